This design comes from an exercise in tuning for small area on the open sky130 flow, not from production work.
The RTL was checked by simulation tests, not by an equivalence proof against the original design.
The runs stand in the order in which they began. Some may have run side by side, so a run need not build on the results above it, and the first need not be the original design.
Not every run is shown, and edits may drop behaviour that the tests do not exercise.
Power figures rest on the tool's default switching activity, not on a simulated workload.

**flow/config.mk**
```make
export PLATFORM = sky130hd
export DESIGN_NAME = mac_unit_Parallel_128_clk
export DESIGN_NICKNAME = mac_unit_Parallel_128_clk
export VERILOG_FILES = /design/flow/design.v
export SDC_FILE = /design/flow/constraint.sdc
export NUM_CORES = 4
export LEC_CHECK = 0
export CAP_MARGIN = 20
export CORE_MARGIN = 2
export CORE_UTILIZATION = 40
export SLEW_MARGIN = 20
```
**flow/constraint.sdc**
```tcl
create_clock -name core_clock -period 8.0 [get_ports {clk}]
set_input_delay 1.6000 -clock core_clock [delete_from_list [all_inputs] [get_ports {clk}]]
set_output_delay 1.6000 -clock core_clock [all_outputs]
set_load 0.01 [all_outputs]
```
**flow/run.sh**
```bash
#!/bin/bash
# synth_recipe.tcl (not shown) runs the flow's synth.tcl, then flattens the netlist and writes it again
# the make line also repeats each setting of config.mk as NAME=value (left out here)
make -C /OpenROAD-flow-scripts/flow DESIGN_CONFIG=/design/flow/config.mk WORK_HOME=/design/flow/orfs CLKGATE_MAP_FILE= SYNTH_SCRIPT=/design/flow/synth_recipe.tcl finish
```
**flow/design.v**
```verilog
module mac_unit_Parallel_128
#(
    parameter DATA_WIDTH    = 8,
    parameter VEC_LENGTH    = 16,
	parameter ACC_WIDTH     = DATA_WIDTH + 16,
	parameter RESULT_WIDTH  = 2*DATA_WIDTH
) (
	input  logic                             clk,
	input  logic                             reset,
	input  logic                             mul_en,
	input  logic                             acc_en,
	input  logic                             load_accum,
	input  logic [VEC_LENGTH*DATA_WIDTH-1:0] act_in_flat, 
	input  logic [VEC_LENGTH*DATA_WIDTH-1:0] w_in_flat, 
	input  logic signed [ACC_WIDTH-1:0]      accum_prev,
	output logic signed [RESULT_WIDTH-1:0]   result
);
	genvar j;
	logic signed [DATA_WIDTH-1:0]     act_in  [VEC_LENGTH-1:0];
	logic signed [DATA_WIDTH-1:0]     w_in    [VEC_LENGTH-1:0];
	generate
		for (j=0; j<VEC_LENGTH; j=j+1) begin
			assign act_in[j] = act_in_flat[DATA_WIDTH*j +: DATA_WIDTH];
			assign w_in[j]   = w_in_flat[DATA_WIDTH*j +: DATA_WIDTH];
		end
	endgenerate
	logic signed [RESULT_WIDTH-1:0]  mul_out [VEC_LENGTH-1:0];
	logic signed [RESULT_WIDTH+0:0]  psum_1 [VEC_LENGTH/2-1:0];
	logic signed [RESULT_WIDTH+1:0]  psum_2 [VEC_LENGTH/4-1:0];
	logic signed [RESULT_WIDTH+2:0]  psum_3 [VEC_LENGTH/8-1:0];
	logic signed [RESULT_WIDTH+3:0]  psum_total, psum_total_reg;
	generate
		for (j=0; j<VEC_LENGTH; j=j+1) begin
			assign mul_out[j] = act_in[j] * w_in[j];
		end
		for (j=0; j<VEC_LENGTH/2; j=j+1) begin
			always @(posedge clk) begin
				if (reset) begin
					psum_1[j] <= 0;
				end else if	(mul_en) begin
			    	psum_1[j] <= mul_out[2*j] + mul_out[2*j+1];
				end
			end
		end
		for (j=0; j<VEC_LENGTH/4; j=j+1) begin
			assign psum_2[j] = psum_1[2*j] + psum_1[2*j+1];
		end
		for (j=0; j<VEC_LENGTH/8; j=j+1) begin
			assign psum_3[j] = psum_2[2*j] + psum_2[2*j+1];
		end
		for (j=0; j<VEC_LENGTH/16; j=j+1) begin
			assign psum_total = psum_3[2*j] + psum_3[2*j+1];
		end
	endgenerate
	logic signed [ACC_WIDTH-1:0]  accum_in, accum_out;
	always_comb begin
		if (load_accum) begin
			accum_in = accum_prev;
		end else begin
			accum_in = accum_out;
		end
	end
	always @(posedge clk) begin
		if (reset) begin
			accum_out <= 0;
			psum_total_reg <= 0;
		end else if	(acc_en) begin
			psum_total_reg <= psum_total;
			accum_out <= psum_total_reg + accum_in;
		end
	end
	assign result = accum_out[ACC_WIDTH-1:ACC_WIDTH-16];
endmodule
module mac_unit_Parallel_128_clk
#(
    parameter DATA_WIDTH    = 8,
    parameter VEC_LENGTH    = 16,
	parameter ACC_WIDTH     = DATA_WIDTH + 16,
	parameter RESULT_WIDTH  = 2*DATA_WIDTH
) (
	input  logic                             clk,
	input  logic                             reset,
	input  logic                             mul_en,
	input  logic                             acc_en,
	input  logic                             load_accum,
	input  logic [VEC_LENGTH*DATA_WIDTH-1:0] act, 
	input  logic [VEC_LENGTH*DATA_WIDTH-1:0] w_in, 
	input  logic signed [ACC_WIDTH-1:0]      accum_prev,
	output logic signed [RESULT_WIDTH-1:0]   result
);
	genvar j;
	logic [VEC_LENGTH*DATA_WIDTH-1:0]  act_in;
	generate
		for (j=0; j<VEC_LENGTH; j=j+1) begin
			always @(posedge clk) begin
				if (reset) begin
					act_in[DATA_WIDTH*j +: DATA_WIDTH] <= 0;
				end else if (mul_en) begin
					act_in[DATA_WIDTH*j +: DATA_WIDTH] <= act[DATA_WIDTH*j +: DATA_WIDTH];
				end
			end
		end
	endgenerate
	mac_unit_Parallel_128 #(DATA_WIDTH, VEC_LENGTH, ACC_WIDTH, RESULT_WIDTH) mac (
		.clk(clk), .reset(reset), .mul_en(mul_en), .acc_en(acc_en), .load_accum(load_accum),
		.act_in_flat(act_in), .w_in_flat(w_in), .accum_prev(accum_prev), .result(result)
	);
endmodule
```
==> results by group, run 1 <==
Status
  • Status: finished clean

Timing
  • Final period utilization: 0.879
  • Worst-Margin Slew: roughly 0.87 ns
  • Fin crit period: around 7 ns
  • Hold WS: around 0.46 ns
  • Max Slew Vio Count: 0
  • Clk_skew: 0.0358 ns
  • Setup violators final: 0
  • Fmax: between 100 and 150 MHz
  • RSZ-0062 raised after global routing: no
  • Final TNS setup: 0 ns
  • Slew HR: 0.421
  • Final hold violation count: 0

Critical path
  • Crit-path most repeated cell: fa_1
  • Reg-to-Reg End: mac.psum_1[0][16]$_SDFFE_PP0P_
  • CP arrival: about 7.6 ns
  • Slowest library cell on the worst path: clkdlybuf4s50_1
  • Top delay family on crit path: adder cells
  • Setup crit end kind: register
  • Crit path cell chain: clkdlybuf4s50_1 -> and2_1 -> fa_1 -> fa_1 -> fa_1 -> fa_1 -> fa_1 -> inv_1 -> fa_1 -> inv_1 -> ha_1 -> or2_2 -> or3_1 -> o21ai_0 -> a21oi_1 -> a41oi_1 -> a21oi_1 -> a2111oi_0
  • CP Buf/Inv Count: 3
  • Worst Path Required: ~8.5 ns
  • FF-to-FF Start: act_in[15]$_SDFFE_PP0P_
  • Worst Path Max Fanout: 8
  • Worst r2r path cells: 17
  • Slowest Stage Delay on Critical Path: around 0.65 ns
  • CP startpoint kind: input port
  • Crit path kind: input port to register
  • R2R Setup Slk: approximately 2.0 ns

Yosys
  • Mean cell area of the mapped netlist: between 9 and 10 µm²
  • Post-synthesis mux area share: 0.0452
  • Largest family of logic cells by synthesized area: adder cells
  • Ys async rst share: 0
  • EDFF count, synth: 0
  • Synth Area in Adders: 0.535
  • Synthesized flop and latch total: a little over 300
  • Mapped cell area: slightly below 0.06 mm²
  • Warnings, synthesis: 8
  • Cell taking the most area after synthesis: fa_1
  • Post-Synth Simple-Gate Area: 0.129
  • Seq/Total Area, Yosys: 0.107
  • Top_reg_cell synth: dfxtp_1
  • Post-synthesis compound-gate area fraction: 0.0454
  • Synth cell types: 72
  • XOR/XNOR share of the synthesized area: 0.0344
  • Synth top area cells: fa_1 (43%), dfxtp_1 (11%), ha_1 (10%), inv_1 (9.4%), and2_1 (6.5%)
  • Post-synth top area share: 0.433
  • Post-synthesis cell count: around 6,000

Floorplan
  • Number of I/O pins: around 300
  • Initial Util: 0.402
  • Die Span X: between 300 and 400 µm
  • DIE HEIGHT: between 300 and 400 µm
  • Row count: around 140
  • Core area: about 0.14 mm²
  • Die area: about 0.15 mm²

Power and ir drop
  • Pwr dens: about 360 mW/mm²
  • Leakage power: around 32 nW
  • Power after layout: 0.0231 W
  • Max IR drop VDD: approximately 0.00042 V

Clock tree
  • Num Clock Sinks: roughly 300
  • Post-CTS Hold Buffers: 0
  • CTS clock-pin slew for the worst setup and hold paths: ~0.060 ns
  • Worst skew pair latency: ~0.64 ns
  • Root buf cell: clkbuf_16
  • CTS tree: yes
  • Post-cts resize count: 0
  • Cts bufs inserted: 45
  • H-tree levels: 2
  • Clock tree buffer depth: 3
  • Setup bufs post-CTS: 0

Finish
  • Layout area overhead: 11.5%
  • Share of cells above drive strength 1: 0.0242
  • Top reg by flops: mac.psum_1
  • Largest registers: mac.psum_1 x136, act_in x128, mac.accum_out x24
  • Fin area: 0.0644 mm²
  • Final Net Count: 8,241
  • Largest register FFs: between 100 and 150

Global routing
  • Total global-route track usage: 0.205
  • Antenna violations before repair: 3
  • Number of global-route vias before repair: between 40,000 and 50,000
  • First-pass GRT wire length: between 200,000 and 250,000 µm
  • Largest net degree at the start of global routing: 84
  • Global route total overflow: 0

Min path
  • Hold EP: mac.psum_1[1][15]$_SDFFE_PP0P_
  • Min-Delay Path Depth: 2
  • Worst hold path startpoint: mac.psum_1[1][15]$_SDFFE_PP0P_
  • Worst Hold Class: register to register

Detailed routing
  • DR vias/cell: roughly 4.8
  • Routed WL: 145,000 µm
  • WL per Instance: 17.8 µm
  • Vias: around 40,000
  • Drt drc: 0
  • Drt initial violations: between 1,500 and 2,000
  • ANT nets after route: 0
  • First drt pass iteration count: 7

Placement
  • Buffers on Ports: 300
  • Post-DP HPWL: between 100,000 and 150,000 µm
  • Routability-driven placement congestion ratio: roughly 0.91
  • Placed cell areas: ~0.063 mm²

Run
  • Max-cap viol count: 0
final cells by class:
type                    count  area [µm²]
well taps                1903        2380
fillers                 13810       79100
flip-flops and latches    308        6170
clock inverters            30         337
multi-input cells        4097       45500
clock buffers              53        1230
diodes                      2        5.00
inverters                1461        5480
repair buffers            326        3200
cell usage in the layout, fill, tap and decap left out, types with 46 or more instances in the layout:
cell / n
a21o_1: 48
a21oi_1: 95
and2_1: 600
clkbuf_16: 46
clkdlybuf4s50_1: 297
dfxtp_1: 308
fa_1: 1250
ha_1: 467
inv_1: 1452
mux2i_1: 235
nand2_1: 370
nor2_1: 403
o21ai_0: 68
xnor2_1: 165
xor2_1: 62
worst max path at each step:
| stage | cells past startpoint | end | from |
|---|---|---|---|
| after floorplan | 18 | mac.psum_1[1][16]$_SDFFE_PP0P_ | w_in[24] |
| after global placement | 20 | mac.psum_1[6][16]$_SDFFE_PP0P_ | w_in[104] |
| after detailed placement | 18 | mac.psum_1[0][16]$_SDFFE_PP0P_ | w_in[9] |
| after CTS | 19 | mac.psum_1[4][15]$_SDFFE_PP0P_ | w_in[65] |
| after global routing | 18 | mac.psum_1[0][16]$_SDFFE_PP0P_ | w_in[9] |
| final | 18 | mac.psum_1[0][16]$_SDFFE_PP0P_ | w_in[9] |
worst reg2reg max path, stage by stage, from the launching register on:
cell       delay (ns)
dfxtp_1          0.60
and2_1           0.46
fa_1             0.52
fa_1             0.51
fa_1             0.56
fa_1             0.45
fa_1             0.50
inv_1            0.05
fa_1             0.48
inv_1            0.04
ha_1             0.19
or2_2            0.34
or3_1            0.31
o21ai_0          0.08
a21oi_1          0.08
a41oi_1          0.32
a21oi_1          0.13
a2111oi_0        0.34
synthesized netlist by cell type, types with 3 or more instances:
cell,n
inv_1,1452
fa_1,1250
and2_1,600
ha_1,467
nor2_1,403
nand2_1,370
dfxtp_1,308
mux2i_1,235
xnor2_1,165
clkbuf_1,97
a21oi_1,95
o21ai_0,68
xor2_1,62
a21o_1,48
nand2b_1,44
a211oi_1,35
o21a_1,24
mux2_2,23
nand3_1,19
nor2b_1,19
buf_4,16
a31oi_1,15
o21bai_1,13
o31ai_1,12
buf_1,11
nor3_1,10
o21ai_1,10
a311oi_1,9
clkinv_1,9
a211o_1,8
or3_1,8
a22o_1,7
nand4_1,7
nand3b_1,6
o22ai_1,6
o211ai_1,5
or2_2,5
a41oi_1,4
nor3b_1,4
o311ai_0,4
and3_1,3
per-stage QoR:
step	util	cells	setup WS, ns
3_3_place_gp	0.438	8095	0.458
3_5_place_dp	0.438	8095	0.301
4_1_cts	0.448	8178	1.02
6_report	0.449	8180	0.970
2_1_floorplan	-	5991	1.12
5_1_grt	0.449	8180	0.583
layer usage:
layer / global-route usage / vias up / share of wire
li1: - / 18392 / -
met1: 0.276 / 20089 / 0.44
met2: 0.352 / 714 / 0.50
met3: 0.0216 / 187 / 0.039
met4: 0.0522 / 0 / 0.027
met5: 0 / - / 0
kinds of logic after synthesis:
family,after synthesis
and+or+nand+nor,1505
adders and majority gates,1717
DFF,308
buffers and inverters,1586
xor gates and xnor gates,227
AOI/OAI and AO/OA,390
muxes,258
where the power goes:
| part | leakage, nW | internal [W] | switching, W |
|---|---|---|---|
| clock network | 0.762 | 0.00127 | 0.000878 |
| logic | 28.5 | 0.00805 | 0.0106 |
| registers | 2.54 | 0.00188 | 0.000396 |
| total | 31.9 | 0.0112 | 0.0119 |
--- run 2: outline of the changes from run 1 ---
flow/design.v: 108 -> 5182 lines; modules unchanged: 0
  mac_fa: new, 4 lines
  mac_ha: new, 4 lines
  mac_unit_Parallel_128_clk: edited, 35 -> 5174 lines, shown in part
  removed: mac_unit_Parallel_128
==> module mac_fa as of run 2 <==
module mac_fa (input logic a, input logic b, input logic c, output logic s, output logic co);
	assign s  = a ^ b ^ c;
	assign co = (a & b) | (a & c) | (b & c);
endmodule
==> module mac_ha as of run 2 <==
module mac_ha (input logic a, input logic b, output logic s, output logic co);
	assign s  = a ^ b;
	assign co = a & b;
endmodule
==> module mac_unit_Parallel_128_clk, changes in run 2, first 103 of 5183 lines <==
@@ -11,25 +11,5164 @@
 	input  logic                             acc_en,
 	input  logic                             load_accum,
-	input  logic [VEC_LENGTH*DATA_WIDTH-1:0] act, 
-	input  logic [VEC_LENGTH*DATA_WIDTH-1:0] w_in, 
+	input  logic [VEC_LENGTH*DATA_WIDTH-1:0] act,
+	input  logic [VEC_LENGTH*DATA_WIDTH-1:0] w_in,
 	input  logic signed [ACC_WIDTH-1:0]      accum_prev,
 	output logic signed [RESULT_WIDTH-1:0]   result
 );
-	genvar j;
-	logic [VEC_LENGTH*DATA_WIDTH-1:0]  act_in;
-	generate
-		for (j=0; j<VEC_LENGTH; j=j+1) begin
-			always @(posedge clk) begin
-				if (reset) begin
-					act_in[DATA_WIDTH*j +: DATA_WIDTH] <= 0;
-				end else if (mul_en) begin
-					act_in[DATA_WIDTH*j +: DATA_WIDTH] <= act[DATA_WIDTH*j +: DATA_WIDTH];
-				end
-			end
+	logic [127:0] a_r;
+	logic a_zero, q_zero;
+	logic [19:0] q0;
+	logic [19:0] q1;
+	logic [19:0] t_r;
+	logic [23:0] acc_r;
+	wire p1;
+	wire p2;
+	wire p3;
+	wire p4;
+	wire p5;
+	wire p6;
+	wire p7;
+	wire p8;
+	wire p9;
+	wire p10;
+	wire p11;
+	wire p12;
+	wire p13;
+	wire p14;
+	wire p15;
+	wire p16;
+	wire p17;
+	wire p18;
+	wire p19;
+	wire p20;
+	wire p21;
+	wire p22;
+	wire p23;
+	wire p24;
+	wire p25;
+	wire p26;
+	wire p27;
+	wire p28;
+	wire p29;
+	wire p30;
+	wire p31;
+	wire p32;
+	wire p33;
+	wire p34;
+	wire p35;
+	wire p36;
+	wire p37;
+	wire p38;
+	wire p39;
+	wire p40;
+	wire p41;
+	wire p42;
+	wire p43;
+	wire p44;
+	wire p45;
+	wire p46;
+	wire p47;
+	wire p48;
+	wire p49;
+	wire p50;
+	wire p51;
+	wire p52;
+	wire p53;
+	wire p54;
+	wire p55;
+	wire p56;
+	wire p57;
+	wire p58;
+	wire p59;
+	wire p60;
+	wire p61;
+	wire p62;
+	wire p63;
+	wire p64;
+	wire p65;
+	wire p66;
+	wire p67;
+	wire p68;
+	wire p69;
+	wire p70;
+	wire p71;
+	wire p72;
+	wire p73;
+	wire p74;
+	wire p75;
+	wire p76;
--- a/flow/config.mk
+++ b/flow/config.mk
@@ -10,2 +10,4 @@
 export CORE_UTILIZATION = 40
 export SLEW_MARGIN = 20
+export SYNTH_HIERARCHICAL = 1
+export SYNTH_MINIMUM_KEEP_SIZE = 0
==> run 2 against run 1 <==
  * Die area fell by 41%
  * Worst hold slack lost 0.046 ns
  * Sequential share of layout area increased by 4.8 points
  * First-iteration DRC count rose by 5.8%
  * Setup slack worse by 0.78 ns
  * Synthesized cell count shrank 53%
  * Non-clock buffer count increased by 160
  * Sequential cell count shrank 104
  * Clock skew is 0.0035 ns higher
  * Critical endpoint is now q1[12]$_DFFE_PP_
  * Highest routed layer is now met5
==> results by group, run 2 <==
Critical path
  • Crit-path most repeated cell: fa_1
  • CP startpoint kind: input port
  • Crit path cell chain: clkdlybuf4s50_1 -> nand2_1 -> fa_1 -> fa_1 -> fa_1 -> fa_1 -> fa_1 -> fa_1 -> fa_1 -> fa_1 -> fa_1 -> fa_1 -> fa_1 -> fa_1
  • Top delay family on crit path: adder cells
  • Worst Path Max Fanout: 6
  • Slowest library cell on the worst path: clkdlybuf4s50_1
  • CP Buf/Inv Count: 1
  • R2R Setup Slk: ~1.3 ns
  • Setup crit end kind: register
  • Slowest Stage Delay on Critical Path: about 0.67 ns
  • CP arrival: between 8 and 9 ns
  • Crit path kind: input port to register
  • Worst Path Required: ~8.4 ns

Placement
  • Routability-driven placement congestion ratio: around 1.0
  • Dpl cells: 4,148
  • Placed cell areas: a little under 0.04 mm²
  • Buffers on Ports: 300
  • Post-DP HPWL: ~120,000 µm

Timing
  • Worst-Margin Slew: 0.869 ns
  • Fin crit period: 7.81 ns
  • Max Slew Vio Count: 0
  • Final hold violation count: 0
  • Setup violators final: 0
  • Slew HR: 0.421
  • Fmax: 128 MHz
  • Final period utilization: 0.976
  • Clk_skew: roughly 0.039 ns
  • RSZ-0062 raised after global routing: no

Yosys
  • Leading cell types by count after synthesis: fa_1 (1,007), nand2_1 (832), clkbuf_1 (239), and2_1 (226), edfxtp_1 (158)
  • Post-synthesis compound-gate area fraction: 0.0233
  • EDFF count, synth: approximately 160
  • Post-synthesis cell count: 2,829
  • Top_reg_cell synth: edfxtp_1
  • Mapped cell area: 0.0337 mm²
  • Post-synthesis mux area share: 0.0116
  • Warnings, synthesis: 7
  • Post-Synth Simple-Gate Area: 0.145
  • Seq/Total Area, Yosys: 0.168
  • Top-count cell post-synth: fa_1
  • Cell taking the most area after synthesis: fa_1
  • Post-synth top area share: 0.599
  • Synth cell types: 48
  • Mean cell area of the mapped netlist: around 12 µm²
  • Synthesized flop and latch total: 204
  • Largest family of logic cells by synthesized area: adder cells
  • Ys async rst share: 0
  • XOR/XNOR share of the synthesized area: 0.00781
  • Synth Area in Adders: 0.613
  • Synth top area cells: fa_1 (60%), edfxtp_1 (14%), nand2_1 (9.3%), and2_1 (4.2%), dfxtp_1 (2.7%)

Global routing
  • First-pass GRT wire length: just under 200,000 µm
  • Total global-route track usage: 0.321
  • Most Used Layer, Global Route: met2
  • Met3 usage: 0.0505
  • Routing usage on met2: 0.524
  • Number of global-route vias before repair: ~26,000
  • Antenna violations before repair: 3
  • Largest net degree at the start of global routing: 72
  • M1 GR Usage: 0.415
  • Global route total overflow: 0

Floorplan
  • Core area: about 0.083 mm²
  • Row count: between 100 and 150
  • Die area: ~0.086 mm²
  • Number of I/O pins: 301
  • Initial Util: 0.404
  • Die Span X: 294 µm
  • DIE HEIGHT: 294 µm

Clock tree
  • Setup bufs post-CTS: 0
  • H-tree levels: 1
  • CTS tree: yes
  • Post-cts resize count: 0
  • Clock tree buffer depth: 3
  • CTS clock-pin slew for the worst setup and hold paths: 0.06 ns
  • Root buf cell: clkbuf_16
  • Worst skew pair latency: around 0.6 ns
  • Cts bufs inserted: 27
  • Post-CTS Hold Buffers: 0
  • Num Clock Sinks: just over 200

Finish
  • Final Net Count: 4,427
  • Layout area overhead: 16.7%
  • Top reg by flops: a_r
  • Final core occ: 0.471
  • Largest register FFs: between 100 and 150
  • Commonest non-fill, non-tap cell in the layout: fa_1
  • Fin area: a little under 0.04 mm²
  • Antenna cell count: 0
  • Share of cells above drive strength 1: 0.0805
  • Commonest cells after routing, fill and taps aside: fa_1 (1,007), nand2_1 (832), clkdlybuf4s50_1 (298), and2_1 (226), buf_4 (181)
  • Fillers: approximately 7,500
  • Cell Count, Final, Fillers Out: 4,197
  • Largest registers: a_r x128, acc_r x24, t_r x20

Status
  • Status: finished clean

Detailed routing
  • DR vias/cell: 5.51
  • Drt drc: 0
  • Vias: 23,124
  • Drt initial violations: 2,096
  • WL per Instance: roughly 32 µm
  • First drt pass iteration count: 6
  • Routed WL: roughly 130,000 µm
  • ANT nets after route: 0

Min path
  • Worst Hold Class: register to register

Run
  • Max-cap viol count: 0
## run 2: cell count changes after synthesis, sizes merged, moves of 222 or more
| cell | change |
|---|---|
| and2 | -375 |
| dfxtp | -262 |
| fa | -243 |
| ha | -429 |
| inv | -1444 |
| mux2i | -222 |
| nand2 | +462 |
| nor2 | -364 |
## run 2: cell families after synthesis
group / after synthesis
buffers and inverters: 265
multiplexers: 36
AO/OA/AOI/OAI: 120
XOR/XNOR: 30
other: 1
adder cells (fa/ha/maj): 1045
flip-flops: 204
AND/OR/NAND/NOR: 1128
## run 2: through the flow
step	setup slack (ns)	setup TNS (ns)	hold WS, ns
floorplan	0.574	0	0.409
global route	0.114	0	0.432
detailed placement	-0.376	-2.10	0.418
CTS	0.267	0	0.422
finish	0.188	0	0.414
global placement	-0.323	-1.79	0.415
## run 2: layout make-up
cell class	instances	area, µm²	area share
Clock buffer	39	731	0.0186
Timing Repair Buffer	486	4460	0.113
Multi-Input combinational cell	2370	27000	0.687
Inverter	8	30.0	0.000764
Tap cell	1080	1350	0.0344
Sequential cell	204	5670	0.144
Clock inverter	10	75.1	0.00191
## run 2: final timing paths
kind	startpoint	end	cells past startpoint
max	w_in[82]	q1[12]$_DFFE_PP_	14
min reg2reg	q0[4]$_DFFE_PP_	t_r[4]$_SDFFE_PP0P_	1
max reg2reg	a_r[83]$_DFFE_PP_	q1[12]$_DFFE_PP_	13
min	q0[4]$_DFFE_PP_	t_r[4]$_SDFFE_PP0P_	1
## run 2: Yosys stat by module (local to each module, per instance)
module                     copies in the design  flip-flops and latches  cells
mac_unit_Parallel_128_clk                     1                     204   1820
mac_fa                                     1005                       0      1
mac_ha                                        4                       0      1
## run 2: metal layers
layer  part of all wire  vias to the layer above
li1                   -                     9219
met1               0.38                    12480
met2               0.48                     1183
met3              0.077                      240
met4              0.064                        2
met5           0.000097                        -
## run 2: worst register-to-register path: cells and delay by family (launching register included)
kind	cells	cell delay [ns]
and+or+nand+nor	1	0.13
adders and majority gates	12	5.76
DFF	1	0.58
Power of run 2 is left out: the tool's default activity adds up to more than one toggle a clock period on the data nets, which glitch-free logic cannot reach.
==> run 3: changes to the inputs <==
--- a/flow/design.v
+++ b/flow/design.v
@@ -3072,4 +3072,20 @@
 	wire s3041;
 	wire c3042;
+	wire s3043;
+	wire c3044;
+	wire s3045;
+	wire c3046;
+	wire s3047;
+	wire c3048;
+	wire s3049;
+	wire c3050;
+	wire s3051;
+	wire c3052;
+	wire s3053;
+	wire c3054;
+	wire s3055;
+	wire c3056;
+	wire s3057;
+	wire c3058;
 	assign p1 = ~(a_r[0] & w_in[0]);
 	assign p2 = ~(a_r[0] & w_in[1]);
@@ -4670,5 +4686,5 @@
 	mac_fa u_s2169 (.a(s2163), .b(s2165), .c(c1944), .s(s2169), .co(c2170));
 	mac_fa u_s2171 (.a(c1946), .b(s2167), .c(s2169), .s(s2171), .co(c2172));
-	mac_ha u_s2173 (.a(c1948), .b(s2171), .s(s2173), .co(c2174));
+	mac_fa u_s2173 (.a(c1948), .b(s2171), .c(c1950), .s(s2173), .co(c2174));
 	mac_fa u_s2175 (.a(1'b1), .b(p24), .c(p31), .s(s2175), .co(c2176));
 	mac_fa u_s2177 (.a(p38), .b(p45), .c(p52), .s(s2177), .co(c2178));
@@ -4774,5 +4790,5 @@
 	mac_fa u_s2377 (.a(s2371), .b(c2168), .c(s2373), .s(s2377), .co(c2378));
 	mac_fa u_s2379 (.a(s2375), .b(c2170), .c(s2377), .s(s2379), .co(c2380));
-	mac_ha u_s2381 (.a(c2172), .b(s2379), .s(s2381), .co(c2382));
+	mac_fa u_s2381 (.a(c2172), .b(s2379), .c(c2174), .s(s2381), .co(c2382));
 	mac_fa u_s2383 (.a(1'b1), .b(p32), .c(p39), .s(s2383), .co(c2384));
 	mac_fa u_s2385 (.a(p46), .b(p53), .c(p60), .s(s2385), .co(c2386));
@@ -4866,5 +4882,5 @@
 	mac_fa u_s2561 (.a(s2555), .b(c2376), .c(s2557), .s(s2561), .co(c2562));
 	mac_fa u_s2563 (.a(c2378), .b(s2559), .c(s2561), .s(s2563), .co(c2564));
-	mac_ha u_s2565 (.a(c2380), .b(s2563), .s(s2565), .co(c2566));
+	mac_fa u_s2565 (.a(c2380), .b(s2563), .c(c2382), .s(s2565), .co(c2566));
 	mac_fa u_s2567 (.a(1'b1), .b(p40), .c(p47), .s(s2567), .co(c2568));
 	mac_fa u_s2569 (.a(p54), .b(p61), .c(p104), .s(s2569), .co(c2570));
@@ -4944,5 +4960,5 @@
 	mac_fa u_s2717 (.a(s2711), .b(s2713), .c(c2560), .s(s2717), .co(c2718));
 	mac_fa u_s2719 (.a(s2715), .b(c2562), .c(s2717), .s(s2719), .co(c2720));
-	mac_ha u_s2721 (.a(c2564), .b(c2566), .s(s2721), .co(c2722));
+	mac_fa u_s2721 (.a(c2564), .b(s2719), .c(c2566), .s(s2721), .co(c2722));
 	mac_fa u_s2723 (.a(p48), .b(p55), .c(p62), .s(s2723), .co(c2724));
 	mac_fa u_s2725 (.a(p112), .b(p119), .c(p126), .s(s2725), .co(c2726));
@@ -5007,102 +5023,110 @@
 	mac_fa u_s2843 (.a(s2839), .b(c2716), .c(s2841), .s(s2843), .co(c2844));
 	mac_fa u_s2845 (.a(c2718), .b(s2843), .c(c2720), .s(s2845), .co(c2846));
-	mac_fa u_s2847 (.a(p56), .b(p63), .c(p120), .s(s2847), .co(c2848));
-	mac_fa u_s2849 (.a(p127), .b(p184), .c(p191), .s(s2849), .co(c2850));
-	mac_fa u_s2851 (.a(p248), .b(p255), .c(p312), .s(s2851), .co(c2852));
-	mac_fa u_s2853 (.a(p319), .b(p376), .c(p383), .s(s2853), .co(c2854));
-	mac_fa u_s2855 (.a(p440), .b(p447), .c(p504), .s(s2855), .co(c2856));
-	mac_fa u_s2857 (.a(p511), .b(p568), .c(p575), .s(s2857), .co(c2858));
-	mac_fa u_s2859 (.a(p632), .b(p639), .c(p696), .s(s2859), .co(c2860));
-	mac_fa u_s2861 (.a(p703), .b(p760), .c(p767), .s(s2861), .co(c2862));
-	mac_fa u_s2863 (.a(p824), .b(p831), .c(p888), .s(s2863), .co(c2864));
-	mac_fa u_s2865 (.a(p895), .b(p952), .c(p959), .s(s2865), .co(c2866));
-	mac_fa u_s2867 (.a(p1016), .b(p1023), .c(c2724), .s(s2867), .co(c2868));
-	mac_fa u_s2869 (.a(c2726), .b(c2728), .c(c2730), .s(s2869), .co(c2870));
-	mac_fa u_s2871 (.a(c2732), .b(c2734), .c(c2736), .s(s2871), .co(c2872));
-	mac_fa u_s2873 (.a(c2738), .b(c2740), .c(c2742), .s(s2873), .co(c2874));
-	mac_fa u_s2875 (.a(c2744), .b(c2746), .c(c2748), .s(s2875), .co(c2876));
-	mac_fa u_s2877 (.a(c2750), .b(c2752), .c(c2754), .s(s2877), .co(c2878));
-	mac_fa u_s2879 (.a(s2847), .b(s2849), .c(s2851), .s(s2879), .co(c2880));
-	mac_fa u_s2881 (.a(s2853), .b(s2855), .c(s2857), .s(s2881), .co(c2882));
-	mac_fa u_s2883 (.a(s2859), .b(s2861), .c(s2863), .s(s2883), .co(c2884));
-	mac_fa u_s2885 (.a(s2865), .b(c2756), .c(c2758), .s(s2885), .co(c2886));
-	mac_fa u_s2887 (.a(c2760), .b(c2762), .c(c2764), .s(s2887), .co(c2888));
-	mac_fa u_s2889 (.a(c2766), .b(c2768), .c(c2770), .s(s2889), .co(c2890));
-	mac_fa u_s2891 (.a(c2772), .b(c2774), .c(c2776), .s(s2891), .co(c2892));
-	mac_fa u_s2893 (.a(c2778), .b(s2867), .c(s2869), .s(s2893), .co(c2894));
-	mac_fa u_s2895 (.a(s2871), .b(s2873), .c(s2875), .s(s2895), .co(c2896));
-	mac_fa u_s2897 (.a(s2877), .b(s2879), .c(s2881), .s(s2897), .co(c2898));
-	mac_fa u_s2899 (.a(s2883), .b(c2780), .c(c2782), .s(s2899), .co(c2900));
-	mac_fa u_s2901 (.a(c2784), .b(c2786), .c(c2788), .s(s2901), .co(c2902));
-	mac_fa u_s2903 (.a(c2790), .b(c2792), .c(c2794), .s(s2903), .co(c2904));
-	mac_fa u_s2905 (.a(s2885), .b(s2887), .c(s2889), .s(s2905), .co(c2906));
-	mac_fa u_s2907 (.a(s2891), .b(s2893), .c(s2895), .s(s2907), .co(c2908));
-	mac_fa u_s2909 (.a(c2796), .b(s2897), .c(c2798), .s(s2909), .co(c2910));
-	mac_fa u_s2911 (.a(c2800), .b(c2802), .c(c2804), .s(s2911), .co(c2912));
-	mac_fa u_s2913 (.a(s2899), .b(c2806), .c(s2901), .s(s2913), .co(c2914));
-	mac_fa u_s2915 (.a(s2903), .b(c2808), .c(c2810), .s(s2915), .co(c2916));
-	mac_fa u_s2917 (.a(s2905), .b(s2907), .c(c2812), .s(s2917), .co(c2918));
-	mac_fa u_s2919 (.a(c2814), .b(c2816), .c(s2909), .s(s2919), .co(c2920));
-	mac_fa u_s2921 (.a(c2818), .b(c2820), .c(s2911), .s(s2921), .co(c2922));
-	mac_fa u_s2923 (.a(s2913), .b(c2822), .c(s2915), .s(s2923), .co(c2924));
-	mac_fa u_s2925 (.a(c2824), .b(s2917), .c(c2826), .s(s2925), .co(c2926));
-	mac_fa u_s2927 (.a(s2919), .b(c2828), .c(s2921), .s(s2927), .co(c2928));
-	mac_fa u_s2929 (.a(c2830), .b(s2923), .c(c2832), .s(s2929), .co(c2930));
-	mac_fa u_s2931 (.a(c2834), .b(s2925), .c(s2927), .s(s2931), .co(c2932));
-	mac_fa u_s2933 (.a(c2836), .b(c2838), .c(s2929), .s(s2933), .co(c2934));
-	mac_fa u_s2935 (.a(s2931), .b(c2840), .c(c2842), .s(s2935), .co(c2936));
-	mac_fa u_s2937 (.a(s2933), .b(c2844), .c(s2935), .s(s2937), .co(c2938));
-	mac_fa u_s2939 (.a(p64), .b(p128), .c(p192), .s(s2939), .co(c2940));
-	mac_fa u_s2941 (.a(p256), .b(p320), .c(p384), .s(s2941), .co(c2942));
-	mac_fa u_s2943 (.a(p448), .b(p512), .c(p576), .s(s2943), .co(c2944));
-	mac_fa u_s2945 (.a(p640), .b(p704), .c(p768), .s(s2945), .co(c2946));
-	mac_fa u_s2947 (.a(p832), .b(p896), .c(p960), .s(s2947), .co(c2948));
-	mac_fa u_s2949 (.a(p1024), .b(c2848), .c(c2850), .s(s2949), .co(c2950));
-	mac_fa u_s2951 (.a(c2852), .b(c2854), .c(c2856), .s(s2951), .co(c2952));
-	mac_fa u_s2953 (.a(c2858), .b(c2860), .c(c2862), .s(s2953), .co(c2954));
-	mac_fa u_s2955 (.a(c2864), .b(c2866), .c(s2939), .s(s2955), .co(c2956));
-	mac_fa u_s2957 (.a(s2941), .b(s2943), .c(s2945), .s(s2957), .co(c2958));
-	mac_fa u_s2959 (.a(s2947), .b(c2868), .c(c2870), .s(s2959), .co(c2960));
-	mac_fa u_s2961 (.a(c2872), .b(c2874), .c(c2876), .s(s2961), .co(c2962));
-	mac_fa u_s2963 (.a(c2878), .b(c2880), .c(c2882), .s(s2963), .co(c2964));
-	mac_fa u_s2965 (.a(c2884), .b(s2949), .c(s2951), .s(s2965), .co(c2966));
-	mac_fa u_s2967 (.a(s2953), .b(s2955), .c(s2957), .s(s2967), .co(c2968));
-	mac_fa u_s2969 (.a(c2886), .b(c2888), .c(c2890), .s(s2969), .co(c2970));
-	mac_fa u_s2971 (.a(c2892), .b(c2894), .c(c2896), .s(s2971), .co(c2972));
-	mac_fa u_s2973 (.a(s2959), .b(s2961), .c(s2963), .s(s2973), .co(c2974));
-	mac_fa u_s2975 (.a(s2965), .b(c2898), .c(s2967), .s(s2975), .co(c2976));
-	mac_fa u_s2977 (.a(c2900), .b(c2902), .c(c2904), .s(s2977), .co(c2978));
-	mac_fa u_s2979 (.a(s2969), .b(s2971), .c(c2906), .s(s2979), .co(c2980));
-	mac_fa u_s2981 (.a(c2908), .b(s2973), .c(s2975), .s(s2981), .co(c2982));
-	mac_fa u_s2983 (.a(c2910), .b(c2912), .c(c2914), .s(s2983), .co(c2984));
-	mac_fa u_s2985 (.a(c2916), .b(s2977), .c(s2979), .s(s2985), .co(c2986));
-	mac_fa u_s2987 (.a(s2981), .b(c2918), .c(c2920), .s(s2987), .co(c2988));
-	mac_fa u_s2989 (.a(c2922), .b(c2924), .c(s2983), .s(s2989), .co(c2990));
-	mac_fa u_s2991 (.a(s2985), .b(c2926), .c(s2987), .s(s2991), .co(c2992));
-	mac_fa u_s2993 (.a(c2928), .b(s2989), .c(c2930), .s(s2993), .co(c2994));
-	mac_fa u_s2995 (.a(s2991), .b(c2932), .c(c2934), .s(s2995), .co(c2996));
-	mac_fa u_s2997 (.a(s2993), .b(s2995), .c(c2936), .s(s2997), .co(c2998));
-	mac_fa u_s2999 (.a(c2940), .b(c2942), .c(c2944), .s(s2999), .co(c3000));
-	mac_fa u_s3001 (.a(c2946), .b(c2948), .c(c2950), .s(s3001), .co(c3002));
-	mac_fa u_s3003 (.a(c2952), .b(c2954), .c(c2956), .s(s3003), .co(c3004));
-	mac_fa u_s3005 (.a(c2958), .b(s2999), .c(c2960), .s(s3005), .co(c3006));
-	mac_fa u_s3007 (.a(c2962), .b(c2964), .c(c2966), .s(s3007), .co(c3008));
-	mac_fa u_s3009 (.a(s3001), .b(s3003), .c(c2968), .s(s3009), .co(c3010));
-	mac_fa u_s3011 (.a(c2970), .b(c2972), .c(s3005), .s(s3011), .co(c3012));
-	mac_fa u_s3013 (.a(s3007), .b(c2974), .c(c2976), .s(s3013), .co(c3014));
-	mac_fa u_s3015 (.a(s3009), .b(c2978), .c(c2980), .s(s3015), .co(c3016));
-	mac_fa u_s3017 (.a(s3011), .b(c2982), .c(s3013), .s(s3017), .co(c3018));
-	mac_fa u_s3019 (.a(c2984), .b(c2986), .c(s3015), .s(s3019), .co(c3020));
-	mac_fa u_s3021 (.a(s3017), .b(c2988), .c(c2990), .s(s3021), .co(c3022));
-	mac_fa u_s3023 (.a(s3019), .b(c2992), .c(s3021), .s(s3023), .co(c3024));
-	mac_fa u_s3025 (.a(c2994), .b(s3023), .c(c2996), .s(s3025), .co(c3026));
-	mac_fa u_s3027 (.a(c3000), .b(c3002), .c(c3004), .s(s3027), .co(c3028));
-	mac_fa u_s3029 (.a(c3006), .b(c3008), .c(s3027), .s(s3029), .co(c3030));
-	mac_fa u_s3031 (.a(c3010), .b(c3012), .c(c3014), .s(s3031), .co(c3032));
-	mac_fa u_s3033 (.a(s3029), .b(c3016), .c(c3018), .s(s3033), .co(c3034));
-	mac_fa u_s3035 (.a(s3031), .b(c3020), .c(s3033), .s(s3035), .co(c3036));
-	mac_fa u_s3037 (.a(c3022), .b(s3035), .c(c3024), .s(s3037), .co(c3038));
-	mac_fa u_s3039 (.a(c3028), .b(c3030), .c(c3032), .s(s3039), .co(c3040));
-	mac_fa u_s3041 (.a(c3034), .b(s3039), .c(c3036), .s(s3041), .co(c3042));
+	mac_ha u_s2847 (.a(s2845), .b(c2722), .s(s2847), .co(c2848));
+	mac_fa u_s2849 (.a(p56), .b(p63), .c(p120), .s(s2849), .co(c2850));
+	mac_fa u_s2851 (.a(p127), .b(p184), .c(p191), .s(s2851), .co(c2852));
+	mac_fa u_s2853 (.a(p248), .b(p255), .c(p312), .s(s2853), .co(c2854));
+	mac_fa u_s2855 (.a(p319), .b(p376), .c(p383), .s(s2855), .co(c2856));
+	mac_fa u_s2857 (.a(p440), .b(p447), .c(p504), .s(s2857), .co(c2858));
+	mac_fa u_s2859 (.a(p511), .b(p568), .c(p575), .s(s2859), .co(c2860));
+	mac_fa u_s2861 (.a(p632), .b(p639), .c(p696), .s(s2861), .co(c2862));
+	mac_fa u_s2863 (.a(p703), .b(p760), .c(p767), .s(s2863), .co(c2864));
+	mac_fa u_s2865 (.a(p824), .b(p831), .c(p888), .s(s2865), .co(c2866));
+	mac_fa u_s2867 (.a(p895), .b(p952), .c(p959), .s(s2867), .co(c2868));
+	mac_fa u_s2869 (.a(p1016), .b(p1023), .c(c2724), .s(s2869), .co(c2870));
+	mac_fa u_s2871 (.a(c2726), .b(c2728), .c(c2730), .s(s2871), .co(c2872));
+	mac_fa u_s2873 (.a(c2732), .b(c2734), .c(c2736), .s(s2873), .co(c2874));
+	mac_fa u_s2875 (.a(c2738), .b(c2740), .c(c2742), .s(s2875), .co(c2876));
+	mac_fa u_s2877 (.a(c2744), .b(c2746), .c(c2748), .s(s2877), .co(c2878));
+	mac_fa u_s2879 (.a(c2750), .b(c2752), .c(c2754), .s(s2879), .co(c2880));
+	mac_fa u_s2881 (.a(s2849), .b(s2851), .c(s2853), .s(s2881), .co(c2882));
+	mac_fa u_s2883 (.a(s2855), .b(s2857), .c(s2859), .s(s2883), .co(c2884));
+	mac_fa u_s2885 (.a(s2861), .b(s2863), .c(s2865), .s(s2885), .co(c2886));
+	mac_fa u_s2887 (.a(s2867), .b(c2756), .c(c2758), .s(s2887), .co(c2888));
+	mac_fa u_s2889 (.a(c2760), .b(c2762), .c(c2764), .s(s2889), .co(c2890));
+	mac_fa u_s2891 (.a(c2766), .b(c2768), .c(c2770), .s(s2891), .co(c2892));
+	mac_fa u_s2893 (.a(c2772), .b(c2774), .c(c2776), .s(s2893), .co(c2894));
+	mac_fa u_s2895 (.a(c2778), .b(s2869), .c(s2871), .s(s2895), .co(c2896));
+	mac_fa u_s2897 (.a(s2873), .b(s2875), .c(s2877), .s(s2897), .co(c2898));
+	mac_fa u_s2899 (.a(s2879), .b(s2881), .c(s2883), .s(s2899), .co(c2900));
+	mac_fa u_s2901 (.a(s2885), .b(c2780), .c(c2782), .s(s2901), .co(c2902));
+	mac_fa u_s2903 (.a(c2784), .b(c2786), .c(c2788), .s(s2903), .co(c2904));
+	mac_fa u_s2905 (.a(c2790), .b(c2792), .c(c2794), .s(s2905), .co(c2906));
+	mac_fa u_s2907 (.a(s2887), .b(s2889), .c(s2891), .s(s2907), .co(c2908));
+	mac_fa u_s2909 (.a(s2893), .b(s2895), .c(s2897), .s(s2909), .co(c2910));
+	mac_fa u_s2911 (.a(c2796), .b(s2899), .c(c2798), .s(s2911), .co(c2912));
+	mac_fa u_s2913 (.a(c2800), .b(c2802), .c(c2804), .s(s2913), .co(c2914));
+	mac_fa u_s2915 (.a(s2901), .b(c2806), .c(s2903), .s(s2915), .co(c2916));
+	mac_fa u_s2917 (.a(s2905), .b(c2808), .c(c2810), .s(s2917), .co(c2918));
+	mac_fa u_s2919 (.a(s2907), .b(s2909), .c(c2812), .s(s2919), .co(c2920));
+	mac_fa u_s2921 (.a(c2814), .b(c2816), .c(s2911), .s(s2921), .co(c2922));
+	mac_fa u_s2923 (.a(c2818), .b(c2820), .c(s2913), .s(s2923), .co(c2924));
+	mac_fa u_s2925 (.a(s2915), .b(c2822), .c(s2917), .s(s2925), .co(c2926));
+	mac_fa u_s2927 (.a(c2824), .b(s2919), .c(c2826), .s(s2927), .co(c2928));
+	mac_fa u_s2929 (.a(s2921), .b(c2828), .c(s2923), .s(s2929), .co(c2930));
+	mac_fa u_s2931 (.a(c2830), .b(s2925), .c(c2832), .s(s2931), .co(c2932));
+	mac_fa u_s2933 (.a(c2834), .b(s2927), .c(s2929), .s(s2933), .co(c2934));
+	mac_fa u_s2935 (.a(c2836), .b(c2838), .c(s2931), .s(s2935), .co(c2936));
+	mac_fa u_s2937 (.a(s2933), .b(c2840), .c(c2842), .s(s2937), .co(c2938));
+	mac_fa u_s2939 (.a(s2935), .b(c2844), .c(s2937), .s(s2939), .co(c2940));
+	mac_fa u_s2941 (.a(s2939), .b(c2846), .c(c2848), .s(s2941), .co(c2942));
+	mac_fa u_s2943 (.a(p64), .b(p128), .c(p192), .s(s2943), .co(c2944));
+	mac_fa u_s2945 (.a(p256), .b(p320), .c(p384), .s(s2945), .co(c2946));
+	mac_fa u_s2947 (.a(p448), .b(p512), .c(p576), .s(s2947), .co(c2948));
+	mac_fa u_s2949 (.a(p640), .b(p704), .c(p768), .s(s2949), .co(c2950));
+	mac_fa u_s2951 (.a(p832), .b(p896), .c(p960), .s(s2951), .co(c2952));
+	mac_fa u_s2953 (.a(p1024), .b(c2850), .c(c2852), .s(s2953), .co(c2954));
+	mac_fa u_s2955 (.a(c2854), .b(c2856), .c(c2858), .s(s2955), .co(c2956));
+	mac_fa u_s2957 (.a(c2860), .b(c2862), .c(c2864), .s(s2957), .co(c2958));
+	mac_fa u_s2959 (.a(c2866), .b(c2868), .c(s2943), .s(s2959), .co(c2960));
+	mac_fa u_s2961 (.a(s2945), .b(s2947), .c(s2949), .s(s2961), .co(c2962));
+	mac_fa u_s2963 (.a(s2951), .b(c2870), .c(c2872), .s(s2963), .co(c2964));
+	mac_fa u_s2965 (.a(c2874), .b(c2876), .c(c2878), .s(s2965), .co(c2966));
+	mac_fa u_s2967 (.a(c2880), .b(c2882), .c(c2884), .s(s2967), .co(c2968));
+	mac_fa u_s2969 (.a(c2886), .b(s2953), .c(s2955), .s(s2969), .co(c2970));
+	mac_fa u_s2971 (.a(s2957), .b(s2959), .c(s2961), .s(s2971), .co(c2972));
+	mac_fa u_s2973 (.a(c2888), .b(c2890), .c(c2892), .s(s2973), .co(c2974));
+	mac_fa u_s2975 (.a(c2894), .b(c2896), .c(c2898), .s(s2975), .co(c2976));
+	mac_fa u_s2977 (.a(s2963), .b(s2965), .c(s2967), .s(s2977), .co(c2978));
+	mac_fa u_s2979 (.a(s2969), .b(c2900), .c(s2971), .s(s2979), .co(c2980));
+	mac_fa u_s2981 (.a(c2902), .b(c2904), .c(c2906), .s(s2981), .co(c2982));
+	mac_fa u_s2983 (.a(s2973), .b(s2975), .c(c2908), .s(s2983), .co(c2984));
+	mac_fa u_s2985 (.a(c2910), .b(s2977), .c(s2979), .s(s2985), .co(c2986));
+	mac_fa u_s2987 (.a(c2912), .b(c2914), .c(c2916), .s(s2987), .co(c2988));
+	mac_fa u_s2989 (.a(c2918), .b(s2981), .c(s2983), .s(s2989), .co(c2990));
+	mac_fa u_s2991 (.a(s2985), .b(c2920), .c(c2922), .s(s2991), .co(c2992));
+	mac_fa u_s2993 (.a(c2924), .b(c2926), .c(s2987), .s(s2993), .co(c2994));
+	mac_fa u_s2995 (.a(s2989), .b(c2928), .c(s2991), .s(s2995), .co(c2996));
+	mac_fa u_s2997 (.a(c2930), .b(s2993), .c(c2932), .s(s2997), .co(c2998));
+	mac_fa u_s2999 (.a(s2995), .b(c2934), .c(c2936), .s(s2999), .co(c3000));
+	mac_fa u_s3001 (.a(s2997), .b(s2999), .c(c2938), .s(s3001), .co(c3002));
+	mac_fa u_s3003 (.a(c2940), .b(s3001), .c(c2942), .s(s3003), .co(c3004));
+	mac_fa u_s3005 (.a(c2944), .b(c2946), .c(c2948), .s(s3005), .co(c3006));
+	mac_fa u_s3007 (.a(c2950), .b(c2952), .c(c2954), .s(s3007), .co(c3008));
+	mac_fa u_s3009 (.a(c2956), .b(c2958), .c(c2960), .s(s3009), .co(c3010));
+	mac_fa u_s3011 (.a(c2962), .b(s3005), .c(c2964), .s(s3011), .co(c3012));
+	mac_fa u_s3013 (.a(c2966), .b(c2968), .c(c2970), .s(s3013), .co(c3014));
+	mac_fa u_s3015 (.a(s3007), .b(s3009), .c(c2972), .s(s3015), .co(c3016));
+	mac_fa u_s3017 (.a(c2974), .b(c2976), .c(s3011), .s(s3017), .co(c3018));
+	mac_fa u_s3019 (.a(s3013), .b(c2978), .c(c2980), .s(s3019), .co(c3020));
+	mac_fa u_s3021 (.a(s3015), .b(c2982), .c(c2984), .s(s3021), .co(c3022));
+	mac_fa u_s3023 (.a(s3017), .b(c2986), .c(s3019), .s(s3023), .co(c3024));
+	mac_fa u_s3025 (.a(c2988), .b(c2990), .c(s3021), .s(s3025), .co(c3026));
+	mac_fa u_s3027 (.a(s3023), .b(c2992), .c(c2994), .s(s3027), .co(c3028));
+	mac_fa u_s3029 (.a(s3025), .b(c2996), .c(s3027), .s(s3029), .co(c3030));
+	mac_fa u_s3031 (.a(c2998), .b(s3029), .c(c3000), .s(s3031), .co(c3032));
+	mac_fa u_s3033 (.a(s3031), .b(c3002), .c(c3004), .s(s3033), .co(c3034));
+	mac_fa u_s3035 (.a(c3006), .b(c3008), .c(c3010), .s(s3035), .co(c3036));
+	mac_fa u_s3037 (.a(c3012), .b(c3014), .c(s3035), .s(s3037), .co(c3038));
+	mac_fa u_s3039 (.a(c3016), .b(c3018), .c(c3020), .s(s3039), .co(c3040));
+	mac_fa u_s3041 (.a(s3037), .b(c3022), .c(c3024), .s(s3041), .co(c3042));
+	mac_fa u_s3043 (.a(s3039), .b(c3026), .c(s3041), .s(s3043), .co(c3044));
+	mac_fa u_s3045 (.a(c3028), .b(s3043), .c(c3030), .s(s3045), .co(c3046));
+	mac_fa u_s3047 (.a(s3045), .b(c3032), .c(c3034), .s(s3047), .co(c3048));
+	mac_fa u_s3049 (.a(c3036), .b(c3038), .c(c3040), .s(s3049), .co(c3050));
+	mac_fa u_s3051 (.a(c3042), .b(s3049), .c(c3044), .s(s3051), .co(c3052));
+	mac_fa u_s3053 (.a(s3051), .b(c3046), .c(c3048), .s(s3053), .co(c3054));
+	mac_fa u_s3055 (.a(c3050), .b(c3052), .c(c3054), .s(s3055), .co(c3056));
+	mac_ha u_s3057 (.a(1'b1), .b(c3056), .s(s3057), .co(c3058));
 	wire [19:0] q0_d, q1_d;
 	assign q0_d[0] = s1039;
@@ -5122,27 +5146,27 @@
 	assign q0_d[7] = s1949;
 	assign q1_d[7] = 1'b0;
-	assign q0_d[8] = c1950;
-	assign q1_d[8] = s2173;
-	assign q0_d[9] = c2174;
-	assign q1_d[9] = s2381;
-	assign q0_d[10] = c2382;
-	assign q1_d[10] = s2565;
-	assign q0_d[11] = s2719;
-	assign q1_d[11] = s2721;
-	assign q0_d[12] = c2722;
-	assign q1_d[12] = s2845;
-	assign q0_d[13] = c2846;
-	assign q1_d[13] = s2937;
-	assign q0_d[14] = c2938;
-	assign q1_d[14] = s2997;
-	assign q0_d[15] = c2998;
-	assign q1_d[15] = s3025;
-	assign q0_d[16] = c3026;
-	assign q1_d[16] = s3037;
-	assign q0_d[17] = c3038;
-	assign q1_d[17] = s3041;
-	assign q0_d[18] = c3040;
-	assign q1_d[18] = c3042;
-	assign q0_d[19] = 1'b1;
+	assign q0_d[8] = s2173;
+	assign q1_d[8] = 1'b0;
+	assign q0_d[9] = s2381;
+	assign q1_d[9] = 1'b0;
+	assign q0_d[10] = s2565;
+	assign q1_d[10] = 1'b0;
+	assign q0_d[11] = s2721;
+	assign q1_d[11] = 1'b0;
+	assign q0_d[12] = s2847;
+	assign q1_d[12] = 1'b0;
+	assign q0_d[13] = s2941;
+	assign q1_d[13] = 1'b0;
+	assign q0_d[14] = s3003;
+	assign q1_d[14] = 1'b0;
+	assign q0_d[15] = s3033;
+	assign q1_d[15] = 1'b0;
+	assign q0_d[16] = s3047;
+	assign q1_d[16] = 1'b0;
+	assign q0_d[17] = s3053;
+	assign q1_d[17] = 1'b0;
+	assign q0_d[18] = s3055;
+	assign q1_d[18] = 1'b0;
+	assign q0_d[19] = s3057;
 	assign q1_d[19] = 1'b0;
 	always @(posedge clk) begin
==> run 3 against run 2 <==
  * Now fails the layout checks on setup timing
  * Final area increased by 7.6%
  * Non-clock buffer count rose by 260
  * Count of clock-buffer cells in the layout fell by 20
  * Clock skew fell by 0.015 ns
  * Setup slack worse by 2.4 ns
  * Fmax shrank 24%
  * Largest cell class unchanged
==> results by group, run 3 <==
Yosys
  • Mapped cell area: approximately 0.033 mm²
  • Post-synthesis cell count: ~2,800
  • Ys async rst share: 0
  • Leading cell types by count after synthesis: fa_1 (1,016), nand2_1 (820), clkbuf_1 (234), and2_1 (225), edfxtp_1 (148)
  • Synthesized flop and latch total: 194
  • Top_reg_cell synth: edfxtp_1
  • Synth top area cells: fa_1 (61%), edfxtp_1 (13%), nand2_1 (9.2%), and2_1 (4.2%), dfxtp_1 (2.8%)
  • Warnings, synthesis: 7
  • Top-count cell post-synth: fa_1
  • EDFF count, synth: 148
  • Mean cell area of the mapped netlist: roughly 12 µm²
  • Synth cell types: 59
  • Seq/Total Area, Yosys: 0.161
  • Post-synth top area share: 0.611
  • Cell taking the most area after synthesis: fa_1

Placement
  • Post-DP HPWL: between 100,000 and 150,000 µm
  • Buffers on Ports: 300
  • Routability-driven placement congestion ratio: ~1.0
  • Pre-CTS WS: -3.35 ns

Clock tree
  • Root buf cell: clkbuf_16
  • Cts bufs inserted: 17
  • CTS tree: yes
  • CTS clock-pin slew for the worst setup and hold paths: 0.10 ns
  • Post-CTS Hold Buffers: 0
  • Worst skew pair latency: around 0.52 ns
  • Num Clock Sinks: between 150 and 200
  • Clock tree buffer depth: 2
  • H-tree levels: 4

Timing
  • Worst setup margin: -2.21 ns
  • Final TNS setup: -10.27 ns
  • Hold WS: ~0.42 ns
  • Fin crit period: between 10 and 15 ns
  • Setup violators final: 8
  • Clk_skew: 0.0243 ns
  • Final hold violation count: 0
  • Slew HR: 0.303
  • Max Slew Vio Count: 0
  • Fmax: between 90 and 100 MHz
  • Final period utilization: 1.28
  • Worst-Margin Slew: approximately 1.0 ns
  • RSZ-0062 raised after global routing: yes

Global routing
  • Number of global-route vias before repair: between 20,000 and 30,000
  • First-pass GRT wire length: about 190,000 µm
  • Global route total overflow: 0
  • Largest net degree at the start of global routing: between 90 and 100
  • Antenna violations before repair: 6
  • Total global-route track usage: 0.324

Critical path
  • FF-to-FF Start: a_r[68]$_DFFE_PP_
  • Slowest Stage Delay on Critical Path: ~0.63 ns
  • CP startpoint kind: input port
  • R2R Setup Slk: -1.62 ns
  • Setup crit end kind: register
  • CP arrival: roughly 11 ns
  • Worst r2r path cells: 24
  • Crit path kind: input port to register
  • Worst Path Required: between 8 and 9 ns
  • Reg-to-Reg End: q0[19]$_DFFE_PP_
  • Worst Path Max Fanout: 7
  • Crit path cell chain: dlygate4sd2_1 -> buf_6 -> and2_1 -> fa_1 -> fa_1 -> fa_2 -> fa_1 -> fa_1 -> fa_1 -> fa_1 -> fa_1 -> fa_1 -> fa_2 -> fa_2 -> fa_2 -> ha_4 -> fa_2 -> fa_2 -> fa_2 -> fa_2 -> fa_2 -> fa_2 -> ha_4
  • Slowest library cell on the worst path: fa_2
  • Crit-path most repeated cell: fa_2

Finish
  • Final Net Count: 4,626
  • Share of cells above drive strength 1: 0.301
  • Layout area overhead: 26.9%
  • Commonest cells after routing, fill and taps aside: fa_1 (749), nand2_1 (726), buf_4 (326), fa_2 (267), and2_1 (200)
  • Commonest non-fill, non-tap cell in the layout: fa_1
  • Largest registers: a_r x128, acc_r x24
  • Largest register FFs: 128
  • Top reg by flops: a_r

Status
  • Failing Checks: setup timing
  • Status: complete, but fails checks

Detailed routing
  • Vias: ~24,000
  • Drt initial violations: between 2,000 and 2,500
  • WL per Instance: just over 30 µm
  • DR vias/cell: between 5 and 6
  • First drt pass iteration count: 5
  • Routed WL: approximately 140,000 µm
  • ANT nets after route: 0
  • Drt drc: 0

Min path
  • Min-Delay Path Depth: 1
  • Hold EP: t_r[4]$_SDFFE_PP0P_
  • Worst Hold Class: register to register
  • Worst hold path startpoint: q0[4]$_DFFE_PP_

Floorplan
  • Core area: a little over 0.08 mm²
  • Die Span X: 293 µm
  • Row count: roughly 110
  • Number of I/O pins: 301
  • Die area: approximately 0.086 mm²
  • DIE HEIGHT: a little under 300 µm
  • Initial Util: 0.405

Run
  • Max-cap viol count: 0
run 3: stage by stage:
stage,util,cells,cell area (µm²)
5_1_grt,0.514,4386,42300
6_report,0.514,4386,42300
2_1_floorplan,-,2797,33700
3_5_place_dp,0.489,4290,40200
4_1_cts,0.511,4378,42100
3_3_place_gp,0.489,4290,40200
run 3: modules after synthesis (local to each module, per instance):
module                     copies in the design  flip-flops and latches  cells  area (µm²)
mac_fa                                     1015                       0      1        20.0
mac_ha                                        2                       0      1        12.5
mac_unit_Parallel_128_clk                     1                     194   1769       13000
run 3: kinds of logic (layout without fill, tap and decap cells):
family / after synthesis / in the layout / share of synthesized area
AND/OR/NAND/NOR: 1119 / 1119 / 0.146
AO/OA/AOI/OAI: 106 / 106 / 0.0227
multiplexers: 35 / 35 / 0.0113
buffers and inverters: 270 / 786 / 0.0337
other: 1 / 15 / 0.000113
XOR/XNOR: 20 / 20 / 0.00526
adder cells (fa/ha/maj): 1041 / 1041 / 0.620
flip-flops: 194 / 194 / 0.161
run 3: worst max-delay path by stage:
stage | slack [ns] | depth (start not counted) | to | startpoint
floorplan | -2.29 | 25 | q0[19]$_DFFE_PP_ | w_in[113]
global route | -2.32 | 26 | q0[19]$_DFFE_PP_ | w_in[113]
detailed placement | -3.35 | 24 | q0[19]$_DFFE_PP_ | w_in[82]
finish | -2.21 | 23 | q0[19]$_DFFE_PP_ | w_in[47]
CTS | -2.23 | 25 | q0[19]$_DFFE_PP_ | w_in[72]
global placement | -3.33 | 25 | q0[19]$_DFFE_PP_ | w_in[64]
run 3: cell type report:
| cell class | instances | area, µm² |
|---|---|---|
| multi-input cells | 2333 | 28000 |
| well taps | 1070 | 1340 |
| fillers | 7259 | 40000 |
| clock buffers | 19 | 433 |
| repair buffers | 746 | 6970 |
| diodes | 3 | 7.51 |
| inverters | 8 | 30.0 |
| clock inverters | 13 | 125 |
| flip-flops and latches | 194 | 5370 |
run 3: repair_timing:
| action | CTS | global route |
|---|---|---|
| pin swaps | 202 | 126 |
| gates resized for setup | 651 | 244 |
| setup buffers | 59 | 16 |
| endpoints found under the setup margin | 10 | 9 |
run 3: metal layers:
layer  global-route usage  routed length (µm)
met5                    0                   0
met4                0.162                7880
met3               0.0765               12100
met2                0.526               65000
met1                0.408               50000
run 3: worst max-delay path, delay by kind of cell:
kind,cells,cell delay (ns)
AND/OR/NAND/NOR,1,0.14
buffers and inverters,2,0.45
adder cells (fa/ha/maj),20,8.40
Power of run 3 is left out for the same reason.
==> run 4: changes to the inputs <==
==> flow/design.v: back to that of run 2 <==
==> flow/flow/run.sh (new file) <==
#!/bin/bash
# Standard ORFS layout (standard.sh, standard synthesis unchanged), with one
# change: the port buffers that global placement inserts on every input and output
# are the smallest buffer cell instead of the default delay buffer.
set -euo pipefail
export BUFFER_PORTS_ARGS="-buffer_cell sky130_fd_sc_hd__buf_1"
bash standard.sh > standard.log 2>&1
==> flow/standard.sh (new file) <==
#!/bin/bash
# synth_recipe.tcl (not shown) runs the flow's synth.tcl, then flattens the netlist and writes it again
# the make line also repeats each setting of config.mk as NAME=value (left out here)
make -C /OpenROAD-flow-scripts/flow DESIGN_CONFIG=/design/flow/config.mk WORK_HOME=/design/flow/orfs CLKGATE_MAP_FILE= SYNTH_SCRIPT=/design/flow/synth_recipe.tcl "${@:-finish}"
removed: flow/run.sh
==> run 4 against run 3 <==
  * Final area shrank 12%
  * Via count down 5.0%
  * Synthesized cell count grew 1.5%
  * Cell count decreased by 6.0%
  * Die area is 1.1% higher
  * The run now finishes clean
  * Count of clock-buffer cells in the layout rose by 13
  * Critical path depth fell by 9
==> results by group, run 4 <==
Status
  • Status: finished clean

Critical path
  • Crit path cell chain: buf_1 -> nand2_1 -> fa_1 -> fa_1 -> fa_1 -> fa_1 -> fa_1 -> fa_1 -> fa_1 -> fa_1 -> fa_1 -> fa_1 -> fa_1 -> fa_1
  • Worst r2r path cells: 13
  • Slowest Stage Delay on Critical Path: about 0.51 ns
  • Setup crit end kind: register
  • Top delay family on crit path: adder cells
  • Crit path kind: input port to register
  • CP startpoint kind: input port
  • Worst Path Max Fanout: 8
  • CP Buf/Inv Count: 1
  • CP arrival: 7.75 ns
  • Crit-path most repeated cell: fa_1
  • Worst Path Required: between 8 and 9 ns
  • Stages on worst setup path: 14
  • Slowest library cell on the worst path: fa_1

Clock tree
  • Worst skew pair latency: ~0.64 ns
  • Post-CTS Hold Buffers: 0
  • Setup bufs post-CTS: 0
  • Num Clock Sinks: approximately 200
  • CTS tree: yes
  • Cts bufs inserted: 28
  • Root buf cell: clkbuf_16
  • Clock tree buffer depth: 3
  • Post-cts resize count: 0
  • H-tree levels: 1
  • CTS clock-pin slew for the worst setup and hold paths: around 0.070 ns

Timing
  • Worst-Margin Slew: ~0.94 ns
  • Clk_skew: between 0.02 and 0.03 ns
  • Fin crit period: 7.37 ns
  • Final hold violation count: 0
  • Max Slew Vio Count: 0
  • Slew HR: 0.373
  • Setup violators final: 0
  • Fmax: 136 MHz
  • Hold WS: between 0.4 and 0.5 ns
  • RSZ-0062 raised after global routing: no
  • Final TNS setup: 0 ns
  • Final period utilization: 0.921

Yosys
  • Cell taking the most area after synthesis: fa_1
  • Synth cell types: 48
  • EDFF count, synth: approximately 160
  • Top-count cell post-synth: fa_1
  • Synth top area cells: fa_1 (60%), edfxtp_1 (14%), nand2_1 (9.3%), and2_1 (4.2%), dfxtp_1 (2.7%)
  • Post-synthesis cell count: ~2,800
  • Ys async rst share: 0
  • Synthesized flop and latch total: roughly 200
  • Top_reg_cell synth: edfxtp_1
  • Mean cell area of the mapped netlist: roughly 12 µm²
  • Warnings, synthesis: 7
  • Post-synth top area share: 0.599
  • Leading cell types by count after synthesis: fa_1 (1,007), nand2_1 (832), clkbuf_1 (239), and2_1 (226), edfxtp_1 (158)
  • Mapped cell area: 0.0337 mm²
  • Seq/Total Area, Yosys: 0.168

Placement
  • Buffers on Ports: 300
  • Post-DP HPWL: 115,000 µm
  • Routability-driven placement congestion ratio: about 1.1

Floorplan
  • Core area: approximately 0.083 mm²
  • Initial Util: 0.404
  • Die Span X: roughly 290 µm
  • DIE HEIGHT: roughly 300 µm
  • Row count: between 100 and 150
  • Number of I/O pins: roughly 300
  • Die area: 0.0865 mm²

Finish
  • Layout area overhead: 10.0%
  • Fillers: approximately 7,800
  • FF/Latch Area: between 0.005 and 0.006 mm²
  • Multi-input gate area: 0.0270 mm²
  • Commonest non-fill, non-tap cell in the layout: fa_1
  • Largest register FFs: between 100 and 150
  • Top reg by flops: a_r
  • Share of cells above drive strength 1: 0.0602
  • Largest registers: a_r x128, acc_r x24, t_r x20
  • Commonest cells after routing, fill and taps aside: fa_1 (1,007), nand2_1 (832), buf_1 (298), and2_1 (226), edfxtp_1 (158)
  • Final Net Count: roughly 4,300

Detailed routing
  • Routed WL: between 100,000 and 150,000 µm
  • First drt pass iteration count: 5
  • WL per Instance: between 30 and 40 µm
  • ANT nets after route: 0
  • Drt initial violations: ~2,200
  • Vias: between 20,000 and 25,000
  • DR vias/cell: 5.52
  • Drt drc: 0

Run
  • Max-cap viol count: 0

Global routing
  • Largest net degree at the start of global routing: 66
  • First-pass GRT wire length: 183,000 µm
  • Global route total overflow: 0
  • Antenna violations before repair: 2
  • Number of global-route vias before repair: 24,808
  • Total global-route track usage: 0.307

Min path
  • Worst Hold Class: register to register
  • Min-Delay Path Depth: 1
==> run 4: cell types whose count changed after synthesis, moves of 6 or more <==
cell      delta
o21ai_1      -8
edfxtp_1    +10
nand2_1     +12
xnor2_1      +6
o21ai_0     +18
ha_1        +13
fa_1         -9
a211oi_1     -8
a21oi_1     +22
nand2b_1     -6
==> run 4: kinds of logic (layout without fill, tap and decap cells) <==
logic type      Yosys count  after routing  synth area share
compound gates          120            120            0.0233
fa+ha+maj              1045           1045             0.613
buf+inv                 265            467            0.0313
flops                   204            204             0.168
mux                      36             36            0.0116
xor+xnor                 30             30           0.00781
other cells               1             13          0.000111
simple gates           1128           1128             0.145
==> run 4: cell type report <==
| cell class | count | share of cell area |
|---|---|---|
| inverters | 8 | 0.000811 |
| diodes | 2 | 0.000135 |
| clock buffers | 32 | 0.0193 |
| multi-input cells | 2370 | 0.728 |
| flip-flops and latches | 204 | 0.153 |
| clock inverters | 20 | 0.00922 |
| well taps | 1080 | 0.0365 |
| repair buffers | 407 | 0.0526 |
==> run 4: Yosys stat by module, one instance, submodules excluded <==
module,area [µm²],cells inside,times used
mac_ha,12.5,1,4
mac_unit_Parallel_128_clk,13500,1820,1
mac_fa,20.0,1,1005
==> run 4: worst reg2reg max path: cells and delay by family (launching register included) <==
| family | cells | cell delay [ns] |
|---|---|---|
| and+or+nand+nor | 1 | 0.15 |
| DFF | 1 | 0.60 |
| adders and majority gates | 12 | 5.81 |
==> run 4: final timing paths <==
kind	start	endpoint	slack, ns
worst max-delay path	w_in[25]	q1[12]$_DFFE_PP_	0.63
worst min-delay path	q0[2]$_DFFE_PP_	t_r[2]$_SDFFE_PP0P_	0.41
worst max register to register	a_r[75]$_DFFE_PP_	q1[12]$_DFFE_PP_	1.22
worst min register to register	q0[2]$_DFFE_PP_	t_r[2]$_SDFFE_PP0P_	0.41
==> run 4: per-layer routing <==
metal  global-route usage  wire length, µm  vias to the layer above
met5                    0               28                        -
met1                0.397            49100                    12224
met4                0.188            10000                        4
li1                     -                -                     9069
met2                0.487            59700                     1213
met3               0.0520            10500                      268
==> run 4: stage by stage <==
stage,area [µm²],utilization,std cells,setup slack [ns]
2_1_floorplan,33700,-,2839,0.574
3_3_place_gp,36000,0.431,4069,0.0761
3_5_place_dp,36000,0.431,4069,0.0408
4_1_cts,37000,0.444,4121,0.733
5_1_grt,37000,0.444,4121,0.567
6_report,37000,0.444,4123,0.632
Power of run 4 is left out for the same reason.
==> run 5: changes to the inputs <==
--- a/flow/config.mk
+++ b/flow/config.mk
@@ -9,4 +9,6 @@
 export CORE_MARGIN = 2
 export CORE_UTILIZATION = 40
+export CTS_BUF_LIST = sky130_fd_sc_hd__clkbuf_4 sky130_fd_sc_hd__clkbuf_8
+export GPL_TIMING_DRIVEN = 0
 export SLEW_MARGIN = 20
 export SYNTH_HIERARCHICAL = 1
==> run 5 against run 4 <==
  * Worst hold slack is essentially flat
  * Critical path type unchanged
  * Critical path depth is the same
  * Die area is the same
  * Register-to-register slack worse by 0.24 ns
  * First-iteration DRC count up 0.55%
  * Critical endpoint is now q1[11]$_DFFE_PP_
  * Count of clock-buffer cells in the layout increased by 20
  * Setup slack lost 0.17 ns
  * Fmax is 2.2% lower
  * Cell count grew 1.5%
==> results by group, run 5 <==
Status
  • Status: finished clean

Finish
  • Largest register FFs: between 100 and 150
  • Final Net Count: roughly 4,400
  • Share of cells above drive strength 1: 0.0364
  • Cell Count, Final, Fillers Out: 4,184
  • Largest registers: a_r x128, acc_r x24, t_r x20
  • Commonest non-fill, non-tap cell in the layout: fa_1
  • Layout area overhead: 9.00%
  • Top reg by flops: a_r
  • Commonest cells after routing, fill and taps aside: fa_1 (1,007), nand2_1 (832), clkbuf_1 (239), and2_1 (226), buf_1 (187)

Clock tree
  • Post-CTS Hold Buffers: 0
  • Post-cts resize count: 0
  • Worst skew pair latency: 0.67 ns
  • Root buf cell: clkbuf_8
  • H-tree levels: 2
  • Clock tree buffer depth: 3
  • Num Clock Sinks: about 200
  • CTS tree: yes
  • Setup bufs post-CTS: 0
  • Cts bufs inserted: 40
  • CTS clock-pin slew for the worst setup and hold paths: 0.06 ns

Yosys
  • Mapped cell area: between 0.03 and 0.04 mm²
  • Ys async rst share: 0
  • Post-synth top area share: 0.599
  • Synth top area cells: fa_1 (60%), edfxtp_1 (14%), nand2_1 (9.3%), and2_1 (4.2%), dfxtp_1 (2.7%)
  • Leading cell types by count after synthesis: fa_1 (1,007), nand2_1 (832), clkbuf_1 (239), and2_1 (226), edfxtp_1 (158)
  • Top_reg_cell synth: edfxtp_1
  • Top-count cell post-synth: fa_1
  • Warnings, synthesis: 7
  • Post-synthesis cell count: between 2,000 and 3,000
  • Mean cell area of the mapped netlist: 11.9 µm²
  • Synth cell types: 48
  • EDFF count, synth: 158
  • Synthesized flop and latch total: ~200
  • Cell taking the most area after synthesis: fa_1
  • Seq/Total Area, Yosys: 0.168

Global routing
  • First-pass GRT wire length: 184,000 µm
  • Total global-route track usage: 0.309
  • Routing usage on met2: 0.480
  • Antenna violations before repair: 3
  • Global route total overflow: 0
  • Met3 usage: 0.0480
  • Largest net degree at the start of global routing: 36
  • Number of global-route vias before repair: 25,154
  • Most Used Layer, Global Route: met2
  • M1 GR Usage: 0.406

Detailed routing
  • Vias: 23,075
  • DR vias/cell: between 5 and 6
  • First drt pass iteration count: 7
  • Routed WL: 130,000 µm
  • Drt drc: 0
  • ANT nets after route: 0
  • Drt initial violations: ~2,200
  • WL per Instance: roughly 31 µm

Timing
  • Setup violators final: 0
  • Final period utilization: 0.942
  • Final hold violation count: 0
  • Hold WS: approximately 0.41 ns
  • RSZ-0062 raised after global routing: no
  • Max Slew Vio Count: 0
  • Worst setup margin: about 0.47 ns
  • Worst-Margin Slew: 0.809 ns
  • Slew HR: 0.461
  • Final TNS setup: 0 ns
  • Fmax: 133 MHz
  • Fin crit period: 7.53 ns
  • Clk_skew: between 0.04 and 0.05 ns

Floorplan
  • Die area: 0.0865 mm²
  • Number of I/O pins: ~300
  • DIE HEIGHT: just under 300 µm
  • Row count: between 100 and 150
  • Initial Util: 0.404
  • Die Span X: about 290 µm
  • Core area: between 0.08 and 0.09 mm²

Critical path
  • Worst Path Required: between 8 and 9 ns
  • Setup crit end kind: register
  • CP startpoint kind: input port
  • CP arrival: between 7 and 8 ns
  • Crit path kind: input port to register
  • Worst Path Max Fanout: 8

Placement
  • Buffers on Ports: roughly 190
  • Post-DP HPWL: ~110,000 µm
  • Routability-driven placement congestion ratio: approximately 1
  • Pre-CTS WS: -0.148 ns
  • Dpl cells: slightly above 4,000

Min path
  • Worst Hold Class: register to register

Run
  • Max-cap viol count: 0
run 5: cell types whose count changed in the layout (fill, tap and decap cells not counted), moves of 2 or more:
cell and delta:
clkbuf_1 +235, buf_1 -111, buf_4 -90, clkbuf_8 +44, clkbuf_16 -28, clkbuf_4 +7, clkinv_1 +7, bufinv_16 -6
buf_12 +4, inv_6 -2
run 5: cell families after synthesis:
logic type / count (synthesis) / share of synthesized area
compound gates: 120 / 0.0233
other cells: 1 / 0.000111
xor+xnor: 30 / 0.00781
simple gates: 1128 / 0.145
fa+ha+maj: 1045 / 0.613
mux: 36 / 0.0116
flops: 204 / 0.168
buf+inv: 265 / 0.0313
run 5: metrics by stage:
step                      utilization  area, µm²
after CTS                       0.440      36700
after floorplan                     -      33700
after global placement          0.429      35700
after detailed placement        0.430      35900
final                           0.440      36700
after global routing            0.440      36700
run 5: layout make-up:
cell class,instances,area (µm²)
clock buffers,52,666
multi-input cells,2370,27000
flip-flops and latches,204,5670
fillers,7949,46700
inverters,8,30.0
clock inverters,20,170
diodes,2,5.00
plain buffers,257,1020
well taps,1080,1350
repair buffers,191,800
run 5: per-layer routing:
metal / wire length (µm) / share of wire
met5: 24 / 0.00019
met4: 10400 / 0.080
met3: 9400 / 0.072
met2: 59700 / 0.46
met1: 50200 / 0.39
run 5: worst paths after layout:
kind	cells past startpoint	end	slack, ns	start
setup / recovery	14	q1[11]$_DFFE_PP_	0.47	w_in[77]
hold reg to reg	1	t_r[0]$_SDFFE_PP0P_	0.41	q0[0]$_DFFE_PP_
setup reg to reg	14	q1[11]$_DFFE_PP_	0.98	a_r[77]$_DFFE_PP_
hold / removal	1	t_r[0]$_SDFFE_PP0P_	0.41	q0[0]$_DFFE_PP_
run 5: per-module statistics from Yosys (local to each module, per instance):
module / times used / flops+latches / area, µm² / cells
mac_unit_Parallel_128_clk: 1 / 204 / 13500 / 1820
mac_fa: 1005 / 0 / 20.0 / 1
mac_ha: 4 / 0 / 12.5 / 1
run 5: critical path: stages:
cell	delay [ns]
clkbuf_1	0.59
nand2_1	0.20
fa_1	0.50
fa_1	0.55
fa_1	0.59
fa_1	0.61
fa_1	0.44
fa_1	0.42
fa_1	0.48
fa_1	0.52
fa_1	0.45
fa_1	0.51
ha_1	0.21
ha_1	0.27
Power of run 5 is left out for the same reason.
==> run 6: changes to the inputs <==
--- a/flow/design.v
+++ b/flow/design.v
@@ -3,4 +3,10 @@
 	assign co = (a & b) | (a & c) | (b & c);
 endmodule
+module mac_bsel (input logic one, input logic two, input logic neg, input logic a0, input logic a1, output logic p);
+	assign p = ((one & a0) | (two & a1)) ^ neg;
+endmodule
+module mac_bseln (input logic one, input logic two, input logic neg, input logic a0, input logic a1, output logic p);
+	assign p = ~(((one & a0) | (two & a1)) ^ neg);
+endmodule
 module mac_ha (input logic a, input logic b, output logic s, output logic co);
 	assign s  = a ^ b;
==> flow/flow/run.sh (replaced) <==
#!/bin/bash
# Standard ORFS layout (standard.sh, standard synthesis unchanged), with these
# changes to how the layout is made:
#  - the port buffers that global placement puts on every input and output are the
#    smallest buffer cell instead of the default delay buffer;
#  - the buffers ABC put in during synthesis are removed at floorplan (the resizer
#    puts back what timing and slew need);
#  - clock tree synthesis adds no dummy loads.
set -euo pipefail
export BUFFER_PORTS_ARGS="-buffer_cell sky130_fd_sc_hd__buf_1"
export REMOVE_ABC_BUFFERS=1
export CTS_ARGS="-sink_clustering_enable -repair_clock_nets -dont_use_dummy_load -buf_list {sky130_fd_sc_hd__clkbuf_4 sky130_fd_sc_hd__clkbuf_8}"
bash standard.sh > standard.log 2>&1
==> run 6 against run 5 <==
  * Largest cell class unchanged
  * Utilization is 0.99 points lower
  * Still clean
  * Critical endpoint is now q1[12]$_DFFE_PP_
  * Register-to-register slack improved by 0.24 ns
  * Area after synthesis did not move
  * First-iteration DRC count is 6.7% higher
  * Non-clock buffer count shrank 142
==> results by group, run 6 <==
Floorplan
  • Number of I/O pins: 301
  • Die area: between 0.08 and 0.09 mm²
  • Initial Util: 0.404
  • Row count: about 110
  • DIE HEIGHT: 294 µm
  • Die Span X: a little under 300 µm
  • Core area: 0.0834 mm²

Placement
  • Post-DP HPWL: between 100,000 and 150,000 µm
  • Routability-driven placement congestion ratio: between 1 and 1.5
  • Buffers on Ports: 300
  • Dpl cells: 3,968

Yosys
  • Synth cell types: 48
  • Mean cell area of the mapped netlist: around 12 µm²
  • Post-synthesis cell count: approximately 2,800
  • Mapped cell area: ~0.034 mm²
  • Synth top area cells: fa_1 (60%), edfxtp_1 (14%), nand2_1 (9.3%), and2_1 (4.2%), dfxtp_1 (2.7%)
  • Seq/Total Area, Yosys: 0.168
  • Post-synth top area share: 0.599
  • EDFF count, synth: approximately 160
  • Top_reg_cell synth: edfxtp_1
  • Ys async rst share: 0
  • Cell taking the most area after synthesis: fa_1
  • Warnings, synthesis: 7
  • Top-count cell post-synth: fa_1
  • Leading cell types by count after synthesis: fa_1 (1,007), nand2_1 (832), clkbuf_1 (239), and2_1 (226), edfxtp_1 (158)
  • Synthesized flop and latch total: approximately 200

Critical path
  • Worst Path Max Fanout: 8
  • R2R Setup Slk: between 1 and 1.5 ns
  • Worst Path Required: roughly 8.3 ns
  • Crit path kind: input port to register
  • CP startpoint kind: input port
  • FF-to-FF Start: a_r[0]$_DFFE_PP_
  • CP arrival: 7.92 ns
  • Crit path launch: w_in[3]
  • Setup crit end kind: register

Global routing
  • Global route total overflow: 0
  • Largest net degree at the start of global routing: between 40 and 50
  • Most Used Layer, Global Route: met2
  • Number of global-route vias before repair: 24,633
  • M1 GR Usage: 0.397
  • First-pass GRT wire length: ~180,000 µm
  • Routing usage on met2: 0.448
  • Antenna violations before repair: 12
  • Met3 usage: 0.0936
  • Total global-route track usage: 0.297

Detailed routing
  • DR vias/cell: 5.63
  • Vias: 22,610
  • Routed WL: ~120,000 µm
  • First drt pass iteration count: 6
  • Drt drc: 0
  • WL per Instance: between 30 and 40 µm
  • Drt initial violations: between 2,000 and 2,500
  • ANT nets after route: 0

Min path
  • Worst hold path startpoint: q0[4]$_DFFE_PP_
  • Worst Hold Class: register to register

Clock tree
  • CTS clock-pin slew for the worst setup and hold paths: about 0.050 ns
  • H-tree levels: 2
  • CTS tree: yes
  • Setup bufs post-CTS: 0
  • Post-cts resize count: 0
  • Worst skew pair latency: 0.65 ns
  • Post-CTS Hold Buffers: 0
  • Clock tree buffer depth: 3
  • Num Clock Sinks: 204
  • Root buf cell: clkbuf_8
  • Cts bufs inserted: between 40 and 50

Finish
  • FF/Latch Area: between 0.005 and 0.006 mm²
  • Cell Count, Final, Fillers Out: approximately 4,000
  • Share of cells above drive strength 1: 0.0266
  • Top reg by flops: a_r
  • Final Net Count: around 4,300
  • Commonest non-fill, non-tap cell in the layout: fa_1
  • Commonest cells after routing, fill and taps aside: fa_1 (1,007), nand2_1 (832), buf_1 (297), and2_1 (226), edfxtp_1 (158)
  • Layout area overhead: 6.55%
  • Fillers: approximately 7,900
  • Multi-input gate area: around 0.027 mm²
  • Largest registers: a_r x128, acc_r x24, t_r x20
  • Largest register FFs: 128

Timing
  • Fin crit period: around 7.6 ns
  • Fmax: between 100 and 150 MHz
  • Final period utilization: 0.952
  • Final hold violation count: 0
  • Slew HR: 0.318
  • Max Slew Vio Count: 0
  • Worst-Margin Slew: 1.02 ns
  • Clk_skew: 0.0749 ns
  • Setup violators final: 0
  • RSZ-0062 raised after global routing: no

Status
  • Status: finished clean

Run
  • Max-cap viol count: 0
-- run 6: cell counts after synthesis --
No cell type changed its count.
-- run 6: final cells by class --
class,instances,area share
Antenna cell,10,0.000698
Clock buffer,41,0.0157
Inverter,8,0.000837
Multi-Input combinational cell,2370,0.752
Sequential cell,204,0.158
Tap cell,1080,0.0377
Timing Repair Buffer,306,0.0349
-- run 6: layer usage --
layer / share of wire / wire length [µm]
met5: 0.00065 / 81
met4: 0.050 / 6250
met2: 0.45 / 56100
met1: 0.38 / 47800
met3: 0.11 / 14200
-- run 6: path summary, 6_finish.rpt --
| check | end | cells after the start |
|---|---|---|
| hold reg to reg | t_r[4]$_SDFFE_PP0P_ | 1 |
| setup / recovery | q1[12]$_DFFE_PP_ | 14 |
| setup reg to reg | q1[12]$_DFFE_PP_ | 13 |
| hold / removal | t_r[4]$_SDFFE_PP0P_ | 1 |
-- run 6: critical path: stages --
cell and delay (ns):
buf_1 0.46, nand2_1 0.18, fa_1 0.52, fa_1 0.54
fa_1 0.50, fa_1 0.47, fa_1 0.46, fa_1 0.55
fa_1 0.43, fa_1 0.40, fa_1 0.39, fa_1 0.48
fa_1 0.42, fa_1 0.51
-- run 6: modules after synthesis, one instance, submodules excluded --
module	cell area (µm²)	times used
mac_fa	20.0	1005
mac_ha	12.5	4
mac_unit_Parallel_128_clk	13500	1
-- run 6: kinds of logic (layout without fill, tap and decap cells) --
group | after synthesis | count (layout) | synth area share
and+or+nand+nor | 1128 | 1128 | 0.145
adders and majority gates | 1045 | 1045 | 0.613
buffers and inverters | 265 | 355 | 0.0313
DFF | 204 | 204 | 0.168
AOI/OAI and AO/OA | 120 | 120 | 0.0233
muxes | 36 | 36 | 0.0116
xor gates and xnor gates | 30 | 30 | 0.00781
other | 1 | 21 | 0.000111
-- run 6: per-stage QoR --
step                worst slack (ns)  TNS (ns)  utilization  hold slack (ns)  area, µm²
finish                         0.383         0        0.430            0.420      35900
global route                   0.320         0        0.430            0.444      35900
CTS                            0.493         0        0.430            0.425      35800
detailed placement            -0.156    -0.337        0.423            0.418      35300
global placement              -0.780   -116.65        0.421            0.414      35200
floorplan                      0.824         0            -            0.409      32700
Power of run 6 is left out for the same reason.
## Run 7: large edit since run 6, in outline
flow/design.v: 5188 -> 3393 lines; modules unchanged: 2
  mac_unit_Parallel_128_clk: edited, 5174 -> 3385 lines, shown in part
  removed: mac_bsel, mac_bseln
==> module mac_unit_Parallel_128_clk, changes in run 7, first 134 of 5752 lines <==
@@ -22,6 +22,6 @@
 	logic [19:0] t_r;
 	logic [23:0] acc_r;
-	wire p1;
-	wire p2;
+	wire bo1;
+	wire bt2;
 	wire p3;
 	wire p4;
@@ -33,6 +33,6 @@
 	wire p10;
 	wire p11;
-	wire p12;
-	wire p13;
+	wire bo12;
+	wire bt13;
 	wire p14;
 	wire p15;
@@ -44,6 +44,6 @@
 	wire p21;
 	wire p22;
-	wire p23;
-	wire p24;
+	wire bo23;
+	wire bt24;
 	wire p25;
 	wire p26;
@@ -55,6 +55,6 @@
 	wire p32;
 	wire p33;
-	wire p34;
-	wire p35;
+	wire bo34;
+	wire bt35;
 	wire p36;
 	wire p37;
@@ -66,6 +66,6 @@
 	wire p43;
 	wire p44;
-	wire p45;
-	wire p46;
+	wire bo45;
+	wire bt46;
 	wire p47;
 	wire p48;
@@ -77,6 +77,6 @@
 	wire p54;
 	wire p55;
-	wire p56;
-	wire p57;
+	wire bo56;
+	wire bt57;
 	wire p58;
 	wire p59;
@@ -88,6 +88,6 @@
 	wire p65;
 	wire p66;
-	wire p67;
-	wire p68;
+	wire bo67;
+	wire bt68;
 	wire p69;
 	wire p70;
@@ -99,6 +99,6 @@
 	wire p76;
 	wire p77;
-	wire p78;
-	wire p79;
+	wire bo78;
+	wire bt79;
 	wire p80;
 	wire p81;
@@ -110,6 +110,6 @@
 	wire p87;
 	wire p88;
-	wire p89;
-	wire p90;
+	wire bo89;
+	wire bt90;
 	wire p91;
 	wire p92;
@@ -121,6 +121,6 @@
 	wire p98;
 	wire p99;
-	wire p100;
-	wire p101;
+	wire bo100;
+	wire bt101;
 	wire p102;
 	wire p103;
@@ -132,6 +132,6 @@
 	wire p109;
 	wire p110;
-	wire p111;
-	wire p112;
+	wire bo111;
+	wire bt112;
 	wire p113;
 	wire p114;
@@ -143,6 +143,6 @@
 	wire p120;
 	wire p121;
-	wire p122;
-	wire p123;
+	wire bo122;
+	wire bt123;
 	wire p124;
 	wire p125;
@@ -154,6 +154,6 @@
 	wire p131;
 	wire p132;
-	wire p133;
-	wire p134;
+	wire bo133;
+	wire bt134;
 	wire p135;
 	wire p136;
@@ -165,6 +165,6 @@
 	wire p142;
 	wire p143;
-	wire p144;
-	wire p145;
+	wire bo144;
+	wire bt145;
 	wire p146;
 	wire p147;
@@ -176,6 +176,6 @@
 	wire p153;
 	wire p154;
-	wire p155;
-	wire p156;
+	wire bo155;
+	wire bt156;
 	wire p157;
--- a/flow/config.mk
+++ b/flow/config.mk
@@ -6,7 +6,8 @@
 export NUM_CORES = 4
 export LEC_CHECK = 0
+export ABC_AREA = 1
 export CAP_MARGIN = 20
 export CORE_MARGIN = 2
-export CORE_UTILIZATION = 40
+export CORE_UTILIZATION = 60
 export CTS_BUF_LIST = sky130_fd_sc_hd__clkbuf_4 sky130_fd_sc_hd__clkbuf_8
 export GPL_TIMING_DRIVEN = 0
==> run 7 against run 6 <==
  * Still clean on timing, DRC and antenna
  * Worst hold slack gained 0.032 ns
  * Wire length shrank 11%
  * Non-clock buffer count is the same
  * Die area shrank 36%
  * Largest cell class unchanged
==> results by group, run 7 <==
Status
  • Status: finished clean

Yosys
  • Top_reg_cell synth: edfxtp_1
  • Mapped cell area: 0.0322 mm²
  • Warnings, synthesis: 7
  • Leading cell types by count after synthesis: fa_1 (614), nand2_1 (480), xor2_1 (415), o22ai_1 (336), inv_1 (311)
  • Post-synthesis cell count: between 3,000 and 4,000
  • Synth top area cells: fa_1 (38%), edfxtp_1 (15%), xor2_1 (11%), o22ai_1 (6.5%), nand2_1 (5.6%)
  • Mean cell area of the mapped netlist: about 9.4 µm²
  • Synth cell types: 33
  • Ys async rst share: 0
  • Synthesized flop and latch total: 206
  • Seq/Total Area, Yosys: 0.178
  • Top-count cell post-synth: fa_1
  • EDFF count, synth: 160
  • Post-synth top area share: 0.381
  • Cell taking the most area after synthesis: fa_1

Global routing
  • Number of global-route vias before repair: approximately 27,000
  • Total global-route track usage: 0.400
  • Largest net degree at the start of global routing: 51
  • Antenna violations before repair: 0
  • First-pass GRT wire length: approximately 160,000 µm
  • Global route total overflow: 0

Timing
  • Slew HR: 0.388
  • Max Slew Vio Count: 0
  • Hold WS: 0.452 ns
  • Fmax: between 100 and 150 MHz
  • Worst-Margin Slew: 0.918 ns
  • Clk_skew: 0.0662 ns
  • Fin crit period: between 7 and 8 ns
  • Final period utilization: 0.984
  • Final TNS setup: 0 ns
  • Final hold violation count: 0
  • RSZ-0062 raised after global routing: no
  • Setup violators final: 0

Run
  • Max-cap viol count: 0

Finish
  • Layout area overhead: 6.93%
  • Largest registers: a_r x128, acc_r x24, t_r x20
  • Commonest cells after routing, fill and taps aside: fa_1 (614), nand2_1 (480), xor2_1 (415), o22ai_1 (336), inv_1 (310)
  • Cell Count, Final, Fillers Out: between 4,000 and 5,000
  • Share of cells above drive strength 1: 0.0304
  • Top reg by flops: a_r
  • Fillers: roughly 4,400
  • Commonest non-fill, non-tap cell in the layout: fa_1
  • Largest register FFs: around 130
  • Final Net Count: approximately 4,600

Critical path
  • Slowest Stage Delay on Critical Path: just under 0.6 ns
  • Crit-path most repeated cell: fa_1
  • Crit path kind: input port to register
  • Slowest library cell on the worst path: fa_1
  • Worst Path Required: approximately 8.3 ns
  • CP startpoint kind: input port
  • CP arrival: about 8.2 ns
  • Setup crit end kind: register
  • CP Buf/Inv Count: 1
  • Crit path cell chain: clkdlybuf4s15_2 -> nor2_1 -> a21oi_1 -> o22ai_1 -> xor2_1 -> fa_1 -> fa_1 -> fa_1 -> fa_1 -> fa_1 -> fa_1 -> fa_1 -> fa_1 -> fa_1 -> fa_1
  • Worst Path Max Fanout: 15
  • Top delay family on crit path: adder cells

Clock tree
  • Worst skew pair latency: about 0.63 ns
  • Post-CTS Hold Buffers: 0
  • Root buf cell: clkbuf_8
  • H-tree levels: 2
  • CTS clock-pin slew for the worst setup and hold paths: approximately 0.06 ns
  • Clock tree buffer depth: 3
  • Num Clock Sinks: 206
  • Cts bufs inserted: 39
  • CTS tree: yes

Placement
  • Post-DP HPWL: approximately 94,000 µm
  • Dpl cells: 4,301
  • Buffers on Ports: 300
  • Routability-driven placement congestion ratio: about 1.1

Floorplan
  • Row count: 84
  • Core area: about 0.053 mm²
  • Initial Util: 0.610
  • Number of I/O pins: 301
  • Die area: 0.0556 mm²
  • Die Span X: ~240 µm
  • DIE HEIGHT: approximately 240 µm

Detailed routing
  • Vias: approximately 27,000
  • DR vias/cell: 6.21
  • Drt initial violations: a little over 3,000
  • Drt drc: 0
  • First drt pass iteration count: 6
  • Routed WL: approximately 110,000 µm
  • WL per Instance: approximately 25 µm
  • ANT nets after route: 0

Min path
  • Worst Hold Class: register to register
## run 7: cell count changes after synthesis, moves of 190 or more
cell      delta
clkbuf_1   -215
fa_1       -393
a21oi_1    +190
inv_1      +303
nor2_1     +266
and2_1     -226
o22ai_1    +336
xor2_1     +402
nand2_1    -352
## run 7: cell families (layout without fill, tap and decap cells)
kind of cell / Yosys count / in the layout / share of synthesized area
multiplexers: 1 / 1 / 0.000349
XOR/XNOR: 416 / 416 / 0.113
adder cells (fa/ha/maj): 664 / 664 / 0.401
other: 1 / 5 / 0.000116
AO/OA/AOI/OAI: 828 / 828 / 0.149
AND/OR/NAND/NOR: 845 / 845 / 0.101
flip-flops: 206 / 206 / 0.178
buffers and inverters: 457 / 688 / 0.0579
## run 7: layout make-up
class                      instances  area, µm²  share of cell area
antenna                            1       2.50           0.0000726
sequential                       206       5730               0.166
multi-input combinational       2758      24700               0.717
timing repair buffer             306       1350              0.0391
inverter                         343       1290              0.0373
clock buffer                      39        537              0.0156
tap                              688        861              0.0250
## run 7: modules after synthesis (local to each module, per instance)
module                     copies in the design  area, µm²  flip-flops and latches  cells inside
mac_fa                                      612       20.0                       0             1
mac_ha                                       14       12.5                       0             1
mac_unit_Parallel_128_clk                     1      19800                     206          2792
## run 7: layer usage
layer	up-vias	GRT usage	part of all wire
met5	-	0	0
met4	0	0.220	0.068
met3	311	0.0769	0.098
met2	1508	0.636	0.46
met1	13296	0.522	0.37
li1	11837	-	-
## run 7: path summary, 6_finish.rpt
path,to,slack (ns),startpoint,depth (start not counted)
setup / recovery,q1[12]$_DFFE_PP_,0.13,w_in[101],15
hold / removal,acc_r[0]$_SDFFE_PP0P_,0.45,acc_r[0]$_SDFFE_PP0P_,2
setup reg to reg,q1[12]$_DFFE_PP_,1.70,a_r[97]$_DFFE_PP_,13
hold reg to reg,acc_r[0]$_SDFFE_PP0P_,0.45,acc_r[0]$_SDFFE_PP0P_,2
## run 7: repair_timing
item,in CTS,in global routing
setup endpoints to repair,1,11
resized for setup,2,62
buffers inserted,0,0
## run 7: per-stage QoR
step,cell area (µm²),setup WS (ns),utilization
floorplan,31700,0.845,-
global placement,33700,-0.598,0.637
detailed placement,33800,-0.671,0.639
CTS,34300,0.0621,0.650
global route,34500,0.00103,0.652
finish,34500,0.126,0.652
## run 7: tightest hold or removal path, cell delays in order, from the launching register on
cell and delay (ns):
dfxtp_1 0.30, inv_1 0.05, a21oi_1 0.05
Power of run 7 is left out for the same reason.
--- run 8: outline of the changes from run 7 ---
flow/design.v: 3393 -> 3393 lines; modules unchanged: 2
  mac_unit_Parallel_128_clk: edited, 3385 -> 3385 lines, shown in part
==> module mac_unit_Parallel_128_clk as of run 8, first 116 of 3385 lines <==
module mac_unit_Parallel_128_clk
#(
    parameter DATA_WIDTH    = 8,
    parameter VEC_LENGTH    = 16,
	parameter ACC_WIDTH     = DATA_WIDTH + 16,
	parameter RESULT_WIDTH  = 2*DATA_WIDTH
) (
	input  logic                             clk,
	input  logic                             reset,
	input  logic                             mul_en,
	input  logic                             acc_en,
	input  logic                             load_accum,
	input  logic [VEC_LENGTH*DATA_WIDTH-1:0] act,
	input  logic [VEC_LENGTH*DATA_WIDTH-1:0] w_in,
	input  logic signed [ACC_WIDTH-1:0]      accum_prev,
	output logic signed [RESULT_WIDTH-1:0]   result
);
	logic [127:0] a_r;
	logic a_zero, q_zero;
	logic [19:0] q0;
	logic [19:0] q1;
	logic [19:0] t_r;
	logic [23:0] acc_r;
	wire bo1;
	wire bt2;
	wire p3;
	wire p4;
	wire p5;
	wire p6;
	wire p7;
	wire p8;
	wire p9;
	wire p10;
	wire p11;
	wire bo12;
	wire bt13;
	wire p14;
	wire p15;
	wire p16;
	wire p17;
	wire p18;
	wire p19;
	wire p20;
	wire p21;
	wire p22;
	wire bo23;
	wire bt24;
	wire p25;
	wire p26;
	wire p27;
	wire p28;
	wire p29;
	wire p30;
	wire p31;
	wire p32;
	wire p33;
	wire bo34;
	wire bt35;
	wire p36;
	wire p37;
	wire p38;
	wire p39;
	wire p40;
	wire p41;
	wire p42;
	wire p43;
	wire p44;
	wire bo45;
	wire bt46;
	wire p47;
	wire p48;
	wire p49;
	wire p50;
	wire p51;
	wire p52;
	wire p53;
	wire p54;
	wire p55;
	wire bo56;
	wire bt57;
	wire p58;
	wire p59;
	wire p60;
	wire p61;
	wire p62;
	wire p63;
	wire p64;
	wire p65;
	wire p66;
	wire bo67;
	wire bt68;
	wire p69;
	wire p70;
	wire p71;
	wire p72;
	wire p73;
	wire p74;
	wire p75;
	wire p76;
	wire p77;
	wire bo78;
	wire bt79;
	wire p80;
	wire p81;
	wire p82;
	wire p83;
	wire p84;
	wire p85;
	wire p86;
	wire p87;
	wire p88;
	wire bo89;
	wire bt90;
	wire p91;
	wire p92;
	wire p93;
--- a/flow/config.mk
+++ b/flow/config.mk
@@ -9,7 +9,8 @@
 export CAP_MARGIN = 20
 export CORE_MARGIN = 2
-export CORE_UTILIZATION = 60
+export CORE_UTILIZATION = 40
 export CTS_BUF_LIST = sky130_fd_sc_hd__clkbuf_4 sky130_fd_sc_hd__clkbuf_8
 export GPL_TIMING_DRIVEN = 0
+export SETUP_SLACK_MARGIN = 0.15
 export SLEW_MARGIN = 20
 export SYNTH_HIERARCHICAL = 1
==> run 8 against run 7 <==
  * Clock skew shrank 0.023 ns
  * Die area up 49%
  * Final area grew 1.1%
  * Still clean
  * Critical path depth shrank 1
  * Non-clock buffer count rose by 1
  * Sequential share of layout area shrank 0.18 points
  * First-iteration DRC count down 17%
  * Critical endpoint unchanged
  * Worst hold slack got worse by 0.0010 ns
  * Utilization decreased by 22 points
  * Synthesized cell count did not move
  * Setup slack better by 0.57 ns
==> results by group, run 8 <==
Placement
  • Routability-driven placement congestion ratio: approximately 1.0
  • Dpl cells: 4,674
  • Post-DP HPWL: 96,500 µm
  • Placed cell areas: 0.0343 mm²
  • Buffers on Ports: 300

Detailed routing
  • Vias: around 26,000
  • Routed WL: 112,000 µm
  • ANT nets after route: 0
  • WL per Instance: 23.8 µm
  • Drt initial violations: between 2,000 and 3,000
  • Drt drc: 0
  • DR vias/cell: ~5.5
  • First drt pass iteration count: 5

Finish
  • Commonest non-fill, non-tap cell in the layout: fa_1
  • Cell Count, Final, Fillers Out: between 4,000 and 5,000
  • Largest registers: a_r x128, acc_r x24, t_r x20
  • Final core occ: 0.435
  • Fin area: around 0.035 mm²
  • Fillers: roughly 8,000
  • Commonest cells after routing, fill and taps aside: fa_1 (614), nand2_1 (480), xor2_1 (415), o22ai_1 (336), inv_1 (310)
  • Top reg by flops: a_r
  • Share of cells above drive strength 1: 0.0216
  • Final Net Count: about 4,600
  • Layout area overhead: 8.10%
  • Largest register FFs: 128

Clock tree
  • Setup bufs post-CTS: 0
  • Post-CTS Hold Buffers: 0
  • Root buf cell: clkbuf_8
  • Post-cts resize count: 0
  • CTS tree: yes
  • Cts bufs inserted: ~40
  • H-tree levels: 2
  • Worst skew pair latency: roughly 0.63 ns
  • CTS clock-pin slew for the worst setup and hold paths: 0.06 ns
  • Clock tree buffer depth: 3
  • Num Clock Sinks: 206

Yosys
  • Synth cell types: 33
  • Top-count cell post-synth: fa_1
  • Mean cell area of the mapped netlist: ~9.4 µm²
  • EDFF count, synth: 160
  • Synthesized flop and latch total: about 200
  • Cell taking the most area after synthesis: fa_1
  • Synth top area cells: fa_1 (38%), edfxtp_1 (15%), xor2_1 (11%), o22ai_1 (6.5%), nand2_1 (5.6%)
  • Top_reg_cell synth: edfxtp_1
  • Post-synthesis cell count: around 3,400
  • Leading cell types by count after synthesis: fa_1 (614), nand2_1 (480), xor2_1 (415), o22ai_1 (336), inv_1 (311)
  • Seq/Total Area, Yosys: 0.178
  • Ys async rst share: 0
  • Warnings, synthesis: 7
  • Mapped cell area: 0.0322 mm²
  • Post-synth top area share: 0.381

Critical path
  • CP startpoint kind: register
  • Slowest library cell on the worst path: edfxtp_1
  • Top delay family on crit path: adder cells
  • CP Buf/Inv Count: 0
  • Worst Path Required: about 8.3 ns
  • Crit path kind: register to register
  • Worst Path Max Fanout: 15
  • Crit path cell chain: nor2_1 -> a21oi_1 -> o22ai_1 -> xor2_1 -> fa_1 -> fa_1 -> fa_1 -> fa_1 -> fa_1 -> fa_1 -> fa_1 -> fa_1 -> fa_1 -> fa_1
  • Setup crit end kind: register
  • Slowest Stage Delay on Critical Path: 0.86 ns
  • CP arrival: 7.63 ns
  • Crit-path most repeated cell: fa_1

Floorplan
  • Row count: ~100
  • Initial Util: 0.402
  • Core area: around 0.080 mm²
  • Number of I/O pins: about 300
  • Die Span X: around 290 µm
  • Die area: approximately 0.083 mm²
  • DIE HEIGHT: 288 µm

Timing
  • RSZ-0062 raised after global routing: no
  • Final period utilization: 0.913
  • Final hold violation count: 0
  • Clk_skew: about 0.043 ns
  • Max Slew Vio Count: 0
  • Hold WS: between 0.4 and 0.5 ns
  • Worst-Margin Slew: about 0.85 ns
  • Fin crit period: 7.30 ns
  • Setup violators final: 0
  • Fmax: approximately 140 MHz
  • Slew HR: 0.435

Min path
  • Worst Hold Class: register to register

Global routing
  • First-pass GRT wire length: ~160,000 µm
  • Total global-route track usage: 0.273
  • Largest net degree at the start of global routing: 48
  • Number of global-route vias before repair: 25,587
  • Antenna violations before repair: 3
  • Global route total overflow: 0

Run
  • Max-cap viol count: 0

Status
  • Status: finished clean
run 8: cell counts after synthesis:
No cell type changed its count.
run 8: cells by family after synthesis:
logic type      Yosys count  share of synthesized area
compound gates          828                      0.149
fa+ha+maj               664                      0.401
xor+xnor                416                      0.113
flops                   206                      0.178
mux                       1                   0.000349
other cells               1                   0.000116
buf+inv                 457                     0.0579
simple gates            845                      0.101
run 8: area by class of cell:
class / instances / area (µm²) / area share
inverters: 343 / 1290 / 0.0369
multi-input cells: 2758 / 24700 / 0.708
clock buffers: 41 / 564 / 0.0162
well taps: 1060 / 1330 / 0.0381
repair buffers: 307 / 1280 / 0.0367
flip-flops and latches: 206 / 5730 / 0.164
diodes: 2 / 5.00 / 0.000144
run 8: through the flow:
stage	TNS [ns]	setup WS (ns)
3_3_place_gp	-95.79	-1.06
5_1_grt	0	0.492
3_5_place_dp	0	0.439
2_1_floorplan	0	1.15
4_1_cts	0	0.773
6_report	0	0.699
run 8: path summary, 6_finish.rpt:
path                    startpoint               endpoint  slack [ns]  cells after the start
max              a_r[91]$_DFFE_PP_       q1[12]$_DFFE_PP_        0.70                     14
min          acc_r[0]$_SDFFE_PP0P_  acc_r[0]$_SDFFE_PP0P_        0.45                      2
min reg2reg  acc_r[0]$_SDFFE_PP0P_  acc_r[0]$_SDFFE_PP0P_        0.45                      2
max reg2reg      a_r[91]$_DFFE_PP_       q1[12]$_DFFE_PP_        0.70                     14
run 8: per-module statistics from Yosys (local to each module, per instance):
module                     area [µm²]  flops+latches  copies in the design  cells inside
mac_fa                           20.0              0                   612             1
mac_unit_Parallel_128_clk       19800            206                     1          2792
mac_ha                           12.5              0                    14             1
run 8: per-layer routing:
layer	vias up	routed length [µm]	part of all wire	track usage
li1	11834	-	-	-
met1	12721	45000	0.40	0.351
met2	1112	53600	0.48	0.453
met3	237	7150	0.064	0.0362
met4	2	6540	0.058	0.134
met5	-	13	0.00012	0
run 8: tightest hold or removal path, delay by kind of cell (launching register included):
family | cells | cell delay, ns
compound gates | 1 | 0.05
buf+inv | 1 | 0.06
flops | 1 | 0.29
Power of run 8 is left out for the same reason.
==> run 9: changes to the inputs <==
--- a/flow/flow/run.sh
+++ b/flow/flow/run.sh
@@ -6,8 +6,8 @@
 #  - the buffers ABC put in during synthesis are removed at floorplan (the resizer
 #    puts back what timing and slew need);
-#  - clock tree synthesis adds no dummy loads.
+#  - clock tree synthesis adds no dummy loads and clusters up to 16 sinks per buffer.
 set -euo pipefail
 export BUFFER_PORTS_ARGS="-buffer_cell sky130_fd_sc_hd__buf_1"
 export REMOVE_ABC_BUFFERS=1
-export CTS_ARGS="-sink_clustering_enable -repair_clock_nets -dont_use_dummy_load -buf_list {sky130_fd_sc_hd__clkbuf_4 sky130_fd_sc_hd__clkbuf_8}"
+export CTS_ARGS="-sink_clustering_enable -repair_clock_nets -dont_use_dummy_load -sink_clustering_size 16 -sink_clustering_max_diameter 100 -buf_list {sky130_fd_sc_hd__clkbuf_4 sky130_fd_sc_hd__clkbuf_8}"
 bash standard.sh > standard.log 2>&1
--- a/flow/config.mk
+++ b/flow/config.mk
@@ -9,5 +9,5 @@
 export CAP_MARGIN = 20
 export CORE_MARGIN = 2
-export CORE_UTILIZATION = 40
+export CORE_UTILIZATION = 60
 export CTS_BUF_LIST = sky130_fd_sc_hd__clkbuf_4 sky130_fd_sc_hd__clkbuf_8
 export GPL_TIMING_DRIVEN = 0
==> run 9 against run 8 <==
  * Critical endpoint unchanged
  * Count of clock-buffer cells in the layout fell by 23
  * Non-clock buffer count shrank 2
  * Largest cell class unchanged
  * Synthesized cell count stayed put
  * Global-route usage grew 13 points
  * Fmax fell by 1.4%
  * Still clean on timing, DRC and antenna
==> results by group, run 9 <==
Global routing
  • First-pass GRT wire length: approximately 160,000 µm
  • Number of global-route vias before repair: around 26,000
  • Largest net degree at the start of global routing: 51
  • Global route total overflow: 0
  • Antenna violations before repair: 0
  • Total global-route track usage: 0.401

Finish
  • Largest registers: a_r x128, acc_r x24, t_r x20
  • FF/Latch Area: ~0.0057 mm²
  • Final Net Count: around 4,600
  • Commonest non-fill, non-tap cell in the layout: fa_1
  • Top reg by flops: a_r
  • Final core occ: 0.644
  • Layout area overhead: 5.53%
  • Multi-input gate area: around 0.025 mm²
  • Largest register FFs: approximately 130
  • Share of cells above drive strength 1: 0.0149
  • Fillers: about 4,400
  • Commonest cells after routing, fill and taps aside: fa_1 (614), nand2_1 (480), xor2_1 (415), o22ai_1 (336), inv_1 (310)

Clock tree
  • Setup bufs post-CTS: 0
  • Cts bufs inserted: 18
  • CTS clock-pin slew for the worst setup and hold paths: 0.11 ns
  • CTS tree: yes
  • Post-CTS Hold Buffers: 0
  • Post-cts resize count: 0
  • H-tree levels: 1
  • Num Clock Sinks: 206
  • Root buf cell: clkbuf_8
  • Worst skew pair latency: about 0.61 ns
  • Clock tree buffer depth: 3

Timing
  • Worst-Margin Slew: ~0.91 ns
  • Worst setup margin: 0.593 ns
  • Final hold violation count: 0
  • Fmax: around 130 MHz
  • Setup violators final: 0
  • Slew HR: 0.390
  • Final period utilization: 0.926
  • Fin crit period: 7.41 ns
  • RSZ-0062 raised after global routing: no
  • Max Slew Vio Count: 0
  • Clk_skew: about 0.063 ns

Critical path
  • Reg-to-Reg End: q1[12]$_DFFE_PP_
  • Worst Path Required: around 8.4 ns
  • Worst r2r path cells: 14
  • Crit path kind: register to register
  • CP arrival: just under 8 ns
  • FF-to-FF Start: a_r[101]$_DFFE_PP_
  • Worst Path Max Fanout: 15
  • R2R Setup Slk: between 0.5 and 0.6 ns
  • Setup crit end kind: register
  • CP startpoint kind: register

Detailed routing
  • Drt drc: 0
  • Drt initial violations: between 2,000 and 3,000
  • Vias: 26,875
  • First drt pass iteration count: 7
  • Routed WL: between 100,000 and 150,000 µm
  • ANT nets after route: 0
  • DR vias/cell: approximately 6.2
  • WL per Instance: 25.5 µm

Placement
  • Routability-driven placement congestion ratio: approximately 1.1
  • Buffers on Ports: 300
  • Post-DP HPWL: about 95,000 µm
  • Pre-CTS WS: between 0.4 and 0.5 ns

Floorplan
  • Core area: around 0.053 mm²
  • DIE HEIGHT: between 200 and 250 µm
  • Die area: about 0.056 mm²
  • Row count: between 80 and 90
  • Number of I/O pins: 301
  • Die Span X: 236 µm
  • Initial Util: 0.610

Yosys
  • Leading cell types by count after synthesis: fa_1 (614), nand2_1 (480), xor2_1 (415), o22ai_1 (336), inv_1 (311)
  • Synth cell types: 33
  • Ys async rst share: 0
  • Mean cell area of the mapped netlist: ~9.4 µm²
  • Synthesized flop and latch total: between 200 and 250
  • Mapped cell area: around 0.032 mm²
  • Seq/Total Area, Yosys: 0.178
  • EDFF count, synth: 160
  • Top_reg_cell synth: edfxtp_1
  • Top-count cell post-synth: fa_1
  • Post-synthesis cell count: 3,418
  • Cell taking the most area after synthesis: fa_1
  • Post-synth top area share: 0.381
  • Warnings, synthesis: 7
  • Synth top area cells: fa_1 (38%), edfxtp_1 (15%), xor2_1 (11%), o22ai_1 (6.5%), nand2_1 (5.6%)

Status
  • Status: finished clean

Min path
  • Worst hold path startpoint: acc_r[0]$_SDFFE_PP0P_
  • Hold EP: acc_r[0]$_SDFFE_PP0P_
  • Min-Delay Path Depth: 2
  • Worst Hold Class: register to register

Run
  • Max-cap viol count: 0
run 9: changes by cell type in the layout (fill, tap and decap cells not counted):
cell,previous run,this run
buf_16,1,0
clkbuf_8,41,18
buf_12,6,5
run 9: cell type report:
cell class	instances	share of cell area
antenna	2	0.000147
tap	688	0.0253
sequential	206	0.168
inverter	343	0.0378
multi-input combinational	2758	0.725
clock buffer	18	0.00728
timing repair buffer	305	0.0362
run 9: cell families (layout without fill, tap and decap cells):
logic type | count (synthesis) | after routing | share of synthesized area
buffers and inverters | 457 | 666 | 0.0579
adder cells (fa/ha/maj) | 664 | 664 | 0.401
other | 1 | 6 | 0.000116
multiplexers | 1 | 1 | 0.000349
AO/OA/AOI/OAI | 828 | 828 | 0.149
flip-flops | 206 | 206 | 0.178
XOR/XNOR | 416 | 416 | 0.113
AND/OR/NAND/NOR | 845 | 845 | 0.101
run 9: Yosys stat by module (local to each module, per instance):
module / cells inside / area [µm²]
mac_unit_Parallel_128_clk: 2792 / 19800
mac_fa: 1 / 20.0
mac_ha: 1 / 12.5
run 9: worst max-delay path by stage:
| stage | startpoint | to | cells past startpoint |
|---|---|---|---|
| after floorplan | w_in[31] | q1[12]$_DFFE_PP_ | 13 |
| after global placement | mul_en | a_zero$_SDFFE_PP1P_ | 2 |
| after detailed placement | w_in[98] | q1[12]$_DFFE_PP_ | 14 |
| after CTS | a_r[101]$_DFFE_PP_ | q1[12]$_DFFE_PP_ | 14 |
| after global routing | a_r[101]$_DFFE_PP_ | q1[12]$_DFFE_PP_ | 14 |
| final | a_r[101]$_DFFE_PP_ | q1[12]$_DFFE_PP_ | 14 |
run 9: layer usage:
metal  GRT usage  part of all wire  wire (µm)  up-vias
met4       0.186             0.060       6650        0
met5           0                 0          0        -
met3      0.0674             0.097      10700      287
met1       0.541              0.38      42100    13255
li1            -                 -          -    11799
met2       0.641              0.46      50700     1534
run 9: worst max-delay path, cell delays in order, from the launching register on:
cell      delay [ns]
edfxtp_1        0.96
nor2_1          0.19
a21oi_1         0.50
o22ai_1         0.21
xor2_1          0.24
fa_1            0.54
fa_1            0.77
fa_1            0.53
fa_1            0.47
fa_1            0.44
fa_1            0.55
fa_1            0.43
fa_1            0.46
fa_1            0.39
fa_1            0.44
run 9: through the flow:
stage	instance area [µm²]	instances	hold slack [ns]	setup TNS, ns
floorplan	31700	3307	0.424	0
global placement	33700	4295	0.435	-31.56
detailed placement	33800	4300	0.446	0
CTS	34000	4318	0.460	0
global route	34000	4318	0.499	0
finish	34000	4320	0.454	0
Power of run 9 is left out for the same reason.
==> run 10: changes to the inputs <==
--- a/flow/design.v
+++ b/flow/design.v
@@ -3373,6 +3373,216 @@
 		end
 	end
-	wire [19:0] q_sum = q0 + q1;
-	wire [19:0] s_val = q_sum;
+	wire [19:0] q_sum, s_val;
+	wire as1957;
+	wire ac1958;
+	wire as1959;
+	wire ac1960;
+	wire as1961;
+	wire ac1962;
+	wire as1963;
+	wire ac1964;
+	wire as1965;
+	wire ac1966;
+	wire as1967;
+	wire ac1968;
+	wire as1969;
+	wire ac1970;
+	wire as1971;
+	wire ac1972;
+	wire as1973;
+	wire ac1974;
+	wire as1975;
+	wire ac1976;
+	wire as1977;
+	wire ac1978;
+	wire as1979;
+	wire ac1980;
+	wire as1981;
+	wire ac1982;
+	wire as1983;
+	wire ac1984;
+	wire as1985;
+	wire ac1986;
+	wire as1987;
+	wire ac1988;
+	wire as1989;
+	wire ac1990;
+	wire as1991;
+	wire ac1992;
+	wire as1993;
+	wire ac1994;
+	wire as1995;
+	wire ac1996;
+	wire as1997;
+	wire ac1998;
+	wire as1999;
+	wire ac2000;
+	wire as2001;
+	wire ac2002;
+	wire as2003;
+	wire ac2004;
+	wire as2005;
+	wire ac2006;
+	wire as2007;
+	wire ac2008;
+	wire as2009;
+	wire ac2010;
+	wire as2011;
+	wire ac2012;
+	wire as2013;
+	wire ac2014;
+	wire as2015;
+	wire ac2016;
+	wire as2017;
+	wire ac2018;
+	wire as2019;
+	wire ac2020;
+	wire as2021;
+	wire ac2022;
+	wire as2023;
+	wire ac2024;
+	wire as2025;
+	wire ac2026;
+	wire as2027;
+	wire ac2028;
+	wire as2029;
+	wire ac2030;
+	wire as2031;
+	wire ac2032;
+	wire ab2033;
+	wire as2034;
+	wire ac2035;
+	wire as2036;
+	wire ac2037;
+	wire as2038;
+	wire ac2039;
+	wire as2040;
+	wire ac2041;
+	wire as2042;
+	wire ac2043;
+	wire as2044;
+	wire ac2045;
+	wire as2046;
+	wire ac2047;
+	wire as2048;
+	wire ac2049;
+	wire as2050;
+	wire ac2051;
+	wire as2052;
+	wire ac2053;
+	wire as2054;
+	wire ac2055;
+	wire as2056;
+	wire ac2057;
+	wire as2058;
+	wire ac2059;
+	wire as2060;
+	wire ac2061;
+	wire as2062;
+	wire ac2063;
+	wire as2064;
+	wire ac2065;
+	wire [23:0] acc_in, acc_sum;
+	assign acc_in = load_accum ? accum_prev : acc_r;
+	mac_ha u_as1957 (.a(q0[6]), .b(q1[6]), .s(as1957), .co(ac1958));
+	mac_fa u_as1959 (.a(q0[7]), .b(q1[7]), .c(ac1958), .s(as1959), .co(ac1960));
+	mac_fa u_as1961 (.a(q0[8]), .b(q1[8]), .c(ac1960), .s(as1961), .co(ac1962));
+	mac_fa u_as1963 (.a(q0[9]), .b(q1[9]), .c(ac1962), .s(as1963), .co(ac1964));
+	mac_fa u_as1965 (.a(q0[10]), .b(q1[10]), .c(ac1964), .s(as1965), .co(ac1966));
+	mac_fa u_as1967 (.a(q0[11]), .b(q1[11]), .c(ac1966), .s(as1967), .co(ac1968));
+	mac_fa u_as1969 (.a(q0[12]), .b(q1[12]), .c(ac1968), .s(as1969), .co(ac1970));
+	mac_fa u_as1971 (.a(q0[13]), .b(q1[13]), .c(ac1970), .s(as1971), .co(ac1972));
+	mac_fa u_as1973 (.a(q0[14]), .b(q1[14]), .c(ac1972), .s(as1973), .co(ac1974));
+	mac_fa u_as1975 (.a(q0[15]), .b(q1[15]), .c(ac1974), .s(as1975), .co(ac1976));
+	mac_fa u_as1977 (.a(q0[16]), .b(q1[16]), .c(ac1976), .s(as1977), .co(ac1978));
+	mac_fa u_as1979 (.a(q0[17]), .b(q1[17]), .c(ac1978), .s(as1979), .co(ac1980));
+	mac_fa u_as1981 (.a(q0[18]), .b(q1[18]), .c(ac1980), .s(as1981), .co(ac1982));
+	mac_ha u_as1983 (.a(1'b1), .b(ac1982), .s(as1983), .co(ac1984));
+	mac_ha u_as1985 (.a(acc_in[0]), .b(t_r[0]), .s(as1985), .co(ac1986));
+	mac_fa u_as1987 (.a(acc_in[1]), .b(t_r[1]), .c(ac1986), .s(as1987), .co(ac1988));
+	mac_fa u_as1989 (.a(acc_in[2]), .b(t_r[2]), .c(ac1988), .s(as1989), .co(ac1990));
+	mac_fa u_as1991 (.a(acc_in[3]), .b(t_r[3]), .c(ac1990), .s(as1991), .co(ac1992));
+	mac_fa u_as1993 (.a(acc_in[4]), .b(t_r[4]), .c(ac1992), .s(as1993), .co(ac1994));
+	mac_fa u_as1995 (.a(acc_in[5]), .b(t_r[5]), .c(ac1994), .s(as1995), .co(ac1996));
+	mac_fa u_as1997 (.a(acc_in[6]), .b(t_r[6]), .c(ac1996), .s(as1997), .co(ac1998));
+	mac_fa u_as1999 (.a(acc_in[7]), .b(t_r[7]), .c(ac1998), .s(as1999), .co(ac2000));
+	mac_ha u_as2001 (.a(acc_in[8]), .b(t_r[8]), .s(as2001), .co(ac2002));
+	mac_fa u_as2003 (.a(acc_in[9]), .b(t_r[9]), .c(ac2002), .s(as2003), .co(ac2004));
+	mac_fa u_as2005 (.a(acc_in[10]), .b(t_r[10]), .c(ac2004), .s(as2005), .co(ac2006));
+	mac_fa u_as2007 (.a(acc_in[11]), .b(t_r[11]), .c(ac2006), .s(as2007), .co(ac2008));
+	mac_fa u_as2009 (.a(acc_in[12]), .b(t_r[12]), .c(ac2008), .s(as2009), .co(ac2010));
+	mac_fa u_as2011 (.a(acc_in[13]), .b(t_r[13]), .c(ac2010), .s(as2011), .co(ac2012));
+	mac_fa u_as2013 (.a(acc_in[14]), .b(t_r[14]), .c(ac2012), .s(as2013), .co(ac2014));
+	mac_fa u_as2015 (.a(acc_in[15]), .b(t_r[15]), .c(ac2014), .s(as2015), .co(ac2016));
+	mac_ha u_as2017 (.a(as2001), .b(ac2000), .s(as2017), .co(ac2018));
+	mac_ha u_as2019 (.a(as2003), .b(ac2018), .s(as2019), .co(ac2020));
+	mac_ha u_as2021 (.a(as2005), .b(ac2020), .s(as2021), .co(ac2022));
+	mac_ha u_as2023 (.a(as2007), .b(ac2022), .s(as2023), .co(ac2024));
+	mac_ha u_as2025 (.a(as2009), .b(ac2024), .s(as2025), .co(ac2026));
+	mac_ha u_as2027 (.a(as2011), .b(ac2026), .s(as2027), .co(ac2028));
+	mac_ha u_as2029 (.a(as2013), .b(ac2028), .s(as2029), .co(ac2030));
+	mac_ha u_as2031 (.a(as2015), .b(ac2030), .s(as2031), .co(ac2032));
+	assign ab2033 = ac2016 | (ac2000 & as2001 & as2003 & as2005 & as2007 & as2009 & as2011 & as2013 & as2015);
+	mac_ha u_as2034 (.a(acc_in[16]), .b(t_r[16]), .s(as2034), .co(ac2035));
+	mac_fa u_as2036 (.a(acc_in[17]), .b(t_r[17]), .c(ac2035), .s(as2036), .co(ac2037));
+	mac_fa u_as2038 (.a(acc_in[18]), .b(t_r[18]), .c(ac2037), .s(as2038), .co(ac2039));
+	mac_fa u_as2040 (.a(acc_in[19]), .b(t_r[19]), .c(ac2039), .s(as2040), .co(ac2041));
+	mac_fa u_as2042 (.a(acc_in[20]), .b(t_r[19]), .c(ac2041), .s(as2042), .co(ac2043));
+	mac_fa u_as2044 (.a(acc_in[21]), .b(t_r[19]), .c(ac2043), .s(as2044), .co(ac2045));
+	mac_fa u_as2046 (.a(acc_in[22]), .b(t_r[19]), .c(ac2045), .s(as2046), .co(ac2047));
+	mac_fa u_as2048 (.a(acc_in[23]), .b(t_r[19]), .c(ac2047), .s(as2048), .co(ac2049));
+	mac_ha u_as2050 (.a(as2034), .b(ab2033), .s(as2050), .co(ac2051));
+	mac_ha u_as2052 (.a(as2036), .b(ac2051), .s(as2052), .co(ac2053));
+	mac_ha u_as2054 (.a(as2038), .b(ac2053), .s(as2054), .co(ac2055));
+	mac_ha u_as2056 (.a(as2040), .b(ac2055), .s(as2056), .co(ac2057));
+	mac_ha u_as2058 (.a(as2042), .b(ac2057), .s(as2058), .co(ac2059));
+	mac_ha u_as2060 (.a(as2044), .b(ac2059), .s(as2060), .co(ac2061));
+	mac_ha u_as2062 (.a(as2046), .b(ac2061), .s(as2062), .co(ac2063));
+	mac_ha u_as2064 (.a(as2048), .b(ac2063), .s(as2064), .co(ac2065));
+	assign q_sum[0] = q0[0];
+	assign q_sum[1] = q0[1];
+	assign q_sum[2] = q0[2];
+	assign q_sum[3] = q0[3];
+	assign q_sum[4] = q0[4];
+	assign q_sum[5] = q0[5];
+	assign q_sum[6] = as1957;
+	assign q_sum[7] = as1959;
+	assign q_sum[8] = as1961;
+	assign q_sum[9] = as1963;
+	assign q_sum[10] = as1965;
+	assign q_sum[11] = as1967;
+	assign q_sum[12] = as1969;
+	assign q_sum[13] = as1971;
+	assign q_sum[14] = as1973;
+	assign q_sum[15] = as1975;
+	assign q_sum[16] = as1977;
+	assign q_sum[17] = as1979;
+	assign q_sum[18] = as1981;
+	assign q_sum[19] = as1983;
+	assign s_val = q_sum;
+	assign acc_sum[0] = as1985;
+	assign acc_sum[1] = as1987;
+	assign acc_sum[2] = as1989;
+	assign acc_sum[3] = as1991;
+	assign acc_sum[4] = as1993;
+	assign acc_sum[5] = as1995;
+	assign acc_sum[6] = as1997;
+	assign acc_sum[7] = as1999;
+	assign acc_sum[8] = as2017;
+	assign acc_sum[9] = as2019;
+	assign acc_sum[10] = as2021;
+	assign acc_sum[11] = as2023;
+	assign acc_sum[12] = as2025;
+	assign acc_sum[13] = as2027;
+	assign acc_sum[14] = as2029;
+	assign acc_sum[15] = as2031;
+	assign acc_sum[16] = as2050;
+	assign acc_sum[17] = as2052;
+	assign acc_sum[18] = as2054;
+	assign acc_sum[19] = as2056;
+	assign acc_sum[20] = as2058;
+	assign acc_sum[21] = as2060;
+	assign acc_sum[22] = as2062;
+	assign acc_sum[23] = as2064;
 	always @(posedge clk) begin
 		if (reset || (acc_en && q_zero)) begin
@@ -3382,10 +3592,9 @@
 		end
 	end
-	wire [23:0] acc_in = load_accum ? accum_prev : acc_r;
 	always @(posedge clk) begin
 		if (reset) begin
 			acc_r <= 0;
 		end else if (acc_en) begin
-			acc_r <= {{4{t_r[19]}}, t_r} + acc_in;
+			acc_r <= acc_sum;
 		end
 	end
==> flow/flow/run.sh (replaced) <==
#!/bin/bash
set -euo pipefail
export BUFFER_PORTS_ARGS="-buffer_cell sky130_fd_sc_hd__buf_1"
export REMOVE_ABC_BUFFERS=1
export CTS_ARGS="-sink_clustering_enable -repair_clock_nets -dont_use_dummy_load -sink_clustering_size 16 -sink_clustering_max_diameter 100 -buf_list {sky130_fd_sc_hd__clkbuf_4 sky130_fd_sc_hd__clkbuf_8}"

rm -rf myscripts
cp -r "$FLOW_HOME/scripts" myscripts
cp flow/abc_area.script myscripts/abc_area.script
sed "s|^make -C |make SCRIPTS_DIR=$PWD/myscripts -C |" standard.sh > synth_custom.sh
bash synth_custom.sh synth > synth.log 2>&1
bash standard.sh > standard.log 2>&1
==> flow/flow/abc_area.script (new file) <==
strash
dch -f
amap
topo
==> run 10 against run 9 <==
  * Still clean
  * Utilization grew 1.1 points
  * Non-clock buffer count is 2 higher
  * Wire length fell by 3.2%
  * Critical path type is now input port to register
  * Largest cell class unchanged
==> results by group, run 10 <==
Global routing
  • Number of global-route vias before repair: 25,158
  • First-pass GRT wire length: 155,000 µm
  • Total global-route track usage: 0.418
  • Global route total overflow: 0
  • Largest net degree at the start of global routing: 46
  • Antenna violations before repair: 3

Detailed routing
  • First drt pass iteration count: 6
  • ANT nets after route: 0
  • Vias: around 27,000
  • DR vias/cell: around 6.6
  • WL per Instance: 26.4 µm
  • Routed WL: 107,000 µm
  • Drt initial violations: 3,615
  • Drt drc: 0

Floorplan
  • Die area: around 0.052 mm²
  • Number of I/O pins: between 300 and 400
  • Row count: 81
  • DIE HEIGHT: roughly 230 µm
  • Initial Util: 0.609
  • Die Span X: between 200 and 250 µm
  • Core area: slightly below 0.05 mm²

Clock tree
  • Worst skew pair latency: just over 0.6 ns
  • Cts bufs inserted: 17
  • H-tree levels: 1
  • CTS tree: yes
  • Setup bufs post-CTS: 0
  • Clock tree buffer depth: 3
  • Post-CTS Hold Buffers: 0
  • CTS clock-pin slew for the worst setup and hold paths: approximately 0.11 ns
  • Num Clock Sinks: approximately 200
  • Root buf cell: clkbuf_8

Yosys
  • Leading cell types by count after synthesis: fa_1 (645), a21oi_1 (593), nor2_1 (580), o22ai_1 (448), clkinv_1 (165)
  • Post-synthesis cell count: 3,053
  • Seq/Total Area, Yosys: 0.192
  • Post-synth top area share: 0.432
  • Synthesized flop and latch total: 206
  • Synth cell types: 20
  • Top-count cell post-synth: fa_1
  • Synth top area cells: fa_1 (43%), edfxtp_1 (16%), a21oi_1 (9.9%), o22ai_1 (9.4%), nor2_1 (7.3%)
  • Warnings, synthesis: 7
  • Cell taking the most area after synthesis: fa_1
  • Ys async rst share: 0
  • Mapped cell area: 0.0299 mm²
  • Mean cell area of the mapped netlist: roughly 9.8 µm²
  • EDFF count, synth: 160
  • Top_reg_cell synth: edfxtp_1

Critical path
  • CP arrival: between 7 and 8 ns
  • CP startpoint kind: input port
  • R2R Setup Slk: approximately 0.58 ns
  • Reg-to-Reg End: q1[12]$_DFFE_PP_
  • Worst r2r path cells: 14
  • FF-to-FF Start: a_r[43]$_DFFE_PP_
  • Worst Path Required: around 8.5 ns
  • Setup crit end kind: register
  • CP Capture Point: acc_r[23]$_SDFFE_PP0P_
  • Crit path kind: input port to register
  • Worst Path Max Fanout: 25
  • Crit path launch: load_accum

Timing
  • Worst-Margin Slew: around 1.2 ns
  • Fmax: 134 MHz
  • Fin crit period: roughly 7.5 ns
  • Slew HR: 0.177
  • RSZ-0062 raised after global routing: no
  • Clk_skew: 0.0430 ns
  • Max Slew Vio Count: 0
  • Setup violators final: 0
  • Hold WS: a little under 0.5 ns
  • Final hold violation count: 0
  • Final period utilization: 0.932

Finish
  • Largest register FFs: roughly 130
  • Final core occ: 0.654
  • Layout area overhead: 7.47%
  • Cell Count, Final, Fillers Out: approximately 4,000
  • Commonest non-fill, non-tap cell in the layout: fa_1
  • Final Net Count: about 4,300
  • Top reg by flops: a_r
  • Share of cells above drive strength 1: 0.00892
  • FF/Latch Area: between 0.005 and 0.006 mm²
  • Commonest cells after routing, fill and taps aside: fa_1 (645), a21oi_1 (593), nor2_1 (580), o22ai_1 (448), buf_1 (297)
  • Fillers: ~4,100
  • Fin area: between 0.03 and 0.04 mm²
  • Multi-input gate area: between 0.02 and 0.025 mm²
  • Largest registers: a_r x128, acc_r x24, t_r x20

Run
  • Max-cap viol count: 0

Placement
  • Placed cell areas: approximately 0.032 mm²
  • Post-DP HPWL: approximately 91,000 µm
  • Buffers on Ports: 300
  • Routability-driven placement congestion ratio: 1.03
  • Dpl cells: around 4,000

Min path
  • Worst Hold Class: register to register

Status
  • Status: finished clean
==> run 10: changes by cell type in the layout (fill, tap and decap cells not counted), sizes merged, moves of 40 or more <==
cell,delta
o21ai,-110
o22ai,+112
xor2,-415
nor2,+272
a21oi,+349
nand3,-44
nand2,-322
inv,-310
clkinv,+132
o22a,+40
==> run 10: area by class of cell <==
type                            instances  share of cell area
Sequential cell                       206               0.178
Timing Repair Buffer                  307              0.0391
Antenna cell                            4            0.000312
Inverter                              165              0.0194
Clock buffer                           17             0.00729
Tap cell                              664              0.0259
Multi-Input combinational cell       2670               0.730
==> run 10: modules after synthesis, one instance, submodules excluded <==
module | cell area (µm²) | copies in the design | cells inside | flops+latches
mac_unit_Parallel_128_clk | 16500 | 1 | 2373 | 206
mac_ha | 12.5 | 35 | 1 | 0
mac_fa | 20.0 | 645 | 1 | 0
==> run 10: worst min-delay path by stage <==
| stage | startpoint | endpoint | slack, ns | cells past startpoint |
|---|---|---|---|---|
| floorplan | q_zero$_SDFFE_PP1P_ | q_zero$_SDFFE_PP1P_ | 0.42 | 2 |
| global placement | q_zero$_SDFFE_PP1P_ | q_zero$_SDFFE_PP1P_ | 0.43 | 2 |
| detailed placement | a_zero$_SDFFE_PP1P_ | q_zero$_SDFFE_PP1P_ | 0.47 | 2 |
| CTS | q_zero$_SDFFE_PP1P_ | q_zero$_SDFFE_PP1P_ | 0.49 | 2 |
| global route | q_zero$_SDFFE_PP1P_ | q_zero$_SDFFE_PP1P_ | 0.50 | 2 |
| finish | q_zero$_SDFFE_PP1P_ | q_zero$_SDFFE_PP1P_ | 0.49 | 2 |
==> run 10: stage by stage <==
step           worst slack, ns  TNS (ns)
2_1_floorplan            0.694         0
3_3_place_gp            -0.796    -20.58
3_5_place_dp             -1.06     -4.69
4_1_cts                  0.329         0
5_1_grt                  0.342         0
6_report                 0.543         0
==> run 10: what timing repair did <==
action / 4_1_cts / 5_1_grt
resized for setup: 3 / 1
pin swaps: 0 / 0
endpoints found under the setup margin: 5 / 1
==> run 10: worst max-delay path, cell delays in order <==
cell,delay (ns)
clkdlybuf4s15_2,0.54
inv_4,0.22
o22a_1,0.25
ha_1,0.21
fa_1,0.39
fa_1,0.39
fa_1,0.40
fa_1,0.42
fa_1,0.43
fa_1,0.42
fa_1,0.47
nand3_1,0.10
nor3_1,0.05
or2_0,0.21
ha_1,0.20
ha_1,0.18
ha_1,0.18
ha_1,0.19
ha_1,0.20
ha_1,0.20
ha_1,0.18
ha_1,0.27
o221a_1,0.25
==> run 10: cells by family (layout without fill, tap and decap cells) <==
kind of cell | Yosys count | count (layout) | share of synthesized area
adders and majority gates | 680 | 680 | 0.447
and+or+nand+nor | 745 | 745 | 0.0939
DFF | 206 | 206 | 0.192
buffers and inverters | 181 | 489 | 0.0248
AOI/OAI and AO/OA | 1240 | 1240 | 0.242
other | 1 | 9 | 0.000126
==> run 10: per-layer routing <==
metal	GRT usage	wire, µm
met1	0.557	38800
met2	0.658	48900
met3	0.0927	12300
met4	0.196	6610
met5	0	0
Power of run 10 is left out for the same reason.
==> run 11: changes to the inputs <==
--- a/flow/design.v
+++ b/flow/design.v
@@ -1986,4 +1986,12 @@
 	wire s1955;
 	wire c1956;
+	wire s1957;
+	wire c1958;
+	wire s1959;
+	wire c1960;
+	wire s1961;
+	wire c1962;
+	wire s1963;
+	wire c1964;
 	assign bo1 = a_r[0] ^ 1'b0;
 	assign bt2 = (a_r[1] & ~a_r[0] & ~1'b0) | (~a_r[1] & a_r[0] & 1'b0);
@@ -2945,375 +2953,379 @@
 	mac_fa u_s1211 (.a(c1082), .b(s1207), .c(s1209), .s(s1211), .co(c1212));
 	mac_fa u_s1213 (.a(c1084), .b(s1211), .c(c1086), .s(s1213), .co(c1214));
-	mac_fa u_s1215 (.a(p10), .b(p19), .c(p28), .s(s1215), .co(c1216));
-	mac_fa u_s1217 (.a(p37), .b(p54), .c(p63), .s(s1217), .co(c1218));
-	mac_fa u_s1219 (.a(p72), .b(p81), .c(p98), .s(s1219), .co(c1220));
-	mac_fa u_s1221 (.a(p107), .b(p116), .c(p125), .s(s1221), .co(c1222));
-	mac_fa u_s1223 (.a(p142), .b(p151), .c(p160), .s(s1223), .co(c1224));
-	mac_fa u_s1225 (.a(p169), .b(p186), .c(p195), .s(s1225), .co(c1226));
-	mac_fa u_s1227 (.a(p204), .b(p213), .c(p230), .s(s1227), .co(c1228));
-	mac_fa u_s1229 (.a(p239), .b(p248), .c(p257), .s(s1229), .co(c1230));
-	mac_fa u_s1231 (.a(p274), .b(p283), .c(p292), .s(s1231), .co(c1232));
-	mac_fa u_s1233 (.a(p301), .b(p318), .c(p327), .s(s1233), .co(c1234));
-	mac_fa u_s1235 (.a(p336), .b(p345), .c(p362), .s(s1235), .co(c1236));
-	mac_fa u_s1237 (.a(p371), .b(p380), .c(p389), .s(s1237), .co(c1238));
-	mac_fa u_s1239 (.a(p406), .b(p415), .c(p424), .s(s1239), .co(c1240));
-	mac_fa u_s1241 (.a(p433), .b(p450), .c(p459), .s(s1241), .co(c1242));
-	mac_fa u_s1243 (.a(p468), .b(p477), .c(p494), .s(s1243), .co(c1244));
-	mac_fa u_s1245 (.a(p503), .b(p512), .c(p521), .s(s1245), .co(c1246));
-	mac_fa u_s1247 (.a(p538), .b(p547), .c(p556), .s(s1247), .co(c1248));
-	mac_fa u_s1249 (.a(p565), .b(p582), .c(p591), .s(s1249), .co(c1250));
-	mac_fa u_s1251 (.a(p600), .b(p609), .c(p626), .s(s1251), .co(c1252));
-	mac_fa u_s1253 (.a(p635), .b(p644), .c(p653), .s(s1253), .co(c1254));
-	mac_fa u_s1255 (.a(p670), .b(p679), .c(p688), .s(s1255), .co(c1256));
-	mac_fa u_s1257 (.a(p697), .b(c1090), .c(c1092), .s(s1257), .co(c1258));
-	mac_fa u_s1259 (.a(c1094), .b(c1096), .c(c1098), .s(s1259), .co(c1260));
-	mac_fa u_s1261 (.a(c1100), .b(c1102), .c(c1104), .s(s1261), .co(c1262));
-	mac_fa u_s1263 (.a(c1106), .b(c1108), .c(c1110), .s(s1263), .co(c1264));
-	mac_fa u_s1265 (.a(c1112), .b(c1114), .c(c1116), .s(s1265), .co(c1266));
-	mac_fa u_s1267 (.a(c1118), .b(c1120), .c(c1122), .s(s1267), .co(c1268));
-	mac_fa u_s1269 (.a(c1124), .b(c1126), .c(c1128), .s(s1269), .co(c1270));
-	mac_fa u_s1271 (.a(c1130), .b(c1132), .c(c1134), .s(s1271), .co(c1272));
-	mac_fa u_s1273 (.a(c1136), .b(c1138), .c(c1140), .s(s1273), .co(c1274));
-	mac_fa u_s1275 (.a(s1215), .b(s1217), .c(s1219), .s(s1275), .co(c1276));
-	mac_fa u_s1277 (.a(s1221), .b(s1223), .c(s1225), .s(s1277), .co(c1278));
-	mac_fa u_s1279 (.a(s1227), .b(s1229), .c(s1231), .s(s1279), .co(c1280));
-	mac_fa u_s1281 (.a(s1233), .b(s1235), .c(s1237), .s(s1281), .co(c1282));
-	mac_fa u_s1283 (.a(s1239), .b(s1241), .c(s1243), .s(s1283), .co(c1284));
-	mac_fa u_s1285 (.a(s1245), .b(s1247), .c(s1249), .s(s1285), .co(c1286));
-	mac_fa u_s1287 (.a(s1251), .b(s1253), .c(s1255), .s(s1287), .co(c1288));
-	mac_fa u_s1289 (.a(c1142), .b(c1144), .c(s1257), .s(s1289), .co(c1290));
-	mac_fa u_s1291 (.a(s1259), .b(c1146), .c(c1148), .s(s1291), .co(c1292));
-	mac_fa u_s1293 (.a(c1150), .b(c1152), .c(c1154), .s(s1293), .co(c1294));
-	mac_fa u_s1295 (.a(c1156), .b(c1158), .c(c1160), .s(s1295), .co(c1296));
-	mac_fa u_s1297 (.a(c1162), .b(c1164), .c(c1166), .s(s1297), .co(c1298));
-	mac_fa u_s1299 (.a(c1168), .b(s1261), .c(s1263), .s(s1299), .co(c1300));
-	mac_fa u_s1301 (.a(s1265), .b(s1267), .c(s1269), .s(s1301), .co(c1302));
-	mac_fa u_s1303 (.a(s1271), .b(s1273), .c(c1170), .s(s1303), .co(c1304));
-	mac_fa u_s1305 (.a(s1275), .b(s1277), .c(s1279), .s(s1305), .co(c1306));
-	mac_fa u_s1307 (.a(s1281), .b(s1283), .c(s1285), .s(s1307), .co(c1308));
-	mac_fa u_s1309 (.a(s1287), .b(s1289), .c(c1172), .s(s1309), .co(c1310));
-	mac_fa u_s1311 (.a(c1174), .b(c1176), .c(c1178), .s(s1311), .co(c1312));
-	mac_fa u_s1313 (.a(s1291), .b(s1293), .c(c1180), .s(s1313), .co(c1314));
-	mac_fa u_s1315 (.a(c1182), .b(c1184), .c(c1186), .s(s1315), .co(c1316));
-	mac_fa u_s1317 (.a(s1295), .b(s1297), .c(s1299), .s(s1317), .co(c1318));
-	mac_fa u_s1319 (.a(s1301), .b(c1188), .c(s1303), .s(s1319), .co(c1320));
-	mac_fa u_s1321 (.a(s1305), .b(s1307), .c(c1190), .s(s1321), .co(c1322));
-	mac_fa u_s1323 (.a(s1309), .b(c1192), .c(s1311), .s(s1323), .co(c1324));
-	mac_fa u_s1325 (.a(c1194), .b(c1196), .c(s1313), .s(s1325), .co(c1326));
-	mac_fa u_s1327 (.a(c1198), .b(s1315), .c(s1317), .s(s1327), .co(c1328));
-	mac_fa u_s1329 (.a(s1319), .b(c1200), .c(s1321), .s(s1329), .co(c1330));
-	mac_fa u_s1331 (.a(c1202), .b(s1323), .c(c1204), .s(s1331), .co(c1332));
-	mac_fa u_s1333 (.a(s1325), .b(s1327), .c(c1206), .s(s1333), .co(c1334));
-	mac_fa u_s1335 (.a(s1329), .b(c1208), .c(s1331), .s(s1335), .co(c1336));
-	mac_fa u_s1337 (.a(c1210), .b(s1333), .c(s1335), .s(s1337), .co(c1338));
-	mac_ha u_s1339 (.a(c1212), .b(s1337), .s(s1339), .co(c1340));
-	mac_fa u_s1341 (.a(p11), .b(p20), .c(p29), .s(s1341), .co(c1342));
-	mac_fa u_s1343 (.a(p38), .b(p55), .c(p64), .s(s1343), .co(c1344));
-	mac_fa u_s1345 (.a(p73), .b(p82), .c(p99), .s(s1345), .co(c1346));
-	mac_fa u_s1347 (.a(p108), .b(p117), .c(p126), .s(s1347), .co(c1348));
-	mac_fa u_s1349 (.a(p143), .b(p152), .c(p161), .s(s1349), .co(c1350));
-	mac_fa u_s1351 (.a(p170), .b(p187), .c(p196), .s(s1351), .co(c1352));
-	mac_fa u_s1353 (.a(p205), .b(p214), .c(p231), .s(s1353), .co(c1354));
-	mac_fa u_s1355 (.a(p240), .b(p249), .c(p258), .s(s1355), .co(c1356));
-	mac_fa u_s1357 (.a(p275), .b(p284), .c(p293), .s(s1357), .co(c1358));
-	mac_fa u_s1359 (.a(p302), .b(p319), .c(p328), .s(s1359), .co(c1360));
-	mac_fa u_s1361 (.a(p337), .b(p346), .c(p363), .s(s1361), .co(c1362));
-	mac_fa u_s1363 (.a(p372), .b(p381), .c(p390), .s(s1363), .co(c1364));
-	mac_fa u_s1365 (.a(p407), .b(p416), .c(p425), .s(s1365), .co(c1366));
-	mac_fa u_s1367 (.a(p434), .b(p451), .c(p460), .s(s1367), .co(c1368));
-	mac_fa u_s1369 (.a(p469), .b(p478), .c(p495), .s(s1369), .co(c1370));
-	mac_fa u_s1371 (.a(p504), .b(p513), .c(p522), .s(s1371), .co(c1372));
-	mac_fa u_s1373 (.a(p539), .b(p548), .c(p557), .s(s1373), .co(c1374));
-	mac_fa u_s1375 (.a(p566), .b(p583), .c(p592), .s(s1375), .co(c1376));
-	mac_fa u_s1377 (.a(p601), .b(p610), .c(p627), .s(s1377), .co(c1378));
-	mac_fa u_s1379 (.a(p636), .b(p645), .c(p654), .s(s1379), .co(c1380));
-	mac_fa u_s1381 (.a(p671), .b(p680), .c(p689), .s(s1381), .co(c1382));
-	mac_fa u_s1383 (.a(p698), .b(c1216), .c(c1218), .s(s1383), .co(c1384));
-	mac_fa u_s1385 (.a(c1220), .b(c1222), .c(c1224), .s(s1385), .co(c1386));
-	mac_fa u_s1387 (.a(c1226), .b(c1228), .c(c1230), .s(s1387), .co(c1388));
-	mac_fa u_s1389 (.a(c1232), .b(c1234), .c(c1236), .s(s1389), .co(c1390));
-	mac_fa u_s1391 (.a(c1238), .b(c1240), .c(c1242), .s(s1391), .co(c1392));
-	mac_fa u_s1393 (.a(c1244), .b(c1246), .c(c1248), .s(s1393), .co(c1394));
-	mac_fa u_s1395 (.a(c1250), .b(c1252), .c(c1254), .s(s1395), .co(c1396));
-	mac_fa u_s1397 (.a(c1256), .b(s1341), .c(s1343), .s(s1397), .co(c1398));
-	mac_fa u_s1399 (.a(s1345), .b(s1347), .c(s1349), .s(s1399), .co(c1400));
-	mac_fa u_s1401 (.a(s1351), .b(s1353), .c(s1355), .s(s1401), .co(c1402));
-	mac_fa u_s1403 (.a(s1357), .b(s1359), .c(s1361), .s(s1403), .co(c1404));
-	mac_fa u_s1405 (.a(s1363), .b(s1365), .c(s1367), .s(s1405), .co(c1406));
-	mac_fa u_s1407 (.a(s1369), .b(s1371), .c(s1373), .s(s1407), .co(c1408));
-	mac_fa u_s1409 (.a(s1375), .b(s1377), .c(s1379), .s(s1409), .co(c1410));
-	mac_fa u_s1411 (.a(s1381), .b(c1258), .c(c1260), .s(s1411), .co(c1412));
-	mac_fa u_s1413 (.a(c1262), .b(c1264), .c(c1266), .s(s1413), .co(c1414));
-	mac_fa u_s1415 (.a(c1268), .b(c1270), .c(c1272), .s(s1415), .co(c1416));
-	mac_fa u_s1417 (.a(c1274), .b(c1276), .c(c1278), .s(s1417), .co(c1418));
-	mac_fa u_s1419 (.a(c1280), .b(c1282), .c(c1284), .s(s1419), .co(c1420));
-	mac_fa u_s1421 (.a(c1286), .b(c1288), .c(s1383), .s(s1421), .co(c1422));
-	mac_fa u_s1423 (.a(s1385), .b(s1387), .c(s1389), .s(s1423), .co(c1424));
-	mac_fa u_s1425 (.a(s1391), .b(s1393), .c(s1395), .s(s1425), .co(c1426));
-	mac_fa u_s1427 (.a(s1397), .b(s1399), .c(s1401), .s(s1427), .co(c1428));
-	mac_fa u_s1429 (.a(s1403), .b(s1405), .c(s1407), .s(s1429), .co(c1430));
-	mac_fa u_s1431 (.a(s1409), .b(c1290), .c(s1411), .s(s1431), .co(c1432));
-	mac_fa u_s1433 (.a(c1292), .b(c1294), .c(c1296), .s(s1433), .co(c1434));
-	mac_fa u_s1435 (.a(c1298), .b(s1413), .c(s1415), .s(s1435), .co(c1436));
-	mac_fa u_s1437 (.a(c1300), .b(c1302), .c(c1304), .s(s1437), .co(c1438));
-	mac_fa u_s1439 (.a(c1306), .b(c1308), .c(s1417), .s(s1439), .co(c1440));
-	mac_fa u_s1441 (.a(s1419), .b(s1421), .c(s1423), .s(s1441), .co(c1442));
-	mac_fa u_s1443 (.a(s1425), .b(s1427), .c(s1429), .s(s1443), .co(c1444));
-	mac_fa u_s1445 (.a(s1431), .b(c1310), .c(c1312), .s(s1445), .co(c1446));
-	mac_fa u_s1447 (.a(c1314), .b(s1433), .c(s1435), .s(s1447), .co(c1448));
-	mac_fa u_s1449 (.a(c1316), .b(c1318), .c(c1320), .s(s1449), .co(c1450));
-	mac_fa u_s1451 (.a(s1437), .b(s1439), .c(s1441), .s(s1451), .co(c1452));
-	mac_fa u_s1453 (.a(s1443), .b(c1322), .c(c1324), .s(s1453), .co(c1454));
-	mac_fa u_s1455 (.a(s1445), .b(c1326), .c(s1447), .s(s1455), .co(c1456));
-	mac_fa u_s1457 (.a(c1328), .b(s1449), .c(s1451), .s(s1457), .co(c1458));
-	mac_fa u_s1459 (.a(c1330), .b(s1453), .c(c1332), .s(s1459), .co(c1460));
-	mac_fa u_s1461 (.a(s1455), .b(s1457), .c(c1334), .s(s1461), .co(c1462));
-	mac_fa u_s1463 (.a(c1336), .b(s1459), .c(s1461), .s(s1463), .co(c1464));
-	mac_ha u_s1465 (.a(c1338), .b(c1340), .s(s1465), .co(c1466));
-	mac_fa u_s1467 (.a(p21), .b(p30), .c(p39), .s(s1467), .co(c1468));
-	mac_fa u_s1469 (.a(p65), .b(p74), .c(p83), .s(s1469), .co(c1470));
-	mac_fa u_s1471 (.a(p109), .b(p118), .c(p127), .s(s1471), .co(c1472));
-	mac_fa u_s1473 (.a(p153), .b(p162), .c(p171), .s(s1473), .co(c1474));
-	mac_fa u_s1475 (.a(p197), .b(p206), .c(p215), .s(s1475), .co(c1476));
-	mac_fa u_s1477 (.a(p241), .b(p250), .c(p259), .s(s1477), .co(c1478));
-	mac_fa u_s1479 (.a(p285), .b(p294), .c(p303), .s(s1479), .co(c1480));
-	mac_fa u_s1481 (.a(p329), .b(p338), .c(p347), .s(s1481), .co(c1482));
-	mac_fa u_s1483 (.a(p373), .b(p382), .c(p391), .s(s1483), .co(c1484));
-	mac_fa u_s1485 (.a(p417), .b(p426), .c(p435), .s(s1485), .co(c1486));
-	mac_fa u_s1487 (.a(p461), .b(p470), .c(p479), .s(s1487), .co(c1488));
-	mac_fa u_s1489 (.a(p505), .b(p514), .c(p523), .s(s1489), .co(c1490));
-	mac_fa u_s1491 (.a(p549), .b(p558), .c(p567), .s(s1491), .co(c1492));
-	mac_fa u_s1493 (.a(p593), .b(p602), .c(p611), .s(s1493), .co(c1494));
-	mac_fa u_s1495 (.a(p637), .b(p646), .c(p655), .s(s1495), .co(c1496));
-	mac_fa u_s1497 (.a(p681), .b(p690), .c(p699), .s(s1497), .co(c1498));
-	mac_fa u_s1499 (.a(c1342), .b(c1344), .c(c1346), .s(s1499), .co(c1500));
-	mac_fa u_s1501 (.a(c1348), .b(c1350), .c(c1352), .s(s1501), .co(c1502));
-	mac_fa u_s1503 (.a(c1354), .b(c1356), .c(c1358), .s(s1503), .co(c1504));
-	mac_fa u_s1505 (.a(c1360), .b(c1362), .c(c1364), .s(s1505), .co(c1506));
-	mac_fa u_s1507 (.a(c1366), .b(c1368), .c(c1370), .s(s1507), .co(c1508));
-	mac_fa u_s1509 (.a(c1372), .b(c1374), .c(c1376), .s(s1509), .co(c1510));
-	mac_fa u_s1511 (.a(c1378), .b(c1380), .c(c1382), .s(s1511), .co(c1512));
-	mac_fa u_s1513 (.a(s1467), .b(s1469), .c(s1471), .s(s1513), .co(c1514));
-	mac_fa u_s1515 (.a(s1473), .b(s1475), .c(s1477), .s(s1515), .co(c1516));
-	mac_fa u_s1517 (.a(s1479), .b(s1481), .c(s1483), .s(s1517), .co(c1518));
-	mac_fa u_s1519 (.a(s1485), .b(s1487), .c(s1489), .s(s1519), .co(c1520));
-	mac_fa u_s1521 (.a(s1491), .b(s1493), .c(s1495), .s(s1521), .co(c1522));
-	mac_fa u_s1523 (.a(s1497), .b(c1384), .c(c1386), .s(s1523), .co(c1524));
-	mac_fa u_s1525 (.a(c1388), .b(c1390), .c(c1392), .s(s1525), .co(c1526));
-	mac_fa u_s1527 (.a(c1394), .b(c1396), .c(c1398), .s(s1527), .co(c1528));
-	mac_fa u_s1529 (.a(c1400), .b(c1402), .c(c1404), .s(s1529), .co(c1530));
-	mac_fa u_s1531 (.a(c1406), .b(c1408), .c(c1410), .s(s1531), .co(c1532));
-	mac_fa u_s1533 (.a(s1499), .b(s1501), .c(s1503), .s(s1533), .co(c1534));
-	mac_fa u_s1535 (.a(s1505), .b(s1507), .c(s1509), .s(s1535), .co(c1536));
-	mac_fa u_s1537 (.a(s1511), .b(c1412), .c(s1513), .s(s1537), .co(c1538));
-	mac_fa u_s1539 (.a(s1515), .b(s1517), .c(s1519), .s(s1539), .co(c1540));
-	mac_fa u_s1541 (.a(s1521), .b(c1414), .c(c1416), .s(s1541), .co(c1542));
-	mac_fa u_s1543 (.a(c1418), .b(c1420), .c(s1523), .s(s1543), .co(c1544));
-	mac_fa u_s1545 (.a(s1525), .b(c1422), .c(c1424), .s(s1545), .co(c1546));
-	mac_fa u_s1547 (.a(c1426), .b(c1428), .c(c1430), .s(s1547), .co(c1548));
-	mac_fa u_s1549 (.a(s1527), .b(s1529), .c(s1531), .s(s1549), .co(c1550));
-	mac_fa u_s1551 (.a(s1533), .b(s1535), .c(c1432), .s(s1551), .co(c1552));
-	mac_fa u_s1553 (.a(s1537), .b(s1539), .c(c1434), .s(s1553), .co(c1554));
-	mac_fa u_s1555 (.a(c1436), .b(s1541), .c(c1438), .s(s1555), .co(c1556));
-	mac_fa u_s1557 (.a(s1543), .b(c1440), .c(c1442), .s(s1557), .co(c1558));
-	mac_fa u_s1559 (.a(s1545), .b(c1444), .c(s1547), .s(s1559), .co(c1560));
-	mac_fa u_s1561 (.a(s1549), .b(s1551), .c(c1446), .s(s1561), .co(c1562));
-	mac_fa u_s1563 (.a(c1448), .b(s1553), .c(c1450), .s(s1563), .co(c1564));
-	mac_fa u_s1565 (.a(s1555), .b(c1452), .c(s1557), .s(s1565), .co(c1566));
-	mac_fa u_s1567 (.a(s1559), .b(c1454), .c(s1561), .s(s1567), .co(c1568));
-	mac_fa u_s1569 (.a(c1456), .b(s1563), .c(c1458), .s(s1569), .co(c1570));
-	mac_fa u_s1571 (.a(s1565), .b(s1567), .c(c1460), .s(s1571), .co(c1572));
-	mac_fa u_s1573 (.a(s1569), .b(c1462), .c(s1571), .s(s1573), .co(c1574));
-	mac_ha u_s1575 (.a(c1464), .b(s1573), .s(s1575), .co(c1576));
-	mac_fa u_s1577 (.a(p22), .b(p31), .c(p40), .s(s1577), .co(c1578));
-	mac_fa u_s1579 (.a(p66), .b(p75), .c(p84), .s(s1579), .co(c1580));
-	mac_fa u_s1581 (.a(p110), .b(p119), .c(p128), .s(s1581), .co(c1582));
-	mac_fa u_s1583 (.a(p154), .b(p163), .c(p172), .s(s1583), .co(c1584));
-	mac_fa u_s1585 (.a(p198), .b(p207), .c(p216), .s(s1585), .co(c1586));
-	mac_fa u_s1587 (.a(p242), .b(p251), .c(p260), .s(s1587), .co(c1588));
-	mac_fa u_s1589 (.a(p286), .b(p295), .c(p304), .s(s1589), .co(c1590));
-	mac_fa u_s1591 (.a(p330), .b(p339), .c(p348), .s(s1591), .co(c1592));
-	mac_fa u_s1593 (.a(p374), .b(p383), .c(p392), .s(s1593), .co(c1594));
-	mac_fa u_s1595 (.a(p418), .b(p427), .c(p436), .s(s1595), .co(c1596));
-	mac_fa u_s1597 (.a(p462), .b(p471), .c(p480), .s(s1597), .co(c1598));
-	mac_fa u_s1599 (.a(p506), .b(p515), .c(p524), .s(s1599), .co(c1600));
-	mac_fa u_s1601 (.a(p550), .b(p559), .c(p568), .s(s1601), .co(c1602));
-	mac_fa u_s1603 (.a(p594), .b(p603), .c(p612), .s(s1603), .co(c1604));
-	mac_fa u_s1605 (.a(p638), .b(p647), .c(p656), .s(s1605), .co(c1606));
-	mac_fa u_s1607 (.a(p682), .b(p691), .c(p700), .s(s1607), .co(c1608));
-	mac_fa u_s1609 (.a(c1468), .b(c1470), .c(c1472), .s(s1609), .co(c1610));
-	mac_fa u_s1611 (.a(c1474), .b(c1476), .c(c1478), .s(s1611), .co(c1612));
-	mac_fa u_s1613 (.a(c1480), .b(c1482), .c(c1484), .s(s1613), .co(c1614));
-	mac_fa u_s1615 (.a(c1486), .b(c1488), .c(c1490), .s(s1615), .co(c1616));
-	mac_fa u_s1617 (.a(c1492), .b(c1494), .c(c1496), .s(s1617), .co(c1618));
-	mac_fa u_s1619 (.a(c1498), .b(s1577), .c(s1579), .s(s1619), .co(c1620));
-	mac_fa u_s1621 (.a(s1581), .b(s1583), .c(s1585), .s(s1621), .co(c1622));
-	mac_fa u_s1623 (.a(s1587), .b(s1589), .c(s1591), .s(s1623), .co(c1624));
-	mac_fa u_s1625 (.a(s1593), .b(s1595), .c(s1597), .s(s1625), .co(c1626));
-	mac_fa u_s1627 (.a(s1599), .b(s1601), .c(s1603), .s(s1627), .co(c1628));
-	mac_fa u_s1629 (.a(s1605), .b(s1607), .c(c1500), .s(s1629), .co(c1630));
-	mac_fa u_s1631 (.a(c1502), .b(c1504), .c(c1506), .s(s1631), .co(c1632));
-	mac_fa u_s1633 (.a(c1508), .b(c1510), .c(c1512), .s(s1633), .co(c1634));
-	mac_fa u_s1635 (.a(c1514), .b(c1516), .c(c1518), .s(s1635), .co(c1636));
-	mac_fa u_s1637 (.a(c1520), .b(c1522), .c(s1609), .s(s1637), .co(c1638));
-	mac_fa u_s1639 (.a(s1611), .b(s1613), .c(s1615), .s(s1639), .co(c1640));
-	mac_fa u_s1641 (.a(s1617), .b(s1619), .c(s1621), .s(s1641), .co(c1642));
-	mac_fa u_s1643 (.a(s1623), .b(s1625), .c(s1627), .s(s1643), .co(c1644));
-	mac_fa u_s1645 (.a(c1524), .b(c1526), .c(c1528), .s(s1645), .co(c1646));
-	mac_fa u_s1647 (.a(c1530), .b(c1532), .c(s1629), .s(s1647), .co(c1648));
-	mac_fa u_s1649 (.a(s1631), .b(s1633), .c(c1534), .s(s1649), .co(c1650));
-	mac_fa u_s1651 (.a(c1536), .b(c1538), .c(c1540), .s(s1651), .co(c1652));
-	mac_fa u_s1653 (.a(s1635), .b(s1637), .c(s1639), .s(s1653), .co(c1654));
-	mac_fa u_s1655 (.a(s1641), .b(s1643), .c(c1542), .s(s1655), .co(c1656));
-	mac_fa u_s1657 (.a(c1544), .b(c1546), .c(s1645), .s(s1657), .co(c1658));
-	mac_fa u_s1659 (.a(s1647), .b(c1548), .c(c1550), .s(s1659), .co(c1660));
-	mac_fa u_s1661 (.a(s1649), .b(c1552), .c(s1651), .s(s1661), .co(c1662));
-	mac_fa u_s1663 (.a(s1653), .b(c1554), .c(s1655), .s(s1663), .co(c1664));
-	mac_fa u_s1665 (.a(c1556), .b(c1558), .c(s1657), .s(s1665), .co(c1666));
-	mac_fa u_s1667 (.a(c1560), .b(s1659), .c(s1661), .s(s1667), .co(c1668));
-	mac_fa u_s1669 (.a(c1562), .b(s1663), .c(c1564), .s(s1669), .co(c1670));
-	mac_fa u_s1671 (.a(c1566), .b(s1665), .c(s1667), .s(s1671), .co(c1672));
-	mac_fa u_s1673 (.a(c1568), .b(s1669), .c(c1570), .s(s1673), .co(c1674));
-	mac_fa u_s1675 (.a(s1671), .b(c1572), .c(s1673), .s(s1675), .co(c1676));
-	mac_ha u_s1677 (.a(c1574), .b(s1675), .s(s1677), .co(c1678));
-	mac_fa u_s1679 (.a(p32), .b(p41), .c(p76), .s(s1679), .co(c1680));
-	mac_fa u_s1681 (.a(p85), .b(p120), .c(p129), .s(s1681), .co(c1682));
-	mac_fa u_s1683 (.a(p164), .b(p173), .c(p208), .s(s1683), .co(c1684));
-	mac_fa u_s1685 (.a(p217), .b(p252), .c(p261), .s(s1685), .co(c1686));
-	mac_fa u_s1687 (.a(p296), .b(p305), .c(p340), .s(s1687), .co(c1688));
-	mac_fa u_s1689 (.a(p349), .b(p384), .c(p393), .s(s1689), .co(c1690));
-	mac_fa u_s1691 (.a(p428), .b(p437), .c(p472), .s(s1691), .co(c1692));
-	mac_fa u_s1693 (.a(p481), .b(p516), .c(p525), .s(s1693), .co(c1694));
-	mac_fa u_s1695 (.a(p560), .b(p569), .c(p604), .s(s1695), .co(c1696));
-	mac_fa u_s1697 (.a(p613), .b(p648), .c(p657), .s(s1697), .co(c1698));
-	mac_fa u_s1699 (.a(p692), .b(p701), .c(c1578), .s(s1699), .co(c1700));
-	mac_fa u_s1701 (.a(c1580), .b(c1582), .c(c1584), .s(s1701), .co(c1702));
-	mac_fa u_s1703 (.a(c1586), .b(c1588), .c(c1590), .s(s1703), .co(c1704));
-	mac_fa u_s1705 (.a(c1592), .b(c1594), .c(c1596), .s(s1705), .co(c1706));
-	mac_fa u_s1707 (.a(c1598), .b(c1600), .c(c1602), .s(s1707), .co(c1708));
-	mac_fa u_s1709 (.a(c1604), .b(c1606), .c(c1608), .s(s1709), .co(c1710));
-	mac_fa u_s1711 (.a(s1679), .b(s1681), .c(s1683), .s(s1711), .co(c1712));
-	mac_fa u_s1713 (.a(s1685), .b(s1687), .c(s1689), .s(s1713), .co(c1714));
-	mac_fa u_s1715 (.a(s1691), .b(s1693), .c(s1695), .s(s1715), .co(c1716));
-	mac_fa u_s1717 (.a(s1697), .b(c1610), .c(c1612), .s(s1717), .co(c1718));
-	mac_fa u_s1719 (.a(c1614), .b(c1616), .c(c1618), .s(s1719), .co(c1720));
-	mac_fa u_s1721 (.a(c1620), .b(c1622), .c(c1624), .s(s1721), .co(c1722));
-	mac_fa u_s1723 (.a(c1626), .b(c1628), .c(s1699), .s(s1723), .co(c1724));
-	mac_fa u_s1725 (.a(s1701), .b(s1703), .c(s1705), .s(s1725), .co(c1726));
-	mac_fa u_s1727 (.a(s1707), .b(s1709), .c(s1711), .s(s1727), .co(c1728));
-	mac_fa u_s1729 (.a(s1713), .b(s1715), .c(c1630), .s(s1729), .co(c1730));
-	mac_fa u_s1731 (.a(c1632), .b(c1634), .c(c1636), .s(s1731), .co(c1732));
-	mac_fa u_s1733 (.a(s1717), .b(s1719), .c(c1638), .s(s1733), .co(c1734));
-	mac_fa u_s1735 (.a(c1640), .b(c1642), .c(c1644), .s(s1735), .co(c1736));
-	mac_fa u_s1737 (.a(s1721), .b(s1723), .c(s1725), .s(s1737), .co(c1738));
-	mac_fa u_s1739 (.a(s1727), .b(c1646), .c(c1648), .s(s1739), .co(c1740));
-	mac_fa u_s1741 (.a(s1729), .b(c1650), .c(s1731), .s(s1741), .co(c1742));
-	mac_fa u_s1743 (.a(c1652), .b(c1654), .c(s1733), .s(s1743), .co(c1744));
-	mac_fa u_s1745 (.a(s1735), .b(s1737), .c(c1656), .s(s1745), .co(c1746));
-	mac_fa u_s1747 (.a(c1658), .b(s1739), .c(c1660), .s(s1747), .co(c1748));
-	mac_fa u_s1749 (.a(s1741), .b(c1662), .c(s1743), .s(s1749), .co(c1750));
-	mac_fa u_s1751 (.a(c1664), .b(s1745), .c(c1666), .s(s1751), .co(c1752));
-	mac_fa u_s1753 (.a(s1747), .b(c1668), .c(s1749), .s(s1753), .co(c1754));
-	mac_fa u_s1755 (.a(c1670), .b(s1751), .c(c1672), .s(s1755), .co(c1756));
-	mac_fa u_s1757 (.a(s1753), .b(c1674), .c(s1755), .s(s1757), .co(c1758));
-	mac_ha u_s1759 (.a(c1676), .b(s1757), .s(s1759), .co(c1760));
-	mac_fa u_s1761 (.a(1'b1), .b(p33), .c(p42), .s(s1761), .co(c1762));
-	mac_fa u_s1763 (.a(p77), .b(p86), .c(p121), .s(s1763), .co(c1764));
-	mac_fa u_s1765 (.a(p130), .b(p165), .c(p174), .s(s1765), .co(c1766));
-	mac_fa u_s1767 (.a(p209), .b(p218), .c(p253), .s(s1767), .co(c1768));
-	mac_fa u_s1769 (.a(p262), .b(p297), .c(p306), .s(s1769), .co(c1770));
-	mac_fa u_s1771 (.a(p341), .b(p350), .c(p385), .s(s1771), .co(c1772));
-	mac_fa u_s1773 (.a(p394), .b(p429), .c(p438), .s(s1773), .co(c1774));
-	mac_fa u_s1775 (.a(p473), .b(p482), .c(p517), .s(s1775), .co(c1776));
-	mac_fa u_s1777 (.a(p526), .b(p561), .c(p570), .s(s1777), .co(c1778));
-	mac_fa u_s1779 (.a(p605), .b(p614), .c(p649), .s(s1779), .co(c1780));
-	mac_fa u_s1781 (.a(p658), .b(p693), .c(p702), .s(s1781), .co(c1782));
-	mac_fa u_s1783 (.a(c1680), .b(c1682), .c(c1684), .s(s1783), .co(c1784));
-	mac_fa u_s1785 (.a(c1686), .b(c1688), .c(c1690), .s(s1785), .co(c1786));
-	mac_fa u_s1787 (.a(c1692), .b(c1694), .c(c1696), .s(s1787), .co(c1788));
-	mac_fa u_s1789 (.a(c1698), .b(s1761), .c(s1763), .s(s1789), .co(c1790));
-	mac_fa u_s1791 (.a(s1765), .b(s1767), .c(s1769), .s(s1791), .co(c1792));
-	mac_fa u_s1793 (.a(s1771), .b(s1773), .c(s1775), .s(s1793), .co(c1794));
-	mac_fa u_s1795 (.a(s1777), .b(s1779), .c(s1781), .s(s1795), .co(c1796));
-	mac_fa u_s1797 (.a(c1700), .b(c1702), .c(c1704), .s(s1797), .co(c1798));
-	mac_fa u_s1799 (.a(c1706), .b(c1708), .c(c1710), .s(s1799), .co(c1800));
-	mac_fa u_s1801 (.a(c1712), .b(c1714), .c(c1716), .s(s1801), .co(c1802));
-	mac_fa u_s1803 (.a(s1783), .b(s1785), .c(s1787), .s(s1803), .co(c1804));
-	mac_fa u_s1805 (.a(s1789), .b(s1791), .c(s1793), .s(s1805), .co(c1806));
-	mac_fa u_s1807 (.a(s1795), .b(c1718), .c(c1720), .s(s1807), .co(c1808));
-	mac_fa u_s1809 (.a(c1722), .b(s1797), .c(s1799), .s(s1809), .co(c1810));
-	mac_fa u_s1811 (.a(c1724), .b(c1726), .c(c1728), .s(s1811), .co(c1812));
-	mac_fa u_s1813 (.a(s1801), .b(s1803), .c(s1805), .s(s1813), .co(c1814));
-	mac_fa u_s1815 (.a(c1730), .b(c1732), .c(s1807), .s(s1815), .co(c1816));
-	mac_fa u_s1817 (.a(c1734), .b(s1809), .c(c1736), .s(s1817), .co(c1818));
-	mac_fa u_s1819 (.a(c1738), .b(s1811), .c(s1813), .s(s1819), .co(c1820));
-	mac_fa u_s1821 (.a(c1740), .b(c1742), .c(s1815), .s(s1821), .co(c1822));
-	mac_fa u_s1823 (.a(c1744), .b(s1817), .c(c1746), .s(s1823), .co(c1824));
-	mac_fa u_s1825 (.a(s1819), .b(c1748), .c(s1821), .s(s1825), .co(c1826));
-	mac_fa u_s1827 (.a(c1750), .b(s1823), .c(c1752), .s(s1827), .co(c1828));
-	mac_fa u_s1829 (.a(s1825), .b(c1754), .c(s1827), .s(s1829), .co(c1830));
-	mac_fa u_s1831 (.a(c1756), .b(s1829), .c(c1758), .s(s1831), .co(c1832));
-	mac_fa u_s1833 (.a(1'b1), .b(p43), .c(p87), .s(s1833), .co(c1834));
-	mac_fa u_s1835 (.a(p131), .b(p175), .c(p219), .s(s1835), .co(c1836));
-	mac_fa u_s1837 (.a(p263), .b(p307), .c(p351), .s(s1837), .co(c1838));
-	mac_fa u_s1839 (.a(p395), .b(p439), .c(p483), .s(s1839), .co(c1840));
-	mac_fa u_s1841 (.a(p527), .b(p571), .c(p615), .s(s1841), .co(c1842));
-	mac_fa u_s1843 (.a(p659), .b(p703), .c(c1762), .s(s1843), .co(c1844));
-	mac_fa u_s1845 (.a(c1764), .b(c1766), .c(c1768), .s(s1845), .co(c1846));
-	mac_fa u_s1847 (.a(c1770), .b(c1772), .c(c1774), .s(s1847), .co(c1848));
-	mac_fa u_s1849 (.a(c1776), .b(c1778), .c(c1780), .s(s1849), .co(c1850));
-	mac_fa u_s1851 (.a(c1782), .b(s1833), .c(s1835), .s(s1851), .co(c1852));
-	mac_fa u_s1853 (.a(s1837), .b(s1839), .c(s1841), .s(s1853), .co(c1854));
-	mac_fa u_s1855 (.a(c1784), .b(c1786), .c(c1788), .s(s1855), .co(c1856));
-	mac_fa u_s1857 (.a(c1790), .b(c1792), .c(c1794), .s(s1857), .co(c1858));
-	mac_fa u_s1859 (.a(c1796), .b(s1843), .c(s1845), .s(s1859), .co(c1860));
-	mac_fa u_s1861 (.a(s1847), .b(s1849), .c(s1851), .s(s1861), .co(c1862));
-	mac_fa u_s1863 (.a(s1853), .b(c1798), .c(c1800), .s(s1863), .co(c1864));
-	mac_fa u_s1865 (.a(c1802), .b(s1855), .c(c1804), .s(s1865), .co(c1866));
-	mac_fa u_s1867 (.a(c1806), .b(s1857), .c(s1859), .s(s1867), .co(c1868));
-	mac_fa u_s1869 (.a(s1861), .b(c1808), .c(c1810), .s(s1869), .co(c1870));
-	mac_fa u_s1871 (.a(s1863), .b(c1812), .c(s1865), .s(s1871), .co(c1872));
-	mac_fa u_s1873 (.a(c1814), .b(s1867), .c(c1816), .s(s1873), .co(c1874));
-	mac_fa u_s1875 (.a(s1869), .b(c1818), .c(s1871), .s(s1875), .co(c1876));
-	mac_fa u_s1877 (.a(c1820), .b(c1822), .c(s1873), .s(s1877), .co(c1878));
-	mac_fa u_s1879 (.a(s1875), .b(c1824), .c(c1826), .s(s1879), .co(c1880));
-	mac_fa u_s1881 (.a(s1877), .b(c1828), .c(s1879), .s(s1881), .co(c1882));
-	mac_ha u_s1883 (.a(c1830), .b(s1881), .s(s1883), .co(c1884));
-	mac_fa u_s1885 (.a(p44), .b(p88), .c(p132), .s(s1885), .co(c1886));
-	mac_fa u_s1887 (.a(p176), .b(p220), .c(p264), .s(s1887), .co(c1888));
-	mac_fa u_s1889 (.a(p308), .b(p352), .c(p396), .s(s1889), .co(c1890));
-	mac_fa u_s1891 (.a(p440), .b(p484), .c(p528), .s(s1891), .co(c1892));
-	mac_fa u_s1893 (.a(p572), .b(p616), .c(p660), .s(s1893), .co(c1894));
-	mac_fa u_s1895 (.a(p704), .b(c1834), .c(c1836), .s(s1895), .co(c1896));
-	mac_fa u_s1897 (.a(c1838), .b(c1840), .c(c1842), .s(s1897), .co(c1898));
-	mac_fa u_s1899 (.a(s1885), .b(s1887), .c(s1889), .s(s1899), .co(c1900));
-	mac_fa u_s1901 (.a(s1891), .b(s1893), .c(c1844), .s(s1901), .co(c1902));
-	mac_fa u_s1903 (.a(c1846), .b(c1848), .c(c1850), .s(s1903), .co(c1904));
-	mac_fa u_s1905 (.a(c1852), .b(c1854), .c(s1895), .s(s1905), .co(c1906));
-	mac_fa u_s1907 (.a(s1897), .b(s1899), .c(c1856), .s(s1907), .co(c1908));
-	mac_fa u_s1909 (.a(c1858), .b(s1901), .c(s1903), .s(s1909), .co(c1910));
-	mac_fa u_s1911 (.a(c1860), .b(c1862), .c(s1905), .s(s1911), .co(c1912));
-	mac_fa u_s1913 (.a(c1864), .b(s1907), .c(c1866), .s(s1913), .co(c1914));
-	mac_fa u_s1915 (.a(s1909), .b(c1868), .c(s1911), .s(s1915), .co(c1916));
-	mac_fa u_s1917 (.a(c1870), .b(c1872), .c(s1913), .s(s1917), .co(c1918));
-	mac_fa u_s1919 (.a(s1915), .b(c1874), .c(c1876), .s(s1919), .co(c1920));
-	mac_fa u_s1921 (.a(s1917), .b(c1878), .c(s1919), .s(s1921), .co(c1922));
-	mac_fa u_s1923 (.a(c1880), .b(s1921), .c(c1882), .s(s1923), .co(c1924));
-	mac_fa u_s1925 (.a(1'b1), .b(c1886), .c(c1888), .s(s1925), .co(c1926));
-	mac_fa u_s1927 (.a(c1890), .b(c1892), .c(c1894), .s(s1927), .co(c1928));
-	mac_fa u_s1929 (.a(c1896), .b(c1898), .c(c1900), .s(s1929), .co(c1930));
-	mac_fa u_s1931 (.a(s1925), .b(s1927), .c(c1902), .s(s1931), .co(c1932));
-	mac_fa u_s1933 (.a(c1904), .b(c1906), .c(s1929), .s(s1933), .co(c1934));
-	mac_fa u_s1935 (.a(c1908), .b(c1910), .c(s1931), .s(s1935), .co(c1936));
-	mac_fa u_s1937 (.a(c1912), .b(s1933), .c(c1914), .s(s1937), .co(c1938));
-	mac_fa u_s1939 (.a(s1935), .b(c1916), .c(c1918), .s(s1939), .co(c1940));
-	mac_fa u_s1941 (.a(s1937), .b(c1920), .c(s1939), .s(s1941), .co(c1942));
-	mac_ha u_s1943 (.a(c1922), .b(s1941), .s(s1943), .co(c1944));
-	mac_fa u_s1945 (.a(c1926), .b(c1928), .c(c1930), .s(s1945), .co(c1946));
-	mac_fa u_s1947 (.a(c1932), .b(s1945), .c(c1934), .s(s1947), .co(c1948));
-	mac_fa u_s1949 (.a(c1936), .b(s1947), .c(c1938), .s(s1949), .co(c1950));
-	mac_fa u_s1951 (.a(c1940), .b(s1949), .c(c1942), .s(s1951), .co(c1952));
-	mac_fa u_s1953 (.a(1'b1), .b(c1946), .c(c1948), .s(s1953), .co(c1954));
-	mac_ha u_s1955 (.a(s1953), .b(c1950), .s(s1955), .co(c1956));
+	mac_ha u_s1215 (.a(c1088), .b(s1213), .s(s1215), .co(c1216));
+	mac_fa u_s1217 (.a(p10), .b(p19), .c(p28), .s(s1217), .co(c1218));
+	mac_fa u_s1219 (.a(p37), .b(p54), .c(p63), .s(s1219), .co(c1220));
+	mac_fa u_s1221 (.a(p72), .b(p81), .c(p98), .s(s1221), .co(c1222));
+	mac_fa u_s1223 (.a(p107), .b(p116), .c(p125), .s(s1223), .co(c1224));
+	mac_fa u_s1225 (.a(p142), .b(p151), .c(p160), .s(s1225), .co(c1226));
+	mac_fa u_s1227 (.a(p169), .b(p186), .c(p195), .s(s1227), .co(c1228));
+	mac_fa u_s1229 (.a(p204), .b(p213), .c(p230), .s(s1229), .co(c1230));
+	mac_fa u_s1231 (.a(p239), .b(p248), .c(p257), .s(s1231), .co(c1232));
+	mac_fa u_s1233 (.a(p274), .b(p283), .c(p292), .s(s1233), .co(c1234));
+	mac_fa u_s1235 (.a(p301), .b(p318), .c(p327), .s(s1235), .co(c1236));
+	mac_fa u_s1237 (.a(p336), .b(p345), .c(p362), .s(s1237), .co(c1238));
+	mac_fa u_s1239 (.a(p371), .b(p380), .c(p389), .s(s1239), .co(c1240));
+	mac_fa u_s1241 (.a(p406), .b(p415), .c(p424), .s(s1241), .co(c1242));
+	mac_fa u_s1243 (.a(p433), .b(p450), .c(p459), .s(s1243), .co(c1244));
+	mac_fa u_s1245 (.a(p468), .b(p477), .c(p494), .s(s1245), .co(c1246));
+	mac_fa u_s1247 (.a(p503), .b(p512), .c(p521), .s(s1247), .co(c1248));
+	mac_fa u_s1249 (.a(p538), .b(p547), .c(p556), .s(s1249), .co(c1250));
+	mac_fa u_s1251 (.a(p565), .b(p582), .c(p591), .s(s1251), .co(c1252));
+	mac_fa u_s1253 (.a(p600), .b(p609), .c(p626), .s(s1253), .co(c1254));
+	mac_fa u_s1255 (.a(p635), .b(p644), .c(p653), .s(s1255), .co(c1256));
+	mac_fa u_s1257 (.a(p670), .b(p679), .c(p688), .s(s1257), .co(c1258));
+	mac_fa u_s1259 (.a(p697), .b(c1090), .c(c1092), .s(s1259), .co(c1260));
+	mac_fa u_s1261 (.a(c1094), .b(c1096), .c(c1098), .s(s1261), .co(c1262));
+	mac_fa u_s1263 (.a(c1100), .b(c1102), .c(c1104), .s(s1263), .co(c1264));
+	mac_fa u_s1265 (.a(c1106), .b(c1108), .c(c1110), .s(s1265), .co(c1266));
+	mac_fa u_s1267 (.a(c1112), .b(c1114), .c(c1116), .s(s1267), .co(c1268));
+	mac_fa u_s1269 (.a(c1118), .b(c1120), .c(c1122), .s(s1269), .co(c1270));
+	mac_fa u_s1271 (.a(c1124), .b(c1126), .c(c1128), .s(s1271), .co(c1272));
+	mac_fa u_s1273 (.a(c1130), .b(c1132), .c(c1134), .s(s1273), .co(c1274));
+	mac_fa u_s1275 (.a(c1136), .b(c1138), .c(c1140), .s(s1275), .co(c1276));
+	mac_fa u_s1277 (.a(s1217), .b(s1219), .c(s1221), .s(s1277), .co(c1278));
+	mac_fa u_s1279 (.a(s1223), .b(s1225), .c(s1227), .s(s1279), .co(c1280));
+	mac_fa u_s1281 (.a(s1229), .b(s1231), .c(s1233), .s(s1281), .co(c1282));
+	mac_fa u_s1283 (.a(s1235), .b(s1237), .c(s1239), .s(s1283), .co(c1284));
+	mac_fa u_s1285 (.a(s1241), .b(s1243), .c(s1245), .s(s1285), .co(c1286));
+	mac_fa u_s1287 (.a(s1247), .b(s1249), .c(s1251), .s(s1287), .co(c1288));
+	mac_fa u_s1289 (.a(s1253), .b(s1255), .c(s1257), .s(s1289), .co(c1290));
+	mac_fa u_s1291 (.a(c1142), .b(c1144), .c(s1259), .s(s1291), .co(c1292));
+	mac_fa u_s1293 (.a(s1261), .b(c1146), .c(c1148), .s(s1293), .co(c1294));
+	mac_fa u_s1295 (.a(c1150), .b(c1152), .c(c1154), .s(s1295), .co(c1296));
+	mac_fa u_s1297 (.a(c1156), .b(c1158), .c(c1160), .s(s1297), .co(c1298));
+	mac_fa u_s1299 (.a(c1162), .b(c1164), .c(c1166), .s(s1299), .co(c1300));
+	mac_fa u_s1301 (.a(c1168), .b(s1263), .c(s1265), .s(s1301), .co(c1302));
+	mac_fa u_s1303 (.a(s1267), .b(s1269), .c(s1271), .s(s1303), .co(c1304));
+	mac_fa u_s1305 (.a(s1273), .b(s1275), .c(c1170), .s(s1305), .co(c1306));
+	mac_fa u_s1307 (.a(s1277), .b(s1279), .c(s1281), .s(s1307), .co(c1308));
+	mac_fa u_s1309 (.a(s1283), .b(s1285), .c(s1287), .s(s1309), .co(c1310));
+	mac_fa u_s1311 (.a(s1289), .b(s1291), .c(c1172), .s(s1311), .co(c1312));
+	mac_fa u_s1313 (.a(c1174), .b(c1176), .c(c1178), .s(s1313), .co(c1314));
+	mac_fa u_s1315 (.a(s1293), .b(s1295), .c(c1180), .s(s1315), .co(c1316));
+	mac_fa u_s1317 (.a(c1182), .b(c1184), .c(c1186), .s(s1317), .co(c1318));
+	mac_fa u_s1319 (.a(s1297), .b(s1299), .c(s1301), .s(s1319), .co(c1320));
+	mac_fa u_s1321 (.a(s1303), .b(c1188), .c(s1305), .s(s1321), .co(c1322));
+	mac_fa u_s1323 (.a(s1307), .b(s1309), .c(c1190), .s(s1323), .co(c1324));
+	mac_fa u_s1325 (.a(s1311), .b(c1192), .c(s1313), .s(s1325), .co(c1326));
+	mac_fa u_s1327 (.a(c1194), .b(c1196), .c(s1315), .s(s1327), .co(c1328));
+	mac_fa u_s1329 (.a(c1198), .b(s1317), .c(s1319), .s(s1329), .co(c1330));
+	mac_fa u_s1331 (.a(s1321), .b(c1200), .c(s1323), .s(s1331), .co(c1332));
+	mac_fa u_s1333 (.a(c1202), .b(s1325), .c(c1204), .s(s1333), .co(c1334));
+	mac_fa u_s1335 (.a(s1327), .b(s1329), .c(c1206), .s(s1335), .co(c1336));
+	mac_fa u_s1337 (.a(s1331), .b(c1208), .c(s1333), .s(s1337), .co(c1338));
+	mac_fa u_s1339 (.a(c1210), .b(s1335), .c(s1337), .s(s1339), .co(c1340));
+	mac_fa u_s1341 (.a(c1212), .b(s1339), .c(c1214), .s(s1341), .co(c1342));
+	mac_ha u_s1343 (.a(c1216), .b(s1341), .s(s1343), .co(c1344));
+	mac_fa u_s1345 (.a(p11), .b(p20), .c(p29), .s(s1345), .co(c1346));
+	mac_fa u_s1347 (.a(p38), .b(p55), .c(p64), .s(s1347), .co(c1348));
+	mac_fa u_s1349 (.a(p73), .b(p82), .c(p99), .s(s1349), .co(c1350));
+	mac_fa u_s1351 (.a(p108), .b(p117), .c(p126), .s(s1351), .co(c1352));
+	mac_fa u_s1353 (.a(p143), .b(p152), .c(p161), .s(s1353), .co(c1354));
+	mac_fa u_s1355 (.a(p170), .b(p187), .c(p196), .s(s1355), .co(c1356));
+	mac_fa u_s1357 (.a(p205), .b(p214), .c(p231), .s(s1357), .co(c1358));
+	mac_fa u_s1359 (.a(p240), .b(p249), .c(p258), .s(s1359), .co(c1360));
+	mac_fa u_s1361 (.a(p275), .b(p284), .c(p293), .s(s1361), .co(c1362));
+	mac_fa u_s1363 (.a(p302), .b(p319), .c(p328), .s(s1363), .co(c1364));
+	mac_fa u_s1365 (.a(p337), .b(p346), .c(p363), .s(s1365), .co(c1366));
+	mac_fa u_s1367 (.a(p372), .b(p381), .c(p390), .s(s1367), .co(c1368));
+	mac_fa u_s1369 (.a(p407), .b(p416), .c(p425), .s(s1369), .co(c1370));
+	mac_fa u_s1371 (.a(p434), .b(p451), .c(p460), .s(s1371), .co(c1372));
+	mac_fa u_s1373 (.a(p469), .b(p478), .c(p495), .s(s1373), .co(c1374));
+	mac_fa u_s1375 (.a(p504), .b(p513), .c(p522), .s(s1375), .co(c1376));
+	mac_fa u_s1377 (.a(p539), .b(p548), .c(p557), .s(s1377), .co(c1378));
+	mac_fa u_s1379 (.a(p566), .b(p583), .c(p592), .s(s1379), .co(c1380));
+	mac_fa u_s1381 (.a(p601), .b(p610), .c(p627), .s(s1381), .co(c1382));
+	mac_fa u_s1383 (.a(p636), .b(p645), .c(p654), .s(s1383), .co(c1384));
+	mac_fa u_s1385 (.a(p671), .b(p680), .c(p689), .s(s1385), .co(c1386));
+	mac_fa u_s1387 (.a(p698), .b(c1218), .c(c1220), .s(s1387), .co(c1388));
+	mac_fa u_s1389 (.a(c1222), .b(c1224), .c(c1226), .s(s1389), .co(c1390));
+	mac_fa u_s1391 (.a(c1228), .b(c1230), .c(c1232), .s(s1391), .co(c1392));
+	mac_fa u_s1393 (.a(c1234), .b(c1236), .c(c1238), .s(s1393), .co(c1394));
+	mac_fa u_s1395 (.a(c1240), .b(c1242), .c(c1244), .s(s1395), .co(c1396));
+	mac_fa u_s1397 (.a(c1246), .b(c1248), .c(c1250), .s(s1397), .co(c1398));
+	mac_fa u_s1399 (.a(c1252), .b(c1254), .c(c1256), .s(s1399), .co(c1400));
+	mac_fa u_s1401 (.a(c1258), .b(s1345), .c(s1347), .s(s1401), .co(c1402));
+	mac_fa u_s1403 (.a(s1349), .b(s1351), .c(s1353), .s(s1403), .co(c1404));
+	mac_fa u_s1405 (.a(s1355), .b(s1357), .c(s1359), .s(s1405), .co(c1406));
+	mac_fa u_s1407 (.a(s1361), .b(s1363), .c(s1365), .s(s1407), .co(c1408));
+	mac_fa u_s1409 (.a(s1367), .b(s1369), .c(s1371), .s(s1409), .co(c1410));
+	mac_fa u_s1411 (.a(s1373), .b(s1375), .c(s1377), .s(s1411), .co(c1412));
+	mac_fa u_s1413 (.a(s1379), .b(s1381), .c(s1383), .s(s1413), .co(c1414));
+	mac_fa u_s1415 (.a(s1385), .b(c1260), .c(c1262), .s(s1415), .co(c1416));
+	mac_fa u_s1417 (.a(c1264), .b(c1266), .c(c1268), .s(s1417), .co(c1418));
+	mac_fa u_s1419 (.a(c1270), .b(c1272), .c(c1274), .s(s1419), .co(c1420));
+	mac_fa u_s1421 (.a(c1276), .b(c1278), .c(c1280), .s(s1421), .co(c1422));
+	mac_fa u_s1423 (.a(c1282), .b(c1284), .c(c1286), .s(s1423), .co(c1424));
+	mac_fa u_s1425 (.a(c1288), .b(c1290), .c(s1387), .s(s1425), .co(c1426));
+	mac_fa u_s1427 (.a(s1389), .b(s1391), .c(s1393), .s(s1427), .co(c1428));
+	mac_fa u_s1429 (.a(s1395), .b(s1397), .c(s1399), .s(s1429), .co(c1430));
+	mac_fa u_s1431 (.a(s1401), .b(s1403), .c(s1405), .s(s1431), .co(c1432));
+	mac_fa u_s1433 (.a(s1407), .b(s1409), .c(s1411), .s(s1433), .co(c1434));
+	mac_fa u_s1435 (.a(s1413), .b(c1292), .c(s1415), .s(s1435), .co(c1436));
+	mac_fa u_s1437 (.a(c1294), .b(c1296), .c(c1298), .s(s1437), .co(c1438));
+	mac_fa u_s1439 (.a(c1300), .b(s1417), .c(s1419), .s(s1439), .co(c1440));
+	mac_fa u_s1441 (.a(c1302), .b(c1304), .c(c1306), .s(s1441), .co(c1442));
+	mac_fa u_s1443 (.a(c1308), .b(c1310), .c(s1421), .s(s1443), .co(c1444));
+	mac_fa u_s1445 (.a(s1423), .b(s1425), .c(s1427), .s(s1445), .co(c1446));
+	mac_fa u_s1447 (.a(s1429), .b(s1431), .c(s1433), .s(s1447), .co(c1448));
+	mac_fa u_s1449 (.a(s1435), .b(c1312), .c(c1314), .s(s1449), .co(c1450));
+	mac_fa u_s1451 (.a(c1316), .b(s1437), .c(s1439), .s(s1451), .co(c1452));
+	mac_fa u_s1453 (.a(c1318), .b(c1320), .c(c1322), .s(s1453), .co(c1454));
+	mac_fa u_s1455 (.a(s1441), .b(s1443), .c(s1445), .s(s1455), .co(c1456));
+	mac_fa u_s1457 (.a(s1447), .b(c1324), .c(c1326), .s(s1457), .co(c1458));
+	mac_fa u_s1459 (.a(s1449), .b(c1328), .c(s1451), .s(s1459), .co(c1460));
+	mac_fa u_s1461 (.a(c1330), .b(s1453), .c(s1455), .s(s1461), .co(c1462));
+	mac_fa u_s1463 (.a(c1332), .b(s1457), .c(c1334), .s(s1463), .co(c1464));
+	mac_fa u_s1465 (.a(s1459), .b(s1461), .c(c1336), .s(s1465), .co(c1466));
+	mac_fa u_s1467 (.a(c1338), .b(s1463), .c(s1465), .s(s1467), .co(c1468));
+	mac_fa u_s1469 (.a(c1340), .b(s1467), .c(c1342), .s(s1469), .co(c1470));
+	mac_ha u_s1471 (.a(c1344), .b(s1469), .s(s1471), .co(c1472));
+	mac_fa u_s1473 (.a(p21), .b(p30), .c(p39), .s(s1473), .co(c1474));
+	mac_fa u_s1475 (.a(p65), .b(p74), .c(p83), .s(s1475), .co(c1476));
+	mac_fa u_s1477 (.a(p109), .b(p118), .c(p127), .s(s1477), .co(c1478));
+	mac_fa u_s1479 (.a(p153), .b(p162), .c(p171), .s(s1479), .co(c1480));
+	mac_fa u_s1481 (.a(p197), .b(p206), .c(p215), .s(s1481), .co(c1482));
+	mac_fa u_s1483 (.a(p241), .b(p250), .c(p259), .s(s1483), .co(c1484));
+	mac_fa u_s1485 (.a(p285), .b(p294), .c(p303), .s(s1485), .co(c1486));
+	mac_fa u_s1487 (.a(p329), .b(p338), .c(p347), .s(s1487), .co(c1488));
+	mac_fa u_s1489 (.a(p373), .b(p382), .c(p391), .s(s1489), .co(c1490));
+	mac_fa u_s1491 (.a(p417), .b(p426), .c(p435), .s(s1491), .co(c1492));
+	mac_fa u_s1493 (.a(p461), .b(p470), .c(p479), .s(s1493), .co(c1494));
+	mac_fa u_s1495 (.a(p505), .b(p514), .c(p523), .s(s1495), .co(c1496));
+	mac_fa u_s1497 (.a(p549), .b(p558), .c(p567), .s(s1497), .co(c1498));
+	mac_fa u_s1499 (.a(p593), .b(p602), .c(p611), .s(s1499), .co(c1500));
+	mac_fa u_s1501 (.a(p637), .b(p646), .c(p655), .s(s1501), .co(c1502));
+	mac_fa u_s1503 (.a(p681), .b(p690), .c(p699), .s(s1503), .co(c1504));
+	mac_fa u_s1505 (.a(c1346), .b(c1348), .c(c1350), .s(s1505), .co(c1506));
+	mac_fa u_s1507 (.a(c1352), .b(c1354), .c(c1356), .s(s1507), .co(c1508));
+	mac_fa u_s1509 (.a(c1358), .b(c1360), .c(c1362), .s(s1509), .co(c1510));
+	mac_fa u_s1511 (.a(c1364), .b(c1366), .c(c1368), .s(s1511), .co(c1512));
+	mac_fa u_s1513 (.a(c1370), .b(c1372), .c(c1374), .s(s1513), .co(c1514));
+	mac_fa u_s1515 (.a(c1376), .b(c1378), .c(c1380), .s(s1515), .co(c1516));
+	mac_fa u_s1517 (.a(c1382), .b(c1384), .c(c1386), .s(s1517), .co(c1518));
+	mac_fa u_s1519 (.a(s1473), .b(s1475), .c(s1477), .s(s1519), .co(c1520));
+	mac_fa u_s1521 (.a(s1479), .b(s1481), .c(s1483), .s(s1521), .co(c1522));
+	mac_fa u_s1523 (.a(s1485), .b(s1487), .c(s1489), .s(s1523), .co(c1524));
+	mac_fa u_s1525 (.a(s1491), .b(s1493), .c(s1495), .s(s1525), .co(c1526));
+	mac_fa u_s1527 (.a(s1497), .b(s1499), .c(s1501), .s(s1527), .co(c1528));
+	mac_fa u_s1529 (.a(s1503), .b(c1388), .c(c1390), .s(s1529), .co(c1530));
+	mac_fa u_s1531 (.a(c1392), .b(c1394), .c(c1396), .s(s1531), .co(c1532));
+	mac_fa u_s1533 (.a(c1398), .b(c1400), .c(c1402), .s(s1533), .co(c1534));
+	mac_fa u_s1535 (.a(c1404), .b(c1406), .c(c1408), .s(s1535), .co(c1536));
+	mac_fa u_s1537 (.a(c1410), .b(c1412), .c(c1414), .s(s1537), .co(c1538));
+	mac_fa u_s1539 (.a(s1505), .b(s1507), .c(s1509), .s(s1539), .co(c1540));
+	mac_fa u_s1541 (.a(s1511), .b(s1513), .c(s1515), .s(s1541), .co(c1542));
+	mac_fa u_s1543 (.a(s1517), .b(c1416), .c(s1519), .s(s1543), .co(c1544));
+	mac_fa u_s1545 (.a(s1521), .b(s1523), .c(s1525), .s(s1545), .co(c1546));
+	mac_fa u_s1547 (.a(s1527), .b(c1418), .c(c1420), .s(s1547), .co(c1548));
+	mac_fa u_s1549 (.a(c1422), .b(c1424), .c(s1529), .s(s1549), .co(c1550));
+	mac_fa u_s1551 (.a(s1531), .b(c1426), .c(c1428), .s(s1551), .co(c1552));
+	mac_fa u_s1553 (.a(c1430), .b(c1432), .c(c1434), .s(s1553), .co(c1554));
+	mac_fa u_s1555 (.a(s1533), .b(s1535), .c(s1537), .s(s1555), .co(c1556));
+	mac_fa u_s1557 (.a(s1539), .b(s1541), .c(c1436), .s(s1557), .co(c1558));
+	mac_fa u_s1559 (.a(s1543), .b(s1545), .c(c1438), .s(s1559), .co(c1560));
+	mac_fa u_s1561 (.a(c1440), .b(s1547), .c(c1442), .s(s1561), .co(c1562));
+	mac_fa u_s1563 (.a(s1549), .b(c1444), .c(c1446), .s(s1563), .co(c1564));
+	mac_fa u_s1565 (.a(s1551), .b(c1448), .c(s1553), .s(s1565), .co(c1566));
+	mac_fa u_s1567 (.a(s1555), .b(s1557), .c(c1450), .s(s1567), .co(c1568));
+	mac_fa u_s1569 (.a(c1452), .b(s1559), .c(c1454), .s(s1569), .co(c1570));
+	mac_fa u_s1571 (.a(s1561), .b(c1456), .c(s1563), .s(s1571), .co(c1572));
+	mac_fa u_s1573 (.a(s1565), .b(c1458), .c(s1567), .s(s1573), .co(c1574));
+	mac_fa u_s1575 (.a(c1460), .b(s1569), .c(c1462), .s(s1575), .co(c1576));
+	mac_fa u_s1577 (.a(s1571), .b(s1573), .c(c1464), .s(s1577), .co(c1578));
+	mac_fa u_s1579 (.a(s1575), .b(c1466), .c(s1577), .s(s1579), .co(c1580));
+	mac_fa u_s1581 (.a(c1468), .b(s1579), .c(c1470), .s(s1581), .co(c1582));
+	mac_ha u_s1583 (.a(c1472), .b(s1581), .s(s1583), .co(c1584));
+	mac_fa u_s1585 (.a(p22), .b(p31), .c(p40), .s(s1585), .co(c1586));
+	mac_fa u_s1587 (.a(p66), .b(p75), .c(p84), .s(s1587), .co(c1588));
+	mac_fa u_s1589 (.a(p110), .b(p119), .c(p128), .s(s1589), .co(c1590));
+	mac_fa u_s1591 (.a(p154), .b(p163), .c(p172), .s(s1591), .co(c1592));
+	mac_fa u_s1593 (.a(p198), .b(p207), .c(p216), .s(s1593), .co(c1594));
+	mac_fa u_s1595 (.a(p242), .b(p251), .c(p260), .s(s1595), .co(c1596));
+	mac_fa u_s1597 (.a(p286), .b(p295), .c(p304), .s(s1597), .co(c1598));
+	mac_fa u_s1599 (.a(p330), .b(p339), .c(p348), .s(s1599), .co(c1600));
+	mac_fa u_s1601 (.a(p374), .b(p383), .c(p392), .s(s1601), .co(c1602));
+	mac_fa u_s1603 (.a(p418), .b(p427), .c(p436), .s(s1603), .co(c1604));
+	mac_fa u_s1605 (.a(p462), .b(p471), .c(p480), .s(s1605), .co(c1606));
+	mac_fa u_s1607 (.a(p506), .b(p515), .c(p524), .s(s1607), .co(c1608));
+	mac_fa u_s1609 (.a(p550), .b(p559), .c(p568), .s(s1609), .co(c1610));
+	mac_fa u_s1611 (.a(p594), .b(p603), .c(p612), .s(s1611), .co(c1612));
+	mac_fa u_s1613 (.a(p638), .b(p647), .c(p656), .s(s1613), .co(c1614));
+	mac_fa u_s1615 (.a(p682), .b(p691), .c(p700), .s(s1615), .co(c1616));
+	mac_fa u_s1617 (.a(c1474), .b(c1476), .c(c1478), .s(s1617), .co(c1618));
+	mac_fa u_s1619 (.a(c1480), .b(c1482), .c(c1484), .s(s1619), .co(c1620));
+	mac_fa u_s1621 (.a(c1486), .b(c1488), .c(c1490), .s(s1621), .co(c1622));
+	mac_fa u_s1623 (.a(c1492), .b(c1494), .c(c1496), .s(s1623), .co(c1624));
+	mac_fa u_s1625 (.a(c1498), .b(c1500), .c(c1502), .s(s1625), .co(c1626));
+	mac_fa u_s1627 (.a(c1504), .b(s1585), .c(s1587), .s(s1627), .co(c1628));
+	mac_fa u_s1629 (.a(s1589), .b(s1591), .c(s1593), .s(s1629), .co(c1630));
+	mac_fa u_s1631 (.a(s1595), .b(s1597), .c(s1599), .s(s1631), .co(c1632));
+	mac_fa u_s1633 (.a(s1601), .b(s1603), .c(s1605), .s(s1633), .co(c1634));
+	mac_fa u_s1635 (.a(s1607), .b(s1609), .c(s1611), .s(s1635), .co(c1636));
+	mac_fa u_s1637 (.a(s1613), .b(s1615), .c(c1506), .s(s1637), .co(c1638));
+	mac_fa u_s1639 (.a(c1508), .b(c1510), .c(c1512), .s(s1639), .co(c1640));
+	mac_fa u_s1641 (.a(c1514), .b(c1516), .c(c1518), .s(s1641), .co(c1642));
+	mac_fa u_s1643 (.a(c1520), .b(c1522), .c(c1524), .s(s1643), .co(c1644));
+	mac_fa u_s1645 (.a(c1526), .b(c1528), .c(s1617), .s(s1645), .co(c1646));
+	mac_fa u_s1647 (.a(s1619), .b(s1621), .c(s1623), .s(s1647), .co(c1648));
+	mac_fa u_s1649 (.a(s1625), .b(s1627), .c(s1629), .s(s1649), .co(c1650));
+	mac_fa u_s1651 (.a(s1631), .b(s1633), .c(s1635), .s(s1651), .co(c1652));
+	mac_fa u_s1653 (.a(c1530), .b(c1532), .c(c1534), .s(s1653), .co(c1654));
+	mac_fa u_s1655 (.a(c1536), .b(c1538), .c(s1637), .s(s1655), .co(c1656));
+	mac_fa u_s1657 (.a(s1639), .b(s1641), .c(c1540), .s(s1657), .co(c1658));
+	mac_fa u_s1659 (.a(c1542), .b(c1544), .c(c1546), .s(s1659), .co(c1660));
+	mac_fa u_s1661 (.a(s1643), .b(s1645), .c(s1647), .s(s1661), .co(c1662));
+	mac_fa u_s1663 (.a(s1649), .b(s1651), .c(c1548), .s(s1663), .co(c1664));
+	mac_fa u_s1665 (.a(c1550), .b(c1552), .c(s1653), .s(s1665), .co(c1666));
+	mac_fa u_s1667 (.a(s1655), .b(c1554), .c(c1556), .s(s1667), .co(c1668));
+	mac_fa u_s1669 (.a(s1657), .b(c1558), .c(s1659), .s(s1669), .co(c1670));
+	mac_fa u_s1671 (.a(s1661), .b(c1560), .c(s1663), .s(s1671), .co(c1672));
+	mac_fa u_s1673 (.a(c1562), .b(c1564), .c(s1665), .s(s1673), .co(c1674));
+	mac_fa u_s1675 (.a(c1566), .b(s1667), .c(s1669), .s(s1675), .co(c1676));
+	mac_fa u_s1677 (.a(c1568), .b(s1671), .c(c1570), .s(s1677), .co(c1678));
+	mac_fa u_s1679 (.a(c1572), .b(s1673), .c(s1675), .s(s1679), .co(c1680));
+	mac_fa u_s1681 (.a(c1574), .b(s1677), .c(c1576), .s(s1681), .co(c1682));
+	mac_fa u_s1683 (.a(s1679), .b(c1578), .c(s1681), .s(s1683), .co(c1684));
+	mac_fa u_s1685 (.a(c1580), .b(s1683), .c(c1582), .s(s1685), .co(c1686));
+	mac_fa u_s1687 (.a(p32), .b(p41), .c(p76), .s(s1687), .co(c1688));
+	mac_fa u_s1689 (.a(p85), .b(p120), .c(p129), .s(s1689), .co(c1690));
+	mac_fa u_s1691 (.a(p164), .b(p173), .c(p208), .s(s1691), .co(c1692));
+	mac_fa u_s1693 (.a(p217), .b(p252), .c(p261), .s(s1693), .co(c1694));
+	mac_fa u_s1695 (.a(p296), .b(p305), .c(p340), .s(s1695), .co(c1696));
+	mac_fa u_s1697 (.a(p349), .b(p384), .c(p393), .s(s1697), .co(c1698));
+	mac_fa u_s1699 (.a(p428), .b(p437), .c(p472), .s(s1699), .co(c1700));
+	mac_fa u_s1701 (.a(p481), .b(p516), .c(p525), .s(s1701), .co(c1702));
+	mac_fa u_s1703 (.a(p560), .b(p569), .c(p604), .s(s1703), .co(c1704));
+	mac_fa u_s1705 (.a(p613), .b(p648), .c(p657), .s(s1705), .co(c1706));
+	mac_fa u_s1707 (.a(p692), .b(p701), .c(c1586), .s(s1707), .co(c1708));
+	mac_fa u_s1709 (.a(c1588), .b(c1590), .c(c1592), .s(s1709), .co(c1710));
+	mac_fa u_s1711 (.a(c1594), .b(c1596), .c(c1598), .s(s1711), .co(c1712));
+	mac_fa u_s1713 (.a(c1600), .b(c1602), .c(c1604), .s(s1713), .co(c1714));
+	mac_fa u_s1715 (.a(c1606), .b(c1608), .c(c1610), .s(s1715), .co(c1716));
+	mac_fa u_s1717 (.a(c1612), .b(c1614), .c(c1616), .s(s1717), .co(c1718));
+	mac_fa u_s1719 (.a(s1687), .b(s1689), .c(s1691), .s(s1719), .co(c1720));
+	mac_fa u_s1721 (.a(s1693), .b(s1695), .c(s1697), .s(s1721), .co(c1722));
+	mac_fa u_s1723 (.a(s1699), .b(s1701), .c(s1703), .s(s1723), .co(c1724));
+	mac_fa u_s1725 (.a(s1705), .b(c1618), .c(c1620), .s(s1725), .co(c1726));
+	mac_fa u_s1727 (.a(c1622), .b(c1624), .c(c1626), .s(s1727), .co(c1728));
+	mac_fa u_s1729 (.a(c1628), .b(c1630), .c(c1632), .s(s1729), .co(c1730));
+	mac_fa u_s1731 (.a(c1634), .b(c1636), .c(s1707), .s(s1731), .co(c1732));
+	mac_fa u_s1733 (.a(s1709), .b(s1711), .c(s1713), .s(s1733), .co(c1734));
+	mac_fa u_s1735 (.a(s1715), .b(s1717), .c(s1719), .s(s1735), .co(c1736));
+	mac_fa u_s1737 (.a(s1721), .b(s1723), .c(c1638), .s(s1737), .co(c1738));
+	mac_fa u_s1739 (.a(c1640), .b(c1642), .c(c1644), .s(s1739), .co(c1740));
+	mac_fa u_s1741 (.a(s1725), .b(s1727), .c(c1646), .s(s1741), .co(c1742));
+	mac_fa u_s1743 (.a(c1648), .b(c1650), .c(c1652), .s(s1743), .co(c1744));
+	mac_fa u_s1745 (.a(s1729), .b(s1731), .c(s1733), .s(s1745), .co(c1746));
+	mac_fa u_s1747 (.a(s1735), .b(c1654), .c(c1656), .s(s1747), .co(c1748));
+	mac_fa u_s1749 (.a(s1737), .b(c1658), .c(s1739), .s(s1749), .co(c1750));
+	mac_fa u_s1751 (.a(c1660), .b(c1662), .c(s1741), .s(s1751), .co(c1752));
+	mac_fa u_s1753 (.a(s1743), .b(s1745), .c(c1664), .s(s1753), .co(c1754));
+	mac_fa u_s1755 (.a(c1666), .b(s1747), .c(c1668), .s(s1755), .co(c1756));
+	mac_fa u_s1757 (.a(s1749), .b(c1670), .c(s1751), .s(s1757), .co(c1758));
+	mac_fa u_s1759 (.a(c1672), .b(s1753), .c(c1674), .s(s1759), .co(c1760));
+	mac_fa u_s1761 (.a(s1755), .b(c1676), .c(s1757), .s(s1761), .co(c1762));
+	mac_fa u_s1763 (.a(c1678), .b(s1759), .c(c1680), .s(s1763), .co(c1764));
+	mac_fa u_s1765 (.a(s1761), .b(c1682), .c(s1763), .s(s1765), .co(c1766));
+	mac_ha u_s1767 (.a(c1684), .b(s1765), .s(s1767), .co(c1768));
+	mac_fa u_s1769 (.a(1'b1), .b(p33), .c(p42), .s(s1769), .co(c1770));
+	mac_fa u_s1771 (.a(p77), .b(p86), .c(p121), .s(s1771), .co(c1772));
+	mac_fa u_s1773 (.a(p130), .b(p165), .c(p174), .s(s1773), .co(c1774));
+	mac_fa u_s1775 (.a(p209), .b(p218), .c(p253), .s(s1775), .co(c1776));
+	mac_fa u_s1777 (.a(p262), .b(p297), .c(p306), .s(s1777), .co(c1778));
+	mac_fa u_s1779 (.a(p341), .b(p350), .c(p385), .s(s1779), .co(c1780));
+	mac_fa u_s1781 (.a(p394), .b(p429), .c(p438), .s(s1781), .co(c1782));
+	mac_fa u_s1783 (.a(p473), .b(p482), .c(p517), .s(s1783), .co(c1784));
+	mac_fa u_s1785 (.a(p526), .b(p561), .c(p570), .s(s1785), .co(c1786));
+	mac_fa u_s1787 (.a(p605), .b(p614), .c(p649), .s(s1787), .co(c1788));
+	mac_fa u_s1789 (.a(p658), .b(p693), .c(p702), .s(s1789), .co(c1790));
+	mac_fa u_s1791 (.a(c1688), .b(c1690), .c(c1692), .s(s1791), .co(c1792));
+	mac_fa u_s1793 (.a(c1694), .b(c1696), .c(c1698), .s(s1793), .co(c1794));
+	mac_fa u_s1795 (.a(c1700), .b(c1702), .c(c1704), .s(s1795), .co(c1796));
+	mac_fa u_s1797 (.a(c1706), .b(s1769), .c(s1771), .s(s1797), .co(c1798));
+	mac_fa u_s1799 (.a(s1773), .b(s1775), .c(s1777), .s(s1799), .co(c1800));
+	mac_fa u_s1801 (.a(s1779), .b(s1781), .c(s1783), .s(s1801), .co(c1802));
+	mac_fa u_s1803 (.a(s1785), .b(s1787), .c(s1789), .s(s1803), .co(c1804));
+	mac_fa u_s1805 (.a(c1708), .b(c1710), .c(c1712), .s(s1805), .co(c1806));
+	mac_fa u_s1807 (.a(c1714), .b(c1716), .c(c1718), .s(s1807), .co(c1808));
+	mac_fa u_s1809 (.a(c1720), .b(c1722), .c(c1724), .s(s1809), .co(c1810));
+	mac_fa u_s1811 (.a(s1791), .b(s1793), .c(s1795), .s(s1811), .co(c1812));
+	mac_fa u_s1813 (.a(s1797), .b(s1799), .c(s1801), .s(s1813), .co(c1814));
+	mac_fa u_s1815 (.a(s1803), .b(c1726), .c(c1728), .s(s1815), .co(c1816));
+	mac_fa u_s1817 (.a(c1730), .b(s1805), .c(s1807), .s(s1817), .co(c1818));
+	mac_fa u_s1819 (.a(c1732), .b(c1734), .c(c1736), .s(s1819), .co(c1820));
+	mac_fa u_s1821 (.a(s1809), .b(s1811), .c(s1813), .s(s1821), .co(c1822));
+	mac_fa u_s1823 (.a(c1738), .b(c1740), .c(s1815), .s(s1823), .co(c1824));
+	mac_fa u_s1825 (.a(c1742), .b(s1817), .c(c1744), .s(s1825), .co(c1826));
+	mac_fa u_s1827 (.a(c1746), .b(s1819), .c(s1821), .s(s1827), .co(c1828));
+	mac_fa u_s1829 (.a(c1748), .b(c1750), .c(s1823), .s(s1829), .co(c1830));
+	mac_fa u_s1831 (.a(c1752), .b(s1825), .c(c1754), .s(s1831), .co(c1832));
+	mac_fa u_s1833 (.a(s1827), .b(c1756), .c(s1829), .s(s1833), .co(c1834));
+	mac_fa u_s1835 (.a(c1758), .b(s1831), .c(c1760), .s(s1835), .co(c1836));
+	mac_fa u_s1837 (.a(s1833), .b(c1762), .c(s1835), .s(s1837), .co(c1838));
+	mac_fa u_s1839 (.a(c1764), .b(s1837), .c(c1766), .s(s1839), .co(c1840));
+	mac_fa u_s1841 (.a(1'b1), .b(p43), .c(p87), .s(s1841), .co(c1842));
+	mac_fa u_s1843 (.a(p131), .b(p175), .c(p219), .s(s1843), .co(c1844));
+	mac_fa u_s1845 (.a(p263), .b(p307), .c(p351), .s(s1845), .co(c1846));
+	mac_fa u_s1847 (.a(p395), .b(p439), .c(p483), .s(s1847), .co(c1848));
+	mac_fa u_s1849 (.a(p527), .b(p571), .c(p615), .s(s1849), .co(c1850));
+	mac_fa u_s1851 (.a(p659), .b(p703), .c(c1770), .s(s1851), .co(c1852));
+	mac_fa u_s1853 (.a(c1772), .b(c1774), .c(c1776), .s(s1853), .co(c1854));
+	mac_fa u_s1855 (.a(c1778), .b(c1780), .c(c1782), .s(s1855), .co(c1856));
+	mac_fa u_s1857 (.a(c1784), .b(c1786), .c(c1788), .s(s1857), .co(c1858));
+	mac_fa u_s1859 (.a(c1790), .b(s1841), .c(s1843), .s(s1859), .co(c1860));
+	mac_fa u_s1861 (.a(s1845), .b(s1847), .c(s1849), .s(s1861), .co(c1862));
+	mac_fa u_s1863 (.a(c1792), .b(c1794), .c(c1796), .s(s1863), .co(c1864));
+	mac_fa u_s1865 (.a(c1798), .b(c1800), .c(c1802), .s(s1865), .co(c1866));
+	mac_fa u_s1867 (.a(c1804), .b(s1851), .c(s1853), .s(s1867), .co(c1868));
+	mac_fa u_s1869 (.a(s1855), .b(s1857), .c(s1859), .s(s1869), .co(c1870));
+	mac_fa u_s1871 (.a(s1861), .b(c1806), .c(c1808), .s(s1871), .co(c1872));
+	mac_fa u_s1873 (.a(c1810), .b(s1863), .c(c1812), .s(s1873), .co(c1874));
+	mac_fa u_s1875 (.a(c1814), .b(s1865), .c(s1867), .s(s1875), .co(c1876));
+	mac_fa u_s1877 (.a(s1869), .b(c1816), .c(c1818), .s(s1877), .co(c1878));
+	mac_fa u_s1879 (.a(s1871), .b(c1820), .c(s1873), .s(s1879), .co(c1880));
+	mac_fa u_s1881 (.a(c1822), .b(s1875), .c(c1824), .s(s1881), .co(c1882));
+	mac_fa u_s1883 (.a(s1877), .b(c1826), .c(s1879), .s(s1883), .co(c1884));
+	mac_fa u_s1885 (.a(c1828), .b(c1830), .c(s1881), .s(s1885), .co(c1886));
+	mac_fa u_s1887 (.a(s1883), .b(c1832), .c(c1834), .s(s1887), .co(c1888));
+	mac_fa u_s1889 (.a(s1885), .b(c1836), .c(s1887), .s(s1889), .co(c1890));
+	mac_ha u_s1891 (.a(c1838), .b(s1889), .s(s1891), .co(c1892));
+	mac_fa u_s1893 (.a(p44), .b(p88), .c(p132), .s(s1893), .co(c1894));
+	mac_fa u_s1895 (.a(p176), .b(p220), .c(p264), .s(s1895), .co(c1896));
+	mac_fa u_s1897 (.a(p308), .b(p352), .c(p396), .s(s1897), .co(c1898));
+	mac_fa u_s1899 (.a(p440), .b(p484), .c(p528), .s(s1899), .co(c1900));
+	mac_fa u_s1901 (.a(p572), .b(p616), .c(p660), .s(s1901), .co(c1902));
+	mac_fa u_s1903 (.a(p704), .b(c1842), .c(c1844), .s(s1903), .co(c1904));
+	mac_fa u_s1905 (.a(c1846), .b(c1848), .c(c1850), .s(s1905), .co(c1906));
+	mac_fa u_s1907 (.a(s1893), .b(s1895), .c(s1897), .s(s1907), .co(c1908));
+	mac_fa u_s1909 (.a(s1899), .b(s1901), .c(c1852), .s(s1909), .co(c1910));
+	mac_fa u_s1911 (.a(c1854), .b(c1856), .c(c1858), .s(s1911), .co(c1912));
+	mac_fa u_s1913 (.a(c1860), .b(c1862), .c(s1903), .s(s1913), .co(c1914));
+	mac_fa u_s1915 (.a(s1905), .b(s1907), .c(c1864), .s(s1915), .co(c1916));
+	mac_fa u_s1917 (.a(c1866), .b(s1909), .c(s1911), .s(s1917), .co(c1918));
+	mac_fa u_s1919 (.a(c1868), .b(c1870), .c(s1913), .s(s1919), .co(c1920));
+	mac_fa u_s1921 (.a(c1872), .b(s1915), .c(c1874), .s(s1921), .co(c1922));
+	mac_fa u_s1923 (.a(s1917), .b(c1876), .c(s1919), .s(s1923), .co(c1924));
+	mac_fa u_s1925 (.a(c1878), .b(c1880), .c(s1921), .s(s1925), .co(c1926));
+	mac_fa u_s1927 (.a(s1923), .b(c1882), .c(c1884), .s(s1927), .co(c1928));
+	mac_fa u_s1929 (.a(s1925), .b(c1886), .c(s1927), .s(s1929), .co(c1930));
+	mac_fa u_s1931 (.a(c1888), .b(s1929), .c(c1890), .s(s1931), .co(c1932));
+	mac_fa u_s1933 (.a(1'b1), .b(c1894), .c(c1896), .s(s1933), .co(c1934));
+	mac_fa u_s1935 (.a(c1898), .b(c1900), .c(c1902), .s(s1935), .co(c1936));
+	mac_fa u_s1937 (.a(c1904), .b(c1906), .c(c1908), .s(s1937), .co(c1938));
+	mac_fa u_s1939 (.a(s1933), .b(s1935), .c(c1910), .s(s1939), .co(c1940));
+	mac_fa u_s1941 (.a(c1912), .b(c1914), .c(s1937), .s(s1941), .co(c1942));
+	mac_fa u_s1943 (.a(c1916), .b(c1918), .c(s1939), .s(s1943), .co(c1944));
+	mac_fa u_s1945 (.a(c1920), .b(s1941), .c(c1922), .s(s1945), .co(c1946));
+	mac_fa u_s1947 (.a(s1943), .b(c1924), .c(c1926), .s(s1947), .co(c1948));
+	mac_fa u_s1949 (.a(s1945), .b(c1928), .c(s1947), .s(s1949), .co(c1950));
+	mac_ha u_s1951 (.a(c1930), .b(s1949), .s(s1951), .co(c1952));
+	mac_fa u_s1953 (.a(c1934), .b(c1936), .c(c1938), .s(s1953), .co(c1954));
+	mac_fa u_s1955 (.a(c1940), .b(s1953), .c(c1942), .s(s1955), .co(c1956));
+	mac_fa u_s1957 (.a(c1944), .b(s1955), .c(c1946), .s(s1957), .co(c1958));
+	mac_fa u_s1959 (.a(c1948), .b(s1957), .c(c1950), .s(s1959), .co(c1960));
+	mac_fa u_s1961 (.a(1'b1), .b(c1954), .c(c1956), .s(s1961), .co(c1962));
+	mac_ha u_s1963 (.a(s1961), .b(c1958), .s(s1963), .co(c1964));
 	wire [19:0] q0_d, q1_d;
 	assign q0_d[0] = s735;
@@ -3329,30 +3341,30 @@
 	assign q0_d[5] = s1087;
 	assign q1_d[5] = 1'b0;
-	assign q0_d[6] = c1088;
-	assign q1_d[6] = s1213;
-	assign q0_d[7] = c1214;
-	assign q1_d[7] = s1339;
-	assign q0_d[8] = s1463;
-	assign q1_d[8] = s1465;
-	assign q0_d[9] = c1466;
-	assign q1_d[9] = s1575;
-	assign q0_d[10] = c1576;
-	assign q1_d[10] = s1677;
-	assign q0_d[11] = c1678;
-	assign q1_d[11] = s1759;
-	assign q0_d[12] = c1760;
-	assign q1_d[12] = s1831;
-	assign q0_d[13] = c1832;
-	assign q1_d[13] = s1883;
-	assign q0_d[14] = c1884;
-	assign q1_d[14] = s1923;
-	assign q0_d[15] = c1924;
-	assign q1_d[15] = s1943;
-	assign q0_d[16] = c1944;
-	assign q1_d[16] = s1951;
-	assign q0_d[17] = c1952;
-	assign q1_d[17] = s1955;
-	assign q0_d[18] = c1954;
-	assign q1_d[18] = c1956;
+	assign q0_d[6] = s1215;
+	assign q1_d[6] = 1'b0;
+	assign q0_d[7] = s1343;
+	assign q1_d[7] = 1'b0;
+	assign q0_d[8] = s1471;
+	assign q1_d[8] = 1'b0;
+	assign q0_d[9] = s1583;
+	assign q1_d[9] = 1'b0;
+	assign q0_d[10] = c1584;
+	assign q1_d[10] = s1685;
+	assign q0_d[11] = c1686;
+	assign q1_d[11] = s1767;
+	assign q0_d[12] = c1768;
+	assign q1_d[12] = s1839;
+	assign q0_d[13] = c1840;
+	assign q1_d[13] = s1891;
+	assign q0_d[14] = c1892;
+	assign q1_d[14] = s1931;
+	assign q0_d[15] = c1932;
+	assign q1_d[15] = s1951;
+	assign q0_d[16] = c1952;
+	assign q1_d[16] = s1959;
+	assign q0_d[17] = c1960;
+	assign q1_d[17] = s1963;
+	assign q0_d[18] = c1962;
+	assign q1_d[18] = c1964;
 	assign q0_d[19] = 1'b1;
 	assign q1_d[19] = 1'b0;
@@ -3374,12 +3386,4 @@
 	end
 	wire [19:0] q_sum, s_val;
-	wire as1957;
-	wire ac1958;
-	wire as1959;
-	wire ac1960;
-	wire as1961;
-	wire ac1962;
-	wire as1963;
-	wire ac1964;
 	wire as1965;
 	wire ac1966;
@@ -3485,9 +3489,5 @@
 	wire [23:0] acc_in, acc_sum;
 	assign acc_in = load_accum ? accum_prev : acc_r;
-	mac_ha u_as1957 (.a(q0[6]), .b(q1[6]), .s(as1957), .co(ac1958));
-	mac_fa u_as1959 (.a(q0[7]), .b(q1[7]), .c(ac1958), .s(as1959), .co(ac1960));
-	mac_fa u_as1961 (.a(q0[8]), .b(q1[8]), .c(ac1960), .s(as1961), .co(ac1962));
-	mac_fa u_as1963 (.a(q0[9]), .b(q1[9]), .c(ac1962), .s(as1963), .co(ac1964));
-	mac_fa u_as1965 (.a(q0[10]), .b(q1[10]), .c(ac1964), .s(as1965), .co(ac1966));
+	mac_ha u_as1965 (.a(q0[10]), .b(q1[10]), .s(as1965), .co(ac1966));
 	mac_fa u_as1967 (.a(q0[11]), .b(q1[11]), .c(ac1966), .s(as1967), .co(ac1968));
 	mac_fa u_as1969 (.a(q0[12]), .b(q1[12]), .c(ac1968), .s(as1969), .co(ac1970));
@@ -3546,8 +3546,8 @@
 	assign q_sum[4] = q0[4];
 	assign q_sum[5] = q0[5];
-	assign q_sum[6] = as1957;
-	assign q_sum[7] = as1959;
-	assign q_sum[8] = as1961;
-	assign q_sum[9] = as1963;
+	assign q_sum[6] = q0[6];
+	assign q_sum[7] = q0[7];
+	assign q_sum[8] = q0[8];
+	assign q_sum[9] = q0[9];
 	assign q_sum[10] = as1965;
 	assign q_sum[11] = as1967;
==> run 11 against run 10 <==
  * Still clean
  * Register-to-register slack worse by 0.30 ns
  * Final area rose by 3.9%
  * Clock skew about the same
  * Fmax down 4.7%
  * Area after synthesis down 0.40%
  * Critical path depth down 5
  * Cell count is 2.2% higher
  * Worst hold slack got worse by 0.0089 ns
  * Non-clock buffer count is 94 higher
  * Wire length increased by 2.7%
  * Via count rose by 2.1%
  * First-iteration DRC count is 6.1% higher
  * Critical endpoint is now q1[10]$_DFFE_PP_
==> results by group, run 11 <==
Yosys
  • Seq/Total Area, Yosys: 0.188
  • Mapped cell area: 0.0297 mm²
  • Top_reg_cell synth: edfxtp_1
  • Top-count cell post-synth: fa_1
  • Mean cell area of the mapped netlist: slightly below 10 µm²
  • Leading cell types by count after synthesis: fa_1 (645), a21oi_1 (593), nor2_1 (580), o22ai_1 (448), clkinv_1 (165)
  • Cell taking the most area after synthesis: fa_1
  • Post-synth top area share: 0.434
  • EDFF count, synth: around 160
  • Synthesized flop and latch total: a little over 200
  • Ys async rst share: 0
  • Synth top area cells: fa_1 (43%), edfxtp_1 (16%), a21oi_1 (10%), o22ai_1 (9.4%), nor2_1 (7.3%)
  • Warnings, synthesis: 7
  • Post-synthesis cell count: ~3,000
  • Synth cell types: 20

Timing
  • Final period utilization: 0.978
  • Setup violators final: 0
  • Hold WS: around 0.48 ns
  • Fin crit period: roughly 7.8 ns
  • Worst-Margin Slew: roughly 1 ns
  • RSZ-0062 raised after global routing: yes
  • Final hold violation count: 0
  • Max Slew Vio Count: 0
  • Clk_skew: between 0.04 and 0.05 ns
  • Slew HR: 0.326
  • Fmax: 128 MHz

Detailed routing
  • Drt drc: 0
  • Drt initial violations: 3,835
  • ANT nets after route: 0
  • Routed WL: ~110,000 µm
  • Vias: between 20,000 and 30,000
  • DR vias/cell: 6.62
  • First drt pass iteration count: 9
  • WL per Instance: between 20 and 30 µm

Critical path
  • Setup crit end kind: register
  • Worst Path Max Fanout: 8
  • Crit-path most repeated cell: fa_1
  • Worst r2r path cells: 17
  • CP arrival: 8.20 ns
  • Crit path kind: input port to register
  • Slowest Stage Delay on Critical Path: about 0.60 ns
  • Worst Path Required: about 8.4 ns
  • Slowest library cell on the worst path: fa_1
  • Crit path cell chain: buf_1 -> clkinvlp_4 -> nor2_2 -> nor2_1 -> a21oi_2 -> fa_1 -> fa_1 -> fa_1 -> fa_1 -> fa_1 -> fa_1 -> fa_1 -> fa_1 -> fa_1 -> fa_2 -> fa_2 -> fa_2 -> fa_1
  • CP startpoint kind: input port

Floorplan
  • Number of I/O pins: 301
  • Core area: between 0.04 and 0.05 mm²
  • DIE HEIGHT: around 230 µm
  • Die area: 0.0514 mm²
  • Row count: 81
  • Initial Util: 0.608
  • Die Span X: about 230 µm

Finish
  • Top reg by flops: a_r
  • Fin area: between 0.03 and 0.04 mm²
  • Fillers: just under 4,000
  • FF/Latch Area: between 0.005 and 0.006 mm²
  • Multi-input gate area: between 0.02 and 0.025 mm²
  • Final Net Count: 4,421
  • Commonest non-fill, non-tap cell in the layout: fa_1
  • Share of cells above drive strength 1: 0.0938
  • Largest register FFs: between 100 and 150
  • Commonest cells after routing, fill and taps aside: fa_1 (609), nor2_1 (561), a21oi_1 (539), o22ai_1 (423), buf_1 (290)
  • Layout area overhead: 12.1%
  • Largest registers: a_r x128, acc_r x24, t_r x20

Clock tree
  • Worst skew pair latency: about 0.63 ns
  • Post-CTS Hold Buffers: 0
  • Root buf cell: clkbuf_8
  • Cts bufs inserted: 16
  • CTS tree: yes
  • Clock tree buffer depth: 3
  • Num Clock Sinks: between 200 and 250
  • CTS clock-pin slew for the worst setup and hold paths: 0.12 ns
  • H-tree levels: 1

Placement
  • Placed cell areas: approximately 0.032 mm²
  • Routability-driven placement congestion ratio: just over 1
  • Post-DP HPWL: 89,400 µm
  • Buffers on Ports: 300

Global routing
  • Largest net degree at the start of global routing: between 40 and 50
  • First-pass GRT wire length: around 160,000 µm
  • Total global-route track usage: 0.426
  • Antenna violations before repair: 3
  • Global route total overflow: 0
  • Number of global-route vias before repair: around 26,000

Min path
  • Worst Hold Class: register to register
  • Min-Delay Path Depth: 2

Status
  • Status: finished clean

Run
  • Max-cap viol count: 0
run 11: cell families after synthesis:
family | count (synthesis) | synth area share
AND/OR/NAND/NOR | 745 | 0.0943
flip-flops | 202 | 0.188
adder cells (fa/ha/maj) | 680 | 0.449
other | 1 | 0.000126
AO/OA/AOI/OAI | 1240 | 0.243
buffers and inverters | 181 | 0.0249
run 11: final cells by class:
type | count | area share
inverters | 165 | 0.0212
flip-flops and latches | 202 | 0.168
well taps | 664 | 0.0249
repair buffers | 401 | 0.0589
multi-input cells | 2670 | 0.720
clock buffers | 16 | 0.00660
diodes | 3 | 0.000225
run 11: what timing repair did:
action | in CTS | in global routing
endpoints found under the setup margin | 11 | 5
setup buffers | 53 | 43
gates resized for setup | 178 | 93
pin swaps | 22 | 17
run 11: per-layer routing:
metal	GRT usage	part of all wire	vias to the layer above
li1	-	-	11976
met1	0.565	0.36	13143
met2	0.662	0.45	1748
met3	0.0941	0.11	421
met4	0.220	0.071	0
met5	0	0	-
run 11: path summary, 6_finish.rpt:
kind / start / endpoint / slack [ns]
worst max-delay path: w_in[104] / q1[10]$_DFFE_PP_ / 0.18
worst min-delay path: q_zero$_SDFFE_PP1P_ / q_zero$_SDFFE_PP1P_ / 0.48
worst max register to register: a_r[81]$_DFFE_PP_ / q1[10]$_DFFE_PP_ / 0.28
worst min register to register: q_zero$_SDFFE_PP1P_ / q_zero$_SDFFE_PP1P_ / 0.48
run 11: Yosys stat by module, one instance, submodules excluded:
module | area (µm²) | flops+latches | cells
mac_fa | 20.0 | 0 | 1
mac_ha | 12.5 | 0 | 1
mac_unit_Parallel_128_clk | 16400 | 202 | 2369
run 11: worst max-delay path, delay by kind of cell:
kind | cells | cell delay [ns]
buf+inv | 2 | 0.37
compound gates | 1 | 0.17
simple gates | 2 | 0.28
fa+ha+maj | 13 | 5.77
run 11: per-stage QoR:
| step | std cells | setup WS [ns] | utilization | setup TNS (ns) |
|---|---|---|---|---|
| after floorplan | 3037 | -0.0596 | - | -0.0596 |
| after global placement | 4001 | -0.937 | 0.645 | -7.85 |
| after detailed placement | 4006 | -1.15 | 0.648 | -10.06 |
| after CTS | 4075 | 0.171 | 0.669 | 0 |
| after global routing | 4120 | 0.0764 | 0.681 | 0 |
| final | 4121 | 0.175 | 0.681 | 0 |
Power of run 11 is left out for the same reason.
==> run 12: changes to the inputs <==
--- a/flow/design.v
+++ b/flow/design.v
@@ -25,5 +25,5 @@
 );
 	logic [127:0] a_r;
-	logic a_zero, q_zero;
+	logic a_zero, q_zero, t_zero;
 	logic [19:0] q0;
 	logic [19:0] q1;
@@ -1986,12 +1986,4 @@
 	wire s1955;
 	wire c1956;
-	wire s1957;
-	wire c1958;
-	wire s1959;
-	wire c1960;
-	wire s1961;
-	wire c1962;
-	wire s1963;
-	wire c1964;
 	assign bo1 = a_r[0] ^ 1'b0;
 	assign bt2 = (a_r[1] & ~a_r[0] & ~1'b0) | (~a_r[1] & a_r[0] & 1'b0);
@@ -2953,379 +2945,375 @@
 	mac_fa u_s1211 (.a(c1082), .b(s1207), .c(s1209), .s(s1211), .co(c1212));
 	mac_fa u_s1213 (.a(c1084), .b(s1211), .c(c1086), .s(s1213), .co(c1214));
-	mac_ha u_s1215 (.a(c1088), .b(s1213), .s(s1215), .co(c1216));
-	mac_fa u_s1217 (.a(p10), .b(p19), .c(p28), .s(s1217), .co(c1218));
-	mac_fa u_s1219 (.a(p37), .b(p54), .c(p63), .s(s1219), .co(c1220));
-	mac_fa u_s1221 (.a(p72), .b(p81), .c(p98), .s(s1221), .co(c1222));
-	mac_fa u_s1223 (.a(p107), .b(p116), .c(p125), .s(s1223), .co(c1224));
-	mac_fa u_s1225 (.a(p142), .b(p151), .c(p160), .s(s1225), .co(c1226));
-	mac_fa u_s1227 (.a(p169), .b(p186), .c(p195), .s(s1227), .co(c1228));
-	mac_fa u_s1229 (.a(p204), .b(p213), .c(p230), .s(s1229), .co(c1230));
-	mac_fa u_s1231 (.a(p239), .b(p248), .c(p257), .s(s1231), .co(c1232));
-	mac_fa u_s1233 (.a(p274), .b(p283), .c(p292), .s(s1233), .co(c1234));
-	mac_fa u_s1235 (.a(p301), .b(p318), .c(p327), .s(s1235), .co(c1236));
-	mac_fa u_s1237 (.a(p336), .b(p345), .c(p362), .s(s1237), .co(c1238));
-	mac_fa u_s1239 (.a(p371), .b(p380), .c(p389), .s(s1239), .co(c1240));
-	mac_fa u_s1241 (.a(p406), .b(p415), .c(p424), .s(s1241), .co(c1242));
-	mac_fa u_s1243 (.a(p433), .b(p450), .c(p459), .s(s1243), .co(c1244));
-	mac_fa u_s1245 (.a(p468), .b(p477), .c(p494), .s(s1245), .co(c1246));
-	mac_fa u_s1247 (.a(p503), .b(p512), .c(p521), .s(s1247), .co(c1248));
-	mac_fa u_s1249 (.a(p538), .b(p547), .c(p556), .s(s1249), .co(c1250));
-	mac_fa u_s1251 (.a(p565), .b(p582), .c(p591), .s(s1251), .co(c1252));
-	mac_fa u_s1253 (.a(p600), .b(p609), .c(p626), .s(s1253), .co(c1254));
-	mac_fa u_s1255 (.a(p635), .b(p644), .c(p653), .s(s1255), .co(c1256));
-	mac_fa u_s1257 (.a(p670), .b(p679), .c(p688), .s(s1257), .co(c1258));
-	mac_fa u_s1259 (.a(p697), .b(c1090), .c(c1092), .s(s1259), .co(c1260));
-	mac_fa u_s1261 (.a(c1094), .b(c1096), .c(c1098), .s(s1261), .co(c1262));
-	mac_fa u_s1263 (.a(c1100), .b(c1102), .c(c1104), .s(s1263), .co(c1264));
-	mac_fa u_s1265 (.a(c1106), .b(c1108), .c(c1110), .s(s1265), .co(c1266));
-	mac_fa u_s1267 (.a(c1112), .b(c1114), .c(c1116), .s(s1267), .co(c1268));
-	mac_fa u_s1269 (.a(c1118), .b(c1120), .c(c1122), .s(s1269), .co(c1270));
-	mac_fa u_s1271 (.a(c1124), .b(c1126), .c(c1128), .s(s1271), .co(c1272));
-	mac_fa u_s1273 (.a(c1130), .b(c1132), .c(c1134), .s(s1273), .co(c1274));
-	mac_fa u_s1275 (.a(c1136), .b(c1138), .c(c1140), .s(s1275), .co(c1276));
-	mac_fa u_s1277 (.a(s1217), .b(s1219), .c(s1221), .s(s1277), .co(c1278));
-	mac_fa u_s1279 (.a(s1223), .b(s1225), .c(s1227), .s(s1279), .co(c1280));
-	mac_fa u_s1281 (.a(s1229), .b(s1231), .c(s1233), .s(s1281), .co(c1282));
-	mac_fa u_s1283 (.a(s1235), .b(s1237), .c(s1239), .s(s1283), .co(c1284));
-	mac_fa u_s1285 (.a(s1241), .b(s1243), .c(s1245), .s(s1285), .co(c1286));
-	mac_fa u_s1287 (.a(s1247), .b(s1249), .c(s1251), .s(s1287), .co(c1288));
-	mac_fa u_s1289 (.a(s1253), .b(s1255), .c(s1257), .s(s1289), .co(c1290));
-	mac_fa u_s1291 (.a(c1142), .b(c1144), .c(s1259), .s(s1291), .co(c1292));
-	mac_fa u_s1293 (.a(s1261), .b(c1146), .c(c1148), .s(s1293), .co(c1294));
-	mac_fa u_s1295 (.a(c1150), .b(c1152), .c(c1154), .s(s1295), .co(c1296));
-	mac_fa u_s1297 (.a(c1156), .b(c1158), .c(c1160), .s(s1297), .co(c1298));
-	mac_fa u_s1299 (.a(c1162), .b(c1164), .c(c1166), .s(s1299), .co(c1300));
-	mac_fa u_s1301 (.a(c1168), .b(s1263), .c(s1265), .s(s1301), .co(c1302));
-	mac_fa u_s1303 (.a(s1267), .b(s1269), .c(s1271), .s(s1303), .co(c1304));
-	mac_fa u_s1305 (.a(s1273), .b(s1275), .c(c1170), .s(s1305), .co(c1306));
-	mac_fa u_s1307 (.a(s1277), .b(s1279), .c(s1281), .s(s1307), .co(c1308));
-	mac_fa u_s1309 (.a(s1283), .b(s1285), .c(s1287), .s(s1309), .co(c1310));
-	mac_fa u_s1311 (.a(s1289), .b(s1291), .c(c1172), .s(s1311), .co(c1312));
-	mac_fa u_s1313 (.a(c1174), .b(c1176), .c(c1178), .s(s1313), .co(c1314));
-	mac_fa u_s1315 (.a(s1293), .b(s1295), .c(c1180), .s(s1315), .co(c1316));
-	mac_fa u_s1317 (.a(c1182), .b(c1184), .c(c1186), .s(s1317), .co(c1318));
-	mac_fa u_s1319 (.a(s1297), .b(s1299), .c(s1301), .s(s1319), .co(c1320));
-	mac_fa u_s1321 (.a(s1303), .b(c1188), .c(s1305), .s(s1321), .co(c1322));
-	mac_fa u_s1323 (.a(s1307), .b(s1309), .c(c1190), .s(s1323), .co(c1324));
-	mac_fa u_s1325 (.a(s1311), .b(c1192), .c(s1313), .s(s1325), .co(c1326));
-	mac_fa u_s1327 (.a(c1194), .b(c1196), .c(s1315), .s(s1327), .co(c1328));
-	mac_fa u_s1329 (.a(c1198), .b(s1317), .c(s1319), .s(s1329), .co(c1330));
-	mac_fa u_s1331 (.a(s1321), .b(c1200), .c(s1323), .s(s1331), .co(c1332));
-	mac_fa u_s1333 (.a(c1202), .b(s1325), .c(c1204), .s(s1333), .co(c1334));
-	mac_fa u_s1335 (.a(s1327), .b(s1329), .c(c1206), .s(s1335), .co(c1336));
-	mac_fa u_s1337 (.a(s1331), .b(c1208), .c(s1333), .s(s1337), .co(c1338));
-	mac_fa u_s1339 (.a(c1210), .b(s1335), .c(s1337), .s(s1339), .co(c1340));
-	mac_fa u_s1341 (.a(c1212), .b(s1339), .c(c1214), .s(s1341), .co(c1342));
-	mac_ha u_s1343 (.a(c1216), .b(s1341), .s(s1343), .co(c1344));
-	mac_fa u_s1345 (.a(p11), .b(p20), .c(p29), .s(s1345), .co(c1346));
-	mac_fa u_s1347 (.a(p38), .b(p55), .c(p64), .s(s1347), .co(c1348));
-	mac_fa u_s1349 (.a(p73), .b(p82), .c(p99), .s(s1349), .co(c1350));
-	mac_fa u_s1351 (.a(p108), .b(p117), .c(p126), .s(s1351), .co(c1352));
-	mac_fa u_s1353 (.a(p143), .b(p152), .c(p161), .s(s1353), .co(c1354));
-	mac_fa u_s1355 (.a(p170), .b(p187), .c(p196), .s(s1355), .co(c1356));
-	mac_fa u_s1357 (.a(p205), .b(p214), .c(p231), .s(s1357), .co(c1358));
-	mac_fa u_s1359 (.a(p240), .b(p249), .c(p258), .s(s1359), .co(c1360));
-	mac_fa u_s1361 (.a(p275), .b(p284), .c(p293), .s(s1361), .co(c1362));
-	mac_fa u_s1363 (.a(p302), .b(p319), .c(p328), .s(s1363), .co(c1364));
-	mac_fa u_s1365 (.a(p337), .b(p346), .c(p363), .s(s1365), .co(c1366));
-	mac_fa u_s1367 (.a(p372), .b(p381), .c(p390), .s(s1367), .co(c1368));
-	mac_fa u_s1369 (.a(p407), .b(p416), .c(p425), .s(s1369), .co(c1370));
-	mac_fa u_s1371 (.a(p434), .b(p451), .c(p460), .s(s1371), .co(c1372));
-	mac_fa u_s1373 (.a(p469), .b(p478), .c(p495), .s(s1373), .co(c1374));
-	mac_fa u_s1375 (.a(p504), .b(p513), .c(p522), .s(s1375), .co(c1376));
-	mac_fa u_s1377 (.a(p539), .b(p548), .c(p557), .s(s1377), .co(c1378));
-	mac_fa u_s1379 (.a(p566), .b(p583), .c(p592), .s(s1379), .co(c1380));
-	mac_fa u_s1381 (.a(p601), .b(p610), .c(p627), .s(s1381), .co(c1382));
-	mac_fa u_s1383 (.a(p636), .b(p645), .c(p654), .s(s1383), .co(c1384));
-	mac_fa u_s1385 (.a(p671), .b(p680), .c(p689), .s(s1385), .co(c1386));
-	mac_fa u_s1387 (.a(p698), .b(c1218), .c(c1220), .s(s1387), .co(c1388));
-	mac_fa u_s1389 (.a(c1222), .b(c1224), .c(c1226), .s(s1389), .co(c1390));
-	mac_fa u_s1391 (.a(c1228), .b(c1230), .c(c1232), .s(s1391), .co(c1392));
-	mac_fa u_s1393 (.a(c1234), .b(c1236), .c(c1238), .s(s1393), .co(c1394));
-	mac_fa u_s1395 (.a(c1240), .b(c1242), .c(c1244), .s(s1395), .co(c1396));
-	mac_fa u_s1397 (.a(c1246), .b(c1248), .c(c1250), .s(s1397), .co(c1398));
-	mac_fa u_s1399 (.a(c1252), .b(c1254), .c(c1256), .s(s1399), .co(c1400));
-	mac_fa u_s1401 (.a(c1258), .b(s1345), .c(s1347), .s(s1401), .co(c1402));
-	mac_fa u_s1403 (.a(s1349), .b(s1351), .c(s1353), .s(s1403), .co(c1404));
-	mac_fa u_s1405 (.a(s1355), .b(s1357), .c(s1359), .s(s1405), .co(c1406));
-	mac_fa u_s1407 (.a(s1361), .b(s1363), .c(s1365), .s(s1407), .co(c1408));
-	mac_fa u_s1409 (.a(s1367), .b(s1369), .c(s1371), .s(s1409), .co(c1410));
-	mac_fa u_s1411 (.a(s1373), .b(s1375), .c(s1377), .s(s1411), .co(c1412));
-	mac_fa u_s1413 (.a(s1379), .b(s1381), .c(s1383), .s(s1413), .co(c1414));
-	mac_fa u_s1415 (.a(s1385), .b(c1260), .c(c1262), .s(s1415), .co(c1416));
-	mac_fa u_s1417 (.a(c1264), .b(c1266), .c(c1268), .s(s1417), .co(c1418));
-	mac_fa u_s1419 (.a(c1270), .b(c1272), .c(c1274), .s(s1419), .co(c1420));
-	mac_fa u_s1421 (.a(c1276), .b(c1278), .c(c1280), .s(s1421), .co(c1422));
-	mac_fa u_s1423 (.a(c1282), .b(c1284), .c(c1286), .s(s1423), .co(c1424));
-	mac_fa u_s1425 (.a(c1288), .b(c1290), .c(s1387), .s(s1425), .co(c1426));
-	mac_fa u_s1427 (.a(s1389), .b(s1391), .c(s1393), .s(s1427), .co(c1428));
-	mac_fa u_s1429 (.a(s1395), .b(s1397), .c(s1399), .s(s1429), .co(c1430));
-	mac_fa u_s1431 (.a(s1401), .b(s1403), .c(s1405), .s(s1431), .co(c1432));
-	mac_fa u_s1433 (.a(s1407), .b(s1409), .c(s1411), .s(s1433), .co(c1434));
-	mac_fa u_s1435 (.a(s1413), .b(c1292), .c(s1415), .s(s1435), .co(c1436));
-	mac_fa u_s1437 (.a(c1294), .b(c1296), .c(c1298), .s(s1437), .co(c1438));
-	mac_fa u_s1439 (.a(c1300), .b(s1417), .c(s1419), .s(s1439), .co(c1440));
-	mac_fa u_s1441 (.a(c1302), .b(c1304), .c(c1306), .s(s1441), .co(c1442));
-	mac_fa u_s1443 (.a(c1308), .b(c1310), .c(s1421), .s(s1443), .co(c1444));
-	mac_fa u_s1445 (.a(s1423), .b(s1425), .c(s1427), .s(s1445), .co(c1446));
-	mac_fa u_s1447 (.a(s1429), .b(s1431), .c(s1433), .s(s1447), .co(c1448));
-	mac_fa u_s1449 (.a(s1435), .b(c1312), .c(c1314), .s(s1449), .co(c1450));
-	mac_fa u_s1451 (.a(c1316), .b(s1437), .c(s1439), .s(s1451), .co(c1452));
-	mac_fa u_s1453 (.a(c1318), .b(c1320), .c(c1322), .s(s1453), .co(c1454));
-	mac_fa u_s1455 (.a(s1441), .b(s1443), .c(s1445), .s(s1455), .co(c1456));
-	mac_fa u_s1457 (.a(s1447), .b(c1324), .c(c1326), .s(s1457), .co(c1458));
-	mac_fa u_s1459 (.a(s1449), .b(c1328), .c(s1451), .s(s1459), .co(c1460));
-	mac_fa u_s1461 (.a(c1330), .b(s1453), .c(s1455), .s(s1461), .co(c1462));
-	mac_fa u_s1463 (.a(c1332), .b(s1457), .c(c1334), .s(s1463), .co(c1464));
-	mac_fa u_s1465 (.a(s1459), .b(s1461), .c(c1336), .s(s1465), .co(c1466));
-	mac_fa u_s1467 (.a(c1338), .b(s1463), .c(s1465), .s(s1467), .co(c1468));
-	mac_fa u_s1469 (.a(c1340), .b(s1467), .c(c1342), .s(s1469), .co(c1470));
-	mac_ha u_s1471 (.a(c1344), .b(s1469), .s(s1471), .co(c1472));
-	mac_fa u_s1473 (.a(p21), .b(p30), .c(p39), .s(s1473), .co(c1474));
-	mac_fa u_s1475 (.a(p65), .b(p74), .c(p83), .s(s1475), .co(c1476));
-	mac_fa u_s1477 (.a(p109), .b(p118), .c(p127), .s(s1477), .co(c1478));
-	mac_fa u_s1479 (.a(p153), .b(p162), .c(p171), .s(s1479), .co(c1480));
-	mac_fa u_s1481 (.a(p197), .b(p206), .c(p215), .s(s1481), .co(c1482));
-	mac_fa u_s1483 (.a(p241), .b(p250), .c(p259), .s(s1483), .co(c1484));
-	mac_fa u_s1485 (.a(p285), .b(p294), .c(p303), .s(s1485), .co(c1486));
-	mac_fa u_s1487 (.a(p329), .b(p338), .c(p347), .s(s1487), .co(c1488));
-	mac_fa u_s1489 (.a(p373), .b(p382), .c(p391), .s(s1489), .co(c1490));
-	mac_fa u_s1491 (.a(p417), .b(p426), .c(p435), .s(s1491), .co(c1492));
-	mac_fa u_s1493 (.a(p461), .b(p470), .c(p479), .s(s1493), .co(c1494));
-	mac_fa u_s1495 (.a(p505), .b(p514), .c(p523), .s(s1495), .co(c1496));
-	mac_fa u_s1497 (.a(p549), .b(p558), .c(p567), .s(s1497), .co(c1498));
-	mac_fa u_s1499 (.a(p593), .b(p602), .c(p611), .s(s1499), .co(c1500));
-	mac_fa u_s1501 (.a(p637), .b(p646), .c(p655), .s(s1501), .co(c1502));
-	mac_fa u_s1503 (.a(p681), .b(p690), .c(p699), .s(s1503), .co(c1504));
-	mac_fa u_s1505 (.a(c1346), .b(c1348), .c(c1350), .s(s1505), .co(c1506));
-	mac_fa u_s1507 (.a(c1352), .b(c1354), .c(c1356), .s(s1507), .co(c1508));
-	mac_fa u_s1509 (.a(c1358), .b(c1360), .c(c1362), .s(s1509), .co(c1510));
-	mac_fa u_s1511 (.a(c1364), .b(c1366), .c(c1368), .s(s1511), .co(c1512));
-	mac_fa u_s1513 (.a(c1370), .b(c1372), .c(c1374), .s(s1513), .co(c1514));
-	mac_fa u_s1515 (.a(c1376), .b(c1378), .c(c1380), .s(s1515), .co(c1516));
-	mac_fa u_s1517 (.a(c1382), .b(c1384), .c(c1386), .s(s1517), .co(c1518));
-	mac_fa u_s1519 (.a(s1473), .b(s1475), .c(s1477), .s(s1519), .co(c1520));
-	mac_fa u_s1521 (.a(s1479), .b(s1481), .c(s1483), .s(s1521), .co(c1522));
-	mac_fa u_s1523 (.a(s1485), .b(s1487), .c(s1489), .s(s1523), .co(c1524));
-	mac_fa u_s1525 (.a(s1491), .b(s1493), .c(s1495), .s(s1525), .co(c1526));
-	mac_fa u_s1527 (.a(s1497), .b(s1499), .c(s1501), .s(s1527), .co(c1528));
-	mac_fa u_s1529 (.a(s1503), .b(c1388), .c(c1390), .s(s1529), .co(c1530));
-	mac_fa u_s1531 (.a(c1392), .b(c1394), .c(c1396), .s(s1531), .co(c1532));
-	mac_fa u_s1533 (.a(c1398), .b(c1400), .c(c1402), .s(s1533), .co(c1534));
-	mac_fa u_s1535 (.a(c1404), .b(c1406), .c(c1408), .s(s1535), .co(c1536));
-	mac_fa u_s1537 (.a(c1410), .b(c1412), .c(c1414), .s(s1537), .co(c1538));
-	mac_fa u_s1539 (.a(s1505), .b(s1507), .c(s1509), .s(s1539), .co(c1540));
-	mac_fa u_s1541 (.a(s1511), .b(s1513), .c(s1515), .s(s1541), .co(c1542));
-	mac_fa u_s1543 (.a(s1517), .b(c1416), .c(s1519), .s(s1543), .co(c1544));
-	mac_fa u_s1545 (.a(s1521), .b(s1523), .c(s1525), .s(s1545), .co(c1546));
-	mac_fa u_s1547 (.a(s1527), .b(c1418), .c(c1420), .s(s1547), .co(c1548));
-	mac_fa u_s1549 (.a(c1422), .b(c1424), .c(s1529), .s(s1549), .co(c1550));
-	mac_fa u_s1551 (.a(s1531), .b(c1426), .c(c1428), .s(s1551), .co(c1552));
-	mac_fa u_s1553 (.a(c1430), .b(c1432), .c(c1434), .s(s1553), .co(c1554));
-	mac_fa u_s1555 (.a(s1533), .b(s1535), .c(s1537), .s(s1555), .co(c1556));
-	mac_fa u_s1557 (.a(s1539), .b(s1541), .c(c1436), .s(s1557), .co(c1558));
-	mac_fa u_s1559 (.a(s1543), .b(s1545), .c(c1438), .s(s1559), .co(c1560));
-	mac_fa u_s1561 (.a(c1440), .b(s1547), .c(c1442), .s(s1561), .co(c1562));
-	mac_fa u_s1563 (.a(s1549), .b(c1444), .c(c1446), .s(s1563), .co(c1564));
-	mac_fa u_s1565 (.a(s1551), .b(c1448), .c(s1553), .s(s1565), .co(c1566));
-	mac_fa u_s1567 (.a(s1555), .b(s1557), .c(c1450), .s(s1567), .co(c1568));
-	mac_fa u_s1569 (.a(c1452), .b(s1559), .c(c1454), .s(s1569), .co(c1570));
-	mac_fa u_s1571 (.a(s1561), .b(c1456), .c(s1563), .s(s1571), .co(c1572));
-	mac_fa u_s1573 (.a(s1565), .b(c1458), .c(s1567), .s(s1573), .co(c1574));
-	mac_fa u_s1575 (.a(c1460), .b(s1569), .c(c1462), .s(s1575), .co(c1576));
-	mac_fa u_s1577 (.a(s1571), .b(s1573), .c(c1464), .s(s1577), .co(c1578));
-	mac_fa u_s1579 (.a(s1575), .b(c1466), .c(s1577), .s(s1579), .co(c1580));
-	mac_fa u_s1581 (.a(c1468), .b(s1579), .c(c1470), .s(s1581), .co(c1582));
-	mac_ha u_s1583 (.a(c1472), .b(s1581), .s(s1583), .co(c1584));
-	mac_fa u_s1585 (.a(p22), .b(p31), .c(p40), .s(s1585), .co(c1586));
-	mac_fa u_s1587 (.a(p66), .b(p75), .c(p84), .s(s1587), .co(c1588));
-	mac_fa u_s1589 (.a(p110), .b(p119), .c(p128), .s(s1589), .co(c1590));
-	mac_fa u_s1591 (.a(p154), .b(p163), .c(p172), .s(s1591), .co(c1592));
-	mac_fa u_s1593 (.a(p198), .b(p207), .c(p216), .s(s1593), .co(c1594));
-	mac_fa u_s1595 (.a(p242), .b(p251), .c(p260), .s(s1595), .co(c1596));
-	mac_fa u_s1597 (.a(p286), .b(p295), .c(p304), .s(s1597), .co(c1598));
-	mac_fa u_s1599 (.a(p330), .b(p339), .c(p348), .s(s1599), .co(c1600));
-	mac_fa u_s1601 (.a(p374), .b(p383), .c(p392), .s(s1601), .co(c1602));
-	mac_fa u_s1603 (.a(p418), .b(p427), .c(p436), .s(s1603), .co(c1604));
-	mac_fa u_s1605 (.a(p462), .b(p471), .c(p480), .s(s1605), .co(c1606));
-	mac_fa u_s1607 (.a(p506), .b(p515), .c(p524), .s(s1607), .co(c1608));
-	mac_fa u_s1609 (.a(p550), .b(p559), .c(p568), .s(s1609), .co(c1610));
-	mac_fa u_s1611 (.a(p594), .b(p603), .c(p612), .s(s1611), .co(c1612));
-	mac_fa u_s1613 (.a(p638), .b(p647), .c(p656), .s(s1613), .co(c1614));
-	mac_fa u_s1615 (.a(p682), .b(p691), .c(p700), .s(s1615), .co(c1616));
-	mac_fa u_s1617 (.a(c1474), .b(c1476), .c(c1478), .s(s1617), .co(c1618));
-	mac_fa u_s1619 (.a(c1480), .b(c1482), .c(c1484), .s(s1619), .co(c1620));
-	mac_fa u_s1621 (.a(c1486), .b(c1488), .c(c1490), .s(s1621), .co(c1622));
-	mac_fa u_s1623 (.a(c1492), .b(c1494), .c(c1496), .s(s1623), .co(c1624));
-	mac_fa u_s1625 (.a(c1498), .b(c1500), .c(c1502), .s(s1625), .co(c1626));
-	mac_fa u_s1627 (.a(c1504), .b(s1585), .c(s1587), .s(s1627), .co(c1628));
-	mac_fa u_s1629 (.a(s1589), .b(s1591), .c(s1593), .s(s1629), .co(c1630));
-	mac_fa u_s1631 (.a(s1595), .b(s1597), .c(s1599), .s(s1631), .co(c1632));
-	mac_fa u_s1633 (.a(s1601), .b(s1603), .c(s1605), .s(s1633), .co(c1634));
-	mac_fa u_s1635 (.a(s1607), .b(s1609), .c(s1611), .s(s1635), .co(c1636));
-	mac_fa u_s1637 (.a(s1613), .b(s1615), .c(c1506), .s(s1637), .co(c1638));
-	mac_fa u_s1639 (.a(c1508), .b(c1510), .c(c1512), .s(s1639), .co(c1640));
-	mac_fa u_s1641 (.a(c1514), .b(c1516), .c(c1518), .s(s1641), .co(c1642));
-	mac_fa u_s1643 (.a(c1520), .b(c1522), .c(c1524), .s(s1643), .co(c1644));
-	mac_fa u_s1645 (.a(c1526), .b(c1528), .c(s1617), .s(s1645), .co(c1646));
-	mac_fa u_s1647 (.a(s1619), .b(s1621), .c(s1623), .s(s1647), .co(c1648));
-	mac_fa u_s1649 (.a(s1625), .b(s1627), .c(s1629), .s(s1649), .co(c1650));
-	mac_fa u_s1651 (.a(s1631), .b(s1633), .c(s1635), .s(s1651), .co(c1652));
-	mac_fa u_s1653 (.a(c1530), .b(c1532), .c(c1534), .s(s1653), .co(c1654));
-	mac_fa u_s1655 (.a(c1536), .b(c1538), .c(s1637), .s(s1655), .co(c1656));
-	mac_fa u_s1657 (.a(s1639), .b(s1641), .c(c1540), .s(s1657), .co(c1658));
-	mac_fa u_s1659 (.a(c1542), .b(c1544), .c(c1546), .s(s1659), .co(c1660));
-	mac_fa u_s1661 (.a(s1643), .b(s1645), .c(s1647), .s(s1661), .co(c1662));
-	mac_fa u_s1663 (.a(s1649), .b(s1651), .c(c1548), .s(s1663), .co(c1664));
-	mac_fa u_s1665 (.a(c1550), .b(c1552), .c(s1653), .s(s1665), .co(c1666));
-	mac_fa u_s1667 (.a(s1655), .b(c1554), .c(c1556), .s(s1667), .co(c1668));
-	mac_fa u_s1669 (.a(s1657), .b(c1558), .c(s1659), .s(s1669), .co(c1670));
-	mac_fa u_s1671 (.a(s1661), .b(c1560), .c(s1663), .s(s1671), .co(c1672));
-	mac_fa u_s1673 (.a(c1562), .b(c1564), .c(s1665), .s(s1673), .co(c1674));
-	mac_fa u_s1675 (.a(c1566), .b(s1667), .c(s1669), .s(s1675), .co(c1676));
-	mac_fa u_s1677 (.a(c1568), .b(s1671), .c(c1570), .s(s1677), .co(c1678));
-	mac_fa u_s1679 (.a(c1572), .b(s1673), .c(s1675), .s(s1679), .co(c1680));
-	mac_fa u_s1681 (.a(c1574), .b(s1677), .c(c1576), .s(s1681), .co(c1682));
-	mac_fa u_s1683 (.a(s1679), .b(c1578), .c(s1681), .s(s1683), .co(c1684));
-	mac_fa u_s1685 (.a(c1580), .b(s1683), .c(c1582), .s(s1685), .co(c1686));
-	mac_fa u_s1687 (.a(p32), .b(p41), .c(p76), .s(s1687), .co(c1688));
-	mac_fa u_s1689 (.a(p85), .b(p120), .c(p129), .s(s1689), .co(c1690));
-	mac_fa u_s1691 (.a(p164), .b(p173), .c(p208), .s(s1691), .co(c1692));
-	mac_fa u_s1693 (.a(p217), .b(p252), .c(p261), .s(s1693), .co(c1694));
-	mac_fa u_s1695 (.a(p296), .b(p305), .c(p340), .s(s1695), .co(c1696));
-	mac_fa u_s1697 (.a(p349), .b(p384), .c(p393), .s(s1697), .co(c1698));
-	mac_fa u_s1699 (.a(p428), .b(p437), .c(p472), .s(s1699), .co(c1700));
-	mac_fa u_s1701 (.a(p481), .b(p516), .c(p525), .s(s1701), .co(c1702));
-	mac_fa u_s1703 (.a(p560), .b(p569), .c(p604), .s(s1703), .co(c1704));
-	mac_fa u_s1705 (.a(p613), .b(p648), .c(p657), .s(s1705), .co(c1706));
-	mac_fa u_s1707 (.a(p692), .b(p701), .c(c1586), .s(s1707), .co(c1708));
-	mac_fa u_s1709 (.a(c1588), .b(c1590), .c(c1592), .s(s1709), .co(c1710));
-	mac_fa u_s1711 (.a(c1594), .b(c1596), .c(c1598), .s(s1711), .co(c1712));
-	mac_fa u_s1713 (.a(c1600), .b(c1602), .c(c1604), .s(s1713), .co(c1714));
-	mac_fa u_s1715 (.a(c1606), .b(c1608), .c(c1610), .s(s1715), .co(c1716));
-	mac_fa u_s1717 (.a(c1612), .b(c1614), .c(c1616), .s(s1717), .co(c1718));
-	mac_fa u_s1719 (.a(s1687), .b(s1689), .c(s1691), .s(s1719), .co(c1720));
-	mac_fa u_s1721 (.a(s1693), .b(s1695), .c(s1697), .s(s1721), .co(c1722));
-	mac_fa u_s1723 (.a(s1699), .b(s1701), .c(s1703), .s(s1723), .co(c1724));
-	mac_fa u_s1725 (.a(s1705), .b(c1618), .c(c1620), .s(s1725), .co(c1726));
-	mac_fa u_s1727 (.a(c1622), .b(c1624), .c(c1626), .s(s1727), .co(c1728));
-	mac_fa u_s1729 (.a(c1628), .b(c1630), .c(c1632), .s(s1729), .co(c1730));
-	mac_fa u_s1731 (.a(c1634), .b(c1636), .c(s1707), .s(s1731), .co(c1732));
-	mac_fa u_s1733 (.a(s1709), .b(s1711), .c(s1713), .s(s1733), .co(c1734));
-	mac_fa u_s1735 (.a(s1715), .b(s1717), .c(s1719), .s(s1735), .co(c1736));
-	mac_fa u_s1737 (.a(s1721), .b(s1723), .c(c1638), .s(s1737), .co(c1738));
-	mac_fa u_s1739 (.a(c1640), .b(c1642), .c(c1644), .s(s1739), .co(c1740));
-	mac_fa u_s1741 (.a(s1725), .b(s1727), .c(c1646), .s(s1741), .co(c1742));
-	mac_fa u_s1743 (.a(c1648), .b(c1650), .c(c1652), .s(s1743), .co(c1744));
-	mac_fa u_s1745 (.a(s1729), .b(s1731), .c(s1733), .s(s1745), .co(c1746));
-	mac_fa u_s1747 (.a(s1735), .b(c1654), .c(c1656), .s(s1747), .co(c1748));
-	mac_fa u_s1749 (.a(s1737), .b(c1658), .c(s1739), .s(s1749), .co(c1750));
-	mac_fa u_s1751 (.a(c1660), .b(c1662), .c(s1741), .s(s1751), .co(c1752));
-	mac_fa u_s1753 (.a(s1743), .b(s1745), .c(c1664), .s(s1753), .co(c1754));
-	mac_fa u_s1755 (.a(c1666), .b(s1747), .c(c1668), .s(s1755), .co(c1756));
-	mac_fa u_s1757 (.a(s1749), .b(c1670), .c(s1751), .s(s1757), .co(c1758));
-	mac_fa u_s1759 (.a(c1672), .b(s1753), .c(c1674), .s(s1759), .co(c1760));
-	mac_fa u_s1761 (.a(s1755), .b(c1676), .c(s1757), .s(s1761), .co(c1762));
-	mac_fa u_s1763 (.a(c1678), .b(s1759), .c(c1680), .s(s1763), .co(c1764));
-	mac_fa u_s1765 (.a(s1761), .b(c1682), .c(s1763), .s(s1765), .co(c1766));
-	mac_ha u_s1767 (.a(c1684), .b(s1765), .s(s1767), .co(c1768));
-	mac_fa u_s1769 (.a(1'b1), .b(p33), .c(p42), .s(s1769), .co(c1770));
-	mac_fa u_s1771 (.a(p77), .b(p86), .c(p121), .s(s1771), .co(c1772));
-	mac_fa u_s1773 (.a(p130), .b(p165), .c(p174), .s(s1773), .co(c1774));
-	mac_fa u_s1775 (.a(p209), .b(p218), .c(p253), .s(s1775), .co(c1776));
-	mac_fa u_s1777 (.a(p262), .b(p297), .c(p306), .s(s1777), .co(c1778));
-	mac_fa u_s1779 (.a(p341), .b(p350), .c(p385), .s(s1779), .co(c1780));
-	mac_fa u_s1781 (.a(p394), .b(p429), .c(p438), .s(s1781), .co(c1782));
-	mac_fa u_s1783 (.a(p473), .b(p482), .c(p517), .s(s1783), .co(c1784));
-	mac_fa u_s1785 (.a(p526), .b(p561), .c(p570), .s(s1785), .co(c1786));
-	mac_fa u_s1787 (.a(p605), .b(p614), .c(p649), .s(s1787), .co(c1788));
-	mac_fa u_s1789 (.a(p658), .b(p693), .c(p702), .s(s1789), .co(c1790));
-	mac_fa u_s1791 (.a(c1688), .b(c1690), .c(c1692), .s(s1791), .co(c1792));
-	mac_fa u_s1793 (.a(c1694), .b(c1696), .c(c1698), .s(s1793), .co(c1794));
-	mac_fa u_s1795 (.a(c1700), .b(c1702), .c(c1704), .s(s1795), .co(c1796));
-	mac_fa u_s1797 (.a(c1706), .b(s1769), .c(s1771), .s(s1797), .co(c1798));
-	mac_fa u_s1799 (.a(s1773), .b(s1775), .c(s1777), .s(s1799), .co(c1800));
-	mac_fa u_s1801 (.a(s1779), .b(s1781), .c(s1783), .s(s1801), .co(c1802));
-	mac_fa u_s1803 (.a(s1785), .b(s1787), .c(s1789), .s(s1803), .co(c1804));
-	mac_fa u_s1805 (.a(c1708), .b(c1710), .c(c1712), .s(s1805), .co(c1806));
-	mac_fa u_s1807 (.a(c1714), .b(c1716), .c(c1718), .s(s1807), .co(c1808));
-	mac_fa u_s1809 (.a(c1720), .b(c1722), .c(c1724), .s(s1809), .co(c1810));
-	mac_fa u_s1811 (.a(s1791), .b(s1793), .c(s1795), .s(s1811), .co(c1812));
-	mac_fa u_s1813 (.a(s1797), .b(s1799), .c(s1801), .s(s1813), .co(c1814));
-	mac_fa u_s1815 (.a(s1803), .b(c1726), .c(c1728), .s(s1815), .co(c1816));
-	mac_fa u_s1817 (.a(c1730), .b(s1805), .c(s1807), .s(s1817), .co(c1818));
-	mac_fa u_s1819 (.a(c1732), .b(c1734), .c(c1736), .s(s1819), .co(c1820));
-	mac_fa u_s1821 (.a(s1809), .b(s1811), .c(s1813), .s(s1821), .co(c1822));
-	mac_fa u_s1823 (.a(c1738), .b(c1740), .c(s1815), .s(s1823), .co(c1824));
-	mac_fa u_s1825 (.a(c1742), .b(s1817), .c(c1744), .s(s1825), .co(c1826));
-	mac_fa u_s1827 (.a(c1746), .b(s1819), .c(s1821), .s(s1827), .co(c1828));
-	mac_fa u_s1829 (.a(c1748), .b(c1750), .c(s1823), .s(s1829), .co(c1830));
-	mac_fa u_s1831 (.a(c1752), .b(s1825), .c(c1754), .s(s1831), .co(c1832));
-	mac_fa u_s1833 (.a(s1827), .b(c1756), .c(s1829), .s(s1833), .co(c1834));
-	mac_fa u_s1835 (.a(c1758), .b(s1831), .c(c1760), .s(s1835), .co(c1836));
-	mac_fa u_s1837 (.a(s1833), .b(c1762), .c(s1835), .s(s1837), .co(c1838));
-	mac_fa u_s1839 (.a(c1764), .b(s1837), .c(c1766), .s(s1839), .co(c1840));
-	mac_fa u_s1841 (.a(1'b1), .b(p43), .c(p87), .s(s1841), .co(c1842));
-	mac_fa u_s1843 (.a(p131), .b(p175), .c(p219), .s(s1843), .co(c1844));
-	mac_fa u_s1845 (.a(p263), .b(p307), .c(p351), .s(s1845), .co(c1846));
-	mac_fa u_s1847 (.a(p395), .b(p439), .c(p483), .s(s1847), .co(c1848));
-	mac_fa u_s1849 (.a(p527), .b(p571), .c(p615), .s(s1849), .co(c1850));
-	mac_fa u_s1851 (.a(p659), .b(p703), .c(c1770), .s(s1851), .co(c1852));
-	mac_fa u_s1853 (.a(c1772), .b(c1774), .c(c1776), .s(s1853), .co(c1854));
-	mac_fa u_s1855 (.a(c1778), .b(c1780), .c(c1782), .s(s1855), .co(c1856));
-	mac_fa u_s1857 (.a(c1784), .b(c1786), .c(c1788), .s(s1857), .co(c1858));
-	mac_fa u_s1859 (.a(c1790), .b(s1841), .c(s1843), .s(s1859), .co(c1860));
-	mac_fa u_s1861 (.a(s1845), .b(s1847), .c(s1849), .s(s1861), .co(c1862));
-	mac_fa u_s1863 (.a(c1792), .b(c1794), .c(c1796), .s(s1863), .co(c1864));
-	mac_fa u_s1865 (.a(c1798), .b(c1800), .c(c1802), .s(s1865), .co(c1866));
-	mac_fa u_s1867 (.a(c1804), .b(s1851), .c(s1853), .s(s1867), .co(c1868));
-	mac_fa u_s1869 (.a(s1855), .b(s1857), .c(s1859), .s(s1869), .co(c1870));
-	mac_fa u_s1871 (.a(s1861), .b(c1806), .c(c1808), .s(s1871), .co(c1872));
-	mac_fa u_s1873 (.a(c1810), .b(s1863), .c(c1812), .s(s1873), .co(c1874));
-	mac_fa u_s1875 (.a(c1814), .b(s1865), .c(s1867), .s(s1875), .co(c1876));
-	mac_fa u_s1877 (.a(s1869), .b(c1816), .c(c1818), .s(s1877), .co(c1878));
-	mac_fa u_s1879 (.a(s1871), .b(c1820), .c(s1873), .s(s1879), .co(c1880));
-	mac_fa u_s1881 (.a(c1822), .b(s1875), .c(c1824), .s(s1881), .co(c1882));
-	mac_fa u_s1883 (.a(s1877), .b(c1826), .c(s1879), .s(s1883), .co(c1884));
-	mac_fa u_s1885 (.a(c1828), .b(c1830), .c(s1881), .s(s1885), .co(c1886));
-	mac_fa u_s1887 (.a(s1883), .b(c1832), .c(c1834), .s(s1887), .co(c1888));
-	mac_fa u_s1889 (.a(s1885), .b(c1836), .c(s1887), .s(s1889), .co(c1890));
-	mac_ha u_s1891 (.a(c1838), .b(s1889), .s(s1891), .co(c1892));
-	mac_fa u_s1893 (.a(p44), .b(p88), .c(p132), .s(s1893), .co(c1894));
-	mac_fa u_s1895 (.a(p176), .b(p220), .c(p264), .s(s1895), .co(c1896));
-	mac_fa u_s1897 (.a(p308), .b(p352), .c(p396), .s(s1897), .co(c1898));
-	mac_fa u_s1899 (.a(p440), .b(p484), .c(p528), .s(s1899), .co(c1900));
-	mac_fa u_s1901 (.a(p572), .b(p616), .c(p660), .s(s1901), .co(c1902));
-	mac_fa u_s1903 (.a(p704), .b(c1842), .c(c1844), .s(s1903), .co(c1904));
-	mac_fa u_s1905 (.a(c1846), .b(c1848), .c(c1850), .s(s1905), .co(c1906));
-	mac_fa u_s1907 (.a(s1893), .b(s1895), .c(s1897), .s(s1907), .co(c1908));
-	mac_fa u_s1909 (.a(s1899), .b(s1901), .c(c1852), .s(s1909), .co(c1910));
-	mac_fa u_s1911 (.a(c1854), .b(c1856), .c(c1858), .s(s1911), .co(c1912));
-	mac_fa u_s1913 (.a(c1860), .b(c1862), .c(s1903), .s(s1913), .co(c1914));
-	mac_fa u_s1915 (.a(s1905), .b(s1907), .c(c1864), .s(s1915), .co(c1916));
-	mac_fa u_s1917 (.a(c1866), .b(s1909), .c(s1911), .s(s1917), .co(c1918));
-	mac_fa u_s1919 (.a(c1868), .b(c1870), .c(s1913), .s(s1919), .co(c1920));
-	mac_fa u_s1921 (.a(c1872), .b(s1915), .c(c1874), .s(s1921), .co(c1922));
-	mac_fa u_s1923 (.a(s1917), .b(c1876), .c(s1919), .s(s1923), .co(c1924));
-	mac_fa u_s1925 (.a(c1878), .b(c1880), .c(s1921), .s(s1925), .co(c1926));
-	mac_fa u_s1927 (.a(s1923), .b(c1882), .c(c1884), .s(s1927), .co(c1928));
-	mac_fa u_s1929 (.a(s1925), .b(c1886), .c(s1927), .s(s1929), .co(c1930));
-	mac_fa u_s1931 (.a(c1888), .b(s1929), .c(c1890), .s(s1931), .co(c1932));
-	mac_fa u_s1933 (.a(1'b1), .b(c1894), .c(c1896), .s(s1933), .co(c1934));
-	mac_fa u_s1935 (.a(c1898), .b(c1900), .c(c1902), .s(s1935), .co(c1936));
-	mac_fa u_s1937 (.a(c1904), .b(c1906), .c(c1908), .s(s1937), .co(c1938));
-	mac_fa u_s1939 (.a(s1933), .b(s1935), .c(c1910), .s(s1939), .co(c1940));
-	mac_fa u_s1941 (.a(c1912), .b(c1914), .c(s1937), .s(s1941), .co(c1942));
-	mac_fa u_s1943 (.a(c1916), .b(c1918), .c(s1939), .s(s1943), .co(c1944));
-	mac_fa u_s1945 (.a(c1920), .b(s1941), .c(c1922), .s(s1945), .co(c1946));
-	mac_fa u_s1947 (.a(s1943), .b(c1924), .c(c1926), .s(s1947), .co(c1948));
-	mac_fa u_s1949 (.a(s1945), .b(c1928), .c(s1947), .s(s1949), .co(c1950));
-	mac_ha u_s1951 (.a(c1930), .b(s1949), .s(s1951), .co(c1952));
-	mac_fa u_s1953 (.a(c1934), .b(c1936), .c(c1938), .s(s1953), .co(c1954));
-	mac_fa u_s1955 (.a(c1940), .b(s1953), .c(c1942), .s(s1955), .co(c1956));
-	mac_fa u_s1957 (.a(c1944), .b(s1955), .c(c1946), .s(s1957), .co(c1958));
-	mac_fa u_s1959 (.a(c1948), .b(s1957), .c(c1950), .s(s1959), .co(c1960));
-	mac_fa u_s1961 (.a(1'b1), .b(c1954), .c(c1956), .s(s1961), .co(c1962));
-	mac_ha u_s1963 (.a(s1961), .b(c1958), .s(s1963), .co(c1964));
+	mac_fa u_s1215 (.a(p10), .b(p19), .c(p28), .s(s1215), .co(c1216));
+	mac_fa u_s1217 (.a(p37), .b(p54), .c(p63), .s(s1217), .co(c1218));
+	mac_fa u_s1219 (.a(p72), .b(p81), .c(p98), .s(s1219), .co(c1220));
+	mac_fa u_s1221 (.a(p107), .b(p116), .c(p125), .s(s1221), .co(c1222));
+	mac_fa u_s1223 (.a(p142), .b(p151), .c(p160), .s(s1223), .co(c1224));
+	mac_fa u_s1225 (.a(p169), .b(p186), .c(p195), .s(s1225), .co(c1226));
+	mac_fa u_s1227 (.a(p204), .b(p213), .c(p230), .s(s1227), .co(c1228));
+	mac_fa u_s1229 (.a(p239), .b(p248), .c(p257), .s(s1229), .co(c1230));
+	mac_fa u_s1231 (.a(p274), .b(p283), .c(p292), .s(s1231), .co(c1232));
+	mac_fa u_s1233 (.a(p301), .b(p318), .c(p327), .s(s1233), .co(c1234));
+	mac_fa u_s1235 (.a(p336), .b(p345), .c(p362), .s(s1235), .co(c1236));
+	mac_fa u_s1237 (.a(p371), .b(p380), .c(p389), .s(s1237), .co(c1238));
+	mac_fa u_s1239 (.a(p406), .b(p415), .c(p424), .s(s1239), .co(c1240));
+	mac_fa u_s1241 (.a(p433), .b(p450), .c(p459), .s(s1241), .co(c1242));
+	mac_fa u_s1243 (.a(p468), .b(p477), .c(p494), .s(s1243), .co(c1244));
+	mac_fa u_s1245 (.a(p503), .b(p512), .c(p521), .s(s1245), .co(c1246));
+	mac_fa u_s1247 (.a(p538), .b(p547), .c(p556), .s(s1247), .co(c1248));
+	mac_fa u_s1249 (.a(p565), .b(p582), .c(p591), .s(s1249), .co(c1250));
+	mac_fa u_s1251 (.a(p600), .b(p609), .c(p626), .s(s1251), .co(c1252));
+	mac_fa u_s1253 (.a(p635), .b(p644), .c(p653), .s(s1253), .co(c1254));
+	mac_fa u_s1255 (.a(p670), .b(p679), .c(p688), .s(s1255), .co(c1256));
+	mac_fa u_s1257 (.a(p697), .b(c1090), .c(c1092), .s(s1257), .co(c1258));
+	mac_fa u_s1259 (.a(c1094), .b(c1096), .c(c1098), .s(s1259), .co(c1260));
+	mac_fa u_s1261 (.a(c1100), .b(c1102), .c(c1104), .s(s1261), .co(c1262));
+	mac_fa u_s1263 (.a(c1106), .b(c1108), .c(c1110), .s(s1263), .co(c1264));
+	mac_fa u_s1265 (.a(c1112), .b(c1114), .c(c1116), .s(s1265), .co(c1266));
+	mac_fa u_s1267 (.a(c1118), .b(c1120), .c(c1122), .s(s1267), .co(c1268));
+	mac_fa u_s1269 (.a(c1124), .b(c1126), .c(c1128), .s(s1269), .co(c1270));
+	mac_fa u_s1271 (.a(c1130), .b(c1132), .c(c1134), .s(s1271), .co(c1272));
+	mac_fa u_s1273 (.a(c1136), .b(c1138), .c(c1140), .s(s1273), .co(c1274));
+	mac_fa u_s1275 (.a(s1215), .b(s1217), .c(s1219), .s(s1275), .co(c1276));
+	mac_fa u_s1277 (.a(s1221), .b(s1223), .c(s1225), .s(s1277), .co(c1278));
+	mac_fa u_s1279 (.a(s1227), .b(s1229), .c(s1231), .s(s1279), .co(c1280));
+	mac_fa u_s1281 (.a(s1233), .b(s1235), .c(s1237), .s(s1281), .co(c1282));
+	mac_fa u_s1283 (.a(s1239), .b(s1241), .c(s1243), .s(s1283), .co(c1284));
+	mac_fa u_s1285 (.a(s1245), .b(s1247), .c(s1249), .s(s1285), .co(c1286));
+	mac_fa u_s1287 (.a(s1251), .b(s1253), .c(s1255), .s(s1287), .co(c1288));
+	mac_fa u_s1289 (.a(c1142), .b(c1144), .c(s1257), .s(s1289), .co(c1290));
+	mac_fa u_s1291 (.a(s1259), .b(c1146), .c(c1148), .s(s1291), .co(c1292));
+	mac_fa u_s1293 (.a(c1150), .b(c1152), .c(c1154), .s(s1293), .co(c1294));
+	mac_fa u_s1295 (.a(c1156), .b(c1158), .c(c1160), .s(s1295), .co(c1296));
+	mac_fa u_s1297 (.a(c1162), .b(c1164), .c(c1166), .s(s1297), .co(c1298));
+	mac_fa u_s1299 (.a(c1168), .b(s1261), .c(s1263), .s(s1299), .co(c1300));
+	mac_fa u_s1301 (.a(s1265), .b(s1267), .c(s1269), .s(s1301), .co(c1302));
+	mac_fa u_s1303 (.a(s1271), .b(s1273), .c(c1170), .s(s1303), .co(c1304));
+	mac_fa u_s1305 (.a(s1275), .b(s1277), .c(s1279), .s(s1305), .co(c1306));
+	mac_fa u_s1307 (.a(s1281), .b(s1283), .c(s1285), .s(s1307), .co(c1308));
+	mac_fa u_s1309 (.a(s1287), .b(s1289), .c(c1172), .s(s1309), .co(c1310));
+	mac_fa u_s1311 (.a(c1174), .b(c1176), .c(c1178), .s(s1311), .co(c1312));
+	mac_fa u_s1313 (.a(s1291), .b(s1293), .c(c1180), .s(s1313), .co(c1314));
+	mac_fa u_s1315 (.a(c1182), .b(c1184), .c(c1186), .s(s1315), .co(c1316));
+	mac_fa u_s1317 (.a(s1295), .b(s1297), .c(s1299), .s(s1317), .co(c1318));
+	mac_fa u_s1319 (.a(s1301), .b(c1188), .c(s1303), .s(s1319), .co(c1320));
+	mac_fa u_s1321 (.a(s1305), .b(s1307), .c(c1190), .s(s1321), .co(c1322));
+	mac_fa u_s1323 (.a(s1309), .b(c1192), .c(s1311), .s(s1323), .co(c1324));
+	mac_fa u_s1325 (.a(c1194), .b(c1196), .c(s1313), .s(s1325), .co(c1326));
+	mac_fa u_s1327 (.a(c1198), .b(s1315), .c(s1317), .s(s1327), .co(c1328));
+	mac_fa u_s1329 (.a(s1319), .b(c1200), .c(s1321), .s(s1329), .co(c1330));
+	mac_fa u_s1331 (.a(c1202), .b(s1323), .c(c1204), .s(s1331), .co(c1332));
+	mac_fa u_s1333 (.a(s1325), .b(s1327), .c(c1206), .s(s1333), .co(c1334));
+	mac_fa u_s1335 (.a(s1329), .b(c1208), .c(s1331), .s(s1335), .co(c1336));
+	mac_fa u_s1337 (.a(c1210), .b(s1333), .c(s1335), .s(s1337), .co(c1338));
+	mac_ha u_s1339 (.a(c1212), .b(s1337), .s(s1339), .co(c1340));
+	mac_fa u_s1341 (.a(p11), .b(p20), .c(p29), .s(s1341), .co(c1342));
+	mac_fa u_s1343 (.a(p38), .b(p55), .c(p64), .s(s1343), .co(c1344));
+	mac_fa u_s1345 (.a(p73), .b(p82), .c(p99), .s(s1345), .co(c1346));
+	mac_fa u_s1347 (.a(p108), .b(p117), .c(p126), .s(s1347), .co(c1348));
+	mac_fa u_s1349 (.a(p143), .b(p152), .c(p161), .s(s1349), .co(c1350));
+	mac_fa u_s1351 (.a(p170), .b(p187), .c(p196), .s(s1351), .co(c1352));
+	mac_fa u_s1353 (.a(p205), .b(p214), .c(p231), .s(s1353), .co(c1354));
+	mac_fa u_s1355 (.a(p240), .b(p249), .c(p258), .s(s1355), .co(c1356));
+	mac_fa u_s1357 (.a(p275), .b(p284), .c(p293), .s(s1357), .co(c1358));
+	mac_fa u_s1359 (.a(p302), .b(p319), .c(p328), .s(s1359), .co(c1360));
+	mac_fa u_s1361 (.a(p337), .b(p346), .c(p363), .s(s1361), .co(c1362));
+	mac_fa u_s1363 (.a(p372), .b(p381), .c(p390), .s(s1363), .co(c1364));
+	mac_fa u_s1365 (.a(p407), .b(p416), .c(p425), .s(s1365), .co(c1366));
+	mac_fa u_s1367 (.a(p434), .b(p451), .c(p460), .s(s1367), .co(c1368));
+	mac_fa u_s1369 (.a(p469), .b(p478), .c(p495), .s(s1369), .co(c1370));
+	mac_fa u_s1371 (.a(p504), .b(p513), .c(p522), .s(s1371), .co(c1372));
+	mac_fa u_s1373 (.a(p539), .b(p548), .c(p557), .s(s1373), .co(c1374));
+	mac_fa u_s1375 (.a(p566), .b(p583), .c(p592), .s(s1375), .co(c1376));
+	mac_fa u_s1377 (.a(p601), .b(p610), .c(p627), .s(s1377), .co(c1378));
+	mac_fa u_s1379 (.a(p636), .b(p645), .c(p654), .s(s1379), .co(c1380));
+	mac_fa u_s1381 (.a(p671), .b(p680), .c(p689), .s(s1381), .co(c1382));
+	mac_fa u_s1383 (.a(p698), .b(c1216), .c(c1218), .s(s1383), .co(c1384));
+	mac_fa u_s1385 (.a(c1220), .b(c1222), .c(c1224), .s(s1385), .co(c1386));
+	mac_fa u_s1387 (.a(c1226), .b(c1228), .c(c1230), .s(s1387), .co(c1388));
+	mac_fa u_s1389 (.a(c1232), .b(c1234), .c(c1236), .s(s1389), .co(c1390));
+	mac_fa u_s1391 (.a(c1238), .b(c1240), .c(c1242), .s(s1391), .co(c1392));
+	mac_fa u_s1393 (.a(c1244), .b(c1246), .c(c1248), .s(s1393), .co(c1394));
+	mac_fa u_s1395 (.a(c1250), .b(c1252), .c(c1254), .s(s1395), .co(c1396));
+	mac_fa u_s1397 (.a(c1256), .b(s1341), .c(s1343), .s(s1397), .co(c1398));
+	mac_fa u_s1399 (.a(s1345), .b(s1347), .c(s1349), .s(s1399), .co(c1400));
+	mac_fa u_s1401 (.a(s1351), .b(s1353), .c(s1355), .s(s1401), .co(c1402));
+	mac_fa u_s1403 (.a(s1357), .b(s1359), .c(s1361), .s(s1403), .co(c1404));
+	mac_fa u_s1405 (.a(s1363), .b(s1365), .c(s1367), .s(s1405), .co(c1406));
+	mac_fa u_s1407 (.a(s1369), .b(s1371), .c(s1373), .s(s1407), .co(c1408));
+	mac_fa u_s1409 (.a(s1375), .b(s1377), .c(s1379), .s(s1409), .co(c1410));
+	mac_fa u_s1411 (.a(s1381), .b(c1258), .c(c1260), .s(s1411), .co(c1412));
+	mac_fa u_s1413 (.a(c1262), .b(c1264), .c(c1266), .s(s1413), .co(c1414));
+	mac_fa u_s1415 (.a(c1268), .b(c1270), .c(c1272), .s(s1415), .co(c1416));
+	mac_fa u_s1417 (.a(c1274), .b(c1276), .c(c1278), .s(s1417), .co(c1418));
+	mac_fa u_s1419 (.a(c1280), .b(c1282), .c(c1284), .s(s1419), .co(c1420));
+	mac_fa u_s1421 (.a(c1286), .b(c1288), .c(s1383), .s(s1421), .co(c1422));
+	mac_fa u_s1423 (.a(s1385), .b(s1387), .c(s1389), .s(s1423), .co(c1424));
+	mac_fa u_s1425 (.a(s1391), .b(s1393), .c(s1395), .s(s1425), .co(c1426));
+	mac_fa u_s1427 (.a(s1397), .b(s1399), .c(s1401), .s(s1427), .co(c1428));
+	mac_fa u_s1429 (.a(s1403), .b(s1405), .c(s1407), .s(s1429), .co(c1430));
+	mac_fa u_s1431 (.a(s1409), .b(c1290), .c(s1411), .s(s1431), .co(c1432));
+	mac_fa u_s1433 (.a(c1292), .b(c1294), .c(c1296), .s(s1433), .co(c1434));
+	mac_fa u_s1435 (.a(c1298), .b(s1413), .c(s1415), .s(s1435), .co(c1436));
+	mac_fa u_s1437 (.a(c1300), .b(c1302), .c(c1304), .s(s1437), .co(c1438));
+	mac_fa u_s1439 (.a(c1306), .b(c1308), .c(s1417), .s(s1439), .co(c1440));
+	mac_fa u_s1441 (.a(s1419), .b(s1421), .c(s1423), .s(s1441), .co(c1442));
+	mac_fa u_s1443 (.a(s1425), .b(s1427), .c(s1429), .s(s1443), .co(c1444));
+	mac_fa u_s1445 (.a(s1431), .b(c1310), .c(c1312), .s(s1445), .co(c1446));
+	mac_fa u_s1447 (.a(c1314), .b(s1433), .c(s1435), .s(s1447), .co(c1448));
+	mac_fa u_s1449 (.a(c1316), .b(c1318), .c(c1320), .s(s1449), .co(c1450));
+	mac_fa u_s1451 (.a(s1437), .b(s1439), .c(s1441), .s(s1451), .co(c1452));
+	mac_fa u_s1453 (.a(s1443), .b(c1322), .c(c1324), .s(s1453), .co(c1454));
+	mac_fa u_s1455 (.a(s1445), .b(c1326), .c(s1447), .s(s1455), .co(c1456));
+	mac_fa u_s1457 (.a(c1328), .b(s1449), .c(s1451), .s(s1457), .co(c1458));
+	mac_fa u_s1459 (.a(c1330), .b(s1453), .c(c1332), .s(s1459), .co(c1460));
+	mac_fa u_s1461 (.a(s1455), .b(s1457), .c(c1334), .s(s1461), .co(c1462));
+	mac_fa u_s1463 (.a(c1336), .b(s1459), .c(s1461), .s(s1463), .co(c1464));
+	mac_ha u_s1465 (.a(c1338), .b(c1340), .s(s1465), .co(c1466));
+	mac_fa u_s1467 (.a(p21), .b(p30), .c(p39), .s(s1467), .co(c1468));
+	mac_fa u_s1469 (.a(p65), .b(p74), .c(p83), .s(s1469), .co(c1470));
+	mac_fa u_s1471 (.a(p109), .b(p118), .c(p127), .s(s1471), .co(c1472));
+	mac_fa u_s1473 (.a(p153), .b(p162), .c(p171), .s(s1473), .co(c1474));
+	mac_fa u_s1475 (.a(p197), .b(p206), .c(p215), .s(s1475), .co(c1476));
+	mac_fa u_s1477 (.a(p241), .b(p250), .c(p259), .s(s1477), .co(c1478));
+	mac_fa u_s1479 (.a(p285), .b(p294), .c(p303), .s(s1479), .co(c1480));
+	mac_fa u_s1481 (.a(p329), .b(p338), .c(p347), .s(s1481), .co(c1482));
+	mac_fa u_s1483 (.a(p373), .b(p382), .c(p391), .s(s1483), .co(c1484));
+	mac_fa u_s1485 (.a(p417), .b(p426), .c(p435), .s(s1485), .co(c1486));
+	mac_fa u_s1487 (.a(p461), .b(p470), .c(p479), .s(s1487), .co(c1488));
+	mac_fa u_s1489 (.a(p505), .b(p514), .c(p523), .s(s1489), .co(c1490));
+	mac_fa u_s1491 (.a(p549), .b(p558), .c(p567), .s(s1491), .co(c1492));
+	mac_fa u_s1493 (.a(p593), .b(p602), .c(p611), .s(s1493), .co(c1494));
+	mac_fa u_s1495 (.a(p637), .b(p646), .c(p655), .s(s1495), .co(c1496));
+	mac_fa u_s1497 (.a(p681), .b(p690), .c(p699), .s(s1497), .co(c1498));
+	mac_fa u_s1499 (.a(c1342), .b(c1344), .c(c1346), .s(s1499), .co(c1500));
+	mac_fa u_s1501 (.a(c1348), .b(c1350), .c(c1352), .s(s1501), .co(c1502));
+	mac_fa u_s1503 (.a(c1354), .b(c1356), .c(c1358), .s(s1503), .co(c1504));
+	mac_fa u_s1505 (.a(c1360), .b(c1362), .c(c1364), .s(s1505), .co(c1506));
+	mac_fa u_s1507 (.a(c1366), .b(c1368), .c(c1370), .s(s1507), .co(c1508));
+	mac_fa u_s1509 (.a(c1372), .b(c1374), .c(c1376), .s(s1509), .co(c1510));
+	mac_fa u_s1511 (.a(c1378), .b(c1380), .c(c1382), .s(s1511), .co(c1512));
+	mac_fa u_s1513 (.a(s1467), .b(s1469), .c(s1471), .s(s1513), .co(c1514));
+	mac_fa u_s1515 (.a(s1473), .b(s1475), .c(s1477), .s(s1515), .co(c1516));
+	mac_fa u_s1517 (.a(s1479), .b(s1481), .c(s1483), .s(s1517), .co(c1518));
+	mac_fa u_s1519 (.a(s1485), .b(s1487), .c(s1489), .s(s1519), .co(c1520));
+	mac_fa u_s1521 (.a(s1491), .b(s1493), .c(s1495), .s(s1521), .co(c1522));
+	mac_fa u_s1523 (.a(s1497), .b(c1384), .c(c1386), .s(s1523), .co(c1524));
+	mac_fa u_s1525 (.a(c1388), .b(c1390), .c(c1392), .s(s1525), .co(c1526));
+	mac_fa u_s1527 (.a(c1394), .b(c1396), .c(c1398), .s(s1527), .co(c1528));
+	mac_fa u_s1529 (.a(c1400), .b(c1402), .c(c1404), .s(s1529), .co(c1530));
+	mac_fa u_s1531 (.a(c1406), .b(c1408), .c(c1410), .s(s1531), .co(c1532));
+	mac_fa u_s1533 (.a(s1499), .b(s1501), .c(s1503), .s(s1533), .co(c1534));
+	mac_fa u_s1535 (.a(s1505), .b(s1507), .c(s1509), .s(s1535), .co(c1536));
+	mac_fa u_s1537 (.a(s1511), .b(c1412), .c(s1513), .s(s1537), .co(c1538));
+	mac_fa u_s1539 (.a(s1515), .b(s1517), .c(s1519), .s(s1539), .co(c1540));
+	mac_fa u_s1541 (.a(s1521), .b(c1414), .c(c1416), .s(s1541), .co(c1542));
+	mac_fa u_s1543 (.a(c1418), .b(c1420), .c(s1523), .s(s1543), .co(c1544));
+	mac_fa u_s1545 (.a(s1525), .b(c1422), .c(c1424), .s(s1545), .co(c1546));
+	mac_fa u_s1547 (.a(c1426), .b(c1428), .c(c1430), .s(s1547), .co(c1548));
+	mac_fa u_s1549 (.a(s1527), .b(s1529), .c(s1531), .s(s1549), .co(c1550));
+	mac_fa u_s1551 (.a(s1533), .b(s1535), .c(c1432), .s(s1551), .co(c1552));
+	mac_fa u_s1553 (.a(s1537), .b(s1539), .c(c1434), .s(s1553), .co(c1554));
+	mac_fa u_s1555 (.a(c1436), .b(s1541), .c(c1438), .s(s1555), .co(c1556));
+	mac_fa u_s1557 (.a(s1543), .b(c1440), .c(c1442), .s(s1557), .co(c1558));
+	mac_fa u_s1559 (.a(s1545), .b(c1444), .c(s1547), .s(s1559), .co(c1560));
+	mac_fa u_s1561 (.a(s1549), .b(s1551), .c(c1446), .s(s1561), .co(c1562));
+	mac_fa u_s1563 (.a(c1448), .b(s1553), .c(c1450), .s(s1563), .co(c1564));
+	mac_fa u_s1565 (.a(s1555), .b(c1452), .c(s1557), .s(s1565), .co(c1566));
+	mac_fa u_s1567 (.a(s1559), .b(c1454), .c(s1561), .s(s1567), .co(c1568));
+	mac_fa u_s1569 (.a(c1456), .b(s1563), .c(c1458), .s(s1569), .co(c1570));
+	mac_fa u_s1571 (.a(s1565), .b(s1567), .c(c1460), .s(s1571), .co(c1572));
+	mac_fa u_s1573 (.a(s1569), .b(c1462), .c(s1571), .s(s1573), .co(c1574));
+	mac_ha u_s1575 (.a(c1464), .b(s1573), .s(s1575), .co(c1576));
+	mac_fa u_s1577 (.a(p22), .b(p31), .c(p40), .s(s1577), .co(c1578));
+	mac_fa u_s1579 (.a(p66), .b(p75), .c(p84), .s(s1579), .co(c1580));
+	mac_fa u_s1581 (.a(p110), .b(p119), .c(p128), .s(s1581), .co(c1582));
+	mac_fa u_s1583 (.a(p154), .b(p163), .c(p172), .s(s1583), .co(c1584));
+	mac_fa u_s1585 (.a(p198), .b(p207), .c(p216), .s(s1585), .co(c1586));
+	mac_fa u_s1587 (.a(p242), .b(p251), .c(p260), .s(s1587), .co(c1588));
+	mac_fa u_s1589 (.a(p286), .b(p295), .c(p304), .s(s1589), .co(c1590));
+	mac_fa u_s1591 (.a(p330), .b(p339), .c(p348), .s(s1591), .co(c1592));
+	mac_fa u_s1593 (.a(p374), .b(p383), .c(p392), .s(s1593), .co(c1594));
+	mac_fa u_s1595 (.a(p418), .b(p427), .c(p436), .s(s1595), .co(c1596));
+	mac_fa u_s1597 (.a(p462), .b(p471), .c(p480), .s(s1597), .co(c1598));
+	mac_fa u_s1599 (.a(p506), .b(p515), .c(p524), .s(s1599), .co(c1600));
+	mac_fa u_s1601 (.a(p550), .b(p559), .c(p568), .s(s1601), .co(c1602));
+	mac_fa u_s1603 (.a(p594), .b(p603), .c(p612), .s(s1603), .co(c1604));
+	mac_fa u_s1605 (.a(p638), .b(p647), .c(p656), .s(s1605), .co(c1606));
+	mac_fa u_s1607 (.a(p682), .b(p691), .c(p700), .s(s1607), .co(c1608));
+	mac_fa u_s1609 (.a(c1468), .b(c1470), .c(c1472), .s(s1609), .co(c1610));
+	mac_fa u_s1611 (.a(c1474), .b(c1476), .c(c1478), .s(s1611), .co(c1612));
+	mac_fa u_s1613 (.a(c1480), .b(c1482), .c(c1484), .s(s1613), .co(c1614));
+	mac_fa u_s1615 (.a(c1486), .b(c1488), .c(c1490), .s(s1615), .co(c1616));
+	mac_fa u_s1617 (.a(c1492), .b(c1494), .c(c1496), .s(s1617), .co(c1618));
+	mac_fa u_s1619 (.a(c1498), .b(s1577), .c(s1579), .s(s1619), .co(c1620));
+	mac_fa u_s1621 (.a(s1581), .b(s1583), .c(s1585), .s(s1621), .co(c1622));
+	mac_fa u_s1623 (.a(s1587), .b(s1589), .c(s1591), .s(s1623), .co(c1624));
+	mac_fa u_s1625 (.a(s1593), .b(s1595), .c(s1597), .s(s1625), .co(c1626));
+	mac_fa u_s1627 (.a(s1599), .b(s1601), .c(s1603), .s(s1627), .co(c1628));
+	mac_fa u_s1629 (.a(s1605), .b(s1607), .c(c1500), .s(s1629), .co(c1630));
+	mac_fa u_s1631 (.a(c1502), .b(c1504), .c(c1506), .s(s1631), .co(c1632));
+	mac_fa u_s1633 (.a(c1508), .b(c1510), .c(c1512), .s(s1633), .co(c1634));
+	mac_fa u_s1635 (.a(c1514), .b(c1516), .c(c1518), .s(s1635), .co(c1636));
+	mac_fa u_s1637 (.a(c1520), .b(c1522), .c(s1609), .s(s1637), .co(c1638));
+	mac_fa u_s1639 (.a(s1611), .b(s1613), .c(s1615), .s(s1639), .co(c1640));
+	mac_fa u_s1641 (.a(s1617), .b(s1619), .c(s1621), .s(s1641), .co(c1642));
+	mac_fa u_s1643 (.a(s1623), .b(s1625), .c(s1627), .s(s1643), .co(c1644));
+	mac_fa u_s1645 (.a(c1524), .b(c1526), .c(c1528), .s(s1645), .co(c1646));
+	mac_fa u_s1647 (.a(c1530), .b(c1532), .c(s1629), .s(s1647), .co(c1648));
+	mac_fa u_s1649 (.a(s1631), .b(s1633), .c(c1534), .s(s1649), .co(c1650));
+	mac_fa u_s1651 (.a(c1536), .b(c1538), .c(c1540), .s(s1651), .co(c1652));
+	mac_fa u_s1653 (.a(s1635), .b(s1637), .c(s1639), .s(s1653), .co(c1654));
+	mac_fa u_s1655 (.a(s1641), .b(s1643), .c(c1542), .s(s1655), .co(c1656));
+	mac_fa u_s1657 (.a(c1544), .b(c1546), .c(s1645), .s(s1657), .co(c1658));
+	mac_fa u_s1659 (.a(s1647), .b(c1548), .c(c1550), .s(s1659), .co(c1660));
+	mac_fa u_s1661 (.a(s1649), .b(c1552), .c(s1651), .s(s1661), .co(c1662));
+	mac_fa u_s1663 (.a(s1653), .b(c1554), .c(s1655), .s(s1663), .co(c1664));
+	mac_fa u_s1665 (.a(c1556), .b(c1558), .c(s1657), .s(s1665), .co(c1666));
+	mac_fa u_s1667 (.a(c1560), .b(s1659), .c(s1661), .s(s1667), .co(c1668));
+	mac_fa u_s1669 (.a(c1562), .b(s1663), .c(c1564), .s(s1669), .co(c1670));
+	mac_fa u_s1671 (.a(c1566), .b(s1665), .c(s1667), .s(s1671), .co(c1672));
+	mac_fa u_s1673 (.a(c1568), .b(s1669), .c(c1570), .s(s1673), .co(c1674));
+	mac_fa u_s1675 (.a(s1671), .b(c1572), .c(s1673), .s(s1675), .co(c1676));
+	mac_ha u_s1677 (.a(c1574), .b(s1675), .s(s1677), .co(c1678));
+	mac_fa u_s1679 (.a(p32), .b(p41), .c(p76), .s(s1679), .co(c1680));
+	mac_fa u_s1681 (.a(p85), .b(p120), .c(p129), .s(s1681), .co(c1682));
+	mac_fa u_s1683 (.a(p164), .b(p173), .c(p208), .s(s1683), .co(c1684));
+	mac_fa u_s1685 (.a(p217), .b(p252), .c(p261), .s(s1685), .co(c1686));
+	mac_fa u_s1687 (.a(p296), .b(p305), .c(p340), .s(s1687), .co(c1688));
+	mac_fa u_s1689 (.a(p349), .b(p384), .c(p393), .s(s1689), .co(c1690));
+	mac_fa u_s1691 (.a(p428), .b(p437), .c(p472), .s(s1691), .co(c1692));
+	mac_fa u_s1693 (.a(p481), .b(p516), .c(p525), .s(s1693), .co(c1694));
+	mac_fa u_s1695 (.a(p560), .b(p569), .c(p604), .s(s1695), .co(c1696));
+	mac_fa u_s1697 (.a(p613), .b(p648), .c(p657), .s(s1697), .co(c1698));
+	mac_fa u_s1699 (.a(p692), .b(p701), .c(c1578), .s(s1699), .co(c1700));
+	mac_fa u_s1701 (.a(c1580), .b(c1582), .c(c1584), .s(s1701), .co(c1702));
+	mac_fa u_s1703 (.a(c1586), .b(c1588), .c(c1590), .s(s1703), .co(c1704));
+	mac_fa u_s1705 (.a(c1592), .b(c1594), .c(c1596), .s(s1705), .co(c1706));
+	mac_fa u_s1707 (.a(c1598), .b(c1600), .c(c1602), .s(s1707), .co(c1708));
+	mac_fa u_s1709 (.a(c1604), .b(c1606), .c(c1608), .s(s1709), .co(c1710));
+	mac_fa u_s1711 (.a(s1679), .b(s1681), .c(s1683), .s(s1711), .co(c1712));
+	mac_fa u_s1713 (.a(s1685), .b(s1687), .c(s1689), .s(s1713), .co(c1714));
+	mac_fa u_s1715 (.a(s1691), .b(s1693), .c(s1695), .s(s1715), .co(c1716));
+	mac_fa u_s1717 (.a(s1697), .b(c1610), .c(c1612), .s(s1717), .co(c1718));
+	mac_fa u_s1719 (.a(c1614), .b(c1616), .c(c1618), .s(s1719), .co(c1720));
+	mac_fa u_s1721 (.a(c1620), .b(c1622), .c(c1624), .s(s1721), .co(c1722));
+	mac_fa u_s1723 (.a(c1626), .b(c1628), .c(s1699), .s(s1723), .co(c1724));
+	mac_fa u_s1725 (.a(s1701), .b(s1703), .c(s1705), .s(s1725), .co(c1726));
+	mac_fa u_s1727 (.a(s1707), .b(s1709), .c(s1711), .s(s1727), .co(c1728));
+	mac_fa u_s1729 (.a(s1713), .b(s1715), .c(c1630), .s(s1729), .co(c1730));
+	mac_fa u_s1731 (.a(c1632), .b(c1634), .c(c1636), .s(s1731), .co(c1732));
+	mac_fa u_s1733 (.a(s1717), .b(s1719), .c(c1638), .s(s1733), .co(c1734));
+	mac_fa u_s1735 (.a(c1640), .b(c1642), .c(c1644), .s(s1735), .co(c1736));
+	mac_fa u_s1737 (.a(s1721), .b(s1723), .c(s1725), .s(s1737), .co(c1738));
+	mac_fa u_s1739 (.a(s1727), .b(c1646), .c(c1648), .s(s1739), .co(c1740));
+	mac_fa u_s1741 (.a(s1729), .b(c1650), .c(s1731), .s(s1741), .co(c1742));
+	mac_fa u_s1743 (.a(c1652), .b(c1654), .c(s1733), .s(s1743), .co(c1744));
+	mac_fa u_s1745 (.a(s1735), .b(s1737), .c(c1656), .s(s1745), .co(c1746));
+	mac_fa u_s1747 (.a(c1658), .b(s1739), .c(c1660), .s(s1747), .co(c1748));
+	mac_fa u_s1749 (.a(s1741), .b(c1662), .c(s1743), .s(s1749), .co(c1750));
+	mac_fa u_s1751 (.a(c1664), .b(s1745), .c(c1666), .s(s1751), .co(c1752));
+	mac_fa u_s1753 (.a(s1747), .b(c1668), .c(s1749), .s(s1753), .co(c1754));
+	mac_fa u_s1755 (.a(c1670), .b(s1751), .c(c1672), .s(s1755), .co(c1756));
+	mac_fa u_s1757 (.a(s1753), .b(c1674), .c(s1755), .s(s1757), .co(c1758));
+	mac_ha u_s1759 (.a(c1676), .b(s1757), .s(s1759), .co(c1760));
+	mac_fa u_s1761 (.a(1'b1), .b(p33), .c(p42), .s(s1761), .co(c1762));
+	mac_fa u_s1763 (.a(p77), .b(p86), .c(p121), .s(s1763), .co(c1764));
+	mac_fa u_s1765 (.a(p130), .b(p165), .c(p174), .s(s1765), .co(c1766));
+	mac_fa u_s1767 (.a(p209), .b(p218), .c(p253), .s(s1767), .co(c1768));
+	mac_fa u_s1769 (.a(p262), .b(p297), .c(p306), .s(s1769), .co(c1770));
+	mac_fa u_s1771 (.a(p341), .b(p350), .c(p385), .s(s1771), .co(c1772));
+	mac_fa u_s1773 (.a(p394), .b(p429), .c(p438), .s(s1773), .co(c1774));
+	mac_fa u_s1775 (.a(p473), .b(p482), .c(p517), .s(s1775), .co(c1776));
+	mac_fa u_s1777 (.a(p526), .b(p561), .c(p570), .s(s1777), .co(c1778));
+	mac_fa u_s1779 (.a(p605), .b(p614), .c(p649), .s(s1779), .co(c1780));
+	mac_fa u_s1781 (.a(p658), .b(p693), .c(p702), .s(s1781), .co(c1782));
+	mac_fa u_s1783 (.a(c1680), .b(c1682), .c(c1684), .s(s1783), .co(c1784));
+	mac_fa u_s1785 (.a(c1686), .b(c1688), .c(c1690), .s(s1785), .co(c1786));
+	mac_fa u_s1787 (.a(c1692), .b(c1694), .c(c1696), .s(s1787), .co(c1788));
+	mac_fa u_s1789 (.a(c1698), .b(s1761), .c(s1763), .s(s1789), .co(c1790));
+	mac_fa u_s1791 (.a(s1765), .b(s1767), .c(s1769), .s(s1791), .co(c1792));
+	mac_fa u_s1793 (.a(s1771), .b(s1773), .c(s1775), .s(s1793), .co(c1794));
+	mac_fa u_s1795 (.a(s1777), .b(s1779), .c(s1781), .s(s1795), .co(c1796));
+	mac_fa u_s1797 (.a(c1700), .b(c1702), .c(c1704), .s(s1797), .co(c1798));
+	mac_fa u_s1799 (.a(c1706), .b(c1708), .c(c1710), .s(s1799), .co(c1800));
+	mac_fa u_s1801 (.a(c1712), .b(c1714), .c(c1716), .s(s1801), .co(c1802));
+	mac_fa u_s1803 (.a(s1783), .b(s1785), .c(s1787), .s(s1803), .co(c1804));
+	mac_fa u_s1805 (.a(s1789), .b(s1791), .c(s1793), .s(s1805), .co(c1806));
+	mac_fa u_s1807 (.a(s1795), .b(c1718), .c(c1720), .s(s1807), .co(c1808));
+	mac_fa u_s1809 (.a(c1722), .b(s1797), .c(s1799), .s(s1809), .co(c1810));
+	mac_fa u_s1811 (.a(c1724), .b(c1726), .c(c1728), .s(s1811), .co(c1812));
+	mac_fa u_s1813 (.a(s1801), .b(s1803), .c(s1805), .s(s1813), .co(c1814));
+	mac_fa u_s1815 (.a(c1730), .b(c1732), .c(s1807), .s(s1815), .co(c1816));
+	mac_fa u_s1817 (.a(c1734), .b(s1809), .c(c1736), .s(s1817), .co(c1818));
+	mac_fa u_s1819 (.a(c1738), .b(s1811), .c(s1813), .s(s1819), .co(c1820));
+	mac_fa u_s1821 (.a(c1740), .b(c1742), .c(s1815), .s(s1821), .co(c1822));
+	mac_fa u_s1823 (.a(c1744), .b(s1817), .c(c1746), .s(s1823), .co(c1824));
+	mac_fa u_s1825 (.a(s1819), .b(c1748), .c(s1821), .s(s1825), .co(c1826));
+	mac_fa u_s1827 (.a(c1750), .b(s1823), .c(c1752), .s(s1827), .co(c1828));
+	mac_fa u_s1829 (.a(s1825), .b(c1754), .c(s1827), .s(s1829), .co(c1830));
+	mac_fa u_s1831 (.a(c1756), .b(s1829), .c(c1758), .s(s1831), .co(c1832));
+	mac_fa u_s1833 (.a(1'b1), .b(p43), .c(p87), .s(s1833), .co(c1834));
+	mac_fa u_s1835 (.a(p131), .b(p175), .c(p219), .s(s1835), .co(c1836));
+	mac_fa u_s1837 (.a(p263), .b(p307), .c(p351), .s(s1837), .co(c1838));
+	mac_fa u_s1839 (.a(p395), .b(p439), .c(p483), .s(s1839), .co(c1840));
+	mac_fa u_s1841 (.a(p527), .b(p571), .c(p615), .s(s1841), .co(c1842));
+	mac_fa u_s1843 (.a(p659), .b(p703), .c(c1762), .s(s1843), .co(c1844));
+	mac_fa u_s1845 (.a(c1764), .b(c1766), .c(c1768), .s(s1845), .co(c1846));
+	mac_fa u_s1847 (.a(c1770), .b(c1772), .c(c1774), .s(s1847), .co(c1848));
+	mac_fa u_s1849 (.a(c1776), .b(c1778), .c(c1780), .s(s1849), .co(c1850));
+	mac_fa u_s1851 (.a(c1782), .b(s1833), .c(s1835), .s(s1851), .co(c1852));
+	mac_fa u_s1853 (.a(s1837), .b(s1839), .c(s1841), .s(s1853), .co(c1854));
+	mac_fa u_s1855 (.a(c1784), .b(c1786), .c(c1788), .s(s1855), .co(c1856));
+	mac_fa u_s1857 (.a(c1790), .b(c1792), .c(c1794), .s(s1857), .co(c1858));
+	mac_fa u_s1859 (.a(c1796), .b(s1843), .c(s1845), .s(s1859), .co(c1860));
+	mac_fa u_s1861 (.a(s1847), .b(s1849), .c(s1851), .s(s1861), .co(c1862));
+	mac_fa u_s1863 (.a(s1853), .b(c1798), .c(c1800), .s(s1863), .co(c1864));
+	mac_fa u_s1865 (.a(c1802), .b(s1855), .c(c1804), .s(s1865), .co(c1866));
+	mac_fa u_s1867 (.a(c1806), .b(s1857), .c(s1859), .s(s1867), .co(c1868));
+	mac_fa u_s1869 (.a(s1861), .b(c1808), .c(c1810), .s(s1869), .co(c1870));
+	mac_fa u_s1871 (.a(s1863), .b(c1812), .c(s1865), .s(s1871), .co(c1872));
+	mac_fa u_s1873 (.a(c1814), .b(s1867), .c(c1816), .s(s1873), .co(c1874));
+	mac_fa u_s1875 (.a(s1869), .b(c1818), .c(s1871), .s(s1875), .co(c1876));
+	mac_fa u_s1877 (.a(c1820), .b(c1822), .c(s1873), .s(s1877), .co(c1878));
+	mac_fa u_s1879 (.a(s1875), .b(c1824), .c(c1826), .s(s1879), .co(c1880));
+	mac_fa u_s1881 (.a(s1877), .b(c1828), .c(s1879), .s(s1881), .co(c1882));
+	mac_ha u_s1883 (.a(c1830), .b(s1881), .s(s1883), .co(c1884));
+	mac_fa u_s1885 (.a(p44), .b(p88), .c(p132), .s(s1885), .co(c1886));
+	mac_fa u_s1887 (.a(p176), .b(p220), .c(p264), .s(s1887), .co(c1888));
+	mac_fa u_s1889 (.a(p308), .b(p352), .c(p396), .s(s1889), .co(c1890));
+	mac_fa u_s1891 (.a(p440), .b(p484), .c(p528), .s(s1891), .co(c1892));
+	mac_fa u_s1893 (.a(p572), .b(p616), .c(p660), .s(s1893), .co(c1894));
+	mac_fa u_s1895 (.a(p704), .b(c1834), .c(c1836), .s(s1895), .co(c1896));
+	mac_fa u_s1897 (.a(c1838), .b(c1840), .c(c1842), .s(s1897), .co(c1898));
+	mac_fa u_s1899 (.a(s1885), .b(s1887), .c(s1889), .s(s1899), .co(c1900));
+	mac_fa u_s1901 (.a(s1891), .b(s1893), .c(c1844), .s(s1901), .co(c1902));
+	mac_fa u_s1903 (.a(c1846), .b(c1848), .c(c1850), .s(s1903), .co(c1904));
+	mac_fa u_s1905 (.a(c1852), .b(c1854), .c(s1895), .s(s1905), .co(c1906));
+	mac_fa u_s1907 (.a(s1897), .b(s1899), .c(c1856), .s(s1907), .co(c1908));
+	mac_fa u_s1909 (.a(c1858), .b(s1901), .c(s1903), .s(s1909), .co(c1910));
+	mac_fa u_s1911 (.a(c1860), .b(c1862), .c(s1905), .s(s1911), .co(c1912));
+	mac_fa u_s1913 (.a(c1864), .b(s1907), .c(c1866), .s(s1913), .co(c1914));
+	mac_fa u_s1915 (.a(s1909), .b(c1868), .c(s1911), .s(s1915), .co(c1916));
+	mac_fa u_s1917 (.a(c1870), .b(c1872), .c(s1913), .s(s1917), .co(c1918));
+	mac_fa u_s1919 (.a(s1915), .b(c1874), .c(c1876), .s(s1919), .co(c1920));
+	mac_fa u_s1921 (.a(s1917), .b(c1878), .c(s1919), .s(s1921), .co(c1922));
+	mac_fa u_s1923 (.a(c1880), .b(s1921), .c(c1882), .s(s1923), .co(c1924));
+	mac_fa u_s1925 (.a(1'b1), .b(c1886), .c(c1888), .s(s1925), .co(c1926));
+	mac_fa u_s1927 (.a(c1890), .b(c1892), .c(c1894), .s(s1927), .co(c1928));
+	mac_fa u_s1929 (.a(c1896), .b(c1898), .c(c1900), .s(s1929), .co(c1930));
+	mac_fa u_s1931 (.a(s1925), .b(s1927), .c(c1902), .s(s1931), .co(c1932));
+	mac_fa u_s1933 (.a(c1904), .b(c1906), .c(s1929), .s(s1933), .co(c1934));
+	mac_fa u_s1935 (.a(c1908), .b(c1910), .c(s1931), .s(s1935), .co(c1936));
+	mac_fa u_s1937 (.a(c1912), .b(s1933), .c(c1914), .s(s1937), .co(c1938));
+	mac_fa u_s1939 (.a(s1935), .b(c1916), .c(c1918), .s(s1939), .co(c1940));
+	mac_fa u_s1941 (.a(s1937), .b(c1920), .c(s1939), .s(s1941), .co(c1942));
+	mac_ha u_s1943 (.a(c1922), .b(s1941), .s(s1943), .co(c1944));
+	mac_fa u_s1945 (.a(c1926), .b(c1928), .c(c1930), .s(s1945), .co(c1946));
+	mac_fa u_s1947 (.a(c1932), .b(s1945), .c(c1934), .s(s1947), .co(c1948));
+	mac_fa u_s1949 (.a(c1936), .b(s1947), .c(c1938), .s(s1949), .co(c1950));
+	mac_fa u_s1951 (.a(c1940), .b(s1949), .c(c1942), .s(s1951), .co(c1952));
+	mac_fa u_s1953 (.a(1'b1), .b(c1946), .c(c1948), .s(s1953), .co(c1954));
+	mac_ha u_s1955 (.a(s1953), .b(c1950), .s(s1955), .co(c1956));
 	wire [19:0] q0_d, q1_d;
 	assign q0_d[0] = s735;
@@ -3341,30 +3329,30 @@
 	assign q0_d[5] = s1087;
 	assign q1_d[5] = 1'b0;
-	assign q0_d[6] = s1215;
-	assign q1_d[6] = 1'b0;
-	assign q0_d[7] = s1343;
-	assign q1_d[7] = 1'b0;
-	assign q0_d[8] = s1471;
-	assign q1_d[8] = 1'b0;
-	assign q0_d[9] = s1583;
-	assign q1_d[9] = 1'b0;
-	assign q0_d[10] = c1584;
-	assign q1_d[10] = s1685;
-	assign q0_d[11] = c1686;
-	assign q1_d[11] = s1767;
-	assign q0_d[12] = c1768;
-	assign q1_d[12] = s1839;
-	assign q0_d[13] = c1840;
-	assign q1_d[13] = s1891;
-	assign q0_d[14] = c1892;
-	assign q1_d[14] = s1931;
-	assign q0_d[15] = c1932;
-	assign q1_d[15] = s1951;
-	assign q0_d[16] = c1952;
-	assign q1_d[16] = s1959;
-	assign q0_d[17] = c1960;
-	assign q1_d[17] = s1963;
-	assign q0_d[18] = c1962;
-	assign q1_d[18] = c1964;
+	assign q0_d[6] = c1088;
+	assign q1_d[6] = s1213;
+	assign q0_d[7] = c1214;
+	assign q1_d[7] = s1339;
+	assign q0_d[8] = s1463;
+	assign q1_d[8] = s1465;
+	assign q0_d[9] = c1466;
+	assign q1_d[9] = s1575;
+	assign q0_d[10] = c1576;
+	assign q1_d[10] = s1677;
+	assign q0_d[11] = c1678;
+	assign q1_d[11] = s1759;
+	assign q0_d[12] = c1760;
+	assign q1_d[12] = s1831;
+	assign q0_d[13] = c1832;
+	assign q1_d[13] = s1883;
+	assign q0_d[14] = c1884;
+	assign q1_d[14] = s1923;
+	assign q0_d[15] = c1924;
+	assign q1_d[15] = s1943;
+	assign q0_d[16] = c1944;
+	assign q1_d[16] = s1951;
+	assign q0_d[17] = c1952;
+	assign q1_d[17] = s1955;
+	assign q0_d[18] = c1954;
+	assign q1_d[18] = c1956;
 	assign q0_d[19] = 1'b1;
 	assign q1_d[19] = 1'b0;
@@ -3386,4 +3374,12 @@
 	end
 	wire [19:0] q_sum, s_val;
+	wire as1957;
+	wire ac1958;
+	wire as1959;
+	wire ac1960;
+	wire as1961;
+	wire ac1962;
+	wire as1963;
+	wire ac1964;
 	wire as1965;
 	wire ac1966;
@@ -3488,6 +3484,15 @@
 	wire ac2065;
 	wire [23:0] acc_in, acc_sum;
-	assign acc_in = load_accum ? accum_prev : acc_r;
-	mac_ha u_as1965 (.a(q0[10]), .b(q1[10]), .s(as1965), .co(ac1966));
+	wire [19:0] t_in;
+	wire take_t = acc_en & ~reset & ~t_zero;
+	wire take_prev = acc_en & load_accum & ~reset;
+	wire keep_acc = ~(acc_en & load_accum) & ~reset;
+	assign t_in = take_t ? t_r : 20'd0;
+	assign acc_in = ({24{take_prev}} & accum_prev) | ({24{keep_acc}} & acc_r);
+	mac_ha u_as1957 (.a(q0[6]), .b(q1[6]), .s(as1957), .co(ac1958));
+	mac_fa u_as1959 (.a(q0[7]), .b(q1[7]), .c(ac1958), .s(as1959), .co(ac1960));
+	mac_fa u_as1961 (.a(q0[8]), .b(q1[8]), .c(ac1960), .s(as1961), .co(ac1962));
+	mac_fa u_as1963 (.a(q0[9]), .b(q1[9]), .c(ac1962), .s(as1963), .co(ac1964));
+	mac_fa u_as1965 (.a(q0[10]), .b(q1[10]), .c(ac1964), .s(as1965), .co(ac1966));
 	mac_fa u_as1967 (.a(q0[11]), .b(q1[11]), .c(ac1966), .s(as1967), .co(ac1968));
 	mac_fa u_as1969 (.a(q0[12]), .b(q1[12]), .c(ac1968), .s(as1969), .co(ac1970));
@@ -3499,20 +3504,20 @@
 	mac_fa u_as1981 (.a(q0[18]), .b(q1[18]), .c(ac1980), .s(as1981), .co(ac1982));
 	mac_ha u_as1983 (.a(1'b1), .b(ac1982), .s(as1983), .co(ac1984));
-	mac_ha u_as1985 (.a(acc_in[0]), .b(t_r[0]), .s(as1985), .co(ac1986));
-	mac_fa u_as1987 (.a(acc_in[1]), .b(t_r[1]), .c(ac1986), .s(as1987), .co(ac1988));
-	mac_fa u_as1989 (.a(acc_in[2]), .b(t_r[2]), .c(ac1988), .s(as1989), .co(ac1990));
-	mac_fa u_as1991 (.a(acc_in[3]), .b(t_r[3]), .c(ac1990), .s(as1991), .co(ac1992));
-	mac_fa u_as1993 (.a(acc_in[4]), .b(t_r[4]), .c(ac1992), .s(as1993), .co(ac1994));
-	mac_fa u_as1995 (.a(acc_in[5]), .b(t_r[5]), .c(ac1994), .s(as1995), .co(ac1996));
-	mac_fa u_as1997 (.a(acc_in[6]), .b(t_r[6]), .c(ac1996), .s(as1997), .co(ac1998));
-	mac_fa u_as1999 (.a(acc_in[7]), .b(t_r[7]), .c(ac1998), .s(as1999), .co(ac2000));
-	mac_ha u_as2001 (.a(acc_in[8]), .b(t_r[8]), .s(as2001), .co(ac2002));
-	mac_fa u_as2003 (.a(acc_in[9]), .b(t_r[9]), .c(ac2002), .s(as2003), .co(ac2004));
-	mac_fa u_as2005 (.a(acc_in[10]), .b(t_r[10]), .c(ac2004), .s(as2005), .co(ac2006));
-	mac_fa u_as2007 (.a(acc_in[11]), .b(t_r[11]), .c(ac2006), .s(as2007), .co(ac2008));
-	mac_fa u_as2009 (.a(acc_in[12]), .b(t_r[12]), .c(ac2008), .s(as2009), .co(ac2010));
-	mac_fa u_as2011 (.a(acc_in[13]), .b(t_r[13]), .c(ac2010), .s(as2011), .co(ac2012));
-	mac_fa u_as2013 (.a(acc_in[14]), .b(t_r[14]), .c(ac2012), .s(as2013), .co(ac2014));
-	mac_fa u_as2015 (.a(acc_in[15]), .b(t_r[15]), .c(ac2014), .s(as2015), .co(ac2016));
+	mac_ha u_as1985 (.a(acc_in[0]), .b(t_in[0]), .s(as1985), .co(ac1986));
+	mac_fa u_as1987 (.a(acc_in[1]), .b(t_in[1]), .c(ac1986), .s(as1987), .co(ac1988));
+	mac_fa u_as1989 (.a(acc_in[2]), .b(t_in[2]), .c(ac1988), .s(as1989), .co(ac1990));
+	mac_fa u_as1991 (.a(acc_in[3]), .b(t_in[3]), .c(ac1990), .s(as1991), .co(ac1992));
+	mac_fa u_as1993 (.a(acc_in[4]), .b(t_in[4]), .c(ac1992), .s(as1993), .co(ac1994));
+	mac_fa u_as1995 (.a(acc_in[5]), .b(t_in[5]), .c(ac1994), .s(as1995), .co(ac1996));
+	mac_fa u_as1997 (.a(acc_in[6]), .b(t_in[6]), .c(ac1996), .s(as1997), .co(ac1998));
+	mac_fa u_as1999 (.a(acc_in[7]), .b(t_in[7]), .c(ac1998), .s(as1999), .co(ac2000));
+	mac_ha u_as2001 (.a(acc_in[8]), .b(t_in[8]), .s(as2001), .co(ac2002));
+	mac_fa u_as2003 (.a(acc_in[9]), .b(t_in[9]), .c(ac2002), .s(as2003), .co(ac2004));
+	mac_fa u_as2005 (.a(acc_in[10]), .b(t_in[10]), .c(ac2004), .s(as2005), .co(ac2006));
+	mac_fa u_as2007 (.a(acc_in[11]), .b(t_in[11]), .c(ac2006), .s(as2007), .co(ac2008));
+	mac_fa u_as2009 (.a(acc_in[12]), .b(t_in[12]), .c(ac2008), .s(as2009), .co(ac2010));
+	mac_fa u_as2011 (.a(acc_in[13]), .b(t_in[13]), .c(ac2010), .s(as2011), .co(ac2012));
+	mac_fa u_as2013 (.a(acc_in[14]), .b(t_in[14]), .c(ac2012), .s(as2013), .co(ac2014));
+	mac_fa u_as2015 (.a(acc_in[15]), .b(t_in[15]), .c(ac2014), .s(as2015), .co(ac2016));
 	mac_ha u_as2017 (.a(as2001), .b(ac2000), .s(as2017), .co(ac2018));
 	mac_ha u_as2019 (.a(as2003), .b(ac2018), .s(as2019), .co(ac2020));
@@ -3524,12 +3529,12 @@
 	mac_ha u_as2031 (.a(as2015), .b(ac2030), .s(as2031), .co(ac2032));
 	assign ab2033 = ac2016 | (ac2000 & as2001 & as2003 & as2005 & as2007 & as2009 & as2011 & as2013 & as2015);
-	mac_ha u_as2034 (.a(acc_in[16]), .b(t_r[16]), .s(as2034), .co(ac2035));
-	mac_fa u_as2036 (.a(acc_in[17]), .b(t_r[17]), .c(ac2035), .s(as2036), .co(ac2037));
-	mac_fa u_as2038 (.a(acc_in[18]), .b(t_r[18]), .c(ac2037), .s(as2038), .co(ac2039));
-	mac_fa u_as2040 (.a(acc_in[19]), .b(t_r[19]), .c(ac2039), .s(as2040), .co(ac2041));
-	mac_fa u_as2042 (.a(acc_in[20]), .b(t_r[19]), .c(ac2041), .s(as2042), .co(ac2043));
-	mac_fa u_as2044 (.a(acc_in[21]), .b(t_r[19]), .c(ac2043), .s(as2044), .co(ac2045));
-	mac_fa u_as2046 (.a(acc_in[22]), .b(t_r[19]), .c(ac2045), .s(as2046), .co(ac2047));
-	mac_fa u_as2048 (.a(acc_in[23]), .b(t_r[19]), .c(ac2047), .s(as2048), .co(ac2049));
+	mac_ha u_as2034 (.a(acc_in[16]), .b(t_in[16]), .s(as2034), .co(ac2035));
+	mac_fa u_as2036 (.a(acc_in[17]), .b(t_in[17]), .c(ac2035), .s(as2036), .co(ac2037));
+	mac_fa u_as2038 (.a(acc_in[18]), .b(t_in[18]), .c(ac2037), .s(as2038), .co(ac2039));
+	mac_fa u_as2040 (.a(acc_in[19]), .b(t_in[19]), .c(ac2039), .s(as2040), .co(ac2041));
+	mac_fa u_as2042 (.a(acc_in[20]), .b(t_in[19]), .c(ac2041), .s(as2042), .co(ac2043));
+	mac_fa u_as2044 (.a(acc_in[21]), .b(t_in[19]), .c(ac2043), .s(as2044), .co(ac2045));
+	mac_fa u_as2046 (.a(acc_in[22]), .b(t_in[19]), .c(ac2045), .s(as2046), .co(ac2047));
+	mac_fa u_as2048 (.a(acc_in[23]), .b(t_in[19]), .c(ac2047), .s(as2048), .co(ac2049));
 	mac_ha u_as2050 (.a(as2034), .b(ab2033), .s(as2050), .co(ac2051));
 	mac_ha u_as2052 (.a(as2036), .b(ac2051), .s(as2052), .co(ac2053));
@@ -3546,8 +3551,8 @@
 	assign q_sum[4] = q0[4];
 	assign q_sum[5] = q0[5];
-	assign q_sum[6] = q0[6];
-	assign q_sum[7] = q0[7];
-	assign q_sum[8] = q0[8];
-	assign q_sum[9] = q0[9];
+	assign q_sum[6] = as1957;
+	assign q_sum[7] = as1959;
+	assign q_sum[8] = as1961;
+	assign q_sum[9] = as1963;
 	assign q_sum[10] = as1965;
 	assign q_sum[11] = as1967;
@@ -3586,17 +3591,18 @@
 	assign acc_sum[23] = as2064;
 	always @(posedge clk) begin
-		if (reset || (acc_en && q_zero)) begin
-			t_r <= 0;
+		if (reset) begin
+			t_zero <= 1'b1;
 		end else if (acc_en) begin
-			t_r <= s_val;
+			t_zero <= q_zero;
 		end
 	end
 	always @(posedge clk) begin
-		if (reset) begin
-			acc_r <= 0;
-		end else if (acc_en) begin
-			acc_r <= acc_sum;
+		if (acc_en) begin
+			t_r <= s_val;
 		end
 	end
+	always @(posedge clk) begin
+		acc_r <= acc_sum;
+	end
 	assign result = acc_r[23:8];
 endmodule
==> run 12 against run 11 <==
  * Still clean
  * Register-to-register slack gained 0.36 ns
  * Sequential cell count up 5
  * First-iteration DRC count rose by 0.55%
  * Setup slack better by 0.24 ns
  * Wire length down 2.3%
  * Critical path type unchanged
  * Critical endpoint is now acc_r[23]$_DFF_P_
==> results by group, run 12 <==
Detailed routing
  • WL per Instance: 26.5 µm
  • DR vias/cell: 6.55
  • Drt initial violations: slightly below 4,000
  • Routed WL: ~110,000 µm
  • Vias: 26,434
  • Drt drc: 0
  • Met3 wire length: 12,000 µm
  • First drt pass iteration count: 8
  • DRT met1 WL: just under 40,000 µm
  • Met2 wire len: a little under 50,000 µm
  • Uppermost layer routed: met5
  • ANT nets after route: 0

Global routing
  • Total global-route track usage: 0.420
  • Largest net degree at the start of global routing: 37
  • First-pass GRT wire length: between 150,000 and 200,000 µm
  • Global route total overflow: 0
  • Antenna violations before repair: 3
  • Number of global-route vias before repair: between 20,000 and 30,000

Yosys
  • Synth cell types: 21
  • Synth Area in Adders: 0.447
  • Mapped cell area: around 0.030 mm²
  • Post-synthesis cell count: slightly above 3,000
  • Synthesized flop and latch total: 207
  • Cell taking the most area after synthesis: fa_1
  • Post-synth top area share: 0.433
  • Leading cell types by count after synthesis: fa_1 (645), a21oi_1 (592), nor2_1 (560), o22ai_1 (472), clkinv_1 (211)
  • Seq/Total Area, Yosys: 0.199
  • Warnings, synthesis: 7
  • Top-count cell post-synth: fa_1
  • Mean cell area of the mapped netlist: 9.75 µm²
  • EDFF count, synth: 180
  • Synth top area cells: fa_1 (43%), edfxtp_1 (18%), a21oi_1 (9.9%), o22ai_1 (9.9%), nor2_1 (7.0%)
  • Top_reg_cell synth: edfxtp_1
  • XOR/XNOR share of the synthesized area: 0
  • Ys async rst share: 0
  • Post-synthesis compound-gate area fraction: 0.226
  • Largest family of logic cells by synthesized area: adder cells
  • Post-Synth Simple-Gate Area: 0.0965
  • Post-synthesis mux area share: 0

Timing
  • Final hold violation count: 0
  • Final period utilization: 0.949
  • Slew HR: 0.213
  • RSZ-0062 raised after global routing: no
  • Max Slew Vio Count: 0
  • Worst-Margin Slew: about 1.2 ns
  • Fmax: 132 MHz
  • Setup violators final: 0
  • Fin crit period: ~7.6 ns
  • Clk_skew: 0.0626 ns

Finish
  • Largest registers: a_r x128, acc_r x24, t_r x20
  • Commonest cells after routing, fill and taps aside: fa_1 (645), a21oi_1 (592), nor2_1 (560), o22ai_1 (472), buf_1 (299)
  • Largest register FFs: between 100 and 150
  • Commonest non-fill, non-tap cell in the layout: fa_1
  • Share of cells above drive strength 1: 0.00682
  • Final Net Count: roughly 4,300
  • Top reg by flops: a_r
  • Final core occ: 0.653
  • Layout area overhead: 7.31%

Critical path
  • Reg-to-Reg End: q1[12]$_DFFE_PP_
  • Setup crit end kind: register
  • Crit path kind: input port to register
  • R2R Setup Slk: roughly 0.64 ns
  • Worst Path Required: between 8 and 9 ns
  • Worst r2r path cells: 14
  • CP Capture Point: acc_r[23]$_DFF_P_
  • Worst Path Max Fanout: 24
  • Crit path launch: acc_en
  • CP startpoint kind: input port
  • CP arrival: ~8.1 ns
  • FF-to-FF Start: a_r[13]$_DFFE_PP_

Clock tree
  • Worst skew pair latency: roughly 0.62 ns
  • Root buf cell: clkbuf_8
  • H-tree levels: 1
  • Post-CTS Hold Buffers: 0
  • Cts bufs inserted: 17
  • Setup bufs post-CTS: 0
  • CTS clock-pin slew for the worst setup and hold paths: around 0.1 ns
  • Post-cts resize count: 0
  • Clock tree buffer depth: 3
  • CTS tree: yes
  • Num Clock Sinks: 207

Min path
  • Worst Hold Class: register to register
  • Min-Delay Path Depth: 0

Run
  • Max-cap viol count: 0

Placement
  • Routability-driven placement congestion ratio: 1.07
  • Buffers on Ports: 300
  • Post-DP HPWL: approximately 90,000 µm

Floorplan
  • Row count: 81
  • Number of I/O pins: 301
  • Die area: about 0.052 mm²
  • Initial Util: 0.609
  • Core area: ~0.05 mm²
  • DIE HEIGHT: 227 µm
  • Die Span X: approximately 230 µm

Status
  • Status: finished clean
-- run 12: area by class of cell --
cell class / count / area (µm²)
inverter: 211 / 792
tap: 664 / 831
timing repair buffer: 305 / 1220
clock buffer: 17 / 234
antenna: 2 / 5.00
sequential: 207 / 5950
fill: 4015 / 17000
multi-input combinational: 2631 / 23000
-- run 12: per-layer routing --
layer / global-route usage / up-vias
li1: - / 11683
met1: 0.562 / 12701
met2: 0.668 / 1715
met3: 0.0879 / 333
met4: 0.189 / 2
met5: 0 / -
-- run 12: worst min path at each step --
| stage | endpoint | startpoint | slack [ns] |
|---|---|---|---|
| 4_1_cts | t_r[4]$_DFFE_PP_ | q0[4]$_DFFE_PP_ | 0.44 |
| 3_5_place_dp | t_r[4]$_DFFE_PP_ | q0[4]$_DFFE_PP_ | 0.41 |
| 3_3_place_gp | t_r[2]$_DFFE_PP_ | q0[2]$_DFFE_PP_ | 0.41 |
| 6_report | t_r[4]$_DFFE_PP_ | q0[4]$_DFFE_PP_ | 0.43 |
| 2_1_floorplan | t_r[0]$_DFFE_PP_ | q0[0]$_DFFE_PP_ | 0.40 |
| 5_1_grt | t_r[4]$_DFFE_PP_ | q0[4]$_DFFE_PP_ | 0.45 |
-- run 12: kinds of logic after synthesis --
group | count (synthesis)
compound gates | 1195
simple gates | 751
fa+ha+maj | 680
buf+inv | 227
flops | 207
other cells | 1
-- run 12: modules after synthesis, one instance, submodules excluded --
module	copies in the design	area (µm²)
mac_unit_Parallel_128_clk	1	16500
mac_fa	645	20.0
mac_ha	35	12.5
-- run 12: through the flow --
stage               area [µm²]  cells  setup TNS (ns)  setup slack [ns]  hold WS, ns
CTS                      32000   4035               0             0.510        0.439
floorplan                29700   3049               0             0.881        0.400
global placement         31700   4013           -8.49            -0.381        0.413
global route             32000   4035               0             0.160        0.452
detailed placement       31800   4018          -0.162            -0.162        0.414
finish                   32000   4037               0             0.411        0.432
-- run 12: worst max-delay path, stage by stage --
cell	delay, ns
buf_1	0.43
nand2_1	0.11
nand2_1	0.64
o22ai_1	0.18
ha_1	0.27
fa_1	0.40
fa_1	0.43
fa_1	0.41
fa_1	0.40
fa_1	0.41
fa_1	0.40
fa_1	0.49
nand3_1	0.11
nor3_1	0.05
or2_0	0.20
ha_1	0.18
ha_1	0.18
ha_1	0.19
ha_1	0.19
ha_1	0.18
ha_1	0.18
ha_1	0.19
ha_1	0.27
Power of run 12 is left out for the same reason.
==> run 13: changes to the inputs <==
--- a/flow/flow/run.sh
+++ b/flow/flow/run.sh
@@ -3,5 +3,5 @@
 export BUFFER_PORTS_ARGS="-buffer_cell sky130_fd_sc_hd__buf_1"
 export REMOVE_ABC_BUFFERS=1
-export CTS_ARGS="-sink_clustering_enable -repair_clock_nets -dont_use_dummy_load -sink_clustering_size 16 -sink_clustering_max_diameter 100 -buf_list {sky130_fd_sc_hd__clkbuf_4 sky130_fd_sc_hd__clkbuf_8}"
+export CTS_ARGS="-sink_clustering_enable -repair_clock_nets -dont_use_dummy_load -sink_clustering_size 12 -sink_clustering_max_diameter 80 -buf_list {sky130_fd_sc_hd__clkbuf_4 sky130_fd_sc_hd__clkbuf_8}"
 
 rm -rf myscripts
==> run 13 against run 12 <==
  * Still clean
  * Clock skew fell by 0.035 ns
  * Global-route usage rose by 0.057 points
  * Via count rose by 1.4%
  * Register-to-register slack barely moved
  * Area after synthesis did not move
  * Critical path depth rose by 1
  * Synthesized cell count did not move
  * Setup slack improved by 0.093 ns
  * Die area did not move
  * Worst hold slack got worse by 0.0089 ns
  * Critical endpoint unchanged
==> results by group, run 13 <==
Yosys
  • Warnings, synthesis: 7
  • Synthesized flop and latch total: 207
  • Top_reg_cell synth: edfxtp_1
  • Synth cell types: 21
  • EDFF count, synth: 180
  • Post-synthesis cell count: between 3,000 and 4,000
  • Ys async rst share: 0
  • Cell taking the most area after synthesis: fa_1
  • Mean cell area of the mapped netlist: approximately 9.8 µm²
  • Top-count cell post-synth: fa_1
  • Seq/Total Area, Yosys: 0.199
  • Leading cell types by count after synthesis: fa_1 (645), a21oi_1 (592), nor2_1 (560), o22ai_1 (472), clkinv_1 (211)
  • Synth top area cells: fa_1 (43%), edfxtp_1 (18%), a21oi_1 (9.9%), o22ai_1 (9.9%), nor2_1 (7.0%)
  • Mapped cell area: 0.0298 mm²
  • Post-synth top area share: 0.433

Critical path
  • Setup crit end kind: register
  • Crit path kind: input port to register
  • CP startpoint kind: input port
  • Worst Path Required: ~8.5 ns
  • Worst Path Max Fanout: 20
  • Worst r2r path cells: 13
  • CP arrival: between 8 and 9 ns

Min path
  • Worst Hold Class: register to register
  • Min-Delay Path Depth: 0

Floorplan
  • DIE HEIGHT: roughly 230 µm
  • Core area: a little under 0.05 mm²
  • Die Span X: approximately 230 µm
  • Number of I/O pins: approximately 300
  • Initial Util: 0.609
  • Row count: 81
  • Die area: ~0.052 mm²

Timing
  • Worst setup margin: between 0.5 and 0.6 ns
  • Setup violators final: 0
  • Slew HR: 0.224
  • Fmax: approximately 130 MHz
  • RSZ-0062 raised after global routing: no
  • Fin crit period: 7.50 ns
  • Final hold violation count: 0
  • Clk_skew: roughly 0.028 ns
  • Max Slew Vio Count: 0
  • Worst-Margin Slew: 1.15 ns
  • Final period utilization: 0.937

Placement
  • Routability-driven placement congestion ratio: around 1.1
  • Buffers on Ports: 300
  • Pre-CTS WS: -0.162 ns
  • Post-DP HPWL: between 90,000 and 100,000 µm

Global routing
  • Largest net degree at the start of global routing: 37
  • Total global-route track usage: 0.421
  • Antenna violations before repair: 3
  • First-pass GRT wire length: roughly 160,000 µm
  • Number of global-route vias before repair: 25,094
  • Global route total overflow: 0

Clock tree
  • CTS tree: yes
  • Clock tree buffer depth: 3
  • Num Clock Sinks: 207
  • Cts bufs inserted: 21
  • Root buf cell: clkbuf_8
  • CTS clock-pin slew for the worst setup and hold paths: around 0.09 ns
  • H-tree levels: 1
  • Worst skew pair latency: 0.62 ns

Finish
  • Commonest cells after routing, fill and taps aside: fa_1 (645), a21oi_1 (592), nor2_1 (560), o22ai_1 (472), buf_1 (299)
  • Top reg by flops: a_r
  • Commonest non-fill, non-tap cell in the layout: fa_1
  • Final Net Count: ~4,300
  • Share of cells above drive strength 1: 0.00830
  • Layout area overhead: 7.51%
  • Largest registers: a_r x128, acc_r x24, t_r x20
  • Largest register FFs: ~130

Detailed routing
  • First drt pass iteration count: 7
  • Vias: 26,797
  • DR vias/cell: ~6.6
  • Drt drc: 0
  • ANT nets after route: 0
  • WL per Instance: roughly 27 µm
  • Drt initial violations: roughly 3,600
  • Routed WL: 108,000 µm

Status
  • Status: finished clean

Run
  • Max-cap viol count: 0
run 13: layer usage:
metal | GRT usage | vias up | wire (µm)
met1 | 0.564 | 12881 | 39300
li1 | - | 11697 | -
met5 | 0 | - | 18
met4 | 0.190 | 2 | 6610
met2 | 0.670 | 1842 | 49500
met3 | 0.0853 | 375 | 12200
run 13: critical path, cell delays in order:
cell,delay [ns]
buf_1,0.25
buf_6,0.26
clkinv_1,0.06
or3_1,0.59
nor2b_1,0.13
ha_1,0.23
fa_1,0.40
fa_1,0.42
fa_1,0.41
fa_1,0.39
fa_1,0.41
fa_1,0.40
fa_1,0.48
nand3_1,0.10
nor3_1,0.05
or2_0,0.20
ha_1,0.18
ha_1,0.19
ha_1,0.20
ha_1,0.19
ha_1,0.18
ha_1,0.19
ha_1,0.19
ha_1,0.27
run 13: Yosys stat by module (local to each module, per instance):
module                     cells inside  flip-flops and latches  area, µm²  times used
mac_unit_Parallel_128_clk          2381                     207      16500           1
mac_ha                                1                       0       12.5          35
mac_fa                                1                       0       20.0         645
run 13: area by class of cell:
class	count	area (µm²)
Fill cell	4014	17000
Timing Repair Buffer	305	1220
Tap cell	664	831
Clock buffer	21	289
Antenna cell	2	5.00
Inverter	211	792
Multi-Input combinational cell	2631	23000
Sequential cell	207	5950
run 13: repair_timing:
item | 4_1_cts | 5_1_grt
setup buffers | 0 | 0
gates resized for setup | 0 | 1
hold buffers | 0 | 0
setup endpoints to repair | 0 | 1
run 13: final timing paths:
kind	slack, ns	from	to
hold / removal	0.42	q0[4]$_DFFE_PP_	t_r[4]$_DFFE_PP_
hold reg to reg	0.42	q0[4]$_DFFE_PP_	t_r[4]$_DFFE_PP_
setup / recovery	0.50	acc_en	acc_r[23]$_DFF_P_
setup reg to reg	0.63	a_r[13]$_DFFE_PP_	q1[12]$_DFFE_PP_
run 13: logic make-up after synthesis:
logic type      share of synthesized area
compound gates                      0.226
simple gates                       0.0965
fa+ha+maj                           0.447
buf+inv                            0.0306
flops                               0.199
other cells                      0.000126
run 13: metrics by stage:
stage / TNS [ns] / util / instances / area [µm²] / hold WS, ns
finish: 0 / 0.654 / 4041 / 32100 / 0.423
global route: 0 / 0.654 / 4039 / 32100 / 0.449
CTS: 0 / 0.654 / 4039 / 32100 / 0.429
detailed placement: -0.162 / 0.648 / 4018 / 31800 / 0.414
global placement: -8.49 / 0.646 / 4013 / 31700 / 0.413
floorplan: 0 / - / 3049 / 29700 / 0.400
Power of run 13 is left out for the same reason.
--- run 14: outline of the changes from run 13 ---
flow/design.v: 3608 -> 3727 lines; modules unchanged: 2
  mac_unit_Parallel_128_clk: edited, 3600 -> 3719 lines, shown in part
==> module mac_unit_Parallel_128_clk, changes in run 14, first 141 of 4255 lines <==
@@ -25,5 +25,5 @@
 	wire bt2;
 	wire p3;
-	wire p4;
+	wire pn4;
 	wire p5;
 	wire p6;
@@ -33,9 +33,9 @@
 	wire p10;
 	wire p11;
-	wire bo12;
-	wire bt13;
-	wire p14;
+	wire p12;
+	wire bo13;
+	wire bt14;
 	wire p15;
-	wire p16;
+	wire pn16;
 	wire p17;
 	wire p18;
@@ -44,10 +44,10 @@
 	wire p21;
 	wire p22;
-	wire bo23;
-	wire bt24;
-	wire p25;
-	wire p26;
+	wire p23;
+	wire p24;
+	wire bo25;
+	wire bt26;
 	wire p27;
-	wire p28;
+	wire pn28;
 	wire p29;
 	wire p30;
@@ -55,50 +55,50 @@
 	wire p32;
 	wire p33;
-	wire bo34;
-	wire bt35;
+	wire p34;
+	wire p35;
 	wire p36;
-	wire p37;
-	wire p38;
+	wire bo37;
+	wire bt38;
 	wire p39;
-	wire p40;
+	wire pn40;
 	wire p41;
 	wire p42;
 	wire p43;
 	wire p44;
-	wire bo45;
-	wire bt46;
+	wire p45;
+	wire p46;
 	wire p47;
 	wire p48;
-	wire p49;
-	wire p50;
+	wire bo49;
+	wire bt50;
 	wire p51;
-	wire p52;
+	wire pn52;
 	wire p53;
 	wire p54;
 	wire p55;
-	wire bo56;
-	wire bt57;
+	wire p56;
+	wire p57;
 	wire p58;
 	wire p59;
 	wire p60;
-	wire p61;
-	wire p62;
+	wire bo61;
+	wire bt62;
 	wire p63;
-	wire p64;
+	wire pn64;
 	wire p65;
 	wire p66;
-	wire bo67;
-	wire bt68;
+	wire p67;
+	wire p68;
 	wire p69;
 	wire p70;
 	wire p71;
 	wire p72;
-	wire p73;
-	wire p74;
+	wire bo73;
+	wire bt74;
 	wire p75;
-	wire p76;
+	wire pn76;
 	wire p77;
-	wire bo78;
-	wire bt79;
+	wire p78;
+	wire p79;
 	wire p80;
 	wire p81;
@@ -106,10 +106,10 @@
 	wire p83;
 	wire p84;
-	wire p85;
-	wire p86;
+	wire bo85;
+	wire bt86;
 	wire p87;
-	wire p88;
-	wire bo89;
-	wire bt90;
+	wire pn88;
+	wire p89;
+	wire p90;
 	wire p91;
 	wire p92;
@@ -118,9 +118,9 @@
 	wire p95;
 	wire p96;
-	wire p97;
-	wire p98;
+	wire bo97;
+	wire bt98;
 	wire p99;
-	wire bo100;
-	wire bt101;
+	wire pn100;
+	wire p101;
 	wire p102;
 	wire p103;
@@ -130,8 +130,8 @@
--- a/flow/flow/run.sh
+++ b/flow/flow/run.sh
@@ -3,5 +3,5 @@
 export BUFFER_PORTS_ARGS="-buffer_cell sky130_fd_sc_hd__buf_1"
 export REMOVE_ABC_BUFFERS=1
-export CTS_ARGS="-sink_clustering_enable -repair_clock_nets -dont_use_dummy_load -sink_clustering_size 12 -sink_clustering_max_diameter 80 -buf_list {sky130_fd_sc_hd__clkbuf_4 sky130_fd_sc_hd__clkbuf_8}"
+export CTS_ARGS="-sink_clustering_enable -repair_clock_nets -dont_use_dummy_load -sink_clustering_size 16 -sink_clustering_max_diameter 100 -buf_list {sky130_fd_sc_hd__clkbuf_4 sky130_fd_sc_hd__clkbuf_8}"
 
 rm -rf myscripts
==> run 14 against run 13 <==
  * Still clean on timing, DRC and antenna
  * Setup slack worse by 0.074 ns
  * Register-to-register slack better by 0.26 ns
  * Sequential cell count stayed put
  * Critical endpoint unchanged
==> results by group, run 14 <==
Status
  • Status: finished clean

Timing
  • Final hold violation count: 0
  • Final period utilization: 0.946
  • Worst-Margin Slew: roughly 1.1 ns
  • Fmax: 132 MHz
  • Clk_skew: roughly 0.057 ns
  • Fin crit period: around 7.6 ns
  • Slew HR: 0.247
  • Final TNS setup: 0 ns
  • RSZ-0062 raised after global routing: no
  • Max Slew Vio Count: 0
  • Setup violators final: 0
  • Hold WS: approximately 0.44 ns

Yosys
  • Post-synth top area share: 0.436
  • Synth top area cells: fa_1 (44%), edfxtp_1 (18%), o22ai_1 (10%), a21oi_1 (9.2%), nor2_1 (6.7%)
  • Mapped cell area: just under 0.03 mm²
  • Synth cell types: 21
  • EDFF count, synth: 180
  • Warnings, synthesis: 7
  • Mean cell area of the mapped netlist: about 10 µm²
  • Seq/Total Area, Yosys: 0.201
  • Post-synthesis cell count: between 2,000 and 3,000
  • Leading cell types by count after synthesis: fa_1 (645), a21oi_1 (544), nor2_1 (528), o22ai_1 (472), clkinv_1 (211)
  • Ys async rst share: 0
  • Synthesized flop and latch total: 207
  • Top_reg_cell synth: edfxtp_1
  • Top-count cell post-synth: fa_1
  • Cell taking the most area after synthesis: fa_1

Critical path
  • CP arrival: between 8 and 9 ns
  • Worst r2r path cells: 13
  • Setup crit end kind: register
  • Crit-path most repeated cell: ha_1
  • Crit path kind: input port to register
  • Crit path cell chain: buf_2 -> nand2_1 -> nand2_1 -> o22ai_1 -> ha_1 -> fa_1 -> fa_1 -> fa_1 -> fa_1 -> fa_1 -> fa_1 -> fa_1 -> nand3_1 -> nor3_1 -> or2_0 -> ha_1 -> ha_1 -> ha_1 -> ha_1 -> ha_1 -> ha_1 -> ha_1 -> ha_1
  • R2R Setup Slk: just under 0.9 ns
  • CP Buf/Inv Count: 1
  • Worst Path Required: 8.51 ns
  • Reg-to-Reg End: q1[10]$_DFFE_PP_
  • Top delay family on crit path: adder cells
  • Worst Path Max Fanout: 24
  • FF-to-FF Start: a_r[51]$_DFFE_PP_
  • Stages on worst setup path: 23
  • Slowest Stage Delay on Critical Path: 0.68 ns
  • Slowest library cell on the worst path: nand2_1
  • CP startpoint kind: input port

Clock tree
  • Worst skew pair latency: between 0.6 and 0.7 ns
  • Cts bufs inserted: 18
  • H-tree levels: 1
  • CTS tree: yes
  • Post-CTS Hold Buffers: 0
  • Root buf cell: clkbuf_8
  • CTS clock-pin slew for the worst setup and hold paths: ~0.10 ns
  • Post-cts resize count: 0
  • Num Clock Sinks: approximately 210
  • Clock tree buffer depth: 3
  • Setup bufs post-CTS: 0

Floorplan
  • Row count: 81
  • Number of I/O pins: 301
  • Initial Util: 0.606
  • DIE HEIGHT: around 230 µm
  • Die Span X: 226 µm
  • Core area: roughly 0.049 mm²
  • Die area: slightly above 0.05 mm²

Placement
  • Routability-driven placement congestion ratio: 1.05
  • Buffers on Ports: 300
  • Placed cell areas: between 0.03 and 0.04 mm²
  • Post-DP HPWL: around 86,000 µm

Finish
  • Largest register FFs: approximately 130
  • Share of cells above drive strength 1: 0.00726
  • Fin area: around 0.032 mm²
  • Final Net Count: 4,268
  • Layout area overhead: 7.40%
  • Top reg by flops: a_r
  • Commonest non-fill, non-tap cell in the layout: fa_1
  • Commonest cells after routing, fill and taps aside: fa_1 (645), a21oi_1 (544), nor2_1 (528), o22ai_1 (472), buf_1 (298)
  • Largest registers: a_r x128, acc_r x24, t_r x20

Detailed routing
  • DR vias/cell: 6.43
  • WL per Instance: ~25 µm
  • ANT nets after route: 0
  • Routed WL: around 100,000 µm
  • Vias: ~26,000
  • First drt pass iteration count: 6
  • Drt initial violations: a little under 3,000
  • Drt drc: 0

Run
  • Max-cap viol count: 0

Min path
  • Hold EP: t_r[3]$_DFFE_PP_
  • Min-Delay Path Depth: 0
  • Worst hold path startpoint: q0[3]$_DFFE_PP_
  • Worst Hold Class: register to register

Global routing
  • Total global-route track usage: 0.399
  • Largest net degree at the start of global routing: 36
  • Antenna violations before repair: 4
  • First-pass GRT wire length: approximately 150,000 µm
  • Number of global-route vias before repair: ~24,000
  • Global route total overflow: 0
## run 14: cell types whose count changed in the layout (fill, tap and decap cells not counted), sizes merged
cell    delta
diode      +2
nor2b     +48
buf        -1
ha         -3
o21ai     -16
clkbuf     -3
nand2     -16
nor2      -32
a21oi     -48
## run 14: worst max-delay path by stage
stage	startpoint	end
6_report	acc_en	acc_r[23]$_DFF_P_
5_1_grt	acc_en	acc_r[23]$_DFF_P_
4_1_cts	acc_en	acc_r[23]$_DFF_P_
3_5_place_dp	acc_en	acc_r[23]$_DFF_P_
3_3_place_gp	acc_en	acc_r[23]$_DFF_P_
2_1_floorplan	reset	acc_r[23]$_DFF_P_
## run 14: layer usage
metal	track usage	part of all wire	vias up
li1	-	-	11447
met1	0.556	0.38	12300
met2	0.627	0.46	1554
met3	0.0714	0.11	238
met4	0.156	0.049	0
met5	0	0	-
## run 14: modules after synthesis (local to each module, per instance)
module | times used | area (µm²) | flip-flops and latches
mac_fa | 645 | 20.0 | 0
mac_ha | 32 | 12.5 | 0
mac_unit_Parallel_128_clk | 1 | 16300 | 207
## run 14: worst register-to-register path, stage by stage (launching register included)
cell and delay, ns:
edfxtp_1 0.69, o21ai_0 0.90, o22ai_1 0.20, a21oi_1 0.39, fa_1 0.51, fa_1 0.49, fa_1 0.52, fa_1 0.43
fa_1 0.39, fa_1 0.48, fa_1 0.54, fa_1 0.44, fa_1 0.40, fa_1 0.47
## run 14: area by class of cell
| class | count | area, µm² |
|---|---|---|
| antenna | 4 | 10.0 |
| clock buffer | 18 | 248 |
| fill | 3938 | 17000 |
| inverter | 211 | 792 |
| multi-input combinational | 2564 | 22800 |
| sequential | 207 | 5950 |
| tap | 664 | 831 |
| timing repair buffer | 304 | 1210 |
## run 14: kinds of logic after synthesis
logic type,share of synthesized area
AOI/OAI and AO/OA,0.217
adders and majority gates,0.450
buffers and inverters,0.0308
DFF,0.201
other,0.000127
and+or+nand+nor,0.101
## run 14: per-stage QoR
stage / setup WS [ns] / std cells / utilization
global route: 0.207 / 3971 / 0.651
floorplan: 0.881 / 2982 / -
CTS: 0.508 / 3968 / 0.651
detailed placement: -0.163 / 3950 / 0.646
global placement: -0.430 / 3946 / 0.644
finish: 0.430 / 3972 / 0.651
Power of run 14 is left out for the same reason.
==> run 15: changes to the inputs <==
--- a/flow/flow/run.sh
+++ b/flow/flow/run.sh
@@ -3,5 +3,5 @@
 export BUFFER_PORTS_ARGS="-buffer_cell sky130_fd_sc_hd__buf_1"
 export REMOVE_ABC_BUFFERS=1
-export CTS_ARGS="-sink_clustering_enable -repair_clock_nets -dont_use_dummy_load -sink_clustering_size 16 -sink_clustering_max_diameter 100 -buf_list {sky130_fd_sc_hd__clkbuf_4 sky130_fd_sc_hd__clkbuf_8}"
+export CTS_ARGS="-sink_clustering_enable -repair_clock_nets -dont_use_dummy_load -sink_clustering_size 12 -sink_clustering_max_diameter 80 -buf_list {sky130_fd_sc_hd__clkbuf_4 sky130_fd_sc_hd__clkbuf_8}"
 
 rm -rf myscripts
==> run 15 against run 14 <==
  * Wire length about the same
  * Area after synthesis unchanged
  * First-iteration DRC count increased by 0.88%
  * Critical endpoint unchanged
==> results by group, run 15 <==
Status
  • Status: finished clean

Critical path
  • Worst r2r path cells: 14
  • CP startpoint kind: input port
  • FF-to-FF Start: a_r[35]$_DFFE_PP_
  • Worst Path Required: 8.53 ns
  • R2R Setup Slk: 0.87 ns
  • CP arrival: 8.07 ns
  • Crit path kind: input port to register
  • Setup crit end kind: register
  • Reg-to-Reg End: q1[14]$_DFFE_PP_
  • Worst Path Max Fanout: 24

Placement
  • Buffers on Ports: 300
  • Post-DP HPWL: between 80,000 and 90,000 µm
  • Routability-driven placement congestion ratio: around 1.1
  • Pre-CTS WS: -0.163 ns
  • Dpl cells: 3,950

Yosys
  • Warnings, synthesis: 7
  • Top_reg_cell synth: edfxtp_1
  • Post-synth top area share: 0.436
  • Synthesized flop and latch total: ~210
  • Leading cell types by count after synthesis: fa_1 (645), a21oi_1 (544), nor2_1 (528), o22ai_1 (472), clkinv_1 (211)
  • Largest family of logic cells by synthesized area: adder cells
  • Synth top area cells: fa_1 (44%), edfxtp_1 (18%), o22ai_1 (10%), a21oi_1 (9.2%), nor2_1 (6.7%)
  • Seq/Total Area, Yosys: 0.201
  • Cell taking the most area after synthesis: fa_1
  • Post-Synth Simple-Gate Area: 0.101
  • Post-synthesis compound-gate area fraction: 0.217
  • Post-synthesis cell count: about 3,000
  • Synth Area in Adders: 0.450
  • Top-count cell post-synth: fa_1
  • Post-synthesis mux area share: 0
  • Ys async rst share: 0
  • XOR/XNOR share of the synthesized area: 0
  • Mean cell area of the mapped netlist: between 9 and 10 µm²
  • EDFF count, synth: 180
  • Synth cell types: 21
  • Mapped cell area: 0.0296 mm²

Timing
  • Fin crit period: about 7.5 ns
  • Final period utilization: 0.942
  • Clk_skew: between 0.05 and 0.06 ns
  • Worst-Margin Slew: about 1.1 ns
  • Max Slew Vio Count: 0
  • Fmax: around 130 MHz
  • Slew HR: 0.267
  • Setup violators final: 0
  • RSZ-0062 raised after global routing: no
  • Final hold violation count: 0
  • Worst setup margin: 0.460 ns

Clock tree
  • Clock tree buffer depth: 3
  • Post-CTS Hold Buffers: 0
  • Worst skew pair latency: 0.64 ns
  • Root buf cell: clkbuf_8
  • Post-cts resize count: 0
  • H-tree levels: 1
  • CTS clock-pin slew for the worst setup and hold paths: 0.08 ns
  • Num Clock Sinks: 207
  • Setup bufs post-CTS: 0
  • CTS tree: yes
  • Cts bufs inserted: 23

Finish
  • Largest registers: a_r x128, acc_r x24, t_r x20
  • Largest register FFs: between 100 and 150
  • Final Net Count: about 4,300
  • Share of cells above drive strength 1: 0.00876
  • Commonest cells after routing, fill and taps aside: fa_1 (645), a21oi_1 (544), nor2_1 (528), o22ai_1 (472), buf_1 (298)
  • Cell Count, Final, Fillers Out: between 3,000 and 4,000
  • Top reg by flops: a_r
  • Fillers: 3,948
  • Commonest non-fill, non-tap cell in the layout: fa_1
  • Layout area overhead: 7.63%

Global routing
  • First-pass GRT wire length: between 100,000 and 150,000 µm
  • Global route total overflow: 0
  • Largest net degree at the start of global routing: 36
  • Number of global-route vias before repair: roughly 24,000
  • Total global-route track usage: 0.399
  • Antenna violations before repair: 3

Min path
  • Hold EP: t_r[3]$_DFFE_PP_
  • Worst Hold Class: register to register
  • Min-Delay Path Depth: 0
  • Worst hold path startpoint: q0[3]$_DFFE_PP_

Floorplan
  • Number of I/O pins: about 300
  • Initial Util: 0.606
  • Core area: between 0.04 and 0.05 mm²
  • Die Span X: between 200 and 250 µm
  • Die area: 0.0511 mm²
  • DIE HEIGHT: between 200 and 250 µm
  • Row count: between 80 and 90

Detailed routing
  • ANT nets after route: 0
  • Drt drc: 0
  • DR vias/cell: between 6 and 7
  • First drt pass iteration count: 6
  • Drt initial violations: approximately 3,000
  • WL per Instance: about 25 µm
  • Routed WL: around 100,000 µm
  • Vias: about 26,000

Run
  • Max-cap viol count: 0
[run 15: changes by cell type in the layout (fill, tap and decap cells not counted), sizes merged]
cell / before / now
diode: 4 / 3
clkbuf: 18 / 23
[run 15: layout make-up]
| class | count | area [µm²] | share of cell area |
|---|---|---|---|
| inverters | 211 | 792 | 0.0249 |
| flip-flops and latches | 207 | 5950 | 0.187 |
| repair buffers | 304 | 1210 | 0.0379 |
| multi-input cells | 2564 | 22800 | 0.714 |
| clock buffers | 23 | 317 | 0.00993 |
| diodes | 3 | 7.51 | 0.000236 |
| well taps | 664 | 831 | 0.0261 |
[run 15: kinds of logic (layout without fill, tap and decap cells)]
| group | after synthesis | count (layout) |
|---|---|---|
| compound gates | 1131 | 1131 |
| other cells | 1 | 8 |
| fa+ha+maj | 677 | 677 |
| simple gates | 751 | 751 |
| buf+inv | 227 | 538 |
| flops | 207 | 207 |
[run 15: critical path, stage by stage]
cell,delay [ns]
buf_2,0.43
nand2_1,0.10
nand2_1,0.67
o22ai_1,0.20
ha_1,0.28
fa_1,0.39
fa_1,0.39
fa_1,0.40
fa_1,0.39
fa_1,0.42
fa_1,0.42
fa_1,0.47
nand3_1,0.10
nor3_1,0.05
or2_0,0.20
ha_1,0.19
ha_1,0.18
ha_1,0.19
ha_1,0.18
ha_1,0.19
ha_1,0.19
ha_1,0.18
ha_1,0.26
[run 15: worst max-delay path by stage]
| stage | from | end | slack (ns) | cells after the start |
|---|---|---|---|---|
| 2_1_floorplan | reset | acc_r[23]$_DFF_P_ | 0.88 | 22 |
| 3_3_place_gp | acc_en | acc_r[23]$_DFF_P_ | -0.43 | 23 |
| 3_5_place_dp | acc_en | acc_r[23]$_DFF_P_ | -0.16 | 23 |
| 4_1_cts | acc_en | acc_r[23]$_DFF_P_ | 0.52 | 23 |
| 5_1_grt | acc_en | acc_r[23]$_DFF_P_ | 0.23 | 23 |
| 6_report | acc_en | acc_r[23]$_DFF_P_ | 0.46 | 23 |
[run 15: Yosys stat by module (local to each module, per instance)]
| module | times used | flops+latches | area, µm² |
|---|---|---|---|
| mac_fa | 645 | 0 | 20.0 |
| mac_ha | 32 | 0 | 12.5 |
| mac_unit_Parallel_128_clk | 1 | 207 | 16300 |
[run 15: metal layers]
metal,share of wire,global-route usage,wire length (µm),vias up
li1,-,-,-,11446
met3,0.11,0.0868,11200,232
met4,0.052,0.172,5230,2
met2,0.46,0.620,46300,1576
met5,0.0012,0.0205,118,-
met1,0.38,0.546,37900,12335
[run 15: per-stage QoR]
step           hold WS, ns  TNS [ns]  cell area [µm²]   util
2_1_floorplan        0.400         0            29500      -
3_3_place_gp         0.411    -29.40            31500  0.644
3_5_place_dp         0.417    -0.169            31500  0.646
4_1_cts              0.438         0            31900  0.652
5_1_grt              0.442         0            31900  0.652
6_report             0.433         0            31900  0.652
Power of run 15 is left out for the same reason.
==> run 16: changes to the inputs <==
--- a/flow/design.v
+++ b/flow/design.v
@@ -3055,5 +3055,5 @@
 	mac_fa u_s1251 (.a(s1245), .b(s1247), .c(c1134), .s(s1251), .co(c1252));
 	mac_fa u_s1253 (.a(s1249), .b(c1136), .c(s1251), .s(s1253), .co(c1254));
-	mac_ha u_s1255 (.a(c1138), .b(s1253), .s(s1255), .co(c1256));
+	mac_fa u_s1255 (.a(c1138), .b(s1253), .c(c1140), .s(s1255), .co(c1256));
 	mac_fa u_s1257 (.a(p11), .b(p21), .c(p31), .s(s1257), .co(c1258));
 	mac_fa u_s1259 (.a(pn40), .b(p41), .c(p59), .s(s1259), .co(c1260));
@@ -3448,6 +3448,6 @@
 	assign q0_d[5] = s1139;
 	assign q1_d[5] = 1'b0;
-	assign q0_d[6] = c1140;
-	assign q1_d[6] = s1255;
+	assign q0_d[6] = s1255;
+	assign q1_d[6] = 1'b0;
 	assign q0_d[7] = c1256;
 	assign q1_d[7] = s1391;
@@ -3567,7 +3567,7 @@
 	wire as2087;
 	wire ac2088;
-	wire as2089;
-	wire ac2090;
-	wire ab2091;
+	wire ab2089;
+	wire as2090;
+	wire ac2091;
 	wire as2092;
 	wire ac2093;
@@ -3600,6 +3600,4 @@
 	wire as2120;
 	wire ac2121;
-	wire as2122;
-	wire ac2123;
 	wire [23:0] acc_in, acc_sum;
 	wire [19:0] t_in;
@@ -3609,35 +3607,35 @@
 	assign t_in = take_t ? t_r : 20'd0;
 	assign acc_in = ({24{take_prev}} & accum_prev) | ({24{keep_acc}} & acc_r);
-	mac_ha u_as2015 (.a(q0[6]), .b(q1[6]), .s(as2015), .co(ac2016));
-	mac_fa u_as2017 (.a(q0[7]), .b(q1[7]), .c(ac2016), .s(as2017), .co(ac2018));
-	mac_fa u_as2019 (.a(q0[8]), .b(q1[8]), .c(ac2018), .s(as2019), .co(ac2020));
-	mac_fa u_as2021 (.a(q0[9]), .b(q1[9]), .c(ac2020), .s(as2021), .co(ac2022));
-	mac_fa u_as2023 (.a(q0[10]), .b(q1[10]), .c(ac2022), .s(as2023), .co(ac2024));
-	mac_fa u_as2025 (.a(q0[11]), .b(q1[11]), .c(ac2024), .s(as2025), .co(ac2026));
-	mac_fa u_as2027 (.a(q0[12]), .b(q1[12]), .c(ac2026), .s(as2027), .co(ac2028));
-	mac_fa u_as2029 (.a(q0[13]), .b(q1[13]), .c(ac2028), .s(as2029), .co(ac2030));
-	mac_fa u_as2031 (.a(q0[14]), .b(q1[14]), .c(ac2030), .s(as2031), .co(ac2032));
-	mac_fa u_as2033 (.a(q0[15]), .b(q1[15]), .c(ac2032), .s(as2033), .co(ac2034));
-	mac_fa u_as2035 (.a(q0[16]), .b(q1[16]), .c(ac2034), .s(as2035), .co(ac2036));
-	mac_fa u_as2037 (.a(q0[17]), .b(q1[17]), .c(ac2036), .s(as2037), .co(ac2038));
-	mac_fa u_as2039 (.a(q0[18]), .b(q1[18]), .c(ac2038), .s(as2039), .co(ac2040));
-	mac_ha u_as2041 (.a(1'b1), .b(ac2040), .s(as2041), .co(ac2042));
-	mac_ha u_as2043 (.a(acc_in[0]), .b(t_in[0]), .s(as2043), .co(ac2044));
-	mac_fa u_as2045 (.a(acc_in[1]), .b(t_in[1]), .c(ac2044), .s(as2045), .co(ac2046));
-	mac_fa u_as2047 (.a(acc_in[2]), .b(t_in[2]), .c(ac2046), .s(as2047), .co(ac2048));
-	mac_fa u_as2049 (.a(acc_in[3]), .b(t_in[3]), .c(ac2048), .s(as2049), .co(ac2050));
-	mac_fa u_as2051 (.a(acc_in[4]), .b(t_in[4]), .c(ac2050), .s(as2051), .co(ac2052));
-	mac_fa u_as2053 (.a(acc_in[5]), .b(t_in[5]), .c(ac2052), .s(as2053), .co(ac2054));
-	mac_fa u_as2055 (.a(acc_in[6]), .b(t_in[6]), .c(ac2054), .s(as2055), .co(ac2056));
-	mac_fa u_as2057 (.a(acc_in[7]), .b(t_in[7]), .c(ac2056), .s(as2057), .co(ac2058));
-	mac_ha u_as2059 (.a(acc_in[8]), .b(t_in[8]), .s(as2059), .co(ac2060));
-	mac_fa u_as2061 (.a(acc_in[9]), .b(t_in[9]), .c(ac2060), .s(as2061), .co(ac2062));
-	mac_fa u_as2063 (.a(acc_in[10]), .b(t_in[10]), .c(ac2062), .s(as2063), .co(ac2064));
-	mac_fa u_as2065 (.a(acc_in[11]), .b(t_in[11]), .c(ac2064), .s(as2065), .co(ac2066));
-	mac_fa u_as2067 (.a(acc_in[12]), .b(t_in[12]), .c(ac2066), .s(as2067), .co(ac2068));
-	mac_fa u_as2069 (.a(acc_in[13]), .b(t_in[13]), .c(ac2068), .s(as2069), .co(ac2070));
-	mac_fa u_as2071 (.a(acc_in[14]), .b(t_in[14]), .c(ac2070), .s(as2071), .co(ac2072));
-	mac_fa u_as2073 (.a(acc_in[15]), .b(t_in[15]), .c(ac2072), .s(as2073), .co(ac2074));
-	mac_ha u_as2075 (.a(as2059), .b(ac2058), .s(as2075), .co(ac2076));
+	mac_ha u_as2015 (.a(q0[7]), .b(q1[7]), .s(as2015), .co(ac2016));
+	mac_fa u_as2017 (.a(q0[8]), .b(q1[8]), .c(ac2016), .s(as2017), .co(ac2018));
+	mac_fa u_as2019 (.a(q0[9]), .b(q1[9]), .c(ac2018), .s(as2019), .co(ac2020));
+	mac_fa u_as2021 (.a(q0[10]), .b(q1[10]), .c(ac2020), .s(as2021), .co(ac2022));
+	mac_fa u_as2023 (.a(q0[11]), .b(q1[11]), .c(ac2022), .s(as2023), .co(ac2024));
+	mac_fa u_as2025 (.a(q0[12]), .b(q1[12]), .c(ac2024), .s(as2025), .co(ac2026));
+	mac_fa u_as2027 (.a(q0[13]), .b(q1[13]), .c(ac2026), .s(as2027), .co(ac2028));
+	mac_fa u_as2029 (.a(q0[14]), .b(q1[14]), .c(ac2028), .s(as2029), .co(ac2030));
+	mac_fa u_as2031 (.a(q0[15]), .b(q1[15]), .c(ac2030), .s(as2031), .co(ac2032));
+	mac_fa u_as2033 (.a(q0[16]), .b(q1[16]), .c(ac2032), .s(as2033), .co(ac2034));
+	mac_fa u_as2035 (.a(q0[17]), .b(q1[17]), .c(ac2034), .s(as2035), .co(ac2036));
+	mac_fa u_as2037 (.a(q0[18]), .b(q1[18]), .c(ac2036), .s(as2037), .co(ac2038));
+	mac_ha u_as2039 (.a(1'b1), .b(ac2038), .s(as2039), .co(ac2040));
+	mac_ha u_as2041 (.a(acc_in[0]), .b(t_in[0]), .s(as2041), .co(ac2042));
+	mac_fa u_as2043 (.a(acc_in[1]), .b(t_in[1]), .c(ac2042), .s(as2043), .co(ac2044));
+	mac_fa u_as2045 (.a(acc_in[2]), .b(t_in[2]), .c(ac2044), .s(as2045), .co(ac2046));
+	mac_fa u_as2047 (.a(acc_in[3]), .b(t_in[3]), .c(ac2046), .s(as2047), .co(ac2048));
+	mac_fa u_as2049 (.a(acc_in[4]), .b(t_in[4]), .c(ac2048), .s(as2049), .co(ac2050));
+	mac_fa u_as2051 (.a(acc_in[5]), .b(t_in[5]), .c(ac2050), .s(as2051), .co(ac2052));
+	mac_fa u_as2053 (.a(acc_in[6]), .b(t_in[6]), .c(ac2052), .s(as2053), .co(ac2054));
+	mac_fa u_as2055 (.a(acc_in[7]), .b(t_in[7]), .c(ac2054), .s(as2055), .co(ac2056));
+	mac_ha u_as2057 (.a(acc_in[8]), .b(t_in[8]), .s(as2057), .co(ac2058));
+	mac_fa u_as2059 (.a(acc_in[9]), .b(t_in[9]), .c(ac2058), .s(as2059), .co(ac2060));
+	mac_fa u_as2061 (.a(acc_in[10]), .b(t_in[10]), .c(ac2060), .s(as2061), .co(ac2062));
+	mac_fa u_as2063 (.a(acc_in[11]), .b(t_in[11]), .c(ac2062), .s(as2063), .co(ac2064));
+	mac_fa u_as2065 (.a(acc_in[12]), .b(t_in[12]), .c(ac2064), .s(as2065), .co(ac2066));
+	mac_fa u_as2067 (.a(acc_in[13]), .b(t_in[13]), .c(ac2066), .s(as2067), .co(ac2068));
+	mac_fa u_as2069 (.a(acc_in[14]), .b(t_in[14]), .c(ac2068), .s(as2069), .co(ac2070));
+	mac_fa u_as2071 (.a(acc_in[15]), .b(t_in[15]), .c(ac2070), .s(as2071), .co(ac2072));
+	mac_ha u_as2073 (.a(as2057), .b(ac2056), .s(as2073), .co(ac2074));
+	mac_ha u_as2075 (.a(as2059), .b(ac2074), .s(as2075), .co(ac2076));
 	mac_ha u_as2077 (.a(as2061), .b(ac2076), .s(as2077), .co(ac2078));
 	mac_ha u_as2079 (.a(as2063), .b(ac2078), .s(as2079), .co(ac2080));
@@ -3646,15 +3644,15 @@
 	mac_ha u_as2085 (.a(as2069), .b(ac2084), .s(as2085), .co(ac2086));
 	mac_ha u_as2087 (.a(as2071), .b(ac2086), .s(as2087), .co(ac2088));
-	mac_ha u_as2089 (.a(as2073), .b(ac2088), .s(as2089), .co(ac2090));
-	assign ab2091 = ac2074 | (ac2058 & as2059 & as2061 & as2063 & as2065 & as2067 & as2069 & as2071 & as2073);
-	mac_ha u_as2092 (.a(acc_in[16]), .b(t_in[16]), .s(as2092), .co(ac2093));
-	mac_fa u_as2094 (.a(acc_in[17]), .b(t_in[17]), .c(ac2093), .s(as2094), .co(ac2095));
-	mac_fa u_as2096 (.a(acc_in[18]), .b(t_in[18]), .c(ac2095), .s(as2096), .co(ac2097));
-	mac_fa u_as2098 (.a(acc_in[19]), .b(t_in[19]), .c(ac2097), .s(as2098), .co(ac2099));
-	mac_fa u_as2100 (.a(acc_in[20]), .b(t_in[19]), .c(ac2099), .s(as2100), .co(ac2101));
-	mac_fa u_as2102 (.a(acc_in[21]), .b(t_in[19]), .c(ac2101), .s(as2102), .co(ac2103));
-	mac_fa u_as2104 (.a(acc_in[22]), .b(t_in[19]), .c(ac2103), .s(as2104), .co(ac2105));
-	mac_fa u_as2106 (.a(acc_in[23]), .b(t_in[19]), .c(ac2105), .s(as2106), .co(ac2107));
-	mac_ha u_as2108 (.a(as2092), .b(ab2091), .s(as2108), .co(ac2109));
+	assign ab2089 = ac2072 | (ac2056 & as2057 & as2059 & as2061 & as2063 & as2065 & as2067 & as2069 & as2071);
+	mac_ha u_as2090 (.a(acc_in[16]), .b(t_in[16]), .s(as2090), .co(ac2091));
+	mac_fa u_as2092 (.a(acc_in[17]), .b(t_in[17]), .c(ac2091), .s(as2092), .co(ac2093));
+	mac_fa u_as2094 (.a(acc_in[18]), .b(t_in[18]), .c(ac2093), .s(as2094), .co(ac2095));
+	mac_fa u_as2096 (.a(acc_in[19]), .b(t_in[19]), .c(ac2095), .s(as2096), .co(ac2097));
+	mac_fa u_as2098 (.a(acc_in[20]), .b(t_in[19]), .c(ac2097), .s(as2098), .co(ac2099));
+	mac_fa u_as2100 (.a(acc_in[21]), .b(t_in[19]), .c(ac2099), .s(as2100), .co(ac2101));
+	mac_fa u_as2102 (.a(acc_in[22]), .b(t_in[19]), .c(ac2101), .s(as2102), .co(ac2103));
+	mac_fa u_as2104 (.a(acc_in[23]), .b(t_in[19]), .c(ac2103), .s(as2104), .co(ac2105));
+	mac_ha u_as2106 (.a(as2090), .b(ab2089), .s(as2106), .co(ac2107));
+	mac_ha u_as2108 (.a(as2092), .b(ac2107), .s(as2108), .co(ac2109));
 	mac_ha u_as2110 (.a(as2094), .b(ac2109), .s(as2110), .co(ac2111));
 	mac_ha u_as2112 (.a(as2096), .b(ac2111), .s(as2112), .co(ac2113));
@@ -3663,5 +3661,4 @@
 	mac_ha u_as2118 (.a(as2102), .b(ac2117), .s(as2118), .co(ac2119));
 	mac_ha u_as2120 (.a(as2104), .b(ac2119), .s(as2120), .co(ac2121));
-	mac_ha u_as2122 (.a(as2106), .b(ac2121), .s(as2122), .co(ac2123));
 	assign q_sum[0] = q0[0];
 	assign q_sum[1] = q0[1];
@@ -3670,43 +3667,43 @@
 	assign q_sum[4] = q0[4];
 	assign q_sum[5] = q0[5];
-	assign q_sum[6] = as2015;
-	assign q_sum[7] = as2017;
-	assign q_sum[8] = as2019;
-	assign q_sum[9] = as2021;
-	assign q_sum[10] = as2023;
-	assign q_sum[11] = as2025;
-	assign q_sum[12] = as2027;
-	assign q_sum[13] = as2029;
-	assign q_sum[14] = as2031;
-	assign q_sum[15] = as2033;
-	assign q_sum[16] = as2035;
-	assign q_sum[17] = as2037;
-	assign q_sum[18] = as2039;
-	assign q_sum[19] = as2041;
+	assign q_sum[6] = q0[6];
+	assign q_sum[7] = as2015;
+	assign q_sum[8] = as2017;
+	assign q_sum[9] = as2019;
+	assign q_sum[10] = as2021;
+	assign q_sum[11] = as2023;
+	assign q_sum[12] = as2025;
+	assign q_sum[13] = as2027;
+	assign q_sum[14] = as2029;
+	assign q_sum[15] = as2031;
+	assign q_sum[16] = as2033;
+	assign q_sum[17] = as2035;
+	assign q_sum[18] = as2037;
+	assign q_sum[19] = as2039;
 	assign s_val = q_sum;
-	assign acc_sum[0] = as2043;
-	assign acc_sum[1] = as2045;
-	assign acc_sum[2] = as2047;
-	assign acc_sum[3] = as2049;
-	assign acc_sum[4] = as2051;
-	assign acc_sum[5] = as2053;
-	assign acc_sum[6] = as2055;
-	assign acc_sum[7] = as2057;
-	assign acc_sum[8] = as2075;
-	assign acc_sum[9] = as2077;
-	assign acc_sum[10] = as2079;
-	assign acc_sum[11] = as2081;
-	assign acc_sum[12] = as2083;
-	assign acc_sum[13] = as2085;
-	assign acc_sum[14] = as2087;
-	assign acc_sum[15] = as2089;
-	assign acc_sum[16] = as2108;
-	assign acc_sum[17] = as2110;
-	assign acc_sum[18] = as2112;
-	assign acc_sum[19] = as2114;
-	assign acc_sum[20] = as2116;
-	assign acc_sum[21] = as2118;
-	assign acc_sum[22] = as2120;
-	assign acc_sum[23] = as2122;
+	assign acc_sum[0] = as2041;
+	assign acc_sum[1] = as2043;
+	assign acc_sum[2] = as2045;
+	assign acc_sum[3] = as2047;
+	assign acc_sum[4] = as2049;
+	assign acc_sum[5] = as2051;
+	assign acc_sum[6] = as2053;
+	assign acc_sum[7] = as2055;
+	assign acc_sum[8] = as2073;
+	assign acc_sum[9] = as2075;
+	assign acc_sum[10] = as2077;
+	assign acc_sum[11] = as2079;
+	assign acc_sum[12] = as2081;
+	assign acc_sum[13] = as2083;
+	assign acc_sum[14] = as2085;
+	assign acc_sum[15] = as2087;
+	assign acc_sum[16] = as2106;
+	assign acc_sum[17] = as2108;
+	assign acc_sum[18] = as2110;
+	assign acc_sum[19] = as2112;
+	assign acc_sum[20] = as2114;
+	assign acc_sum[21] = as2116;
+	assign acc_sum[22] = as2118;
+	assign acc_sum[23] = as2120;
 	always @(posedge clk) begin
 		if (reset) begin
--- a/flow/flow/run.sh
+++ b/flow/flow/run.sh
@@ -3,5 +3,5 @@
 export BUFFER_PORTS_ARGS="-buffer_cell sky130_fd_sc_hd__buf_1"
 export REMOVE_ABC_BUFFERS=1
-export CTS_ARGS="-sink_clustering_enable -repair_clock_nets -dont_use_dummy_load -sink_clustering_size 12 -sink_clustering_max_diameter 80 -buf_list {sky130_fd_sc_hd__clkbuf_4 sky130_fd_sc_hd__clkbuf_8}"
+export CTS_ARGS="-sink_clustering_enable -repair_clock_nets -dont_use_dummy_load -sink_clustering_size 16 -sink_clustering_max_diameter 100 -buf_list {sky130_fd_sc_hd__clkbuf_4 sky130_fd_sc_hd__clkbuf_8}"
 
 rm -rf myscripts
==> run 16 against run 15 <==
  * Still clean on timing, DRC and antenna
  * Register-to-register slack is essentially flat
  * Critical path type unchanged
  * Global-route usage down 0.10 points
  * Critical path depth unchanged
==> results by group, run 16 <==
Timing
  • Final TNS setup: 0 ns
  • Slew HR: 0.249
  • RSZ-0062 raised after global routing: no
  • Worst-Margin Slew: about 1.1 ns
  • Hold WS: around 0.43 ns
  • Final hold violation count: 0
  • Max Slew Vio Count: 0
  • Worst setup margin: roughly 0.41 ns
  • Setup violators final: 0
  • Fmax: roughly 130 MHz
  • Fin crit period: approximately 7.6 ns
  • Final period utilization: 0.948
  • Clk_skew: between 0.06 and 0.07 ns

Min path
  • Worst hold path startpoint: q0[4]$_DFFE_PP_
  • Worst Hold Class: register to register
  • Hold EP: t_r[4]$_DFFE_PP_
  • Min-Delay Path Depth: 0

Yosys
  • Post-synthesis compound-gate area fraction: 0.218
  • Post-Synth Simple-Gate Area: 0.101
  • Mapped cell area: 0.0296 mm²
  • Synthesized flop and latch total: ~200
  • Synth cell types: 21
  • Synth Area in Adders: 0.450
  • Cell taking the most area after synthesis: fa_1
  • Seq/Total Area, Yosys: 0.200
  • Post-synthesis cell count: ~3,000
  • Top-count cell post-synth: fa_1
  • XOR/XNOR share of the synthesized area: 0
  • Warnings, synthesis: 7
  • Largest family of logic cells by synthesized area: adder cells
  • Leading cell types by count after synthesis: fa_1 (645), a21oi_1 (544), nor2_1 (528), o22ai_1 (472), clkinv_1 (211)
  • EDFF count, synth: between 150 and 200
  • Top_reg_cell synth: edfxtp_1
  • Post-synthesis mux area share: 0
  • Synth top area cells: fa_1 (44%), edfxtp_1 (18%), o22ai_1 (10%), a21oi_1 (9.2%), nor2_1 (6.7%)
  • Ys async rst share: 0
  • Post-synth top area share: 0.437
  • Mean cell area of the mapped netlist: a little under 10 µm²

Clock tree
  • Cts bufs inserted: 18
  • Clock tree buffer depth: 3
  • Num Clock Sinks: between 200 and 250
  • Post-cts resize count: 0
  • Root buf cell: clkbuf_8
  • Post-CTS Hold Buffers: 0
  • Setup bufs post-CTS: 0
  • Worst skew pair latency: around 0.60 ns
  • CTS tree: yes
  • CTS clock-pin slew for the worst setup and hold paths: 0.10 ns
  • H-tree levels: 1

Floorplan
  • Row count: about 80
  • Die area: 0.0511 mm²
  • Core area: between 0.04 and 0.05 mm²
  • DIE HEIGHT: ~230 µm
  • Die Span X: between 200 and 250 µm
  • Number of I/O pins: 301
  • Initial Util: 0.607

Critical path
  • R2R Setup Slk: 0.87 ns
  • Slowest library cell on the worst path: nand2_1
  • Worst r2r path cells: 14
  • CP arrival: 8.08 ns
  • Top delay family on crit path: adder cells
  • Worst Path Max Fanout: 24
  • Worst Path Required: approximately 8.5 ns
  • Setup crit end kind: register
  • Crit path cell chain: buf_2 -> nand2_1 -> nand2_1 -> o22ai_1 -> ha_1 -> fa_1 -> fa_1 -> fa_1 -> fa_1 -> fa_1 -> fa_1 -> fa_1 -> nand3_1 -> nor3_1 -> or2_0 -> ha_1 -> ha_1 -> ha_1 -> ha_1 -> ha_1 -> ha_1 -> ha_1 -> ha_1
  • Crit-path most repeated cell: ha_1
  • Slowest Stage Delay on Critical Path: ~0.60 ns
  • Crit path kind: input port to register
  • CP Buf/Inv Count: 1
  • Reg-to-Reg End: q1[14]$_DFFE_PP_
  • FF-to-FF Start: a_r[35]$_DFFE_PP_
  • CP startpoint kind: input port

Global routing
  • Largest net degree at the start of global routing: 36
  • Total global-route track usage: 0.398
  • First-pass GRT wire length: around 150,000 µm
  • Number of global-route vias before repair: approximately 24,000
  • Global route total overflow: 0
  • Antenna violations before repair: 3

Finish
  • Share of cells above drive strength 1: 0.00787
  • Commonest non-fill, non-tap cell in the layout: fa_1
  • Cell Count, Final, Fillers Out: 3,970
  • Top reg by flops: a_r
  • Final Net Count: 4,267
  • Largest register FFs: 128
  • Largest registers: a_r x128, acc_r x24, t_r x20
  • Layout area overhead: 7.51%
  • Commonest cells after routing, fill and taps aside: fa_1 (645), a21oi_1 (544), nor2_1 (528), o22ai_1 (472), buf_1 (298)

Detailed routing
  • Drt drc: 0
  • Routed WL: 100,000 µm
  • First drt pass iteration count: 7
  • WL per Instance: ~25 µm
  • ANT nets after route: 0
  • Drt initial violations: 3,162
  • Vias: around 25,000
  • DR vias/cell: 6.41

Placement
  • Buffers on Ports: 300
  • Pre-CTS WS: -0.193 ns
  • Dpl cells: approximately 4,000
  • Post-DP HPWL: between 80,000 and 90,000 µm
  • Routability-driven placement congestion ratio: between 1 and 1.5

Run
  • Max-cap viol count: 0

Status
  • Status: finished clean
[run 16: cell families (layout without fill, tap and decap cells)]
| family | count (synthesis) | count (layout) |
|---|---|---|
| AOI/OAI and AO/OA | 1131 | 1131 |
| and+or+nand+nor | 751 | 751 |
| adders and majority gates | 676 | 676 |
| buffers and inverters | 227 | 535 |
| DFF | 206 | 206 |
| other | 1 | 7 |
[run 16: modules after synthesis (local to each module, per instance)]
module	times used	cell area (µm²)	flops+latches
mac_unit_Parallel_128_clk	1	16300	206
mac_fa	645	20.0	0
mac_ha	31	12.5	0
[run 16: through the flow]
| step | area, µm² | util |
|---|---|---|
| after floorplan | 29500 | - |
| after global placement | 31400 | 0.645 |
| after detailed placement | 31500 | 0.647 |
| after CTS | 31800 | 0.652 |
| after global routing | 31800 | 0.652 |
| final | 31800 | 0.652 |
[run 16: final cells by class]
cell class	instances	area, µm²
antenna	2	5.00
multi-input combinational	2563	22800
timing repair buffer	306	1240
clock buffer	18	248
inverter	211	792
sequential	206	5920
fill	3978	17000
tap	664	831
[run 16: worst max-delay path by stage]
stage,from,end,cells past startpoint,slack (ns)
after floorplan,reset,acc_r[23]$_DFF_P_,22,0.88
after global placement,acc_en,acc_r[23]$_DFF_P_,23,-0.44
after detailed placement,acc_en,acc_r[23]$_DFF_P_,23,-0.19
after CTS,acc_en,acc_r[23]$_DFF_P_,23,0.46
after global routing,acc_en,acc_r[23]$_DFF_P_,23,0.16
final,acc_en,acc_r[23]$_DFF_P_,23,0.41
[run 16: per-layer routing]
layer / vias up / GRT usage / wire [µm]
met3: 253 / 0.0744 / 10400
met2: 1492 / 0.628 / 46500
met1: 12291 / 0.550 / 38200
met4: 2 / 0.162 / 5050
met5: - / 0 / 18
li1: 11429 / - / -
Power of run 16 is left out for the same reason.
==> run 17: changes to the inputs <==
==> flow/design.v: back to that of run 14 <==
--- a/flow/config.mk
+++ b/flow/config.mk
@@ -9,5 +9,5 @@
 export CAP_MARGIN = 20
 export CORE_MARGIN = 2
-export CORE_UTILIZATION = 60
+export CORE_UTILIZATION = 70
 export CTS_BUF_LIST = sky130_fd_sc_hd__clkbuf_4 sky130_fd_sc_hd__clkbuf_8
 export GPL_TIMING_DRIVEN = 0
==> run 17 against run 16 <==
  * Still clean on timing, DRC and antenna
  * Global-route usage increased by 5.6 points
  * Worst hold slack got worse by 0.0012 ns
  * Fmax increased by 1.3%
  * Wire length decreased by 1.9%
  * Register-to-register slack got worse by 0.09 ns
  * Die area decreased by 14%
  * Count of clock-buffer cells in the layout decreased by 1
  * Final area decreased by 0.51%
  * Critical path type unchanged
  * Largest cell class unchanged
  * Highest routed layer unchanged
==> results by group, run 17 <==
Timing
  • Setup violators final: 0
  • Clk_skew: 0.0472 ns
  • Final period utilization: 0.936
  • Fmax: roughly 130 MHz
  • Fin crit period: approximately 7.5 ns
  • Worst-Margin Slew: 1.23 ns
  • Hold WS: 0.429 ns
  • Slew HR: 0.169
  • Final hold violation count: 0
  • Max Slew Vio Count: 0
  • RSZ-0062 raised after global routing: no

Yosys
  • Mapped cell area: between 0.02 and 0.03 mm²
  • Synth cell types: 21
  • Warnings, synthesis: 7
  • Top-count cell post-synth: fa_1
  • Top_reg_cell synth: edfxtp_1
  • Ys async rst share: 0
  • Post-synth top area share: 0.436
  • Cell taking the most area after synthesis: fa_1
  • Post-synthesis cell count: 2,994
  • Seq/Total Area, Yosys: 0.201
  • Mean cell area of the mapped netlist: 9.89 µm²
  • EDFF count, synth: 180
  • Synth top area cells: fa_1 (44%), edfxtp_1 (18%), o22ai_1 (10%), a21oi_1 (9.2%), nor2_1 (6.7%)
  • Leading cell types by count after synthesis: fa_1 (645), a21oi_1 (544), nor2_1 (528), o22ai_1 (472), clkinv_1 (211)
  • Synthesized flop and latch total: a little over 200

Floorplan
  • Die Span X: 210 µm
  • Row count: 75
  • Initial Util: 0.708
  • Number of I/O pins: between 300 and 400
  • Die area: ~0.044 mm²
  • DIE HEIGHT: 210 µm
  • Core area: 0.0419 mm²

Global routing
  • First-pass GRT wire length: 146,000 µm
  • Antenna violations before repair: 2
  • Global route total overflow: 0
  • Number of global-route vias before repair: 25,119
  • Total global-route track usage: 0.454
  • Largest net degree at the start of global routing: 37

Status
  • Status: finished clean

Critical path
  • CP startpoint kind: input port
  • Crit path kind: input port to register
  • Setup crit end kind: register
  • CP arrival: between 7 and 8 ns
  • FF-to-FF Start: a_r[27]$_DFFE_PP_
  • Worst r2r path cells: 14
  • Worst Path Required: 8.50 ns
  • R2R Setup Slk: about 0.78 ns
  • Worst Path Max Fanout: 24
  • Reg-to-Reg End: q1[12]$_DFFE_PP_

Clock tree
  • Worst skew pair latency: roughly 0.62 ns
  • Setup bufs post-CTS: 0
  • Cts bufs inserted: 17
  • H-tree levels: 1
  • CTS tree: yes
  • Num Clock Sinks: around 210
  • Root buf cell: clkbuf_8
  • Clock tree buffer depth: 3
  • CTS clock-pin slew for the worst setup and hold paths: around 0.10 ns

Detailed routing
  • Drt drc: 0
  • ANT nets after route: 0
  • Drt initial violations: 3,615
  • DR vias/cell: just under 7
  • WL per Instance: 25.6 µm
  • First drt pass iteration count: 8
  • Routed WL: 98,200 µm
  • Vias: between 20,000 and 30,000

Min path
  • Worst hold path startpoint: q0[2]$_DFFE_PP_
  • Worst Hold Class: register to register
  • Hold EP: t_r[2]$_DFFE_PP_
  • Min-Delay Path Depth: 0

Finish
  • Largest register FFs: roughly 130
  • Commonest cells after routing, fill and taps aside: fa_1 (645), a21oi_1 (544), nor2_1 (528), o22ai_1 (472), buf_1 (298)
  • Cell Count, Final, Fillers Out: between 3,000 and 4,000
  • Antenna cell count: 0
  • Layout area overhead: 6.80%
  • Top reg by flops: a_r
  • Commonest non-fill, non-tap cell in the layout: fa_1
  • Share of cells above drive strength 1: 0.00727
  • Largest registers: a_r x128, acc_r x24, t_r x20
  • Final Net Count: roughly 4,300
  • Fillers: between 2,000 and 3,000

Placement
  • Dpl cells: around 3,800
  • Routability-driven placement congestion ratio: about 1.1
  • Buffers on Ports: 300
  • Post-DP HPWL: around 83,000 µm

Run
  • Max-cap viol count: 0
[run 17: worst max-delay path: stages]
cell     delay [ns]
buf_2          0.28
nand3_1        0.78
o22ai_1        0.16
ha_1           0.27
fa_1           0.38
fa_1           0.39
fa_1           0.39
fa_1           0.42
fa_1           0.43
fa_1           0.42
fa_1           0.50
nand3_1        0.12
nor3_1         0.06
or2_0          0.20
ha_1           0.19
ha_1           0.19
ha_1           0.18
ha_1           0.18
ha_1           0.18
ha_1           0.18
ha_1           0.18
ha_1           0.28
[run 17: per-stage QoR]
step / cell area (µm²) / util / TNS (ns) / worst slack (ns)
2_1_floorplan: 29500 / - / 0 / 0.881
3_3_place_gp: 31300 / 0.748 / -3.85 / -0.413
3_5_place_dp: 31400 / 0.750 / -0.220 / -0.215
4_1_cts: 31600 / 0.756 / 0 / 0.463
5_1_grt: 31600 / 0.756 / 0 / 0.328
6_report: 31600 / 0.756 / 0 / 0.511
[run 17: how the worst max path moves through the flow]
stage,from,to,slack [ns],depth (start not counted)
6_report,acc_en,acc_r[23]$_DFF_P_,0.51,22
5_1_grt,acc_en,acc_r[23]$_DFF_P_,0.33,22
4_1_cts,acc_en,acc_r[23]$_DFF_P_,0.46,23
3_5_place_dp,acc_en,acc_r[23]$_DFF_P_,-0.21,23
3_3_place_gp,acc_en,acc_r[23]$_DFF_P_,-0.41,23
2_1_floorplan,reset,acc_r[23]$_DFF_P_,0.88,22
[run 17: cell type report]
| cell class | instances | area, µm² | share of cell area |
|---|---|---|---|
| well taps | 539 | 674 | 0.0213 |
| flip-flops and latches | 207 | 5950 | 0.188 |
| repair buffers | 304 | 1210 | 0.0382 |
| multi-input cells | 2564 | 22800 | 0.720 |
| inverters | 211 | 792 | 0.0250 |
| clock buffers | 17 | 234 | 0.00740 |
[run 17: metal layers]
layer  part of all wire  GRT usage  wire, µm
met5            0.00027    0.00334        27
met4              0.070      0.233      6890
met1               0.35      0.614     34100
met3               0.14      0.113     13300
met2               0.45      0.693     43900
[run 17: logic make-up after synthesis]
| group | Yosys count | synth area share |
|---|---|---|
| simple gates | 751 | 0.101 |
| other cells | 1 | 0.000127 |
| compound gates | 1131 | 0.217 |
| flops | 207 | 0.201 |
| fa+ha+maj | 677 | 0.450 |
| buf+inv | 227 | 0.0308 |
[run 17: Yosys stat by module, one instance, submodules excluded]
module	cell area, µm²	flops+latches
mac_fa	20.0	0
mac_ha	12.5	0
mac_unit_Parallel_128_clk	16300	207
[run 17: what timing repair did]
item	in CTS	in global routing
endpoints found under the hold margin	0	0
setup endpoints to repair	0	1
resized for setup	0	1
hold buffers	0	0
Power of run 17 is left out for the same reason.

==> what the ideal ports hide <==
How much do the figures lean on ideal ports? The routed layouts below were timed once more, with nothing changed but the port constraints. Step 1, drivers: a clkbuf_16 drives clk and a buf_2 each remaining input, both assumed. Step 2 adds t to the input delays and takes it off the output delays; t is the mean of the earliest and latest rising clock arrival at the registers after step 1. Input paths then give back, and output paths get back, about the clock's delay inside the block. Three values: ideal ports, drivers, drivers and shift; two values: the first two.
| run | t (ns) | setup slack, ns | latest minus earliest clock arrival (ns) | worst slew at a driven data input, ns | pins driven straight from the clock port |
|---|---|---|---|---|---|
| run 1 | 0.705 | 0.970 / 0.957 / 0.252 | 0.038 / 0.038 | 0.12 | 1 |
| run 2 | 0.662 | 0.188 / 0.205 / -0.457 | 0.040 / 0.040 | 0.08 | 1 |
| run 3 | 0.578 | -2.213 / -2.179 / -2.757 | 0.026 / 0.026 | 0.11 | 1 |
| run 4 | 0.691 | 0.632 / 0.664 / -0.027 | 0.033 / 0.033 | 0.09 | 1 |
| run 5 | 0.720 | 0.465 / 0.445 / -0.275 | 0.054 / 0.053 | 0.10 | 1 |
| run 6 | 0.677 | 0.383 / 0.409 / -0.268 | 0.075 / 0.075 | 0.12 | 1 |
| run 7 | 0.658 | 0.126 / 0.107 / -0.551 | 0.067 / 0.066 | 0.08 | 1 |
| run 8 | 0.674 | 0.699 / 0.699 / 0.273 | 0.043 / 0.044 | 0.13 | 1 |
| run 9 | 0.645 | 0.593 / 0.593 / 0.367 | 0.064 / 0.064 | 0.05 | 1 |
| run 10 | 0.651 | 0.543 / 0.577 / -0.075 | 0.043 / 0.043 | 0.08 | 1 |
| run 11 | 0.661 | 0.175 / 0.206 / -0.455 | 0.044 / 0.043 | 0.09 | 1 |
| run 12 | 0.647 | 0.411 / 0.440 / -0.207 | 0.063 / 0.063 | 0.07 | 1 |
| run 13 | 0.669 | 0.504 / 0.537 / -0.132 | 0.031 / 0.031 | 0.07 | 1 |
| run 14 | 0.647 | 0.430 / 0.467 / -0.179 | 0.061 / 0.061 | 0.08 | 1 |
| run 15 | 0.670 | 0.460 / 0.497 / -0.173 | 0.060 / 0.060 | 0.08 | 1 |
| run 16 | 0.633 | 0.414 / 0.443 / -0.189 | 0.067 / 0.067 | 0.07 | 1 |
| run 17 | 0.651 | 0.511 / 0.543 / -0.108 | 0.052 / 0.051 | 0.06 | 1 |
Met with ideal ports but missed after step 2: setup timing in 13 of these runs. For run 5, which loses most, drivers alone change the setup slack by -0.020 ns; drivers and shift together by -0.740 ns.
